What follows belongs to an exercise in optimizing a design on an open flow for small area, a short achievable clock period and few clock cycles per item; a production flow would make more cautious choices.
At most, simulation tests tie the RTL to the original design; equivalence was not proved.
Runs are listed by start time; runs that overlapped did not see each other's results, and the first one shown may already differ from the original design.
Some runs may be left out. An edit can pass the tests and still lose a function that they never use.
The RTL of runs 34 and 35 was laid out without a check of its function.

--- design/flow/design.v ---
package fp_pkg;
localparam int unsigned GUARD_BITS = 3;
typedef enum logic [2:0] {
    RNE = 3'b000,
    RTZ = 3'b001,
    RDN = 3'b010,
    RUP = 3'b011,
    RMM = 3'b100,
    DYN = 3'b111
} roundmode_e;
typedef struct packed {
    logic NV;  
    logic DZ;  
    logic OF;  
    logic UF;  
    logic NX;  
} status_t;
typedef struct packed {
    logic is_minus;       
    logic is_finite;      
    logic is_normal;      
    logic is_subnormal;   
    logic is_zero;        
    logic is_inf;         
    logic is_nan;         
    logic is_signalling;  
    logic is_canonical;   
    logic is_boxed;       
    logic is_quiet;       
} fp_info_t;
typedef enum logic [9:0] {
    NEGINF     = 10'b00_0000_0001,
    NEGNORM    = 10'b00_0000_0010,
    NEGSUBNORM = 10'b00_0000_0100,
    NEGZERO    = 10'b00_0000_1000,
    POSZERO    = 10'b00_0001_0000,
    POSSUBNORM = 10'b00_0010_0000,
    POSNORM    = 10'b00_0100_0000,
    POSINF     = 10'b00_1000_0000,
    SNAN       = 10'b01_0000_0000,
    QNAN       = 10'b10_0000_0000
} classmask_e;
typedef enum logic[3:0] {
	FADD,
	FMUL,
	FDIV,
	I2F,
	F2I,
	F2F,
	FCMP,
	FCLASS,
	FMIN,
	FMAX,
	FSGNJ,
	FMADD,
	NO_FP_OP
} float_op_e;
localparam int unsigned NUM_FP_FORMATS = 4;  
localparam int unsigned FP_FORMAT_BITS = $clog2(NUM_FP_FORMATS);
typedef enum logic [FP_FORMAT_BITS-1:0] {
FP32    = 2'd0,
FP48    = 2'd1,   
FP64    = 2'd2,
FP118   = 2'd3    
} fp_format_e;
localparam int unsigned NUM_INT_FORMATS = 2;  
localparam int unsigned INT_FORMAT_BITS = $clog2(NUM_INT_FORMATS);
typedef enum logic [INT_FORMAT_BITS-1:0] {
    INT32,
    INT64
} int_format_e;
typedef struct packed {
    logic sign;
    logic [7:0] exp;
    logic [22:0] mant;
} fp32_encoding_t;
typedef struct packed {
    logic sign;
    logic [10:0] exp;
    logic [51:0] mant;
} fp64_encoding_t;
function automatic fp_info_t fp32_info(input logic [31:0] val);
    fp_info_t info;
    fp32_encoding_t decoded;
    decoded = val;
    info = '0;
    info.is_minus       = decoded.sign;
    info.is_normal      = (decoded.exp >= 8'd1) && (decoded.exp <= 8'd254);
    info.is_subnormal   = (decoded.exp == 8'd0) && (decoded.mant != '0);
    info.is_zero        = (decoded.exp == '0) && (decoded.mant == '0);
    info.is_inf         = (decoded.exp == 8'hff) && (decoded.mant == '0);
    info.is_nan         = (decoded.exp == 8'hff) && (decoded.mant != '0);
    info.is_signalling  = info.is_nan && !decoded.mant[22];
    info.is_quiet       = info.is_nan && decoded.mant[22];
    info.is_finite      = info.is_zero | info.is_subnormal | info.is_normal;
    info.is_canonical   = info.is_finite | info.is_inf | info.is_quiet;
    fp32_info = info;
endfunction
function automatic fp_info_t fp64_info(input logic [63:0] val);
    fp_info_t info;
    fp64_encoding_t decoded;
    decoded = val;
    info = '0;
    info.is_minus       = decoded.sign;
    info.is_normal      = (decoded.exp >= 11'd1) && (decoded.exp <= 11'd2046);
    info.is_subnormal   = (decoded.exp == 11'd0) && (decoded.mant != '0);
    info.is_zero        = (decoded.exp == '0) && (decoded.mant == '0);
    info.is_inf         = (decoded.exp == 11'h7ff) && (decoded.mant == '0);
    info.is_nan         = (decoded.exp == 11'h7ff) && (decoded.mant != '0);
    info.is_signalling  = info.is_nan && !decoded.mant[51];
    info.is_quiet       = info.is_nan && decoded.mant[51];
    info.is_finite      = info.is_zero | info.is_subnormal | info.is_normal;
    info.is_canonical   = info.is_finite | info.is_inf | info.is_quiet;
    fp64_info = info;
endfunction
function automatic int maximum(int a, int b);
    if (a > b) maximum = a;
    else        maximum = b;
endfunction
function automatic int unsigned int_width(int_format_e ifmt);
    case (ifmt)
        fp_pkg::INT32:   int_width = 32;
        fp_pkg::INT64:   int_width = 64;
        default: int_width = 32;
    endcase
endfunction
function automatic int unsigned fp_width(fp_format_e fmt);
    case (fmt)
        fp_pkg::FP32:    fp_width = 32;
        fp_pkg::FP48:    fp_width = 57;
        fp_pkg::FP64:    fp_width = 64;
        fp_pkg::FP118:   fp_width = 118;
        default: fp_width = 32;
    endcase
endfunction
function automatic int unsigned exp_bits(fp_format_e fmt);
    case (fmt)
        fp_pkg::FP64:    exp_bits = 11;
        fp_pkg::FP118:   exp_bits = 11;
        default: exp_bits = 8;
    endcase
endfunction
function automatic int unsigned man_bits(fp_format_e fmt);
    case (fmt)
        fp_pkg::FP32:    man_bits = 23;
        fp_pkg::FP48:    man_bits = 48;
        fp_pkg::FP64:    man_bits = 52;
        fp_pkg::FP118:   man_bits = 106;
        default: man_bits = 23;
    endcase
endfunction
function automatic int unsigned fma_format(fp_format_e fmt);
    case (fmt)
        fp_pkg::FP64:    fma_format = int'(fp_pkg::FP118);
        default: fma_format = int'(fp_pkg::FP48);
    endcase
endfunction
endpackage
module lzc
#(
    parameter WIDTH = 32
)
(
    input [WIDTH-1:0] a_i,
    output logic [$clog2(WIDTH)-1:0] cnt_o,
    output logic zero_o
);
localparam LZC_WIDTH = 2**$clog2(WIDTH);
localparam LSB_PAD = LZC_WIDTH-WIDTH;
logic zero;
logic [$clog2(WIDTH)-1:0] cnt;
gen_lzc #(.WIDTH(LZC_WIDTH)) gen_lzc_inst
(
    .a_i({a_i, {LSB_PAD{1'b1}}}),
    .cnt_o(cnt),
    .zero_o(zero)
);
assign zero_o = (a_i == {WIDTH{1'b0}});
assign cnt_o = zero_o? 0 : cnt;
endmodule
module gen_lzc
#(
    parameter WIDTH = 32
)
(
    input [WIDTH-1:0] a_i,
    output logic [$clog2(WIDTH)-1:0] cnt_o,
    output logic zero_o
);
generate
    if(WIDTH == 4)
    begin
        lzc_4 leaf(.a_i(a_i), .cnt_o(cnt_o), .zero_o(zero_o));
    end
    else
    begin
        logic [$clog2(WIDTH/2)-1:0] c[1:0];
        logic [1:0] z;
        gen_lzc #(.WIDTH(WIDTH/2)) h(.a_i(a_i[WIDTH-1:(WIDTH/2)]), .cnt_o(c[1]), .zero_o(z[1]));
        gen_lzc #(.WIDTH(WIDTH/2)) l(.a_i(a_i[(WIDTH/2) - 1:0]  ), .cnt_o(c[0]), .zero_o(z[0]));
        assign cnt_o = {z[1], z[1]? c[0]:c[1]};
        assign zero_o = &z;
    end
endgenerate
endmodule
module lzc_4
(
    input [3:0] a_i,
    output [1:0] cnt_o,
    output zero_o
);
assign zero_o = ~(|a_i);
assign cnt_o[0] = (~a_i[3] & a_i[2]) | (~a_i[3] & ~a_i[1]);
assign cnt_o[1] = (~a_i[3] & ~a_i[2]);
endmodule
module int_div
#(
  parameter WIDTH = 32
)
(
  input clk_i,
  input reset_i,
  input start_i,
  input [WIDTH-1:0] n_i,
  input [WIDTH-1:0] d_i,
  output logic [WIDTH-1:0] q_o,
  output logic [WIDTH-1:0] r_o,
  output logic valid_o
);
logic [2*WIDTH-1:0] R;
logic [2*WIDTH-1:0] D;
logic [WIDTH-1:0]   Q;
logic [$clog2(WIDTH):0] run_cnt;
typedef enum logic [1:0] {IDLE, RUN, DONE} state;
state cur_state, nxt_state;
always_comb begin
  case (cur_state)
    IDLE:    nxt_state = start_i ? RUN : IDLE;
    RUN:     nxt_state = (run_cnt == 0) ? DONE : RUN;
    DONE:    nxt_state = IDLE;
    default: nxt_state = IDLE;
  endcase
end
always_ff @(posedge clk_i or negedge reset_i) begin
  if (!reset_i)
    cur_state <= IDLE;
  else
    cur_state <= nxt_state;
end
always_ff @(posedge clk_i or negedge reset_i) begin
  if (!reset_i)
    run_cnt <= '0;
  else if (cur_state == IDLE)
    run_cnt <= WIDTH - 1;
  else if (cur_state == RUN)
    run_cnt <= run_cnt - 1'b1;
  else
    run_cnt <= '0;
end
always_ff @(posedge clk_i or negedge reset_i) begin
  if (!reset_i) begin
    R <= '0;
    Q <= '0;
    D <= '0;
  end else if (cur_state == IDLE) begin
    R <= {{WIDTH{1'b0}}, n_i};       
    D <= {d_i, {WIDTH{1'b0}}};       
  end else if (cur_state == RUN) begin
    if (~R[2*WIDTH-1]) begin
      Q[run_cnt] <= 1'b1;
      R          <= (R << 1) - D;
    end else begin
      Q[run_cnt] <= 1'b0;
      R          <= (R << 1) + D;
    end
  end
end
logic [2*WIDTH-1:0] R_fix;
assign R_fix = $signed(R) + $signed(D);
logic [WIDTH-1:0] Q_fix;
assign Q_fix = Q - (~Q);
always_ff @(posedge clk_i or negedge reset_i) begin
  if (!reset_i)
    q_o <= '0;
  else if (cur_state == DONE)
    q_o <= R[2*WIDTH-1] ? Q_fix - 1'b1 : Q_fix;
end
always_ff @(posedge clk_i or negedge reset_i) begin
  if (!reset_i)
    r_o <= '0;
  else if (cur_state == DONE)
    r_o <= R[2*WIDTH-1] ? R_fix[2*WIDTH-1 -: WIDTH] : R[2*WIDTH-1 -: WIDTH];
end
always_ff @(posedge clk_i or negedge reset_i) begin
  if (!reset_i)
    valid_o <= '0;
  else
    valid_o <= (cur_state == DONE);
end
endmodule
module int_sqrt
#(
  parameter WIDTH = 24
)
(
  input clk_i,
  input reset_i,
  input start_i,
  input [WIDTH-1:0] n_i, 
  output logic [WIDTH-1:0] q_o,
  output logic [WIDTH-1:0] r_o, 
  output logic valid_o
);
localparam int N = WIDTH / 2;
localparam int CNT_W = (N <= 1) ? 1 : $clog2(N);
localparam int REM_W = N + 2;
logic signed [REM_W-1:0] R;
logic signed [REM_W-1:0] R_int;
logic signed [REM_W-1:0] R_fix;
logic [N-1:0] Q;
logic [CNT_W-1:0] run_cnt;
typedef enum logic[1:0] {IDLE, RUN, DONE} state;
state cur_state, nxt_state;
always_comb begin
  case(cur_state)
    IDLE: nxt_state = start_i? RUN : IDLE;
    RUN:  nxt_state = (run_cnt == 0)? DONE : RUN;
    DONE: nxt_state = IDLE;
    default: nxt_state = IDLE;
  endcase
end
always_ff @( posedge clk_i or negedge reset_i ) begin
  if(!reset_i)
    cur_state <= IDLE;
  else
    cur_state <= nxt_state;
end
logic [1:0] lut [N - 1:0];
genvar i;
generate
    for(i = 0; i < N; i=i+1) begin : gen_lut
        assign lut[i] = n_i[2*i+1:2*i];
    end
endgenerate
always_comb begin
  logic signed [REM_W+1:0] r_shifted;
  logic signed [REM_W+1:0] pair_ext;
  logic signed [REM_W+1:0] q_term;
  logic signed [REM_W+1:0] r_next_wide;
  r_shifted = $signed(R) <<< 2;
  pair_ext = $signed({{REM_W{1'b0}}, lut[run_cnt]});
  if (R >= 0) begin
    q_term = $signed({2'b00, Q, 2'b01});
    r_next_wide = r_shifted + pair_ext - q_term;
  end
  else begin
    q_term = $signed({2'b00, Q, 2'b11});
    r_next_wide = r_shifted + pair_ext + q_term;
  end
  R_int = r_next_wide[REM_W-1:0];
end
always_comb begin
  R_fix = R;
  if (R < 0)
    R_fix = R + $signed({1'b0, Q, 1'b1});
end
always_ff @( posedge clk_i or negedge reset_i ) begin
  if(!reset_i)
    run_cnt <= 'h0;
  else if(cur_state == IDLE)
    run_cnt <= CNT_W'(N - 1);
  else if(cur_state == RUN && run_cnt != '0)
    run_cnt <= run_cnt - 1'b1;
  else if(cur_state == DONE)
    run_cnt <= 'h0;
end
always_ff @( posedge clk_i or negedge reset_i ) begin
  if(!reset_i) begin
    R <= 'h0;
    Q <= 'h0;
  end
  else if(cur_state == IDLE) begin
    R <= 'h0;
    Q <= 'h0;
  end
  else if(cur_state == RUN) begin
      R <= R_int;
      Q <= (R_int < 0)? (Q << 1) : ((Q << 1) | {{(N-1){1'b0}}, 1'b1});
  end
end
always_ff @( posedge clk_i or negedge reset_i ) begin
  if(!reset_i)
    q_o <= 'h0;
  else if(cur_state == DONE)
    q_o <= {{(WIDTH-N){1'b0}}, Q};
end
always_ff @( posedge clk_i or negedge reset_i ) begin
  if(!reset_i)
    r_o <= 'h0;
  else if(cur_state == DONE)
    r_o <= {{(WIDTH-REM_W){1'b0}}, R_fix};
end
always_ff @( posedge clk_i or negedge reset_i ) begin
  if(!reset_i)
    valid_o <= 'h0;
  else 
    valid_o <= (cur_state == DONE);
end
endmodule
module fp_rnd
#(
    parameter fp_pkg::fp_format_e FP_FORMAT = fp_pkg::FP32
)
(
    urnd_result_i,
    rnd_i,
    round_only,
    mul_ovf,
    rnd_result_o
);
localparam int unsigned FP_WIDTH   = fp_pkg::fp_width(FP_FORMAT);
localparam int unsigned EXP_WIDTH  = fp_pkg::exp_bits(FP_FORMAT);
localparam int unsigned MANT_WIDTH = fp_pkg::man_bits(FP_FORMAT);
function logic sign(input logic [FP_WIDTH-1:0] val);
    sign = val[FP_WIDTH-1];
endfunction
function logic [EXP_WIDTH-1:0] exp(input logic [FP_WIDTH-1:0] val);
    exp = val[FP_WIDTH-2-:EXP_WIDTH];
endfunction
function logic [MANT_WIDTH-1:0] mant(input logic [FP_WIDTH-1:0] val);
    mant = val[FP_WIDTH-2-EXP_WIDTH:0];
endfunction
function logic is_minus(input logic [FP_WIDTH-1:0] val);
    is_minus = sign(val);
endfunction
function logic is_normal(input logic [FP_WIDTH-1:0] val);
    is_normal = (exp(val) >= 1) && (exp(val) <= (2**EXP_WIDTH-2));
endfunction
function logic is_subnormal(input logic [FP_WIDTH-1:0] val);
    is_subnormal = (exp(val) == 0) && (mant(val) != 0);
endfunction
function logic is_zero(input logic [FP_WIDTH-1:0] val);
    is_zero = val[FP_WIDTH-2:0] == 0;
endfunction
function logic is_inf(input logic [FP_WIDTH-1:0] val);
    is_inf = exp(val) == (2**EXP_WIDTH-1) && mant(val) == 0;
endfunction
function logic is_nan(input logic [FP_WIDTH-1:0] val);
    is_nan = exp(val) == (2**EXP_WIDTH-1) && mant(val) != 0;
endfunction
function logic is_signalling(input logic [FP_WIDTH-1:0] val);
    is_signalling = exp(val) == (2**EXP_WIDTH-1) && mant(val) != 0 && !val[FP_WIDTH-2-EXP_WIDTH];
endfunction
function logic is_quiet(input logic [FP_WIDTH-1:0] val);
    is_quiet = exp(val) == (2**EXP_WIDTH-1) && val[FP_WIDTH-2-EXP_WIDTH];
endfunction
function logic is_canonical(input logic [FP_WIDTH-1:0] val);
    is_canonical = is_finite(val) | is_inf(val) | (exp(val) == (2**EXP_WIDTH-1) && val[FP_WIDTH-2-EXP_WIDTH]);
endfunction
function logic is_finite(input logic [FP_WIDTH-1:0] val);
    is_finite = is_zero(val) | is_subnormal(val) | is_normal(val);
endfunction
function fp_pkg::fp_info_t fp_info(input logic [FP_WIDTH-1:0] val);
    fp_pkg::fp_info_t info;
    info = '0;
    info.is_minus       = is_minus(val);
    info.is_normal      = is_normal(val);
    info.is_subnormal   = is_subnormal(val);
    info.is_zero        = is_zero(val);
    info.is_inf         = is_inf(val);
    info.is_nan         = is_nan(val);
    info.is_signalling  = is_signalling(val);
    info.is_canonical   = is_canonical(val);
    info.is_finite      = is_finite(val);
    info.is_quiet       = is_quiet(val);
    fp_info = info;
endfunction
typedef struct packed {
    logic sign;
    logic [EXP_WIDTH-1:0] exp;
    logic [MANT_WIDTH-1:0] mant;
} fp_encoding_t;
typedef struct packed {
    fp_encoding_t u_result;
    logic [1:0] rs;
    logic round_en;
    logic invalid;
    logic [1:0] exp_cout;
} uround_res_t;
typedef struct packed {
    fp_encoding_t result;
    fp_pkg::status_t flags;
} round_res_t;
typedef struct packed {
    logic sign;
    logic [EXP_WIDTH-1:0] exp;
    logic [2*MANT_WIDTH + 1:0] mant;
} fp_encoding_fma_t;
typedef struct packed {
    fp_encoding_fma_t u_result;
    logic [1:0] rs;
    logic round_en;
    logic invalid;
    logic [1:0] exp_cout;
} uround_res_fma_t;
input uround_res_t urnd_result_i;
input fp_pkg::roundmode_e rnd_i;
input round_only;
input mul_ovf;
output round_res_t rnd_result_o;
fp_encoding_t a_i;
logic [1:0] rs_i;
logic round_en_i;
logic invalid_i;
logic [1:0] exp_cout_i;
fp_encoding_t out_o;
fp_pkg::status_t flags_o;
logic round_bit;
logic sticky_bit;
logic uround_bit;
logic usticky_bit;
logic round_out;
logic round_up;
logic [MANT_WIDTH+1:0] rounded_mant;
logic uround_up;
logic [MANT_WIDTH:0] urounded_mant;
logic sign_o;
logic [EXP_WIDTH+1:0] exp_o;
logic [MANT_WIDTH-1:0] mant_o;
logic usign_o;
logic [MANT_WIDTH-1:0] umant_o;
logic ovf;
logic uf;
logic [EXP_WIDTH-1:0] denorm_shift;
logic [EXP_WIDTH:0] stickyindex;
logic [MANT_WIDTH:0] sigB;
logic [MANT_WIDTH:0] compressed_mant;
logic new_stickybit;
assign a_i        = urnd_result_i.u_result;
assign rs_i       = urnd_result_i.rs;
assign round_en_i = urnd_result_i.round_en;
assign invalid_i  = urnd_result_i.invalid;
assign exp_cout_i = urnd_result_i.exp_cout;
assign round_bit = rs_i[1];
assign sticky_bit = rs_i[0];
assign uround_bit = round_out;
assign usticky_bit = |rs_i[1:0] | new_stickybit;
assign round_up =   ((rnd_i == fp_pkg::RNE) & round_bit & (a_i.mant[0] | sticky_bit)) |
                    ((rnd_i == fp_pkg::RDN) & a_i.sign  & (round_bit   | sticky_bit)) |
                    ((rnd_i == fp_pkg::RUP) & !a_i.sign & (round_bit   | sticky_bit)) |
                    ((rnd_i == fp_pkg::RMM) & round_bit);
assign uround_up =  ((rnd_i == fp_pkg::RNE) & uround_bit & (umant_o[0] | usticky_bit)) |
                    ((rnd_i == fp_pkg::RDN) & a_i.sign  & (uround_bit   | usticky_bit)) |
                    ((rnd_i == fp_pkg::RUP) & !a_i.sign & (uround_bit   | usticky_bit)) |
                    ((rnd_i == fp_pkg::RMM) & uround_bit);
assign rounded_mant = {2'b01, a_i.mant} + round_up;
assign urounded_mant = {1'b0, umant_o} + uround_up;
assign sign_o = a_i.sign;
assign exp_o = (round_en_i & rounded_mant[MANT_WIDTH+1])? {exp_cout_i, a_i.exp} + 1'b1 : {exp_cout_i, a_i.exp};
assign mant_o = round_en_i? (rounded_mant[MANT_WIDTH+1]? rounded_mant[MANT_WIDTH:1] : rounded_mant[MANT_WIDTH-1:0]) : a_i.mant;
assign ovf  = round_en_i && ($signed(exp_o) >= $signed(2**EXP_WIDTH-1));
assign uf   = round_en_i && ($signed(exp_o) <= $signed(0)) & (uround_bit | usticky_bit);
assign flags_o.NV = invalid_i;
assign flags_o.OF = ovf;
assign flags_o.UF = uf;
assign flags_o.NX = round_en_i && ((round_bit | sticky_bit) | uf | ovf);
assign flags_o.DZ = 1'b0;
always_comb
begin
    if((round_en_i && flags_o.OF) | mul_ovf)
    begin
        out_o.sign = sign_o;
        case(rnd_i)
            fp_pkg::RNE, fp_pkg::RMM: begin
                out_o.exp  = (2**EXP_WIDTH-1);
                out_o.mant = 0;
            end
            fp_pkg::RTZ     : begin
                out_o.exp  = (2**EXP_WIDTH-2);
                out_o.mant = {MANT_WIDTH{1'b1}};
            end
            fp_pkg::RDN     : begin
                if(!sign_o)
                begin
                    out_o.exp  = (2**EXP_WIDTH-2);
                    out_o.mant = {MANT_WIDTH{1'b1}};
                end
                else
                begin
                    out_o.exp  = (2**EXP_WIDTH-1);
                    out_o.mant = 0;
                end
            end
            fp_pkg::RUP     : begin
                if(~sign_o)
                begin
                    out_o.exp  = (2**EXP_WIDTH-1);
                    out_o.mant = 0;
                end
                else
                begin
                    out_o.exp  = (2**EXP_WIDTH-2);
                    out_o.mant = {MANT_WIDTH{1'b1}};
                end
            end
            default : begin
                out_o.exp  = exp_o;
                out_o.mant = mant_o;
            end
        endcase
    end
    else if(round_en_i && $signed(exp_o) <= $signed(0) && !round_only)
    begin
        out_o.sign  = usign_o;
        out_o.exp  = urounded_mant[MANT_WIDTH]? 'd1 : 'd0;
        out_o.mant  = urounded_mant[MANT_WIDTH-1:0];
    end
    else
    begin
        out_o.sign  = sign_o;
        out_o.exp  = exp_o;
        out_o.mant  = mant_o;
    end 
end
assign denorm_shift = $signed(0)-$signed(a_i.exp);
always_comb
begin
    usign_o = a_i.sign;
    {umant_o, round_out} = {1'b1, a_i.mant[MANT_WIDTH-1:1], a_i.mant[0]} >> denorm_shift;
end
assign sigB = {1'b1, a_i.mant[MANT_WIDTH-1:0]};
genvar i;
generate
    for(i = 0; i <= MANT_WIDTH; i= i+1)
	begin : combine_sig
        assign compressed_mant[i] = |sigB[i:0];
	end
endgenerate
assign stickyindex = denorm_shift - 1;
always_comb
    if($signed(stickyindex) < $signed(0))
        new_stickybit = 1'b0;
    else if($signed(stickyindex) > $signed(MANT_WIDTH))
        new_stickybit = compressed_mant[MANT_WIDTH];
    else
        new_stickybit = compressed_mant[stickyindex];
assign rnd_result_o.result = out_o;
assign rnd_result_o.flags = flags_o;
endmodule
module fp_add
#(
    parameter fp_pkg::fp_format_e FP_FORMAT = fp_pkg::FP32
)
(
    a_i,
    b_i,
    start_i,
    sub_i,
    rnd_i,
    done_o,
    urnd_result_o
);
localparam int unsigned FP_WIDTH   = fp_pkg::fp_width(FP_FORMAT);
localparam int unsigned EXP_WIDTH  = fp_pkg::exp_bits(FP_FORMAT);
localparam int unsigned MANT_WIDTH = fp_pkg::man_bits(FP_FORMAT);
localparam int unsigned BIAS       = (2**(EXP_WIDTH-1)-1);
localparam INF   = {{EXP_WIDTH{1'b1}}, {MANT_WIDTH{1'b0}}};
localparam R_IND = {1'b1, {EXP_WIDTH{1'b1}}, 1'b1, {MANT_WIDTH-1{1'b0}}};
function logic sign(input logic [FP_WIDTH-1:0] val);
    sign = val[FP_WIDTH-1];
endfunction
function logic [EXP_WIDTH-1:0] exp(input logic [FP_WIDTH-1:0] val);
    exp = val[FP_WIDTH-2-:EXP_WIDTH];
endfunction
function logic [MANT_WIDTH-1:0] mant(input logic [FP_WIDTH-1:0] val);
    mant = val[FP_WIDTH-2-EXP_WIDTH:0];
endfunction
function logic is_minus(input logic [FP_WIDTH-1:0] val);
    is_minus = sign(val);
endfunction
function logic is_normal(input logic [FP_WIDTH-1:0] val);
    is_normal = (exp(val) >= 1) && (exp(val) <= (2**EXP_WIDTH-2));
endfunction
function logic is_subnormal(input logic [FP_WIDTH-1:0] val);
    is_subnormal = (exp(val) == 0) && (mant(val) != 0);
endfunction
function logic is_zero(input logic [FP_WIDTH-1:0] val);
    is_zero = val[FP_WIDTH-2:0] == 0;
endfunction
function logic is_inf(input logic [FP_WIDTH-1:0] val);
    is_inf = exp(val) == (2**EXP_WIDTH-1) && mant(val) == 0;
endfunction
function logic is_nan(input logic [FP_WIDTH-1:0] val);
    is_nan = exp(val) == (2**EXP_WIDTH-1) && mant(val) != 0;
endfunction
function logic is_signalling(input logic [FP_WIDTH-1:0] val);
    is_signalling = exp(val) == (2**EXP_WIDTH-1) && mant(val) != 0 && !val[FP_WIDTH-2-EXP_WIDTH];
endfunction
function logic is_quiet(input logic [FP_WIDTH-1:0] val);
    is_quiet = exp(val) == (2**EXP_WIDTH-1) && val[FP_WIDTH-2-EXP_WIDTH];
endfunction
function logic is_canonical(input logic [FP_WIDTH-1:0] val);
    is_canonical = is_finite(val) | is_inf(val) | (exp(val) == (2**EXP_WIDTH-1) && val[FP_WIDTH-2-EXP_WIDTH]);
endfunction
function logic is_finite(input logic [FP_WIDTH-1:0] val);
    is_finite = is_zero(val) | is_subnormal(val) | is_normal(val);
endfunction
function fp_pkg::fp_info_t fp_info(input logic [FP_WIDTH-1:0] val);
    fp_pkg::fp_info_t info;
    info = '0;
    info.is_minus       = is_minus(val);
    info.is_normal      = is_normal(val);
    info.is_subnormal   = is_subnormal(val);
    info.is_zero        = is_zero(val);
    info.is_inf         = is_inf(val);
    info.is_nan         = is_nan(val);
    info.is_signalling  = is_signalling(val);
    info.is_canonical   = is_canonical(val);
    info.is_finite      = is_finite(val);
    info.is_quiet       = is_quiet(val);
    fp_info = info;
endfunction
typedef struct packed {
    logic sign;
    logic [EXP_WIDTH-1:0] exp;
    logic [MANT_WIDTH-1:0] mant;
} fp_encoding_t;
typedef struct packed {
    fp_encoding_t u_result;
    logic [1:0] rs;
    logic round_en;
    logic invalid;
    logic [1:0] exp_cout;
} uround_res_t;
typedef struct packed {
    fp_encoding_t result;
    fp_pkg::status_t flags;
} round_res_t;
typedef struct packed {
    logic sign;
    logic [EXP_WIDTH-1:0] exp;
    logic [2*MANT_WIDTH + 1:0] mant;
} fp_encoding_fma_t;
typedef struct packed {
    fp_encoding_fma_t u_result;
    logic [1:0] rs;
    logic round_en;
    logic invalid;
    logic [1:0] exp_cout;
} uround_res_fma_t;
input [FP_WIDTH-1:0] a_i;
input [FP_WIDTH-1:0] b_i;
input start_i;
input sub_i;
input fp_pkg::roundmode_e rnd_i;
output done_o;
output uround_res_t urnd_result_o;
fp_encoding_t result_o;
logic [1:0] rs_o;
logic round_en_o;
logic invalid_o;
logic [1:0] exp_cout_o;
logic exp_eq, exp_lt;
logic mant_lt;
logic lt;
logic [EXP_WIDTH-1:0]exp_diff;
logic [MANT_WIDTH + fp_pkg::GUARD_BITS:0]shifted_mant;
logic [MANT_WIDTH:0]bigger_mant;
logic urpr_s;
logic [MANT_WIDTH + fp_pkg::GUARD_BITS + 2:0] urpr_mant;
logic [EXP_WIDTH-1:0] urpr_exp;
logic sign_o;
logic [EXP_WIDTH-1:0] exp_o;
logic [MANT_WIDTH-1:0] mant_o;
fp_encoding_t a_decoded;
fp_encoding_t b_decoded;
logic [EXP_WIDTH:0] stickyindex;
logic [MANT_WIDTH:0] sigB;
logic [MANT_WIDTH:0] compressed_mant;
logic stickybit;
assign a_decoded = a_i;
assign b_decoded = b_i;
fp_pkg::fp_info_t a_info;
fp_pkg::fp_info_t b_info;
assign a_info = fp_info(a_i);
assign b_info = fp_info(b_i);
always_comb
begin
    round_en_o = 1'b0;
	result_o = 0;
    if(a_info.is_nan)
    begin
        result_o.sign = a_decoded.sign;
        result_o.mant = {1'b1, a_decoded.mant[MANT_WIDTH-2:0]};
        result_o.exp = a_decoded.exp;
    end
    else if(b_info.is_nan)
    begin
        result_o.sign = b_decoded.sign;
        result_o.mant = {1'b1, b_decoded.mant[MANT_WIDTH-2:0]};
        result_o.exp = b_decoded.exp;
    end
    else if(a_info.is_inf)
        result_o = ((a_decoded.sign ^ (sub_i ^ b_decoded.sign)) & a_info.is_inf & b_info.is_inf)? R_IND : a_decoded;
    else if(a_info.is_normal || a_info.is_subnormal)
        if(b_info.is_inf)
        begin
            result_o.sign = sub_i ^ b_decoded.sign;
            result_o.mant = b_decoded.mant;
            result_o.exp = b_decoded.exp;
        end
        else if(b_info.is_zero)
            result_o = a_decoded;
        else
        begin
            if(a_decoded.exp == b_decoded.exp && a_decoded.mant == b_decoded.mant && (a_decoded.sign != (sub_i ^ b_decoded.sign)))
            begin
                result_o.sign = (rnd_i == fp_pkg::RDN);
                result_o.mant = 0;
                result_o.exp = 0;
            end
            else if(a_info.is_subnormal && b_info.is_subnormal) 
            begin
                result_o.sign = sign_o;
                result_o.mant = urpr_mant[MANT_WIDTH + fp_pkg::GUARD_BITS-:MANT_WIDTH];
                result_o.exp = urpr_mant[MANT_WIDTH + fp_pkg::GUARD_BITS + 1] ? 'd1 : 'd0;
            end
            else 
            begin
                round_en_o = 1'b1;
                result_o.sign = sign_o;
                result_o.mant = mant_o;
                result_o.exp = exp_o;
            end
        end
    else if(a_info.is_zero)
    begin
        result_o.sign = sub_i ^ b_decoded.sign;
        result_o.mant = b_decoded.mant;
        result_o.exp = b_decoded.exp;
        if(b_info.is_zero && ((sub_i ^ b_info.is_minus) ^ a_info.is_minus))
            result_o.sign = (rnd_i == fp_pkg::RDN);
    end
end
logic denormalA;
logic denormalB;
assign denormalA = (a_info.is_subnormal ^ b_info.is_subnormal) & a_info.is_subnormal;
assign denormalB = (a_info.is_subnormal ^ b_info.is_subnormal) & b_info.is_subnormal;
assign exp_eq = (a_decoded.exp == b_decoded.exp);
assign exp_lt = (a_decoded.exp < b_decoded.exp);
assign mant_lt = (a_decoded.mant < b_decoded.mant);
assign lt = exp_lt | (exp_eq & mant_lt);
assign exp_diff = lt? (b_decoded.exp - a_decoded.exp) 
                    : (a_decoded.exp - b_decoded.exp);
assign shifted_mant = lt? ({{a_info.is_normal, a_decoded.mant},{fp_pkg::GUARD_BITS{1'b0}}} >> (denormalA ? exp_diff - 1 : exp_diff)) 
                        : ({{b_info.is_normal, b_decoded.mant},{fp_pkg::GUARD_BITS{1'b0}}} >> (denormalB ? exp_diff - 1 : exp_diff));
assign bigger_mant = lt? {b_info.is_normal, b_decoded.mant} : {a_info.is_normal, a_decoded.mant};
assign urpr_s = lt? sub_i ^ b_decoded.sign : a_decoded.sign;
assign urpr_mant = (a_decoded.sign ^ (sub_i ^ b_decoded.sign))? ({1'b0, bigger_mant,{fp_pkg::GUARD_BITS{1'b0}},1'b0} - {1'b0,shifted_mant,stickybit}) 
                                                            : ({1'b0, bigger_mant,{fp_pkg::GUARD_BITS{1'b0}},1'b0} + {1'b0,shifted_mant,stickybit});
assign urpr_exp = lt? b_decoded.exp : a_decoded.exp;
logic [MANT_WIDTH + fp_pkg::GUARD_BITS + 1:0] shifted_mant_norm;
logic [$clog2(FP_WIDTH)-1:0] shamt;
lzc #(.WIDTH(MANT_WIDTH+fp_pkg::GUARD_BITS)) lzc_inst
(
    .a_i(urpr_mant[MANT_WIDTH + fp_pkg::GUARD_BITS + 1 : fp_pkg::GUARD_BITS - 1]),
    .cnt_o(shamt),
    .zero_o()
);
logic bitout;
assign {shifted_mant_norm, bitout} = urpr_mant[MANT_WIDTH + fp_pkg::GUARD_BITS + 2]?  {urpr_mant[MANT_WIDTH + fp_pkg::GUARD_BITS + 2:1],1'b0} >> 1'b1 
                                    : {urpr_mant[MANT_WIDTH + fp_pkg::GUARD_BITS + 2:1],1'b0} << shamt;
assign sign_o = urpr_s;
assign mant_o = shifted_mant_norm[MANT_WIDTH + (fp_pkg::GUARD_BITS - 1)-:MANT_WIDTH];
assign {exp_cout_o, exp_o} = urpr_mant[MANT_WIDTH + fp_pkg::GUARD_BITS + 2]? urpr_exp + 1'b1 : urpr_exp - shamt;
assign sigB = lt? {a_info.is_normal, a_decoded.mant} : {b_info.is_normal, b_decoded.mant};
genvar i;
generate
    for(i = 0; i <= MANT_WIDTH; i= i+1)
	begin : combine_sig
        assign compressed_mant[i] = |sigB[i:0];
	end
endgenerate
assign stickyindex = exp_diff - (fp_pkg::GUARD_BITS + 1);
always_comb
    if($signed(stickyindex) < $signed(0))
        stickybit = 1'b0;
    else if($signed(stickyindex) > $signed(MANT_WIDTH))
        stickybit = compressed_mant[MANT_WIDTH];
    else
        stickybit = compressed_mant[stickyindex];
assign rs_o = {shifted_mant_norm[fp_pkg::GUARD_BITS - 1], |shifted_mant_norm[fp_pkg::GUARD_BITS - 2:0] | stickybit | bitout};
assign invalid_o = a_info.is_signalling | b_info.is_signalling | ((a_decoded.sign ^ (sub_i ^ b_decoded.sign)) & a_info.is_inf & b_info.is_inf); 
assign urnd_result_o.u_result =  result_o;
assign urnd_result_o.rs =  rs_o;
assign urnd_result_o.round_en =  round_en_o;
assign urnd_result_o.invalid =  invalid_o;
assign urnd_result_o.exp_cout =  exp_cout_o;
assign done_o = start_i;
endmodule
module fp_mul
#(
    parameter fp_pkg::fp_format_e FP_FORMAT = fp_pkg::FP32
)
(
    a_i,
    b_i,
    start_i,
    done_o,
    urnd_result_o
);
localparam int unsigned FP_WIDTH   = fp_pkg::fp_width(FP_FORMAT);
localparam int unsigned EXP_WIDTH  = fp_pkg::exp_bits(FP_FORMAT);
localparam int unsigned MANT_WIDTH = fp_pkg::man_bits(FP_FORMAT);
localparam int unsigned BIAS       = (2**(EXP_WIDTH-1)-1);
localparam INF   = {{EXP_WIDTH{1'b1}}, {MANT_WIDTH{1'b0}}};
localparam R_IND = {1'b1, {EXP_WIDTH{1'b1}}, 1'b1, {MANT_WIDTH-1{1'b0}}};
function logic sign(input logic [FP_WIDTH-1:0] val);
    sign = val[FP_WIDTH-1];
endfunction
function logic [EXP_WIDTH-1:0] exp(input logic [FP_WIDTH-1:0] val);
    exp = val[FP_WIDTH-2-:EXP_WIDTH];
endfunction
function logic [MANT_WIDTH-1:0] mant(input logic [FP_WIDTH-1:0] val);
    mant = val[FP_WIDTH-2-EXP_WIDTH:0];
endfunction
function logic is_minus(input logic [FP_WIDTH-1:0] val);
    is_minus = sign(val);
endfunction
function logic is_normal(input logic [FP_WIDTH-1:0] val);
    is_normal = (exp(val) >= 1) && (exp(val) <= (2**EXP_WIDTH-2));
endfunction
function logic is_subnormal(input logic [FP_WIDTH-1:0] val);
    is_subnormal = (exp(val) == 0) && (mant(val) != 0);
endfunction
function logic is_zero(input logic [FP_WIDTH-1:0] val);
    is_zero = val[FP_WIDTH-2:0] == 0;
endfunction
function logic is_inf(input logic [FP_WIDTH-1:0] val);
    is_inf = exp(val) == (2**EXP_WIDTH-1) && mant(val) == 0;
endfunction
function logic is_nan(input logic [FP_WIDTH-1:0] val);
    is_nan = exp(val) == (2**EXP_WIDTH-1) && mant(val) != 0;
endfunction
function logic is_signalling(input logic [FP_WIDTH-1:0] val);
    is_signalling = exp(val) == (2**EXP_WIDTH-1) && mant(val) != 0 && !val[FP_WIDTH-2-EXP_WIDTH];
endfunction
function logic is_quiet(input logic [FP_WIDTH-1:0] val);
    is_quiet = exp(val) == (2**EXP_WIDTH-1) && val[FP_WIDTH-2-EXP_WIDTH];
endfunction
function logic is_canonical(input logic [FP_WIDTH-1:0] val);
    is_canonical = is_finite(val) | is_inf(val) | (exp(val) == (2**EXP_WIDTH-1) && val[FP_WIDTH-2-EXP_WIDTH]);
endfunction
function logic is_finite(input logic [FP_WIDTH-1:0] val);
    is_finite = is_zero(val) | is_subnormal(val) | is_normal(val);
endfunction
function fp_pkg::fp_info_t fp_info(input logic [FP_WIDTH-1:0] val);
    fp_pkg::fp_info_t info;
    info = '0;
    info.is_minus       = is_minus(val);
    info.is_normal      = is_normal(val);
    info.is_subnormal   = is_subnormal(val);
    info.is_zero        = is_zero(val);
    info.is_inf         = is_inf(val);
    info.is_nan         = is_nan(val);
    info.is_signalling  = is_signalling(val);
    info.is_canonical   = is_canonical(val);
    info.is_finite      = is_finite(val);
    info.is_quiet       = is_quiet(val);
    fp_info = info;
endfunction
typedef struct packed {
    logic sign;
    logic [EXP_WIDTH-1:0] exp;
    logic [MANT_WIDTH-1:0] mant;
} fp_encoding_t;
typedef struct packed {
    fp_encoding_t u_result;
    logic [1:0] rs;
    logic round_en;
    logic invalid;
    logic [1:0] exp_cout;
} uround_res_t;
typedef struct packed {
    fp_encoding_t result;
    fp_pkg::status_t flags;
} round_res_t;
typedef struct packed {
    logic sign;
    logic [EXP_WIDTH-1:0] exp;
    logic [2*MANT_WIDTH + 1:0] mant;
} fp_encoding_fma_t;
typedef struct packed {
    fp_encoding_fma_t u_result;
    logic [1:0] rs;
    logic round_en;
    logic invalid;
    logic [1:0] exp_cout;
} uround_res_fma_t;
input [FP_WIDTH-1:0] a_i;
input [FP_WIDTH-1:0] b_i;
input start_i;
output done_o;
output uround_res_t urnd_result_o;
fp_encoding_t result_o;
logic [1:0] rs_o;
logic round_en_o;
logic invalid_o;
logic [1:0] exp_cout_o;
logic urpr_s;
logic [2*MANT_WIDTH + 1:0] urpr_mant;
logic [EXP_WIDTH + 1:0] urpr_exp;
logic sign_o;
logic [EXP_WIDTH-1:0] exp_o;
logic [MANT_WIDTH-1:0] mant_o;
fp_encoding_t a_decoded;
fp_encoding_t b_decoded;
assign a_decoded = a_i;
assign b_decoded = b_i;
fp_pkg::fp_info_t a_info;
fp_pkg::fp_info_t b_info;
assign a_info = fp_info(a_i);
assign b_info = fp_info(b_i);
always_comb
begin
    round_en_o = 1'b0;
	result_o = 0;
    if(a_info.is_nan)
    begin
        result_o.sign = a_decoded.sign;
        result_o.mant = {1'b1, a_decoded.mant[MANT_WIDTH-2:0]};
        result_o.exp = a_decoded.exp;
    end
    else if(b_info.is_nan)
    begin
        result_o.sign = b_decoded.sign;
        result_o.mant = {1'b1, b_decoded.mant[MANT_WIDTH-2:0]};
        result_o.exp = b_decoded.exp;
    end
    else if(a_info.is_inf)
        if(b_info.is_zero)
            result_o = R_IND;
        else
            result_o = {sign_o, INF}; 
    else if(a_info.is_normal || a_info.is_subnormal)
        if(b_info.is_inf)
            result_o = {sign_o, INF};
        else if(b_info.is_zero)
            result_o = {sign_o, {FP_WIDTH-1{1'b0}}};
        else
        begin
            round_en_o = 1'b1;
            result_o.sign = sign_o;
            result_o.mant = mant_o;
            result_o.exp = exp_o;
        end
    else if(a_info.is_zero)
        if(b_info.is_inf)
            result_o = R_IND;
        else
            result_o = {sign_o, {FP_WIDTH-1{1'b0}}};
end
assign urpr_s = a_decoded.sign ^ b_decoded.sign;
assign urpr_exp = (a_decoded.exp + b_decoded.exp) - ((a_info.is_subnormal | b_info.is_subnormal) ? BIAS-1 : BIAS );
assign urpr_mant = {a_info.is_normal, a_decoded.mant} * {b_info.is_normal, b_decoded.mant};
logic [2*MANT_WIDTH + 1:0] shifted_mant_norm;
logic [$clog2(FP_WIDTH):0] shamt;
lzc #(.WIDTH(2*MANT_WIDTH+1)) lzc_inst
(
    .a_i(urpr_mant[2*MANT_WIDTH:0]),
    .cnt_o(shamt),
    .zero_o()
);
assign shifted_mant_norm = urpr_mant << shamt; 
assign sign_o = urpr_s;
assign {exp_cout_o, exp_o} = urpr_mant[2*MANT_WIDTH + 1] ? urpr_exp + 1'b1 : urpr_exp - shamt;
assign mant_o = urpr_mant[2*MANT_WIDTH + 1] ? urpr_mant[2*MANT_WIDTH -: MANT_WIDTH] : shifted_mant_norm[2*MANT_WIDTH - 1 -: MANT_WIDTH];
assign rs_o[1] = urpr_mant[2*MANT_WIDTH + 1] ? urpr_mant[MANT_WIDTH] : shifted_mant_norm[MANT_WIDTH - 1];
assign rs_o[0] = urpr_mant[2*MANT_WIDTH + 1] ? |urpr_mant[MANT_WIDTH-1:0] : |shifted_mant_norm[MANT_WIDTH - 2:0];
assign invalid_o = a_info.is_signalling | b_info.is_signalling | ((a_info.is_zero & b_info.is_inf) | (a_info.is_inf & b_info.is_zero));
assign urnd_result_o.u_result =  result_o;
assign urnd_result_o.rs =  rs_o;
assign urnd_result_o.round_en =  round_en_o;
assign urnd_result_o.invalid =  invalid_o;
assign urnd_result_o.exp_cout =  exp_cout_o;
assign done_o = start_i;
endmodule
module fp_fma
#(
    parameter fp_pkg::fp_format_e FP_FORMAT = fp_pkg::FP32
)
(
    clk_i,
    reset_i,
    a_i,
    b_i,
    c_i,
    start_i,
    sub_i,
    rnd_i,
    done_o,
    round_only,
    mul_ovf,
    mul_uf,
    mul_uround_out,
    urnd_result_o
);
localparam int unsigned FP_WIDTH   = fp_pkg::fp_width(FP_FORMAT);
localparam int unsigned EXP_WIDTH  = fp_pkg::exp_bits(FP_FORMAT);
localparam int unsigned MANT_WIDTH = fp_pkg::man_bits(FP_FORMAT);
localparam int unsigned BIAS       = (2**(EXP_WIDTH-1)-1);
localparam fp_pkg::fp_format_e  FMA_FMT    = fp_pkg::fp_format_e'(fp_pkg::fma_format(FP_FORMAT));
localparam INF   = {{EXP_WIDTH{1'b1}}, {MANT_WIDTH{1'b0}}};
localparam R_IND = {1'b1, {EXP_WIDTH{1'b1}}, 1'b1, {MANT_WIDTH-1{1'b0}}};
function logic sign(input logic [FP_WIDTH-1:0] val);
    sign = val[FP_WIDTH-1];
endfunction
function logic [EXP_WIDTH-1:0] exp(input logic [FP_WIDTH-1:0] val);
    exp = val[FP_WIDTH-2-:EXP_WIDTH];
endfunction
function logic [MANT_WIDTH-1:0] mant(input logic [FP_WIDTH-1:0] val);
    mant = val[FP_WIDTH-2-EXP_WIDTH:0];
endfunction
function logic is_minus(input logic [FP_WIDTH-1:0] val);
    is_minus = sign(val);
endfunction
function logic is_normal(input logic [FP_WIDTH-1:0] val);
    is_normal = (exp(val) >= 1) && (exp(val) <= (2**EXP_WIDTH-2));
endfunction
function logic is_subnormal(input logic [FP_WIDTH-1:0] val);
    is_subnormal = (exp(val) == 0) && (mant(val) != 0);
endfunction
function logic is_zero(input logic [FP_WIDTH-1:0] val);
    is_zero = val[FP_WIDTH-2:0] == 0;
endfunction
function logic is_inf(input logic [FP_WIDTH-1:0] val);
    is_inf = exp(val) == (2**EXP_WIDTH-1) && mant(val) == 0;
endfunction
function logic is_nan(input logic [FP_WIDTH-1:0] val);
    is_nan = exp(val) == (2**EXP_WIDTH-1) && mant(val) != 0;
endfunction
function logic is_signalling(input logic [FP_WIDTH-1:0] val);
    is_signalling = exp(val) == (2**EXP_WIDTH-1) && mant(val) != 0 && !val[FP_WIDTH-2-EXP_WIDTH];
endfunction
function logic is_quiet(input logic [FP_WIDTH-1:0] val);
    is_quiet = exp(val) == (2**EXP_WIDTH-1) && val[FP_WIDTH-2-EXP_WIDTH];
endfunction
function logic is_canonical(input logic [FP_WIDTH-1:0] val);
    is_canonical = is_finite(val) | is_inf(val) | (exp(val) == (2**EXP_WIDTH-1) && val[FP_WIDTH-2-EXP_WIDTH]);
endfunction
function logic is_finite(input logic [FP_WIDTH-1:0] val);
    is_finite = is_zero(val) | is_subnormal(val) | is_normal(val);
endfunction
function fp_pkg::fp_info_t fp_info(input logic [FP_WIDTH-1:0] val);
    fp_pkg::fp_info_t info;
    info = '0;
    info.is_minus       = is_minus(val);
    info.is_normal      = is_normal(val);
    info.is_subnormal   = is_subnormal(val);
    info.is_zero        = is_zero(val);
    info.is_inf         = is_inf(val);
    info.is_nan         = is_nan(val);
    info.is_signalling  = is_signalling(val);
    info.is_canonical   = is_canonical(val);
    info.is_finite      = is_finite(val);
    info.is_quiet       = is_quiet(val);
    fp_info = info;
endfunction
typedef struct packed {
    logic sign;
    logic [EXP_WIDTH-1:0] exp;
    logic [MANT_WIDTH-1:0] mant;
} fp_encoding_t;
typedef struct packed {
    fp_encoding_t u_result;
    logic [1:0] rs;
    logic round_en;
    logic invalid;
    logic [1:0] exp_cout;
} uround_res_t;
typedef struct packed {
    fp_encoding_t result;
    fp_pkg::status_t flags;
} round_res_t;
typedef struct packed {
    logic sign;
    logic [EXP_WIDTH-1:0] exp;
    logic [2*MANT_WIDTH + 1:0] mant;
} fp_encoding_fma_t;
typedef struct packed {
    fp_encoding_fma_t u_result;
    logic [1:0] rs;
    logic round_en;
    logic invalid;
    logic [1:0] exp_cout;
} uround_res_fma_t;
input clk_i;
input reset_i;
input [FP_WIDTH-1:0] a_i;
input [FP_WIDTH-1:0] b_i;
input [FP_WIDTH-1:0] c_i;
input start_i;
input sub_i;
input fp_pkg::roundmode_e rnd_i;
output done_o;
output logic round_only;
output logic mul_ovf;
output logic mul_uf;
output logic mul_uround_out;
output uround_res_t urnd_result_o;
fp_encoding_t result_o;
logic [1:0] rs_o;
logic round_en_o;
logic invalid_o;
logic [1:0] exp_cout_o;
fp_encoding_t a_decoded;
fp_encoding_t b_decoded;
fp_encoding_t c_decoded;
assign a_decoded = a_i;
assign b_decoded = b_i;
assign c_decoded = c_i;
fp_pkg::fp_info_t a_info;
fp_pkg::fp_info_t b_info;
fp_pkg::fp_info_t c_info;
assign a_info = fp_info(a_i);
assign b_info = fp_info(b_i);
assign c_info = fp_info(c_i);
localparam int unsigned MANT_WIDTH_ADDER = 2*MANT_WIDTH + 2;
localparam int unsigned FP_WIDTH_ADDER = 1 + EXP_WIDTH + MANT_WIDTH_ADDER;
localparam INF_ADDER = {{EXP_WIDTH{1'b1}}, {MANT_WIDTH_ADDER{1'b0}}};
localparam R_IND_ADDER = {1'b1, {EXP_WIDTH{1'b1}}, 1'b1, {MANT_WIDTH_ADDER-1{1'b0}}};
fp_encoding_t mul_result;
logic mul_round_en;
logic [1:0] mul_exp_cout;
logic mul_urpr_s;
logic [2*MANT_WIDTH + 1:0] mul_urpr_mant;
logic [EXP_WIDTH + 1:0] mul_urpr_exp;
logic mul_sign;
logic [EXP_WIDTH-1:0] mul_exp;
logic [2*MANT_WIDTH + 1:0] mul_norm_mant;
logic [FP_WIDTH_ADDER-1:0] joined_mul_result;
always_comb
begin
    mul_round_en = 1'b0;
	mul_result = 0;
    if(a_info.is_nan)
    begin
        mul_result.sign = a_decoded.sign;
        mul_result.exp = a_decoded.exp;
    end
    else if(b_info.is_nan)
    begin
        mul_result.sign = b_decoded.sign;
        mul_result.exp = b_decoded.exp;
    end
    else if(a_info.is_inf)
        if(b_info.is_zero)
            mul_result = R_IND;
        else
            mul_result = {mul_sign, INF};
    else if(a_info.is_normal || a_info.is_subnormal)
        if(b_info.is_inf)
            mul_result = {mul_sign, INF};
        else if(b_info.is_zero)
            mul_result = {mul_sign, {FP_WIDTH-1{1'b0}}};
        else
        begin
            mul_round_en = 1'b1;
            mul_result.sign = mul_sign;
            mul_result.exp = mul_exp;
        end
    else if(a_info.is_zero)
        if(b_info.is_inf)
            mul_result = R_IND;
        else
            mul_result = {mul_sign, {FP_WIDTH-1{1'b0}}};
end
assign mul_urpr_s = a_decoded.sign ^ b_decoded.sign;
assign mul_urpr_exp = (a_decoded.exp + b_decoded.exp) - ((a_info.is_subnormal | b_info.is_subnormal) ? BIAS-1 : BIAS );
assign mul_urpr_mant = {a_info.is_normal, a_decoded.mant} * {b_info.is_normal, b_decoded.mant};
logic [2*MANT_WIDTH + 1:0] mul_shifted_mant_norm;
logic [$clog2(FP_WIDTH):0] mul_shamt;
lzc #(.WIDTH(2*MANT_WIDTH+1)) mul_lzc_inst
(
    .a_i(mul_urpr_mant[2*MANT_WIDTH:0]),
    .cnt_o(mul_shamt),
    .zero_o()
);
assign mul_shifted_mant_norm = mul_urpr_mant << mul_shamt; 
assign mul_sign = mul_urpr_s;
assign {mul_exp_cout, mul_exp} = mul_urpr_mant[2*MANT_WIDTH + 1] ? mul_urpr_exp + 1'b1 : mul_urpr_exp - mul_shamt;
assign mul_norm_mant = mul_urpr_mant[2*MANT_WIDTH + 1] ? {mul_urpr_mant[2*MANT_WIDTH : 0],1'b0} : {mul_shifted_mant_norm[2*MANT_WIDTH - 1 : 0],2'b0};
logic [EXP_WIDTH-1:0] mul_uexp;
logic [2*MANT_WIDTH + 1:0] mul_umant;
logic mul_round_out;
logic [EXP_WIDTH-1:0] mul_denorm_shift;
assign mul_denorm_shift = $signed(0)-$signed({mul_exp_cout,mul_result.exp});
always_comb
begin
    mul_uexp = {EXP_WIDTH{1'b0}};
    {mul_umant, mul_round_out} = {1'b1, mul_norm_mant[2*MANT_WIDTH + 1:0]} >> mul_denorm_shift;
end
logic [EXP_WIDTH:0] stickyindex;
logic [2*MANT_WIDTH + 2:0] sigB;
logic [2*MANT_WIDTH + 2:0] compressed_mant;
logic new_stickybit;
assign sigB = {1'b1, mul_norm_mant[2*MANT_WIDTH + 1:0]};
genvar i;
generate
    for(i = 0; i <= (2*MANT_WIDTH+2); i= i+1)
	begin : combine_sig_mul
        assign compressed_mant[i] = |sigB[i:0];
	end
endgenerate
assign stickyindex = mul_denorm_shift - 1;
always_comb
    if($signed(stickyindex) < $signed(0))
        new_stickybit = 1'b0;
    else if($signed(stickyindex) > $signed(2*MANT_WIDTH+2))
        new_stickybit = compressed_mant[2*MANT_WIDTH+2];
    else
        new_stickybit = compressed_mant[stickyindex];
logic mult_sticky_bit;
always_comb
    if($signed({mul_exp_cout,mul_result.exp}) <= $signed(0))
        mult_sticky_bit = mul_round_out | new_stickybit;
    else
        mult_sticky_bit = 1'b0;
always_comb begin
    if ($signed({mul_exp_cout,mul_result.exp}) <= $signed(0) && !(a_info.is_zero || b_info.is_zero))
        joined_mul_result = {mul_result.sign,mul_uexp,mul_umant[2*MANT_WIDTH+1:1],mul_umant[0] | mult_sticky_bit};
    else
        joined_mul_result = {mul_result.sign,mul_result.exp,mul_norm_mant};
end
logic [FP_WIDTH_ADDER-1:0] joined_mul_result_q;
logic mul_round_en_q;
logic [1:0] mul_exp_cout_q;
logic mult_sticky_bit_q;
logic sub_q;
fp_pkg::roundmode_e rnd_q;
logic valid_q;
fp_encoding_t mul_result_q;
fp_encoding_t a_decoded_q;
fp_encoding_t b_decoded_q;
fp_encoding_t c_decoded_q;
fp_pkg::fp_info_t a_info_q;
fp_pkg::fp_info_t b_info_q;
fp_pkg::fp_info_t c_info_q;
always_ff @(posedge clk_i or negedge reset_i) begin
    if (!reset_i) begin
        joined_mul_result_q <= '0;
        mul_round_en_q <= 1'b0;
        mul_exp_cout_q <= '0;
        mult_sticky_bit_q <= 1'b0;
        sub_q <= 1'b0;
        rnd_q <= fp_pkg::RNE;
        valid_q <= 1'b0;
        mul_result_q <= '0;
        a_decoded_q <= '0;
        b_decoded_q <= '0;
        c_decoded_q <= '0;
        a_info_q <= '0;
        b_info_q <= '0;
        c_info_q <= '0;
    end else begin
        valid_q <= start_i;
        if (start_i) begin
            joined_mul_result_q <= joined_mul_result;
            mul_round_en_q <= mul_round_en;
            mul_exp_cout_q <= mul_exp_cout;
            mult_sticky_bit_q <= mult_sticky_bit;
            sub_q <= sub_i;
            rnd_q <= rnd_i;
            mul_result_q <= mul_result;
            a_decoded_q <= a_decoded;
            b_decoded_q <= b_decoded;
            c_decoded_q <= c_decoded;
            a_info_q <= a_info;
            b_info_q <= b_info;
            c_info_q <= c_info;
        end
    end
end
logic mul_ovf_sig;
uround_res_fma_t add_result;
fp_fma_add_unit  #(.FP_FORMAT(FMA_FMT)) fp_add_inst
(
    .a_i(joined_mul_result_q),
    .b_i({c_decoded_q, {MANT_WIDTH+2{1'b0}}}),
    .sub_i(sub_q),
    .exp_in(mul_exp_cout_q),
    .round_en(mul_round_en_q),
    .rnd_i(rnd_q),
    .round_only(round_only),
    .mul_ovf(mul_ovf_sig),
    .mul_uf(mul_uf),
    .urnd_result_o(add_result)
);
logic [MANT_WIDTH-1:0] mant_o;
assign mant_o = add_result.u_result.mant[2*MANT_WIDTH + 1 -: MANT_WIDTH];
assign rs_o[1] = add_result.u_result.mant[MANT_WIDTH + 1];
assign rs_o[0] = (|add_result.u_result.mant[MANT_WIDTH:0]) | (|add_result.rs) | mult_sticky_bit_q;
assign invalid_o = a_info_q.is_signalling | b_info_q.is_signalling | c_info_q.is_signalling | 
                    ((a_info_q.is_inf & b_info_q.is_zero) | (a_info_q.is_zero & b_info_q.is_inf)) |
                    (!a_info_q.is_nan && !b_info_q.is_nan && c_info_q.is_inf & ((mul_result_q.sign ^ (sub_q ^ c_decoded_q.sign)) & (a_info_q.is_inf | b_info_q.is_inf)));
always_comb
    case (rnd_q)
        fp_pkg::RNE, fp_pkg::RMM :  mul_uround_out = ~add_result.u_result.mant[MANT_WIDTH];
        default:    mul_uround_out = ~(|add_result.rs) & (rs_o == 2'b01 | rs_o == 2'b10);
    endcase
always_comb
begin
    round_en_o = 1'b0;
	result_o = 0;
    mul_ovf = 1'b0;
    if((a_info_q.is_inf & b_info_q.is_zero) | (a_info_q.is_zero & b_info_q.is_inf))
        result_o = R_IND;
    else if(a_info_q.is_nan)
    begin
        result_o.sign = a_decoded_q.sign;
        result_o.mant = {1'b1, a_decoded_q.mant[MANT_WIDTH-2:0]};
        result_o.exp = a_decoded_q.exp;
    end
    else if(b_info_q.is_nan)
    begin
        result_o.sign = b_decoded_q.sign;
        result_o.mant = {1'b1, b_decoded_q.mant[MANT_WIDTH-2:0]};
        result_o.exp = b_decoded_q.exp;
    end
    else if(c_info_q.is_nan)
    begin
        result_o.sign = c_decoded_q.sign;
        result_o.mant = {1'b1, c_decoded_q.mant[MANT_WIDTH-2:0]};
        result_o.exp = c_decoded_q.exp;
    end
    else if(c_info_q.is_inf)
        result_o = ((mul_result_q.sign ^ (sub_q ^ c_decoded_q.sign)) & (a_info_q.is_inf | b_info_q.is_inf))? R_IND : {sub_q ^ c_decoded_q.sign,c_decoded_q.exp,c_decoded_q.mant} ;
    else
    begin
        round_en_o       = add_result.round_en;
        result_o.sign    = add_result.u_result.sign;
        result_o.mant    = mant_o;
        result_o.exp     = add_result.u_result.exp;
        mul_ovf          = mul_ovf_sig & ~invalid_o;
    end
end
assign urnd_result_o.u_result   =  result_o;
assign urnd_result_o.rs         =  rs_o;
assign urnd_result_o.round_en   =  round_en_o;
assign urnd_result_o.invalid    =  invalid_o;
assign urnd_result_o.exp_cout   =  add_result.exp_cout;
assign done_o = valid_q;
endmodule
module fp_fma_add_unit
#(
    parameter fp_pkg::fp_format_e FP_FORMAT = fp_pkg::FP32
)
(
    a_i,
    b_i,
    start_i,
    sub_i,
    exp_in,
    round_en,
    rnd_i,
    done_o,
    round_only,
    mul_ovf,
    mul_uf,
    urnd_result_o
);
localparam int unsigned FP_WIDTH   = fp_pkg::fp_width(FP_FORMAT);
localparam int unsigned EXP_WIDTH  = fp_pkg::exp_bits(FP_FORMAT);
localparam int unsigned MANT_WIDTH = fp_pkg::man_bits(FP_FORMAT);
localparam int unsigned BIAS       = (2**(EXP_WIDTH-1)-1);
localparam INF   = {{EXP_WIDTH{1'b1}}, {MANT_WIDTH{1'b0}}};
localparam R_IND = {1'b1, {EXP_WIDTH{1'b1}}, 1'b1, {MANT_WIDTH-1{1'b0}}};
function logic sign(input logic [FP_WIDTH-1:0] val);
    sign = val[FP_WIDTH-1];
endfunction
function logic [EXP_WIDTH-1:0] exp(input logic [FP_WIDTH-1:0] val);
    exp = val[FP_WIDTH-2-:EXP_WIDTH];
endfunction
function logic [MANT_WIDTH-1:0] mant(input logic [FP_WIDTH-1:0] val);
    mant = val[FP_WIDTH-2-EXP_WIDTH:0];
endfunction
function logic is_minus(input logic [FP_WIDTH-1:0] val);
    is_minus = sign(val);
endfunction
function logic is_normal(input logic [FP_WIDTH-1:0] val);
    is_normal = (exp(val) >= 1) && (exp(val) <= (2**EXP_WIDTH-2));
endfunction
function logic is_subnormal(input logic [FP_WIDTH-1:0] val);
    is_subnormal = (exp(val) == 0) && (mant(val) != 0);
endfunction
function logic is_zero(input logic [FP_WIDTH-1:0] val);
    is_zero = val[FP_WIDTH-2:0] == 0;
endfunction
function logic is_inf(input logic [FP_WIDTH-1:0] val);
    is_inf = exp(val) == (2**EXP_WIDTH-1) && mant(val) == 0;
endfunction
function logic is_nan(input logic [FP_WIDTH-1:0] val);
    is_nan = exp(val) == (2**EXP_WIDTH-1) && mant(val) != 0;
endfunction
function logic is_signalling(input logic [FP_WIDTH-1:0] val);
    is_signalling = exp(val) == (2**EXP_WIDTH-1) && mant(val) != 0 && !val[FP_WIDTH-2-EXP_WIDTH];
endfunction
function logic is_quiet(input logic [FP_WIDTH-1:0] val);
    is_quiet = exp(val) == (2**EXP_WIDTH-1) && val[FP_WIDTH-2-EXP_WIDTH];
endfunction
function logic is_canonical(input logic [FP_WIDTH-1:0] val);
    is_canonical = is_finite(val) | is_inf(val) | (exp(val) == (2**EXP_WIDTH-1) && val[FP_WIDTH-2-EXP_WIDTH]);
endfunction
function logic is_finite(input logic [FP_WIDTH-1:0] val);
    is_finite = is_zero(val) | is_subnormal(val) | is_normal(val);
endfunction
function fp_pkg::fp_info_t fp_info(input logic [FP_WIDTH-1:0] val);
    fp_pkg::fp_info_t info;
    info = '0;
    info.is_minus       = is_minus(val);
    info.is_normal      = is_normal(val);
    info.is_subnormal   = is_subnormal(val);
    info.is_zero        = is_zero(val);
    info.is_inf         = is_inf(val);
    info.is_nan         = is_nan(val);
    info.is_signalling  = is_signalling(val);
    info.is_canonical   = is_canonical(val);
    info.is_finite      = is_finite(val);
    info.is_quiet       = is_quiet(val);
    fp_info = info;
endfunction
typedef struct packed {
    logic sign;
    logic [EXP_WIDTH-1:0] exp;
    logic [MANT_WIDTH-1:0] mant;
} fp_encoding_t;
typedef struct packed {
    fp_encoding_t u_result;
    logic [1:0] rs;
    logic round_en;
    logic invalid;
    logic [1:0] exp_cout;
} uround_res_t;
typedef struct packed {
    fp_encoding_t result;
    fp_pkg::status_t flags;
} round_res_t;
typedef struct packed {
    logic sign;
    logic [EXP_WIDTH-1:0] exp;
    logic [2*MANT_WIDTH + 1:0] mant;
} fp_encoding_fma_t;
typedef struct packed {
    fp_encoding_fma_t u_result;
    logic [1:0] rs;
    logic round_en;
    logic invalid;
    logic [1:0] exp_cout;
} uround_res_fma_t;
input [FP_WIDTH-1:0] a_i;
input [FP_WIDTH-1:0] b_i;
input start_i;
input sub_i;
input [1:0]exp_in;
input round_en;
input fp_pkg::roundmode_e rnd_i;
output done_o;
output logic round_only;
output logic mul_ovf;
output logic mul_uf;
output uround_res_t urnd_result_o;
fp_encoding_t result_o;
logic [1:0] rs_o;
logic round_en_o;
logic invalid_o;
logic [1:0] exp_cout_o;
logic exp_eq, exp_lt;
logic mant_lt;
logic lt;
logic [EXP_WIDTH-1:0]exp_diff;
logic [MANT_WIDTH + fp_pkg::GUARD_BITS:0]shifted_mant;
logic [MANT_WIDTH:0]bigger_mant;
logic urpr_s;
logic [MANT_WIDTH + fp_pkg::GUARD_BITS + 2:0] urpr_mant;
logic [EXP_WIDTH-1:0] urpr_exp;
logic sign_o;
logic [EXP_WIDTH-1:0] exp_o;
logic [MANT_WIDTH-1:0] mant_o;
fp_encoding_t a_decoded;
fp_encoding_t b_decoded;
logic [EXP_WIDTH:0] stickyindex;
logic [MANT_WIDTH:0] sigB;
logic [MANT_WIDTH:0] compressed_mant;
logic stickybit;
assign a_decoded = a_i;
assign b_decoded = b_i;
fp_pkg::fp_info_t a_info;
fp_pkg::fp_info_t b_info;
assign a_info = fp_info(a_i);
assign b_info = fp_info(b_i);
logic [EXP_WIDTH+1:0] comb_exp;
logic inf_cond;
assign comb_exp = {exp_in, a_decoded.exp};
always_comb
begin
    round_en_o = 1'b0;
	result_o = 0;
    round_only = 1'b0;
    mul_ovf = 1'b0;
    mul_uf = 1'b0;
    if(a_info.is_nan)
    begin
        if(~round_en)
        begin
            result_o.sign = a_decoded.sign;
            result_o.mant = {1'b1, a_decoded.mant[MANT_WIDTH-2:0]};
            result_o.exp = a_decoded.exp;
        end
        else begin
        round_en_o = 1'b1;
        result_o.sign = sign_o;
        result_o.mant = mant_o;
        result_o.exp = exp_o;
        end
    end
    if(b_info.is_nan)
    begin
        result_o.sign = b_decoded.sign;
        result_o.mant = {1'b1, b_decoded.mant[MANT_WIDTH-2:0]};
        result_o.exp = b_decoded.exp;
    end
    else if(a_info.is_inf)
    begin
        if(~round_en)
            result_o = ((a_decoded.sign ^ (sub_i ^ b_decoded.sign)) & a_info.is_inf & b_info.is_inf)? R_IND : a_decoded;
        else begin
            round_en_o = 1'b1;
            result_o.sign = sign_o;
            result_o.mant = mant_o;
            result_o.exp = exp_o;
        end
    end
    else if(inf_cond & ~b_info.is_inf)
    begin
        mul_ovf = 1'b1;
        result_o = {a_decoded.sign, INF};
    end
    else if(a_info.is_normal || a_info.is_subnormal)
        if(b_info.is_inf)
        begin
            result_o.sign = sub_i ^ b_decoded.sign;
            result_o.mant = b_decoded.mant;
            result_o.exp = b_decoded.exp;
        end
        else if(b_info.is_zero)
        begin
            round_en_o = 1'b1;
            round_only = 1'b1;
            mul_uf = 1'b1;
            result_o = a_decoded;
        end
        else
        begin
            if(a_decoded.exp == b_decoded.exp && a_decoded.mant == b_decoded.mant && (a_decoded.sign != (sub_i ^ b_decoded.sign)))
            begin
                result_o.sign = (rnd_i == fp_pkg::RDN);
                result_o.mant = 0;
                result_o.exp = 0;
            end
            else if(a_info.is_subnormal && b_info.is_subnormal) 
            begin
                round_en_o = 1'b1;
                round_only = 1'b1;
                mul_uf = 1'b1;
                result_o.sign = sign_o;
                result_o.mant = urpr_mant[MANT_WIDTH + fp_pkg::GUARD_BITS-:MANT_WIDTH];
                result_o.exp = urpr_mant[MANT_WIDTH + fp_pkg::GUARD_BITS + 1] ? 'd1 : 'd0;
            end
            else 
            begin
                round_en_o = 1'b1;
                result_o.sign = sign_o;
                result_o.mant = mant_o;
                result_o.exp = exp_o;
            end
        end
    else if(a_info.is_zero)
    begin
        result_o.sign = sub_i ^ b_decoded.sign;
        result_o.mant = b_decoded.mant;
        result_o.exp = b_decoded.exp;
        if(b_info.is_zero && ((sub_i ^ b_info.is_minus) ^ a_info.is_minus))
            result_o.sign = (rnd_i == fp_pkg::RDN);
    end
end
logic denormalA;
logic denormalB;
assign denormalA = (a_info.is_subnormal ^ b_info.is_subnormal) & a_info.is_subnormal;
assign denormalB = (a_info.is_subnormal ^ b_info.is_subnormal) & b_info.is_subnormal;
assign exp_eq = (a_decoded.exp == b_decoded.exp);
assign exp_lt = (a_decoded.exp < b_decoded.exp);
assign mant_lt = (a_decoded.mant < b_decoded.mant);
assign lt = exp_lt | (exp_eq & mant_lt);
assign exp_diff = lt? (b_decoded.exp - a_decoded.exp) 
                    : (a_decoded.exp - b_decoded.exp);
assign shifted_mant = lt? ({{a_info.is_normal | a_info.is_nan | a_info.is_inf, a_decoded.mant},{fp_pkg::GUARD_BITS{1'b0}}} >> (denormalA ? exp_diff - 1 : exp_diff)) 
                        : ({{b_info.is_normal, b_decoded.mant},{fp_pkg::GUARD_BITS{1'b0}}} >> (denormalB ? exp_diff - 1 : exp_diff));
assign bigger_mant = lt? {b_info.is_normal, b_decoded.mant} : {a_info.is_normal | a_info.is_nan | a_info.is_inf, a_decoded.mant};
assign urpr_s = lt? sub_i ^ b_decoded.sign : a_decoded.sign;
assign urpr_mant = (a_decoded.sign ^ (sub_i ^ b_decoded.sign))? ({1'b0, bigger_mant,{fp_pkg::GUARD_BITS{1'b0}},1'b0} - {1'b0,shifted_mant,stickybit}) 
                                                            : ({1'b0, bigger_mant,{fp_pkg::GUARD_BITS{1'b0}},1'b0} + {1'b0,shifted_mant,stickybit});
assign urpr_exp = lt? b_decoded.exp : a_decoded.exp;
logic [MANT_WIDTH + fp_pkg::GUARD_BITS + 1:0] shifted_mant_norm;
logic [$clog2(FP_WIDTH)-1:0] shamt;
lzc #(.WIDTH(MANT_WIDTH+fp_pkg::GUARD_BITS)) lzc_inst
(
    .a_i(urpr_mant[MANT_WIDTH + fp_pkg::GUARD_BITS + 1 : fp_pkg::GUARD_BITS - 1]),
    .cnt_o(shamt),
    .zero_o()
);
assign inf_cond  = ($signed(comb_exp) >  $signed(2**EXP_WIDTH-1) );
logic bitout;
assign {shifted_mant_norm, bitout} = urpr_mant[MANT_WIDTH + fp_pkg::GUARD_BITS + 2]?  {urpr_mant[MANT_WIDTH + fp_pkg::GUARD_BITS + 2:1],1'b0} >> 1'b1 
                                    : {urpr_mant[MANT_WIDTH + fp_pkg::GUARD_BITS + 2:1],1'b0} << shamt;
assign sign_o = urpr_s;
assign mant_o = shifted_mant_norm[MANT_WIDTH + (fp_pkg::GUARD_BITS - 1)-:MANT_WIDTH];
assign {exp_cout_o, exp_o} = urpr_mant[MANT_WIDTH + fp_pkg::GUARD_BITS + 2]? urpr_exp + 1'b1 : urpr_exp - shamt;
assign sigB = lt? {a_info.is_normal, a_decoded.mant} : {b_info.is_normal, b_decoded.mant};
genvar i;
generate
    for(i = 0; i <= MANT_WIDTH; i= i+1)
	begin : combine_sig
        assign compressed_mant[i] = |sigB[i:0];
	end
endgenerate
assign stickyindex = exp_diff - (fp_pkg::GUARD_BITS + 1);
always_comb
    if($signed(stickyindex) < $signed(0))
        stickybit = 1'b0;
    else if($signed(stickyindex) > $signed(MANT_WIDTH))
        stickybit = compressed_mant[MANT_WIDTH];
    else
        stickybit = compressed_mant[stickyindex];
assign rs_o = {shifted_mant_norm[fp_pkg::GUARD_BITS - 1], |shifted_mant_norm[fp_pkg::GUARD_BITS - 2:0] | stickybit | bitout};
assign invalid_o = a_info.is_signalling | b_info.is_signalling | ((a_decoded.sign ^ (sub_i ^ b_decoded.sign)) & a_info.is_inf & b_info.is_inf); 
assign urnd_result_o.u_result =  result_o;
assign urnd_result_o.rs =  rs_o;
assign urnd_result_o.round_en =  round_en_o;
assign urnd_result_o.invalid =  invalid_o;
assign urnd_result_o.exp_cout =  exp_cout_o;
assign done_o = start_i;
endmodule
module fp_div
#(
    parameter fp_pkg::fp_format_e FP_FORMAT = fp_pkg::FP32
)
(
    clk_i,
    reset_i,
    a_i,
    b_i,
    start_i,
    rnd_i,
    done_o,
    urnd_result_o,
    divide_by_zero
);
localparam int unsigned FP_WIDTH   = fp_pkg::fp_width(FP_FORMAT);
localparam int unsigned EXP_WIDTH  = fp_pkg::exp_bits(FP_FORMAT);
localparam int unsigned MANT_WIDTH = fp_pkg::man_bits(FP_FORMAT);
localparam int unsigned BIAS       = (2**(EXP_WIDTH-1)-1);
localparam INF   = {{EXP_WIDTH{1'b1}}, {MANT_WIDTH{1'b0}}};
localparam R_IND = {1'b1, {EXP_WIDTH{1'b1}}, 1'b1, {MANT_WIDTH-1{1'b0}}};
function logic sign(input logic [FP_WIDTH-1:0] val);
    sign = val[FP_WIDTH-1];
endfunction
function logic [EXP_WIDTH-1:0] exp(input logic [FP_WIDTH-1:0] val);
    exp = val[FP_WIDTH-2-:EXP_WIDTH];
endfunction
function logic [MANT_WIDTH-1:0] mant(input logic [FP_WIDTH-1:0] val);
    mant = val[FP_WIDTH-2-EXP_WIDTH:0];
endfunction
function logic is_minus(input logic [FP_WIDTH-1:0] val);
    is_minus = sign(val);
endfunction
function logic is_normal(input logic [FP_WIDTH-1:0] val);
    is_normal = (exp(val) >= 1) && (exp(val) <= (2**EXP_WIDTH-2));
endfunction
function logic is_subnormal(input logic [FP_WIDTH-1:0] val);
    is_subnormal = (exp(val) == 0) && (mant(val) != 0);
endfunction
function logic is_zero(input logic [FP_WIDTH-1:0] val);
    is_zero = val[FP_WIDTH-2:0] == 0;
endfunction
function logic is_inf(input logic [FP_WIDTH-1:0] val);
    is_inf = exp(val) == (2**EXP_WIDTH-1) && mant(val) == 0;
endfunction
function logic is_nan(input logic [FP_WIDTH-1:0] val);
    is_nan = exp(val) == (2**EXP_WIDTH-1) && mant(val) != 0;
endfunction
function logic is_signalling(input logic [FP_WIDTH-1:0] val);
    is_signalling = exp(val) == (2**EXP_WIDTH-1) && mant(val) != 0 && !val[FP_WIDTH-2-EXP_WIDTH];
endfunction
function logic is_quiet(input logic [FP_WIDTH-1:0] val);
    is_quiet = exp(val) == (2**EXP_WIDTH-1) && val[FP_WIDTH-2-EXP_WIDTH];
endfunction
function logic is_canonical(input logic [FP_WIDTH-1:0] val);
    is_canonical = is_finite(val) | is_inf(val) | (exp(val) == (2**EXP_WIDTH-1) && val[FP_WIDTH-2-EXP_WIDTH]);
endfunction
function logic is_finite(input logic [FP_WIDTH-1:0] val);
    is_finite = is_zero(val) | is_subnormal(val) | is_normal(val);
endfunction
function fp_pkg::fp_info_t fp_info(input logic [FP_WIDTH-1:0] val);
    fp_pkg::fp_info_t info;
    info = '0;
    info.is_minus       = is_minus(val);
    info.is_normal      = is_normal(val);
    info.is_subnormal   = is_subnormal(val);
    info.is_zero        = is_zero(val);
    info.is_inf         = is_inf(val);
    info.is_nan         = is_nan(val);
    info.is_signalling  = is_signalling(val);
    info.is_canonical   = is_canonical(val);
    info.is_finite      = is_finite(val);
    info.is_quiet       = is_quiet(val);
    fp_info = info;
endfunction
typedef struct packed {
    logic sign;
    logic [EXP_WIDTH-1:0] exp;
    logic [MANT_WIDTH-1:0] mant;
} fp_encoding_t;
typedef struct packed {
    fp_encoding_t u_result;
    logic [1:0] rs;
    logic round_en;
    logic invalid;
    logic [1:0] exp_cout;
} uround_res_t;
typedef struct packed {
    fp_encoding_t result;
    fp_pkg::status_t flags;
} round_res_t;
typedef struct packed {
    logic sign;
    logic [EXP_WIDTH-1:0] exp;
    logic [2*MANT_WIDTH + 1:0] mant;
} fp_encoding_fma_t;
typedef struct packed {
    fp_encoding_fma_t u_result;
    logic [1:0] rs;
    logic round_en;
    logic invalid;
    logic [1:0] exp_cout;
} uround_res_fma_t;
input clk_i;
input reset_i;
input [FP_WIDTH-1:0] a_i;
input [FP_WIDTH-1:0] b_i;
input start_i;
input fp_pkg::roundmode_e rnd_i;
output done_o;
output uround_res_t urnd_result_o;
output logic divide_by_zero;
fp_encoding_t result_o;
logic [1:0] rs_o;
logic round_en_o;
logic invalid_o;
logic [1:0] exp_cout_o;
logic urpr_s;
logic [MANT_WIDTH+1+fp_pkg::GUARD_BITS:0] urpr_mant;
logic [EXP_WIDTH+1:0] urpr_exp;
logic [EXP_WIDTH+1:0] shift_exp;
logic sign_o;
logic [EXP_WIDTH-1:0] exp_o;
logic [MANT_WIDTH-1:0] mant_o;
fp_encoding_t a_decoded;
fp_encoding_t b_decoded;
assign a_decoded = a_i;
assign b_decoded = b_i;
fp_pkg::fp_info_t a_info;
fp_pkg::fp_info_t b_info;
assign a_info = fp_info(a_i);
assign b_info = fp_info(b_i);
always_comb
begin
  round_en_o = 1'b0;
  result_o = 'h0;
  divide_by_zero = 1'b0;
  if(a_info.is_nan)
    begin
        result_o.sign = a_decoded.sign;
        result_o.mant = {1'b1, a_decoded.mant[MANT_WIDTH-2:0]};
        result_o.exp = a_decoded.exp;
    end
    else if(b_info.is_nan)
    begin
        result_o.sign = b_decoded.sign;
        result_o.mant = {1'b1, b_decoded.mant[MANT_WIDTH-2:0]};
        result_o.exp = b_decoded.exp;
    end
    else if(a_info.is_inf)
        if(b_info.is_inf)
          result_o = R_IND;
        else
          result_o = {sign_o, INF}; 
    else if(a_info.is_normal || a_info.is_subnormal)
        if(b_info.is_inf)
          result_o = {sign_o, {FP_WIDTH-1{1'b0}}};
        else if(b_info.is_zero)
        begin
          divide_by_zero = 1'b1;
          result_o = {sign_o, INF};
        end
        else
        begin
            round_en_o = 1'b1;
            result_o.sign = sign_o;
            result_o.mant = mant_o;
            result_o.exp = exp_o;
        end
    else if(a_info.is_zero)
        if(b_info.is_zero)
            result_o = R_IND;
        else
            result_o = {sign_o, {FP_WIDTH-1{1'b0}}};
end
assign urpr_s = a_decoded.sign ^ b_decoded.sign;
always_comb 
  case({a_info.is_subnormal, b_info.is_subnormal})
  2'b00:  urpr_exp = (a_decoded.exp - b_decoded.exp) + (BIAS - 1);
  2'b01:  urpr_exp = (a_decoded.exp - b_decoded.exp) + (BIAS - 2);
  2'b10:  urpr_exp = (a_decoded.exp - b_decoded.exp) + (BIAS);
  2'b11:  urpr_exp = (a_decoded.exp - b_decoded.exp) + (BIAS - 1);
  endcase
logic [$clog2(FP_WIDTH):0] shamt_a;
lzc #(.WIDTH(MANT_WIDTH+1+fp_pkg::GUARD_BITS)) lzc_inst_0
(
    .a_i({a_info.is_normal,a_decoded.mant,{fp_pkg::GUARD_BITS{1'b0}}}),
    .cnt_o(shamt_a),
    .zero_o()
);
logic [$clog2(FP_WIDTH):0] shamt_b;
lzc #(.WIDTH(MANT_WIDTH+1+fp_pkg::GUARD_BITS)) lzc_inst_1
(
    .a_i({b_info.is_normal,b_decoded.mant,{fp_pkg::GUARD_BITS{1'b0}}}),
    .cnt_o(shamt_b),
    .zero_o()
);
assign shift_exp = urpr_exp - shamt_a + shamt_b;
logic [MANT_WIDTH+1+fp_pkg::GUARD_BITS:0] rem_o;
int_div #(.WIDTH(2*MANT_WIDTH+2+fp_pkg::GUARD_BITS)) int_div_inst
(
  .clk_i(clk_i),
  .reset_i(reset_i),
  .start_i(start_i),
  .n_i({a_info.is_normal, a_decoded.mant,{MANT_WIDTH+1{1'b0}},{fp_pkg::GUARD_BITS{1'b0}}} << shamt_a), 
  .d_i({{MANT_WIDTH+1{1'b0}},{fp_pkg::GUARD_BITS{1'b0}},b_info.is_normal, b_decoded.mant} << shamt_b),
  .q_o(urpr_mant), 
  .r_o(rem_o), 
  .valid_o(done_o)
);
assign sign_o = urpr_s;
assign {exp_cout_o, exp_o} = (urpr_mant[MANT_WIDTH+1+fp_pkg::GUARD_BITS])? shift_exp + 1: shift_exp;
assign mant_o = (urpr_mant[MANT_WIDTH+1+fp_pkg::GUARD_BITS])? urpr_mant >> (1+fp_pkg::GUARD_BITS) : urpr_mant >> (fp_pkg::GUARD_BITS);
logic sticky_bit;
assign sticky_bit = rem_o != 'h0;
assign rs_o[1] = (urpr_mant[MANT_WIDTH+1+fp_pkg::GUARD_BITS])? urpr_mant[fp_pkg::GUARD_BITS] : urpr_mant[fp_pkg::GUARD_BITS-1];
assign rs_o[0] = (urpr_mant[MANT_WIDTH+1+fp_pkg::GUARD_BITS])? |urpr_mant[fp_pkg::GUARD_BITS-1:0] | sticky_bit: |urpr_mant[fp_pkg::GUARD_BITS-2:0] | sticky_bit;
assign invalid_o = a_info.is_signalling | b_info.is_signalling | ((a_info.is_inf & b_info.is_inf) | (a_info.is_zero & b_info.is_zero));
assign urnd_result_o.u_result =  result_o;
assign urnd_result_o.rs =  rs_o;
assign urnd_result_o.round_en =  round_en_o;
assign urnd_result_o.invalid =  invalid_o;
assign urnd_result_o.exp_cout =  exp_cout_o;
endmodule
module fp_sqrt
#(
    parameter fp_pkg::fp_format_e FP_FORMAT = fp_pkg::FP32
)
(
    clk_i,
    reset_i,
    a_i,
    start_i,
    rnd_i,
    done_o,
    urnd_result_o
);
localparam int unsigned FP_WIDTH   = fp_pkg::fp_width(FP_FORMAT);
localparam int unsigned EXP_WIDTH  = fp_pkg::exp_bits(FP_FORMAT);
localparam int unsigned MANT_WIDTH = fp_pkg::man_bits(FP_FORMAT);
localparam int unsigned BIAS       = (2**(EXP_WIDTH-1)-1);
localparam INF   = {{EXP_WIDTH{1'b1}}, {MANT_WIDTH{1'b0}}};
localparam R_IND = {1'b1, {EXP_WIDTH{1'b1}}, 1'b1, {MANT_WIDTH-1{1'b0}}};
function logic sign(input logic [FP_WIDTH-1:0] val);
    sign = val[FP_WIDTH-1];
endfunction
function logic [EXP_WIDTH-1:0] exp(input logic [FP_WIDTH-1:0] val);
    exp = val[FP_WIDTH-2-:EXP_WIDTH];
endfunction
function logic [MANT_WIDTH-1:0] mant(input logic [FP_WIDTH-1:0] val);
    mant = val[FP_WIDTH-2-EXP_WIDTH:0];
endfunction
function logic is_minus(input logic [FP_WIDTH-1:0] val);
    is_minus = sign(val);
endfunction
function logic is_normal(input logic [FP_WIDTH-1:0] val);
    is_normal = (exp(val) >= 1) && (exp(val) <= (2**EXP_WIDTH-2));
endfunction
function logic is_subnormal(input logic [FP_WIDTH-1:0] val);
    is_subnormal = (exp(val) == 0) && (mant(val) != 0);
endfunction
function logic is_zero(input logic [FP_WIDTH-1:0] val);
    is_zero = val[FP_WIDTH-2:0] == 0;
endfunction
function logic is_inf(input logic [FP_WIDTH-1:0] val);
    is_inf = exp(val) == (2**EXP_WIDTH-1) && mant(val) == 0;
endfunction
function logic is_nan(input logic [FP_WIDTH-1:0] val);
    is_nan = exp(val) == (2**EXP_WIDTH-1) && mant(val) != 0;
endfunction
function logic is_signalling(input logic [FP_WIDTH-1:0] val);
    is_signalling = exp(val) == (2**EXP_WIDTH-1) && mant(val) != 0 && !val[FP_WIDTH-2-EXP_WIDTH];
endfunction
function logic is_quiet(input logic [FP_WIDTH-1:0] val);
    is_quiet = exp(val) == (2**EXP_WIDTH-1) && val[FP_WIDTH-2-EXP_WIDTH];
endfunction
function logic is_canonical(input logic [FP_WIDTH-1:0] val);
    is_canonical = is_finite(val) | is_inf(val) | (exp(val) == (2**EXP_WIDTH-1) && val[FP_WIDTH-2-EXP_WIDTH]);
endfunction
function logic is_finite(input logic [FP_WIDTH-1:0] val);
    is_finite = is_zero(val) | is_subnormal(val) | is_normal(val);
endfunction
function fp_pkg::fp_info_t fp_info(input logic [FP_WIDTH-1:0] val);
    fp_pkg::fp_info_t info;
    info = '0;
    info.is_minus       = is_minus(val);
    info.is_normal      = is_normal(val);
    info.is_subnormal   = is_subnormal(val);
    info.is_zero        = is_zero(val);
    info.is_inf         = is_inf(val);
    info.is_nan         = is_nan(val);
    info.is_signalling  = is_signalling(val);
    info.is_canonical   = is_canonical(val);
    info.is_finite      = is_finite(val);
    info.is_quiet       = is_quiet(val);
    fp_info = info;
endfunction
typedef struct packed {
    logic sign;
    logic [EXP_WIDTH-1:0] exp;
    logic [MANT_WIDTH-1:0] mant;
} fp_encoding_t;
typedef struct packed {
    fp_encoding_t u_result;
    logic [1:0] rs;
    logic round_en;
    logic invalid;
    logic [1:0] exp_cout;
} uround_res_t;
typedef struct packed {
    fp_encoding_t result;
    fp_pkg::status_t flags;
} round_res_t;
typedef struct packed {
    logic sign;
    logic [EXP_WIDTH-1:0] exp;
    logic [2*MANT_WIDTH + 1:0] mant;
} fp_encoding_fma_t;
typedef struct packed {
    fp_encoding_fma_t u_result;
    logic [1:0] rs;
    logic round_en;
    logic invalid;
    logic [1:0] exp_cout;
} uround_res_fma_t;
input clk_i;
input reset_i;
input [FP_WIDTH-1:0] a_i;
input start_i;
input fp_pkg::roundmode_e rnd_i;
output done_o;
output uround_res_t urnd_result_o;
fp_encoding_t result_o;
logic [1:0] rs_o;
logic round_en_o;
logic invalid_o;
logic [1:0] exp_cout_o;
logic urpr_s;
logic [MANT_WIDTH + fp_pkg::GUARD_BITS:0] urpr_mant;
logic [EXP_WIDTH+1:0] urpr_exp;
logic sign_o;
logic [EXP_WIDTH-1:0] exp_o;
logic [MANT_WIDTH-1:0] mant_o;
fp_encoding_t a_decoded;
assign a_decoded = a_i;
fp_pkg::fp_info_t a_info;
assign a_info = fp_info(a_i);
always_comb
begin
    round_en_o = 1'b0;
    result_o = 'h0;
    if(a_info.is_nan)
    begin
        result_o.sign = a_decoded.sign;
        result_o.mant = {1'b1, a_decoded.mant[MANT_WIDTH-2:0]};
        result_o.exp = a_decoded.exp;
    end
    else if(a_info.is_minus && !(a_info.is_zero))
        result_o = R_IND;
    else if(a_info.is_normal || a_info.is_subnormal)
        begin
            round_en_o = 1'b1;
            result_o.sign = sign_o;
            result_o.mant = mant_o;
            result_o.exp = exp_o;
        end
    else  
        result_o = a_decoded;
end
logic [MANT_WIDTH + fp_pkg::GUARD_BITS: 0] mant_sqrt;
logic [MANT_WIDTH + fp_pkg::GUARD_BITS + 1: 0] mant_rem;
logic [$clog2(FP_WIDTH)-1:0] shamt_a;
lzc #(.WIDTH(MANT_WIDTH+1)) lzc_inst_0
(
    .a_i({a_info.is_normal, a_decoded.mant}),
    .cnt_o(shamt_a),
    .zero_o()
);
logic [$clog2(FP_WIDTH)-1:0] shamt_val;
logic [EXP_WIDTH+1:0] exp_adj;
assign exp_adj = (a_decoded.exp | a_info.is_subnormal) - (shamt_a);
assign shamt_val = shamt_a | a_decoded.exp[0] | a_info.is_subnormal;
int_sqrt #(.WIDTH(2*MANT_WIDTH+4+fp_pkg::GUARD_BITS+1)) int_sqrt_inst
(
  .clk_i(clk_i),
  .reset_i(reset_i),
  .start_i(start_i),
  .n_i({2'b0,a_info.is_normal, a_decoded.mant,{MANT_WIDTH+1+fp_pkg::GUARD_BITS+1{1'b0}}} << shamt_val), 
  .q_o(mant_sqrt),
  .r_o(mant_rem), 
  .valid_o(done_o)
);
assign urpr_s = a_decoded.sign;
assign urpr_exp = (exp_adj >>> 1) + ((BIAS - 1)/2) + (exp_adj[0]);
assign urpr_mant = mant_sqrt;
logic [MANT_WIDTH + fp_pkg::GUARD_BITS:0] shifted_mant_norm;
assign shifted_mant_norm = urpr_mant[MANT_WIDTH+fp_pkg::GUARD_BITS]? urpr_mant[MANT_WIDTH+fp_pkg::GUARD_BITS : 0] : urpr_mant << 1'b1;
assign sign_o = urpr_s;
assign exp_o = urpr_exp;
assign mant_o = shifted_mant_norm[MANT_WIDTH+fp_pkg::GUARD_BITS-1 -: MANT_WIDTH];
assign rs_o[1] = shifted_mant_norm[fp_pkg::GUARD_BITS-1];
assign rs_o[0] = |shifted_mant_norm[fp_pkg::GUARD_BITS-2:0] || mant_rem != 'h0; 
assign invalid_o = a_info.is_signalling | (a_info.is_minus & ~(a_info.is_quiet | a_info.is_zero));
assign exp_cout_o = 'h0;
assign urnd_result_o.u_result =  result_o;
assign urnd_result_o.rs =  rs_o;
assign urnd_result_o.round_en =  round_en_o;
assign urnd_result_o.invalid =  invalid_o;
assign urnd_result_o.exp_cout =  exp_cout_o;
endmodule
module fp_i2f
#(
    parameter fp_pkg::fp_format_e FP_FORMAT = fp_pkg::FP32,
    parameter fp_pkg::int_format_e INT_FORMAT = fp_pkg::INT32
)
(
    a_i,
    start_i,
    signed_i,
    done_o,
    urnd_result_o
);
localparam int unsigned FP_WIDTH    = fp_pkg::fp_width(FP_FORMAT);
localparam int unsigned EXP_WIDTH   = fp_pkg::exp_bits(FP_FORMAT);
localparam int unsigned MANT_WIDTH  = fp_pkg::man_bits(FP_FORMAT);
localparam int unsigned INT_WIDTH   = fp_pkg::int_width(INT_FORMAT);
localparam int unsigned SHIFT_WIDTH = fp_pkg::maximum(FP_WIDTH, INT_WIDTH);
localparam int unsigned BIAS        = (2**(EXP_WIDTH-1)-1);
function logic sign(input logic [FP_WIDTH-1:0] val);
    sign = val[FP_WIDTH-1];
endfunction
function logic [EXP_WIDTH-1:0] exp(input logic [FP_WIDTH-1:0] val);
    exp = val[FP_WIDTH-2-:EXP_WIDTH];
endfunction
function logic [MANT_WIDTH-1:0] mant(input logic [FP_WIDTH-1:0] val);
    mant = val[FP_WIDTH-2-EXP_WIDTH:0];
endfunction
function logic is_minus(input logic [FP_WIDTH-1:0] val);
    is_minus = sign(val);
endfunction
function logic is_normal(input logic [FP_WIDTH-1:0] val);
    is_normal = (exp(val) >= 1) && (exp(val) <= (2**EXP_WIDTH-2));
endfunction
function logic is_subnormal(input logic [FP_WIDTH-1:0] val);
    is_subnormal = (exp(val) == 0) && (mant(val) != 0);
endfunction
function logic is_zero(input logic [FP_WIDTH-1:0] val);
    is_zero = val[FP_WIDTH-2:0] == 0;
endfunction
function logic is_inf(input logic [FP_WIDTH-1:0] val);
    is_inf = exp(val) == (2**EXP_WIDTH-1) && mant(val) == 0;
endfunction
function logic is_nan(input logic [FP_WIDTH-1:0] val);
    is_nan = exp(val) == (2**EXP_WIDTH-1) && mant(val) != 0;
endfunction
function logic is_signalling(input logic [FP_WIDTH-1:0] val);
    is_signalling = exp(val) == (2**EXP_WIDTH-1) && mant(val) != 0 && !val[FP_WIDTH-2-EXP_WIDTH];
endfunction
function logic is_quiet(input logic [FP_WIDTH-1:0] val);
    is_quiet = exp(val) == (2**EXP_WIDTH-1) && val[FP_WIDTH-2-EXP_WIDTH];
endfunction
function logic is_canonical(input logic [FP_WIDTH-1:0] val);
    is_canonical = is_finite(val) | is_inf(val) | (exp(val) == (2**EXP_WIDTH-1) && val[FP_WIDTH-2-EXP_WIDTH]);
endfunction
function logic is_finite(input logic [FP_WIDTH-1:0] val);
    is_finite = is_zero(val) | is_subnormal(val) | is_normal(val);
endfunction
function fp_pkg::fp_info_t fp_info(input logic [FP_WIDTH-1:0] val);
    fp_pkg::fp_info_t info;
    info = '0;
    info.is_minus       = is_minus(val);
    info.is_normal      = is_normal(val);
    info.is_subnormal   = is_subnormal(val);
    info.is_zero        = is_zero(val);
    info.is_inf         = is_inf(val);
    info.is_nan         = is_nan(val);
    info.is_signalling  = is_signalling(val);
    info.is_canonical   = is_canonical(val);
    info.is_finite      = is_finite(val);
    info.is_quiet       = is_quiet(val);
    fp_info = info;
endfunction
typedef struct packed {
    logic sign;
    logic [EXP_WIDTH-1:0] exp;
    logic [MANT_WIDTH-1:0] mant;
} fp_encoding_t;
typedef struct packed {
    fp_encoding_t u_result;
    logic [1:0] rs;
    logic round_en;
    logic invalid;
    logic [1:0] exp_cout;
} uround_res_t;
typedef struct packed {
    fp_encoding_t result;
    fp_pkg::status_t flags;
} round_res_t;
typedef struct packed {
    logic sign;
    logic [EXP_WIDTH-1:0] exp;
    logic [2*MANT_WIDTH + 1:0] mant;
} fp_encoding_fma_t;
typedef struct packed {
    fp_encoding_fma_t u_result;
    logic [1:0] rs;
    logic round_en;
    logic invalid;
    logic [1:0] exp_cout;
} uround_res_fma_t;
input [INT_WIDTH-1:0] a_i;
input start_i;
input signed_i;
output done_o;
output uround_res_t urnd_result_o;
fp_encoding_t result_o;
logic [1:0] rs_o;
logic round_en_o;
logic invalid_o;
logic [1:0] exp_cout_o;
logic sign_o;
logic [EXP_WIDTH-1:0] exp_o;
logic [MANT_WIDTH-1:0] mant_o;
logic [INT_WIDTH-1:0] int_val;
logic [$clog2(INT_WIDTH)-1:0] shamt;
logic [SHIFT_WIDTH-1:0] shift_out;
always_comb
begin
    if(a_i == 0)
    begin
        result_o = 0;
        round_en_o = 1'b0;
    end
    else
    begin
        result_o.sign = sign_o;
        result_o.exp = exp_o;
        result_o.mant = mant_o;
        round_en_o = 1'b1;
    end
end
assign int_val = (signed_i & a_i[INT_WIDTH-1])? -a_i : a_i;
logic [$clog2(INT_WIDTH)-1:0] shamt_lzc;
lzc #(.WIDTH(INT_WIDTH)) lzc_inst
(
    .a_i(int_val),
    .cnt_o(shamt_lzc),
    .zero_o()
);
assign shamt = (INT_WIDTH-1) - shamt_lzc;
assign shift_out = {int_val, {SHIFT_WIDTH{1'b0}}} >> shamt;
assign sign_o = signed_i & a_i[INT_WIDTH-1];
assign mant_o = shift_out[SHIFT_WIDTH-1 -: MANT_WIDTH];
assign exp_o = BIAS + shamt;
assign rs_o[1] = shift_out[SHIFT_WIDTH-MANT_WIDTH-1];
assign rs_o[0] = |shift_out[SHIFT_WIDTH-MANT_WIDTH-2:0];
assign exp_cout_o = 2'b00;
assign invalid_o = 1'b0;
assign urnd_result_o.u_result =  result_o;
assign urnd_result_o.rs =  rs_o;
assign urnd_result_o.round_en =  round_en_o;
assign urnd_result_o.invalid =  invalid_o;
assign urnd_result_o.exp_cout =  exp_cout_o;
assign done_o = start_i;
endmodule
module fp_f2i
#(
    parameter fp_pkg::fp_format_e FP_FORMAT = fp_pkg::FP32,
    parameter fp_pkg::int_format_e INT_FORMAT = fp_pkg::INT32
)
(
    a_i,
    signed_i,
    start_i,
    rnd_i,
    result_o,
    flags_o,
    done_o
);
localparam int unsigned FP_WIDTH   = fp_pkg::fp_width(FP_FORMAT);
localparam int unsigned EXP_WIDTH  = fp_pkg::exp_bits(FP_FORMAT);
localparam int unsigned MANT_WIDTH = fp_pkg::man_bits(FP_FORMAT);
localparam int unsigned INT_WIDTH  = fp_pkg::int_width(INT_FORMAT);
localparam int unsigned BIAS       = (2**(EXP_WIDTH-1)-1);
function logic sign(input logic [FP_WIDTH-1:0] val);
    sign = val[FP_WIDTH-1];
endfunction
function logic [EXP_WIDTH-1:0] exp(input logic [FP_WIDTH-1:0] val);
    exp = val[FP_WIDTH-2-:EXP_WIDTH];
endfunction
function logic [MANT_WIDTH-1:0] mant(input logic [FP_WIDTH-1:0] val);
    mant = val[FP_WIDTH-2-EXP_WIDTH:0];
endfunction
function logic is_minus(input logic [FP_WIDTH-1:0] val);
    is_minus = sign(val);
endfunction
function logic is_normal(input logic [FP_WIDTH-1:0] val);
    is_normal = (exp(val) >= 1) && (exp(val) <= (2**EXP_WIDTH-2));
endfunction
function logic is_subnormal(input logic [FP_WIDTH-1:0] val);
    is_subnormal = (exp(val) == 0) && (mant(val) != 0);
endfunction
function logic is_zero(input logic [FP_WIDTH-1:0] val);
    is_zero = val[FP_WIDTH-2:0] == 0;
endfunction
function logic is_inf(input logic [FP_WIDTH-1:0] val);
    is_inf = exp(val) == (2**EXP_WIDTH-1) && mant(val) == 0;
endfunction
function logic is_nan(input logic [FP_WIDTH-1:0] val);
    is_nan = exp(val) == (2**EXP_WIDTH-1) && mant(val) != 0;
endfunction
function logic is_signalling(input logic [FP_WIDTH-1:0] val);
    is_signalling = exp(val) == (2**EXP_WIDTH-1) && mant(val) != 0 && !val[FP_WIDTH-2-EXP_WIDTH];
endfunction
function logic is_quiet(input logic [FP_WIDTH-1:0] val);
    is_quiet = exp(val) == (2**EXP_WIDTH-1) && val[FP_WIDTH-2-EXP_WIDTH];
endfunction
function logic is_canonical(input logic [FP_WIDTH-1:0] val);
    is_canonical = is_finite(val) | is_inf(val) | (exp(val) == (2**EXP_WIDTH-1) && val[FP_WIDTH-2-EXP_WIDTH]);
endfunction
function logic is_finite(input logic [FP_WIDTH-1:0] val);
    is_finite = is_zero(val) | is_subnormal(val) | is_normal(val);
endfunction
function fp_pkg::fp_info_t fp_info(input logic [FP_WIDTH-1:0] val);
    fp_pkg::fp_info_t info;
    info = '0;
    info.is_minus       = is_minus(val);
    info.is_normal      = is_normal(val);
    info.is_subnormal   = is_subnormal(val);
    info.is_zero        = is_zero(val);
    info.is_inf         = is_inf(val);
    info.is_nan         = is_nan(val);
    info.is_signalling  = is_signalling(val);
    info.is_canonical   = is_canonical(val);
    info.is_finite      = is_finite(val);
    info.is_quiet       = is_quiet(val);
    fp_info = info;
endfunction
typedef struct packed {
    logic sign;
    logic [EXP_WIDTH-1:0] exp;
    logic [MANT_WIDTH-1:0] mant;
} fp_encoding_t;
typedef struct packed {
    fp_encoding_t u_result;
    logic [1:0] rs;
    logic round_en;
    logic invalid;
    logic [1:0] exp_cout;
} uround_res_t;
typedef struct packed {
    fp_encoding_t result;
    fp_pkg::status_t flags;
} round_res_t;
typedef struct packed {
    logic sign;
    logic [EXP_WIDTH-1:0] exp;
    logic [2*MANT_WIDTH + 1:0] mant;
} fp_encoding_fma_t;
typedef struct packed {
    fp_encoding_fma_t u_result;
    logic [1:0] rs;
    logic round_en;
    logic invalid;
    logic [1:0] exp_cout;
} uround_res_fma_t;
input [FP_WIDTH-1:0] a_i;
input signed_i;
input start_i;
input fp_pkg::roundmode_e rnd_i;
output logic [INT_WIDTH-1:0] result_o;
output fp_pkg::status_t flags_o;
output done_o;
logic [MANT_WIDTH+INT_WIDTH-1:0] pre_round_mant;
logic [INT_WIDTH:0] round_int;
logic [1:0] rs;
logic [MANT_WIDTH:0] sigB;
logic stickybit;
logic round_up;
logic  [EXP_WIDTH-1:0] shamt;
fp_encoding_t a_decoded;
assign a_decoded = a_i;
fp_pkg::fp_info_t a_info;
assign a_info = fp_info(a_i);
always_comb
begin
    result_o = 0;
    flags_o  = '0;
    if(~signed_i)
    begin
        if(a_info.is_nan || (a_info.is_inf & ~a_info.is_minus))
        begin
            result_o =  2**(INT_WIDTH) - 1;
            flags_o.NV = 1'b1;
        end
        else if(a_info.is_inf & a_info.is_minus)
        begin
            result_o =  0;
            flags_o.NV = 1'b1;
        end
        else if(a_info.is_zero)
        begin
            result_o =  0;
        end
        else
            if(a_info.is_minus)
                case(rnd_i)
                    fp_pkg::RDN:        begin
                                    result_o = 0;
                                    flags_o.NV = 1'b1;
                                end
                    fp_pkg::RUP, fp_pkg::RTZ:   begin
                                    result_o = 0;
                                    flags_o.NV = (a_decoded.exp >= BIAS);
                                    flags_o.NX = ~flags_o.NV & (|rs);
                                end
                    fp_pkg::RNE, fp_pkg::RMM:   begin
                                    result_o = 0;
                                    flags_o.NV = (a_decoded.exp >= BIAS) | round_up;
                                    flags_o.NX = ~flags_o.NV & (|rs);
                                end
                    default:    begin
                                    result_o = 0;
                                end
                endcase
            else
                begin
                    result_o = ((a_decoded.exp >= BIAS && shamt >= INT_WIDTH) | round_int[INT_WIDTH])? 2**(INT_WIDTH) - 1 : round_int;
                    flags_o.NV = (a_decoded.exp >= BIAS && shamt >= INT_WIDTH) | round_int[INT_WIDTH];
                    flags_o.NX = ~flags_o.NV & (|rs);
                end
    end
    else
    begin
        if(a_info.is_nan || (a_info.is_inf & ~a_info.is_minus))
        begin
            result_o =  2**(INT_WIDTH-1) - 1;
            flags_o.NV = 1'b1;
        end
        else if(a_info.is_inf & a_info.is_minus)
        begin
            result_o =  2**(INT_WIDTH-1);
            flags_o.NV = 1'b1;
        end
        else if(a_info.is_zero)
        begin
            result_o =  0;
        end
        else
            if(a_info.is_minus)
            begin
                result_o = (a_decoded.exp >= BIAS && shamt >= (INT_WIDTH-1))? 2**(INT_WIDTH-1) : -round_int;
                flags_o.NV = (a_decoded.exp >= BIAS && shamt > (INT_WIDTH-1)) | (round_int > (2**(INT_WIDTH-1)));
                flags_o.NX = ~flags_o.NV & (|rs);
            end
            else
            begin
                result_o = (a_decoded.exp >= BIAS && shamt >= (INT_WIDTH-1))? 2**(INT_WIDTH-1) - 1 : round_int;
                flags_o.NV = (a_decoded.exp >= BIAS && shamt > (INT_WIDTH-1)) | (round_int >= (2**(INT_WIDTH-1)));
                flags_o.NX = ~flags_o.NV & (|rs);
            end
    end
end
assign shamt = (a_decoded.exp >= BIAS)? a_decoded.exp - BIAS : BIAS - a_decoded.exp;
assign pre_round_mant = (a_decoded.exp >= BIAS)?    {{INT_WIDTH-1{1'b0}}, a_info.is_normal, a_decoded.mant} << shamt 
                                                :   {{INT_WIDTH-1{1'b0}}, a_info.is_normal, a_decoded.mant} >> shamt;
always_comb
begin
    if(a_decoded.exp >= BIAS)
    begin
        rs[1] = pre_round_mant[MANT_WIDTH-1];
        rs[0] = |pre_round_mant[MANT_WIDTH-2:0];
    end
    else
    begin
        rs[1] = pre_round_mant[MANT_WIDTH-1];
        rs[0] = stickybit;
    end
end
assign round_up =   ((rnd_i == fp_pkg::RNE) & rs[1] & (pre_round_mant[MANT_WIDTH] | rs[0])) |
                    ((rnd_i == fp_pkg::RDN) & a_decoded.sign  & (rs[1]   | rs[0])) |
                    ((rnd_i == fp_pkg::RUP) & !a_decoded.sign & (rs[1]   | rs[0])) |
                    ((rnd_i == fp_pkg::RMM) & rs[1]);
assign round_int = pre_round_mant[MANT_WIDTH+INT_WIDTH-1 -: INT_WIDTH] + round_up;
assign sigB = {a_info.is_normal, a_decoded.mant};
always_comb
    if(shamt == 0)
        stickybit = |sigB[MANT_WIDTH-2:0];
    else if(shamt == 1'b1)
        stickybit = |sigB[MANT_WIDTH-1:0];
    else
        stickybit = |sigB[MANT_WIDTH:0];
assign done_o = start_i;
endmodule
module fp_cmp
#(
    parameter fp_pkg::fp_format_e FP_FORMAT = fp_pkg::FP32
)
(
    a_i,
    b_i,
    start_i,
    eq_en_i,
    lt_o,
    le_o,
    eq_o,
    done_o,
    flags_o
);
localparam int unsigned FP_WIDTH   = fp_pkg::fp_width(FP_FORMAT);
localparam int unsigned EXP_WIDTH  = fp_pkg::exp_bits(FP_FORMAT);
localparam int unsigned MANT_WIDTH = fp_pkg::man_bits(FP_FORMAT);
function logic sign(input logic [FP_WIDTH-1:0] val);
    sign = val[FP_WIDTH-1];
endfunction
function logic [EXP_WIDTH-1:0] exp(input logic [FP_WIDTH-1:0] val);
    exp = val[FP_WIDTH-2-:EXP_WIDTH];
endfunction
function logic [MANT_WIDTH-1:0] mant(input logic [FP_WIDTH-1:0] val);
    mant = val[FP_WIDTH-2-EXP_WIDTH:0];
endfunction
function logic is_minus(input logic [FP_WIDTH-1:0] val);
    is_minus = sign(val);
endfunction
function logic is_normal(input logic [FP_WIDTH-1:0] val);
    is_normal = (exp(val) >= 1) && (exp(val) <= (2**EXP_WIDTH-2));
endfunction
function logic is_subnormal(input logic [FP_WIDTH-1:0] val);
    is_subnormal = (exp(val) == 0) && (mant(val) != 0);
endfunction
function logic is_zero(input logic [FP_WIDTH-1:0] val);
    is_zero = val[FP_WIDTH-2:0] == 0;
endfunction
function logic is_inf(input logic [FP_WIDTH-1:0] val);
    is_inf = exp(val) == (2**EXP_WIDTH-1) && mant(val) == 0;
endfunction
function logic is_nan(input logic [FP_WIDTH-1:0] val);
    is_nan = exp(val) == (2**EXP_WIDTH-1) && mant(val) != 0;
endfunction
function logic is_signalling(input logic [FP_WIDTH-1:0] val);
    is_signalling = exp(val) == (2**EXP_WIDTH-1) && mant(val) != 0 && !val[FP_WIDTH-2-EXP_WIDTH];
endfunction
function logic is_quiet(input logic [FP_WIDTH-1:0] val);
    is_quiet = exp(val) == (2**EXP_WIDTH-1) && val[FP_WIDTH-2-EXP_WIDTH];
endfunction
function logic is_canonical(input logic [FP_WIDTH-1:0] val);
    is_canonical = is_finite(val) | is_inf(val) | (exp(val) == (2**EXP_WIDTH-1) && val[FP_WIDTH-2-EXP_WIDTH]);
endfunction
function logic is_finite(input logic [FP_WIDTH-1:0] val);
    is_finite = is_zero(val) | is_subnormal(val) | is_normal(val);
endfunction
function fp_pkg::fp_info_t fp_info(input logic [FP_WIDTH-1:0] val);
    fp_pkg::fp_info_t info;
    info = '0;
    info.is_minus       = is_minus(val);
    info.is_normal      = is_normal(val);
    info.is_subnormal   = is_subnormal(val);
    info.is_zero        = is_zero(val);
    info.is_inf         = is_inf(val);
    info.is_nan         = is_nan(val);
    info.is_signalling  = is_signalling(val);
    info.is_canonical   = is_canonical(val);
    info.is_finite      = is_finite(val);
    info.is_quiet       = is_quiet(val);
    fp_info = info;
endfunction
typedef struct packed {
    logic sign;
    logic [EXP_WIDTH-1:0] exp;
    logic [MANT_WIDTH-1:0] mant;
} fp_encoding_t;
typedef struct packed {
    fp_encoding_t u_result;
    logic [1:0] rs;
    logic round_en;
    logic invalid;
    logic [1:0] exp_cout;
} uround_res_t;
typedef struct packed {
    fp_encoding_t result;
    fp_pkg::status_t flags;
} round_res_t;
typedef struct packed {
    logic sign;
    logic [EXP_WIDTH-1:0] exp;
    logic [2*MANT_WIDTH + 1:0] mant;
} fp_encoding_fma_t;
typedef struct packed {
    fp_encoding_fma_t u_result;
    logic [1:0] rs;
    logic round_en;
    logic invalid;
    logic [1:0] exp_cout;
} uround_res_fma_t;
input [FP_WIDTH-1:0] a_i;
input [FP_WIDTH-1:0] b_i;
input start_i;
input eq_en_i;
output logic lt_o;
output logic le_o;
output logic eq_o;
output done_o;
output fp_pkg::status_t flags_o;
logic exp_eq, exp_lt, exp_gt;
logic mant_eq, mant_lt, mant_gt;
logic eq;
logic lt;
logic le;
logic invalid;
fp_encoding_t a_decoded;
fp_encoding_t b_decoded;
assign a_decoded = a_i;
assign b_decoded = b_i;
fp_pkg::fp_info_t a_info;
fp_pkg::fp_info_t b_info;
assign a_info = fp_info(a_i);
assign b_info = fp_info(b_i);
assign exp_eq = (a_decoded.exp == b_decoded.exp);
assign exp_lt = (a_decoded.exp < b_decoded.exp);
assign exp_gt = (a_decoded.exp > b_decoded.exp);
assign mant_eq = (a_decoded.mant == b_decoded.mant);
assign mant_lt = (a_decoded.mant < b_decoded.mant);
assign mant_gt = (a_decoded.mant > b_decoded.mant);
always_comb
begin
    if(a_info.is_zero & b_info.is_zero)
        lt = 1'b0;
    else
        case({a_decoded.sign, b_decoded.sign})
            2'b00: lt = (exp_lt | (exp_eq & mant_lt));
            2'b01: lt = 1'b0;
            2'b10: lt = 1'b1;
            2'b11: lt = (exp_gt | (exp_eq & mant_gt));
        endcase
end
assign eq = (a_info.is_zero & b_info.is_zero) | ((a_decoded.sign ~^ b_decoded.sign) & exp_eq & mant_eq);
assign le = lt | eq;
assign invalid = eq_en_i? (a_info.is_signalling | b_info.is_signalling) : (a_info.is_nan | b_info.is_nan);
assign flags_o.NV = invalid;
assign flags_o.OF = 1'b0;
assign flags_o.UF = 1'b0;
assign flags_o.NX = 1'b0;
assign flags_o.DZ = 1'b0;
assign lt_o = ~(a_info.is_nan | b_info.is_nan) & lt;
assign le_o = ~(a_info.is_nan | b_info.is_nan) & le;
assign eq_o = ~(a_info.is_nan | b_info.is_nan) & eq;
assign done_o = start_i;
endmodule
module fp_classify
#(
    parameter fp_pkg::fp_format_e FP_FORMAT = fp_pkg::FP32
)
(
    a_i,
    start_i,
    class_o,
    done_o
);
localparam int unsigned FP_WIDTH   = fp_pkg::fp_width(FP_FORMAT);
localparam int unsigned EXP_WIDTH  = fp_pkg::exp_bits(FP_FORMAT);
localparam int unsigned MANT_WIDTH = fp_pkg::man_bits(FP_FORMAT);
function logic sign(input logic [FP_WIDTH-1:0] val);
    sign = val[FP_WIDTH-1];
endfunction
function logic [EXP_WIDTH-1:0] exp(input logic [FP_WIDTH-1:0] val);
    exp = val[FP_WIDTH-2-:EXP_WIDTH];
endfunction
function logic [MANT_WIDTH-1:0] mant(input logic [FP_WIDTH-1:0] val);
    mant = val[FP_WIDTH-2-EXP_WIDTH:0];
endfunction
function logic is_minus(input logic [FP_WIDTH-1:0] val);
    is_minus = sign(val);
endfunction
function logic is_normal(input logic [FP_WIDTH-1:0] val);
    is_normal = (exp(val) >= 1) && (exp(val) <= (2**EXP_WIDTH-2));
endfunction
function logic is_subnormal(input logic [FP_WIDTH-1:0] val);
    is_subnormal = (exp(val) == 0) && (mant(val) != 0);
endfunction
function logic is_zero(input logic [FP_WIDTH-1:0] val);
    is_zero = val[FP_WIDTH-2:0] == 0;
endfunction
function logic is_inf(input logic [FP_WIDTH-1:0] val);
    is_inf = exp(val) == (2**EXP_WIDTH-1) && mant(val) == 0;
endfunction
function logic is_nan(input logic [FP_WIDTH-1:0] val);
    is_nan = exp(val) == (2**EXP_WIDTH-1) && mant(val) != 0;
endfunction
function logic is_signalling(input logic [FP_WIDTH-1:0] val);
    is_signalling = exp(val) == (2**EXP_WIDTH-1) && mant(val) != 0 && !val[FP_WIDTH-2-EXP_WIDTH];
endfunction
function logic is_quiet(input logic [FP_WIDTH-1:0] val);
    is_quiet = exp(val) == (2**EXP_WIDTH-1) && val[FP_WIDTH-2-EXP_WIDTH];
endfunction
function logic is_canonical(input logic [FP_WIDTH-1:0] val);
    is_canonical = is_finite(val) | is_inf(val) | (exp(val) == (2**EXP_WIDTH-1) && val[FP_WIDTH-2-EXP_WIDTH]);
endfunction
function logic is_finite(input logic [FP_WIDTH-1:0] val);
    is_finite = is_zero(val) | is_subnormal(val) | is_normal(val);
endfunction
function fp_pkg::fp_info_t fp_info(input logic [FP_WIDTH-1:0] val);
    fp_pkg::fp_info_t info;
    info = '0;
    info.is_minus       = is_minus(val);
    info.is_normal      = is_normal(val);
    info.is_subnormal   = is_subnormal(val);
    info.is_zero        = is_zero(val);
    info.is_inf         = is_inf(val);
    info.is_nan         = is_nan(val);
    info.is_signalling  = is_signalling(val);
    info.is_canonical   = is_canonical(val);
    info.is_finite      = is_finite(val);
    info.is_quiet       = is_quiet(val);
    fp_info = info;
endfunction
typedef struct packed {
    logic sign;
    logic [EXP_WIDTH-1:0] exp;
    logic [MANT_WIDTH-1:0] mant;
} fp_encoding_t;
typedef struct packed {
    fp_encoding_t u_result;
    logic [1:0] rs;
    logic round_en;
    logic invalid;
    logic [1:0] exp_cout;
} uround_res_t;
typedef struct packed {
    fp_encoding_t result;
    fp_pkg::status_t flags;
} round_res_t;
typedef struct packed {
    logic sign;
    logic [EXP_WIDTH-1:0] exp;
    logic [2*MANT_WIDTH + 1:0] mant;
} fp_encoding_fma_t;
typedef struct packed {
    fp_encoding_fma_t u_result;
    logic [1:0] rs;
    logic round_en;
    logic invalid;
    logic [1:0] exp_cout;
} uround_res_fma_t;
input [FP_WIDTH-1:0] a_i;
input start_i;
output fp_pkg::classmask_e class_o;
output done_o;
fp_pkg::fp_info_t a_info;
assign a_info = fp_info(a_i);
assign class_o[0] = a_info.is_inf       & a_info.is_minus;
assign class_o[1] = a_info.is_normal    & a_info.is_minus; 
assign class_o[2] = a_info.is_subnormal & a_info.is_minus;
assign class_o[3] = a_info.is_zero      & a_info.is_minus;
assign class_o[4] = a_info.is_zero      & !a_info.is_minus;
assign class_o[5] = a_info.is_subnormal & !a_info.is_minus;
assign class_o[6] = a_info.is_normal    & !a_info.is_minus; 
assign class_o[7] = a_info.is_inf       & !a_info.is_minus;
assign class_o[8] = a_info.is_signalling;
assign class_o[9] = a_info.is_quiet;
assign done_o = start_i;
endmodule
module f2d
(
    a_i,
    rnd_result_o
);
localparam fp_pkg::fp_format_e FP_FORMAT = fp_pkg::FP64;
localparam int unsigned FP_WIDTH = fp_pkg::fp_width(FP_FORMAT);
localparam int unsigned EXP_WIDTH = fp_pkg::exp_bits(FP_FORMAT);
localparam int unsigned MANT_WIDTH = fp_pkg::man_bits(FP_FORMAT);
function logic sign(input logic [FP_WIDTH-1:0] val);
    sign = val[FP_WIDTH-1];
endfunction
function logic [EXP_WIDTH-1:0] exp(input logic [FP_WIDTH-1:0] val);
    exp = val[FP_WIDTH-2-:EXP_WIDTH];
endfunction
function logic [MANT_WIDTH-1:0] mant(input logic [FP_WIDTH-1:0] val);
    mant = val[FP_WIDTH-2-EXP_WIDTH:0];
endfunction
function logic is_minus(input logic [FP_WIDTH-1:0] val);
    is_minus = sign(val);
endfunction
function logic is_normal(input logic [FP_WIDTH-1:0] val);
    is_normal = (exp(val) >= 1) && (exp(val) <= (2**EXP_WIDTH-2));
endfunction
function logic is_subnormal(input logic [FP_WIDTH-1:0] val);
    is_subnormal = (exp(val) == 0) && (mant(val) != 0);
endfunction
function logic is_zero(input logic [FP_WIDTH-1:0] val);
    is_zero = val[FP_WIDTH-2:0] == 0;
endfunction
function logic is_inf(input logic [FP_WIDTH-1:0] val);
    is_inf = exp(val) == (2**EXP_WIDTH-1) && mant(val) == 0;
endfunction
function logic is_nan(input logic [FP_WIDTH-1:0] val);
    is_nan = exp(val) == (2**EXP_WIDTH-1) && mant(val) != 0;
endfunction
function logic is_signalling(input logic [FP_WIDTH-1:0] val);
    is_signalling = exp(val) == (2**EXP_WIDTH-1) && mant(val) != 0 && !val[FP_WIDTH-2-EXP_WIDTH];
endfunction
function logic is_quiet(input logic [FP_WIDTH-1:0] val);
    is_quiet = exp(val) == (2**EXP_WIDTH-1) && val[FP_WIDTH-2-EXP_WIDTH];
endfunction
function logic is_canonical(input logic [FP_WIDTH-1:0] val);
    is_canonical = is_finite(val) | is_inf(val) | (exp(val) == (2**EXP_WIDTH-1) && val[FP_WIDTH-2-EXP_WIDTH]);
endfunction
function logic is_finite(input logic [FP_WIDTH-1:0] val);
    is_finite = is_zero(val) | is_subnormal(val) | is_normal(val);
endfunction
function fp_pkg::fp_info_t fp_info(input logic [FP_WIDTH-1:0] val);
    fp_pkg::fp_info_t info;
    info = '0;
    info.is_minus       = is_minus(val);
    info.is_normal      = is_normal(val);
    info.is_subnormal   = is_subnormal(val);
    info.is_zero        = is_zero(val);
    info.is_inf         = is_inf(val);
    info.is_nan         = is_nan(val);
    info.is_signalling  = is_signalling(val);
    info.is_canonical   = is_canonical(val);
    info.is_finite      = is_finite(val);
    info.is_quiet       = is_quiet(val);
    fp_info = info;
endfunction
typedef struct packed {
    logic sign;
    logic [EXP_WIDTH-1:0] exp;
    logic [MANT_WIDTH-1:0] mant;
} fp_encoding_t;
typedef struct packed {
    fp_encoding_t u_result;
    logic [1:0] rs;
    logic round_en;
    logic invalid;
    logic [1:0] exp_cout;
} uround_res_t;
typedef struct packed {
    fp_encoding_t result;
    fp_pkg::status_t flags;
} round_res_t;
typedef struct packed {
    logic sign;
    logic [EXP_WIDTH-1:0] exp;
    logic [2*MANT_WIDTH + 1:0] mant;
} fp_encoding_fma_t;
typedef struct packed {
    fp_encoding_fma_t u_result;
    logic [1:0] rs;
    logic round_en;
    logic invalid;
    logic [1:0] exp_cout;
} uround_res_fma_t;
input [31:0] a_i;
output round_res_t rnd_result_o;
fp_encoding_t result_o;
fp_pkg::status_t flags_o;
logic [10:0] exp_o;
logic [23:0] shifted_mant;
logic [10:0] a_exp_ext;
logic [10:0] shamt_ext;
fp_pkg::fp32_encoding_t a_decoded;
assign a_decoded = a_i;
fp_pkg::fp_info_t a_info;
assign a_info = fp_pkg::fp32_info(a_i);
always_comb
begin
    flags_o = '0;
    if(a_info.is_signalling)
    begin
        result_o.sign = a_decoded.sign;
        result_o.mant = {1'b1, a_decoded.mant[21:0], 29'd0};
        result_o.exp = 11'd2047;
        flags_o.NV = 1'b1;
    end
    else if(a_info.is_inf | a_info.is_nan)
    begin
        result_o.sign = a_decoded.sign;
        result_o.mant = {a_decoded.mant,29'd0};
        result_o.exp = 11'd2047;
    end
    else if(a_info.is_zero)
    begin
        result_o.sign = a_decoded.sign;
        result_o.mant = 'd0;
        result_o.exp = 'd0;
    end
    else
    begin
        result_o.sign = a_decoded.sign;
        result_o.mant = {shifted_mant[22:0],29'd0};
        result_o.exp = exp_o;
    end
end
logic [4:0] shamt;
lzc #(.WIDTH(24)) lzc_inst
(
    .a_i({a_info.is_normal, a_decoded.mant}),
    .cnt_o(shamt),
    .zero_o()
);
assign shifted_mant = {a_info.is_normal, a_decoded.mant} << shamt;
assign a_exp_ext = {3'b0, a_decoded.exp};
assign shamt_ext = {6'b0, shamt};
assign exp_o = a_info.is_normal ? (a_exp_ext - 11'd127 + 11'd1023) : (a_exp_ext - 11'd126 + 11'd1023 - shamt_ext);
assign rnd_result_o.result = result_o;
assign rnd_result_o.flags = flags_o; 
endmodule
module d2f
(
    a_i,
    urnd_result_o
);
localparam fp_pkg::fp_format_e FP_FORMAT = fp_pkg::FP32;
localparam int unsigned FP_WIDTH = fp_pkg::fp_width(FP_FORMAT);
localparam int unsigned EXP_WIDTH = fp_pkg::exp_bits(FP_FORMAT);
localparam int unsigned MANT_WIDTH = fp_pkg::man_bits(FP_FORMAT);
function logic sign(input logic [FP_WIDTH-1:0] val);
    sign = val[FP_WIDTH-1];
endfunction
function logic [EXP_WIDTH-1:0] exp(input logic [FP_WIDTH-1:0] val);
    exp = val[FP_WIDTH-2-:EXP_WIDTH];
endfunction
function logic [MANT_WIDTH-1:0] mant(input logic [FP_WIDTH-1:0] val);
    mant = val[FP_WIDTH-2-EXP_WIDTH:0];
endfunction
function logic is_minus(input logic [FP_WIDTH-1:0] val);
    is_minus = sign(val);
endfunction
function logic is_normal(input logic [FP_WIDTH-1:0] val);
    is_normal = (exp(val) >= 1) && (exp(val) <= (2**EXP_WIDTH-2));
endfunction
function logic is_subnormal(input logic [FP_WIDTH-1:0] val);
    is_subnormal = (exp(val) == 0) && (mant(val) != 0);
endfunction
function logic is_zero(input logic [FP_WIDTH-1:0] val);
    is_zero = val[FP_WIDTH-2:0] == 0;
endfunction
function logic is_inf(input logic [FP_WIDTH-1:0] val);
    is_inf = exp(val) == (2**EXP_WIDTH-1) && mant(val) == 0;
endfunction
function logic is_nan(input logic [FP_WIDTH-1:0] val);
    is_nan = exp(val) == (2**EXP_WIDTH-1) && mant(val) != 0;
endfunction
function logic is_signalling(input logic [FP_WIDTH-1:0] val);
    is_signalling = exp(val) == (2**EXP_WIDTH-1) && mant(val) != 0 && !val[FP_WIDTH-2-EXP_WIDTH];
endfunction
function logic is_quiet(input logic [FP_WIDTH-1:0] val);
    is_quiet = exp(val) == (2**EXP_WIDTH-1) && val[FP_WIDTH-2-EXP_WIDTH];
endfunction
function logic is_canonical(input logic [FP_WIDTH-1:0] val);
    is_canonical = is_finite(val) | is_inf(val) | (exp(val) == (2**EXP_WIDTH-1) && val[FP_WIDTH-2-EXP_WIDTH]);
endfunction
function logic is_finite(input logic [FP_WIDTH-1:0] val);
    is_finite = is_zero(val) | is_subnormal(val) | is_normal(val);
endfunction
function fp_pkg::fp_info_t fp_info(input logic [FP_WIDTH-1:0] val);
    fp_pkg::fp_info_t info;
    info = '0;
    info.is_minus       = is_minus(val);
    info.is_normal      = is_normal(val);
    info.is_subnormal   = is_subnormal(val);
    info.is_zero        = is_zero(val);
    info.is_inf         = is_inf(val);
    info.is_nan         = is_nan(val);
    info.is_signalling  = is_signalling(val);
    info.is_canonical   = is_canonical(val);
    info.is_finite      = is_finite(val);
    info.is_quiet       = is_quiet(val);
    fp_info = info;
endfunction
typedef struct packed {
    logic sign;
    logic [EXP_WIDTH-1:0] exp;
    logic [MANT_WIDTH-1:0] mant;
} fp_encoding_t;
typedef struct packed {
    fp_encoding_t u_result;
    logic [1:0] rs;
    logic round_en;
    logic invalid;
    logic [1:0] exp_cout;
} uround_res_t;
typedef struct packed {
    fp_encoding_t result;
    fp_pkg::status_t flags;
} round_res_t;
typedef struct packed {
    logic sign;
    logic [EXP_WIDTH-1:0] exp;
    logic [2*MANT_WIDTH + 1:0] mant;
} fp_encoding_fma_t;
typedef struct packed {
    fp_encoding_fma_t u_result;
    logic [1:0] rs;
    logic round_en;
    logic invalid;
    logic [1:0] exp_cout;
} uround_res_fma_t;
input [63:0] a_i;
output uround_res_t urnd_result_o;
fp_encoding_t result_o;
logic [1:0] rs_o;
logic round_en_o;
logic invalid_o;
logic [1:0] exp_cout_o;
logic urpr_s;
logic [23 + 2:0] urpr_mant;
logic [11:0] urpr_exp;
logic sign_o;
logic [7:0] exp_o;
logic [22:0] mant_o;
fp_pkg::fp64_encoding_t a_decoded;
assign a_decoded = a_i;
fp_pkg::fp_info_t a_info;
assign a_info = fp_pkg::fp64_info(a_i);
always_comb
begin
    round_en_o = 1'b0;
    invalid_o = 1'b0;
    if(a_info.is_signalling)
    begin
        result_o.sign = a_decoded.sign;
        result_o.mant = {1'b1, a_decoded.mant[50-:22]};
        result_o.exp = 8'd255;
        invalid_o = 1'b1;
    end
    else if(a_info.is_inf | a_info.is_nan)
    begin
        result_o.sign = a_decoded.sign;
        result_o.mant = a_decoded.mant[51-:23];
        result_o.exp = 8'd255;
    end
    else if(a_info.is_zero)
    begin
        result_o.sign = a_decoded.sign;
        result_o.mant = 'd0;
        result_o.exp = 'd0;
    end
    else
    begin
        result_o.sign = sign_o;
        result_o.mant = mant_o;
        result_o.exp = exp_o;
        round_en_o = 1'b1;
    end
end
assign urpr_s = a_decoded.sign;
assign urpr_mant = {a_info.is_normal, a_decoded.mant[51-:23], a_decoded.mant[28], |a_decoded.mant[27:0]};
assign urpr_exp = {1'b0, a_decoded.exp} + 12'd127 - 12'd1023;
assign exp_cout_o = {urpr_exp[11] , |urpr_exp[10:8]};
assign sign_o = urpr_s;
assign mant_o = urpr_mant[24-:23];
assign exp_o = ($signed(urpr_exp) < -12'sd127) ? 8'd1 : urpr_exp[7:0];
assign rs_o = urpr_mant[1:0];
assign urnd_result_o.u_result =  result_o;
assign urnd_result_o.rs =  rs_o;
assign urnd_result_o.round_en =  round_en_o;
assign urnd_result_o.invalid =  invalid_o;
assign urnd_result_o.exp_cout =  exp_cout_o;
endmodule
module fp_top
#(
    parameter fp_pkg::fp_format_e  FP_FORMAT   = fp_pkg::FP32,
    parameter fp_pkg::int_format_e INT_FORMAT  = fp_pkg::INT32,
    parameter logic        RISCV_MODE  = 1'b0
)
(
    input clk_i,
    input rst_i,
    input start_i,
    output logic ready_o,
    input [63:0] a_i,
    input [63:0] b_i,
    input [63:0] c_i,
    input fp_pkg::roundmode_e rnd_i,
    input fp_pkg::float_op_e op_i,
    input [1:0] op_modify_i,
    output logic [63:0] result_o,
    output logic valid_o,
    output fp_pkg::status_t flags_o
);
localparam int unsigned FP_WIDTH   = fp_pkg::fp_width(FP_FORMAT);
localparam int unsigned EXP_WIDTH  = fp_pkg::exp_bits(FP_FORMAT);
localparam int unsigned MANT_WIDTH = fp_pkg::man_bits(FP_FORMAT);
localparam int unsigned INT_WIDTH  = fp_pkg::int_width(INT_FORMAT);
function logic sign(input logic [FP_WIDTH-1:0] val);
    sign = val[FP_WIDTH-1];
endfunction
function logic [EXP_WIDTH-1:0] exp(input logic [FP_WIDTH-1:0] val);
    exp = val[FP_WIDTH-2-:EXP_WIDTH];
endfunction
function logic [MANT_WIDTH-1:0] mant(input logic [FP_WIDTH-1:0] val);
    mant = val[FP_WIDTH-2-EXP_WIDTH:0];
endfunction
function logic is_minus(input logic [FP_WIDTH-1:0] val);
    is_minus = sign(val);
endfunction
function logic is_normal(input logic [FP_WIDTH-1:0] val);
    is_normal = (exp(val) >= 1) && (exp(val) <= (2**EXP_WIDTH-2));
endfunction
function logic is_subnormal(input logic [FP_WIDTH-1:0] val);
    is_subnormal = (exp(val) == 0) && (mant(val) != 0);
endfunction
function logic is_zero(input logic [FP_WIDTH-1:0] val);
    is_zero = val[FP_WIDTH-2:0] == 0;
endfunction
function logic is_inf(input logic [FP_WIDTH-1:0] val);
    is_inf = exp(val) == (2**EXP_WIDTH-1) && mant(val) == 0;
endfunction
function logic is_nan(input logic [FP_WIDTH-1:0] val);
    is_nan = exp(val) == (2**EXP_WIDTH-1) && mant(val) != 0;
endfunction
function logic is_signalling(input logic [FP_WIDTH-1:0] val);
    is_signalling = exp(val) == (2**EXP_WIDTH-1) && mant(val) != 0 && !val[FP_WIDTH-2-EXP_WIDTH];
endfunction
function logic is_quiet(input logic [FP_WIDTH-1:0] val);
    is_quiet = exp(val) == (2**EXP_WIDTH-1) && val[FP_WIDTH-2-EXP_WIDTH];
endfunction
function logic is_canonical(input logic [FP_WIDTH-1:0] val);
    is_canonical = is_finite(val) | is_inf(val) | (exp(val) == (2**EXP_WIDTH-1) && val[FP_WIDTH-2-EXP_WIDTH]);
endfunction
function logic is_finite(input logic [FP_WIDTH-1:0] val);
    is_finite = is_zero(val) | is_subnormal(val) | is_normal(val);
endfunction
function fp_pkg::fp_info_t fp_info(input logic [FP_WIDTH-1:0] val);
    fp_pkg::fp_info_t info;
    info = '0;
    info.is_minus       = is_minus(val);
    info.is_normal      = is_normal(val);
    info.is_subnormal   = is_subnormal(val);
    info.is_zero        = is_zero(val);
    info.is_inf         = is_inf(val);
    info.is_nan         = is_nan(val);
    info.is_signalling  = is_signalling(val);
    info.is_canonical   = is_canonical(val);
    info.is_finite      = is_finite(val);
    info.is_quiet       = is_quiet(val);
    fp_info = info;
endfunction
typedef struct packed {
    logic sign;
    logic [EXP_WIDTH-1:0] exp;
    logic [MANT_WIDTH-1:0] mant;
} fp_encoding_t;
typedef struct packed {
    fp_encoding_t u_result;
    logic [1:0] rs;
    logic round_en;
    logic invalid;
    logic [1:0] exp_cout;
} uround_res_t;
typedef struct packed {
    fp_encoding_t result;
    fp_pkg::status_t flags;
} round_res_t;
typedef struct packed {
    logic sign;
    logic [EXP_WIDTH-1:0] exp;
    logic [2*MANT_WIDTH + 1:0] mant;
} fp_encoding_fma_t;
typedef struct packed {
    fp_encoding_fma_t u_result;
    logic [1:0] rs;
    logic round_en;
    logic invalid;
    logic [1:0] exp_cout;
} uround_res_fma_t;
localparam logic [FP_WIDTH-1:0] QNAN_FP = {1'b0, {EXP_WIDTH{1'b1}}, 1'b1, {MANT_WIDTH-1{1'b0}}};
fp_encoding_t a_decoded;
fp_encoding_t b_decoded;
logic [FP_WIDTH-1:0] a_fp;
logic [FP_WIDTH-1:0] b_fp;
logic [FP_WIDTH-1:0] c_fp;
generate
    if (RISCV_MODE && FP_FORMAT == fp_pkg::FP32) begin : gen_nanbox
        assign a_fp = (a_i[63:32] == 32'hFFFF_FFFF) ? a_i[31:0] : QNAN_FP;
        assign b_fp = (b_i[63:32] == 32'hFFFF_FFFF) ? b_i[31:0] : QNAN_FP;
        assign c_fp = (c_i[63:32] == 32'hFFFF_FFFF) ? c_i[31:0] : QNAN_FP;
    end else begin : gen_no_nanbox
        assign a_fp = a_i[FP_WIDTH-1:0];
        assign b_fp = b_i[FP_WIDTH-1:0];
        assign c_fp = c_i[FP_WIDTH-1:0];
    end
endgenerate
assign a_decoded = a_fp;
assign b_decoded = b_fp;
fp_pkg::fp_info_t a_info;
fp_pkg::fp_info_t b_info;
assign a_info = fp_info(a_fp);
assign b_info = fp_info(b_fp);
logic [INT_WIDTH-1:0] a_int;
logic [31:0] a_fp32;
logic [63:0] a_fp64;
assign a_int = a_i[INT_WIDTH-1:0];
assign a_fp32 = a_i[31:0];
assign a_fp64 = a_i;
logic longop_busy_q;
logic longop_sqrt_q;
fp_pkg::roundmode_e longop_rnd_q;
logic fma_busy_q;
fp_pkg::roundmode_e fma_rnd_q;
logic accept_start;
logic fdv_start;
logic add_start;
logic mul_start;
logic div_start;
logic sqrt_start;
logic i2f_start;
logic f2i_start;
logic cmp_start;
logic class_start;
logic minmax_start;
logic sgnj_start;
logic fma_start;
logic f2f_start;
assign ready_o = ~longop_busy_q & ~fma_busy_q;
assign accept_start = start_i & ready_o;
assign add_start = accept_start & (op_i == fp_pkg::FADD);
assign mul_start = accept_start & (op_i == fp_pkg::FMUL);
assign fdv_start = accept_start & (op_i == fp_pkg::FDIV);
assign div_start = fdv_start & ~op_modify_i[0];
assign sqrt_start = fdv_start & op_modify_i[0];
assign i2f_start = accept_start & (op_i == fp_pkg::I2F);
assign f2i_start = accept_start & (op_i == fp_pkg::F2I);
assign cmp_start = accept_start & (op_i == fp_pkg::FCMP);
assign class_start = accept_start & (op_i == fp_pkg::FCLASS);
assign minmax_start = accept_start & ((op_i == fp_pkg::FMIN) || (op_i == fp_pkg::FMAX));
assign sgnj_start = accept_start & (op_i == fp_pkg::FSGNJ);
assign fma_start = accept_start & (op_i == fp_pkg::FMADD);
assign f2f_start = accept_start & (op_i == fp_pkg::F2F);
logic div_done;
logic sqrt_done;
always_ff @(posedge clk_i or negedge rst_i) begin
    if (!rst_i) begin
        longop_busy_q <= 1'b0;
        longop_sqrt_q <= 1'b0;
        longop_rnd_q <= fp_pkg::RNE;
    end else begin
        if (fdv_start) begin
            longop_busy_q <= 1'b1;
            longop_sqrt_q <= op_modify_i[0];
            longop_rnd_q <= rnd_i;
        end else if ((longop_sqrt_q && sqrt_done) || (~longop_sqrt_q && div_done)) begin
            longop_busy_q <= 1'b0;
        end
    end
end
always_ff @(posedge clk_i or negedge rst_i) begin
    if (!rst_i) begin
        fma_busy_q <= 1'b0;
        fma_rnd_q  <= fp_pkg::RNE;
    end else begin
        if (fma_start) begin
            fma_busy_q <= 1'b1;
            fma_rnd_q  <= rnd_i;
        end else if (fma_done) begin
            fma_busy_q <= 1'b0;
        end
    end
end
uround_res_t add_urnd_result;
logic add_done;
fp_add #(.FP_FORMAT(FP_FORMAT)) fp_add_inst
(
    .a_i(a_fp),
    .b_i(b_fp),
    .start_i(add_start),
    .sub_i(op_modify_i == 2'b01),
    .rnd_i(rnd_i),
    .done_o(add_done),
    .urnd_result_o(add_urnd_result)
);
uround_res_t mul_urnd_result;
logic mul_done;
fp_mul #(.FP_FORMAT(FP_FORMAT)) fp_mul_inst
(
    .a_i(a_fp),
    .b_i(b_fp),
    .start_i(mul_start),
    .done_o(mul_done),
    .urnd_result_o(mul_urnd_result)
);
uround_res_t div_urnd_result;
logic div_by_zero;
fp_div #(.FP_FORMAT(FP_FORMAT)) fp_div_inst
(
    .clk_i(clk_i),
    .reset_i(rst_i),
    .a_i(a_fp),
    .b_i(b_fp),
    .start_i(div_start),
    .rnd_i(rnd_i),
    .done_o(div_done),
    .urnd_result_o(div_urnd_result),
    .divide_by_zero(div_by_zero)
);
uround_res_t sqrt_urnd_result;
fp_sqrt #(.FP_FORMAT(FP_FORMAT)) fp_sqrt_inst
(
    .clk_i(clk_i),
    .reset_i(rst_i),
    .a_i(a_fp),
    .start_i(sqrt_start),
    .rnd_i(rnd_i),
    .done_o(sqrt_done),
    .urnd_result_o(sqrt_urnd_result)
);
uround_res_t i2f_urnd_result;
logic i2f_done;
fp_i2f #(.FP_FORMAT(FP_FORMAT), .INT_FORMAT(INT_FORMAT)) fp_i2f_inst
(
    .a_i(a_int),
    .start_i(i2f_start),
    .signed_i(op_modify_i == 2'b01),
    .done_o(i2f_done),
    .urnd_result_o(i2f_urnd_result)
);
logic [INT_WIDTH-1:0] f2i_result;
fp_pkg::status_t f2i_flags;
logic f2i_done;
fp_f2i #(.FP_FORMAT(FP_FORMAT), .INT_FORMAT(INT_FORMAT)) fp_f2i_inst
(
    .a_i(a_fp),
    .signed_i(op_modify_i == 2'b01),
    .start_i(f2i_start),
    .rnd_i(rnd_i),
    .result_o(f2i_result),
    .flags_o(f2i_flags),
    .done_o(f2i_done)
);
logic cmp_lt;
logic cmp_le;
logic cmp_eq;
fp_pkg::status_t cmp_flags;
logic cmp_done;
fp_cmp #(.FP_FORMAT(FP_FORMAT)) fp_cmp_inst
(
    .a_i(a_fp),
    .b_i(b_fp),
    .start_i(cmp_start),
    .eq_en_i(op_modify_i == 2'b01),
    .lt_o(cmp_lt),
    .le_o(cmp_le),
    .eq_o(cmp_eq),
    .done_o(cmp_done),
    .flags_o(cmp_flags)
);
fp_pkg::classmask_e class_mask;
logic class_done;
fp_classify #(.FP_FORMAT(FP_FORMAT)) fp_classify_inst
(
    .a_i(a_fp),
    .start_i(class_start),
    .class_o(class_mask),
    .done_o(class_done)
);
logic [FP_WIDTH-1:0] fma_a_i;
assign fma_a_i = {a_fp[FP_WIDTH-1] ^ op_modify_i[1], a_fp[FP_WIDTH-2:0]};
uround_res_t fma_urnd_result;
logic fma_done;
logic fma_round_only;
logic fma_mul_ovf;
logic fma_mul_uf;
logic fma_mul_uround_out;
fp_fma #(.FP_FORMAT(FP_FORMAT)) fp_fma_inst
(
    .clk_i(clk_i),
    .reset_i(rst_i),
    .a_i(fma_a_i),
    .b_i(b_fp),
    .c_i(c_fp),
    .start_i(fma_start),
    .sub_i(op_modify_i[0]),
    .rnd_i(rnd_i),
    .done_o(fma_done),
    .round_only(fma_round_only),
    .mul_ovf(fma_mul_ovf),
    .mul_uf(fma_mul_uf),
    .mul_uround_out(fma_mul_uround_out),
    .urnd_result_o(fma_urnd_result)
);
uround_res_t f2f_urnd_result;
logic [FP_WIDTH-1:0] f2f_direct_result;
fp_pkg::status_t f2f_direct_flags;
logic f2f_done;
logic f2f_need_rnd;
round_res_t f2d_rnd_result;
uround_res_t d2f_urnd_result;
generate
    if (FP_FORMAT == fp_pkg::FP64) begin : gen_f2d
        f2d f2d_inst
        (
            .a_i(a_fp32),
            .rnd_result_o(f2d_rnd_result)
        );
        assign f2f_done = f2f_start;
        assign f2f_need_rnd = 1'b0;
        assign f2f_direct_result = f2d_rnd_result.result;
        assign f2f_direct_flags = f2d_rnd_result.flags;
        assign f2f_urnd_result = '0;
    end else if (FP_FORMAT == fp_pkg::FP32) begin : gen_d2f
        d2f d2f_inst
        (
            .a_i(a_fp64),
            .urnd_result_o(d2f_urnd_result)
        );
        assign f2f_done = f2f_start;
        assign f2f_need_rnd = 1'b1;
        assign f2f_urnd_result = d2f_urnd_result;
        assign f2f_direct_result = '0;
        assign f2f_direct_flags = '0;
    end else begin : gen_no_f2f
        assign f2f_done = 1'b0;
        assign f2f_need_rnd = 1'b0;
        assign f2f_urnd_result = '0;
        assign f2f_direct_result = '0;
        assign f2f_direct_flags = '0;
    end
endgenerate
logic [FP_WIDTH-1:0] minmax_result;
fp_pkg::status_t minmax_flags;
logic minmax_done;
assign minmax_done = minmax_start;
always_comb begin
    minmax_flags = '0;
    minmax_flags.NV = a_info.is_signalling | b_info.is_signalling;
    if (a_info.is_nan || b_info.is_nan) begin
        if (RISCV_MODE && a_info.is_nan && !b_info.is_nan)
            minmax_result = b_fp;
        else if (RISCV_MODE && b_info.is_nan && !a_info.is_nan)
            minmax_result = a_fp;
        else
            minmax_result = QNAN_FP;
    end else if (a_info.is_zero && b_info.is_zero) begin
        minmax_result = '0;
        if (op_i == fp_pkg::FMIN) begin
            minmax_result[FP_WIDTH-1] = a_decoded.sign | b_decoded.sign;
        end else begin
            minmax_result[FP_WIDTH-1] = a_decoded.sign & b_decoded.sign;
        end
    end else if (op_i == fp_pkg::FMIN) begin
        minmax_result = cmp_lt ? a_fp : b_fp;
    end else begin
        minmax_result = cmp_lt ? b_fp : a_fp;
    end
end
logic [FP_WIDTH-1:0] sgnj_result;
fp_pkg::status_t sgnj_flags;
logic sgnj_done;
assign sgnj_done = sgnj_start;
always_comb begin
    sgnj_flags = '0;
    sgnj_result = a_fp;
    case (op_modify_i)
        2'b00: sgnj_result[FP_WIDTH-1] = b_decoded.sign;
        2'b01: sgnj_result[FP_WIDTH-1] = ~b_decoded.sign;
        2'b10: sgnj_result[FP_WIDTH-1] = a_decoded.sign ^ b_decoded.sign;
        default: sgnj_result[FP_WIDTH-1] = b_decoded.sign;
    endcase
end
logic [63:0] f2i_result_fp;
logic signed [63:0] f2i_result_signed_ext;
logic [63:0] f2i_result_unsigned_ext;
assign f2i_result_signed_ext = $signed(f2i_result);
assign f2i_result_unsigned_ext = f2i_result;
assign f2i_result_fp = op_modify_i[0] ? f2i_result_signed_ext : f2i_result_unsigned_ext;
logic cmp_bit;
always_comb begin
    case (op_modify_i)
        2'b00: cmp_bit = cmp_le;
        2'b01: cmp_bit = cmp_eq;
        default: cmp_bit = cmp_lt;
    endcase
end
logic [63:0] cmp_result_fp;
assign cmp_result_fp = {{63{1'b0}}, cmp_bit};
logic [63:0] class_result_fp;
assign class_result_fp = {{54{1'b0}}, class_mask};
fp_pkg::float_op_e op_sel;
logic fdv_sqrt_sel;
fp_pkg::roundmode_e rnd_sel;
assign op_sel = longop_busy_q ? fp_pkg::FDIV : (fma_busy_q ? fp_pkg::FMADD : op_i);
assign fdv_sqrt_sel = longop_busy_q ? longop_sqrt_q : op_modify_i[0];
uround_res_t urnd_sel;
logic [63:0] direct_result_sel;
fp_pkg::status_t direct_flags_sel;
logic done_sel;
logic need_rnd_sel;
logic round_only_sel;
logic mul_ovf_sel;
logic mul_uf_sel;
logic mul_uround_out_sel;
logic dz_sel;
always_comb begin
    urnd_sel = '0;
    direct_result_sel = '0;
    direct_flags_sel = '0;
    done_sel = 1'b0;
    need_rnd_sel = 1'b0;
    round_only_sel = 1'b0;
    mul_ovf_sel = 1'b0;
    mul_uf_sel = 1'b0;
    mul_uround_out_sel = 1'b0;
    dz_sel = 1'b0;
    rnd_sel = rnd_i;
    case (op_sel)
        fp_pkg::FADD: begin
            urnd_sel = add_urnd_result;
            done_sel = add_done;
            need_rnd_sel = 1'b1;
        end
        fp_pkg::FMUL: begin
            urnd_sel = mul_urnd_result;
            done_sel = mul_done;
            need_rnd_sel = 1'b1;
        end
        fp_pkg::FDIV: begin
            urnd_sel = fdv_sqrt_sel ? sqrt_urnd_result : div_urnd_result;
            done_sel = fdv_sqrt_sel ? sqrt_done : div_done;
            need_rnd_sel = 1'b1;
            dz_sel = (~fdv_sqrt_sel) & div_by_zero;
            rnd_sel = longop_busy_q ? longop_rnd_q : rnd_i;
        end
        fp_pkg::I2F: begin
            urnd_sel = i2f_urnd_result;
            done_sel = i2f_done;
            need_rnd_sel = 1'b1;
        end
        fp_pkg::FMADD: begin
            urnd_sel = fma_urnd_result;
            done_sel = fma_done;
            need_rnd_sel = 1'b1;
            round_only_sel = fma_round_only;
            mul_ovf_sel = fma_mul_ovf;
            mul_uf_sel = fma_mul_uf;
            mul_uround_out_sel = fma_mul_uround_out;
            rnd_sel = fma_busy_q ? fma_rnd_q : rnd_i;
        end
        fp_pkg::F2F: begin
            done_sel = f2f_done;
            need_rnd_sel = f2f_need_rnd;
            if (f2f_need_rnd) begin
                urnd_sel = f2f_urnd_result;
            end else begin
                direct_result_sel = {{(64-FP_WIDTH){1'b0}}, f2f_direct_result};
                direct_flags_sel = f2f_direct_flags;
            end
        end
        fp_pkg::F2I: begin
            done_sel = f2i_done;
            direct_result_sel = f2i_result_fp;
            direct_flags_sel = f2i_flags;
        end
        fp_pkg::FCMP: begin
            done_sel = cmp_done;
            direct_result_sel = cmp_result_fp;
            direct_flags_sel = cmp_flags;
        end
        fp_pkg::FCLASS: begin
            done_sel = class_done;
            direct_result_sel = class_result_fp;
            direct_flags_sel = '0;
        end
        fp_pkg::FMIN, fp_pkg::FMAX: begin
            done_sel = minmax_done;
            direct_result_sel = {{(64-FP_WIDTH){1'b0}}, minmax_result};
            direct_flags_sel = minmax_flags;
        end
        fp_pkg::FSGNJ: begin
            done_sel = sgnj_done;
            direct_result_sel = {{(64-FP_WIDTH){1'b0}}, sgnj_result};
            direct_flags_sel = sgnj_flags;
        end
        default: begin
            done_sel = 1'b0;
        end
    endcase
end
uround_res_t urnd_q;
logic [63:0] direct_result_q;
fp_pkg::status_t direct_flags_q;
logic done_q;
fp_pkg::float_op_e op_q;
logic need_rnd_q;
logic round_only_q;
logic mul_ovf_q;
logic mul_uf_q;
logic mul_uround_out_q;
logic dz_q;
fp_pkg::roundmode_e rnd_q;
always_ff @(posedge clk_i or negedge rst_i) begin
    if (!rst_i) begin
        urnd_q <= '0;
        direct_result_q <= '0;
        direct_flags_q <= '0;
        done_q <= 1'b0;
        op_q <= fp_pkg::NO_FP_OP;
        need_rnd_q <= 1'b0;
        round_only_q <= 1'b0;
        mul_ovf_q <= 1'b0;
        mul_uf_q <= 1'b0;
        mul_uround_out_q <= 1'b0;
        dz_q <= 1'b0;
        rnd_q <= fp_pkg::RNE;
    end else begin
        done_q <= done_sel;
        if (done_sel) begin
            urnd_q <= urnd_sel;
            direct_result_q <= direct_result_sel;
            direct_flags_q <= direct_flags_sel;
            op_q <= op_sel;
            need_rnd_q <= need_rnd_sel;
            round_only_q <= round_only_sel;
            mul_ovf_q <= mul_ovf_sel;
            mul_uf_q <= mul_uf_sel;
            mul_uround_out_q <= mul_uround_out_sel;
            dz_q <= dz_sel;
            rnd_q <= rnd_sel;
        end
    end
end
round_res_t rnd_result;
fp_rnd #(.FP_FORMAT(FP_FORMAT)) fp_rnd_inst
(
    .urnd_result_i(urnd_q),
    .rnd_i(rnd_q),
    .round_only(round_only_q),
    .mul_ovf(mul_ovf_q),
    .rnd_result_o(rnd_result)
);
logic fma_uf_fix;
logic fma_uf_fix1;
assign fma_uf_fix = (rnd_result.result.exp == '0) & (|urnd_q.rs);
assign fma_uf_fix1 = (urnd_q.u_result.exp == '0) &
                     (rnd_result.result.exp == {{EXP_WIDTH-1{1'b0}}, 1'b1}) &
                     mul_uround_out_q;
logic result_is_fp;
fp_pkg::fp_info_t raw_fp_info;
assign result_is_fp = need_rnd_q
                    | (op_q == fp_pkg::FMIN) | (op_q == fp_pkg::FMAX)
                    | (op_q == fp_pkg::FSGNJ)
                    | (op_q == fp_pkg::F2F);
logic [FP_WIDTH-1:0] raw_fp_result;
assign raw_fp_result = need_rnd_q ? rnd_result.result
                                  : direct_result_q[FP_WIDTH-1:0];
always_comb begin
    result_o = '0;
    flags_o = '0;
    valid_o = done_q;
    if (need_rnd_q) begin
        result_o = {{(64-FP_WIDTH){1'b0}}, rnd_result.result};
        flags_o = rnd_result.flags;
    end else begin
        result_o = direct_result_q;
        flags_o = direct_flags_q;
    end
    if (need_rnd_q && (op_q == fp_pkg::FMADD)) begin
        flags_o.NV = rnd_result.flags.NV;
        flags_o.DZ = rnd_result.flags.DZ;
        flags_o.OF = rnd_result.flags.OF | mul_ovf_q;
        flags_o.UF = mul_uf_q ? (fma_uf_fix | fma_uf_fix1) : rnd_result.flags.UF;
        flags_o.NX = mul_uf_q ? (|urnd_q.rs) : (rnd_result.flags.NX | mul_ovf_q);
    end
    flags_o.DZ = flags_o.DZ | dz_q;
    raw_fp_info = fp_info(raw_fp_result);
    if (RISCV_MODE && result_is_fp && raw_fp_info.is_nan)
        result_o = {{(64-FP_WIDTH){1'b0}}, QNAN_FP};
end
endmodule
--- design/flow/run.sh ---
#!/bin/bash
# synth_recipe.tcl (not shown) runs the flow's synth.tcl, then flattens the netlist and writes it again
# the make line also repeats each setting of config.mk as NAME=value (left out here)
make -C /OpenROAD-flow-scripts/flow DESIGN_CONFIG=/design/flow/config.mk WORK_HOME=/design/flow/orfs CLKGATE_MAP_FILE= SYNTH_SCRIPT=/design/flow/synth_recipe.tcl finish
--- design/flow/config.mk ---
export PLATFORM = sky130hd
export DESIGN_NAME = fp_top
export DESIGN_NICKNAME = fp_top
export VERILOG_FILES = /design/flow/design.v
export SDC_FILE = /design/flow/constraint.sdc
export NUM_CORES = 8
export LEC_CHECK = 0
export CAP_MARGIN = 20
export CORE_MARGIN = 2
export CORE_UTILIZATION = 40
export SETUP_SLACK_MARGIN = 1.0
export SLEW_MARGIN = 20
--- design/flow/constraint.sdc ---
create_clock -name core_clock -period 20.0 [get_ports {clk_i}]
set_input_delay 4.0000 -clock core_clock [delete_from_list [all_inputs] [get_ports {clk_i}]]
set_output_delay 4.0000 -clock core_clock [all_outputs]
set_load 0.01 [all_outputs]
==> results of run 1 <==
[flip-flops by register name, indices dropped and copies added, names as in the netlist, 28 cells and up, named ones only]
signal                           flops
fp_div_inst.int_div_inst.R          75
fp_fma_inst.joined_mul_result_q     56
fp_div_inst.int_div_inst.D          51
urnd_q                              38
direct_result_q                     33
fp_fma_inst.c_decoded_q             32
fp_fma_inst.a_decoded_q             31
fp_fma_inst.b_decoded_q             31
fp_sqrt_inst.int_sqrt_inst.R        29
fp_div_inst.int_div_inst.q_o        28
fp_div_inst.int_div_inst.r_o        28
fp_sqrt_inst.int_sqrt_inst.r_o      28
[final cells by class]
cell class / count / area [µm²]
Fill cell: 29800 / 161000
Multi-Input combinational cell: 13400 / 91800
Sequential cell: 601 / 15100
Timing Repair Buffer: 799 / 6340
Tap cell: 3762 / 4710
Inverter: 1068 / 4010
Clock buffer: 97 / 2060
Clock inverter: 35 / 591
Antenna cell: 49 / 123
[worst max-delay path: cells and delay by family]
kind	cells	cell delay [ns]
AOI/OAI and AO/OA	18	3.64
xor gates and xnor gates	4	0.68
adders and majority gates	9	4.24
buffers and inverters	8	1.62
muxes	1	0.40
and+or+nand+nor	15	4.38
[layer usage]
layer / vias to the layer above / track usage (%)
li1: 57400 / -
met1: 62600 / 49.1
met2: 8666 / 56.9
met3: 2262 / 9.89
met4: 24 / 30.3
met5: - / 0.345
[Yosys cell counts, drive strengths merged (45+ instances only)]
| cell type | number |
|---|---|
| a21boi | 45 |
| or3 | 114 |
| a221oi | 149 |
| a22oi | 73 |
| nor3 | 405 |
| a31oi | 160 |
| mux4 | 62 |
| a21oi | 1346 |
| o221ai | 106 |
| o22ai | 171 |
| or2 | 56 |
| o31ai | 141 |
| nand4 | 134 |
| nor4 | 162 |
| ha | 676 |
| dfrtp | 599 |
| xor2 | 188 |
| fa | 502 |
| a22o | 81 |
| o2111ai | 52 |
| a211o | 58 |
| nand2 | 2163 |
| o211ai | 210 |
| inv | 1039 |
| clkbuf | 1002 |
| and2 | 293 |
| nor2 | 1553 |
| o21bai | 104 |
| a2111oi | 62 |
| a211oi | 210 |
| mux2i | 641 |
| and3 | 132 |
| a21o | 160 |
| nand3 | 475 |
| o21a | 68 |
| mux2 | 132 |
| buf | 249 |
| xnor2 | 364 |
| o21ai | 1325 |
| nor2b | 96 |
| nand2b | 93 |
[what timing repair did]
action | 4_1_cts | 5_1_grt
resized for setup | 0 | 17
hold buffers | 0 | 0
setup endpoints to repair | 0 | 57
[logic make-up (layout without fill, tap and decap cells)]
kind of cell             after synthesis  count (layout)  share of synthesized area (%)
multiplexers                         835             835                           8.09
AND/OR/NAND/NOR                     5827            5827                           23.0
AO/OA/AOI/OAI                       4959            4959                           27.7
XOR/XNOR                             553             553                           4.26
buffers and inverters               2319            1999                           7.81
other                                  0              49                              0
adder cells (fa/ha/maj)             1178            1178                           16.1
flip-flops                           601             601                           13.1
[final timing paths]
path                                                                    to  cells past startpoint
max                        fp_fma_inst.joined_mul_result_q[13]$_DFFE_PN0P_                     55
min                            fp_div_inst.int_div_inst.q_o[2]$_DFFE_PN0P_                      2
max reg2reg                                         urnd_q[36]$_DFFE_PN0P_                     63
min reg2reg                    fp_div_inst.int_div_inst.q_o[2]$_DFFE_PN0P_                      2
max in group asynchronous  fp_fma_inst.joined_mul_result_q[15]$_DFFE_PN0P_                      4
min in group asynchronous                  direct_result_q[14]$_DFFE_PN0P_                      1
[through the flow]
| stage | setup WS (ns) | util, % |
|---|---|---|
| finish | 1.65 | 43.6 |
| global route | 1.02 | 43.6 |
| CTS | 1.47 | 43.5 |
| detailed placement | 0.723 | 42.6 |
| global placement | 0.721 | 42.6 |
| floorplan | 1.17 | - |
==> out/qor.yml, run 1 <==
run_status: "finished clean"
rrSetupSlack_ns: 1.71
dpl.cell_count: 19600
synth.top_cell.area_share_pct: 13.0
postPlaceCellArea_um2: 122000
io_buffers: 210
grt_pass1_wl_um: 853000
core_um2: 286000
r2r_start: "fp_fma_inst.c_decoded_q[16]$_DFFE_PN0P_"
maxCapViolCount: 0
num_rows: 196
avgSynthCellArea_um2: 7.07
grt_usage_pct: 39.1
dr.pass1.iters: 10
synth_edf_count: 0
max_stage_delay_ns: 0.73
io_pins: 275
path_max_fanout: 9
startpoint: "a_i[25]"
slew_viol_final: 0
clock_path_buffers: 3
rsz0062_at_grt: "no"
cts_buffers: 75
cts_setup_buffers: 0
worst_path_max_delay_cell: "clkdlybuf4s50_1"
fin_setup_tns_ns: 0
drive_above_1_share_pct: 7.72
cts_tree: "done"
die_h_um: 540
mostFrequentLayoutCells: "nand2_1 (2158), nor2_1 (1538), a21oi_1 (1335), o21ai_0 (1288), inv_1 (1027)"
yosysSeqAreaShare_pct: 13.1
gp_congestion: 1.09
route.detailed.drc: 0
wl_met3_um: 66400
cts_root_buf: "clkbuf_16"
die_x_um: 540
dp_hpwl_um: 454000
fin_crit_ns: 18.35
via_count: 131000
grt_start_max_net_pins: 147
fin_skew_ns: 0.0784
syn_to_final_growth_pct: 8.35
final_common_cell: "nand2_1"
fin_cells: 19800
clk_pin_slew_ns: 0.06
worst_pin_slew_ns: 1.37
clk_latency_ns: 0.76
dr.first_iter.drc_count: 17900
yosysTopAreaCell: "dfrtp_1"
grt_overflow: 0
synth-seq-cells: 601
synth-main-ff-cell: "dfrtp_1"
hold_viol_final: 0
crit_path_end_kind: "register"
netlist_instances: 16300
synth_area_leaders: "dfrtp_1 (13%), fa_1 (8.7%), ha_1 (7.4%), nand2_1 (7.1%), a21oi_1 (5.8%)"
met2_length_um: 245000
postRouteAntennaNets: 0
setup_violations: 0
final_cell_area_um2: 125000
worstSetupPathType: "primary input to register"
top_layer_used: "met5"
hold_slack_ns: 0.388
fin_crit_sh_pct: 91.7
crit_top_cell: "fa_1"
slew_headroom_pct: 6.34
max_freq_ghz: 0.0545
ys_types: 130
hp-class: "register to register"
syn_area_um2: 115000
met1_length_um: 227000
dieArea_um2: 292000
cts_sinks: 601
wl_per_cell_um: 30.1
crit_arrival_ns: 19.02
cts_htree_levels: 3
routed_wl_um: 594000
layout.nets: 17300
postSynth.asyncResetShare_pct: 100
start_util_pct: 40.3
grt_pass1_vias: 121000
synth_warnings: 30
antenna_found_initial: 57
viasPerCell: 6.63
synthesis.nets: 17700
critPathLaunchType: "primary input"
worstPathRequired_ns: 20.68
Testbench counts, summed over its fixed seeds: cycles 93,473, ops 24,000.
Power of run 1 is not shown: default switching activity piles up to over one toggle a cycle in this logic, so the estimate is an artifact.
## Run 2: large edit since run 1, in outline
design/flow/design.v: 3721 -> 3733 lines; modules unchanged: 15
  int_div: edited, 85 -> 86 lines, shown in part
  ks_sub: new, 36 lines, not shown
  int_sqrt: edited, 109 -> 76 lines, not shown
  fp_div: edited, 224 -> 229 lines, not shown
  fp_sqrt: edited, 186 -> 189 lines, not shown
==> module int_div, changes in run 2, first 58 of 158 lines <==
@@ -1,85 +1,86 @@
 module int_div
 #(
-  parameter WIDTH = 32
+  parameter int S = 6
 )
 (
   input clk_i,
   input reset_i,
   input start_i,
-  input [WIDTH-1:0] n_i,
-  input [WIDTH-1:0] d_i,
-  output logic [WIDTH-1:0] q_o,
-  output logic [WIDTH-1:0] r_o,
-  output logic valid_o
+  input [23:0] x_i,
+  input [23:0] y_i,
+  output logic [27:0] q_o,
+  output logic sticky_o,
+  output logic done_o
 );
-logic [2*WIDTH-1:0] R;
-logic [2*WIDTH-1:0] D;
-logic [WIDTH-1:0]   Q;
-logic [$clog2(WIDTH):0] run_cnt;
-typedef enum logic [1:0] {IDLE, RUN, DONE} state;
-state cur_state, nxt_state;
-always_comb begin
-  case (cur_state)
-    IDLE:    nxt_state = start_i ? RUN : IDLE;
-    RUN:     nxt_state = (run_cnt == 0) ? DONE : RUN;
-    DONE:    nxt_state = IDLE;
-    default: nxt_state = IDLE;
-  endcase
-end
-always_ff @(posedge clk_i or negedge reset_i) begin
-  if (!reset_i)
-    cur_state <= IDLE;
-  else
-    cur_state <= nxt_state;
-end
-always_ff @(posedge clk_i or negedge reset_i) begin
-  if (!reset_i)
-    run_cnt <= '0;
-  else if (cur_state == IDLE)
-    run_cnt <= WIDTH - 1;
-  else if (cur_state == RUN)
-    run_cnt <= run_cnt - 1'b1;
-  else
-    run_cnt <= '0;
-end
+localparam int K  = (27 + S - 1) / S;    
+localparam int E  = K * S - 27;          
+localparam int QW = 1 + K * S;           
+localparam int CW = (K <= 1) ? 1 : $clog2(K);
+logic busy_q;
+logic [CW-1:0] cnt_q;
+logic [23:0] r_q;
==> out/qor.yml, run 2 <==
grt_overflow: 0
final_cell_area_um2: 130000
syn_to_final_growth_pct: 13.0
cts_tree: "done"
grt_pass1_vias: 127000
worst_path_max_delay_cell: "edfxtp_1"
path_max_fanout: 5
rr_endpoint: "fp_div_inst.int_div_inst.r_q[5]$_DFFE_PP_"
hp-class: "register to register"
clk_latency_ns: 0.78
syn_area_um2: 115000
r2r_start: "fp_div_inst.int_div_inst.r_q[0]$_DFFE_PP_"
synthesis.nets: 18300
cts_root_buf: "clkbuf_16"
slew_headroom_pct: 8.10
dieArea_um2: 293000
fin_crit_ns: 21.05
wl_per_cell_um: 30.9
rrSetupSlack_ns: -1.05
cts_htree_levels: 2
io_pins: 275
gp_congestion: 1.12
worstSetupPathType: "register to register"
rsz0062_at_grt: "yes"
critPathLaunchType: "register"
hold_viol_final: 0
reg2regPathDepth: 157
yosysMostFrequentCell: "nand2_1"
max_stage_delay_ns: 0.43
num_rows: 197
layout.nets: 18500
ys_types: 127
routed_wl_um: 644000
maxCapViolCount: 0
synth_commonest_cells: "nand2_1 (2090), nor2_1 (1766), a21oi_1 (1431), o21ai_0 (1285), inv_1 (1153)"
avgSynthCellArea_um2: 6.88
synth_edf_count: 75
worst_pin_slew_ns: 1.36
antenna_found_initial: 82
run_status: "complete, but fails checks"
fin_crit_sh_pct: 105
core_um2: 287000
dp_hpwl_um: 489000
violations: "setup timing"
netlist_instances: 16800
yosysSeqAreaShare_pct: 9.26
worstPathRequired_ns: 20.61
grt_start_max_net_pins: 140
min_to: "op_q[2]$_DFFE_PN1P_"
start_util_pct: 40.1
synth_area_leaders: "fa_1 (8.7%), ha_1 (8.6%), nand2_1 (6.8%), a21oi_1 (6.2%), dfrtp_1 (5.8%)"
dr.pass1.iters: 12
postPlaceCellArea_um2: 125000
hp-start: "op_q[2]$_DFFE_PN1P_"
slew_viol_final: 0
setup_violations: 26
final_common_cell: "nand2_1"
hold-path-cell-count: 2
max_freq_ghz: 0.0475
synth.top_cell.area_share_pct: 8.70
postRouteAntennaNets: 0
crit_path_end_kind: "register"
route.detailed.drc: 0
synth_warnings: 34
crit_arrival_ns: 21.66
place_ws_ns: -1.80
crit_top_cell: "buf_4"
dr.first_iter.drc_count: 22800
via_count: 140000
dpl.cell_count: 20400
die_h_um: 541
viasPerCell: 6.70
postSynth.asyncResetShare_pct: 63.3
synth-seq-cells: 428
top_regs: "fp_fma_inst.joined_mul_result_q x56, urnd_q x38, direct_result_q x33"
yosysTopAreaCell: "fa_1"
cts_sinks: 428
io_buffers: 210
mostFrequentLayoutCells: "nand2_1 (2080), nor2_1 (1742), a21oi_1 (1404), o21ai_0 (1228), inv_1 (1149)"
fin_cells: 20900
die_x_um: 541
drive_above_1_share_pct: 12.0
synth-main-ff-cell: "dfrtp_1"
largest_register: "fp_fma_inst.joined_mul_result_q"
clk_pin_slew_ns: 0.07
clock_path_buffers: 3
largest_register_ffs: 56
fin_ws_ns: -1.05
grt_pass1_wl_um: 911000
grt_usage_pct: 41.9
cts_buffers: 54
fin_skew_ns: 0.0960
fin_util_pct: 45.3
run 2: changes by cell type after synthesis, moves of 82 or more:
cell	delta
dfxtp_1	+82
nor2_1	+217
inv_1	+122
a21oi_1	+87
nand3_1	-112
ha_1	+119
dfrtp_1	-330
o21a_1	+82
run 2: worst max path at each step:
stage	from	cells after the start	to
after CTS	fp_div_inst.int_div_inst.y_q[1]$_DFFE_PP_	130	fp_div_inst.int_div_inst.r_q[22]$_DFFE_PP_
after global routing	fp_div_inst.int_div_inst.y_q[1]$_DFFE_PP_	142	fp_div_inst.int_div_inst.r_q[5]$_DFFE_PP_
after floorplan	fp_div_inst.int_div_inst.y_q[1]$_DFFE_PP_	134	fp_div_inst.int_div_inst.r_q[22]$_DFFE_PP_
after detailed placement	fp_div_inst.int_div_inst.r_q[0]$_DFFE_PP_	130	fp_div_inst.int_div_inst.r_q[20]$_DFFE_PP_
after global placement	fp_div_inst.int_div_inst.r_q[0]$_DFFE_PP_	133	fp_div_inst.int_div_inst.r_q[1]$_DFFE_PP_
final	fp_div_inst.int_div_inst.r_q[0]$_DFFE_PP_	157	fp_div_inst.int_div_inst.r_q[5]$_DFFE_PP_
run 2: kinds of logic (layout without fill, tap and decap cells):
logic type,count (synthesis),after routing,synth area share (%)
muxes,895,895,8.65
xor gates and xnor gates,502,502,3.83
buffers and inverters,2402,2687,8.04
adders and majority gates,1296,1296,17.3
AOI/OAI and AO/OA,5303,5303,29.6
and+or+nand+nor,5926,5926,23.3
other,0,45,0
DFF,428,428,9.26
run 2: stage by stage:
step	setup TNS [ns]	hold slack (ns)
floorplan	0	0.435
global placement	-46.69	0.441
detailed placement	-42.80	0.446
CTS	-0.808	0.455
global route	-43.31	0.467
finish	-22.87	0.453
run 2: timing repair:
| action | CTS | global route |
|---|---|---|
| gates resized for setup | 145 | 125 |
| hold buffers | 0 | 0 |
| hold endpoints to repair | 0 | 0 |
| endpoints found under the setup margin | 26 | 83 |
| gates cloned | 2 | 0 |
| setup buffers | 299 | 25 |
| pin swaps | 123 | 113 |
run 2: worst max-delay path, delay by kind of cell (launching register included):
kind            cells  cell delay (ns)
fa+ha+maj           5             1.29
buf+inv            91            10.99
simple gates       10             1.15
compound gates     50             6.82
flops               1             0.43
mux                 1             0.18
run 2: layout make-up:
cell class	instances	area, µm²
Fill cell	29900	157000
Sequential cell	428	10700
Timing Repair Buffer	1403	11300
Clock inverter	30	370
Antenna cell	45	113
Tap cell	3781	4730
Multi-Input combinational cell	13900	97100
Clock buffer	66	1500
Inverter	1188	4470
run 2: routing by layer:
metal | global-route usage [%] | up-vias | wire [µm]
met1 | 56.5 | 67000 | 257000
met5 | 0.427 | - | 606
met2 | 58.2 | 9768 | 252000
li1 | - | 60900 | -
met3 | 13.1 | 2095 | 88100
met4 | 24.4 | 58 | 46100
Testbench counts for the RTL of run 2, summed over its fixed seeds: cycles 37,408, ops 24,000.
Power of run 2 is left out for the same reason.
==> run 3: too many edits to list; what changed since run 2 <==
design/flow/design.v: 3733 -> 4247 lines; modules unchanged: 12
  int_div: edited, 86 -> 97 lines, not shown
  fp_add_head: new, 223 lines, not shown
  fp_add_tail: new, 141 lines, not shown
  fp_mul_head: new, 120 lines, not shown
  fp_mul_tail: new, 179 lines, not shown
  fp_fma_s2: new, 296 lines, not shown
  fp_fma_tail: new, 186 lines, not shown
  fp_fma_add_head: new, 297 lines, not shown
  fp_div: edited, 229 -> 229 lines
  fp_sqrt: edited, 189 -> 189 lines
  fp_top: edited, 609 -> 773 lines, shown in part
  removed: fp_add, fp_mul, fp_fma, fp_fma_add_unit
==> module fp_div, changes in run 3 <==
@@ -1,7 +1,7 @@
 module fp_div
 #(
     parameter fp_pkg::fp_format_e FP_FORMAT = fp_pkg::FP32,
-    parameter int DIV_S = 5
+    parameter int DIV_S = 6
 )
 (
     clk_i,
==> module fp_sqrt, changes in run 3 <==
@@ -1,7 +1,7 @@
 module fp_sqrt
 #(
     parameter fp_pkg::fp_format_e FP_FORMAT = fp_pkg::FP32,
-    parameter int SQRT_S = 4
+    parameter int SQRT_S = 3
 )
 (
     clk_i,
==> module fp_top, changes in run 3, first 34 of 418 lines <==
@@ -198,28 +198,189 @@
         end
     end
 end
-uround_res_t add_urnd_result;
 logic add_done;
-fp_add #(.FP_FORMAT(FP_FORMAT)) fp_add_inst
+assign add_done = add_start;
+logic [31:0] add_spec;
+logic [1:0]  add_sel;
+logic        add_sign;
+logic [28:0] add_urpr_mant;
+logic [7:0]  add_urpr_exp;
+logic [4:0]  add_shamt;
+logic        add_sticky;
+logic        add_invalid;
+fp_add_head #(.FP_FORMAT(FP_FORMAT)) fp_add_head_inst
 (
     .a_i(a_fp),
     .b_i(b_fp),
-    .start_i(add_start),
     .sub_i(op_modify_i == 2'b01),
     .rnd_i(rnd_i),
-    .done_o(add_done),
+    .spec_o(add_spec),
+    .sel_o(add_sel),
+    .sign_o(add_sign),
+    .urpr_mant_o(add_urpr_mant),
+    .urpr_exp_o(add_urpr_exp),
+    .shamt_o(add_shamt),
+    .sticky_o(add_sticky),
+    .invalid_o(add_invalid)
+);
+logic [31:0] add_spec_q;
==> out/qor.yml, run 3 <==
run_status: "finished clean"
worstSetupPathType: "register to register"
fin_skew_ns: 0.125
worst_path_max_delay_cell: "or4_4"
grt_overflow: 0
fin_crit_ns: 18.35
syn_area_um2: 114000
clk_latency_ns: 0.91
synth_commonest_cells: "nand2_1 (1792), nor2_1 (1644), inv_1 (1286), a21oi_1 (1189), o21ai_0 (959)"
crit_arrival_ns: 19.12
yosysTopAreaCell: "fa_1"
core_um2: 285000
postRouteAntennaNets: 0
worstPathRequired_ns: 20.78
postSynth.asyncResetShare_pct: 2.84
yosysSeqAreaShare_pct: 13.6
io_buffers: 210
gp_congestion: 1.06
routed_wl_um: 588000
cts_hold_buf: 0
max_freq_ghz: 0.0545
cts_root_buf: "clkbuf_16"
via_count: 124000
synth.top_cell.area_share_pct: 11.3
grt_usage_pct: 39.1
die_x_um: 539
mostFrequentLayoutCells: "nand2_1 (1788), nor2_1 (1632), inv_1 (1285), a21oi_1 (1184), o21ai_0 (949)"
clk_pin_slew_ns: 0.07
cts_sinks: 705
synth-seq-cells: 705
grt_pass1_wl_um: 840000
antenna_found_initial: 55
dp_hpwl_um: 452000
slew_viol_final: 0
hold_viol_final: 0
fin_setup_tns_ns: 0
grt_start_max_net_pins: 77
final_common_cell: "nand2_1"
dr.pass1.iters: 9
top_regs: "f_aurpr_mant_q x54, m_prod_q x48, urnd_q x38"
synth-main-ff-cell: "dfxtp_1"
ys_types: 125
wl_per_cell_um: 30.6
critPathLaunchType: "register"
hp-class: "register to register"
dr.first_iter.drc_count: 16400
largest_register: "f_aurpr_mant_q"
hold_slack_ns: 0.440
max_stage_delay_ns: 0.62
cts_buffers: 93
clock_path_buffers: 4
synth_edf_count: 134
fin_util_pct: 44.2
slew_headroom_pct: 10.3
path_max_fanout: 16
cts_htree_levels: 3
synth_warnings: 37
io_pins: 275
n_fill_cell: 29200
fin_crit_sh_pct: 91.7
largest_register_ffs: 54
grt_pass1_vias: 116000
synth_area_leaders: "fa_1 (11%), dfxtp_1 (9.6%), ha_1 (8.0%), nand2_1 (5.9%), mux2i_1 (5.4%)"
avgSynthCellArea_um2: 7.40
worst_pin_slew_ns: 1.35
rsz0062_at_grt: "yes"
cts_tree: "done"
dieArea_um2: 290000
layout.nets: 17000
setup_violations: 0
start_util_pct: 40.2
viasPerCell: 6.42
netlist_instances: 15500
syn_to_final_growth_pct: 10.0
yosysMostFrequentCell: "nand2_1"
synthesis.nets: 17000
route.detailed.drc: 0
maxCapViolCount: 0
die_h_um: 539
drive_above_1_share_pct: 9.48
crit_path_end_kind: "register"
num_rows: 196
==> run 3: cells by family after synthesis <==
family          share of synthesized area, %
compound gates                          24.8
xor+xnor                                3.75
fa+ha+maj                               19.3
buf+inv                                 8.08
flops                                   13.6
mux                                     9.68
simple gates                            20.7
==> run 3: final timing paths <==
kind,from,to,slack [ns],cells after the start
setup / recovery,m_b_q[6]$_DFF_P_,f_ashamt_q[0]$_SDFF_PN0_,1.65,76
hold / removal,fp_div_inst.int_div_inst.p_q[19]$_DFFE_PP_,fp_div_inst.int_div_inst.p_q[25]$_DFFE_PP_,0.44,0
setup reg to reg,m_b_q[6]$_DFF_P_,f_ashamt_q[0]$_SDFF_PN0_,1.65,76
hold reg to reg,fp_div_inst.int_div_inst.p_q[19]$_DFFE_PP_,fp_div_inst.int_div_inst.p_q[25]$_DFFE_PP_,0.44,0
max in group asynchronous,rst_i,fp_sqrt_inst.int_sqrt_inst.busy_q$_DFF_PN0_,16.40,1
min in group asynchronous,rst_i,done_q$_DFF_PN0_,3.08,1
==> run 3: cell type report <==
cell class / count / area (µm²) / share of cell area [%]
Tap cell: 3762 / 4710 / 3.74
Antenna cell: 32 / 80.1 / 0.0636
Clock inverter: 40 / 524 / 0.417
Clock buffer: 119 / 2590 / 2.05
Sequential cell: 705 / 15600 / 12.4
Inverter: 1318 / 4950 / 3.94
Multi-Input combinational cell: 12400 / 90400 / 71.8
Timing Repair Buffer: 894 / 7050 / 5.60
==> run 3: timing repair <==
action | CTS | global route
endpoints found under the setup margin | 0 | 25
resized for setup | 0 | 35
setup buffers | 0 | 7
==> run 3: critical path, delay by kind of cell, from the launching register on <==
family | cells | cell delay (ns)
AOI/OAI and AO/OA | 38 | 8.68
and+or+nand+nor | 21 | 5.36
buffers and inverters | 11 | 2.02
adders and majority gates | 3 | 1.03
muxes | 2 | 0.67
DFF | 1 | 0.34
xor gates and xnor gates | 1 | 0.14
==> run 3: stage by stage <==
step	instance area, µm²	worst slack (ns)	instances
after floorplan	114000	2.21	15500
after global placement	122000	1.07	19000
after detailed placement	122000	1.10	19000
after CTS	126000	1.09	19200
after global routing	126000	0.954	19200
final	126000	1.65	19200
==> run 3: metal layers <==
metal | global-route usage (%) | up-vias | wire, µm
li1 | - | 54800 | -
met1 | 48.0 | 59300 | 224000
met2 | 60.1 | 7408 | 255000
met3 | 7.92 | 1935 | 55600
met4 | 29.7 | 34 | 53700
met5 | 0 | - | 249
Testbench counts for the RTL of run 3, summed over its fixed seeds: cycles 38,356, ops 24,000.
Power of run 3 is left out for the same reason.
==> run 4, diff against run 3 <==
--- a/design/flow/config.mk
+++ b/design/flow/config.mk
@@ -8,5 +8,5 @@
 export CAP_MARGIN = 20
 export CORE_MARGIN = 2
 export CORE_UTILIZATION = 40
-export SETUP_SLACK_MARGIN = 1.0
+export SETUP_SLACK_MARGIN = 5
 export SLEW_MARGIN = 20
==> out/qor.yml, run 4 <==
drive_above_1_share_pct: 13.6
grt_pass1_vias: 118000
hold_viol_final: 0
antenna_found_initial: 53
worstSetupPathType: "register to register"
postSynth.asyncResetShare_pct: 2.84
mostFrequentLayoutCells: "nand2_1 (1770), nor2_1 (1605), inv_1 (1259), a21oi_1 (1142), buf_4 (907)"
slew_viol_final: 0
yosysMostFrequentCell: "nand2_1"
num_rows: 196
synth_edf_count: 134
top_regs: "f_aurpr_mant_q x54, m_prod_q x48, urnd_q x38"
dieArea_um2: 290000
crit_arrival_ns: 16.87
yosysTopAreaCell: "fa_1"
worst_path_max_delay_cell: "a211oi_1"
slew_headroom_pct: 10.9
rsz0062_at_grt: "yes"
grt_usage_pct: 38.2
synth_commonest_cells: "nand2_1 (1792), nor2_1 (1644), inv_1 (1286), a21oi_1 (1189), o21ai_0 (959)"
die_h_um: 539
gp_congestion: 1.08
max_stage_delay_ns: 0.62
fin_setup_tns_ns: 0
fin_skew_ns: 0.0960
synth_warnings: 37
postRouteAntennaNets: 0
layout.nets: 17300
max_freq_ghz: 0.0622
routed_wl_um: 579000
largest_register: "f_aurpr_mant_q"
grt_overflow: 0
cts_root_buf: "clkbuf_16"
crit_path_end_kind: "register"
fin_crit_ns: 16.08
critPathLaunchType: "register"
ys_types: 125
die_x_um: 539
syn_to_final_growth_pct: 14.9
via_count: 125000
hp-class: "register to register"
syn_area_um2: 114000
io_buffers: 210
path_max_fanout: 14
grt_pass1_wl_um: 827000
avgSynthCellArea_um2: 7.40
run_status: "finished clean"
synth-seq-cells: 705
route.detailed.drc: 0
grt_start_max_net_pins: 77
core_um2: 285000
synth_area_leaders: "fa_1 (11%), dfxtp_1 (9.6%), ha_1 (8.0%), nand2_1 (5.9%), mux2i_1 (5.4%)"
clk_latency_ns: 0.89
synth-main-ff-cell: "dfxtp_1"
final_common_cell: "nand2_1"
yosysSeqAreaShare_pct: 13.6
start_util_pct: 40.2
synthesis.nets: 17000
cts_htree_levels: 3
largest_register_ffs: 54
worst_pin_slew_ns: 1.30
io_pins: 275
viasPerCell: 6.40
worstPathRequired_ns: 20.79
maxCapViolCount: 0
cts_tree: "done"
clock_path_buffers: 4
setup_violations: 0
synth.top_cell.area_share_pct: 11.3
netlist_instances: 15500
cts_buffers: 92
wl_per_cell_um: 29.6
cts_sinks: 705
clk_pin_slew_ns: 0.07
reg2regPathDepth: 75
fin_crit_sh_pct: 80.4
hold-path-cell-count: 0
dr.first_iter.drc_count: 16200
dp_hpwl_um: 439000
dr.pass1.iters: 10
==> run 4: cell count changes in the layout (fill, tap and decap cells not counted), moves of 18 or more <==
cell / before / now
o21ai_0: 949 / 894
buf_4: 674 / 907
nand2_1: 1788 / 1770
a21oi_1: 1184 / 1142
inv_1: 1285 / 1259
a21oi_2: 9 / 41
nor2_1: 1632 / 1605
o21ai_1: 40 / 68
buf_6: 2 / 46
buf_12: 5 / 24
clkinvlp_4: 7 / 27
==> run 4: logic make-up after synthesis <==
logic type	Yosys count	synth area share (%)
flops	705	13.6
buf+inv	2391	8.08
xor+xnor	488	3.75
simple gates	5231	20.7
fa+ha+maj	1378	19.3
compound gates	4356	24.8
mux	907	9.68
==> run 4: stage by stage <==
stage / utilization [%] / std cells / hold slack (ns) / area [µm²] / worst slack, ns
global placement: 43.4 / 19100 / 0.434 / 124000 / 2.05
global route: 46.1 / 19500 / 0.453 / 131000 / 3.45
floorplan: - / 15500 / 0.426 / 115000 / 4.92
finish: 46.2 / 19600 / 0.443 / 131000 / 3.92
detailed placement: 43.4 / 19100 / 0.432 / 124000 / 1.83
CTS: 45.4 / 19400 / 0.443 / 129000 / 4.19
==> run 4: path summary, 6_finish.rpt <==
path / slack, ns / startpoint / end
worst max-delay path: 3.92 / m_b_q[4]$_DFF_P_ / f_ashamt_q[0]$_SDFF_PN0_
worst min-delay path: 0.44 / fp_div_inst.int_div_inst.p_q[17]$_DFFE_PP_ / fp_div_inst.int_div_inst.p_q[23]$_DFFE_PP_
worst max register to register: 3.92 / m_b_q[4]$_DFF_P_ / f_ashamt_q[0]$_SDFF_PN0_
worst min register to register: 0.44 / fp_div_inst.int_div_inst.p_q[17]$_DFFE_PP_ / fp_div_inst.int_div_inst.p_q[23]$_DFFE_PP_
max in group asynchronous: 16.45 / rst_i / fp_sqrt_inst.int_sqrt_inst.busy_q$_DFF_PN0_
min in group asynchronous: 3.09 / rst_i / done_q$_DFF_PN0_
==> run 4: cell type report <==
cell class              instances  area [µm²]
well taps                    3762        4710
fillers                     28800      153000
multi-input cells           12400       92700
clock buffers                 110        2500
inverters                    1318        5040
flip-flops and latches        705       15600
repair inverters                2        10.0
clock inverters                52         562
repair buffers               1215       10200
diodes                         40         100
==> run 4: timing repair <==
| item | in CTS | in global routing |
|---|---|---|
| gates cloned | 8 | 9 |
| setup buffers | 114 | 90 |
| endpoints found under the setup margin | 105 | 81 |
| hold buffers | 0 | 0 |
| resized for setup | 299 | 257 |
| pin swaps | 117 | 118 |
| endpoints found under the hold margin | 0 | 0 |
==> run 4: worst max-delay path: cells and delay by family, from the launching register on <==
family,cells,cell delay (ns)
compound gates,34,6.27
mux,2,0.27
simple gates,24,6.29
flops,1,0.33
xor+xnor,1,0.19
fa+ha+maj,4,1.00
buf+inv,10,1.61
==> run 4: per-layer routing <==
metal  vias up  share of wire (%)  global-route usage [%]  routed length, µm
li1      55500                  -                       -                  -
met1     59800                 37                    45.9             215000
met2      7667                 43                    58.8             250000
met3      2296                9.9                    8.05              57300
met4        24                 10                    31.6              57800
met5         -              0.028                       0                161
Power of run 4 is left out for the same reason.
==> run 5: too many edits to list; what changed since run 4 <==
design/flow/design.v: 4247 -> 4278 lines; modules unchanged: 17
  fp_add_head: edited, 223 -> 221 lines
  fp_mul_head: edited, 120 -> 125 lines, not shown
  fp_mul_tail: edited, 179 -> 173 lines, not shown
  fp_fma_s2: edited, 296 -> 290 lines, not shown
  fp_fma_add_head: edited, 297 -> 302 lines, not shown
  fma_addsub: new, 35 lines, not shown
  fp_top: edited, 773 -> 773 lines, not shown
==> module fp_add_head, changes in run 5 <==
@@ -1,7 +1,4 @@
 module fp_add_head
-#(
-    parameter fp_pkg::fp_format_e FP_FORMAT = fp_pkg::FP32
-)
 (
     input  [31:0] a_i,
     input  [31:0] b_i,
@@ -16,6 +13,7 @@
     output logic        sticky_o,
     output logic        invalid_o
 );
+localparam fp_pkg::fp_format_e FP_FORMAT = fp_pkg::FP32;
 localparam int unsigned FP_WIDTH   = fp_pkg::fp_width(FP_FORMAT);
 localparam int unsigned EXP_WIDTH  = fp_pkg::exp_bits(FP_FORMAT);
 localparam int unsigned MANT_WIDTH = fp_pkg::man_bits(FP_FORMAT);
--- a/design/flow/config.mk
+++ b/design/flow/config.mk
@@ -10,3 +10,5 @@
 export CORE_UTILIZATION = 40
 export SETUP_SLACK_MARGIN = 5
 export SLEW_MARGIN = 20
+export SYNTH_HIERARCHICAL = 1
+export SYNTH_MINIMUM_KEEP_SIZE = 200
==> out/qor.yml, run 5 <==
viasPerCell: 6.40
die_h_um: 543
netlist_instances: 15600
layout.nets: 17000
place_ws_ns: 2.04
dr.pass1.iters: 10
wl_per_cell_um: 27.9
final_common_cell: "nand2_1"
fin_ws_ns: 5.28
fin_crit_sh_pct: 73.6
seqCellArea_um2: 15700
grt_pass1_wl_um: 776000
die_x_um: 543
slew_headroom_pct: 13.6
num_rows: 197
synth_warnings: 46
setup_violations: 0
clock_path_buffers: 3
cts_htree_levels: 3
mostFrequentLayoutCells: "nand2_1 (1754), nor2_1 (1644), inv_1 (1267), a21oi_1 (1139), o21ai_0 (988)"
gp_congestion: 1.05
crit_top_cell: "fa_1"
max_stage_delay_ns: 0.72
rsz0062_at_grt: "no"
grt_start_max_net_pins: 84
crit_path_end_kind: "register"
clk_pin_slew_ns: 0.06
io_pins: 275
multi_input_area_um2: 93000
fin_skew_ns: 0.0465
top_regs: "f_aurpr_mant_q x53, m_prod_q x48, urnd_q x38"
slew_viol_final: 0
worst_path_max_delay_cell: "clkdlybuf4s50_1"
syn_area_um2: 116000
syn_to_final_growth_pct: 9.99
dr.first_iter.drc_count: 17100
grt_overflow: 0
cts_sinks: 709
fin_crit_ns: 14.72
avgSynthCellArea_um2: 7.44
final_cell_area_um2: 128000
maxCapViolCount: 0
clk_latency_ns: 0.75
synthesis.nets: 17200
largest_register: "f_aurpr_mant_q"
dieArea_um2: 294000
dp_hpwl_um: 403000
worstPathRequired_ns: 20.62
run_status: "finished clean"
cts_tree: "done"
fin_util_pct: 44.3
via_count: 124000
grt_pass1_vias: 114000
drive_above_1_share_pct: 9.52
critPathLaunchType: "primary input"
worst_pin_slew_ns: 1.28
core_um2: 288000
io_buffers: 210
hp-class: "register to register"
route.detailed.drc: 0
start_util_pct: 40.2
routed_wl_um: 537000
worstSetupPathType: "primary input to register"
crit_arrival_ns: 15.33
cts_root_buf: "clkbuf_16"
fin_setup_tns_ns: 0
max_freq_ghz: 0.0680
path_max_fanout: 24
antenna_found_initial: 47
hold_viol_final: 0
postRouteAntennaNets: 0
postPlaceCellArea_um2: 122000
grt_usage_pct: 35.0
n_fill_cell: 29600
cts_buffers: 83
largest_register_ffs: 53
[run 5: critical path: cells and delay by family]
family / cells / cell delay, ns
buffers and inverters: 6 / 1.64
adders and majority gates: 8 / 4.12
and+or+nand+nor: 7 / 2.46
xor gates and xnor gates: 1 / 0.23
AOI/OAI and AO/OA: 6 / 2.04
muxes: 3 / 0.77
[run 5: layout make-up]
class	count	area share (%)
repair buffers	733	4.99
clock inverters	39	0.459
inverters	1305	3.87
multi-input cells	12600	72.8
repair inverters	1	0.00392
clock buffers	115	1.86
well taps	3781	3.71
diodes	17	0.0333
flip-flops and latches	709	12.3
[run 5: routing by layer]
| layer | GRT usage [%] | wire, µm | vias to the layer above |
|---|---|---|---|
| met4 | 18.0 | 33400 | 44 |
| li1 | - | - | 55200 |
| met2 | 49.1 | 215000 | 7520 |
| met1 | 48.6 | 223000 | 59100 |
| met5 | 0 | 264 | - |
| met3 | 9.21 | 65500 | 1579 |
[run 5: metrics by stage]
stage,hold WS (ns),instances
finish,0.453,19300
global route,0.464,19300
CTS,0.457,19200
detailed placement,0.438,19000
global placement,0.434,19000
floorplan,0.426,15600
[run 5: worst paths after layout]
check / startpoint / endpoint / slack [ns] / cells past startpoint
max: b_i[27] / m_prod_q[47]$_DFF_P_ / 5.28 / 31
min: fp_div_inst.int_div_inst.p_q[6]$_DFFE_PP_ / fp_div_inst.int_div_inst.p_q[12]$_DFFE_PP_ / 0.45 / 0
max reg2reg: m_b_q[23]$_DFF_P_ / f_ashamt_q[0]$_SDFF_PN0_ / 5.46 / 60
min reg2reg: fp_div_inst.int_div_inst.p_q[6]$_DFFE_PP_ / fp_div_inst.int_div_inst.p_q[12]$_DFFE_PP_ / 0.45 / 0
max in group asynchronous: rst_i / fp_sqrt_inst.int_sqrt_inst.busy_q$_DFF_PN0_ / 15.95 / 2
min in group asynchronous: rst_i / fp_div_inst.int_div_inst.busy_q$_DFF_PN0_ / 3.67 / 2
[run 5: timing repair]
| item | in CTS | in global routing |
|---|---|---|
| hold buffers | 0 | 0 |
| endpoints found under the setup margin | 120 | 90 |
| pin swaps | 16 | 24 |
| resized for setup | 139 | 186 |
| setup buffers | 35 | 52 |
| cloned | 10 | 6 |
Testbench counts for the RTL of run 5, summed over its fixed seeds: cycles 38,356, ops 24,000.
Power of run 5 is not shown: the default activity estimate is doubtful for this run.
## Run 6: large edit since run 5, in outline
design/flow/design.v: 4278 -> 6272 lines; modules unchanged: 23
  fp_mul_head: edited, 125 -> 130 lines
  mul24: new, 1955 lines, shown in part
  ks_add: new, 34 lines, not shown
==> module fp_mul_head, changes in run 6 <==
@@ -115,7 +115,12 @@
 logic [MANT_WIDTH:0] mb_n;
 assign ma_n = ma << la;
 assign mb_n = mb << lb;
-assign prod_o = ma_n * mb_n;
+mul24 mul24_inst
+(
+    .x_i(ma_n),
+    .y_i(mb_n),
+    .p_o(prod_o)
+);
 logic [EXP_WIDTH + 1:0] urpr_exp;
 logic [EXP_WIDTH + 1:0] uexp_n;
 assign urpr_exp = (a_decoded.exp + b_decoded.exp) - ((a_info.is_subnormal | b_info.is_subnormal) ? BIAS-1 : BIAS );
==> module mul24 as of run 6, first 96 of 1955 lines <==
module mul24 (
  input  [23:0] x_i,
  input  [23:0] y_i,
  output [47:0] p_o
);
wire b1_1;
wire b2_2;
wire bn_3;
wire pp4;
wire pp5;
wire pp6;
wire pp7;
wire pp8;
wire pp9;
wire pp10;
wire pp11;
wire pp12;
wire pp13;
wire pp14;
wire pp15;
wire pp16;
wire pp17;
wire pp18;
wire pp19;
wire pp20;
wire pp21;
wire pp22;
wire pp23;
wire pp24;
wire pp25;
wire pp26;
wire pp27;
wire pp28;
wire nn29;
wire b1_30;
wire b2_31;
wire bn_32;
wire pp33;
wire pp34;
wire pp35;
wire pp36;
wire pp37;
wire pp38;
wire pp39;
wire pp40;
wire pp41;
wire pp42;
wire pp43;
wire pp44;
wire pp45;
wire pp46;
wire pp47;
wire pp48;
wire pp49;
wire pp50;
wire pp51;
wire pp52;
wire pp53;
wire pp54;
wire pp55;
wire pp56;
wire pp57;
wire nn58;
wire b1_59;
wire b2_60;
wire bn_61;
wire pp62;
wire pp63;
wire pp64;
wire pp65;
wire pp66;
wire pp67;
wire pp68;
wire pp69;
wire pp70;
wire pp71;
wire pp72;
wire pp73;
wire pp74;
wire pp75;
wire pp76;
wire pp77;
wire pp78;
wire pp79;
wire pp80;
wire pp81;
wire pp82;
wire pp83;
wire pp84;
wire pp85;
wire pp86;
wire nn87;
wire b1_88;
wire b2_89;
wire bn_90;
wire pp91;
==> out/qor.yml, run 6 <==
run_status: "finished clean"
cts_hold_buf: 0
antenna_found_initial: 48
worst_pin_slew_ns: 1.26
final_common_cell: "nand2_1"
mostFrequentLayoutCells: "nand2_1 (1531), nor2_1 (1364), a21oi_1 (1077), inv_1 (1004), o21ai_0 (951)"
clock_path_buffers: 3
largest_register: "f_aurpr_mant_q"
maxCapViolCount: 0
worst_path_max_delay_cell: "or4_4"
via_count: 121000
crit_arrival_ns: 10.78
top_regs: "f_aurpr_mant_q x53, m_prod_q x48, urnd_q x38"
io_pins: 275
largest_register_ffs: 53
path_max_fanout: 39
synth_warnings: 49
cts_buffers: 84
cts_htree_levels: 3
io_buffers: 210
grt_overflow: 0
hp-class: "register to register"
wl_per_cell_um: 28.8
grt_usage_pct: 36.4
fin_setup_tns_ns: 0
postRouteAntennaNets: 0
multi_input_area_um2: 88800
hold_viol_final: 0
fin_skew_ns: 0.0634
cts_root_buf: "clkbuf_16"
die_x_um: 530
layout.nets: 16000
num_rows: 193
avgSynthCellArea_um2: 7.41
dieArea_um2: 281000
worstPathRequired_ns: 16.00
slew_viol_final: 0
gp_congestion: 1.11
netlist_instances: 14900
cts_sinks: 709
fin_crit_ns: 14.78
route.detailed.drc: 0
syn_to_final_growth_pct: 11.7
viasPerCell: 6.51
clk_pin_slew_ns: 0.06
n_fill_cell: 28300
worstSetupPathType: "register to output port"
syn_area_um2: 111000
grt_start_max_net_pins: 70
cts_tree: "done"
fin_ws_ns: 5.22
core_um2: 276000
die_h_um: 530
setup_violations: 0
max_stage_delay_ns: 0.58
critPathLaunchType: "register"
grt_pass1_wl_um: 767000
drive_above_1_share_pct: 10.7
dr.pass1.iters: 12
slew_headroom_pct: 13.4
place_ws_ns: 2.58
start_util_pct: 40.1
dpl.cell_count: 18300
dp_hpwl_um: 397000
dr.first_iter.drc_count: 17200
seqCellArea_um2: 15700
max_freq_ghz: 0.0677
grt_pass1_vias: 111000
routed_wl_um: 537000
synthesis.nets: 16200
fin_cells: 18600
crit_path_end_kind: "output port"
clk_latency_ns: 0.77
fin_crit_sh_pct: 73.9
rsz0062_at_grt: "yes"
run 6: worst max-delay path, delay by kind of cell (launching register included):
| family | cells | cell delay (ns) |
|---|---|---|
| buffers and inverters | 6 | 1.55 |
| AO/OA/AOI/OAI | 11 | 2.34 |
| multiplexers | 3 | 0.80 |
| AND/OR/NAND/NOR | 14 | 4.36 |
| XOR/XNOR | 2 | 0.39 |
| adder cells (fa/ha/maj) | 1 | 0.23 |
| flip-flops | 1 | 0.32 |
run 6: repair_timing:
item / CTS / global route
resized for setup: 187 / 179
gates cloned: 14 / 10
buffers inserted: 47 / 63
setup endpoints to repair: 141 / 99
pin swaps: 24 / 33
run 6: per-stage QoR:
| step | util [%] | area (µm²) | hold slack (ns) |
|---|---|---|---|
| detailed placement | 42.6 | 118000 | 0.434 |
| CTS | 44.2 | 122000 | 0.436 |
| floorplan | - | 111000 | 0.426 |
| finish | 44.8 | 124000 | 0.427 |
| global placement | 42.6 | 118000 | 0.432 |
| global route | 44.8 | 123000 | 0.451 |
run 6: area by class of cell:
cell class	instances	area share, %
sequential	709	12.7
clock inverter	51	0.547
timing repair buffer	855	6.02
tap	3705	3.75
clock buffer	104	1.82
inverter	1041	3.23
multi-input combinational	12100	71.9
antenna	39	0.0790
timing repair inverter	2	0.0111
run 6: path summary, 6_finish.rpt:
kind / startpoint / to / slack [ns] / depth (start not counted)
setup / recovery: m_b_q[5]$_DFF_P_ / result_o[21] / 5.22 / 37
hold / removal: fp_div_inst.int_div_inst.p_q[15]$_DFFE_PP_ / fp_div_inst.int_div_inst.p_q[21]$_DFFE_PP_ / 0.43 / 0
setup reg to reg: m_b_q[5]$_DFF_P_ / f_ashamt_q[0]$_SDFF_PN0_ / 5.22 / 61
hold reg to reg: fp_div_inst.int_div_inst.p_q[15]$_DFFE_PP_ / fp_div_inst.int_div_inst.p_q[21]$_DFFE_PP_ / 0.43 / 0
max in group asynchronous: rst_i / fp_div_inst.int_div_inst.busy_q$_DFF_PN0_ / 15.90 / 2
min in group asynchronous: rst_i / fp_sqrt_inst.int_sqrt_inst.cnt_q[1]$_DFFE_PN0P_ / 3.70 / 2
run 6: layer usage:
| layer | share of wire (%) | GRT usage (%) | vias up |
|---|---|---|---|
| li1 | - | - | 53900 |
| met1 | 37 | 44.3 | 57500 |
| met2 | 42 | 54.6 | 7852 |
| met3 | 11 | 9.13 | 2050 |
| met4 | 9.7 | 28.8 | 22 |
| met5 | 0.027 | 0.0342 | - |
Testbench counts for the RTL of run 6, summed over its fixed seeds: cycles 38,356, ops 24,000.
Power of run 6 is not shown: default switching activity piles up to over one toggle a cycle in this logic, so the estimate is an artifact.
==> run 7, diff against run 6 <==
==> design/flow/design.v: back to that of run 5 <==
==> design/flow/flow/run.sh (new file) <==
#!/bin/bash
set -euo pipefail
bash standard.sh SETUP_SLACK_MARGIN=8 finish > flow_make.log 2>&1
==> design/flow/standard.sh (new file) <==
#!/bin/bash
# synth_recipe.tcl (not shown) runs the flow's synth.tcl, then flattens the netlist and writes it again
# the make line also repeats each setting of config.mk as NAME=value (left out here)
make -C /OpenROAD-flow-scripts/flow DESIGN_CONFIG=/design/flow/config.mk WORK_HOME=/design/flow/orfs CLKGATE_MAP_FILE= SYNTH_SCRIPT=/design/flow/synth_recipe.tcl "${@:-finish}"
removed: design/flow/run.sh
==> out/qor.yml, run 7 <==
crit_path_end_kind: "output port"
crit_arrival_ns: 9.53
dr.first_iter.drc_count: 18600
hold_slack_ns: 0.449
hold-path-cell-count: 0
grt_start_max_net_pins: 90
clock_path_buffers: 4
wl_per_cell_um: 28.8
dpl.cell_count: 19000
crit_buf_inv: 15
path_max_fanout: 7
gp_congestion: 1.05
drive_above_1_share_pct: 20.8
cts_root_buf: "clkbuf_16"
io_pins: 275
postPlaceCellArea_um2: 123000
max_stage_delay_ns: 0.67
grt_pass1_wl_um: 817000
cp_num_cells: 45
syn_area_um2: 116000
use_met3_pct: 11.1
die_x_um: 543
cts_buffers: 89
final_common_cell: "nand2_1"
worst_pin_slew_ns: 1.33
cts_htree_levels: 3
route.detailed.drc: 0
syn_to_final_growth_pct: 24.3
postRouteAntennaNets: 0
rrSetupSlack_ns: 6.49
netlist_instances: 15600
hold_viol_final: 0
grt_overflow: 0
critPathLaunchType: "register"
slew_headroom_pct: 10.7
fin_crit_ns: 13.53
max_freq_ghz: 0.0739
worstSetupPathType: "register to output port"
largest_register_ffs: 53
antenna_found_initial: 51
met1_usage_pct: 49.4
grtUsageMet2_pct: 51.7
mostFrequentLayoutCells: "nand2_1 (1676), nor2_1 (1567), inv_1 (1217), a21oi_1 (1038), buf_4 (1013)"
grt.busiest_layer: "met2"
hp-class: "register to register"
fin_skew_ns: 0.0839
fin_crit_sh_pct: 67.7
cp_top_family: "simple AND/OR/NAND/NOR gates"
grt_usage_pct: 36.9
worst_path_max_delay_cell: "a222oi_1"
setup_violations: 0
clk_latency_ns: 0.86
dr.pass1.iters: 12
synth_warnings: 46
num_rows: 197
largest_register: "f_aurpr_mant_q"
core_um2: 288000
die_h_um: 543
cts_tree: "done"
final_cell_area_um2: 144000
dieArea_um2: 294000
rsz0062_at_grt: "yes"
slew_viol_final: 0
top_regs: "f_aurpr_mant_q x53, m_prod_q x48, urnd_q x38"
avgSynthCellArea_um2: 7.44
dp_hpwl_um: 403000
fin_cells: 20200
io_buffers: 210
clk_pin_slew_ns: 0.06
via_count: 131000
start_util_pct: 40.2
maxCapViolCount: 0
viasPerCell: 6.49
layout.nets: 17800
run_status: "finished clean"
fin_setup_tns_ns: 0
reg2regPathDepth: 58
grt_pass1_vias: 120000
worstPathRequired_ns: 16.00
synthesis.nets: 17200
cts_sinks: 709
cts_hold_buf: 0
routed_wl_um: 581000
-- run 7: what timing repair did --
item,in CTS,in global routing
pin swaps,384,424
setup buffers,582,351
resized for setup,1513,821
cloned,57,19
setup endpoints to repair,274,256
-- run 7: layout make-up --
cell class,count,area [µm²]
Antenna cell,24,60.1
Inverter,1305,5150
Clock buffer,115,2480
Tap cell,3781,4730
Timing Repair Buffer,1570,15300
Fill cell,27500,144000
Timing Repair inverter,4,31.3
Multi-Input combinational cell,12600,100000
Sequential cell,709,15700
Clock inverter,43,507
-- run 7: final timing paths --
kind / end / from
worst max-delay path: flags_o[1] / m_b_q[6]$_DFF_P_
worst min-delay path: fp_div_inst.int_div_inst.p_q[6]$_DFFE_PP_ / fp_div_inst.int_div_inst.p_q[0]$_DFFE_PP_
worst max register to register: f_ashamt_q[0]$_SDFF_PN0_ / m_b_q[6]$_DFF_P_
worst min register to register: fp_div_inst.int_div_inst.p_q[6]$_DFFE_PP_ / fp_div_inst.int_div_inst.p_q[0]$_DFFE_PP_
max in group asynchronous: fp_sqrt_inst.int_sqrt_inst.busy_q$_DFF_PN0_ / rst_i
min in group asynchronous: fp_div_inst.int_div_inst.busy_q$_DFF_PN0_ / rst_i
-- run 7: through the flow --
step           setup slack (ns)  util [%]
6_report                   6.47      50.0
5_1_grt                    6.16      50.0
3_5_place_dp               1.49      42.7
2_1_floorplan              6.84         -
4_1_cts                    6.51      47.7
3_3_place_gp               1.64      42.7
-- run 7: metal layers --
| metal | vias to the layer above | part of all wire [%] | wire, µm |
|---|---|---|---|
| li1 | 57200 | - | - |
| met1 | 62500 | 39 | 227000 |
| met2 | 9014 | 40 | 231000 |
| met3 | 2232 | 14 | 78700 |
| met4 | 44 | 7.4 | 43100 |
| met5 | - | 0.052 | 302 |
Testbench counts for the RTL of run 7, summed over its fixed seeds: cycles 38,356, ops 24,000.
Power of run 7 is left out for the same reason.
==> run 8, diff against run 7 <==
==> design/flow/design.v: back to that of run 6 <==
==> design/flow/run.sh (new file) <==
#!/bin/bash
# synth_recipe.tcl (not shown) runs the flow's synth.tcl, then flattens the netlist and writes it again
# the make line also repeats each setting of config.mk as NAME=value (left out here)
make -C /OpenROAD-flow-scripts/flow DESIGN_CONFIG=/design/flow/config.mk WORK_HOME=/design/flow/orfs CLKGATE_MAP_FILE= SYNTH_SCRIPT=/design/flow/synth_recipe.tcl finish
--- a/design/flow/config.mk
+++ b/design/flow/config.mk
@@ -7,7 +7,7 @@
 export LEC_CHECK = 0
 export CAP_MARGIN = 20
 export CORE_MARGIN = 2
-export CORE_UTILIZATION = 40
+export CORE_UTILIZATION = 55
 export SETUP_SLACK_MARGIN = 5
 export SLEW_MARGIN = 20
 export SYNTH_HIERARCHICAL = 1
removed: design/flow/flow/run.sh
removed: design/flow/standard.sh
==> out/qor.yml, run 8 <==
synth_warnings: 49
num_rows: 164
clock_path_buffers: 3
netlist_instances: 14900
io_pins: 275
endpoint_type: "sequential cell input"
die_h_um: 452
haltStage: "global routing (5_1_grt)"
gp_congestion: 1.11
synthesis.nets: 16200
die_x_um: 452
avgSynthCellArea_um2: 7.41
cts_htree_levels: 3
cts_buffers: 85
dp_hpwl_um: 422000
error_line: "[ERROR GRT-0232] Routing congestion too high. Check the congestion heatmap in the GUI."
io_buffers: 210
run_status: "stopped before the end"
cts_root_buf: "clkbuf_16"
grt_start_max_net_pins: 85
grt_worst_setup_endpoint: "f_ashamt_q[0]$_SDFF_PN0_/D"
syn_area_um2: 111000
cts_sinks: 709
start_util_pct: 55.3
cts_hold_buf: 0
-- run 8: repair_timing --
| item | CTS |
|---|---|
| gates resized for setup | 179 |
| setup buffers | 49 |
| pin swaps | 28 |
| setup endpoints to repair | 142 |
| gates cloned | 15 |
-- run 8: worst max path at each step --
stage                                                   from                                         end  slack, ns  depth (start not counted)
4_1_cts                                     m_b_q[3]$_DFF_P_                                  flags_o[1]       5.00                         40
3_5_place_dp   fp_div_inst.int_div_inst.s_q[24]$_SDFFE_PP0P_  fp_div_inst.int_div_inst.s_q[17]$_DFFE_PP_       1.88                         69
2_1_floorplan                               m_b_q[5]$_DFF_P_                    f_ashamt_q[0]$_SDFF_PN0_       5.04                         67
3_3_place_gp   fp_div_inst.int_div_inst.s_q[24]$_SDFFE_PP0P_   fp_div_inst.int_div_inst.s_q[9]$_DFFE_PP_       2.62                         69
-- run 8: through the flow --
stage	std cells	area (µm²)	setup WS, ns
floorplan	14900	111000	5.04
global placement	17500	119000	2.62
detailed placement	17500	119000	1.88
CTS	17800	123000	5.00
Testbench counts for the RTL of run 8, summed over its fixed seeds: cycles 38,356, ops 24,000.
==> run 9, diff against run 8 <==
--- a/design/flow/config.mk
+++ b/design/flow/config.mk
@@ -7,8 +7,6 @@
 export LEC_CHECK = 0
 export CAP_MARGIN = 20
 export CORE_MARGIN = 2
-export CORE_UTILIZATION = 55
+export CORE_UTILIZATION = 40
 export SETUP_SLACK_MARGIN = 5
 export SLEW_MARGIN = 20
-export SYNTH_HIERARCHICAL = 1
-export SYNTH_MINIMUM_KEEP_SIZE = 200
==> out/qor.yml, run 9 <==
final_common_cell: "nand2_1"
dpl.cell_count: 17300
dieArea_um2: 269000
grt_overflow: 0
yosysSeqAreaShare_pct: 14.8
max_stage_delay_ns: 0.92
grt_pass1_wl_um: 719000
multi_input_area_um2: 84200
fin_setup_tns_ns: 0
path_max_fanout: 35
crit_path_end_kind: "output port"
slew_headroom_pct: -3.01
fin_cells: 17600
io_buffers: 210
worstPathRequired_ns: 16.00
cts_sinks: 709
worst_path_max_delay_cell: "a222oi_1"
slew_viol_final: 2
syn_to_final_growth_pct: 11.6
max_freq_ghz: 0.0679
place_ws_ns: 1.91
antenna_found_initial: 55
largest_register: "f_aurpr_mant_q"
crit_arrival_ns: 10.73
via_count: 113000
maxCapViolCount: 1
num_rows: 188
fin_crit_ns: 14.73
run_status: "complete, but fails checks"
synth-main-ff-cell: "dfxtp_1"
n_fill_cell: 26900
largest_register_ffs: 53
worstSetupPathType: "register to output port"
grt_pass1_vias: 104000
grt_start_max_net_pins: 92
synth_commonest_cells: "nand2_1 (1507), nor2_1 (1347), a21oi_1 (1157), inv_1 (976), o21ai_0 (879)"
yosysMostFrequentCell: "nand2_1"
clk_pin_slew_ns: 0.06
cts_buffers: 85
cts_htree_levels: 3
netlist_instances: 14200
top_regs: "f_aurpr_mant_q x53, m_prod_q x48, urnd_q x38"
route.detailed.drc: 0
start_util_pct: 40.3
setup_violations: 0
clk_latency_ns: 0.78
fin_util_pct: 44.9
wl_per_cell_um: 28.5
worst_pin_slew_ns: 1.53
postRouteAntennaNets: 0
postSynth.asyncResetShare_pct: 2.82
crit_buf_inv: 3
violations: "capacitance limit, slew limit"
gp_congestion: 1.07
clock_path_buffers: 3
rsz0062_at_grt: "no"
synth_warnings: 43
fin_crit_sh_pct: 73.7
mostFrequentLayoutCells: "nand2_1 (1497), nor2_1 (1322), a21oi_1 (1136), inv_1 (955), o21ai_0 (858)"
avgSynthCellArea_um2: 7.45
io_pins: 275
synth_area_leaders: "dfxtp_1 (11%), fa_1 (7.8%), ha_1 (6.9%), mux2i_1 (6.3%), a21oi_1 (5.5%)"
viasPerCell: 6.42
synth.top_cell.area_share_pct: 10.5
synthesis.nets: 15400
fin_skew_ns: 0.0813
dr.first_iter.drc_count: 14700
drive_above_1_share_pct: 10.7
cts_root_buf: "clkbuf_16"
seqCellArea_um2: 15700
hp-class: "register to register"
synth_edf_count: 134
critPathLaunchType: "register"
grt_usage_pct: 35.4
die_h_um: 518
synth-seq-cells: 709
core_um2: 263000
cts_tree: "done"
ys_types: 127
yosysTopAreaCell: "dfxtp_1"
dp_hpwl_um: 372000
die_x_um: 518
routed_wl_um: 503000
hold_viol_final: 0
dr.pass1.iters: 9
fin_ws_ns: 5.27
layout.nets: 15200
cp_top_family: "simple AND/OR/NAND/NOR gates"
syn_area_um2: 106000
## run 9: path summary, 6_finish.rpt
kind,slack [ns],endpoint,start,cells past startpoint
hold reg to reg,0.45,fp_div_inst.int_div_inst.p_q[16]$_DFFE_PP_,fp_div_inst.int_div_inst.p_q[10]$_DFFE_PP_,0
hold / removal,0.45,fp_div_inst.int_div_inst.p_q[16]$_DFFE_PP_,fp_div_inst.int_div_inst.p_q[10]$_DFFE_PP_,0
min in group asynchronous,3.61,done_q$_DFF_PN0_,rst_i,2
setup reg to reg,5.49,f_ashamt_q[0]$_SDFF_PN0_,m_b_q[10]$_DFF_P_,52
max in group asynchronous,16.07,fp_sqrt_inst.int_sqrt_inst.busy_q$_DFF_PN0_,rst_i,2
setup / recovery,5.27,flags_o[1],m_a_q[29]$_DFF_P_,36
## run 9: logic make-up (layout without fill, tap and decap cells)
logic type / count (synthesis) / count (layout) / share of synthesized area [%]
XOR/XNOR: 860 / 860 / 7.15
buffers and inverters: 2057 / 1931 / 7.52
AO/OA/AOI/OAI: 4288 / 4291 / 26.5
AND/OR/NAND/NOR: 4329 / 4331 / 18.4
other: 0 / 34 / 0
flip-flops: 709 / 709 / 14.8
multiplexers: 958 / 958 / 10.8
adder cells (fa/ha/maj): 1001 / 1001 / 14.8
## run 9: through the flow
step | instance area, µm² | hold WS [ns]
2_1_floorplan | 106000 | 0.426
3_3_place_gp | 112000 | 0.431
3_5_place_dp | 112000 | 0.437
4_1_cts | 116000 | 0.451
5_1_grt | 118000 | 0.457
6_report | 118000 | 0.446
## run 9: area by class of cell
cell class | instances | area share [%]
Clock inverter | 46 | 0.527
Antenna cell | 34 | 0.0721
Timing Repair inverter | 1 | 0.00424
Tap cell | 3515 | 3.72
Sequential cell | 709 | 13.3
Multi-Input combinational cell | 11400 | 71.3
Timing Repair Buffer | 773 | 5.83
Clock buffer | 110 | 2.05
Inverter | 1001 | 3.24
## run 9: worst reg2reg max path, delay by kind of cell (launching register included)
family          cells  cell delay (ns)
xor+xnor            3             1.26
buf+inv             4             1.09
simple gates       19             4.69
compound gates     22             5.64
flops               1             0.33
fa+ha+maj           3             1.08
mux                 1             0.35
## run 9: metal layers
layer  GRT usage (%)  vias to the layer above  wire, µm
li1                -                    50800         -
met1            45.3                    54000    197000
met2            53.5                     6800    216000
met3            8.38                     1595     52400
met4            21.7                       26     36900
met5               0                        -       163
## run 9: timing repair
action / CTS / global route
setup endpoints to repair: 163 / 77
gates cloned: 6 / 13
gates resized for setup: 136 / 241
hold buffers: 0 / 0
buffers inserted: 24 / 66
pin swaps: 12 / 31
Power of run 9 is not shown: the default activity estimate is doubtful for this run.
==> run 10, diff against run 9 <==
--- a/design/flow/design.v
+++ b/design/flow/design.v
@@ -348,7 +348,8 @@
 endmodule
 module int_sqrt
 #(
-  parameter int S = 5
+  parameter int S = 5,
+  parameter int L0 = 6
 )
 (
   input clk_i,
@@ -359,9 +360,10 @@
   output logic sticky_o,
   output logic done_o
 );
-localparam int K  = (27 + S - 1) / S;    
-localparam int E  = K * S - 27;          
-localparam int QW = K * S;               
+localparam int K  = (27 - L0 + S - 1) / S;   
+localparam int QW = L0 + K * S;          
+localparam int E  = QW - 27;             
+localparam int RW0 = L0 + 3;             
 localparam int RW = QW + 3;              
 localparam int CW = (K <= 1) ? 1 : $clog2(K);
 logic busy_q;
@@ -387,6 +389,24 @@
     assign q[i+1] = {q[i][QW-2:0], bit_q};
   end
 endgenerate
+logic [RW0-1:0] r0 [0:L0];
+logic [L0-1:0]  q0 [0:L0];
+assign r0[0] = '0;
+assign q0[0] = '0;
+generate
+  for (i = 0; i < L0; i++) begin : g_step0
+    logic [RW0-1:0] rp;
+    logic [RW0-1:0] t;
+    logic [RW0:0] d;
+    logic bit_q;
+    assign rp = {r0[i][RW0-3:0], v_i[25-2*i -: 2]};
+    assign t = {1'b0, q0[i], 2'b01};
+    assign d = {1'b0, rp} - {1'b0, t};
+    assign bit_q = ~d[RW0];
+    assign r0[i+1] = bit_q ? d[RW0-1:0] : rp;
+    assign q0[i+1] = {q0[i][L0-2:0], bit_q};
+  end
+endgenerate
 logic last;
 assign last = busy_q & (cnt_q == CW'(K-1));
 assign done_o = last;
@@ -404,9 +424,9 @@
 end
 always_ff @(posedge clk_i) begin
   if (start_i) begin
-    r_q <= '0;
-    q_q <= '0;
-    v_q <= v_i;
+    r_q <= {{(RW-RW0){1'b0}}, r0[L0]};
+    q_q <= {{(QW-L0){1'b0}}, q0[L0]};
+    v_q <= {v_i[25-2*L0:0], {(2*L0){1'b0}}};
   end else if (busy_q) begin
     r_q <= r[S];
     q_q <= q[S];
--- a/design/flow/config.mk
+++ b/design/flow/config.mk
@@ -10,3 +10,5 @@
 export CORE_UTILIZATION = 40
 export SETUP_SLACK_MARGIN = 5
 export SLEW_MARGIN = 20
+export SYNTH_HIERARCHICAL = 1
+export SYNTH_MINIMUM_KEEP_SIZE = 200
==> out/qor.yml, run 10 <==
run_status: "finished clean"
dr.first_iter.drc_count: 18900
gp_congestion: 1.07
n_fill_cell: 29000
grt_start_max_net_pins: 87
fin_util_pct: 44.4
cts_tree: "done"
worstPathRequired_ns: 20.62
worst_pin_slew_ns: 1.36
die_h_um: 537
final_cell_area_um2: 125000
fin_crit_ns: 14.67
crit_path_end_kind: "register"
start_util_pct: 40.2
mostFrequentLayoutCells: "nand2_1 (1513), nor2_1 (1507), a21oi_1 (1257), o21ai_0 (1033), inv_1 (1018)"
path_max_fanout: 31
slew_viol_final: 0
postPlaceCellArea_um2: 120000
route.detailed.drc: 0
avgSynthCellArea_um2: 7.37
fin_skew_ns: 0.0719
synth_warnings: 51
wl_per_cell_um: 29.0
routed_wl_um: 551000
startpoint: "b_i[0]"
hp-class: "register to register"
critPathLaunchType: "primary input"
postRouteAntennaNets: 0
hold_slack_ns: 0.442
worst_path_max_delay_cell: "nor4_2"
final_common_cell: "nand2_1"
netlist_instances: 15400
clk_latency_ns: 0.77
antenna_found_initial: 58
syn_to_final_growth_pct: 10.4
syn_area_um2: 114000
hp-start: "fp_div_inst.int_div_inst.p_q[15]$_DFFE_PP_"
num_rows: 195
r2r_start: "m_b_q[23]$_DFF_P_"
grt_pass1_wl_um: 792000
cts_buffers: 85
synthesis.nets: 16700
drive_above_1_share_pct: 10.2
largest_register: "f_aurpr_mant_q"
crit_arrival_ns: 15.29
slew_headroom_pct: 8.44
viasPerCell: 6.59
fin_setup_tns_ns: 0
layout.nets: 16400
core_um2: 282000
seqCellArea_um2: 15400
clk_pin_slew_ns: 0.06
largest_register_ffs: 53
clock_path_buffers: 3
fin_crit_sh_pct: 73.3
dr.pass1.iters: 19
max_freq_ghz: 0.0682
cts_hold_buf: 0
cts_htree_levels: 3
maxCapViolCount: 0
grt_overflow: 0
dp_hpwl_um: 413000
die_x_um: 537
io_pins: 275
cts_root_buf: "clkbuf_16"
io_buffers: 210
dieArea_um2: 288000
grt_pass1_vias: 114000
top_regs: "f_aurpr_mant_q x53, m_prod_q x48, urnd_q x38"
setup_violations: 0
multi_input_area_um2: 91300
rsz0062_at_grt: "no"
worstSetupPathType: "primary input to register"
via_count: 125000
max_stage_delay_ns: 0.89
cts_sinks: 696
hold_viol_final: 0
grt_usage_pct: 36.5
[run 10: cell types whose count changed in the layout (fill, tap and decap cells not counted), sizes merged, moves of 47 or more]
cell    previous run  this run
o21ai            918      1100
o221ai           131        83
ha               586       634
a21oi           1161      1280
inv              979      1044
nand2b            69       123
nand3            306       353
nor4             120       171
buf              551       612
o22ai            114       177
nor2            1349      1536
[run 10: layer usage]
layer	GRT usage, %	vias up	share of wire (%)
li1	-	55500	-
met1	48.6	59500	39
met2	52.1	8575	40
met3	10.1	1813	13
met4	22.3	32	7.4
met5	0	-	0.040
[run 10: cell type report]
cell class	count	area share [%]
multi-input cells	12500	72.8
flip-flops and latches	696	12.3
repair buffers	792	5.37
well taps	3743	3.74
inverters	1055	3.19
clock buffers	109	1.89
clock inverters	50	0.565
diodes	41	0.0819
repair inverters	1	0.00400
[run 10: worst paths after layout]
kind / to / slack, ns / cells past startpoint
worst max-delay path: m_prod_q[43]$_DFF_P_ / 5.33 / 32
min in group asynchronous: fma_rnd_q[1]$_DFFE_PN0P_ / 3.62 / 2
worst max register to register: f_ashamt_q[0]$_SDFF_PN0_ / 5.45 / 48
worst min register to register: fp_div_inst.int_div_inst.p_q[21]$_DFFE_PP_ / 0.44 / 0
max in group asynchronous: fp_div_inst.int_div_inst.busy_q$_DFF_PN0_ / 16.03 / 2
worst min-delay path: fp_div_inst.int_div_inst.p_q[21]$_DFFE_PP_ / 0.44 / 0
[run 10: what timing repair did]
| action | in CTS | in global routing |
|---|---|---|
| hold endpoints to repair | 0 | 0 |
| cloned | 10 | 5 |
| gates resized for setup | 113 | 123 |
| setup endpoints to repair | 143 | 121 |
| buffers inserted | 30 | 48 |
| pin swaps | 17 | 26 |
[run 10: worst max-delay path, delay by kind of cell]
kind,cells,cell delay [ns]
AO/OA/AOI/OAI,7,1.72
AND/OR/NAND/NOR,8,3.31
buffers and inverters,9,2.90
adder cells (fa/ha/maj),7,3.04
XOR/XNOR,1,0.24
[run 10: through the flow]
stage               setup slack [ns]  instances
floorplan                       5.02      15400
global placement                2.24      18700
detailed placement              2.12      18700
CTS                             5.02      18900
global route                    4.93      19000
finish                          5.33      19000
Testbench counts for the RTL of run 10, summed over its fixed seeds: cycles 37,408, ops 24,000.
Power of run 10 is not shown: the default activity estimate is doubtful for this run.
==> run 11: too many edits to list; what changed since run 10 <==
design/flow/design.v: 6292 -> 6466 lines; modules unchanged: 23
  int_div: edited, 97 -> 107 lines, not shown
  fp_div: edited, 229 -> 225 lines, not shown
  fp_div_tail: new, 124 lines, shown in part
  fp_top: edited, 773 -> 817 lines, not shown
==> module fp_div_tail as of run 11, first 39 of 124 lines <==
module fp_div_tail
(
    input  [31:0] spec_i,        
    input         round_en_i,
    input         invalid_i,
    input         sign_i,
    input  [9:0]  shift_exp_i,
    input  [27:0] q_i,
    input         sticky_i,
    output logic [37:0] urnd_result_o
);
localparam fp_pkg::fp_format_e FP_FORMAT = fp_pkg::FP32;
localparam int unsigned FP_WIDTH   = fp_pkg::fp_width(FP_FORMAT);
localparam int unsigned EXP_WIDTH  = fp_pkg::exp_bits(FP_FORMAT);
localparam int unsigned MANT_WIDTH = fp_pkg::man_bits(FP_FORMAT);
function logic sign(input logic [FP_WIDTH-1:0] val);
    sign = val[FP_WIDTH-1];
endfunction
function logic [EXP_WIDTH-1:0] exp(input logic [FP_WIDTH-1:0] val);
    exp = val[FP_WIDTH-2-:EXP_WIDTH];
endfunction
function logic [MANT_WIDTH-1:0] mant(input logic [FP_WIDTH-1:0] val);
    mant = val[FP_WIDTH-2-EXP_WIDTH:0];
endfunction
function logic is_minus(input logic [FP_WIDTH-1:0] val);
    is_minus = sign(val);
endfunction
function logic is_normal(input logic [FP_WIDTH-1:0] val);
    is_normal = (exp(val) >= 1) && (exp(val) <= (2**EXP_WIDTH-2));
endfunction
function logic is_subnormal(input logic [FP_WIDTH-1:0] val);
    is_subnormal = (exp(val) == 0) && (mant(val) != 0);
endfunction
function logic is_zero(input logic [FP_WIDTH-1:0] val);
    is_zero = val[FP_WIDTH-2:0] == 0;
endfunction
function logic is_inf(input logic [FP_WIDTH-1:0] val);
    is_inf = exp(val) == (2**EXP_WIDTH-1) && mant(val) == 0;
endfunction
==> out/qor.yml, run 11 <==
die_x_um: 547
rrSetupSlack_ns: 5.16
synthesis.nets: 17100
io_buffers: 210
clk_latency_ns: 0.77
crit_arrival_ns: 10.92
slew_headroom_pct: 9.13
dr.pass1.iters: 9
critPathLaunchType: "register"
top_regs: "f_aurpr_mant_q x53, m_prod_q x48, urnd_q x38"
core_um2: 293000
grt_usage_pct: 35.7
grt_pass1_vias: 117000
seqCellArea_um2: 16300
syn_to_final_growth_pct: 9.81
layout.nets: 16900
die_h_um: 547
fin_crit_sh_pct: 74.6
fin_setup_tns_ns: 0
worst_path_max_delay_cell: "clkdlybuf4s50_1"
route.detailed.drc: 0
hold_viol_final: 0
rsz0062_at_grt: "yes"
io_pins: 275
worst_pin_slew_ns: 1.35
netlist_instances: 15900
largest_register: "f_aurpr_mant_q"
cts_sinks: 741
start_util_pct: 40.1
dr.first_iter.drc_count: 19200
viasPerCell: 6.57
grt_overflow: 0
clock_path_buffers: 3
hp-start: "int_div_inst.n_q[15]$_DFFE_PP_"
wl_per_cell_um: 28.8
max_freq_ghz: 0.0670
multi_input_area_um2: 94200
fin_skew_ns: 0.0735
dieArea_um2: 299000
grt_pass1_wl_um: 810000
setup_violations: 0
cts_htree_levels: 3
fin_crit_ns: 14.92
num_rows: 199
grt_start_max_net_pins: 124
clk_pin_slew_ns: 0.06
cts_buffers: 89
worstPathRequired_ns: 16.00
gp_congestion: 1.03
mostFrequentLayoutCells: "nand2_1 (1575), nor2_1 (1465), a21oi_1 (1270), inv_1 (1020), o21ai_0 (939)"
run_status: "finished clean"
hp-class: "register to register"
routed_wl_um: 565000
crit_path_end_kind: "output port"
min_to: "int_div_inst.n_q[21]$_DFFE_PP_"
worstSetupPathType: "register to output port"
path_max_fanout: 22
reg2regPathDepth: 62
via_count: 129000
hold-path-cell-count: 0
slew_viol_final: 0
antenna_found_initial: 38
n_fill_cell: 30400
largest_register_ffs: 53
maxCapViolCount: 0
cts_root_buf: "clkbuf_16"
postRouteAntennaNets: 0
crit_top_cell: "a21o_1"
max_stage_delay_ns: 0.54
r2r_start: "m_b_q[1]$_DFF_P_"
drive_above_1_share_pct: 10.3
syn_area_um2: 118000
final_common_cell: "nand2_1"
cts_tree: "done"
rr_endpoint: "f_ashamt_q[0]$_SDFF_PN0_"
synth_warnings: 58
dp_hpwl_um: 419000
avgSynthCellArea_um2: 7.42
[run 11: layer usage]
layer | track usage [%] | up-vias | share of wire [%]
met4 | 17.3 | 32 | 5.8
met2 | 51.3 | 8330 | 41
met1 | 49.2 | 61500 | 41
met3 | 9.18 | 1527 | 12
li1 | - | 57400 | -
met5 | 0 | - | 0.044
[run 11: area by class of cell]
| type | count | area share (%) |
|---|---|---|
| tap | 3919 | 3.79 |
| inverter | 1066 | 3.13 |
| antenna | 25 | 0.0484 |
| timing repair buffer | 791 | 5.17 |
| clock inverter | 39 | 0.370 |
| clock buffer | 123 | 2.00 |
| multi-input combinational | 12900 | 72.9 |
| sequential | 741 | 12.6 |
[run 11: timing repair]
action	CTS	global route
hold buffers	0	0
cloned	6	8
buffers inserted	40	70
endpoints found under the setup margin	137	100
gates resized for setup	114	159
pin swaps	20	35
[run 11: worst max path at each step]
stage | from | to | slack (ns) | cells after the start
2_1_floorplan | int_div_inst.s_q[24]$_SDFFE_PP0P_ | int_div_inst.s_q[5]$_DFFE_PP_ | 5.01 | 65
5_1_grt | int_div_inst.s_q[2]$_DFFE_PP_ | result_o[5] | 4.76 | 47
3_3_place_gp | int_div_inst.s_q[24]$_SDFFE_PP0P_ | int_div_inst.s_q[14]$_DFFE_PP_ | 2.03 | 67
3_5_place_dp | int_div_inst.s_q[24]$_SDFFE_PP0P_ | int_div_inst.s_q[3]$_DFFE_PP_ | 1.90 | 66
6_report | int_div_inst.s_q[2]$_DFFE_PP_ | result_o[10] | 5.08 | 47
4_1_cts | m_a_q[1]$_DFF_P_ | f_ashamt_q[0]$_SDFF_PN0_ | 5.01 | 63
[run 11: worst max-delay path, delay by kind of cell (launching register included)]
kind	cells	cell delay [ns]
simple gates	10	1.92
buf+inv	9	2.10
xor+xnor	1	0.12
mux	2	0.40
fa+ha+maj	5	1.06
compound gates	20	4.06
flops	1	0.47
[run 11: metrics by stage]
stage               cells  area [µm²]  setup slack [ns]  utilization [%]  hold slack (ns)
finish              19600      129000              5.08             44.1            0.429
global route        19600      129000              4.76             44.1            0.458
CTS                 19500      128000              5.01             43.6            0.444
detailed placement  19300      124000              1.90             42.2            0.438
global placement    19300      124000              2.03             42.2            0.433
floorplan           15900      118000              5.01                -            0.426
Testbench counts for the RTL of run 11, summed over its fixed seeds: cycles 36,437, ops 24,000.
Power of run 11 is not shown: default switching activity piles up to over one toggle a cycle in this logic, so the estimate is an artifact.
==> run 12, diff against run 11 <==
--- a/design/flow/design.v
+++ b/design/flow/design.v
@@ -282,16 +282,12 @@
   end
 end
 always_ff @(posedge clk_i) begin
-  if (start_i) begin
-    s_q <= {{(W-24){1'b0}}, x_i};
-    c_q <= '0;
+  if (start_i)
     d_q <= {{(W-25){1'b0}}, y_i, 1'b0};
-  end else if (busy_q) begin
-    s_q <= ss[S];
-    c_q <= cs[S];
-    p_q <= {p_q[QW-S-1:0], dp};
-    n_q <= {n_q[QW-S-1:0], dn};
-  end
+  s_q <= start_i ? {{(W-24){1'b0}}, x_i} : ss[S];
+  c_q <= start_i ? '0 : cs[S];
+  p_q <= {p_q[QW-S-1:0], dp};
+  n_q <= {n_q[QW-S-1:0], dn};
 end
 logic [W-1:0] rem;
 logic rem_neg;
@@ -467,15 +463,9 @@
   end
 end
 always_ff @(posedge clk_i) begin
-  if (start_i) begin
-    r_q <= {{(RW-RW0){1'b0}}, r0[L0]};
-    q_q <= {{(QW-L0){1'b0}}, q0[L0]};
-    v_q <= {v_i[25-2*L0:0], {(2*L0){1'b0}}};
-  end else if (busy_q) begin
-    r_q <= r[S];
-    q_q <= q[S];
-    v_q <= {v_q[25-2*S:0], {(2*S){1'b0}}};
-  end
+  r_q <= start_i ? {{(RW-RW0){1'b0}}, r0[L0]} : r[S];
+  q_q <= start_i ? {{(QW-L0){1'b0}}, q0[L0]} : q[S];
+  v_q <= start_i ? {v_i[25-2*L0:0], {(2*L0){1'b0}}} : {v_q[25-2*S:0], {(2*S){1'b0}}};
 end
 assign q_o = q[S][QW-1:E];
 generate
==> out/qor.yml, run 12 <==
hold_slack_ns: 0.349
crit_path_end_kind: "register"
worst_path_max_delay_cell: "a222oi_1"
start_util_pct: 40.3
path_max_fanout: 19
critical_path.endpoint: "f_ashamt_q[0]$_SDFF_PN0_"
grt_overflow: 0
final_cell_area_um2: 127000
rr_endpoint: "f_ashamt_q[0]$_SDFF_PN0_"
antenna_found_initial: 49
gp_congestion: 1.05
fin_setup_tns_ns: 0
rrSetupSlack_ns: 5.25
num_rows: 195
wl_per_cell_um: 28.5
top_regs: "f_aurpr_mant_q x53, m_prod_q x48, urnd_q x38"
slew_headroom_pct: 14.7
fin_crit_ns: 14.75
syn_area_um2: 114000
route.detailed.drc: 0
grt_usage_pct: 35.7
cts_buffers: 85
hp-class: "register to register"
avgSynthCellArea_um2: 7.36
cts_root_buf: "clkbuf_16"
run_status: "finished clean"
dieArea_um2: 289000
cts_sinks: 741
hold_viol_final: 0
worst_pin_slew_ns: 1.27
n_fill_cell: 28800
postRouteAntennaNets: 0
core_um2: 283000
rsz0062_at_grt: "no"
viasPerCell: 6.57
syn_to_final_growth_pct: 11.5
drive_above_1_share_pct: 11.1
slew_viol_final: 0
dr.first_iter.drc_count: 18800
synth_warnings: 58
die_h_um: 537
layout.nets: 16500
cts_htree_levels: 3
critPathLaunchType: "register"
netlist_instances: 15500
dpl.cell_count: 18700
routed_wl_um: 545000
max_stage_delay_ns: 0.69
r2r_start: "m_b_q[10]$_DFF_P_"
worstPathRequired_ns: 20.61
reg2regPathDepth: 64
grt_start_max_net_pins: 72
grt_pass1_wl_um: 780000
largest_register: "f_aurpr_mant_q"
via_count: 126000
largest_register_ffs: 53
maxCapViolCount: 0
cts_tree: "done"
die_x_um: 537
dr.pass1.iters: 11
startpoint: "m_b_q[10]$_DFF_P_"
postPlaceCellArea_um2: 120000
clock_path_buffers: 3
io_pins: 275
io_buffers: 210
fin_skew_ns: 0.0542
fin_crit_sh_pct: 73.8
clk_pin_slew_ns: 0.06
final_common_cell: "nand2_1"
clk_latency_ns: 0.76
dp_hpwl_um: 404000
max_freq_ghz: 0.0678
worstSetupPathType: "register to register"
mostFrequentLayoutCells: "nand2_1 (1575), nor2_1 (1432), a21oi_1 (1230), inv_1 (1003), o21ai_0 (942)"
synthesis.nets: 16700
setup_violations: 0
crit_arrival_ns: 15.36
grt_pass1_vias: 113000
fin_cells: 19100
run 12: changes by cell type in the layout (fill, tap and decap cells not counted), moves of 33 or more:
cell      before   now
xor2_1       270   316
nand3_1      419   318
edfxtp_1     137    24
a31oi_1      172   126
a211oi_1     241   202
nor2_1      1465  1432
dfxtp_1      575   686
xnor2_1      547   512
a21oi_1     1270  1230
run 12: final cells by class:
class                      count  area, µm²  area share, %
antenna                       27       67.6         0.0532
tap                         3743       4680           3.69
clock buffer                 100       2300           1.82
clock inverter                60        910          0.717
multi-input combinational  12600      92700           73.0
timing repair buffer         806       7050           5.55
sequential                   741      15200           12.0
timing repair inverter         2       16.3         0.0128
inverter                    1051       4020           3.17
run 12: stage by stage:
stage | util (%) | setup slack (ns)
4_1_cts | 44.1 | 4.95
6_report | 44.9 | 5.25
3_3_place_gp | 42.4 | 2.12
3_5_place_dp | 42.4 | 1.94
2_1_floorplan | - | 5.02
5_1_grt | 44.9 | 4.92
run 12: metal layers:
layer	part of all wire (%)	vias up	global-route usage, %
met4	5.2	22	15.5
met3	14	1470	11.1
li1	-	55800	-
met2	40	8448	50.3
met5	0.063	-	0.493
met1	41	59900	49.5
run 12: worst min-delay path by stage:
stage	start	end	slack, ns	depth (start not counted)
after floorplan	int_div_inst.n_q[4]$_DFF_P_	int_div_inst.n_q[10]$_DFF_P_	0.33	0
after global placement	int_div_inst.n_q[8]$_DFF_P_	int_div_inst.n_q[14]$_DFF_P_	0.34	0
after detailed placement	int_div_inst.n_q[6]$_DFF_P_	int_div_inst.n_q[12]$_DFF_P_	0.33	0
after CTS	int_div_inst.n_q[6]$_DFF_P_	int_div_inst.n_q[12]$_DFF_P_	0.35	0
after global routing	int_div_inst.n_q[6]$_DFF_P_	int_div_inst.n_q[12]$_DFF_P_	0.36	0
final	int_div_inst.n_q[6]$_DFF_P_	int_div_inst.n_q[12]$_DFF_P_	0.35	0
run 12: worst max-delay path: cells and delay by family, from the launching register on:
| kind | cells | cell delay (ns) |
|---|---|---|
| buffers and inverters | 11 | 1.76 |
| adder cells (fa/ha/maj) | 4 | 0.98 |
| XOR/XNOR | 2 | 0.43 |
| AND/OR/NAND/NOR | 15 | 3.59 |
| multiplexers | 2 | 0.79 |
| flip-flops | 1 | 0.33 |
| AO/OA/AOI/OAI | 30 | 6.68 |
run 12: timing repair:
item | 4_1_cts | 5_1_grt
pin swaps | 50 | 85
cloned | 14 | 11
endpoints found under the setup margin | 153 | 119
gates resized for setup | 215 | 228
buffers inserted | 62 | 103
hold buffers | 0 | 0
Testbench counts for the RTL of run 12, summed over its fixed seeds: cycles 36,437, ops 24,000.
Power of run 12 is not shown: the default activity estimate is doubtful for this run.
## Run 13: large edit since run 12, in outline
design/flow/design.v: 6456 -> 6622 lines; modules unchanged: 24
  int_div: edited, 103 -> 122 lines, not shown
  fp_add_head: edited, 221 -> 166 lines, not shown
  fp_add_spec: new, 160 lines, shown in part
  fp_top: edited, 817 -> 859 lines, not shown
==> module fp_add_spec as of run 13, first 39 of 160 lines <==
module fp_add_spec
#(
    parameter fp_pkg::fp_format_e FP_FORMAT = fp_pkg::FP32
)
(
    input  [31:0] a_i,
    input  [31:0] b_i,
    input         sub_i,
    input  fp_pkg::roundmode_e rnd_i,
    output logic [31:0] spec_o,      
    output logic [1:0]  sel_o,       
    output logic        invalid_o
);
localparam int unsigned FP_WIDTH   = fp_pkg::fp_width(FP_FORMAT);
localparam int unsigned EXP_WIDTH  = fp_pkg::exp_bits(FP_FORMAT);
localparam int unsigned MANT_WIDTH = fp_pkg::man_bits(FP_FORMAT);
localparam R_IND = {1'b1, {EXP_WIDTH{1'b1}}, 1'b1, {MANT_WIDTH-1{1'b0}}};
function logic sign(input logic [FP_WIDTH-1:0] val);
    sign = val[FP_WIDTH-1];
endfunction
function logic [EXP_WIDTH-1:0] exp(input logic [FP_WIDTH-1:0] val);
    exp = val[FP_WIDTH-2-:EXP_WIDTH];
endfunction
function logic [MANT_WIDTH-1:0] mant(input logic [FP_WIDTH-1:0] val);
    mant = val[FP_WIDTH-2-EXP_WIDTH:0];
endfunction
function logic is_minus(input logic [FP_WIDTH-1:0] val);
    is_minus = sign(val);
endfunction
function logic is_normal(input logic [FP_WIDTH-1:0] val);
    is_normal = (exp(val) >= 1) && (exp(val) <= (2**EXP_WIDTH-2));
endfunction
function logic is_subnormal(input logic [FP_WIDTH-1:0] val);
    is_subnormal = (exp(val) == 0) && (mant(val) != 0);
endfunction
function logic is_zero(input logic [FP_WIDTH-1:0] val);
    is_zero = val[FP_WIDTH-2:0] == 0;
endfunction
function logic is_inf(input logic [FP_WIDTH-1:0] val);
==> out/qor.yml, run 13 <==
clock_path_buffers: 3
syn_to_final_growth_pct: 10.7
fin_crit_ns: 14.84
syn_area_um2: 115000
netlist_instances: 16000
run_status: "finished clean"
max_freq_ghz: 0.0674
clk_latency_ns: 0.76
core_um2: 288000
drive_above_1_share_pct: 10.2
mostFrequentLayoutCells: "nand2_1 (1619), nor2_1 (1421), a21oi_1 (1200), inv_1 (1122), o21ai_0 (1047)"
die_x_um: 541
min_to: "int_div_inst.n_q[22]$_DFF_P_"
largest_register: "f_aurpr_mant_q"
hold_viol_final: 0
fin_skew_ns: 0.0630
r2r_start: "m_b_q[17]$_DFF_P_"
max_stage_delay_ns: 0.41
cts_htree_levels: 3
critPathLaunchType: "register"
clk_pin_slew_ns: 0.06
n_fill_cell: 29600
wl_per_cell_um: 27.5
slew_viol_final: 0
fin_setup_tns_ns: 0
grt_usage_pct: 34.9
gp_congestion: 1.05
slew_headroom_pct: 8.71
grt_overflow: 0
synthesis.nets: 17400
hp-class: "register to register"
synth_warnings: 60
cts_root_buf: "clkbuf_16"
io_buffers: 210
route.detailed.drc: 0
viasPerCell: 6.48
largest_register_ffs: 53
die_h_um: 541
maxCapViolCount: 0
path_max_fanout: 8
num_rows: 197
rrSetupSlack_ns: 5.27
worstPathRequired_ns: 16.00
start_util_pct: 40.1
grt_pass1_wl_um: 779000
cts_sinks: 633
crit_arrival_ns: 10.84
cts_tree: "done"
reg2regPathDepth: 56
cts_buffers: 84
layout.nets: 17100
grt_pass1_vias: 115000
crit_path_end_kind: "output port"
worst_pin_slew_ns: 1.35
postRouteAntennaNets: 0
routed_wl_um: 539000
avgSynthCellArea_um2: 7.23
cts_hold_buf: 0
via_count: 127000
setup_violations: 0
dp_hpwl_um: 406000
fin_crit_sh_pct: 74.2
worstSetupPathType: "register to output port"
dr.first_iter.drc_count: 18500
rr_endpoint: "f_ashamt_q[0]$_SDFF_PN0_"
io_pins: 275
dieArea_um2: 293000
worst_path_max_delay_cell: "a2111oi_4"
hold-path-cell-count: 0
hp-start: "int_div_inst.n_q[15]$_DFF_P_"
grt_start_max_net_pins: 87
final_common_cell: "nand2_1"
dr.pass1.iters: 9
rsz0062_at_grt: "yes"
antenna_found_initial: 44
crit_buf_inv: 9
cp_top_family: "compound AO/OA/AOI/OAI gates"
top_regs: "f_aurpr_mant_q x53, m_prod_q x48, urnd_q x38"
-- run 13: timing repair --
item                                    4_1_cts  5_1_grt
resized for setup                           155      239
buffers inserted                             38       78
pin swaps                                    28       70
endpoints found under the setup margin       86      107
gates cloned                                  6       12
-- run 13: worst max-delay path by stage --
stage                           startpoint                                                  to  depth (start not counted)
2_1_floorplan                      a_i[23]  fp_sqrt_inst.int_sqrt_inst.g_step[0].rp[6]$_DFF_P_                         52
3_3_place_gp                       a_i[27]  fp_sqrt_inst.int_sqrt_inst.g_step[0].rp[3]$_DFF_P_                         50
3_5_place_dp                       a_i[27]  fp_sqrt_inst.int_sqrt_inst.g_step[0].rp[3]$_DFF_P_                         50
4_1_cts        int_div_inst.s_q[2]$_DFF_P_                                        result_o[15]                         49
5_1_grt                            a_i[25]  fp_sqrt_inst.int_sqrt_inst.g_step[0].rp[3]$_DFF_P_                         52
6_report       int_div_inst.s_q[2]$_DFF_P_                                          flags_o[1]                         52
-- run 13: per-stage QoR --
step | hold slack [ns] | worst slack [ns] | cell area (µm²) | cells | util (%)
6_report | 0.353 | 5.16 | 128000 | 19600 | 44.4
3_5_place_dp | 0.338 | 2.36 | 122000 | 19300 | 42.3
2_1_floorplan | 0.331 | 5.00 | 115000 | 16000 | -
4_1_cts | 0.351 | 5.00 | 126000 | 19500 | 43.7
5_1_grt | 0.360 | 4.88 | 128000 | 19600 | 44.4
3_3_place_gp | 0.341 | 2.48 | 122000 | 19300 | 42.3
-- run 13: cell type report --
class / count / area (µm²) / share of cell area [%]
multi-input combinational: 13000 / 95600 / 74.9
sequential: 633 / 13000 / 10.2
timing repair buffer: 809 / 6890 / 5.39
tap: 3781 / 4730 / 3.70
inverter: 1163 / 4410 / 3.45
clock buffer: 105 / 2290 / 1.79
clock inverter: 52 / 687 / 0.538
antenna: 33 / 82.6 / 0.0646
timing repair inverter: 1 / 5.00 / 0.00392
-- run 13: metal layers --
layer	part of all wire (%)	wire length [µm]	track usage, %
met1	41	219000	47.6
met2	41	220000	50.3
met3	13	68000	9.39
met4	6.0	32600	17.2
met5	0.016	84	0
Testbench counts for the RTL of run 13, summed over its fixed seeds: cycles 35,466, ops 24,000.
Power of run 13 is left out: the tool's default activity adds up to more than one toggle a clock period on the data nets, which glitch-free logic cannot reach.
==> run 14, diff against run 13 <==
==> design/flow/design.v: back to that of run 12 <==
--- a/design/flow/config.mk
+++ b/design/flow/config.mk
@@ -12,3 +12,4 @@
 export SLEW_MARGIN = 20
 export SYNTH_HIERARCHICAL = 1
 export SYNTH_MINIMUM_KEEP_SIZE = 200
+export TNS_END_PERCENT = 5
==> out/qor.yml, run 14 <==
run_status: "finished clean"
die_h_um: 537
mostFrequentLayoutCells: "nand2_1 (1575), nor2_1 (1436), a21oi_1 (1229), inv_1 (1006), o21ai_0 (952)"
antenna_found_initial: 45
dp_hpwl_um: 403000
netlist_instances: 15500
crit_path_end_kind: "output port"
grt_overflow: 0
avgSynthCellArea_um2: 7.36
fin_ws_ns: 5.12
max_freq_ghz: 0.0672
synth_warnings: 58
worst_pin_slew_ns: 1.30
worst_path_max_delay_cell: "or4b_4"
crit_buf_inv: 9
maxCapViolCount: 0
cts_sinks: 741
cp_top_family: "compound AO/OA/AOI/OAI gates"
setup_violations: 0
worstSetupPathType: "register to output port"
cts_buffers: 87
syn_to_final_growth_pct: 10.7
io_pins: 275
via_count: 126000
synthesis.nets: 16700
cts_tree: "done"
top_regs: "f_aurpr_mant_q x53, m_prod_q x48, urnd_q x38"
largest_register: "f_aurpr_mant_q"
die_x_um: 537
path_max_fanout: 6
largest_register_ffs: 53
grt_usage_pct: 35.7
max_stage_delay_ns: 0.55
fin_skew_ns: 0.0265
clk_latency_ns: 0.74
fin_setup_tns_ns: 0
wl_per_cell_um: 28.5
syn_area_um2: 114000
gp_congestion: 1.03
dr.first_iter.drc_count: 19100
layout.nets: 16500
slew_headroom_pct: 12.7
grt_start_max_net_pins: 67
clock_path_buffers: 3
cts_htree_levels: 3
drive_above_1_share_pct: 10.6
rsz0062_at_grt: "yes"
hp-class: "register to register"
dieArea_um2: 289000
final_common_cell: "nand2_1"
crit_arrival_ns: 10.88
routed_wl_um: 544000
slew_viol_final: 0
viasPerCell: 6.58
hold_viol_final: 0
grt_pass1_wl_um: 781000
crit_top_cell: "a21o_1"
dr.pass1.iters: 20
worstPathRequired_ns: 16.00
route.detailed.drc: 0
io_buffers: 210
clk_pin_slew_ns: 0.06
start_util_pct: 40.3
cts_root_buf: "clkbuf_16"
grt_pass1_vias: 113000
num_rows: 195
postRouteAntennaNets: 0
fin_crit_ns: 14.88
cts_hold_buf: 0
fin_crit_sh_pct: 74.4
critPathLaunchType: "register"
core_um2: 283000
place_ws_ns: 2.03
run 14: cell type report:
class	instances	area [µm²]
flip-flops and latches	741	15200
multi-input cells	12600	92300
well taps	3743	4680
repair inverters	1	8.76
repair buffers	780	6720
inverters	1051	4020
diodes	17	42.5
clock buffers	111	2460
clock inverters	50	689
fillers	29000	157000
run 14: routing by layer:
layer / global-route usage (%) / vias to the layer above / wire length, µm
met4: 15.4 / 12 / 28400
met2: 50.6 / 8394 / 218000
met5: 0.164 / - / 153
met1: 50.2 / 59900 / 225000
li1: - / 55700 / -
met3: 10.0 / 1523 / 72300
run 14: final timing paths:
| path | startpoint | to | slack (ns) | depth (start not counted) |
|---|---|---|---|---|
| worst max-delay path | int_div_inst.c_q[2]$_SDFF_PP0_ | flags_o[1] | 5.12 | 50 |
| worst min-delay path | int_div_inst.n_q[12]$_DFF_P_ | int_div_inst.n_q[18]$_DFF_P_ | 0.36 | 0 |
| worst max register to register | m_b_q[5]$_DFF_P_ | f_ashamt_q[2]$_SDFF_PN0_ | 5.24 | 58 |
| worst min register to register | int_div_inst.n_q[12]$_DFF_P_ | int_div_inst.n_q[18]$_DFF_P_ | 0.36 | 0 |
| max in group asynchronous | rst_i | longop_sqrt_q$_DFFE_PN0P_ | 16.05 | 2 |
| min in group asynchronous | rst_i | int_div_inst.cnt_q[1]$_DFFE_PN0P_ | 3.65 | 2 |
run 14: worst reg2reg max path: cells and delay by family, from the launching register on:
kind | cells | cell delay, ns
and+or+nand+nor | 16 | 4.17
DFF | 1 | 0.33
AOI/OAI and AO/OA | 24 | 6.25
adders and majority gates | 3 | 0.80
buffers and inverters | 9 | 1.44
xor gates and xnor gates | 3 | 0.52
muxes | 3 | 1.11
run 14: repair_timing:
item / 4_1_cts / 5_1_grt
resized for setup: 156 / 196
endpoints found under the hold margin: 0 / 0
endpoints found under the setup margin: 139 / 125
gates cloned: 12 / 7
buffers inserted: 43 / 84
pin swaps: 27 / 65
run 14: stage by stage:
stage | utilization [%] | hold slack [ns] | cells | cell area [µm²]
6_report | 44.6 | 0.356 | 19100 | 126000
5_1_grt | 44.6 | 0.363 | 19100 | 126000
4_1_cts | 44.0 | 0.354 | 19000 | 124000
3_5_place_dp | 42.4 | 0.343 | 18800 | 120000
3_3_place_gp | 42.4 | 0.335 | 18800 | 120000
2_1_floorplan | - | 0.331 | 15500 | 114000
Testbench counts for the RTL of run 14, summed over its fixed seeds: cycles 36,437, ops 24,000.
Power of run 14 is not shown: the default activity estimate is doubtful for this run.
--- run 15: outline of the changes from run 14 ---
design/flow/design.v: 6456 -> 6624 lines; modules unchanged: 24
  int_div: edited, 103 -> 122 lines, not shown
  fp_add_head: edited, 221 -> 168 lines, not shown
  fp_add_spec: new, 160 lines, shown in part
  fp_top: edited, 817 -> 859 lines, not shown
==> module fp_add_spec as of run 15, first 35 of 160 lines <==
module fp_add_spec
#(
    parameter fp_pkg::fp_format_e FP_FORMAT = fp_pkg::FP32
)
(
    input  [31:0] a_i,
    input  [31:0] b_i,
    input         sub_i,
    input  fp_pkg::roundmode_e rnd_i,
    output logic [31:0] spec_o,      
    output logic [1:0]  sel_o,       
    output logic        invalid_o
);
localparam int unsigned FP_WIDTH   = fp_pkg::fp_width(FP_FORMAT);
localparam int unsigned EXP_WIDTH  = fp_pkg::exp_bits(FP_FORMAT);
localparam int unsigned MANT_WIDTH = fp_pkg::man_bits(FP_FORMAT);
localparam R_IND = {1'b1, {EXP_WIDTH{1'b1}}, 1'b1, {MANT_WIDTH-1{1'b0}}};
function logic sign(input logic [FP_WIDTH-1:0] val);
    sign = val[FP_WIDTH-1];
endfunction
function logic [EXP_WIDTH-1:0] exp(input logic [FP_WIDTH-1:0] val);
    exp = val[FP_WIDTH-2-:EXP_WIDTH];
endfunction
function logic [MANT_WIDTH-1:0] mant(input logic [FP_WIDTH-1:0] val);
    mant = val[FP_WIDTH-2-EXP_WIDTH:0];
endfunction
function logic is_minus(input logic [FP_WIDTH-1:0] val);
    is_minus = sign(val);
endfunction
function logic is_normal(input logic [FP_WIDTH-1:0] val);
    is_normal = (exp(val) >= 1) && (exp(val) <= (2**EXP_WIDTH-2));
endfunction
function logic is_subnormal(input logic [FP_WIDTH-1:0] val);
    is_subnormal = (exp(val) == 0) && (mant(val) != 0);
endfunction
--- a/design/flow/config.mk
+++ b/design/flow/config.mk
@@ -12,4 +12,3 @@
 export SLEW_MARGIN = 20
 export SYNTH_HIERARCHICAL = 1
 export SYNTH_MINIMUM_KEEP_SIZE = 200
-export TNS_END_PERCENT = 5
==> out/qor.yml, run 15 <==
die_x_um: 536
run_status: "finished clean"
cp_top_family: "compound AO/OA/AOI/OAI gates"
rsz0062_at_grt: "yes"
final_common_cell: "nand2_1"
worst_pin_slew_ns: 1.34
cts_root_buf: "clkbuf_16"
io_pins: 275
fin_ws_ns: 5.16
max_freq_ghz: 0.0674
crit_arrival_ns: 15.44
n_fill_cell: 29000
multi_input_area_um2: 94000
via_count: 124000
start_util_pct: 40.1
grt_overflow: 0
cts_buffers: 81
grt_usage_pct: 36.1
place_ws_ns: 2.48
crit_top_cell: "buf_4"
synth_warnings: 60
clock_path_buffers: 3
top_regs: "f_aurpr_mant_q x53, m_prod_q x48, urnd_q x38"
fin_crit_ns: 14.84
dr.pass1.iters: 12
clk_latency_ns: 0.74
ys_types: 137
cts_hold_buf: 0
yosysSeqAreaShare_pct: 11.5
mostFrequentLayoutCells: "nand2_1 (1597), nor2_1 (1401), a21oi_1 (1148), inv_1 (1065), o21ai_0 (950)"
grt_pass1_wl_um: 782000
yosysMostFrequentCell: "nand2_1"
slew_viol_final: 0
synth-main-ff-cell: "dfxtp_1"
maxCapViolCount: 0
routed_wl_um: 546000
worst_path_max_delay_cell: "or4_4"
hold_viol_final: 0
hold_slack_ns: 0.348
clk_pin_slew_ns: 0.07
drive_above_1_share_pct: 10.4
synth_edf_count: 24
syn_area_um2: 113000
hp-class: "register to register"
synth.top_cell.area_share_pct: 10.4
io_buffers: 210
fin_crit_sh_pct: 74.2
largest_register_ffs: 53
antenna_found_initial: 56
gp_congestion: 1.04
postSynth.asyncResetShare_pct: 3.00
seqCellArea_um2: 13000
dr.first_iter.drc_count: 17900
synth-seq-cells: 633
viasPerCell: 6.45
wl_per_cell_um: 28.5
synth_commonest_cells: "nand2_1 (1614), nor2_1 (1437), a21oi_1 (1178), inv_1 (1076), o21ai_0 (978)"
cts_sinks: 633
avgSynthCellArea_um2: 7.27
netlist_instances: 15600
setup_violations: 0
core_um2: 282000
grt_start_max_net_pins: 84
crit_buf_inv: 14
cts_tree: "done"
layout.nets: 16700
max_stage_delay_ns: 0.60
dp_hpwl_um: 415000
die_h_um: 536
num_rows: 195
worstPathRequired_ns: 20.60
yosysTopAreaCell: "dfxtp_1"
cts_htree_levels: 3
fin_skew_ns: 0.0542
fin_util_pct: 44.6
critPathLaunchType: "register"
worstSetupPathType: "register to register"
fin_setup_tns_ns: 0
synth_area_leaders: "dfxtp_1 (10%), fa_1 (8.8%), ha_1 (7.7%), mux2i_1 (6.4%), nand2_1 (5.4%)"
crit_path_end_kind: "register"
syn_to_final_growth_pct: 11.1
largest_register: "f_aurpr_mant_q"
path_max_fanout: 31
slew_headroom_pct: 9.86
dieArea_um2: 287000
postRouteAntennaNets: 0
grt_pass1_vias: 113000
synthesis.nets: 17000
route.detailed.drc: 0
run 15: metrics by stage:
step / area [µm²] / std cells
finish: 126000 / 19100
global route: 126000 / 19100
CTS: 124000 / 19000
detailed placement: 120000 / 18800
global placement: 120000 / 18800
floorplan: 113000 / 15600
run 15: cell families after synthesis:
| group | synth area share, % |
|---|---|
| simple gates | 19.7 |
| mux | 9.57 |
| compound gates | 27.7 |
| buf+inv | 7.77 |
| flops | 11.5 |
| fa+ha+maj | 16.5 |
| xor+xnor | 7.27 |
run 15: final timing paths:
check	startpoint	to	slack, ns	cells after the start
max	m_b_q[17]$_DFF_P_	f_ashamt_q[0]$_SDFF_PN0_	5.16	65
min	int_div_inst.p_q[1]$_DFF_P_	int_div_inst.p_q[8]$_DFF_P_	0.35	0
max reg2reg	m_b_q[17]$_DFF_P_	f_ashamt_q[0]$_SDFF_PN0_	5.16	65
min reg2reg	int_div_inst.p_q[1]$_DFF_P_	int_div_inst.p_q[8]$_DFF_P_	0.35	0
max in group asynchronous	rst_i	fma_rnd_q[2]$_DFFE_PN0P_	15.54	1
min in group asynchronous	rst_i	int_div_inst.cnt_q[1]$_DFFE_PN0P_	3.83	1
run 15: what timing repair did:
item	in CTS	in global routing
endpoints found under the setup margin	120	116
pin swaps	20	47
hold endpoints to repair	0	0
cloned	5	10
gates resized for setup	186	277
setup buffers	42	65
run 15: Yosys stat by module (local to each module, per instance):
module       cell area (µm²)  times used  flip-flops and latches
fp_top                 93300           1                     633
d2f                      458           1                       0
mul24                  15500           1                       0
fp_mul_head             3900           1                       0
run 15: layout make-up:
class | instances | share of cell area [%]
Antenna cell | 26 | 0.0518
Clock buffer | 102 | 1.76
Clock inverter | 47 | 0.514
Inverter | 1107 | 3.37
Multi-Input combinational cell | 12700 | 74.8
Sequential cell | 633 | 10.4
Tap cell | 3743 | 3.73
Timing Repair Buffer | 814 | 5.38
Timing Repair inverter | 1 | 0.00398
run 15: per-layer routing:
metal	vias up	GRT usage, %	routed length, µm
met3	1614	9.54	62900
met5	-	0	449
li1	55600	-	-
met2	7528	52.1	223000
met1	58800	48.8	224000
met4	34	19.5	35800
Testbench counts for the RTL of run 15, summed over its fixed seeds: cycles 35,466, ops 24,000.
Power of run 15 is left out: the tool's default activity adds up to more than one toggle a clock period on the data nets, which glitch-free logic cannot reach.
==> run 16, diff against run 15 <==
--- a/design/flow/design.v
+++ b/design/flow/design.v
@@ -736,9 +736,6 @@
 assign rnd_result_o.flags = flags_o;
 endmodule
 module fp_add_head
-#(
-    parameter fp_pkg::fp_format_e FP_FORMAT = fp_pkg::FP32
-)
 (
     input  [31:0] a_i,
     input  [31:0] b_i,
@@ -750,6 +747,7 @@
     output logic [4:0]  shamt_o,
     output logic        sticky_o
 );
+localparam fp_pkg::fp_format_e FP_FORMAT = fp_pkg::FP32;
 localparam int unsigned FP_WIDTH   = fp_pkg::fp_width(FP_FORMAT);
 localparam int unsigned EXP_WIDTH  = fp_pkg::exp_bits(FP_FORMAT);
 localparam int unsigned MANT_WIDTH = fp_pkg::man_bits(FP_FORMAT);
@@ -5970,7 +5968,7 @@
 logic [7:0]  add_urpr_exp;
 logic [4:0]  add_shamt;
 logic        add_sticky;
-fp_add_head #(.FP_FORMAT(FP_FORMAT)) fp_add_head_inst
+fp_add_head fp_add_head_inst
 (
     .a_i(a_fp),
     .b_i(b_fp),
--- a/design/flow/config.mk
+++ b/design/flow/config.mk
@@ -7,7 +7,7 @@
 export LEC_CHECK = 0
 export CAP_MARGIN = 20
 export CORE_MARGIN = 2
-export CORE_UTILIZATION = 40
+export CORE_UTILIZATION = 48
 export SETUP_SLACK_MARGIN = 5
 export SLEW_MARGIN = 20
 export SYNTH_HIERARCHICAL = 1
==> out/qor.yml, run 16 <==
syn_to_final_growth_pct: 9.54
largest_register_ffs: 53
slew_headroom_pct: 11.0
clock_path_buffers: 3
drive_above_1_share_pct: 9.99
fin_skew_ns: 0.0542
viasPerCell: 6.66
rsz0062_at_grt: "no"
worst_path_max_delay_cell: "or4_1"
cts_tree: "done"
avgSynthCellArea_um2: 7.23
fin_crit_sh_pct: 73.8
grt_pass1_wl_um: 782000
fin_setup_tns_ns: 0
dr.first_iter.drc_count: 17700
clk_latency_ns: 0.75
gp_congestion: 1.06
netlist_instances: 16000
routed_wl_um: 543000
clk_pin_slew_ns: 0.07
mostFrequentLayoutCells: "nand2_1 (1624), nor2_1 (1423), a21oi_1 (1208), inv_1 (1124), o21ai_0 (1060)"
num_rows: 180
crit_top_cell: "a21o_1"
route.detailed.drc: 0
run_status: "finished clean"
cts_sinks: 633
worstSetupPathType: "register to register"
via_count: 127000
largest_register: "f_aurpr_mant_q"
cts_root_buf: "clkbuf_16"
wl_per_cell_um: 28.5
io_buffers: 210
max_stage_delay_ns: 0.69
cts_htree_levels: 3
grt_pass1_vias: 115000
die_h_um: 494
hold_viol_final: 0
fin_crit_ns: 14.75
dr.pass1.iters: 16
crit_path_end_kind: "register"
fin_util_pct: 52.7
syn_area_um2: 115000
antenna_found_initial: 34
path_max_fanout: 68
grt_usage_pct: 42.2
die_x_um: 494
synthesis.nets: 17400
io_pins: 275
grt_start_max_net_pins: 87
start_util_pct: 48.1
hp-class: "register to register"
maxCapViolCount: 0
synth_warnings: 60
worst_pin_slew_ns: 1.32
dp_hpwl_um: 413000
worstPathRequired_ns: 20.62
core_um2: 240000
dieArea_um2: 244000
slew_viol_final: 0
final_common_cell: "nand2_1"
fin_cells: 19000
max_freq_ghz: 0.0678
setup_violations: 0
cts_hold_buf: 0
layout.nets: 17200
postRouteAntennaNets: 0
top_regs: "f_aurpr_mant_q x53, m_prod_q x48, urnd_q x38"
cts_buffers: 79
grt_overflow: 0
crit_arrival_ns: 15.37
critPathLaunchType: "register"
dpl.cell_count: 18700
-- run 16: cell types whose count changed in the layout (fill, tap and decap cells not counted), moves of 47 or more --
cell     before   now
nand3_1     312   397
nor3_1      309   384
o21ai_0     950  1060
a21oi_1    1148  1208
mux2i_1     691   642
o22ai_1     222   175
inv_1      1065  1124
-- run 16: timing repair --
action                     4_1_cts  5_1_grt
setup endpoints to repair       89      126
pin swaps                       22       58
cloned                           6        9
setup buffers                   31       65
gates resized for setup        115      193
-- run 16: layer usage --
layer	wire length (µm)	share of wire (%)	track usage, %	vias to the layer above
met4	32400	6.0	21.2	26
met3	69000	13	12.9	1612
li1	-	-	-	57000
met1	221000	41	56.9	60300
met5	155	0.029	0	-
met2	221000	41	60.5	7899
-- run 16: worst paths after layout --
| check | startpoint | end | slack, ns | cells past startpoint |
|---|---|---|---|---|
| min in group asynchronous | rst_i | fma_busy_q$_DFFE_PN0P_ | 3.61 | 2 |
| min | int_div_inst.p_q[20]$_DFF_P_ | int_div_inst.p_q[27]$_DFF_P_ | 0.34 | 0 |
| max in group asynchronous | rst_i | fma_rnd_q[2]$_DFFE_PN0P_ | 16.12 | 2 |
| min reg2reg | int_div_inst.p_q[20]$_DFF_P_ | int_div_inst.p_q[27]$_DFF_P_ | 0.34 | 0 |
| max | m_b_q[23]$_DFF_P_ | f_ashamt_q[2]$_SDFF_PN0_ | 5.25 | 55 |
| max reg2reg | m_b_q[23]$_DFF_P_ | f_ashamt_q[2]$_SDFF_PN0_ | 5.25 | 55 |
-- run 16: cell type report --
| type | count | area (µm²) |
|---|---|---|
| antenna | 34 | 85.1 |
| clock buffer | 100 | 2200 |
| clock inverter | 41 | 422 |
| fill | 24200 | 113000 |
| inverter | 1163 | 4400 |
| multi-input combinational | 13000 | 95400 |
| sequential | 633 | 13000 |
| tap | 3185 | 3990 |
| timing repair buffer | 839 | 6930 |
| timing repair inverter | 2 | 12.5 |
-- run 16: metrics by stage --
stage | hold slack (ns) | area (µm²) | worst slack [ns]
2_1_floorplan | 0.331 | 115000 | 5.00
3_3_place_gp | 0.337 | 121000 | 2.92
3_5_place_dp | 0.337 | 121000 | 2.82
4_1_cts | 0.350 | 125000 | 4.95
5_1_grt | 0.351 | 126000 | 4.95
6_report | 0.339 | 126000 | 5.25
-- run 16: critical path, delay by kind of cell (launching register included) --
| family | cells | cell delay [ns] |
|---|---|---|
| AOI/OAI and AO/OA | 24 | 5.44 |
| and+or+nand+nor | 17 | 4.88 |
| muxes | 5 | 1.39 |
| buffers and inverters | 5 | 1.24 |
| adders and majority gates | 3 | 1.07 |
| DFF | 1 | 0.34 |
| xor gates and xnor gates | 1 | 0.16 |
Testbench counts for the RTL of run 16, summed over its fixed seeds: cycles 35,466, ops 24,000.
Power of run 16 is left out for the same reason.
==> run 17, diff against run 16 <==
--- a/design/flow/design.v
+++ b/design/flow/design.v
@@ -736,6 +736,9 @@
 assign rnd_result_o.flags = flags_o;
 endmodule
 module fp_add_head
+#(
+    parameter fp_pkg::fp_format_e FP_FORMAT = fp_pkg::FP32
+)
 (
     input  [31:0] a_i,
     input  [31:0] b_i,
@@ -747,7 +750,6 @@
     output logic [4:0]  shamt_o,
     output logic        sticky_o
 );
-localparam fp_pkg::fp_format_e FP_FORMAT = fp_pkg::FP32;
 localparam int unsigned FP_WIDTH   = fp_pkg::fp_width(FP_FORMAT);
 localparam int unsigned EXP_WIDTH  = fp_pkg::exp_bits(FP_FORMAT);
 localparam int unsigned MANT_WIDTH = fp_pkg::man_bits(FP_FORMAT);
@@ -1203,6 +1205,9 @@
 assign urnd_result_o = urnd;
 endmodule
 module fp_mul_head
+#(
+    parameter fp_pkg::fp_format_e FP_FORMAT = fp_pkg::FP32
+)
 (
     input  [31:0] a_i,
     input  [31:0] b_i,
@@ -1210,7 +1215,6 @@
     output logic [9:0]  expa_o,      
     output logic [9:0]  expb_o       
 );
-localparam fp_pkg::fp_format_e FP_FORMAT = fp_pkg::FP32;
 localparam int unsigned FP_WIDTH   = fp_pkg::fp_width(FP_FORMAT);
 localparam int unsigned EXP_WIDTH  = fp_pkg::exp_bits(FP_FORMAT);
 localparam int unsigned MANT_WIDTH = fp_pkg::man_bits(FP_FORMAT);
@@ -5968,7 +5972,7 @@
 logic [7:0]  add_urpr_exp;
 logic [4:0]  add_shamt;
 logic        add_sticky;
-fp_add_head fp_add_head_inst
+fp_add_head #(.FP_FORMAT(FP_FORMAT)) fp_add_head_inst
 (
     .a_i(a_fp),
     .b_i(b_fp),
@@ -5999,7 +6003,7 @@
 logic [47:0] m_prod;
 logic [9:0]  m_expa;
 logic [9:0]  m_expb;
-fp_mul_head fp_mul_head_inst
+fp_mul_head #(.FP_FORMAT(FP_FORMAT)) fp_mul_head_inst
 (
     .a_i(m_a_fp),
     .b_i(b_fp),
--- a/design/flow/config.mk
+++ b/design/flow/config.mk
@@ -7,7 +7,7 @@
 export LEC_CHECK = 0
 export CAP_MARGIN = 20
 export CORE_MARGIN = 2
-export CORE_UTILIZATION = 48
+export CORE_UTILIZATION = 40
 export SETUP_SLACK_MARGIN = 5
 export SLEW_MARGIN = 20
 export SYNTH_HIERARCHICAL = 1
==> out/qor.yml, run 17 <==
synth_warnings: 60
io_pins: 275
dp_hpwl_um: 431000
synth.top_cell.area_share_pct: 10.8
final_common_cell: "nand2_1"
dieArea_um2: 278000
netlist_instances: 15200
largest_register: "f_aurpr_mant_q"
start_util_pct: 40.1
postSynth.asyncResetShare_pct: 3.00
maxCapViolCount: 0
top_regs: "f_aurpr_mant_q x53, m_prod_q x48, urnd_q x38"
cts_buffers: 82
avgSynthCellArea_um2: 7.22
worst_path_max_delay_cell: "or4b_4"
yosys-mux-area-fraction_pct: 8.71
fin_skew_ns: 0.0640
cts_root_buf: "clkbuf_16"
synth_commonest_cells: "nand2_1 (1582), nor2_1 (1560), a21oi_1 (1269), inv_1 (1084), o21ai_0 (914)"
grt_pass1_wl_um: 792000
wl_per_cell_um: 29.7
crit_top_cell: "a21o_1"
hp-class: "register to register"
synth_top_family_by_area: "compound AO/OA/AOI/OAI gates"
core_um2: 273000
syn_area_um2: 110000
postRouteAntennaNets: 0
routed_wl_um: 560000
grt_pass1_vias: 110000
slew_headroom_pct: 11.5
grt_start_max_net_pins: 77
crit_arrival_ns: 10.88
dr.first_iter.drc_count: 17300
viasPerCell: 6.49
run_status: "finished clean"
cts_hold_buf: 0
path_max_fanout: 12
yosysSeqAreaShare_pct: 11.9
startpoint: "int_div_inst.c_q[2]$_SDFF_PP0_"
io_buffers: 210
crit_path_end_kind: "output port"
cts_sinks: 633
drive_above_1_share_pct: 12.2
dr.pass1.iters: 9
via_count: 123000
num_rows: 192
slew_viol_final: 0
max_stage_delay_ns: 0.61
synthesis.nets: 16600
yosysMostFrequentCell: "nand2_1"
synth-main-ff-cell: "dfxtp_1"
ys_types: 129
cts_tree: "done"
n_fill_cell: 28300
fin_crit_sh_pct: 74.4
largest_register_ffs: 53
synth_edf_count: 24
clk_pin_slew_ns: 0.06
grt_usage_pct: 38.2
grt_overflow: 0
mostFrequentLayoutCells: "nand2_1 (1555), nor2_1 (1504), a21oi_1 (1216), inv_1 (1063), o21ai_0 (867)"
synthXorXnorAreaFrac_pct: 7.22
clock_path_buffers: 3
die_h_um: 528
fin_setup_tns_ns: 0
worstSetupPathType: "register to output port"
worstPathRequired_ns: 16.00
die_x_um: 528
rsz0062_at_grt: "yes"
layout.nets: 16500
hp-start: "int_div_inst.n_q[12]$_DFF_P_"
r2r_start: "m_b_q[19]$_DFF_P_"
synth-compound-area-share_pct: 26.8
cts_htree_levels: 3
max_freq_ghz: 0.0672
synth_fa_ha_area_share_pct: 16.8
synth_area_leaders: "dfxtp_1 (11%), fa_1 (9.1%), ha_1 (7.7%), a21oi_1 (5.8%), mux2i_1 (5.5%)"
hold_viol_final: 0
syn_to_final_growth_pct: 13.4
gp_congestion: 1.06
setup_violations: 0
worst_pin_slew_ns: 1.32
clk_latency_ns: 0.76
critPathLaunchType: "register"
synth-seq-cells: 633
route.detailed.drc: 0
yosysTopAreaCell: "dfxtp_1"
antenna_found_initial: 63
fin_crit_ns: 14.88
synth-simple-area-share_pct: 20.7
-- run 17: path summary, 6_finish.rpt --
kind | slack (ns) | depth (start not counted) | endpoint
worst max-delay path | 5.12 | 46 | result_o[15]
worst min-delay path | 0.35 | 0 | int_div_inst.n_q[19]$_DFF_P_
worst max register to register | 5.24 | 60 | f_ashamt_q[5]$_SDFF_PN0_
worst min register to register | 0.35 | 0 | int_div_inst.n_q[19]$_DFF_P_
max in group asynchronous | 15.61 | 1 | done_q$_DFF_PN0_
min in group asynchronous | 3.80 | 1 | fp_sqrt_inst.int_sqrt_inst.cnt_q[1]$_DFFE_PN0P_
-- run 17: kinds of logic (layout without fill, tap and decap cells) --
kind of cell,after synthesis,count (layout)
AO/OA/AOI/OAI,4532,4533
XOR/XNOR,899,900
adder cells (fa/ha/maj),1176,1176
buffers and inverters,2189,2218
flip-flops,633,633
multiplexers,828,828
other,0,56
AND/OR/NAND/NOR,4942,4946
-- run 17: layout make-up --
type	instances	area, µm²	share of cell area [%]
antenna	56	140	0.113
clock buffer	108	2330	1.87
clock inverter	44	489	0.393
inverter	1110	4250	3.42
multi-input combinational	12400	91500	73.6
sequential	633	13000	10.5
tap	3589	4490	3.61
timing repair buffer	953	8130	6.54
timing repair inverter	3	15.0	0.0121
-- run 17: per-module statistics from Yosys (local to each module, per instance) --
module	area [µm²]	times used	cells inside	flops+latches
d2f	458	1	76	0
fp_top	109000	1	15100	633
-- run 17: timing repair --
item                                    CTS  global route
gates cloned                              4            11
endpoints found under the hold margin     0             0
pin swaps                                42           107
endpoints found under the setup margin  114            78
setup buffers                            70           133
resized for setup                       313           412
-- run 17: layer usage --
layer | share of wire (%) | up-vias | routed length, µm | track usage, %
met2 | 41 | 7789 | 230000 | 54.9
met5 | 0.045 | - | 254 | 0.139
met4 | 6.6 | 32 | 36800 | 22.0
met1 | 40 | 58600 | 226000 | 50.9
li1 | - | 54400 | - | -
met3 | 12 | 1642 | 67000 | 10.7
-- run 17: through the flow --
stage                     area (µm²)  std cells  util (%)  setup WS (ns)  hold slack [ns]
final                         124000      18900      45.5           5.12            0.352
after global routing          124000      18800      45.5           4.82            0.363
after CTS                     121000      18700      44.4           4.99            0.352
after detailed placement      117000      18400      42.7           2.04            0.340
after global placement        117000      18400      42.7           2.16            0.335
after floorplan               110000      15200         -           5.01            0.331
-- run 17: worst max-delay path: cells and delay by family (launching register included) --
| kind | cells | cell delay [ns] |
|---|---|---|
| buffers and inverters | 10 | 2.01 |
| adders and majority gates | 3 | 0.71 |
| xor gates and xnor gates | 2 | 0.30 |
| and+or+nand+nor | 12 | 2.80 |
| muxes | 1 | 0.53 |
| AOI/OAI and AO/OA | 18 | 3.36 |
| DFF | 1 | 0.44 |
Testbench counts for the RTL of run 17, summed over its fixed seeds: cycles 35,466, ops 24,000.
Power of run 17 is left out for the same reason.
==> run 18, diff against run 17 <==
--- a/design/flow/config.mk
+++ b/design/flow/config.mk
@@ -7,7 +7,7 @@
 export LEC_CHECK = 0
 export CAP_MARGIN = 20
 export CORE_MARGIN = 2
-export CORE_UTILIZATION = 40
+export CORE_UTILIZATION = 48
 export SETUP_SLACK_MARGIN = 5
 export SLEW_MARGIN = 20
 export SYNTH_HIERARCHICAL = 1
==> out/qor.yml, run 18 <==
cts_htree_levels: 3
hp-class: "register to register"
worstPathRequired_ns: 20.65
netlist_instances: 15200
die_h_um: 482
io_pins: 275
grt_pass1_wl_um: 821000
crit_arrival_ns: 15.77
layout.nets: 16500
grt_start_max_net_pins: 80
worst_pin_slew_ns: 1.27
crit_path_end_kind: "register"
min_to: "int_div_inst.n_q[22]$_DFF_P_"
top_regs: "f_aurpr_mant_q x53, m_prod_q x48, urnd_q x38"
routed_wl_um: 583000
route.detailed.drc: 0
cts_tree: "done"
mostFrequentLayoutCells: "nand2_1 (1558), nor2_1 (1505), a21oi_1 (1211), inv_1 (1068), o21ai_0 (867)"
fin_skew_ns: 0.0445
yosysSeqAreaShare_pct: 11.9
hp-start: "int_div_inst.n_q[15]$_DFF_P_"
largest_register: "f_aurpr_mant_q"
cts_hold_buf: 0
rr_endpoint: "f_ashamt_q[5]$_SDFF_PN0_"
clk_latency_ns: 0.76
slew_viol_final: 0
postPlaceCellArea_um2: 116000
grt_overflow: 0
n_fill_cell: 21600
cts_buffers: 83
die_x_um: 482
max_freq_ghz: 0.0661
viasPerCell: 7.01
syn_to_final_growth_pct: 12.5
synth_commonest_cells: "nand2_1 (1582), nor2_1 (1560), a21oi_1 (1269), inv_1 (1084), o21ai_0 (914)"
clk_pin_slew_ns: 0.07
fin_crit_sh_pct: 75.6
wl_per_cell_um: 31.9
largest_register_ffs: 53
final_cell_area_um2: 123000
fin_crit_ns: 15.12
dieArea_um2: 232000
synth-seq-cells: 633
avgSynthCellArea_um2: 7.22
r2r_start: "m_b_q[26]$_DFF_P_"
postSynth.asyncResetShare_pct: 3.00
cts_sinks: 633
num_rows: 175
dp_hpwl_um: 445000
fin_setup_tns_ns: 0
gp_congestion: 1.11
maxCapViolCount: 0
antenna_found_initial: 66
postRouteAntennaNets: 0
core_um2: 227000
worstSetupPathType: "register to register"
synth_area_leaders: "dfxtp_1 (11%), fa_1 (9.1%), ha_1 (7.7%), a21oi_1 (5.8%), mux2i_1 (5.5%)"
slew_headroom_pct: 13.7
dr.first_iter.drc_count: 20500
hold-path-cell-count: 0
drive_above_1_share_pct: 12.0
start_util_pct: 48.3
setup_violations: 0
via_count: 128000
rsz0062_at_grt: "yes"
max_stage_delay_ns: 0.58
worst_path_max_delay_cell: "or4_4"
dr.pass1.iters: 13
critPathLaunchType: "register"
crit_top_cell: "buf_4"
synth-main-ff-cell: "dfxtp_1"
yosysMostFrequentCell: "nand2_1"
rrSetupSlack_ns: 4.88
hold_viol_final: 0
path_max_fanout: 14
ys_types: 129
grt_usage_pct: 47.6
io_buffers: 210
synthesis.nets: 16600
synth.top_cell.area_share_pct: 10.8
cts_root_buf: "clkbuf_16"
reg2regPathDepth: 61
clock_path_buffers: 3
synth_edf_count: 24
syn_area_um2: 110000
yosysTopAreaCell: "dfxtp_1"
synth_warnings: 60
final_common_cell: "nand2_1"
run_status: "finished clean"
grt_pass1_vias: 118000
[run 18: worst max-delay path by stage]
stage | from | end | slack, ns | depth (start not counted)
after global routing | m_b_q[26]$_DFF_P_ | f_ashamt_q[5]$_SDFF_PN0_ | 4.63 | 62
after global placement | m_a_q[16]$_DFF_P_ | f_ashamt_q[1]$_SDFF_PN0_ | 2.36 | 60
final | m_b_q[26]$_DFF_P_ | f_ashamt_q[5]$_SDFF_PN0_ | 4.88 | 61
after floorplan | a_i[23] | fp_sqrt_inst.int_sqrt_inst.g_step[0].rp[5]$_DFF_P_ | 5.01 | 51
after detailed placement | a_i[24] | fp_sqrt_inst.int_sqrt_inst.g_step[0].rp[8]$_DFF_P_ | 2.01 | 48
after CTS | int_div_inst.s_q[2]$_DFF_P_ | flags_o[1] | 4.97 | 46
[run 18: cells by family (layout without fill, tap and decap cells)]
kind of cell / after synthesis / after routing / share of synthesized area, %
mux: 828 / 828 / 8.71
other cells: 0 / 44 / 0
fa+ha+maj: 1176 / 1176 / 16.8
compound gates: 4532 / 4532 / 26.8
buf+inv: 2189 / 2190 / 7.84
simple gates: 4942 / 4944 / 20.7
xor+xnor: 899 / 900 / 7.22
flops: 633 / 633 / 11.9
[run 18: worst max-delay path, delay by kind of cell, from the launching register on]
kind                     cells  cell delay, ns
AND/OR/NAND/NOR             21            6.13
AO/OA/AOI/OAI               23            4.63
buffers and inverters        9            1.69
multiplexers                 4            1.03
adder cells (fa/ha/maj)      3            0.94
flip-flops                   1            0.34
XOR/XNOR                     1            0.17
[run 18: what timing repair did]
item,CTS,global route
setup buffers,67,124
setup endpoints to repair,109,114
resized for setup,318,391
cloned,4,8
pin swaps,51,98
[run 18: cell type report]
cell class              count  area (µm²)  share of cell area [%]
diodes                     44         110                  0.0892
clock buffers             108        2340                    1.89
clock inverters            45         556                   0.450
inverters                1110        4250                    3.44
multi-input cells       12400       91400                    74.1
flip-flops and latches    633       13000                    10.6
well taps                3009        3760                    3.05
repair buffers            925        7920                    6.41
repair inverters            2        10.0                 0.00811
[run 18: per-module statistics from Yosys, one instance, submodules excluded]
module  copies in the design  cells  flops+latches
fp_top                     1  15100            633
d2f                        1     76              0
[run 18: routing by layer]
metal	GRT usage, %	vias up	wire length [µm]
met3	16.4	2712	80900
met1	59.3	60600	215000
met4	34.8	66	53200
li1	-	54400	-
met5	0	-	478
met2	67.7	10200	233000
[run 18: stage by stage]
stage	utilization, %	worst slack [ns]	instances	hold WS [ns]
2_1_floorplan	-	5.01	15200	0.331
3_3_place_gp	50.9	2.36	17900	0.340
3_5_place_dp	50.9	2.01	17900	0.344
4_1_cts	53.0	4.97	18100	0.349
5_1_grt	54.3	4.63	18200	0.358
6_report	54.3	4.88	18300	0.349
Power of run 18 is left out for the same reason.
==> run 19, diff against run 18 <==
--- a/design/flow/config.mk
+++ b/design/flow/config.mk
@@ -7,8 +7,6 @@
 export LEC_CHECK = 0
 export CAP_MARGIN = 20
 export CORE_MARGIN = 2
-export CORE_UTILIZATION = 48
+export CORE_UTILIZATION = 40
 export SETUP_SLACK_MARGIN = 5
 export SLEW_MARGIN = 20
-export SYNTH_HIERARCHICAL = 1
-export SYNTH_MINIMUM_KEEP_SIZE = 200
==> out/qor.yml, run 19 <==
via_count: 120000
start_util_pct: 40.2
fin_setup_tns_ns: 0
dp_hpwl_um: 407000
yosysSeqAreaShare_pct: 12.1
top_regs: "f_aurpr_mant_q x53, m_prod_q x48, urnd_q x38"
use_met3_pct: 12.7
cts_sinks: 633
clk_latency_ns: 0.75
synth.top_cell.area_share_pct: 11.0
mostFrequentLayoutCells: "nand2_1 (1671), nor2_1 (1330), a21oi_1 (1122), inv_1 (1092), o21ai_0 (870)"
postSynth.asyncResetShare_pct: 3.00
grt_pass1_vias: 109000
cts_htree_levels: 3
worstSetupPathType: "register to output port"
synth-seq-cells: 633
max_stage_delay_ns: 0.64
slew_headroom_pct: 9.37
synth_commonest_cells: "nand2_1 (1688), nor2_1 (1358), a21oi_1 (1157), inv_1 (1106), o21ai_0 (904)"
grt_pass1_wl_um: 771000
dr.first_iter.drc_count: 17900
worst_pin_slew_ns: 1.35
final_common_cell: "nand2_1"
synth_warnings: 54
syn_area_um2: 108000
fin_crit_ns: 14.71
route.detailed.drc: 0
hp-class: "register to register"
hold_viol_final: 0
grt_usage_pct: 37.9
layout.nets: 16100
setup_violations: 0
synth_edf_count: 24
yosysTopAreaCell: "dfxtp_1"
die_h_um: 523
ys_types: 131
clock_path_buffers: 3
fin_crit_sh_pct: 73.5
clk_pin_slew_ns: 0.08
routed_wl_um: 543000
rsz0062_at_grt: "yes"
slew_viol_final: 0
antenna_found_initial: 50
crit_top_cell: "a21o_1"
viasPerCell: 6.56
crit_arrival_ns: 10.71
cts_root_buf: "clkbuf_16"
synthesis.nets: 16200
grt_overflow: 0
die_x_um: 523
dieArea_um2: 274000
maxCapViolCount: 0
worst_path_max_delay_cell: "o41ai_1"
core_um2: 268000
max_freq_ghz: 0.0680
grt_start_max_net_pins: 81
syn_to_final_growth_pct: 11.8
netlist_instances: 14900
worstPathRequired_ns: 16.00
run_status: "finished clean"
drive_above_1_share_pct: 10.3
num_rows: 190
io_buffers: 210
seqCellArea_um2: 13000
crit_path_end_kind: "output port"
met1_usage_pct: 49.1
cts_hold_buf: 0
synth-main-ff-cell: "dfxtp_1"
wl_per_cell_um: 29.6
yosysMostFrequentCell: "nand2_1"
fin_util_pct: 45.0
avgSynthCellArea_um2: 7.25
cp_top_family: "compound AO/OA/AOI/OAI gates"
largest_register_ffs: 53
cts_tree: "done"
dr.pass1.iters: 9
gp_congestion: 1.11
fin_skew_ns: 0.0703
cts_buffers: 80
fin_ws_ns: 5.29
place_ws_ns: 2.43
path_max_fanout: 13
crit_buf_inv: 7
synth_area_leaders: "dfxtp_1 (11%), fa_1 (9.1%), ha_1 (7.9%), nand2_1 (5.9%), a21oi_1 (5.4%)"
grtUsageMet2_pct: 53.6
largest_register: "f_aurpr_mant_q"
io_pins: 275
n_fill_cell: 27400
grt.busiest_layer: "met2"
multi_input_area_um2: 88800
postRouteAntennaNets: 0
critPathLaunchType: "register"
## run 19: cell type report
type / instances / area share (%)
Clock inverter: 53 / 0.604
Multi-Input combinational cell: 12000 / 73.7
Sequential cell: 633 / 10.8
Clock buffer: 95 / 1.79
Inverter: 1130 / 3.58
Tap cell: 3552 / 3.69
Antenna cell: 35 / 0.0727
Timing Repair Buffer: 790 / 5.72
## run 19: what timing repair did
| action | CTS | global route |
|---|---|---|
| buffers inserted | 35 | 85 |
| resized for setup | 192 | 327 |
| gates cloned | 4 | 10 |
| pin swaps | 19 | 48 |
| setup endpoints to repair | 89 | 74 |
## run 19: cell families after synthesis
group	count (synthesis)	synth area share, %
and+or+nand+nor	4754	20.2
AOI/OAI and AO/OA	4468	27.3
buffers and inverters	2186	7.88
adders and majority gates	1168	17.0
xor gates and xnor gates	909	7.40
muxes	737	8.10
DFF	633	12.1
## run 19: worst register-to-register path: cells and delay by family, from the launching register on
kind                     cells  cell delay, ns
AO/OA/AOI/OAI               22            5.29
adder cells (fa/ha/maj)      3            0.89
XOR/XNOR                     1            0.20
flip-flops                   1            0.36
multiplexers                 4            1.63
AND/OR/NAND/NOR             15            4.47
buffers and inverters        9            1.72
## run 19: final timing paths
path	cells after the start	from	slack, ns	endpoint
min in group asynchronous	2	rst_i	3.65	longop_sqrt_q$_DFFE_PN0P_
hold reg to reg	0	int_div_inst.n_q[20]$_DFF_P_	0.36	int_div_inst.n_q[27]$_DFF_P_
hold / removal	0	int_div_inst.n_q[20]$_DFF_P_	0.36	int_div_inst.n_q[27]$_DFF_P_
setup reg to reg	54	m_b_q[24]$_DFF_P_	5.36	f_ashamt_q[0]$_SDFF_PN0_
setup / recovery	39	int_div_inst.s_q[2]$_DFF_P_	5.29	result_o[16]
max in group asynchronous	2	rst_i	16.06	longop_sqrt_q$_DFFE_PN0P_
## run 19: per-stage QoR
| step | hold WS, ns | area [µm²] | instances |
|---|---|---|---|
| 2_1_floorplan | 0.331 | 108000 | 14900 |
| 3_3_place_gp | 0.336 | 114000 | 18000 |
| 3_5_place_dp | 0.342 | 114000 | 18000 |
| 4_1_cts | 0.358 | 118000 | 18200 |
| 5_1_grt | 0.367 | 120000 | 18300 |
| 6_report | 0.359 | 120000 | 18300 |
## run 19: layer usage
metal | up-vias | routed length [µm]
li1 | 52900 | -
met1 | 57200 | 213000
met2 | 8175 | 217000
met3 | 1968 | 71800
met4 | 44 | 40800
met5 | - | 397
Power of run 19 is not shown: the default activity estimate is doubtful for this run.
==> run 20, diff against run 19 <==
--- a/design/flow/design.v
+++ b/design/flow/design.v
@@ -6018,7 +6018,9 @@
 logic [31:0] m_b_q;
 logic [31:0] m_c_q;
 logic        m_sub_q;
+logic        m_mod1_q;
 always_ff @(posedge clk_i) begin
+    m_mod1_q  <= op_modify_i[1];
     m_prod_q  <= m_prod;
     m_expa_q  <= m_expa;
     m_expb_q  <= m_expb;
@@ -6585,6 +6587,124 @@
     .mul_ovf(mul_ovf_q),
     .rnd_result_o(rnd_result)
 );
+logic [1:0] r_mod;
+assign r_mod = {m_mod1_q, m_sub_q};
+fp_encoding_t r_a_decoded;
+fp_encoding_t r_b_decoded;
+fp_pkg::fp_info_t r_a_info;
+fp_pkg::fp_info_t r_b_info;
+assign r_a_decoded = m_a_q;
+assign r_b_decoded = m_b_q;
+assign r_a_info = fp_info(m_a_q);
+assign r_b_info = fp_info(m_b_q);
+logic [INT_WIDTH-1:0] r_f2i_result;
+fp_pkg::status_t r_f2i_flags;
+fp_f2i #(.FP_FORMAT(FP_FORMAT), .INT_FORMAT(INT_FORMAT)) fp_f2i_r_inst
+(
+    .a_i(m_a_q),
+    .signed_i(r_mod == 2'b01),
+    .start_i(1'b1),
+    .rnd_i(rnd_q),
+    .result_o(r_f2i_result),
+    .flags_o(r_f2i_flags),
+    .done_o()
+);
+logic r_cmp_lt;
+logic r_cmp_le;
+logic r_cmp_eq;
+fp_pkg::status_t r_cmp_flags;
+fp_cmp #(.FP_FORMAT(FP_FORMAT)) fp_cmp_r_inst
+(
+    .a_i(m_a_q),
+    .b_i(m_b_q),
+    .start_i(1'b1),
+    .eq_en_i(r_mod == 2'b01),
+    .lt_o(r_cmp_lt),
+    .le_o(r_cmp_le),
+    .eq_o(r_cmp_eq),
+    .done_o(),
+    .flags_o(r_cmp_flags)
+);
+fp_pkg::classmask_e r_class_mask;
+fp_classify #(.FP_FORMAT(FP_FORMAT)) fp_classify_r_inst
+(
+    .a_i(m_a_q),
+    .start_i(1'b1),
+    .class_o(r_class_mask),
+    .done_o()
+);
+logic [FP_WIDTH-1:0] r_minmax_result;
+fp_pkg::status_t r_minmax_flags;
+always_comb begin
+    r_minmax_flags = '0;
+    r_minmax_flags.NV = r_a_info.is_signalling | r_b_info.is_signalling;
+    if (r_a_info.is_nan || r_b_info.is_nan) begin
+        if (RISCV_MODE && r_a_info.is_nan && !r_b_info.is_nan)
+            r_minmax_result = m_b_q;
+        else if (RISCV_MODE && r_b_info.is_nan && !r_a_info.is_nan)
+            r_minmax_result = m_a_q;
+        else
+            r_minmax_result = QNAN_FP;
+    end else if (r_a_info.is_zero && r_b_info.is_zero) begin
+        r_minmax_result = '0;
+        if (op_q == fp_pkg::FMIN) begin
+            r_minmax_result[FP_WIDTH-1] = r_a_decoded.sign | r_b_decoded.sign;
+        end else begin
+            r_minmax_result[FP_WIDTH-1] = r_a_decoded.sign & r_b_decoded.sign;
+        end
+    end else if (op_q == fp_pkg::FMIN) begin
+        r_minmax_result = r_cmp_lt ? m_a_q : m_b_q;
+    end else begin
+        r_minmax_result = r_cmp_lt ? m_b_q : m_a_q;
+    end
+end
+logic [FP_WIDTH-1:0] r_sgnj_result;
+always_comb begin
+    r_sgnj_result = m_a_q;
+    case (r_mod)
+        2'b00: r_sgnj_result[FP_WIDTH-1] = r_b_decoded.sign;
+        2'b01: r_sgnj_result[FP_WIDTH-1] = ~r_b_decoded.sign;
+        2'b10: r_sgnj_result[FP_WIDTH-1] = r_a_decoded.sign ^ r_b_decoded.sign;
+        default: r_sgnj_result[FP_WIDTH-1] = r_b_decoded.sign;
+    endcase
+end
+logic r_cmp_bit;
+always_comb begin
+    case (r_mod)
+        2'b00: r_cmp_bit = r_cmp_le;
+        2'b01: r_cmp_bit = r_cmp_eq;
+        default: r_cmp_bit = r_cmp_lt;
+    endcase
+end
+logic signed [63:0] r_f2i_signed_ext;
+assign r_f2i_signed_ext = $signed(r_f2i_result);
+logic [63:0] direct_result_r;
+fp_pkg::status_t direct_flags_r;
+always_comb begin
+    direct_result_r = '0;
+    direct_flags_r = '0;
+    case (op_q)
+        fp_pkg::F2I: begin
+            direct_result_r = r_mod[0] ? r_f2i_signed_ext : {{(64-INT_WIDTH){1'b0}}, r_f2i_result};
+            direct_flags_r = r_f2i_flags;
+        end
+        fp_pkg::FCMP: begin
+            direct_result_r = {63'b0, r_cmp_bit};
+            direct_flags_r = r_cmp_flags;
+        end
+        fp_pkg::FCLASS: begin
+            direct_result_r = {54'b0, r_class_mask};
+        end
+        fp_pkg::FMIN, fp_pkg::FMAX: begin
+            direct_result_r = {{(64-FP_WIDTH){1'b0}}, r_minmax_result};
+            direct_flags_r = r_minmax_flags;
+        end
+        fp_pkg::FSGNJ: begin
+            direct_result_r = {{(64-FP_WIDTH){1'b0}}, r_sgnj_result};
+        end
+        default: ;
+    endcase
+end
 logic fma_uf_fix;
 logic fma_uf_fix1;
 assign fma_uf_fix = (rnd_result.result.exp == '0) & (|urnd_o.rs);
@@ -6599,7 +6719,7 @@
                     | (op_q == fp_pkg::F2F);
 logic [FP_WIDTH-1:0] raw_fp_result;
 assign raw_fp_result = need_rnd_q ? rnd_result.result
-                                  : direct_result_q[FP_WIDTH-1:0];
+                                  : direct_result_r[FP_WIDTH-1:0];
 always_comb begin
     result_o = '0;
     flags_o = '0;
@@ -6608,8 +6728,8 @@
         result_o = {{(64-FP_WIDTH){1'b0}}, rnd_result.result};
         flags_o = rnd_result.flags;
     end else begin
-        result_o = direct_result_q;
-        flags_o = direct_flags_q;
+        result_o = direct_result_r;
+        flags_o = direct_flags_r;
     end
     if (need_rnd_q && (op_q == fp_pkg::FMADD)) begin
         flags_o.NV = rnd_result.flags.NV;
--- a/design/flow/config.mk
+++ b/design/flow/config.mk
@@ -10,3 +10,5 @@
 export CORE_UTILIZATION = 40
 export SETUP_SLACK_MARGIN = 5
 export SLEW_MARGIN = 20
+export SYNTH_HIERARCHICAL = 1
+export SYNTH_MINIMUM_KEEP_SIZE = 200
==> out/qor.yml, run 20 <==
die_h_um: 526
io_pins: 275
cts_tree: "done"
slew_headroom_pct: 11.9
num_rows: 191
syn_area_um2: 109000
worstSetupPathType: "register to output port"
synth_fa_ha_area_share_pct: 17.3
dp_hpwl_um: 417000
setup_violations: 0
die_x_um: 526
grt_pass1_wl_um: 778000
yosysMostFrequentCell: "nand2_1"
hold_viol_final: 0
synth-simple-area-share_pct: 19.9
final_common_cell: "nand2_1"
layout.nets: 16300
crit_top_cell: "buf_4"
dr.first_iter.drc_count: 16300
grt_start_max_net_pins: 84
synth-compound-area-share_pct: 26.4
grt_pass1_vias: 111000
max_stage_delay_ns: 0.63
synth_top_family_by_area: "compound AO/OA/AOI/OAI gates"
synth-main-ff-cell: "dfxtp_1"
slew_viol_final: 0
run_status: "finished clean"
yosysTopAreaCell: "dfxtp_1"
io_buffers: 210
mostFrequentLayoutCells: "nand2_1 (1558), nor2_1 (1393), a21oi_1 (1148), inv_1 (1092), o21ai_0 (909)"
fin_setup_tns_ns: 0
crit_arrival_ns: 10.96
wl_per_cell_um: 29.3
critPathLaunchType: "register"
largest_register: "f_aurpr_mant_q"
synth_commonest_cells: "nand2_1 (1575), nor2_1 (1438), a21oi_1 (1194), inv_1 (1104), o21ai_0 (951)"
routed_wl_um: 543000
via_count: 120000
clk_latency_ns: 0.76
worst_pin_slew_ns: 1.31
netlist_instances: 14900
fin_crit_ns: 14.96
viasPerCell: 6.48
yosysSeqAreaShare_pct: 11.3
antenna_found_initial: 40
synth.top_cell.area_share_pct: 10.2
synth_area_leaders: "dfxtp_1 (10%), fa_1 (9.2%), ha_1 (8.1%), mux2i_1 (5.8%), a21oi_1 (5.5%)"
start_util_pct: 40.2
dieArea_um2: 277000
max_freq_ghz: 0.0669
ys_types: 132
postSynth.asyncResetShare_pct: 3.17
n_fill_cell: 27900
worst_path_max_delay_cell: "a221oi_4"
route.detailed.drc: 0
syn_to_final_growth_pct: 12.5
worstPathRequired_ns: 16.00
synth_edf_count: 24
rsz0062_at_grt: "yes"
maxCapViolCount: 0
largest_register_ffs: 53
synth-seq-cells: 599
avgSynthCellArea_um2: 7.29
synthXorXnorAreaFrac_pct: 7.16
yosys-mux-area-fraction_pct: 10.1
fin_crit_sh_pct: 74.8
drive_above_1_share_pct: 11.5
postRouteAntennaNets: 0
clk_pin_slew_ns: 0.06
cts_htree_levels: 3
cts_root_buf: "clkbuf_16"
grt_usage_pct: 37.5
synth_warnings: 60
cts_buffers: 75
crit_path_end_kind: "output port"
core_um2: 271000
hp-class: "register to register"
top_regs: "f_aurpr_mant_q x53, m_prod_q x48, urnd_q x38"
fin_skew_ns: 0.0436
path_max_fanout: 34
cts_sinks: 599
dr.pass1.iters: 12
gp_congestion: 1.13
clock_path_buffers: 3
grt_overflow: 0
synthesis.nets: 16300
cts_hold_buf: 0
==> run 20: cell types whose count changed in the layout (fill, tap and decap cells not counted), sizes merged, moves of 34 or more <==
| cell | delta |
|---|---|
| a211oi | -56 |
| a21oi | +36 |
| buf | +142 |
| dfxtp | -34 |
| dlymetal6s2s | +35 |
| mux2i | +104 |
| mux4 | +43 |
| nand2 | -113 |
| nand3 | +41 |
| nor2 | +79 |
| o21ai | +34 |
==> run 20: what timing repair did <==
action | in CTS | in global routing
buffers inserted | 49 | 65
cloned | 2 | 9
resized for setup | 265 | 316
endpoints found under the hold margin | 0 | 0
pin swaps | 30 | 65
endpoints found under the setup margin | 154 | 161
==> run 20: kinds of logic (layout without fill, tap and decap cells) <==
kind of cell	count (synthesis)	in the layout
compound gates	4411	4412
xor+xnor	891	891
fa+ha+maj	1207	1207
buf+inv	2177	2201
flops	599	599
mux	906	906
other cells	0	16
simple gates	4744	4746
==> run 20: area by class of cell <==
type / count / area (µm²) / area share (%)
Clock inverter: 39 / 404 / 0.330
Clock buffer: 99 / 2150 / 1.75
Timing Repair inverter: 1 / 8.76 / 0.00714
Inverter: 1127 / 4310 / 3.52
Antenna cell: 16 / 40.0 / 0.0327
Sequential cell: 599 / 12400 / 10.1
Tap cell: 3570 / 4470 / 3.64
Multi-Input combinational cell: 12200 / 90800 / 74.0
Timing Repair Buffer: 935 / 8070 / 6.58
==> run 20: per-stage QoR <==
stage               utilization (%)  hold WS [ns]  cells  instance area [µm²]  setup WS, ns
floorplan                         -         0.331  14900               109000          5.01
global placement               43.1         0.335  18300               117000          2.27
detailed placement             43.1         0.336  18300               117000          2.19
CTS                            44.5         0.350  18500               121000          5.01
global route                   45.3         0.355  18500               123000          4.90
finish                         45.3         0.350  18500               123000          5.04
==> run 20: final timing paths <==
| kind | slack (ns) | from | cells past startpoint | to |
|---|---|---|---|---|
| setup / recovery | 5.04 | m_a_q[2]$_DFF_P_ | 36 | result_o[19] |
| hold / removal | 0.35 | int_div_inst.n_q[14]$_DFF_P_ | 0 | int_div_inst.n_q[21]$_DFF_P_ |
| setup reg to reg | 5.30 | m_b_q[1]$_DFF_P_ | 62 | f_ashamt_q[0]$_SDFF_PN0_ |
| hold reg to reg | 0.35 | int_div_inst.n_q[14]$_DFF_P_ | 0 | int_div_inst.n_q[21]$_DFF_P_ |
| max in group asynchronous | 16.04 | rst_i | 2 | longop_sqrt_q$_DFFE_PN0P_ |
| min in group asynchronous | 3.68 | rst_i | 2 | fp_sqrt_inst.int_sqrt_inst.cnt_q[2]$_DFFE_PN0P_ |
==> run 20: critical path: cells and delay by family (launching register included) <==
kind | cells | cell delay (ns)
fa+ha+maj | 1 | 0.23
mux | 2 | 0.40
xor+xnor | 1 | 0.16
flops | 1 | 0.53
buf+inv | 7 | 1.94
compound gates | 12 | 3.54
simple gates | 13 | 3.36
==> run 20: routing by layer <==
| layer | share of wire (%) | vias to the layer above | global-route usage (%) | wire length [µm] |
|---|---|---|---|---|
| li1 | - | 53500 | - | - |
| met4 | 7.9 | 30 | 23.5 | 43100 |
| met3 | 11 | 1758 | 9.25 | 61100 |
| met1 | 39 | 57100 | 48.4 | 212000 |
| met5 | 0.047 | - | 0 | 253 |
| met2 | 42 | 7707 | 55.7 | 226000 |
==> run 20: per-module statistics from Yosys (local to each module, per instance) <==
| module | times used | area [µm²] | flops+latches | cells |
|---|---|---|---|---|
| fp_top | 1 | 108000 | 599 | 14900 |
| d2f | 1 | 458 | 0 | 76 |
Testbench counts for the RTL of run 20, summed over its fixed seeds: cycles 35,466, ops 24,000.
Power of run 20 is not shown: default switching activity piles up to over one toggle a cycle in this logic, so the estimate is an artifact.
==> run 21, diff against run 20 <==
--- a/design/flow/config.mk
+++ b/design/flow/config.mk
@@ -10,5 +10,3 @@
 export CORE_UTILIZATION = 40
 export SETUP_SLACK_MARGIN = 5
 export SLEW_MARGIN = 20
-export SYNTH_HIERARCHICAL = 1
-export SYNTH_MINIMUM_KEEP_SIZE = 200
==> out/qor.yml, run 21 <==
max_freq_ghz: 0.0675
worstSetupPathType: "register to register"
via_count: 122000
dr.pass1.iters: 13
final_common_cell: "nand2_1"
met1_usage_pct: 49.2
grt_pass1_wl_um: 781000
grt.busiest_layer: "met2"
largest_register_ffs: 53
min_to: "int_div_inst.n_q[24]$_DFF_P_"
maxCapViolCount: 0
viasPerCell: 6.52
cts_buffers: 79
hp-start: "int_div_inst.n_q[17]$_DFF_P_"
slew_headroom_pct: 9.43
grt_overflow: 0
cts_tree: "done"
start_util_pct: 40.2
r2r_start: "m_a_q[5]$_DFF_P_"
hold_viol_final: 0
crit_path_end_kind: "register"
syn_area_um2: 110000
run_status: "finished clean"
cts_root_buf: "clkbuf_16"
startpoint: "m_a_q[5]$_DFF_P_"
num_rows: 192
routed_wl_um: 544000
worst_pin_slew_ns: 1.34
synth_commonest_cells: "nand2_1 (1604), nor2_1 (1411), a21oi_1 (1250), inv_1 (1072), o21ai_0 (978)"
synthesis.nets: 16600
synth.top_cell.area_share_pct: 10.1
dieArea_um2: 279000
fin_setup_tns_ns: 0
antenna_found_initial: 31
hold-path-cell-count: 0
use_met3_pct: 9.91
slew_viol_final: 0
clk_latency_ns: 0.78
max_stage_delay_ns: 0.60
fin_ws_ns: 5.18
grtUsageMet2_pct: 54.5
rr_endpoint: "f_ashamt_q[1]$_SDFF_PN0_"
worst_path_max_delay_cell: "or4_4"
synth_area_leaders: "dfxtp_1 (10%), fa_1 (9.1%), ha_1 (8.0%), a21oi_1 (5.7%), nand2_1 (5.5%)"
rsz0062_at_grt: "yes"
setup_violations: 0
yosysMostFrequentCell: "nand2_1"
dr.first_iter.drc_count: 17600
fin_crit_sh_pct: 74.1
io_buffers: 210
dp_hpwl_um: 412000
yosysTopAreaCell: "dfxtp_1"
reg2regPathDepth: 60
largest_register: "f_aurpr_mant_q"
path_max_fanout: 20
clock_path_buffers: 3
mostFrequentLayoutCells: "nand2_1 (1586), nor2_1 (1366), a21oi_1 (1189), inv_1 (1056), o21ai_0 (926)"
yosysSeqAreaShare_pct: 11.2
fin_crit_ns: 14.82
postRouteAntennaNets: 0
place_ws_ns: 1.70
gp_congestion: 1.08
postSynth.asyncResetShare_pct: 3.17
drive_above_1_share_pct: 12.2
top_regs: "f_aurpr_mant_q x53, m_prod_q x48, urnd_q x38"
synth_edf_count: 24
io_pins: 275
synth-main-ff-cell: "dfxtp_1"
critPathLaunchType: "register"
ys_types: 138
grt_pass1_vias: 112000
die_x_um: 528
rrSetupSlack_ns: 5.18
route.detailed.drc: 0
layout.nets: 16500
wl_per_cell_um: 29.0
clk_pin_slew_ns: 0.07
die_h_um: 528
core_um2: 274000
crit_top_cell: "buf_4"
cts_sinks: 599
fin_skew_ns: 0.0756
cts_htree_levels: 3
syn_to_final_growth_pct: 13.2
grt_start_max_net_pins: 80
netlist_instances: 15100
avgSynthCellArea_um2: 7.26
cts_hold_buf: 0
hp-class: "register to register"
synth_warnings: 54
grt_usage_pct: 37.2
worstPathRequired_ns: 20.61
synth-seq-cells: 599
crit_arrival_ns: 15.43
[run 21: layer usage]
layer | routed length [µm] | vias up
met5 | 160 | -
met4 | 36300 | 20
met3 | 63600 | 1596
met2 | 225000 | 7507
met1 | 219000 | 58600
li1 | - | 54500
[run 21: cells by family (layout without fill, tap and decap cells)]
logic type	Yosys count	in the layout	share of synthesized area, %
buf+inv	2168	2162	7.66
compound gates	4671	4673	27.8
flops	599	599	11.2
xor+xnor	909	909	7.26
fa+ha+maj	1206	1206	17.1
other cells	0	21	0
mux	782	784	8.83
simple gates	4811	4815	20.1
[run 21: worst max-delay path, delay by kind of cell (launching register included)]
kind	cells	cell delay, ns
and+or+nand+nor	16	5.51
AOI/OAI and AO/OA	22	4.90
buffers and inverters	14	2.44
adders and majority gates	3	0.61
muxes	2	0.38
xor gates and xnor gates	3	0.37
DFF	1	0.30
[run 21: repair_timing]
item | 4_1_cts | 5_1_grt
cloned | 5 | 9
pin swaps | 26 | 107
endpoints found under the setup margin | 159 | 138
buffers inserted | 59 | 109
gates resized for setup | 288 | 419
[run 21: per-stage QoR]
| step | std cells | hold slack, ns | util [%] | area (µm²) |
|---|---|---|---|---|
| after floorplan | 15100 | 0.331 | - | 110000 |
| after global placement | 18400 | 0.339 | 42.8 | 117000 |
| after detailed placement | 18400 | 0.338 | 42.8 | 117000 |
| after CTS | 18600 | 0.352 | 44.5 | 122000 |
| after global routing | 18700 | 0.363 | 45.5 | 124000 |
| final | 18800 | 0.354 | 45.5 | 124000 |
[run 21: area by class of cell]
type / instances / area, µm²
fill: 28100 / 149000
tap: 3589 / 4490
timing repair buffer: 920 / 7890
sequential: 599 / 12400
timing repair inverter: 1 / 5.00
clock inverter: 48 / 713
clock buffer: 98 / 2140
inverter: 1095 / 4190
antenna: 21 / 52.6
multi-input combinational: 12400 / 92600
[run 21: how the worst max path moves through the flow]
stage                               end  slack (ns)  cells past startpoint
5_1_grt        f_ashamt_q[1]$_SDFF_PN0_        4.86                     60
3_3_place_gp   f_ashamt_q[2]$_SDFF_PN0_        1.72                     61
4_1_cts        f_ashamt_q[1]$_SDFF_PN0_        4.96                     64
6_report       f_ashamt_q[1]$_SDFF_PN0_        5.18                     60
3_5_place_dp   f_ashamt_q[1]$_SDFF_PN0_        1.70                     61
2_1_floorplan  f_ashamt_q[1]$_SDFF_PN0_        4.96                     70
Power of run 21 is left out for the same reason.
==> run 22, diff against run 21 <==
--- a/design/flow/design.v
+++ b/design/flow/design.v
@@ -4629,7 +4629,7 @@
 module fp_sqrt
 #(
     parameter fp_pkg::fp_format_e FP_FORMAT = fp_pkg::FP32,
-    parameter int SQRT_S = 3
+    parameter int SQRT_S = 4
 )
 (
     clk_i,
@@ -4787,7 +4787,7 @@
 logic [25:0] sqrt_v;
 logic sqrt_sticky;
 assign sqrt_v = {2'b0, a_info.is_normal, a_decoded.mant} << shamt_val;
-int_sqrt #(.S(SQRT_S)) int_sqrt_inst
+int_sqrt #(.S(SQRT_S), .L0(5)) int_sqrt_inst
 (
   .clk_i(clk_i),
   .reset_i(reset_i),
==> out/qor.yml, run 22 <==
dr.first_iter.drc_count: 17300
yosys-mux-area-fraction_pct: 8.02
maxCapViolCount: 0
synth.top_cell.area_share_pct: 10.2
synth_fa_ha_area_share_pct: 17.4
max_freq_ghz: 0.0658
place_ws_ns: 2.29
syn_to_final_growth_pct: 14.0
gp_congestion: 1.10
fin_crit_ns: 15.19
final_common_cell: "nand2_1"
synth-main-ff-cell: "dfxtp_1"
slew_headroom_pct: 12.2
crit_arrival_ns: 11.19
grtUsageMet2_pct: 58.1
cts_tree: "done"
critPathLaunchType: "register"
multi_input_area_um2: 92800
route.detailed.drc: 0
synth_commonest_cells: "nand2_1 (1598), nor2_1 (1459), a21oi_1 (1289), inv_1 (1073), o21ai_0 (1020)"
yosysSeqAreaShare_pct: 11.3
synth-compound-area-share_pct: 28.2
clk_pin_slew_ns: 0.06
worst_path_max_delay_cell: "dfxtp_1"
clk_latency_ns: 0.74
dr.pass1.iters: 10
largest_register: "f_aurpr_mant_q"
yosysTopAreaCell: "dfxtp_1"
largest_register_ffs: 53
postRouteAntennaNets: 0
cts_htree_levels: 3
synth_warnings: 54
num_rows: 192
grt_pass1_vias: 113000
antenna_found_initial: 50
max_stage_delay_ns: 0.83
io_buffers: 210
n_fill_cell: 28100
fin_setup_tns_ns: 0
worst_pin_slew_ns: 1.31
grt_overflow: 0
met1_usage_pct: 50.7
io_pins: 275
grt_usage_pct: 38.7
routed_wl_um: 569000
clock_path_buffers: 3
worstSetupPathType: "register to output port"
fin_crit_sh_pct: 76.0
die_h_um: 528
fin_ws_ns: 4.81
grt.busiest_layer: "met2"
netlist_instances: 15300
top_regs: "f_aurpr_mant_q x53, m_prod_q x48, urnd_q x38"
hold_viol_final: 0
cts_buffers: 75
grt_start_max_net_pins: 83
cts_root_buf: "clkbuf_16"
via_count: 124000
die_x_um: 528
fin_skew_ns: 0.0514
drive_above_1_share_pct: 12.2
cts_sinks: 605
setup_violations: 0
wl_per_cell_um: 29.9
ys_types: 126
synth_top_family_by_area: "compound AO/OA/AOI/OAI gates"
crit_path_end_kind: "output port"
synth_area_leaders: "dfxtp_1 (10%), fa_1 (9.0%), ha_1 (8.4%), a21oi_1 (5.9%), mux2i_1 (5.6%)"
grt_pass1_wl_um: 803000
yosysMostFrequentCell: "nand2_1"
avgSynthCellArea_um2: 7.20
synth-seq-cells: 605
syn_area_um2: 110000
hp-class: "register to register"
cp_top_family: "simple AND/OR/NAND/NOR gates"
viasPerCell: 6.52
use_met3_pct: 7.96
start_util_pct: 40.2
layout.nets: 16800
synth-simple-area-share_pct: 20.0
slew_viol_final: 0
dp_hpwl_um: 436000
rsz0062_at_grt: "yes"
dieArea_um2: 279000
crit_buf_inv: 4
postSynth.asyncResetShare_pct: 3.14
run_status: "finished clean"
synthesis.nets: 16700
seqCellArea_um2: 12500
worstPathRequired_ns: 16.00
synth_edf_count: 24
synthXorXnorAreaFrac_pct: 7.45
path_max_fanout: 19
mostFrequentLayoutCells: "nand2_1 (1572), nor2_1 (1415), a21oi_1 (1231), inv_1 (1045), o21ai_0 (960)"
cts_hold_buf: 0
core_um2: 274000
## run 22: changes by cell type after synthesis, sizes merged, moves of 35 or more
cell    before   now
o21ai     1021  1066
mux4       139    71
mux2i      530   618
clkbuf     882   818
xnor2      581   642
a21oi     1251  1292
o22ai      141   201
a21o       210   258
nand3      394   314
xor2       328   293
nor2      1416  1462
a221oi      88   133
## run 22: cell type report
cell class | instances | area share (%)
clock inverter | 40 | 0.496
antenna | 27 | 0.0539
multi-input combinational | 12500 | 74.1
tap | 3589 | 3.58
inverter | 1101 | 3.38
timing repair inverter | 4 | 0.0230
timing repair buffer | 996 | 6.76
clock buffer | 96 | 1.68
sequential | 605 | 9.96
## run 22: kinds of logic (layout without fill, tap and decap cells)
family	after synthesis	after routing
compound gates	4795	4799
xor+xnor	935	935
fa+ha+maj	1234	1234
buf+inv	2138	2237
flops	605	605
mux	779	779
other cells	0	27
simple gates	4786	4793
## run 22: metrics by stage
stage	utilization, %	hold WS, ns	cells	instance area (µm²)
after detailed placement	42.8	0.338	18600	117000
after CTS	44.6	0.347	18800	122000
after global routing	45.8	0.359	19000	125000
after floorplan	-	0.331	15300	110000
after global placement	42.8	0.337	18500	117000
final	45.8	0.348	19000	125000
## run 22: worst paths after layout
path	end	cells after the start	start	slack, ns
max in group asynchronous	longop_sqrt_q$_DFFE_PN0P_	1	rst_i	16.36
worst min register to register	int_div_inst.n_q[20]$_DFF_P_	0	int_div_inst.n_q[13]$_DFF_P_	0.35
worst max-delay path	flags_o[1]	33	m_b_q[6]$_DFF_P_	4.81
worst min-delay path	int_div_inst.n_q[20]$_DFF_P_	0	int_div_inst.n_q[13]$_DFF_P_	0.35
min in group asynchronous	fma_done$_DFF_PN0_	1	rst_i	3.26
worst max register to register	f_ashamt_q[0]$_SDFF_PN0_	61	m_a_q[13]$_DFF_P_	5.21
## run 22: repair_timing
action	CTS	global route
pin swaps	59	152
resized for setup	363	418
setup buffers	81	178
endpoints found under the setup margin	139	181
gates cloned	9	15
## run 22: per-layer routing
layer,wire length [µm],vias to the layer above
met2,239000,8032
met3,59900,1750
li1,-,55000
met4,42900,16
met1,227000,59000
met5,125,-
Testbench counts for the RTL of run 22, summed over its fixed seeds: cycles 34,992, ops 24,000.
Power of run 22 is left out for the same reason.
## Run 23: large edit since run 22, in outline
design/flow/design.v: 6746 -> 6631 lines; modules unchanged: 25
  int_div: edited, 122 -> 127 lines, not shown
  fp_sqrt: edited, 189 -> 189 lines
  fp_top: edited, 979 -> 859 lines, not shown
==> module fp_sqrt, changes in run 23 <==
@@ -1,7 +1,7 @@
 module fp_sqrt
 #(
     parameter fp_pkg::fp_format_e FP_FORMAT = fp_pkg::FP32,
-    parameter int SQRT_S = 4
+    parameter int SQRT_S = 3
 )
 (
     clk_i,
@@ -159,7 +159,7 @@
 logic [25:0] sqrt_v;
 logic sqrt_sticky;
 assign sqrt_v = {2'b0, a_info.is_normal, a_decoded.mant} << shamt_val;
-int_sqrt #(.S(SQRT_S), .L0(5)) int_sqrt_inst
+int_sqrt #(.S(SQRT_S)) int_sqrt_inst
 (
   .clk_i(clk_i),
   .reset_i(reset_i),
==> out/qor.yml, run 23 <==
cts_buffers: 83
fin_util_pct: 45.1
routed_wl_um: 551000
slew_headroom_pct: 13.4
layout.nets: 16100
netlist_instances: 14900
dpl.cell_count: 18100
place_ws_ns: 2.33
top_regs: "f_aurpr_mant_q x53, m_prod_q x48, urnd_q x38"
slew_viol_final: 0
grt_overflow: 0
largest_register_ffs: 53
critPathLaunchType: "register"
antenna_found_initial: 52
hold_viol_final: 0
worstPathRequired_ns: 16.00
max_stage_delay_ns: 0.92
syn_to_final_growth_pct: 12.1
fin_skew_ns: 0.0565
seqCellArea_um2: 13500
cts_sinks: 655
via_count: 120000
dr.first_iter.drc_count: 17200
synth-main-ff-cell: "dfxtp_1"
synth_commonest_cells: "nand2_1 (1580), nor2_1 (1435), a21oi_1 (1200), inv_1 (1004), o21ai_0 (868)"
grt_pass1_wl_um: 783000
multi_input_area_um2: 88800
gp_congestion: 1.05
largest_register: "f_aurpr_mant_q"
postRouteAntennaNets: 0
route.detailed.drc: 0
n_fill_cell: 27700
yosysSeqAreaShare_pct: 12.5
synth_area_leaders: "dfxtp_1 (11%), ha_1 (8.1%), fa_1 (7.1%), a21oi_1 (5.6%), nand2_1 (5.5%)"
postSynth.asyncResetShare_pct: 2.90
final_common_cell: "nand2_1"
fin_crit_sh_pct: 74.2
die_h_um: 524
yosysTopAreaCell: "dfxtp_1"
dr.pass1.iters: 9
max_freq_ghz: 0.0674
synth-seq-cells: 655
grt_usage_pct: 38.3
crit_arrival_ns: 10.83
maxCapViolCount: 0
setup_violations: 0
fin_setup_tns_ns: 0
num_rows: 190
cts_htree_levels: 3
io_buffers: 210
clk_latency_ns: 0.76
mostFrequentLayoutCells: "nand2_1 (1564), nor2_1 (1407), a21oi_1 (1166), inv_1 (987), o21ai_0 (837)"
rsz0062_at_grt: "yes"
worst_pin_slew_ns: 1.29
cts_hold_buf: 0
ys_types: 135
grt_start_max_net_pins: 70
core_um2: 268000
viasPerCell: 6.52
fin_crit_ns: 14.83
dp_hpwl_um: 416000
clock_path_buffers: 3
synth_edf_count: 24
die_x_um: 524
dieArea_um2: 274000
yosysMostFrequentCell: "nand2_1"
synthesis.nets: 16200
wl_per_cell_um: 29.9
crit_top_cell: "nor2_1"
syn_area_um2: 108000
worst_path_max_delay_cell: "nor4_1"
synth.top_cell.area_share_pct: 11.3
avgSynthCellArea_um2: 7.24
fin_cells: 18400
crit_path_end_kind: "output port"
fin_ws_ns: 5.17
worstSetupPathType: "register to output port"
path_max_fanout: 25
io_pins: 275
cts_tree: "done"
cts_root_buf: "clkbuf_16"
hp-class: "register to register"
grt_pass1_vias: 109000
run_status: "finished clean"
synth_warnings: 56
clk_pin_slew_ns: 0.06
start_util_pct: 40.3
drive_above_1_share_pct: 10.9
[run 23: worst paths after layout]
check	to	start	slack (ns)	depth (start not counted)
setup / recovery	flags_o[1]	m_a_q[16]$_DFF_P_	5.17	33
hold / removal	int_div_inst.n_q[29]$_DFF_P_	int_div_inst.n_q[21]$_DFF_P_	0.35	0
hold reg to reg	int_div_inst.n_q[29]$_DFF_P_	int_div_inst.n_q[21]$_DFF_P_	0.35	0
setup reg to reg	f_ashamt_q[4]$_SDFF_PN0_	m_b_q[9]$_DFF_P_	5.20	51
min in group asynchronous	int_div_inst.cnt_q[2]$_DFFE_PN0P_	rst_i	3.79	1
max in group asynchronous	longop_sqrt_q$_DFFE_PN0P_	rst_i	15.60	1
[run 23: cell type report]
type | count | share of cell area [%]
Multi-Input combinational cell | 12200 | 73.4
Sequential cell | 655 | 11.1
Timing Repair Buffer | 859 | 6.06
Tap cell | 3552 | 3.67
Inverter | 1040 | 3.28
Clock buffer | 96 | 1.81
Clock inverter | 56 | 0.580
Antenna cell | 34 | 0.0703
[run 23: cells by family after synthesis]
| family | Yosys count | synth area share, % |
|---|---|---|
| AO/OA/AOI/OAI | 4552 | 27.8 |
| adder cells (fa/ha/maj) | 1083 | 15.2 |
| buffers and inverters | 2121 | 7.67 |
| AND/OR/NAND/NOR | 4785 | 20.4 |
| flip-flops | 655 | 12.5 |
| multiplexers | 812 | 9.00 |
| XOR/XNOR | 911 | 7.47 |
[run 23: timing repair]
item	in CTS	in global routing
buffers inserted	41	106
pin swaps	27	53
cloned	10	9
setup endpoints to repair	150	126
gates resized for setup	183	270
[run 23: metrics by stage]
step	hold slack, ns	area (µm²)
floorplan	0.331	108000
global placement	0.337	115000
detailed placement	0.343	115000
CTS	0.354	119000
global route	0.368	121000
finish	0.353	121000
[run 23: worst max-delay path, delay by kind of cell (launching register included)]
kind	cells	cell delay, ns
DFF	1	0.44
and+or+nand+nor	17	5.34
muxes	2	0.31
AOI/OAI and AO/OA	10	2.83
xor gates and xnor gates	1	0.57
buffers and inverters	2	0.43
adders and majority gates	1	0.15
[run 23: per-layer routing]
metal / vias up / track usage [%] / wire, µm / share of wire [%]
li1: 53500 / - / - / -
met1: 57200 / 51.6 / 223000 / 40
met2: 7900 / 55.9 / 226000 / 41
met3: 1668 / 8.33 / 61400 / 11
met4: 32 / 22.6 / 40700 / 7.4
met5: - / 0 / 281 / 0.051
Testbench counts for the RTL of run 23, summed over its fixed seeds: cycles 35,466, ops 24,000.
Power of run 23 is left out for the same reason.
==> run 24, diff against run 23 <==
==> design/flow/design.v: back to that of run 17 <==
--- a/design/flow/config.mk
+++ b/design/flow/config.mk
@@ -7,6 +7,6 @@
 export LEC_CHECK = 0
 export CAP_MARGIN = 20
 export CORE_MARGIN = 2
-export CORE_UTILIZATION = 40
+export CORE_UTILIZATION = 45
 export SETUP_SLACK_MARGIN = 5
 export SLEW_MARGIN = 20
==> out/qor.yml, run 24 <==
dr.pass1.iters: 10
fin_crit_ns: 14.77
synth_edf_count: 24
synth.top_cell.area_share_pct: 11.0
wl_per_cell_um: 29.0
viasPerCell: 6.63
postSynth.asyncResetShare_pct: 3.00
via_count: 119000
synth-seq-cells: 633
die_h_um: 493
crit_top_cell: "a21oi_1"
postRouteAntennaNets: 0
setup_violations: 0
mostFrequentLayoutCells: "nand2_1 (1670), nor2_1 (1327), a21oi_1 (1122), inv_1 (1089), o21ai_0 (868)"
crit_path_end_kind: "register"
antenna_found_initial: 38
num_rows: 179
fin_crit_sh_pct: 73.9
yosysSeqAreaShare_pct: 12.1
cts_htree_levels: 3
clock_path_buffers: 3
maxCapViolCount: 0
path_max_fanout: 28
grt_overflow: 0
dr.first_iter.drc_count: 18400
grt_usage_pct: 40.7
critPathLaunchType: "primary input"
gp_congestion: 1.10
netlist_instances: 14900
yosysMostFrequentCell: "nand2_1"
worst_pin_slew_ns: 1.38
worstPathRequired_ns: 20.68
hp-class: "register to register"
io_pins: 275
largest_register: "f_aurpr_mant_q"
rsz0062_at_grt: "yes"
cts_sinks: 633
fin_skew_ns: 0.0718
grt_pass1_wl_um: 744000
grt_pass1_vias: 108000
crit_arrival_ns: 15.45
cts_tree: "done"
io_buffers: 210
run_status: "finished clean"
hold_viol_final: 0
max_stage_delay_ns: 0.64
syn_to_final_growth_pct: 11.4
cts_hold_buf: 0
max_freq_ghz: 0.0677
cts_root_buf: "clkbuf_16"
worstSetupPathType: "primary input to register"
die_x_um: 493
cts_buffers: 79
routed_wl_um: 519000
slew_headroom_pct: 7.42
worst_path_max_delay_cell: "clkdlybuf4s50_1"
dp_hpwl_um: 391000
yosysTopAreaCell: "dfxtp_1"
route.detailed.drc: 0
start_util_pct: 45.3
synth-main-ff-cell: "dfxtp_1"
largest_register_ffs: 53
clk_pin_slew_ns: 0.07
syn_area_um2: 108000
fin_setup_tns_ns: 0
slew_viol_final: 0
layout.nets: 16000
synth_commonest_cells: "nand2_1 (1688), nor2_1 (1358), a21oi_1 (1157), inv_1 (1106), o21ai_0 (904)"
hold_slack_ns: 0.347
synth_area_leaders: "dfxtp_1 (11%), fa_1 (9.1%), ha_1 (7.9%), nand2_1 (5.9%), a21oi_1 (5.4%)"
synth_warnings: 54
cp_top_family: "compound AO/OA/AOI/OAI gates"
avgSynthCellArea_um2: 7.25
core_um2: 238000
synthesis.nets: 16200
final_common_cell: "nand2_1"
grt_start_max_net_pins: 84
top_regs: "f_aurpr_mant_q x53, m_prod_q x48, urnd_q x38"
drive_above_1_share_pct: 10.4
clk_latency_ns: 0.79
ys_types: 131
crit_buf_inv: 10
dieArea_um2: 243000
-- run 24: changes by cell type after synthesis, moves of 31 or more --
cell	change
nor2_1	-77
nand2b_1	-31
xor2_1	-41
fa_1	+109
a21oi_1	-43
xnor2_1	+44
inv_1	+102
nand2_1	+108
o211ai_1	-70
nor2b_1	-35
o31ai_1	+33
o21ai_0	+36
-- run 24: final cells by class --
class	count	area, µm²
multi-input cells	12000	89100
flip-flops and latches	633	13000
diodes	23	57.6
clock buffers	93	2110
clock inverters	54	785
fillers	23900	118000
inverters	1130	4340
repair buffers	759	6620
repair inverters	4	27.5
well taps	3167	3960
-- run 24: path summary, 6_finish.rpt --
| kind | from | depth (start not counted) | slack (ns) | to |
|---|---|---|---|---|
| max reg2reg | m_b_q[1]$_DFF_P_ | 60 | 5.38 | f_ashamt_q[5]$_SDFF_PN0_ |
| min in group asynchronous | rst_i | 1 | 3.22 | int_div_inst.busy_q$_DFF_PN0_ |
| min | int_div_inst.n_q[18]$_DFF_P_ | 0 | 0.35 | int_div_inst.n_q[25]$_DFF_P_ |
| min reg2reg | int_div_inst.n_q[18]$_DFF_P_ | 0 | 0.35 | int_div_inst.n_q[25]$_DFF_P_ |
| max | a_i[11] | 44 | 5.23 | m_prod_q[46]$_DFF_P_ |
| max in group asynchronous | rst_i | 1 | 16.30 | longop_sqrt_q$_DFFE_PN0P_ |
-- run 24: per-layer routing --
layer / GRT usage [%] / part of all wire [%] / vias up / routed length, µm
li1: - / - / 52900 / -
met1: 52.9 / 39 / 55800 / 201000
met2: 58.8 / 40 / 8142 / 210000
met5: 0.196 / 0.12 / - / 615
met4: 23.3 / 7.3 / 40 / 38000
met3: 13.1 / 13 / 1871 / 69400
-- run 24: worst register-to-register path: cells and delay by family, from the launching register on --
family                   cells  cell delay, ns
AO/OA/AOI/OAI               29            7.05
XOR/XNOR                     2            0.40
buffers and inverters        8            1.73
AND/OR/NAND/NOR             15            3.53
adder cells (fa/ha/maj)      3            0.82
flip-flops                   1            0.40
multiplexers                 3            0.66
-- run 24: repair_timing --
item | in CTS | in global routing
endpoints found under the setup margin | 100 | 78
setup buffers | 34 | 76
pin swaps | 26 | 45
resized for setup | 256 | 302
gates cloned | 8 | 3
-- run 24: per-stage QoR --
stage	setup slack [ns]	cell area [µm²]	utilization, %	cells
global placement	1.97	114000	47.7	17600
finish	5.23	120000	50.4	17900
CTS	5.01	118000	49.5	17800
detailed placement	2.60	114000	47.7	17600
floorplan	5.02	108000	-	14900
global route	4.87	120000	50.4	17900
-- run 24: cells by family after synthesis --
| logic type | after synthesis | synth area share [%] |
|---|---|---|
| and+or+nand+nor | 4754 | 20.2 |
| AOI/OAI and AO/OA | 4468 | 27.3 |
| buffers and inverters | 2186 | 7.88 |
| adders and majority gates | 1168 | 17.0 |
| xor gates and xnor gates | 909 | 7.40 |
| muxes | 737 | 8.10 |
| DFF | 633 | 12.1 |
Testbench counts for the RTL of run 24, summed over its fixed seeds: cycles 35,466, ops 24,000.
Power of run 24 is not shown: the default activity estimate is doubtful for this run.
==> run 25, diff against run 24 <==
--- a/design/flow/config.mk
+++ b/design/flow/config.mk
@@ -5,8 +5,9 @@
 export SDC_FILE = /design/flow/constraint.sdc
 export NUM_CORES = 8
 export LEC_CHECK = 0
+export ABC_AREA = 1
 export CAP_MARGIN = 20
 export CORE_MARGIN = 2
-export CORE_UTILIZATION = 45
+export CORE_UTILIZATION = 40
 export SETUP_SLACK_MARGIN = 5
 export SLEW_MARGIN = 20
==> out/qor.yml, run 25 <==
viasPerCell: 5.94
clock_path_buffers: 3
worstPathRequired_ns: 16.00
seqCellArea_um2: 13000
yosysMostFrequentCell: "nand2_1"
cts_sinks: 633
min_to: "int_div_inst.n_q[22]$_DFF_P_"
syn_to_final_growth_pct: 9.01
crit_arrival_ns: 10.54
synth-seq-cells: 633
routed_wl_um: 539000
netlist_instances: 18000
critPathLaunchType: "register"
gp_congestion: 1.12
slew_viol_final: 0
hp-start: "int_div_inst.n_q[15]$_DFF_P_"
hold-path-cell-count: 0
dp_hpwl_um: 421000
postRouteAntennaNets: 0
synth.top_cell.area_share_pct: 13.6
dieArea_um2: 279000
crit_top_cell: "nand2_1"
cts_buffers: 80
wl_per_cell_um: 25.1
synth_edf_count: 24
grt_pass1_vias: 117000
largest_register: "f_aurpr_mant_q"
yosysSeqAreaShare_pct: 11.9
cts_root_buf: "clkbuf_16"
synth_commonest_cells: "nand2_1 (3977), inv_1 (2341), o21ai_0 (1943), nor2_1 (1460), nand3_1 (1226)"
io_buffers: 210
start_util_pct: 40.1
path_max_fanout: 34
r2r_start: "m_a_q[29]$_DFF_P_"
syn_area_um2: 110000
synth_warnings: 54
grt_start_max_net_pins: 101
grt_pass1_wl_um: 782000
die_h_um: 528
die_x_um: 528
ys_types: 93
slew_headroom_pct: 8.98
final_common_cell: "nand2_1"
dr.first_iter.drc_count: 16800
worst_path_max_delay_cell: "clkdlybuf4s50_1"
cts_tree: "done"
grt_overflow: 0
crit_path_end_kind: "output port"
n_fill_cell: 29800
synth_area_leaders: "nand2_1 (14%), dfxtp_1 (11%), fa_1 (9.0%), o21ai_0 (8.9%), inv_1 (8.0%)"
grt_usage_pct: 37.2
worstSetupPathType: "register to output port"
clk_latency_ns: 0.76
rr_endpoint: "f_ashamt_q[0]$_SDFF_PN0_"
maxCapViolCount: 0
cp_top_family: "simple AND/OR/NAND/NOR gates"
route.detailed.drc: 0
cts_htree_levels: 3
largest_register_ffs: 53
clk_pin_slew_ns: 0.06
top_regs: "f_aurpr_mant_q x53, m_prod_q x48, urnd_q x38"
layout.nets: 19100
synthesis.nets: 19300
yosysTopAreaCell: "nand2_1"
antenna_found_initial: 46
mostFrequentLayoutCells: "nand2_1 (3969), inv_1 (2316), o21ai_0 (1906), nor2_1 (1430), nand3_1 (1223)"
synth-main-ff-cell: "dfxtp_1"
hold_viol_final: 0
max_stage_delay_ns: 0.62
fin_crit_sh_pct: 72.7
max_freq_ghz: 0.0688
num_rows: 192
multi_input_area_um2: 84300
dr.pass1.iters: 7
fin_skew_ns: 0.0968
crit_buf_inv: 10
worst_pin_slew_ns: 1.35
postSynth.asyncResetShare_pct: 3.00
rsz0062_at_grt: "no"
rrSetupSlack_ns: 5.80
io_pins: 275
via_count: 127000
fin_setup_tns_ns: 0
fin_crit_ns: 14.54
drive_above_1_share_pct: 6.21
setup_violations: 0
avgSynthCellArea_um2: 6.11
run_status: "finished clean"
reg2regPathDepth: 67
hp-class: "register to register"
core_um2: 273000
==> run 25: cell types whose count changed in the layout (fill, tap and decap cells not counted), moves of 152 or more <==
cell      delta
a211oi_1   -154
a21o_1     -152
a22oi_1    -313
inv_1     +1227
mux2i_1    -409
nand2_1   +2299
nand3_1    +914
o21ai_0   +1038
o22ai_1    +205
xnor2_1    -408
xor2_1     +346
==> run 25: final cells by class <==
type                    instances  area share (%)
repair buffers                613            4.41
flip-flops and latches        633            10.9
clock inverters                52           0.662
well taps                    3589            3.75
clock buffers                  98            1.86
repair inverters               12          0.0586
inverters                    2477            7.88
diodes                         33          0.0690
multi-input cells           13900            70.4
==> run 25: logic make-up after synthesis <==
logic type	share of synthesized area, %
AOI/OAI and AO/OA	23.2
xor gates and xnor gates	6.51
adders and majority gates	16.7
buffers and inverters	12.0
DFF	11.9
muxes	0.968
and+or+nand+nor	28.8
==> run 25: how the worst max path moves through the flow <==
stage / start / endpoint / slack, ns / cells after the start
3_5_place_dp: b_i[25] / m_prod_q[46]$_DFF_P_ / 3.38 / 52
2_1_floorplan: a_i[23] / m_prod_q[46]$_DFF_P_ / 6.04 / 47
6_report: int_div_inst.s_q[2]$_DFF_P_ / result_o[3] / 5.46 / 47
5_1_grt: b_i[19] / m_prod_q[46]$_DFF_P_ / 4.97 / 59
3_3_place_gp: b_i[18] / m_prod_q[46]$_DFF_P_ / 3.46 / 53
4_1_cts: int_div_inst.s_q[23]$_DFF_P_ / result_o[16] / 4.93 / 55
==> run 25: routing by layer <==
metal / up-vias / wire, µm / track usage [%]
met3: 1696 / 61600 / 9.92
met2: 7517 / 224000 / 55.4
met4: 24 / 39800 / 23.0
met1: 58900 / 213000 / 47.5
met5: - / 184 / 0
li1: 59300 / - / -
==> run 25: worst reg2reg max path: cells and delay by family, from the launching register on <==
kind,cells,cell delay (ns)
AO/OA/AOI/OAI,16,5.02
XOR/XNOR,1,0.14
adder cells (fa/ha/maj),3,1.14
buffers and inverters,16,3.24
flip-flops,1,0.39
AND/OR/NAND/NOR,31,4.12
==> run 25: repair_timing <==
action,in CTS,in global routing
hold buffers,0,0
pin swaps,1,11
gates cloned,3,10
setup buffers,7,46
endpoints found under the setup margin,52,122
gates resized for setup,64,150
==> run 25: metrics by stage <==
stage	cells	setup slack [ns]	cell area [µm²]	util, %	hold slack (ns)
floorplan	18000	6.04	110000	-	0.331
global placement	21200	3.46	115000	42.2	0.338
detailed placement	21200	3.38	115000	42.2	0.337
CTS	21400	4.93	119000	43.4	0.351
global route	21400	4.97	120000	43.7	0.353
finish	21500	5.46	120000	43.8	0.349
Power of run 25 is not shown: the default activity estimate is doubtful for this run.
==> run 26, diff against run 25 <==
--- a/design/flow/design.v
+++ b/design/flow/design.v
@@ -1212,6 +1212,7 @@
     input  [31:0] a_i,
     input  [31:0] b_i,
     output logic [47:0] prod_o,      
+    output logic [5:0]  lsum_o,      
     output logic [9:0]  expa_o,      
     output logic [9:0]  expb_o       
 );
@@ -1319,16 +1320,13 @@
 logic zb;
 lzc #(.WIDTH(MANT_WIDTH+1)) lzc_a (.a_i(ma), .cnt_o(la), .zero_o(za));
 lzc #(.WIDTH(MANT_WIDTH+1)) lzc_b (.a_i(mb), .cnt_o(lb), .zero_o(zb));
-logic [MANT_WIDTH:0] ma_n;
-logic [MANT_WIDTH:0] mb_n;
-assign ma_n = ma << la;
-assign mb_n = mb << lb;
 mul24 mul24_inst
 (
-    .x_i(ma_n),
-    .y_i(mb_n),
+    .x_i(ma),
+    .y_i(mb),
     .p_o(prod_o)
 );
+assign lsum_o = la + lb;
 logic [EXP_WIDTH + 1:0] urpr_exp;
 logic [EXP_WIDTH + 1:0] uexp_n;
 assign urpr_exp = (a_decoded.exp + b_decoded.exp) - ((a_info.is_subnormal | b_info.is_subnormal) ? BIAS-1 : BIAS );
@@ -1344,6 +1342,7 @@
     input  [31:0] a_i,
     input  [31:0] b_i,
     input  [47:0] prod_i,
+    input  [5:0]  lsum_i,
     input  [9:0]  expa_i,
     input  [9:0]  expb_i,
     output logic [38:0] urnd_result_o
@@ -1455,7 +1454,7 @@
 fp_pkg::fp_info_t b_info;
 assign a_info = fp_info(a_i);
 assign b_info = fp_info(b_i);
-assign prod_n = prod_i;
+assign prod_n = prod_i << lsum_i;
 always_comb
 begin
     round_en_o = 1'b0;
@@ -3470,6 +3469,7 @@
 )
 (
     input  [47:0] prod_i,
+    input  [5:0]  lsum_i,
     input  [9:0]  expa_i,
     input  [9:0]  expb_i,
     input  [31:0] a_i,           
@@ -3645,7 +3645,7 @@
             mul_result = {mul_sign, {FP_WIDTH-1{1'b0}}};
 end
 assign mul_urpr_s = a_decoded.sign ^ b_decoded.sign;
-assign prod_n = prod_i;
+assign prod_n = prod_i << lsum_i;
 assign mul_sign = mul_urpr_s;
 assign {mul_exp_cout, mul_exp} = prod_n[2*MANT_WIDTH + 1] ? expb_i : expa_i;
 assign mul_norm_mant = prod_n[2*MANT_WIDTH + 1] ? {prod_n[2*MANT_WIDTH : 0],1'b0} : {prod_n[2*MANT_WIDTH - 1 : 0],2'b0};
@@ -6001,6 +6001,7 @@
 logic [FP_WIDTH-1:0] m_a_fp;
 assign m_a_fp = {a_fp[FP_WIDTH-1] ^ ((op_i == fp_pkg::FMADD) & op_modify_i[1]), a_fp[FP_WIDTH-2:0]};
 logic [47:0] m_prod;
+logic [5:0]  m_lsum;
 logic [9:0]  m_expa;
 logic [9:0]  m_expb;
 fp_mul_head #(.FP_FORMAT(FP_FORMAT)) fp_mul_head_inst
@@ -6008,10 +6009,12 @@
     .a_i(m_a_fp),
     .b_i(b_fp),
     .prod_o(m_prod),
+    .lsum_o(m_lsum),
     .expa_o(m_expa),
     .expb_o(m_expb)
 );
 logic [47:0] m_prod_q;
+logic [5:0]  m_lsum_q;
 logic [9:0]  m_expa_q;
 logic [9:0]  m_expb_q;
 logic [31:0] m_a_q;
@@ -6020,6 +6023,7 @@
 logic        m_sub_q;
 always_ff @(posedge clk_i) begin
     m_prod_q  <= m_prod;
+    m_lsum_q  <= m_lsum;
     m_expa_q  <= m_expa;
     m_expb_q  <= m_expb;
     m_a_q     <= m_a_fp;
@@ -6033,6 +6037,7 @@
     .a_i(m_a_q),
     .b_i(m_b_q),
     .prod_i(m_prod_q),
+    .lsum_i(m_lsum_q),
     .expa_i(m_expa_q),
     .expb_i(m_expb_q),
     .urnd_result_o(mul_urnd_result)
@@ -6058,6 +6063,7 @@
 fp_fma_s2 #(.FP_FORMAT(FP_FORMAT)) fp_fma_s2_inst
 (
     .prod_i(m_prod_q),
+    .lsum_i(m_lsum_q),
     .expa_i(m_expa_q),
     .expb_i(m_expb_q),
     .a_i(m_a_q),
@@ -6466,6 +6472,7 @@
 fp_fma_s2 #(.FP_FORMAT(FP_FORMAT)) fp_fma_spec_inst
 (
     .prod_i(m_prod_q),
+    .lsum_i(m_lsum_q),
     .expa_i(m_expa_q),
     .expb_i(m_expb_q),
     .a_i(m_a_q),
==> out/qor.yml, run 26 <==
fin_setup_tns_ns: 0
max_freq_ghz: 0.0682
crit_buf_inv: 11
fin_crit_sh_pct: 73.3
start_util_pct: 40.2
hold-path-cell-count: 0
synth_commonest_cells: "nand2_1 (4310), inv_1 (2349), o21ai_0 (1988), nor2_1 (1424), nand3_1 (1347)"
dr.pass1.iters: 9
viasPerCell: 5.91
cts_sinks: 639
largest_register_ffs: 53
worstSetupPathType: "register to output port"
cts_hold_buf: 0
syn_area_um2: 112000
layout.nets: 19600
grt_usage_pct: 37.2
yosysMostFrequentCell: "nand2_1"
slew_viol_final: 0
synthesis.nets: 19900
final_common_cell: "nand2_1"
dp_hpwl_um: 434000
largest_register: "f_aurpr_mant_q"
fin_skew_ns: 0.0732
crit_path_end_kind: "output port"
netlist_instances: 18500
worst_pin_slew_ns: 1.25
routed_wl_um: 553000
grt_start_max_net_pins: 90
cts_root_buf: "clkbuf_16"
synth_warnings: 54
clk_pin_slew_ns: 0.08
crit_top_cell: "nand2_1"
avgSynthCellArea_um2: 6.07
critPathLaunchType: "register"
mostFrequentLayoutCells: "nand2_1 (4288), inv_1 (2323), o21ai_0 (1950), nor2_1 (1393), nand3_1 (1341)"
fin_crit_ns: 14.66
postRouteAntennaNets: 0
cts_tree: "done"
grt_pass1_wl_um: 798000
route.detailed.drc: 0
ys_types: 94
grt_overflow: 0
crit_arrival_ns: 10.66
postSynth.asyncResetShare_pct: 2.97
top_regs: "f_aurpr_mant_q x53, m_prod_q x48, urnd_q x38"
setup_violations: 0
cts_buffers: 81
fin_util_pct: 43.7
yosysTopAreaCell: "nand2_1"
hold_viol_final: 0
cp_top_family: "simple AND/OR/NAND/NOR gates"
synth-seq-cells: 639
io_buffers: 210
run_status: "finished clean"
synth_edf_count: 24
max_stage_delay_ns: 0.56
wl_per_cell_um: 25.1
synth.top_cell.area_share_pct: 14.4
hp-class: "register to register"
die_h_um: 533
syn_to_final_growth_pct: 8.89
antenna_found_initial: 46
rrSetupSlack_ns: 5.71
rr_endpoint: "f_ashamt_q[2]$_SDFF_PN0_"
worst_path_max_delay_cell: "clkdlybuf4s50_1"
cts_htree_levels: 3
drive_above_1_share_pct: 5.79
reg2regPathDepth: 69
hold_slack_ns: 0.344
num_rows: 194
clock_path_buffers: 3
rsz0062_at_grt: "no"
clk_latency_ns: 0.77
maxCapViolCount: 0
core_um2: 279000
worstPathRequired_ns: 16.00
r2r_start: "m_b_q[18]$_DFF_P_"
hp-start: "int_div_inst.n_q[20]$_DFF_P_"
gp_congestion: 1.10
synth_area_leaders: "nand2_1 (14%), dfxtp_1 (11%), o21ai_0 (8.9%), fa_1 (8.8%), inv_1 (7.9%)"
die_x_um: 533
min_to: "int_div_inst.n_q[27]$_DFF_P_"
yosysSeqAreaShare_pct: 11.7
io_pins: 275
grt_pass1_vias: 119000
dieArea_um2: 284000
path_max_fanout: 28
slew_headroom_pct: 16.0
via_count: 130000
synth-main-ff-cell: "dfxtp_1"
dr.first_iter.drc_count: 17900
## run 26: changes by cell type in the layout (fill, tap and decap cells not counted), moves of 37 or more
cell / previous run / this run
xnor2_1: 191 / 134
nand3_1: 1223 / 1341
xor2_1: 611 / 665
nor2_1: 1430 / 1393
or2_2: 120 / 78
o21ai_0: 1906 / 1950
buf_4: 379 / 418
nand2_1: 3969 / 4288
## run 26: area by class of cell
type                    count  area (µm²)
multi-input cells       14400       86400
well taps                3724        4660
diodes                     46         115
fillers                 30700      157000
repair buffers            646        5510
clock inverters            48         566
clock buffers             101        2240
flip-flops and latches    639       13100
repair inverters            7        42.5
inverters                2470        9410
## run 26: cell families (layout without fill, tap and decap cells)
group           after synthesis  in the layout  share of synthesized area (%)
xor+xnor                    813            813                           6.35
other cells                   0             46                              0
flops                       639            639                           11.7
fa+ha+maj                  1175           1175                           16.4
simple gates               7820           7825                           29.4
compound gates             4463           4463                           23.0
buf+inv                    3452           3272                           12.0
mux                         118            118                           1.05
## run 26: layer usage
metal	GRT usage (%)	share of wire [%]
met1	47.1	40
met2	56.3	42
met3	7.33	9.9
met4	26.5	8.4
met5	0	0.027
## run 26: metrics by stage
stage	area [µm²]	cells	setup WS, ns
after floorplan	112000	18500	7.02
after global placement	117000	21800	3.35
after detailed placement	117000	21800	3.21
after CTS	121000	22000	4.97
after global routing	122000	22000	4.90
final	122000	22100	5.34
## run 26: how the worst max path moves through the flow
stage | start | to | slack, ns | depth (start not counted)
floorplan | a_i[23] | add_shamt_q[1]$_SDFF_PN0_ | 7.02 | 66
global placement | a_i[28] | add_shamt_q[1]$_SDFF_PN0_ | 3.35 | 64
detailed placement | a_i[28] | add_shamt_q[1]$_SDFF_PN0_ | 3.21 | 64
CTS | m_a_q[14]$_DFF_P_ | flags_o[1] | 4.97 | 55
global route | m_lsum_q[0]$_DFF_P_ | f_ashamt_q[2]$_SDFF_PN0_ | 4.90 | 77
finish | m_a_q[12]$_DFF_P_ | result_o[7] | 5.34 | 51
## run 26: worst reg2reg max path: cells and delay by family, from the launching register on
kind                     cells  cell delay, ns
AND/OR/NAND/NOR             39            7.23
AO/OA/AOI/OAI               12            2.88
buffers and inverters       12            1.82
XOR/XNOR                     4            0.97
adder cells (fa/ha/maj)      2            0.94
flip-flops                   1            0.39
## run 26: what timing repair did
item,in CTS,in global routing
setup endpoints to repair,82,132
gates cloned,4,9
pin swaps,7,19
setup buffers,25,53
gates resized for setup,82,179
Testbench counts for the RTL of run 26, summed over its fixed seeds: cycles 35,466, ops 24,000.
Power of run 26 is left out: the tool's default activity adds up to more than one toggle a clock period on the data nets, which glitch-free logic cannot reach.
==> run 27, diff against run 26 <==
==> design/flow/design.v: back to that of run 20 <==
==> out/qor.yml, run 27 <==
cts_htree_levels: 3
setup_violations: 0
dieArea_um2: 276000
io_buffers: 210
grt_pass1_wl_um: 750000
drive_above_1_share_pct: 5.70
max_stage_delay_ns: 0.71
max_freq_ghz: 0.0676
clk_latency_ns: 0.84
wl_per_cell_um: 24.2
cts_sinks: 599
crit_arrival_ns: 10.80
die_h_um: 525
synth_warnings: 54
mostFrequentLayoutCells: "nand2_1 (4098), inv_1 (2225), o21ai_0 (1991), nor2_1 (1315), nand3_1 (1303)"
num_rows: 191
synth-main-ff-cell: "dfxtp_1"
hold_viol_final: 0
final_common_cell: "nand2_1"
grt_overflow: 0
path_max_fanout: 41
syn_area_um2: 109000
yosysMostFrequentCell: "nand2_1"
ys_types: 86
synth-seq-cells: 599
synth_area_leaders: "nand2_1 (14%), dfxtp_1 (10%), o21ai_0 (9.4%), fa_1 (9.1%), ha_1 (8.1%)"
postSynth.asyncResetShare_pct: 3.17
gp_congestion: 1.10
worst_path_max_delay_cell: "dfxtp_1"
grt_pass1_vias: 113000
routed_wl_um: 515000
cts_root_buf: "clkbuf_16"
viasPerCell: 5.89
top_regs: "f_aurpr_mant_q x53, m_prod_q x48, urnd_q x38"
grt_start_max_net_pins: 84
fin_setup_tns_ns: 0
netlist_instances: 17800
hp-class: "register to register"
min_to: "int_div_inst.n_q[26]$_DFF_P_"
cts_tree: "done"
hold-path-cell-count: 0
r2r_start: "m_b_q[23]$_DFF_P_"
rsz0062_at_grt: "yes"
fin_crit_ns: 14.80
synth_edf_count: 24
dr.pass1.iters: 8
layout.nets: 19000
start_util_pct: 40.1
cts_buffers: 80
dr.first_iter.drc_count: 16400
worstPathRequired_ns: 16.00
maxCapViolCount: 0
route.detailed.drc: 0
yosysSeqAreaShare_pct: 11.3
core_um2: 271000
clock_path_buffers: 4
slew_headroom_pct: 8.83
largest_register: "f_aurpr_mant_q"
yosysTopAreaCell: "nand2_1"
antenna_found_initial: 40
dp_hpwl_um: 408000
fin_crit_sh_pct: 74.0
synth.top_cell.area_share_pct: 14.2
slew_viol_final: 0
syn_to_final_growth_pct: 8.89
worstSetupPathType: "register to output port"
synth_commonest_cells: "nand2_1 (4120), inv_1 (2245), o21ai_0 (2032), nor2_1 (1355), nand3_1 (1306)"
reg2regPathDepth: 69
grt_usage_pct: 35.7
rr_endpoint: "f_ashamt_q[0]$_SDFF_PN0_"
critPathLaunchType: "register"
clk_pin_slew_ns: 0.07
synthesis.nets: 19200
die_x_um: 525
fin_skew_ns: 0.0893
cts_hold_buf: 0
postRouteAntennaNets: 0
io_pins: 275
rrSetupSlack_ns: 5.52
avgSynthCellArea_um2: 6.09
via_count: 125000
worst_pin_slew_ns: 1.33
crit_path_end_kind: "output port"
hp-start: "int_div_inst.n_q[19]$_DFF_P_"
run_status: "finished clean"
largest_register_ffs: 53
-- run 27: cell types whose count changed in the layout (fill, tap and decap cells not counted), sizes merged, moves of 40 or more --
cell	change
nor2	-52
nand2	-203
nand3	-43
o21ai	+52
inv	-103
buf	-85
dfxtp	-40
a21oi	-86
-- run 27: timing repair --
| action | CTS | global route |
|---|---|---|
| setup buffers | 14 | 38 |
| gates resized for setup | 86 | 196 |
| setup endpoints to repair | 112 | 192 |
| pin swaps | 9 | 17 |
| cloned | 8 | 9 |
-- run 27: critical path, delay by kind of cell, from the launching register on --
family | cells | cell delay, ns
flip-flops | 1 | 0.71
XOR/XNOR | 1 | 0.09
adder cells (fa/ha/maj) | 2 | 0.44
AO/OA/AOI/OAI | 13 | 2.61
buffers and inverters | 13 | 2.67
AND/OR/NAND/NOR | 25 | 3.31
-- run 27: how the worst max path moves through the flow --
| stage | from | to | slack, ns |
|---|---|---|---|
| 2_1_floorplan | a_i[0] | m_prod_q[46]$_DFF_P_ | 6.59 |
| 3_3_place_gp | m_a_q[23]$_DFF_P_ | result_o[16] | 3.19 |
| 3_5_place_dp | m_a_q[23]$_DFF_P_ | result_o[8] | 3.14 |
| 4_1_cts | int_div_inst.s_q[24]$_SDFF_PP0_ | int_div_inst.s_q[17]$_DFF_P_ | 4.98 |
| 5_1_grt | m_a_q[23]$_DFF_P_ | result_o[4] | 4.93 |
| 6_report | m_a_q[9]$_DFF_P_ | result_o[4] | 5.20 |
-- run 27: layout make-up --
cell class,instances,area [µm²]
inverters,2374,9030
clock buffers,101,2220
clock inverters,38,489
flip-flops and latches,599,12300
diodes,22,55.1
well taps,3570,4470
repair buffers,560,4900
repair inverters,9,47.5
multi-input cells,14000,84700
fillers,29600,152000
-- run 27: logic make-up (layout without fill, tap and decap cells) --
family	after synthesis	after routing	share of synthesized area, %
compound gates	4322	4322	22.8
xor+xnor	818	818	6.63
flops	599	599	11.3
simple gates	7528	7536	29.4
other cells	0	22	0
fa+ha+maj	1200	1200	17.3
mux	103	103	0.949
buf+inv	3264	3082	11.7
-- run 27: metal layers --
| layer | vias to the layer above | global-route usage [%] | part of all wire [%] |
|---|---|---|---|
| li1 | 58900 | - | - |
| met2 | 6726 | 53.1 | 42 |
| met3 | 1260 | 6.82 | 10 |
| met1 | 58200 | 48.7 | 42 |
| met4 | 27 | 18.4 | 6.1 |
| met5 | - | 0.156 | 0.060 |
-- run 27: metrics by stage --
| step | hold slack (ns) | utilization, % | cells | area, µm² | setup WS (ns) |
|---|---|---|---|---|---|
| 2_1_floorplan | 0.331 | - | 17800 | 109000 | 6.59 |
| 6_report | 0.351 | 43.7 | 21300 | 118000 | 5.20 |
| 5_1_grt | 0.360 | 43.7 | 21200 | 118000 | 4.93 |
| 3_3_place_gp | 0.335 | 42.1 | 21000 | 114000 | 3.19 |
| 3_5_place_dp | 0.338 | 42.1 | 21000 | 114000 | 3.14 |
| 4_1_cts | 0.351 | 43.3 | 21200 | 117000 | 4.98 |
Testbench counts for the RTL of run 27, summed over its fixed seeds: cycles 35,466, ops 24,000.
Power of run 27 is not shown: the default activity estimate is doubtful for this run.
==> run 28, diff against run 27 <==
--- a/design/flow/design.v
+++ b/design/flow/design.v
@@ -871,8 +871,13 @@
                         : ({{b_info.is_normal, b_decoded.mant},{fp_pkg::GUARD_BITS{1'b0}}} >> (denormalB ? exp_diff - 1 : exp_diff));
 assign bigger_mant = lt? {b_info.is_normal, b_decoded.mant} : {a_info.is_normal, a_decoded.mant};
 assign urpr_s = lt? sub_i ^ b_decoded.sign : a_decoded.sign;
-assign urpr_mant = (a_decoded.sign ^ (sub_i ^ b_decoded.sign))? ({1'b0, bigger_mant,{fp_pkg::GUARD_BITS{1'b0}},1'b0} - {1'b0,shifted_mant,stickybit})
-                                                            : ({1'b0, bigger_mant,{fp_pkg::GUARD_BITS{1'b0}},1'b0} + {1'b0,shifted_mant,stickybit});
+ks_addsub #(.W(MANT_WIDTH + fp_pkg::GUARD_BITS + 3)) addsub_inst
+(
+    .x_i({1'b0, bigger_mant,{fp_pkg::GUARD_BITS{1'b0}},1'b0}),
+    .y_i({1'b0,shifted_mant,stickybit}),
+    .sub_i(a_decoded.sign ^ (sub_i ^ b_decoded.sign)),
+    .s_o(urpr_mant)
+);
 assign urpr_exp = lt? b_decoded.exp : a_decoded.exp;
 logic [$clog2(FP_WIDTH)-1:0] shamt;
 lzc #(.WIDTH(MANT_WIDTH+fp_pkg::GUARD_BITS)) lzc_inst
@@ -1204,6 +1209,43 @@
 assign urnd.exp_cout = exp_cout_o;
 assign urnd_result_o = urnd;
 endmodule
+module ks_addsub
+#(
+    parameter int W = 29
+)
+(
+    input  [W-1:0] x_i,
+    input  [W-1:0] y_i,
+    input          sub_i,
+    output [W-1:0] s_o
+);
+localparam int L = $clog2(W);
+logic [W-1:0] yy;
+logic [W-1:0] p0;
+logic [W-1:0] g0;
+assign yy = y_i ^ {W{sub_i}};
+assign p0 = x_i ^ yy;
+assign g0 = x_i & yy;
+logic [W-1:0] p [0:L];
+logic [W-1:0] g [0:L];
+assign p[0] = p0;
+assign g[0] = {g0[W-1:1], g0[0] | (p0[0] & sub_i)};
+genvar l, j;
+generate
+    for (l = 0; l < L; l++) begin : g_lvl
+        for (j = 0; j < W; j++) begin : g_bit
+            if (j >= (1 << l)) begin : g_op
+                assign g[l+1][j] = g[l][j] | (p[l][j] & g[l][j - (1 << l)]);
+                assign p[l+1][j] = p[l][j] & p[l][j - (1 << l)];
+            end else begin : g_pass
+                assign g[l+1][j] = g[l][j];
+                assign p[l+1][j] = p[l][j];
+            end
+        end
+    end
+endgenerate
+assign s_o = p0 ^ {g[L][W-2:0], sub_i};
+endmodule
 module fp_mul_head
 #(
     parameter fp_pkg::fp_format_e FP_FORMAT = fp_pkg::FP32
==> out/qor.yml, run 28 <==
run_status: "complete, but fails checks"
violations: "capacitance limit, slew limit"
worstPathRequired_ns: 16.00
core_um2: 268000
max_freq_ghz: 0.0678
crit_top_cell: "nand2_1"
syn_to_final_growth_pct: 9.23
synthesis.nets: 19100
largest_register: "f_aurpr_mant_q"
hold_slack_ns: 0.338
crit_buf_inv: 7
hp-class: "register to register"
clock_path_buffers: 4
start_util_pct: 40.3
rsz0062_at_grt: "yes"
syn_area_um2: 108000
n_fill_cell: 29300
fin_crit_ns: 14.74
slew_headroom_pct: -15.2
crit_arrival_ns: 10.74
netlist_instances: 17800
postSynth.asyncResetShare_pct: 3.17
synth-seq-cells: 599
path_max_fanout: 29
cts_sinks: 599
dieArea_um2: 274000
wl_per_cell_um: 25.4
clk_pin_slew_ns: 0.06
synth_area_leaders: "nand2_1 (14%), dfxtp_1 (10%), fa_1 (9.1%), o21ai_0 (8.9%), ha_1 (7.8%)"
dr.pass1.iters: 9
rrSetupSlack_ns: 5.55
route.detailed.drc: 0
yosysSeqAreaShare_pct: 11.4
cp_top_family: "simple AND/OR/NAND/NOR gates"
grt_usage_pct: 37.7
via_count: 125000
drive_above_1_share_pct: 6.56
cts_hold_buf: 0
cts_root_buf: "clkbuf_16"
die_h_um: 524
postRouteAntennaNets: 0
setup_violations: 0
final_cell_area_um2: 118000
grt_pass1_vias: 114000
layout.nets: 18900
dr.first_iter.drc_count: 16000
worst_path_max_delay_cell: "o21ai_0"
fin_setup_tns_ns: 0
mostFrequentLayoutCells: "nand2_1 (4078), inv_1 (2233), o21ai_0 (1861), nor2_1 (1381), nand3_1 (1240)"
hold_viol_final: 0
io_buffers: 210
synth-main-ff-cell: "dfxtp_1"
antenna_found_initial: 40
clk_latency_ns: 0.87
grt_overflow: 0
largest_register_ffs: 53
cts_tree: "done"
worstSetupPathType: "register to output port"
die_x_um: 524
num_rows: 190
dp_hpwl_um: 427000
top_regs: "f_aurpr_mant_q x53, m_prod_q x48, urnd_q x38"
routed_wl_um: 539000
viasPerCell: 5.91
synth_warnings: 57
fin_crit_sh_pct: 73.7
crit_path_end_kind: "output port"
maxCapViolCount: 1
grt_start_max_net_pins: 89
gp_congestion: 1.07
cts_buffers: 81
io_pins: 275
grt_pass1_wl_um: 774000
yosysTopAreaCell: "nand2_1"
ys_types: 93
cts_htree_levels: 3
final_common_cell: "nand2_1"
synth.top_cell.area_share_pct: 14.2
yosysMostFrequentCell: "nand2_1"
postPlaceCellArea_um2: 114000
slew_viol_final: 3
synth_edf_count: 24
fin_skew_ns: 0.0955
avgSynthCellArea_um2: 6.08
worst_pin_slew_ns: 1.71
max_stage_delay_ns: 1.10
critPathLaunchType: "register"
synth_commonest_cells: "nand2_1 (4103), inv_1 (2253), o21ai_0 (1926), nor2_1 (1420), nand3_1 (1246)"
-- run 28: cell types whose count changed in the layout (fill, tap and decap cells not counted), sizes merged, moves of 22 or more --
cell / previous run / this run
inv: 2307 / 2341
buf: 350 / 393
nand4: 203 / 181
xor2: 652 / 629
ha: 704 / 676
a31oi: 115 / 138
o21ai: 2136 / 2039
xnor2: 166 / 192
nor2: 1405 / 1479
nand3: 1326 / 1264
-- run 28: final timing paths --
kind | end | startpoint | cells after the start
max in group asynchronous | int_div_inst.cnt_q[0]$_DFFE_PN0P_ | rst_i | 2
worst min-delay path | int_div_inst.n_q[23]$_DFF_P_ | int_div_inst.n_q[16]$_DFF_P_ | 0
worst max-delay path | result_o[23] | int_div_inst.s_q[23]$_DFF_P_ | 50
worst min register to register | int_div_inst.n_q[23]$_DFF_P_ | int_div_inst.n_q[16]$_DFF_P_ | 0
worst max register to register | f_ashamt_q[0]$_SDFF_PN0_ | m_a_q[0]$_DFF_P_ | 72
min in group asynchronous | done_q$_DFF_PN0_ | rst_i | 2
-- run 28: worst reg2reg max path: cells and delay by family, from the launching register on --
family	cells	cell delay, ns
buffers and inverters	13	3.35
adder cells (fa/ha/maj)	3	1.10
AND/OR/NAND/NOR	43	6.53
AO/OA/AOI/OAI	12	2.69
XOR/XNOR	1	0.15
flip-flops	1	0.48
-- run 28: final cells by class --
class,count,area (µm²),share of cell area [%]
antenna,18,45.0,0.0381
clock buffer,101,2190,1.86
clock inverter,40,558,0.472
inverter,2395,9130,7.73
multi-input combinational,13900,84100,71.2
sequential,599,12300,10.4
tap,3552,4440,3.76
timing repair buffer,607,5270,4.46
timing repair inverter,9,50.0,0.0424
-- run 28: cells by family after synthesis --
kind of cell	share of synthesized area, %
simple gates	29.6
compound gates	22.6
buf+inv	11.9
fa+ha+maj	16.9
xor+xnor	6.66
flops	11.4
mux	0.936
-- run 28: layer usage --
metal  vias up  part of all wire, %  GRT usage, %
met4        26                  6.0          19.0
met5         -                0.032             0
li1      58600                    -             -
met2      6631                   42          56.4
met3      1268                   10          7.34
met1     58800                   42          51.3
-- run 28: per-stage QoR --
step	worst slack, ns	util, %	cells
3_5_place_dp	2.07	42.3	21000
2_1_floorplan	5.76	-	17800
6_report	5.26	44.0	21200
4_1_cts	4.93	43.5	21100
3_3_place_gp	2.22	42.3	21000
5_1_grt	4.83	44.0	21200
-- run 28: timing repair --
item                       in CTS  in global routing
buffers inserted               12                 50
setup endpoints to repair     115                161
resized for setup             112                265
gates cloned                    3                 12
pin swaps                       7                 25
Testbench counts for the RTL of run 28, summed over its fixed seeds: cycles 35,466, ops 24,000.
Power of run 28 is not shown: the default activity estimate is doubtful for this run.
==> run 29, diff against run 28 <==
--- a/design/flow/design.v
+++ b/design/flow/design.v
@@ -871,13 +871,8 @@
                         : ({{b_info.is_normal, b_decoded.mant},{fp_pkg::GUARD_BITS{1'b0}}} >> (denormalB ? exp_diff - 1 : exp_diff));
 assign bigger_mant = lt? {b_info.is_normal, b_decoded.mant} : {a_info.is_normal, a_decoded.mant};
 assign urpr_s = lt? sub_i ^ b_decoded.sign : a_decoded.sign;
-ks_addsub #(.W(MANT_WIDTH + fp_pkg::GUARD_BITS + 3)) addsub_inst
-(
-    .x_i({1'b0, bigger_mant,{fp_pkg::GUARD_BITS{1'b0}},1'b0}),
-    .y_i({1'b0,shifted_mant,stickybit}),
-    .sub_i(a_decoded.sign ^ (sub_i ^ b_decoded.sign)),
-    .s_o(urpr_mant)
-);
+assign urpr_mant = (a_decoded.sign ^ (sub_i ^ b_decoded.sign))? ({1'b0, bigger_mant,{fp_pkg::GUARD_BITS{1'b0}},1'b0} - {1'b0,shifted_mant,stickybit})
+                                                            : ({1'b0, bigger_mant,{fp_pkg::GUARD_BITS{1'b0}},1'b0} + {1'b0,shifted_mant,stickybit});
 assign urpr_exp = lt? b_decoded.exp : a_decoded.exp;
 logic [$clog2(FP_WIDTH)-1:0] shamt;
 lzc #(.WIDTH(MANT_WIDTH+fp_pkg::GUARD_BITS)) lzc_inst
@@ -1209,43 +1204,6 @@
 assign urnd.exp_cout = exp_cout_o;
 assign urnd_result_o = urnd;
 endmodule
-module ks_addsub
-#(
-    parameter int W = 29
-)
-(
-    input  [W-1:0] x_i,
-    input  [W-1:0] y_i,
-    input          sub_i,
-    output [W-1:0] s_o
-);
-localparam int L = $clog2(W);
-logic [W-1:0] yy;
-logic [W-1:0] p0;
-logic [W-1:0] g0;
-assign yy = y_i ^ {W{sub_i}};
-assign p0 = x_i ^ yy;
-assign g0 = x_i & yy;
-logic [W-1:0] p [0:L];
-logic [W-1:0] g [0:L];
-assign p[0] = p0;
-assign g[0] = {g0[W-1:1], g0[0] | (p0[0] & sub_i)};
-genvar l, j;
-generate
-    for (l = 0; l < L; l++) begin : g_lvl
-        for (j = 0; j < W; j++) begin : g_bit
-            if (j >= (1 << l)) begin : g_op
-                assign g[l+1][j] = g[l][j] | (p[l][j] & g[l][j - (1 << l)]);
-                assign p[l+1][j] = p[l][j] & p[l][j - (1 << l)];
-            end else begin : g_pass
-                assign g[l+1][j] = g[l][j];
-                assign p[l+1][j] = p[l][j];
-            end
-        end
-    end
-endgenerate
-assign s_o = p0 ^ {g[L][W-2:0], sub_i};
-endmodule
 module fp_mul_head
 #(
     parameter fp_pkg::fp_format_e FP_FORMAT = fp_pkg::FP32
==> design/flow/flow/run.sh (new file) <==
#!/bin/bash
set -euo pipefail
bash standard.sh SETUP_SLACK_MARGIN=6.5 finish > flow_make.log 2>&1
==> design/flow/standard.sh (new file) <==
#!/bin/bash
# synth_recipe.tcl (not shown) runs the flow's synth.tcl, then flattens the netlist and writes it again
# the make line also repeats each setting of config.mk as NAME=value (left out here)
make -C /OpenROAD-flow-scripts/flow DESIGN_CONFIG=/design/flow/config.mk WORK_HOME=/design/flow/orfs CLKGATE_MAP_FILE= SYNTH_SCRIPT=/design/flow/synth_recipe.tcl "${@:-finish}"
removed: design/flow/run.sh
==> out/qor.yml, run 29 <==
worst_path_max_delay_cell: "o211ai_1"
hp-class: "register to register"
final_common_cell: "nand2_1"
cts_sinks: 599
largest_register_ffs: 53
rsz0062_at_grt: "yes"
gp_congestion: 1.10
max_freq_ghz: 0.0748
yosysMostFrequentCell: "nand2_1"
cts_hold_buf: 0
num_rows: 191
slew_headroom_pct: 11.4
syn_to_final_growth_pct: 13.0
crit_buf_inv: 14
cts_buffers: 80
largest_register: "f_aurpr_mant_q"
synth-main-ff-cell: "dfxtp_1"
antenna_found_initial: 32
synth_edf_count: 24
dr.first_iter.drc_count: 16300
worstSetupPathType: "register to output port"
worstPathRequired_ns: 16.00
max_stage_delay_ns: 0.62
route.detailed.drc: 0
critPathLaunchType: "register"
synth-seq-cells: 599
fin_skew_ns: 0.0840
dr.pass1.iters: 9
die_h_um: 525
io_buffers: 210
postRouteAntennaNets: 0
postPlaceCellArea_um2: 114000
cp_top_family: "simple AND/OR/NAND/NOR gates"
maxCapViolCount: 0
synth.top_cell.area_share_pct: 14.2
layout.nets: 19200
cts_htree_levels: 3
hold_viol_final: 0
crit_arrival_ns: 9.36
routed_wl_um: 523000
run_status: "finished clean"
via_count: 127000
path_max_fanout: 41
fin_crit_ns: 13.36
fin_crit_sh_pct: 66.8
wl_per_cell_um: 24.4
io_pins: 275
postSynth.asyncResetShare_pct: 3.17
die_x_um: 525
slew_viol_final: 0
avgSynthCellArea_um2: 6.09
yosysSeqAreaShare_pct: 11.3
netlist_instances: 17800
grt_usage_pct: 36.0
top_regs: "f_aurpr_mant_q x53, m_prod_q x48, urnd_q x38"
cts_tree: "done"
worst_pin_slew_ns: 1.31
cts_root_buf: "clkbuf_16"
yosysTopAreaCell: "nand2_1"
clock_path_buffers: 4
n_fill_cell: 29200
mostFrequentLayoutCells: "nand2_1 (4039), inv_1 (2188), o21ai_0 (1880), nand3_1 (1283), nor2_1 (1264)"
setup_violations: 0
clk_pin_slew_ns: 0.07
synth_warnings: 54
viasPerCell: 5.90
synth_commonest_cells: "nand2_1 (4120), inv_1 (2245), o21ai_0 (2032), nor2_1 (1355), nand3_1 (1306)"
crit_path_end_kind: "output port"
clk_latency_ns: 0.84
synthesis.nets: 19200
ys_types: 86
fin_setup_tns_ns: 0
syn_area_um2: 109000
grt_pass1_vias: 114000
grt_start_max_net_pins: 85
grt_overflow: 0
start_util_pct: 40.1
drive_above_1_share_pct: 9.00
dieArea_um2: 276000
synth_area_leaders: "nand2_1 (14%), dfxtp_1 (10%), o21ai_0 (9.4%), fa_1 (9.1%), ha_1 (8.1%)"
final_cell_area_um2: 123000
dp_hpwl_um: 408000
grt_pass1_wl_um: 757000
crit_top_cell: "nor2_4"
core_um2: 271000
[run 29: metal layers]
| layer | track usage [%] | part of all wire [%] |
|---|---|---|
| met1 | 49.0 | 42 |
| met2 | 53.5 | 42 |
| met3 | 6.82 | 10 |
| met4 | 19.0 | 6.4 |
| met5 | 0.156 | 0.018 |
[run 29: final timing paths]
path | to | cells after the start | slack, ns | start
max in group asynchronous | longop_busy_q$_DFFE_PN0P_ | 1 | 16.48 | rst_i
min in group asynchronous | fp_sqrt_inst.int_sqrt_inst.busy_q$_DFF_PN0_ | 1 | 3.11 | rst_i
hold / removal | int_div_inst.n_q[10]$_DFF_P_ | 0 | 0.35 | int_div_inst.n_q[3]$_DFF_P_
hold reg to reg | int_div_inst.n_q[10]$_DFF_P_ | 0 | 0.35 | int_div_inst.n_q[3]$_DFF_P_
setup / recovery | result_o[20] | 54 | 6.64 | m_a_q[10]$_DFF_P_
setup reg to reg | f_ashamt_q[0]$_SDFF_PN0_ | 69 | 7.06 | m_a_q[1]$_DFF_P_
[run 29: logic make-up after synthesis]
kind of cell	share of synthesized area, %
buffers and inverters	11.7
xor gates and xnor gates	6.63
adders and majority gates	17.3
DFF	11.3
muxes	0.949
AOI/OAI and AO/OA	22.8
and+or+nand+nor	29.4
[run 29: layout make-up]
cell class	count	area, µm²	area share [%]
clock buffer	101	2220	1.81
timing repair buffer	761	7180	5.85
clock inverter	38	489	0.399
multi-input combinational	14000	86600	70.6
tap	3570	4470	3.64
sequential	599	12400	10.1
timing repair inverter	13	76.3	0.0622
inverter	2374	9230	7.52
antenna	24	60.1	0.0489
[run 29: per-stage QoR]
| step | util, % | std cells | hold slack, ns | worst slack [ns] |
|---|---|---|---|---|
| final | 45.4 | 21500 | 0.352 | 6.64 |
| after floorplan | - | 17800 | 0.331 | 6.59 |
| after CTS | 44.1 | 21300 | 0.351 | 6.50 |
| after global placement | 42.1 | 21000 | 0.335 | 3.19 |
| after detailed placement | 42.1 | 21000 | 0.338 | 3.14 |
| after global routing | 45.3 | 21400 | 0.360 | 6.40 |
[run 29: timing repair]
item,4_1_cts,5_1_grt
gates cloned,25,21
setup endpoints to repair,233,193
pin swaps,46,144
resized for setup,529,674
setup buffers,74,159
Testbench counts for the RTL of run 29, summed over its fixed seeds: cycles 35,466, ops 24,000.
Power of run 29 is not shown: the default activity estimate is doubtful for this run.
==> run 30, diff against run 29 <==
==> design/flow/flow/run.sh (replaced) <==
#!/bin/bash
set -euo pipefail
bash standard.sh SETUP_SLACK_MARGIN=8 finish > flow_make.log 2>&1
==> out/qor.yml, run 30 <==
postSynth.asyncResetShare_pct: 3.17
yosysMostFrequentCell: "nand2_1"
dr.first_iter.drc_count: 18900
dp_hpwl_um: 411000
n_fill_cell: 27500
syn_to_final_growth_pct: 26.4
fin_crit_ns: 13.20
grt_pass1_vias: 120000
hold-path-cell-count: 0
cp_top_family: "buffers and inverters"
crit_top_cell: "buf_4"
crit_path_end_kind: "output port"
yosysSeqAreaShare_pct: 11.3
route.detailed.drc: 0
syn_area_um2: 109000
worstSetupPathType: "register to output port"
die_h_um: 525
setup_violations: 0
run_status: "finished clean"
dieArea_um2: 276000
fin_skew_ns: 0.0856
top_regs: "f_aurpr_mant_q x53, m_prod_q x48, urnd_q x38"
postRouteAntennaNets: 0
synth.top_cell.area_share_pct: 14.2
synthesis.nets: 19200
hp-class: "register to register"
grt_overflow: 0
io_pins: 275
clk_pin_slew_ns: 0.06
largest_register_ffs: 53
clock_path_buffers: 4
netlist_instances: 17800
slew_headroom_pct: 20.4
worst_pin_slew_ns: 1.19
fin_setup_tns_ns: 0
start_util_pct: 40.1
cts_sinks: 599
rsz0062_at_grt: "yes"
antenna_found_initial: 27
max_freq_ghz: 0.0757
ys_types: 86
final_common_cell: "nand2_1"
slew_viol_final: 0
maxCapViolCount: 0
synth_commonest_cells: "nand2_1 (4120), inv_1 (2245), o21ai_0 (2032), nor2_1 (1355), nand3_1 (1306)"
seqCellArea_um2: 12600
worst_path_max_delay_cell: "o211ai_1"
largest_register: "f_aurpr_mant_q"
die_x_um: 525
layout.nets: 20100
synth_warnings: 54
crit_arrival_ns: 9.20
grt_usage_pct: 37.9
multi_input_area_um2: 91800
worstPathRequired_ns: 16.00
cts_hold_buf: 0
cts_buffers: 83
critPathLaunchType: "register"
drive_above_1_share_pct: 18.8
clk_latency_ns: 0.84
fin_crit_sh_pct: 66.0
grt_pass1_wl_um: 795000
cts_root_buf: "clkbuf_16"
io_buffers: 210
cts_tree: "done"
via_count: 133000
dr.pass1.iters: 9
path_max_fanout: 6
hold_viol_final: 0
viasPerCell: 5.98
core_um2: 271000
num_rows: 191
synth_edf_count: 24
cts_htree_levels: 3
yosysTopAreaCell: "nand2_1"
max_stage_delay_ns: 0.42
synth_area_leaders: "nand2_1 (14%), dfxtp_1 (10%), o21ai_0 (9.4%), fa_1 (9.1%), ha_1 (8.1%)"
reg2regPathDepth: 83
mostFrequentLayoutCells: "nand2_1 (3891), inv_1 (2082), o21ai_0 (1647), nand3_1 (1213), nor2_1 (1157)"
grt_start_max_net_pins: 71
crit_buf_inv: 27
synth-seq-cells: 599
synth-main-ff-cell: "dfxtp_1"
routed_wl_um: 565000
avgSynthCellArea_um2: 6.09
wl_per_cell_um: 25.3
cp_num_cells: 62
gp_congestion: 1.09
run 30: cell count changes in the layout (fill, tap and decap cells not counted), moves of 75 or more:
cell,previous run,this run
nor2_1,1264,1157
nand2_2,101,205
o21ai_2,59,201
buf_4,450,1025
buf_12,33,115
o21ai_0,1880,1647
ha_4,11,86
nand2_1,4039,3891
inv_1,2188,2082
o21ai_1,166,242
ha_1,683,600
buf_6,40,228
run 30: layout make-up:
cell class	count	share of cell area, %
multi-input combinational	14000	66.9
timing repair buffer	1600	11.6
sequential	599	9.19
inverter	2374	6.94
tap	3570	3.25
clock buffer	104	1.65
clock inverter	40	0.286
timing repair inverter	34	0.174
antenna	9	0.0164
run 30: layer usage:
metal,vias to the layer above,track usage [%],part of all wire (%)
li1,61200,-,-
met1,62100,50.1,40
met5,-,0,0.018
met4,12,22.0,7.6
met2,8170,56.6,41
met3,1941,8.08,11
run 30: worst reg2reg max path, delay by kind of cell, from the launching register on:
kind            cells  cell delay, ns
fa+ha+maj           4            0.85
buf+inv            21            2.56
flops               1            0.37
compound gates     16            2.52
simple gates       41            5.08
xor+xnor            1            0.20
run 30: what timing repair did:
item / in CTS / in global routing
setup endpoints to repair: 261 / 202
buffers inserted: 595 / 430
pin swaps: 336 / 529
resized for setup: 2096 / 1423
cloned: 74 / 53
run 30: worst paths after layout:
kind,from,endpoint,slack [ns]
worst max-delay path,m_a_q[23]$_DFF_P_,result_o[7],6.80
worst min register to register,int_div_inst.n_q[2]$_DFF_P_,int_div_inst.n_q[9]$_DFF_P_,0.36
min in group asynchronous,rst_i,fp_sqrt_inst.int_sqrt_inst.cnt_q[1]$_DFFE_PN0P_,3.13
worst min-delay path,int_div_inst.n_q[2]$_DFF_P_,int_div_inst.n_q[9]$_DFF_P_,0.36
worst max register to register,m_a_q[24]$_DFF_P_,f_ashamt_q[0]$_SDFF_PN0_,8.28
max in group asynchronous,rst_i,longop_rnd_q[0]$_DFFE_PN0P_,16.47
run 30: metrics by stage:
| step | std cells | utilization, % | setup WS [ns] | hold slack, ns | cell area (µm²) |
|---|---|---|---|---|---|
| after floorplan | 17800 | - | 7.96 | 0.331 | 109000 |
| after global placement | 21000 | 42.2 | 3.59 | 0.340 | 114000 |
| after detailed placement | 21000 | 42.2 | 3.60 | 0.344 | 114000 |
| after CTS | 21800 | 47.5 | 7.22 | 0.356 | 128000 |
| after global routing | 22300 | 50.8 | 6.51 | 0.366 | 137000 |
| final | 22300 | 50.8 | 6.80 | 0.355 | 137000 |
run 30: cell families after synthesis:
logic type                 after synthesis  share of synthesized area (%)
DFF                                    599                           11.3
xor gates and xnor gates               818                           6.63
AOI/OAI and AO/OA                     4322                           22.8
buffers and inverters                 3264                           11.7
and+or+nand+nor                       7528                           29.4
adders and majority gates             1200                           17.3
muxes                                  103                          0.949
Power of run 30 is not shown: default switching activity piles up to over one toggle a cycle in this logic, so the estimate is an artifact.
==> run 31, diff against run 30 <==
==> design/flow/design.v: back to that of run 26 <==
==> design/flow/flow/run.sh (replaced) <==
#!/bin/bash
set -euo pipefail
bash standard.sh SETUP_SLACK_MARGIN=7 finish > flow_make.log 2>&1
==> out/qor.yml, run 31 <==
ys_types: 94
crit_buf_inv: 22
postSynth.asyncResetShare_pct: 2.97
worstSetupPathType: "register to output port"
grt_pass1_wl_um: 812000
final_common_cell: "nand2_1"
postRouteAntennaNets: 0
cts_htree_levels: 3
min_to: "int_div_inst.n_q[27]$_DFF_P_"
drive_above_1_share_pct: 10.1
fin_crit_ns: 13.35
cts_buffers: 81
slew_headroom_pct: 16.2
reg2regPathDepth: 64
worst_path_max_delay_cell: "fa_1"
syn_area_um2: 112000
fin_skew_ns: 0.0783
via_count: 133000
io_buffers: 210
maxCapViolCount: 0
netlist_instances: 18500
gp_congestion: 1.10
hp-class: "register to register"
hold-path-cell-count: 0
setup_violations: 0
n_fill_cell: 30200
fin_setup_tns_ns: 0
dr.pass1.iters: 10
synth_warnings: 54
dr.first_iter.drc_count: 17500
largest_register: "f_aurpr_mant_q"
synth.top_cell.area_share_pct: 14.4
viasPerCell: 5.93
dieArea_um2: 284000
grt_overflow: 0
synth-compound-area-share_pct: 23.0
dpl.cell_count: 21800
route.detailed.drc: 0
clk_latency_ns: 0.79
max_freq_ghz: 0.0749
antenna_found_initial: 42
die_h_um: 533
wl_per_cell_um: 25.4
largest_register_ffs: 53
synth_commonest_cells: "nand2_1 (4310), inv_1 (2349), o21ai_0 (1988), nor2_1 (1424), nand3_1 (1347)"
clk_pin_slew_ns: 0.08
die_x_um: 533
syn_to_final_growth_pct: 14.1
synthXorXnorAreaFrac_pct: 6.35
cp_top_family: "buffers and inverters"
hp-start: "int_div_inst.n_q[20]$_DFF_P_"
crit_path_end_kind: "output port"
hold_viol_final: 0
rsz0062_at_grt: "yes"
grt_usage_pct: 37.9
yosysMostFrequentCell: "nand2_1"
rr_endpoint: "f_ashamt_q[2]$_SDFF_PN0_"
multi_input_area_um2: 88800
seqCellArea_um2: 13200
slew_viol_final: 0
avgSynthCellArea_um2: 6.07
synth_area_leaders: "nand2_1 (14%), dfxtp_1 (11%), o21ai_0 (8.9%), fa_1 (8.8%), inv_1 (7.9%)"
cts_sinks: 639
synthesis.nets: 19900
cts_root_buf: "clkbuf_16"
yosysSeqAreaShare_pct: 11.7
grt_start_max_net_pins: 76
clock_path_buffers: 3
grt_pass1_vias: 120000
run_status: "finished clean"
start_util_pct: 40.2
worst_pin_slew_ns: 1.24
cts_hold_buf: 0
layout.nets: 19900
mostFrequentLayoutCells: "nand2_1 (4222), inv_1 (2249), o21ai_0 (1853), nor2_1 (1345), nand3_1 (1306)"
fin_cells: 22400
synth_fa_ha_area_share_pct: 16.4
worstPathRequired_ns: 16.00
synth-simple-area-share_pct: 29.4
yosys-mux-area-fraction_pct: 1.05
max_stage_delay_ns: 0.45
io_pins: 275
core_um2: 279000
num_rows: 194
crit_top_cell: "buf_6"
critPathLaunchType: "register"
fin_util_pct: 45.8
yosysTopAreaCell: "nand2_1"
top_regs: "f_aurpr_mant_q x53, m_prod_q x48, urnd_q x38"
synth_edf_count: 24
dp_hpwl_um: 434000
fin_crit_sh_pct: 66.8
cts_tree: "done"
r2r_start: "m_b_q[18]$_DFF_P_"
synth-seq-cells: 639
routed_wl_um: 568000
crit_arrival_ns: 9.35
synth-main-ff-cell: "dfxtp_1"
path_max_fanout: 5
rrSetupSlack_ns: 7.39
synth_top_family_by_area: "simple AND/OR/NAND/NOR gates"
==> run 31: cell types whose count changed in the layout (fill, tap and decap cells not counted), sizes merged, moves of 43 or more <==
cell | previous run | this run
clkdlybuf4s50 | 79 | 159
nor2 | 1406 | 1457
a21oi | 905 | 991
nand3 | 1326 | 1369
o21ai | 2137 | 2084
inv | 2282 | 2376
nand2 | 4180 | 4380
buf | 1430 | 735
==> run 31: layer usage <==
layer | track usage [%] | vias to the layer above | share of wire, %
li1 | - | 61600 | -
met3 | 7.82 | 1894 | 10
met2 | 57.1 | 7709 | 42
met1 | 47.6 | 61500 | 39
met5 | 0 | - | 0.023
met4 | 28.0 | 18 | 8.9
==> run 31: how the worst max path moves through the flow <==
stage | startpoint | cells past startpoint | slack [ns] | end
finish | m_a_q[14]$_DFF_P_ | 57 | 6.65 | result_o[15]
global route | b_i[18] | 71 | 6.41 | add_shamt_q[0]$_SDFF_PN0_
CTS | m_a_q[14]$_DFF_P_ | 51 | 6.88 | result_o[15]
detailed placement | a_i[28] | 64 | 3.21 | add_shamt_q[1]$_SDFF_PN0_
global placement | a_i[28] | 64 | 3.35 | add_shamt_q[1]$_SDFF_PN0_
floorplan | a_i[23] | 66 | 7.02 | add_shamt_q[1]$_SDFF_PN0_
==> run 31: cell type report <==
type,instances,share of cell area (%)
sequential,639,10.3
clock inverter,48,0.442
clock buffer,101,1.75
timing repair buffer,938,6.64
multi-input combinational,14400,69.5
inverter,2470,7.55
antenna,45,0.0881
timing repair inverter,16,0.0783
tap,3724,3.64
==> run 31: what timing repair did <==
action	CTS	global route
setup buffers	185	173
setup endpoints to repair	202	171
resized for setup	697	595
pin swaps	115	165
gates cloned	23	18
==> run 31: cell families after synthesis <==
family          Yosys count
buf+inv                3452
fa+ha+maj              1175
mux                     118
simple gates           7820
compound gates         4463
flops                   639
xor+xnor                813
==> run 31: worst reg2reg max path, delay by kind of cell (launching register included) <==
| kind | cells | cell delay [ns] |
|---|---|---|
| adder cells (fa/ha/maj) | 2 | 0.71 |
| AO/OA/AOI/OAI | 14 | 2.73 |
| flip-flops | 1 | 0.37 |
| XOR/XNOR | 3 | 0.93 |
| buffers and inverters | 10 | 2.06 |
| multiplexers | 1 | 0.33 |
| AND/OR/NAND/NOR | 34 | 5.39 |
==> run 31: stage by stage <==
| step | setup slack (ns) | hold slack, ns | cell area [µm²] |
|---|---|---|---|
| finish | 6.65 | 0.347 | 128000 |
| global route | 6.41 | 0.352 | 128000 |
| CTS | 6.88 | 0.344 | 124000 |
| detailed placement | 3.21 | 0.341 | 117000 |
| global placement | 3.35 | 0.336 | 117000 |
| floorplan | 7.02 | 0.331 | 112000 |
Testbench counts for the RTL of run 31, summed over its fixed seeds: cycles 35,466, ops 24,000.
Power of run 31 is left out for the same reason.
==> run 32, diff against run 31 <==
==> design/flow/design.v: back to that of run 20 <==
==> out/qor.yml, run 32 <==
critPathLaunchType: "register"
fin_util_pct: 46.7
routed_wl_um: 537000
cts_root_buf: "clkbuf_16"
fin_ws_ns: 6.95
hp-class: "register to register"
hold-path-cell-count: 0
dr.first_iter.drc_count: 16700
fin_crit_sh_pct: 65.2
yosysSeqAreaShare_pct: 11.3
dr.pass1.iters: 9
yosysTopAreaCell: "nand2_1"
worst_pin_slew_ns: 1.20
rrSetupSlack_ns: 7.26
synth.top_cell.area_share_pct: 14.2
final_common_cell: "nand2_1"
reg2regPathDepth: 60
ys_types: 86
route.detailed.drc: 0
io_pins: 275
crit_top_cell: "nor2_4"
dp_hpwl_um: 412000
path_max_fanout: 16
grt_usage_pct: 36.7
layout.nets: 19400
syn_to_final_growth_pct: 16.4
slew_viol_final: 0
synth_area_leaders: "nand2_1 (14%), dfxtp_1 (10%), o21ai_0 (9.4%), fa_1 (9.1%), ha_1 (8.1%)"
final_cell_area_um2: 126000
cts_htree_levels: 3
fin_crit_ns: 13.05
die_h_um: 525
postRouteAntennaNets: 0
cts_sinks: 599
max_freq_ghz: 0.0766
drive_above_1_share_pct: 11.8
grt_pass1_wl_um: 770000
crit_path_end_kind: "output port"
synth_edf_count: 24
worstPathRequired_ns: 16.00
rsz0062_at_grt: "yes"
worst_path_max_delay_cell: "o211ai_1"
max_stage_delay_ns: 0.63
worstSetupPathType: "register to output port"
setup_violations: 0
run_status: "finished clean"
grt_pass1_vias: 116000
min_to: "int_div_inst.n_q[27]$_DFF_P_"
largest_register_ffs: 53
place_ws_ns: 3.31
fin_skew_ns: 0.0968
synthesis.nets: 19200
netlist_instances: 17800
die_x_um: 525
maxCapViolCount: 0
viasPerCell: 5.92
hold_viol_final: 0
wl_per_cell_um: 24.8
cts_tree: "done"
grt.busiest_layer: "met2"
grt_start_max_net_pins: 90
largest_register: "f_aurpr_mant_q"
mostFrequentLayoutCells: "nand2_1 (3984), inv_1 (2168), o21ai_0 (1828), nand3_1 (1265), nor2_1 (1226)"
fin_setup_tns_ns: 0
hp-start: "int_div_inst.n_q[20]$_DFF_P_"
syn_area_um2: 109000
via_count: 128000
antenna_found_initial: 49
r2r_start: "m_b_q[29]$_DFF_P_"
clock_path_buffers: 4
use_met3_pct: 6.44
postSynth.asyncResetShare_pct: 3.17
postPlaceCellArea_um2: 114000
grtUsageMet2_pct: 55.2
avgSynthCellArea_um2: 6.09
dieArea_um2: 276000
start_util_pct: 40.1
cts_buffers: 82
core_um2: 271000
met1_usage_pct: 49.9
clk_pin_slew_ns: 0.06
clk_latency_ns: 0.85
rr_endpoint: "f_ashamt_q[2]$_SDFF_PN0_"
num_rows: 191
gp_congestion: 1.07
synth-main-ff-cell: "dfxtp_1"
crit_arrival_ns: 9.05
top_regs: "f_aurpr_mant_q x53, m_prod_q x48, urnd_q x38"
io_buffers: 210
synth-seq-cells: 599
synth_warnings: 54
synth_commonest_cells: "nand2_1 (4120), inv_1 (2245), o21ai_0 (2032), nor2_1 (1355), nand3_1 (1306)"
grt_overflow: 0
slew_headroom_pct: 19.1
yosysMostFrequentCell: "nand2_1"
[run 32: changes by cell type in the layout (fill, tap and decap cells not counted), moves of 41 or more]
cell,previous run,this run
a21oi_1,957,862
clkdlybuf4s50_1,159,104
dfxtp_1,552,465
dlygate4sd2_1,5,55
inv_1,2249,2168
nand2_1,4222,3984
nand3_1,1306,1265
nor2_1,1345,1226
nor2_4,45,94
[run 32: critical path: cells and delay by family, from the launching register on]
kind,cells,cell delay [ns]
DFF,1,0.36
adders and majority gates,3,0.65
and+or+nand+nor,27,2.52
xor gates and xnor gates,1,0.21
buffers and inverters,17,2.26
AOI/OAI and AO/OA,8,2.23
[run 32: worst max-delay path by stage]
stage / from / endpoint / slack [ns]
global route: m_a_q[23]$_DFF_P_ / result_o[29] / 6.70
global placement: m_a_q[23]$_DFF_P_ / result_o[8] / 3.47
floorplan: a_i[1] / m_prod_q[46]$_DFF_P_ / 7.08
detailed placement: m_a_q[23]$_DFF_P_ / result_o[8] / 3.31
finish: m_a_q[23]$_DFF_P_ / result_o[8] / 6.95
CTS: a_i[21] / m_prod_q[44]$_DFF_P_ / 6.95
[run 32: kinds of logic (layout without fill, tap and decap cells)]
kind of cell               after synthesis  count (layout)  share of synthesized area, %
adders and majority gates             1200            1200                          17.3
xor gates and xnor gates               818             818                          6.63
buffers and inverters                 3264            3519                          11.7
and+or+nand+nor                       7528            7545                          29.4
muxes                                  103             103                         0.949
AOI/OAI and AO/OA                     4322            4323                          22.8
DFF                                    599             599                          11.3
other                                    0              17                             0
[run 32: repair_timing]
item	in CTS	in global routing
cloned	44	18
pin swaps	117	247
resized for setup	948	814
hold buffers	0	0
endpoints found under the hold margin	0	0
endpoints found under the setup margin	246	189
setup buffers	219	212
[run 32: metrics by stage]
step	std cells	hold slack, ns
after global routing	21700	0.356
final	21700	0.350
after detailed placement	21000	0.340
after CTS	21400	0.352
after global placement	21000	0.337
after floorplan	17800	0.331
[run 32: area by class of cell]
class | instances | area (µm²)
clock buffers | 101 | 2250
fillers | 29000 | 144000
diodes | 17 | 42.5
flip-flops and latches | 599 | 12500
well taps | 3570 | 4470
clock inverters | 45 | 571
repair inverters | 16 | 96.3
multi-input cells | 14000 | 88000
inverters | 2374 | 9250
repair buffers | 983 | 9290
[run 32: per-layer routing]
layer,vias to the layer above,wire length (µm)
met2,7160,225000
met1,59900,222000
met4,18,34500
met3,1397,55100
li1,59900,-
met5,-,112
Testbench counts for the RTL of run 32, summed over its fixed seeds: cycles 35,466, ops 24,000.
Power of run 32 is not shown: the default activity estimate is doubtful for this run.
==> run 33, diff against run 32 <==
==> design/flow/flow/run.sh (replaced) <==
#!/bin/bash
set -euo pipefail
bash standard.sh SETUP_SLACK_MARGIN=6.5 finish > flow_make.log 2>&1
--- a/design/flow/config.mk
+++ b/design/flow/config.mk
@@ -5,7 +5,6 @@
 export SDC_FILE = /design/flow/constraint.sdc
 export NUM_CORES = 8
 export LEC_CHECK = 0
-export ABC_AREA = 1
 export CAP_MARGIN = 20
 export CORE_MARGIN = 2
 export CORE_UTILIZATION = 40
==> out/qor.yml, run 33 <==
yosysMostFrequentCell: "nand2_1"
drive_above_1_share_pct: 20.1
via_count: 128000
max_stage_delay_ns: 0.63
fin_crit_ns: 14.53
avgSynthCellArea_um2: 7.26
cts_htree_levels: 3
grt_start_max_net_pins: 77
fin_skew_ns: 0.120
synth_warnings: 54
ys_types: 138
critPathLaunchType: "register"
setup_violations: 0
synth-seq-cells: 599
synth.top_cell.area_share_pct: 10.1
start_util_pct: 40.2
viasPerCell: 6.54
grt_pass1_wl_um: 810000
largest_register: "f_aurpr_mant_q"
top_regs: "f_aurpr_mant_q x53, m_prod_q x48, urnd_q x38"
crit_arrival_ns: 10.53
cp_top_family: "compound AO/OA/AOI/OAI gates"
dp_hpwl_um: 412000
crit_top_cell: "a21o_1"
final_common_cell: "nand2_1"
cts_tree: "done"
run_status: "finished clean"
n_fill_cell: 26900
clk_pin_slew_ns: 0.06
io_buffers: 210
synth_commonest_cells: "nand2_1 (1604), nor2_1 (1411), a21oi_1 (1250), inv_1 (1072), o21ai_0 (978)"
clk_latency_ns: 0.88
io_pins: 275
synthesis.nets: 16600
netlist_instances: 15100
synth_area_leaders: "dfxtp_1 (10%), fa_1 (9.1%), ha_1 (8.0%), a21oi_1 (5.7%), nand2_1 (5.5%)"
dieArea_um2: 279000
largest_register_ffs: 53
grt_pass1_vias: 117000
synth-main-ff-cell: "dfxtp_1"
cts_root_buf: "clkbuf_16"
postSynth.asyncResetShare_pct: 3.17
fin_setup_tns_ns: 0
routed_wl_um: 570000
worst_path_max_delay_cell: "a2111oi_1"
fin_crit_sh_pct: 72.6
worstPathRequired_ns: 16.00
max_freq_ghz: 0.0688
mostFrequentLayoutCells: "nand2_1 (1564), nor2_1 (1333), buf_4 (1287), a21oi_1 (1113), inv_1 (1027)"
slew_viol_final: 0
cts_buffers: 81
yosysSeqAreaShare_pct: 11.2
syn_area_um2: 110000
rsz0062_at_grt: "yes"
grt_usage_pct: 38.6
route.detailed.drc: 0
hp-class: "register to register"
layout.nets: 17300
wl_per_cell_um: 29.1
yosysTopAreaCell: "dfxtp_1"
die_x_um: 528
synth_edf_count: 24
hold_viol_final: 0
num_rows: 192
crit_path_end_kind: "output port"
path_max_fanout: 9
core_um2: 274000
dr.pass1.iters: 12
syn_to_final_growth_pct: 23.7
cts_sinks: 599
grt_overflow: 0
fin_util_pct: 49.7
crit_buf_inv: 5
antenna_found_initial: 28
dr.first_iter.drc_count: 18300
worst_pin_slew_ns: 1.44
hold_slack_ns: 0.355
postRouteAntennaNets: 0
die_h_um: 528
maxCapViolCount: 0
slew_headroom_pct: 3.32
gp_congestion: 1.10
clock_path_buffers: 4
worstSetupPathType: "register to output port"
run 33: final cells by class:
cell class | count | area (µm²) | share of cell area, %
sequential | 599 | 12400 | 9.10
clock inverter | 36 | 429 | 0.316
tap | 3589 | 4490 | 3.30
clock buffer | 103 | 2260 | 1.66
inverter | 1095 | 4320 | 3.17
antenna | 19 | 47.5 | 0.0350
timing repair inverter | 6 | 43.8 | 0.0322
multi-input combinational | 12400 | 96400 | 70.9
timing repair buffer | 1733 | 15600 | 11.5
run 33: final timing paths:
path / start / endpoint / slack, ns / cells past startpoint
max reg2reg: m_b_q[30]$_DFF_P_ / f_ashamt_q[0]$_SDFF_PN0_ / 5.82 / 60
max in group asynchronous: rst_i / longop_sqrt_q$_DFFE_PN0P_ / 16.04 / 2
min reg2reg: int_div_inst.n_q[20]$_DFF_P_ / int_div_inst.n_q[27]$_DFF_P_ / 0.35 / 0
min in group asynchronous: rst_i / int_div_inst.cnt_q[0]$_DFFE_PN0P_ / 3.51 / 2
max: int_div_inst.c_q[2]$_SDFF_PP0_ / flags_o[1] / 5.47 / 42
min: int_div_inst.n_q[20]$_DFF_P_ / int_div_inst.n_q[27]$_DFF_P_ / 0.35 / 0
run 33: kinds of logic (layout without fill, tap and decap cells):
family / Yosys count / in the layout / synth area share [%]
multiplexers: 782 / 784 / 8.83
other: 0 / 19 / 0
flip-flops: 599 / 599 / 11.2
XOR/XNOR: 909 / 909 / 7.26
adder cells (fa/ha/maj): 1206 / 1206 / 17.1
buffers and inverters: 2168 / 2973 / 7.66
AND/OR/NAND/NOR: 4811 / 4824 / 20.1
AO/OA/AOI/OAI: 4671 / 4676 / 27.8
run 33: what timing repair did:
action / CTS / global route
setup endpoints to repair: 256 / 198
buffers inserted: 442 / 321
pin swaps: 326 / 323
endpoints found under the hold margin: 0 / 0
gates resized for setup: 1178 / 763
hold buffers: 0 / 0
gates cloned: 40 / 15
run 33: metal layers:
metal	vias to the layer above	track usage, %	share of wire, %
met5	-	0.416	0.045
met4	12	23.3	7.5
met3	2172	12.3	13
met2	8649	55.4	40
met1	60900	49.9	39
li1	56300	-	-
run 33: through the flow:
step | cell area (µm²) | std cells | setup WS, ns
global route | 136000 | 19600 | 5.31
finish | 136000 | 19600 | 5.47
CTS | 130000 | 19200 | 5.82
floorplan | 111000 | 15100 | 6.48
global placement | 119000 | 18600 | 2.39
detailed placement | 119000 | 18600 | 2.34
Power of run 33 is left out: the tool's default activity adds up to more than one toggle a clock period on the data nets, which glitch-free logic cannot reach.
==> run 34, diff against run 33 <==
--- a/design/flow/design.v
+++ b/design/flow/design.v
@@ -1212,6 +1212,7 @@
     input  [31:0] a_i,
     input  [31:0] b_i,
     output logic [47:0] prod_o,      
+    output logic [5:0]  lsum_o,      
     output logic [9:0]  expa_o,      
     output logic [9:0]  expb_o       
 );
@@ -1319,16 +1320,13 @@
 logic zb;
 lzc #(.WIDTH(MANT_WIDTH+1)) lzc_a (.a_i(ma), .cnt_o(la), .zero_o(za));
 lzc #(.WIDTH(MANT_WIDTH+1)) lzc_b (.a_i(mb), .cnt_o(lb), .zero_o(zb));
-logic [MANT_WIDTH:0] ma_n;
-logic [MANT_WIDTH:0] mb_n;
-assign ma_n = ma << la;
-assign mb_n = mb << lb;
 mul24 mul24_inst
 (
-    .x_i(ma_n),
-    .y_i(mb_n),
+    .x_i(ma),
+    .y_i(mb),
     .p_o(prod_o)
 );
+assign lsum_o = la + lb;
 logic [EXP_WIDTH + 1:0] urpr_exp;
 logic [EXP_WIDTH + 1:0] uexp_n;
 assign urpr_exp = (a_decoded.exp + b_decoded.exp) - ((a_info.is_subnormal | b_info.is_subnormal) ? BIAS-1 : BIAS );
@@ -1344,6 +1342,7 @@
     input  [31:0] a_i,
     input  [31:0] b_i,
     input  [47:0] prod_i,
+    input  [5:0]  lsum_i,
     input  [9:0]  expa_i,
     input  [9:0]  expb_i,
     output logic [38:0] urnd_result_o
@@ -1455,7 +1454,7 @@
 fp_pkg::fp_info_t b_info;
 assign a_info = fp_info(a_i);
 assign b_info = fp_info(b_i);
-assign prod_n = prod_i;
+assign prod_n = prod_i << lsum_i;
 always_comb
 begin
     round_en_o = 1'b0;
@@ -3470,6 +3469,7 @@
 )
 (
     input  [47:0] prod_i,
+    input  [5:0]  lsum_i,
     input  [9:0]  expa_i,
     input  [9:0]  expb_i,
     input  [31:0] a_i,           
@@ -3645,7 +3645,7 @@
             mul_result = {mul_sign, {FP_WIDTH-1{1'b0}}};
 end
 assign mul_urpr_s = a_decoded.sign ^ b_decoded.sign;
-assign prod_n = prod_i;
+assign prod_n = prod_i << lsum_i;
 assign mul_sign = mul_urpr_s;
 assign {mul_exp_cout, mul_exp} = prod_n[2*MANT_WIDTH + 1] ? expb_i : expa_i;
 assign mul_norm_mant = prod_n[2*MANT_WIDTH + 1] ? {prod_n[2*MANT_WIDTH : 0],1'b0} : {prod_n[2*MANT_WIDTH - 1 : 0],2'b0};
@@ -6001,6 +6001,7 @@
 logic [FP_WIDTH-1:0] m_a_fp;
 assign m_a_fp = {a_fp[FP_WIDTH-1] ^ ((op_i == fp_pkg::FMADD) & op_modify_i[1]), a_fp[FP_WIDTH-2:0]};
 logic [47:0] m_prod;
+logic [5:0]  m_lsum;
 logic [9:0]  m_expa;
 logic [9:0]  m_expb;
 fp_mul_head #(.FP_FORMAT(FP_FORMAT)) fp_mul_head_inst
@@ -6008,10 +6009,12 @@
     .a_i(m_a_fp),
     .b_i(b_fp),
     .prod_o(m_prod),
+    .lsum_o(m_lsum),
     .expa_o(m_expa),
     .expb_o(m_expb)
 );
 logic [47:0] m_prod_q;
+logic [5:0]  m_lsum_q;
 logic [9:0]  m_expa_q;
 logic [9:0]  m_expb_q;
 logic [31:0] m_a_q;
@@ -6022,6 +6025,7 @@
 always_ff @(posedge clk_i) begin
     m_mod1_q  <= op_modify_i[1];
     m_prod_q  <= m_prod;
+    m_lsum_q  <= m_lsum;
     m_expa_q  <= m_expa;
     m_expb_q  <= m_expb;
     m_a_q     <= m_a_fp;
@@ -6035,6 +6039,7 @@
     .a_i(m_a_q),
     .b_i(m_b_q),
     .prod_i(m_prod_q),
+    .lsum_i(m_lsum_q),
     .expa_i(m_expa_q),
     .expb_i(m_expb_q),
     .urnd_result_o(mul_urnd_result)
@@ -6060,6 +6065,7 @@
 fp_fma_s2 #(.FP_FORMAT(FP_FORMAT)) fp_fma_s2_inst
 (
     .prod_i(m_prod_q),
+    .lsum_i(m_lsum_q),
     .expa_i(m_expa_q),
     .expb_i(m_expb_q),
     .a_i(m_a_q),
@@ -6468,6 +6474,7 @@
 fp_fma_s2 #(.FP_FORMAT(FP_FORMAT)) fp_fma_spec_inst
 (
     .prod_i(m_prod_q),
+    .lsum_i(m_lsum_q),
     .expa_i(m_expa_q),
     .expb_i(m_expb_q),
     .a_i(m_a_q),
--- a/design/flow/config.mk
+++ b/design/flow/config.mk
@@ -5,6 +5,7 @@
 export SDC_FILE = /design/flow/constraint.sdc
 export NUM_CORES = 8
 export LEC_CHECK = 0
+export ABC_AREA = 1
 export CAP_MARGIN = 20
 export CORE_MARGIN = 2
 export CORE_UTILIZATION = 40
==> out/qor.yml, run 34 <==
yosysTopAreaCell: "nand2_1"
place_ws_ns: 2.82
worstPathRequired_ns: 16.00
synth-main-ff-cell: "dfxtp_1"
dr.pass1.iters: 7
fin_crit_ns: 13.37
largest_register_ffs: 53
rrSetupSlack_ns: 7.05
layout.nets: 19600
cts_buffers: 78
grt_start_max_net_pins: 86
crit_arrival_ns: 9.37
final_common_cell: "nand2_1"
clock_path_buffers: 3
fin_ws_ns: 6.63
hold-path-cell-count: 0
hold_viol_final: 0
synth_warnings: 54
grt_pass1_wl_um: 780000
rsz0062_at_grt: "yes"
dpl.cell_count: 21500
via_count: 130000
io_pins: 275
yosysSeqAreaShare_pct: 11.2
io_buffers: 210
grt_usage_pct: 36.7
grt_pass1_vias: 117000
max_freq_ghz: 0.0748
rr_endpoint: "f_ashamt_q[1]$_SDFF_PN0_"
min_to: "int_div_inst.n_q[17]$_DFF_P_"
syn_to_final_growth_pct: 12.9
postSynth.asyncResetShare_pct: 3.14
synth_area_leaders: "nand2_1 (15%), dfxtp_1 (10%), fa_1 (8.9%), o21ai_0 (8.9%), ha_1 (7.9%)"
slew_viol_final: 0
max_stage_delay_ns: 0.81
synth-seq-cells: 605
run_status: "finished clean"
dieArea_um2: 281000
viasPerCell: 5.93
reg2regPathDepth: 69
start_util_pct: 40.2
gp_congestion: 1.07
fin_skew_ns: 0.0405
cts_sinks: 605
route.detailed.drc: 0
setup_violations: 0
mostFrequentLayoutCells: "nand2_1 (4277), inv_1 (2197), o21ai_0 (1818), nand3_1 (1295), nor2_1 (1288)"
cts_htree_levels: 3
fin_setup_tns_ns: 0
synth.top_cell.area_share_pct: 14.7
slew_headroom_pct: 2.32
core_um2: 276000
cts_hold_buf: 0
clk_pin_slew_ns: 0.07
synth_commonest_cells: "nand2_1 (4345), inv_1 (2252), o21ai_0 (1967), nor2_1 (1391), nand3_1 (1321)"
synthesis.nets: 19700
path_max_fanout: 21
top_regs: "f_aurpr_mant_q x53, m_prod_q x48, urnd_q x38"
worst_path_max_delay_cell: "nor3_1"
die_x_um: 530
worstSetupPathType: "register to output port"
hp-start: "int_div_inst.n_q[10]$_DFF_P_"
drive_above_1_share_pct: 9.17
worst_pin_slew_ns: 1.46
postRouteAntennaNets: 0
dp_hpwl_um: 419000
cts_root_buf: "clkbuf_16"
maxCapViolCount: 0
crit_path_end_kind: "output port"
routed_wl_um: 545000
netlist_instances: 18300
clk_latency_ns: 0.75
die_h_um: 530
dr.first_iter.drc_count: 17500
cts_tree: "done"
yosysMostFrequentCell: "nand2_1"
hp-class: "register to register"
largest_register: "f_aurpr_mant_q"
antenna_found_initial: 42
grt_overflow: 0
avgSynthCellArea_um2: 6.07
critPathLaunchType: "register"
crit_top_cell: "nand2_1"
synth_edf_count: 24
syn_area_um2: 111000
num_rows: 193
wl_per_cell_um: 24.7
fin_crit_sh_pct: 66.9
ys_types: 89
r2r_start: "m_b_q[7]$_DFF_P_"
fin_cells: 22000
## run 34: cell count changes after synthesis, moves of 204 or more
cell     before   now
nand3_1     392  1321
inv_1      1072  2252
o22ai_1     140   344
mux2i_1     530   102
xnor2_1     580   128
a22oi_1     360    20
o21ai_0     978  1967
a21oi_1    1250   875
nand2_1    1604  4345
xor2_1      327   682
## run 34: logic make-up (layout without fill, tap and decap cells)
| kind of cell | count (synthesis) | after routing | synth area share, % |
|---|---|---|---|
| simple gates | 7797 | 7816 | 29.7 |
| compound gates | 4360 | 4360 | 22.9 |
| buf+inv | 3392 | 3377 | 11.9 |
| fa+ha+maj | 1196 | 1196 | 16.8 |
| xor+xnor | 815 | 816 | 6.50 |
| flops | 605 | 605 | 11.2 |
| mux | 104 | 104 | 0.941 |
| other cells | 0 | 27 | 0 |
## run 34: routing by layer
metal / wire length, µm / track usage (%)
met1: 228000 / 50.5
met2: 225000 / 54.0
met3: 56000 / 6.49
met4: 35300 / 20.1
met5: 183 / 0
## run 34: worst max path at each step
stage                                      from  slack, ns  depth (start not counted)                       end
finish                         m_b_q[8]$_DFF_P_       6.63                         40               result_o[9]
global route        int_div_inst.s_q[2]$_DFF_P_       6.35                         59               result_o[9]
CTS                         m_lsum_q[1]$_DFF_P_       6.49                         85  f_ashamt_q[0]$_SDFF_PN0_
detailed placement          m_lsum_q[0]$_DFF_P_       2.82                         69  f_ashamt_q[0]$_SDFF_PN0_
global placement            m_lsum_q[0]$_DFF_P_       2.81                         69  f_ashamt_q[0]$_SDFF_PN0_
floorplan                     m_a_q[24]$_DFF_P_       7.37                         53              result_o[33]
## run 34: layout make-up
| type | count | area (µm²) |
|---|---|---|
| Multi-Input combinational cell | 14300 | 88200 |
| Tap cell | 3705 | 4640 |
| Sequential cell | 605 | 12500 |
| Clock buffer | 98 | 2140 |
| Timing Repair Buffer | 819 | 7570 |
| Antenna cell | 27 | 67.6 |
| Inverter | 2406 | 9320 |
| Clock inverter | 44 | 691 |
| Fill cell | 29800 | 151000 |
| Timing Repair inverter | 10 | 70.1 |
## run 34: critical path: cells and delay by family, from the launching register on
| family | cells | cell delay, ns |
|---|---|---|
| flip-flops | 1 | 0.61 |
| adder cells (fa/ha/maj) | 1 | 0.17 |
| AND/OR/NAND/NOR | 22 | 4.01 |
| buffers and inverters | 7 | 1.46 |
| XOR/XNOR | 1 | 0.21 |
| AO/OA/AOI/OAI | 9 | 2.15 |
## run 34: timing repair
action | in CTS | in global routing
setup endpoints to repair | 211 | 181
resized for setup | 434 | 680
buffers inserted | 55 | 189
pin swaps | 56 | 163
cloned | 28 | 24
## run 34: per-stage QoR
stage	area [µm²]	util [%]	hold slack, ns
floorplan	111000	-	0.331
global placement	116000	42.1	0.337
detailed placement	116000	42.1	0.338
CTS	121000	43.9	0.347
global route	125000	45.3	0.353
finish	125000	45.4	0.345
Power of run 34 is not shown: the default activity estimate is doubtful for this run.
==> run 35, diff against run 34 <==
--- a/design/flow/design.v
+++ b/design/flow/design.v
@@ -215,7 +215,7 @@
 endmodule
 module int_div
 #(
-  parameter int S = 6
+  parameter int S = 4
 )
 (
   input clk_i,
@@ -227,10 +227,10 @@
   output logic sticky_o,
   output logic done_o
 );
-localparam int W  = 28;
-localparam int K  = (28 + S - 1) / S;    
-localparam int E  = K * S - 28;          
-localparam int QW = K * S;               
+localparam int W  = 30;
+localparam int ND = 16;                  
+localparam int K  = ND / S;              
+localparam int QW = 2 * ND;
 localparam int CW = $clog2(K + 1);
 logic busy_q;
 logic [CW-1:0] cnt_q;
@@ -239,50 +239,61 @@
 logic [W-1:0] d_q;       
 logic [QW-1:0] p_q;      
 logic [QW-1:0] n_q;      
+logic signed [6:0] m2;
+logic signed [6:0] m1;
+logic signed [6:0] m0;
+logic signed [6:0] mn1;
+always_comb begin
+  case (d_q[25:23])
+    3'd0: begin m2 = 7'sd12; m1 = 7'sd4; m0 = -7'sd4; mn1 = -7'sd13; end
+    3'd1: begin m2 = 7'sd14; m1 = 7'sd5; m0 = -7'sd5; mn1 = -7'sd15; end
+    3'd2: begin m2 = 7'sd15; m1 = 7'sd5; m0 = -7'sd5; mn1 = -7'sd16; end
+    3'd3: begin m2 = 7'sd17; m1 = 7'sd6; m0 = -7'sd5; mn1 = -7'sd17; end
+    3'd4: begin m2 = 7'sd19; m1 = 7'sd7; m0 = -7'sd6; mn1 = -7'sd19; end
+    3'd5: begin m2 = 7'sd20; m1 = 7'sd7; m0 = -7'sd6; mn1 = -7'sd20; end
+    3'd6: begin m2 = 7'sd22; m1 = 7'sd8; m0 = -7'sd6; mn1 = -7'sd21; end
+    3'd7: begin m2 = 7'sd24; m1 = 7'sd9; m0 = -7'sd7; mn1 = -7'sd23; end
+    default: begin m2 = '0; m1 = '0; m0 = '0; mn1 = '0; end
+  endcase
+end
 logic [W-1:0] ss [0:S];
 logic [W-1:0] cs [0:S];
-logic [3:0] es [0:S];      
-logic [S-1:0] dp;
-logic [S-1:0] dn;
+logic [2*S-1:0] dp;
+logic [2*S-1:0] dn;
 assign ss[0] = s_q;
 assign cs[0] = c_q;
-assign es[0] = s_q[W-2 -: 4] + c_q[W-2 -: 4];
 genvar i;
 generate
   for (i = 0; i < S; i++) begin : g_step
-    logic [W-1:0] s2;
-    logic [W-1:0] c2;
-    logic [W-1:0] dd;
-    logic pos;
-    logic neg;
-    assign s2 = {ss[i][W-2:0], 1'b0};
-    assign c2 = {cs[i][W-2:0], 1'b0};
-    assign pos = ~es[i][3];
-    assign neg = es[i][3] & ~(&es[i][2:0]);
-    assign dd = ({W{pos}} & ~d_q) | ({W{neg}} & d_q);
-    assign ss[i+1] = s2 ^ c2 ^ dd;
-    assign cs[i+1] = {(s2[W-2:0] & c2[W-2:0]) | (s2[W-2:0] & dd[W-2:0]) | (c2[W-2:0] & dd[W-2:0]), pos};
-    assign dp[S-1-i] = pos;
-    assign dn[S-1-i] = neg;
-    logic [W-1:0] sp;
-    logic [W-1:0] cp;
-    logic [W-1:0] sn;
-    logic [W-1:0] cn;
-    logic [W-1:0] sz;
-    logic [W-1:0] cz;
-    assign sp = s2 ^ c2 ^ ~d_q;
-    assign cp = {(s2[W-2:0] & c2[W-2:0]) | (s2[W-2:0] & ~d_q[W-2:0]) | (c2[W-2:0] & ~d_q[W-2:0]), 1'b1};
-    assign sn = s2 ^ c2 ^ d_q;
-    assign cn = {(s2[W-2:0] & c2[W-2:0]) | (s2[W-2:0] & d_q[W-2:0]) | (c2[W-2:0] & d_q[W-2:0]), 1'b0};
-    assign sz = s2 ^ c2;
-    assign cz = {s2[W-2:0] & c2[W-2:0], 1'b0};
-    logic [3:0] ep;
-    logic [3:0] en;
-    logic [3:0] ez;
-    assign ep = sp[W-2 -: 4] + cp[W-2 -: 4];
-    assign en = sn[W-2 -: 4] + cn[W-2 -: 4];
-    assign ez = sz[W-2 -: 4] + cz[W-2 -: 4];
-    assign es[i+1] = pos ? ep : (neg ? en : ez);
+    logic [W-1:0] s4;
+    logic [W-1:0] c4;
+    logic [W-1:0] mm;
+    logic signed [6:0] e;
+    logic ge2;
+    logic ge1;
+    logic ge0;
+    logic gen1;
+    logic p2;
+    logic p1;
+    logic n1;
+    logic n2;
+    assign s4 = {ss[i][W-3:0], 2'b00};
+    assign c4 = {cs[i][W-3:0], 2'b00};
+    assign e = s4[W-1 -: 7] + c4[W-1 -: 7];
+    assign ge2 = e >= m2;
+    assign ge1 = e >= m1;
+    assign ge0 = e >= m0;
+    assign gen1 = e >= mn1;
+    assign p2 = ge2;
+    assign p1 = ge1 & ~ge2;
+    assign n1 = gen1 & ~ge0;
+    assign n2 = ~gen1;
+    assign mm = ({W{p1}} & ~d_q) | ({W{p2}} & ~{d_q[W-2:0], 1'b0})
+              | ({W{n1}} & d_q) | ({W{n2}} & {d_q[W-2:0], 1'b0});
+    assign ss[i+1] = s4 ^ c4 ^ mm;
+    assign cs[i+1] = {(s4[W-2:0] & c4[W-2:0]) | (s4[W-2:0] & mm[W-2:0]) | (c4[W-2:0] & mm[W-2:0]), p1 | p2};
+    assign dp[2*(S-1-i) +: 2] = {p2, p1};
+    assign dn[2*(S-1-i) +: 2] = {n2, n1};
   end
 endgenerate
 logic last;      
@@ -302,11 +313,11 @@
 end
 always_ff @(posedge clk_i) begin
   if (start_i)
-    d_q <= {{(W-25){1'b0}}, y_i, 1'b0};
+    d_q <= {{(W-27){1'b0}}, y_i, 3'b000};
   s_q <= start_i ? {{(W-24){1'b0}}, x_i} : ss[S];
   c_q <= start_i ? '0 : cs[S];
-  p_q <= {p_q[QW-S-1:0], dp};
-  n_q <= {n_q[QW-S-1:0], dn};
+  p_q <= {p_q[QW-2*S-1:0], dp};
+  n_q <= {n_q[QW-2*S-1:0], dn};
 end
 logic [W-1:0] rem;
 logic rem_neg;
@@ -326,14 +337,8 @@
 ks_sub #(.W(QW)) u_qpn (.a_i(p_q), .b_i(n_q), .d_o(q_pn), .co_o());
 ks_add #(.W(QW)) u_qpn1 (.a_i(p_q), .b_i(~n_q), .s_o(q_pn1));
 assign q_full = rem_neg ? q_pn1 : q_pn;
-assign q_o = q_full[QW-1:E];
-generate
-  if (E > 0) begin : g_e
-    assign sticky_o = (rem_neg ? ~fix_zero : ~rem_zero) | (q_full[E-1:0] != '0);
-  end else begin : g_ne
-    assign sticky_o = (rem_neg ? ~fix_zero : ~rem_zero);
-  end
-endgenerate
+assign q_o = q_full[29:2];
+assign sticky_o = (rem_neg ? ~fix_zero : ~rem_zero) | (q_full[1:0] != '0);
 endmodule
 module ks_sub
 #(
@@ -1212,7 +1217,6 @@
     input  [31:0] a_i,
     input  [31:0] b_i,
     output logic [47:0] prod_o,      
-    output logic [5:0]  lsum_o,      
     output logic [9:0]  expa_o,      
     output logic [9:0]  expb_o       
 );
@@ -1320,13 +1324,16 @@
 logic zb;
 lzc #(.WIDTH(MANT_WIDTH+1)) lzc_a (.a_i(ma), .cnt_o(la), .zero_o(za));
 lzc #(.WIDTH(MANT_WIDTH+1)) lzc_b (.a_i(mb), .cnt_o(lb), .zero_o(zb));
+logic [MANT_WIDTH:0] ma_n;
+logic [MANT_WIDTH:0] mb_n;
+assign ma_n = ma << la;
+assign mb_n = mb << lb;
 mul24 mul24_inst
 (
-    .x_i(ma),
-    .y_i(mb),
+    .x_i(ma_n),
+    .y_i(mb_n),
     .p_o(prod_o)
 );
-assign lsum_o = la + lb;
 logic [EXP_WIDTH + 1:0] urpr_exp;
 logic [EXP_WIDTH + 1:0] uexp_n;
 assign urpr_exp = (a_decoded.exp + b_decoded.exp) - ((a_info.is_subnormal | b_info.is_subnormal) ? BIAS-1 : BIAS );
@@ -1342,7 +1349,6 @@
     input  [31:0] a_i,
     input  [31:0] b_i,
     input  [47:0] prod_i,
-    input  [5:0]  lsum_i,
     input  [9:0]  expa_i,
     input  [9:0]  expb_i,
     output logic [38:0] urnd_result_o
@@ -1454,7 +1460,7 @@
 fp_pkg::fp_info_t b_info;
 assign a_info = fp_info(a_i);
 assign b_info = fp_info(b_i);
-assign prod_n = prod_i << lsum_i;
+assign prod_n = prod_i;
 always_comb
 begin
     round_en_o = 1'b0;
@@ -3469,7 +3475,6 @@
 )
 (
     input  [47:0] prod_i,
-    input  [5:0]  lsum_i,
     input  [9:0]  expa_i,
     input  [9:0]  expb_i,
     input  [31:0] a_i,           
@@ -3645,7 +3650,7 @@
             mul_result = {mul_sign, {FP_WIDTH-1{1'b0}}};
 end
 assign mul_urpr_s = a_decoded.sign ^ b_decoded.sign;
-assign prod_n = prod_i << lsum_i;
+assign prod_n = prod_i;
 assign mul_sign = mul_urpr_s;
 assign {mul_exp_cout, mul_exp} = prod_n[2*MANT_WIDTH + 1] ? expb_i : expa_i;
 assign mul_norm_mant = prod_n[2*MANT_WIDTH + 1] ? {prod_n[2*MANT_WIDTH : 0],1'b0} : {prod_n[2*MANT_WIDTH - 1 : 0],2'b0};
@@ -6001,7 +6006,6 @@
 logic [FP_WIDTH-1:0] m_a_fp;
 assign m_a_fp = {a_fp[FP_WIDTH-1] ^ ((op_i == fp_pkg::FMADD) & op_modify_i[1]), a_fp[FP_WIDTH-2:0]};
 logic [47:0] m_prod;
-logic [5:0]  m_lsum;
 logic [9:0]  m_expa;
 logic [9:0]  m_expb;
 fp_mul_head #(.FP_FORMAT(FP_FORMAT)) fp_mul_head_inst
@@ -6009,12 +6013,10 @@
     .a_i(m_a_fp),
     .b_i(b_fp),
     .prod_o(m_prod),
-    .lsum_o(m_lsum),
     .expa_o(m_expa),
     .expb_o(m_expb)
 );
 logic [47:0] m_prod_q;
-logic [5:0]  m_lsum_q;
 logic [9:0]  m_expa_q;
 logic [9:0]  m_expb_q;
 logic [31:0] m_a_q;
@@ -6025,7 +6027,6 @@
 always_ff @(posedge clk_i) begin
     m_mod1_q  <= op_modify_i[1];
     m_prod_q  <= m_prod;
-    m_lsum_q  <= m_lsum;
     m_expa_q  <= m_expa;
     m_expb_q  <= m_expb;
     m_a_q     <= m_a_fp;
@@ -6039,7 +6040,6 @@
     .a_i(m_a_q),
     .b_i(m_b_q),
     .prod_i(m_prod_q),
-    .lsum_i(m_lsum_q),
     .expa_i(m_expa_q),
     .expb_i(m_expb_q),
     .urnd_result_o(mul_urnd_result)
@@ -6065,7 +6065,6 @@
 fp_fma_s2 #(.FP_FORMAT(FP_FORMAT)) fp_fma_s2_inst
 (
     .prod_i(m_prod_q),
-    .lsum_i(m_lsum_q),
     .expa_i(m_expa_q),
     .expb_i(m_expb_q),
     .a_i(m_a_q),
@@ -6151,7 +6150,7 @@
 end
 logic [27:0] div_q;
 logic div_sticky;
-int_div #(.S(7)) int_div_inst
+int_div #(.S(4)) int_div_inst
 (
     .clk_i(clk_i),
     .reset_i(rst_i),
@@ -6474,7 +6473,6 @@
 fp_fma_s2 #(.FP_FORMAT(FP_FORMAT)) fp_fma_spec_inst
 (
     .prod_i(m_prod_q),
-    .lsum_i(m_lsum_q),
     .expa_i(m_expa_q),
     .expb_i(m_expb_q),
     .a_i(m_a_q),
==> out/qor.yml, run 35 <==
run_status: "finished clean"
clock_path_buffers: 3
reg2regPathDepth: 58
path_max_fanout: 33
hp-start: "int_div_inst.p_q[4]$_DFF_P_"
cts_htree_levels: 3
die_h_um: 526
yosysMostFrequentCell: "nand2_1"
synthXorXnorAreaFrac_pct: 6.45
netlist_instances: 18000
crit_arrival_ns: 9.56
met1_usage_pct: 47.4
critPathLaunchType: "register"
fin_crit_sh_pct: 67.8
dp_hpwl_um: 412000
synth_area_leaders: "nand2_1 (14%), dfxtp_1 (11%), ha_1 (8.3%), o21ai_0 (8.2%), inv_1 (8.2%)"
crit_top_cell: "nand2_1"
rsz0062_at_grt: "yes"
via_count: 129000
dr.first_iter.drc_count: 17400
yosys-mux-area-fraction_pct: 0.938
antenna_found_initial: 36
mostFrequentLayoutCells: "nand2_1 (3915), inv_1 (2290), o21ai_0 (1629), nor2_1 (1324), nand3_1 (1229)"
yosysTopAreaCell: "nand2_1"
synthesis.nets: 19300
worstPathRequired_ns: 16.00
dieArea_um2: 277000
synth.top_cell.area_share_pct: 13.7
layout.nets: 19300
max_stage_delay_ns: 0.69
worst_path_max_delay_cell: "dfxtp_1"
synth_fa_ha_area_share_pct: 15.3
viasPerCell: 5.98
top_regs: "f_aurpr_mant_q x53, m_prod_q x48, urnd_q x38"
slew_headroom_pct: 10.5
hp-class: "register to register"
n_fill_cell: 29200
grt_pass1_vias: 116000
use_met3_pct: 7.95
clk_latency_ns: 0.76
synth_edf_count: 24
grt_usage_pct: 36.3
syn_area_um2: 109000
synth-simple-area-share_pct: 29.3
slew_viol_final: 0
cts_sinks: 621
cts_tree: "done"
grtUsageMet2_pct: 55.1
multi_input_area_um2: 86200
core_um2: 271000
fin_util_pct: 45.8
num_rows: 191
worst_pin_slew_ns: 1.34
route.detailed.drc: 0
rrSetupSlack_ns: 6.84
cts_root_buf: "clkbuf_16"
synth-main-ff-cell: "dfxtp_1"
grt_overflow: 0
clk_pin_slew_ns: 0.06
final_common_cell: "nand2_1"
postRouteAntennaNets: 0
largest_register_ffs: 53
synth-seq-cells: 621
largest_register: "f_aurpr_mant_q"
hold_viol_final: 0
setup_violations: 0
fin_setup_tns_ns: 0
wl_per_cell_um: 24.8
worstSetupPathType: "register to output port"
dr.pass1.iters: 14
rr_endpoint: "int_div_inst.c_q[8]$_SDFF_PP0_"
gp_congestion: 1.12
synth_commonest_cells: "nand2_1 (3995), inv_1 (2370), o21ai_0 (1778), nor2_1 (1420), nand3_1 (1244)"
grt_start_max_net_pins: 104
maxCapViolCount: 0
fin_skew_ns: 0.0533
drive_above_1_share_pct: 10.4
synth_warnings: 56
fin_crit_ns: 13.56
grt.busiest_layer: "met2"
synth_top_family_by_area: "simple AND/OR/NAND/NOR gates"
cts_buffers: 79
postSynth.asyncResetShare_pct: 3.06
grt_pass1_wl_um: 766000
yosysSeqAreaShare_pct: 11.7
r2r_start: "int_div_inst.s_q[21]$_DFF_P_"
die_x_um: 526
synth-compound-area-share_pct: 23.8
ys_types: 95
io_buffers: 210
hold-path-cell-count: 0
max_freq_ghz: 0.0738
avgSynthCellArea_um2: 6.06
seqCellArea_um2: 12900
start_util_pct: 40.2
io_pins: 275
syn_to_final_growth_pct: 13.9
crit_path_end_kind: "output port"
routed_wl_um: 536000
min_to: "int_div_inst.p_q[12]$_DFF_P_"
==> run 35: cell types whose count changed in the layout (fill, tap and decap cells not counted), sizes merged, moves of 68 or more <==
cell / delta
o21ai: -196
nand2: -337
nand4: +68
fa: -112
inv: +96
==> run 35: critical path, delay by kind of cell, from the launching register on <==
kind	cells	cell delay [ns]
AO/OA/AOI/OAI	10	2.81
XOR/XNOR	1	0.20
adder cells (fa/ha/maj)	2	0.37
buffers and inverters	9	1.88
flip-flops	1	0.69
AND/OR/NAND/NOR	18	2.79
==> run 35: how the worst max path moves through the flow <==
| stage | depth (start not counted) | startpoint | to |
|---|---|---|---|
| floorplan | 51 | a_i[0] | m_prod_q[44]$_DFF_P_ |
| global placement | 59 | a_i[24] | fp_sqrt_inst.int_sqrt_inst.r_q[8]$_DFF_P_ |
| detailed placement | 59 | a_i[24] | fp_sqrt_inst.int_sqrt_inst.r_q[8]$_DFF_P_ |
| CTS | 55 | m_a_q[23]$_DFF_P_ | result_o[26] |
| global route | 54 | m_a_q[23]$_DFF_P_ | flags_o[0] |
| finish | 40 | m_a_q[2]$_DFF_P_ | result_o[4] |
==> run 35: metal layers <==
metal | vias to the layer above | wire length [µm]
met3 | 1644 | 59800
met4 | 24 | 37200
met1 | 59800 | 214000
met5 | - | 148
li1 | 60200 | -
met2 | 7692 | 226000
==> run 35: kinds of logic after synthesis <==
family / Yosys count
flops: 621
mux: 102
simple gates: 7498
xor+xnor: 802
buf+inv: 3472
compound gates: 4403
fa+ha+maj: 1108
==> run 35: area by class of cell <==
class / count / share of cell area, %
clock buffer: 102 / 1.77
timing repair inverter: 18 / 0.0887
timing repair buffer: 820 / 6.51
clock inverter: 40 / 0.376
tap: 3570 / 3.60
multi-input combinational: 13900 / 69.4
antenna: 12 / 0.0242
sequential: 621 / 10.4
inverter: 2518 / 7.83
==> run 35: timing repair <==
action / 4_1_cts / 5_1_grt
hold buffers: 0 / 0
pin swaps: 55 / 156
setup buffers: 101 / 170
endpoints found under the setup margin: 246 / 198
resized for setup: 644 / 825
cloned: 29 / 31
==> run 35: metrics by stage <==
step                      instance area (µm²)  hold slack [ns]  cells  setup slack (ns)
after floorplan                        109000            0.331  18000              6.59
after detailed placement               114000            0.340  21100              3.12
after CTS                              120000            0.348  21400              6.43
final                                  124000            0.337  21600              6.44
after global routing                   124000            0.360  21600              6.37
after global placement                 114000            0.337  21100              3.14
Power of run 35 is not shown: the default activity estimate is doubtful for this run.

==> what the ideal ports hide <==
No port has a modelled driver above. Below, the same layouts with a new extraction and two added sets of constraints.
Step 1: set_driving_cell puts a clkbuf_16 on clk_i and a buf_2 on each other input, an assumption about the parent block.
Step 2 moves the port delays by t, midway between the first and last clock arrival at a register: inputs arrive t later, outputs are due t later. That takes back most of the time a late clock gives input paths.
Three values: no drivers, after step 1, after step 2; two values: the first two.
run | shift t [ns] | slack for setup (ns) | worst slew at a driven data input, ns
run 1 | 0.814 | 1.654 / 1.683 / 0.869 | 0.31
run 2 | 0.850 | -1.051 / -1.051 / -1.051 | 0.22
run 3 | 0.955 | 1.655 / 1.655 / 1.655 | 0.16
run 4 | 0.944 | 3.916 / 3.916 / 3.916 | 0.26
run 5 | 0.843 | 5.285 / 5.365 / 4.522 | 0.11
run 6 | 0.848 | 5.219 / 5.110 / 4.573 | 0.30
run 7 | 0.915 | 6.468 / 6.365 / 6.373 | 0.13
run 9 | 0.829 | 5.267 / 5.181 / 4.611 | 0.28
run 10 | 0.834 | 5.332 / 5.260 / 4.580 | 0.17
run 11 | 0.831 | 5.076 / 4.976 / 4.532 | 0.16
run 12 | 0.832 | 5.247 / 5.156 / 4.519 | 0.20
run 13 | 0.820 | 5.161 / 5.065 / 4.526 | 0.16
run 14 | 0.827 | 5.117 / 5.020 / 4.374 | 0.17
run 15 | 0.824 | 5.162 / 5.101 / 4.354 | 0.17
run 16 | 0.831 | 5.247 / 5.169 / 4.709 | 0.15
run 17 | 0.844 | 5.122 / 5.009 / 4.496 | 0.20
run 18 | 0.853 | 4.881 / 4.881 / 4.469 | 0.27
run 19 | 0.835 | 5.292 / 5.176 / 4.536 | 0.23
run 20 | 0.828 | 5.045 / 4.954 / 4.667 | 0.22
run 21 | 0.856 | 5.180 / 5.123 / 4.501 | 0.12
run 22 | 0.814 | 4.808 / 4.715 / 4.514 | 0.22
run 23 | 0.820 | 5.166 / 5.079 / 4.592 | 0.11
run 24 | 0.863 | 5.228 / 5.123 / 4.445 | 0.11
run 25 | 0.806 | 5.463 / 5.365 / 4.766 | 0.16
run 26 | 0.846 | 5.341 / 5.233 / 4.937 | 0.17
run 27 | 0.902 | 5.199 / 5.096 / 4.718 | 0.15
run 28 | 0.915 | 5.257 / 5.157 / 4.677 | 0.25
run 29 | 0.906 | 6.636 / 6.531 / 5.989 | 0.15
run 30 | 0.899 | 6.799 / 6.699 / 7.150 | 0.14
run 31 | 0.858 | 6.649 / 6.537 / 6.274 | 0.18
run 32 | 0.900 | 6.953 / 6.855 / 6.351 | 0.15
run 33 | 0.906 | 5.470 / 5.387 / 5.634 | 0.23
run 34 | 0.827 | 6.627 / 6.527 / 6.252 | 0.17
run 35 | 0.831 | 6.443 / 6.346 / 6.094 | 0.19
For run 15, which loses most, drivers alone change the setup slack by -0.061 ns; drivers and shift together by -0.808 ns.
